From an optimization exercise on the open Yosys and OpenROAD flow, aimed at small area and a short achievable clock period; shortcuts taken in it are not production practice. Where RTL was checked, it was by simulation tests only, not by an equivalence proof against the original. Runs are listed by start time; runs that overlapped did not see each other's results, and the first one shown may already differ from the original design. Some runs may be left out. An edit can pass the tests and still lose a function that they never use. Only the layout flow was run in runs 3, 5 to 9, 14 to 19, 21 to 23, 29 and 33; the RTL was not checked for function there.

===== run.sh =====
#!/bin/bash
# synth_recipe.tcl (not shown) runs the flow's synth.tcl, then flattens the netlist and writes it again
# the make line also repeats each setting of config.mk as NAME=value (left out here)
make -C /OpenROAD-flow-scripts/flow DESIGN_CONFIG=/design/flow/config.mk WORK_HOME=/design/flow/orfs CLKGATE_MAP_FILE= SYNTH_SCRIPT=/design/flow/synth_recipe.tcl finish

===== config.mk =====
export PLATFORM = sky130hd
export DESIGN_NAME = cubic_fixed
export DESIGN_NICKNAME = cubic_fixed
export VERILOG_FILES = /design/flow/design.v
export SDC_FILE = /design/flow/constraint.sdc
export NUM_CORES = 4
export LEC_CHECK = 0
export CAP_MARGIN = 20
export CORE_MARGIN = 2
export CORE_UTILIZATION = 40
export SLEW_MARGIN = 20

===== constraint.sdc =====
create_clock -name core_clock -period 15.0 [get_ports {clk}]
set_input_delay 3.0000 -clock core_clock [delete_from_list [all_inputs] [get_ports {clk}]]
set_output_delay 3.0000 -clock core_clock [all_outputs]
set_load 0.01 [all_outputs]

===== design.v =====
`timescale 1ns/1ps
module cubic_fixed #(
    parameter int WID     = 16,    
    parameter int FBITS   = 8      
)(
    input  logic                        clk,
    input  logic                        rst,
    input  logic signed [WID-1:0]       x,
    input  logic signed [WID-1:0]       a0,
    input  logic signed [WID-1:0]       a1,
    input  logic signed [WID-1:0]       a2,
    output logic signed [WID-1:0]       y
);
    localparam int WID_ACC1 = 2*WID - FBITS + 2;
    localparam int WID_ACC = (WID_ACC1 > 32) ? WID_ACC1 : 32; 
    logic signed [WID-1:0] x_s0, a0_s0, a1_s0, a2_s0;
    logic signed [WID_ACC-1:0] a2_s1, x_s1, x2_s1, ax1_s1;
    logic signed [WID_ACC-1:0] x2_s1_next, ax1_s1_next;
    logic signed [WID_ACC-1:0] ax2, x3, yfull;
    function automatic logic signed [WID_ACC-1:0] sat (
        input logic signed [WID_ACC-1:0] in_val
    );
        localparam logic signed [WID_ACC-1:0] max_val = (1 << (WID - 1)) - 1;
        localparam logic signed [WID_ACC-1:0] min_val = -(1 << (WID - 1));
        begin
            if (in_val > max_val) begin
                sat = max_val;
            end else if (in_val < min_val) begin
                sat = min_val;
            end else begin
                sat = in_val;
            end
        end
    endfunction
    always_comb begin
     x2_s1_next  = sat( (x_s0*x_s0)>>>FBITS );
ax1_s1_next = sat( ((a1_s0*x_s0)>>>FBITS) + a0_s0 );
          ax2 = sat((a2_s1*x2_s1)>>>FBITS);
	  x3 = sat((x2_s1*x_s1)>>>FBITS);
	  yfull = ax2+x3+ax1_s1;
	  y  = sat(yfull);
    end
    always_ff @(posedge clk) begin
        if (rst) begin
            x_s0   <= '0;
            a0_s0  <= '0;
            a1_s0  <= '0;
            a2_s0  <= '0;
            a2_s1  <= '0;
            x_s1   <= '0;
            x2_s1  <= '0;
            ax1_s1 <= '0;
        end else begin
        	x_s0 <=x;
	    	a0_s0<=a0;
		a1_s0<=a1;
	        a2_s0<=a2;
	       a2_s1 <= a2_s0;  
       	       x_s1  <=	x_s0;  
	       x2_s1 <= x2_s1_next;
	       ax1_s1 <= ax1_s1_next;
        end
    end
endmodule

==> results of run 1 <==
-- metal layers --
metal | up-vias | track usage
met5 | - | 0
met4 | 0 | 0.06274
met3 | 149 | 0.02432
met2 | 714 | 0.3464
met1 | 18040 | 0.2768
li1 | 15910 | -
-- state kept, by name, indices dropped and copies added (netlist names) --
name and count:
ax1_s1 25, x2_s1 24, a1_s0 16, a2_s0 16, x_s1 16, a0_s0 16
a2_s1 16, x_s0 16
-- metrics by stage --
| step | utilization | hold WS (ns) | cells |
|---|---|---|---|
| after global routing | 0.4365 | 0.4475 | 7055 |
| after global placement | 0.4291 | 0.4237 | 7012 |
| after detailed placement | 0.4291 | 0.4272 | 7012 |
| after floorplan | - | 0.4138 | 5435 |
| final | 0.4366 | 0.4366 | 7056 |
| after CTS | 0.4349 | 0.4389 | 7045 |
-- layout make-up --
class                   instances  area share
well taps                    1612     0.03846
repair buffers                206     0.03636
multi-input cells            3658      0.7569
inverters                    1402      0.1003
diodes                          1  0.00004772
clock inverters                12    0.002314
flip-flops and latches        145     0.05707
clock buffers                  20    0.008517
-- kinds of logic (layout without fill, tap and decap cells) --
family	count (synthesis)	in the layout	share of synthesized area
fa+ha+maj	1510	1510	0.5624
buf+inv	1632	1640	0.1267
other cells	0	1	0
compound gates	447	447	0.06138
simple gates	1505	1505	0.1543
flops	145	145	0.05976
xor+xnor	193	193	0.03480
mux	3	3	0.0006440
-- worst paths after layout --
kind,from,endpoint,slack [ns],cells after the start
hold reg to reg,a2_s0[5]$_SDFF_PP0_,a2_s1[5]$_SDFF_PP0_,0.44,1
hold / removal,a2_s0[5]$_SDFF_PP0_,a2_s1[5]$_SDFF_PP0_,0.44,1
setup / recovery,x2_s1[7]$_SDFF_PP0_,y[1],0.37,42
setup reg to reg,x_s0[5]$_SDFF_PP0_,ax1_s1[5]$_SDFF_PP0_,3.58,35
-- critical path, delay by kind of cell, from the launching register on --
family,cells,cell delay [ns]
fa+ha+maj,11,4.84
compound gates,14,2.84
simple gates,6,1.74
buf+inv,10,1.05
flops,1,0.40
xor+xnor,1,0.18
-- placed cells by master (no fill, tap or decap), types with 10 or more instances in the layout --
cell type / n
nand2_1: 644
clkdlybuf4s50_1: 65
o211a_1: 10
buf_4: 102
nor3_1: 19
xnor2_1: 133
o21a_1: 38
ha_1: 383
nand3_1: 26
or3_1: 10
and3_1: 27
and2_1: 446
o21ai_0: 78
nand2b_1: 45
buf_12: 13
dfxtp_1: 107
clkbuf_16: 19
nor4_1: 10
clkbuf_2: 14
xor2_1: 57
nor2b_1: 110
a21oi_1: 115
a211oi_1: 10
dfxtp_4: 17
inv_1: 1400
a21o_1: 56
nand4_1: 14
nor2_1: 122
a31oi_1: 13
o21bai_1: 12
dfxtp_2: 21
fa_1: 1121
-- timing repair --
item	CTS	global route
buffers inserted	1	6
resized for setup	72	77
pin swaps	6	17
gates cloned	0	3
endpoints found under the setup margin	15	15
==> impl_metrics.toml, run 1 <==
[run_status]
status = "complete, no violations"

[cells_and_area]
syn_to_final_growth_pct = 7.965
multi_input_area_sq_mm = 0.03969
fin_nets = 7006
fin_area_sq_mm = 0.05244
fillers = 11970
regArea_sq_mm = 0.002993
drive_gt1_frac = 0.04869

[sta]
tightestPinTransition_ns = 1.092
setup_viol = 0
post-route-min-period_ns = 14.63
hold_viol = 0
setup_tns_ns = 0
finalCritPeriodShare = 0.9754
maxSlewViolCount = 0
skew_ns = 0.03549
fmax_ghz = 0.06835
worst_slack_ns = 0.3685
max_slew_margin = 0.2719

[yosys]
synth_largest_area_cell = "fa_1"
syn-cell-area_sq_mm = 0.04857
ys_types = 81
synth-seq-area-share = 0.05976
dominantRegCellSynth = "dfxtp_1"
synthArstFlopShare = 0
ys_warn_count = 1
synth_commonest_cells = "inv_1, fa_1, nand2_1"
synth.area.top_cells = "fa_1, inv_1, ha_1"
synth_edf_count = 0
synth_cells = 5435
postSynthAreaPerCell_sq_um = 8.937
synth.top_cell.area_share = 0.4624
synth-seq-cells = 145
yosysMostFrequentCell = "inv_1"

[clock_tree]
numCtsBuffers = 17
hold_buffers = 0
root_buffer = "clkbuf_16"
clockBufferDepth = 2
cts_tree = "yes"
h-tree-depth = 4
cts_sinks = 145
path_clk_slew_ns = 0.07
insertion_delay_ns = 0.53

[floorplan]
pin_count = 82
die_area_sq_mm = 0.1242
fp.coreArea_sq_mm = 0.1201
die_w_um = 352.5
num_rows = 127
start_util = 0.4043
die_h_um = 352.5

[routing]
wl_met3_um = 5244
drt_first_pass_iters = 7
wl_met2_um = 59980
vias = 34820
wl_met1_um = 55060
avgViaCountPerCell = 4.935
wl_um = 124000
ant_nets = 0
highest_layer = "met4"
drc = 0
post_drt_wl_per_cell_um = 17.57
drt_iter0_drc = 1821

[grt]
grt.overflow.total = 0
grt_pass1_wl_um = 202000
grt_pass1_vias = 37810
grt_max_degree = 82
antenna_found_initial = 2
grt_util_all_layers = 0.2055

[flow_run]
maxCapViolations = 0

[setup_path]
crit_path_end_kind = "output pin"
worstSetupStartpointType = "register"
required_ns = 12.00
crit_path_frequent_cell = "fa_1"
worst-endpoint-arrival_ns = 11.63
cp_max_fo = 16
max_stage_delay_ns = 0.54
slowest_stage = "fa_1"
path_class = "register to output pin"

[worst_hold_path]
hold_class = "register to register"

[place]
place.gp.congestion = 0.8814
io_buffers = 81
pre_cts_ws_ns = -0.1562
dpl_cell_area_sq_mm = 0.05154
hpwl_um = 101300
Power of run 1 is not shown: the default activity estimate is doubtful for this run.
## Run 2: large edit since run 1, in outline
design.v: 64 -> 1307 lines; modules unchanged: 0
  cubic_fixed: edited, 63 -> 1306 lines, shown in part
==> module cubic_fixed, changes in run 2, first 51 of 1343 lines <==
@@ -12,52 +12,1295 @@
 );
-    localparam int WID_ACC1 = 2*WID - FBITS + 2;
-    localparam int WID_ACC = (WID_ACC1 > 32) ? WID_ACC1 : 32; 
-    logic signed [WID-1:0] x_s0, a0_s0, a1_s0, a2_s0;
-    logic signed [WID_ACC-1:0] a2_s1, x_s1, x2_s1, ax1_s1;
-    logic signed [WID_ACC-1:0] x2_s1_next, ax1_s1_next;
-    logic signed [WID_ACC-1:0] ax2, x3, yfull;
-    function automatic logic signed [WID_ACC-1:0] sat (
-        input logic signed [WID_ACC-1:0] in_val
-    );
-        localparam logic signed [WID_ACC-1:0] max_val = (1 << (WID - 1)) - 1;
-        localparam logic signed [WID_ACC-1:0] min_val = -(1 << (WID - 1));
-        begin
-            if (in_val > max_val) begin
-                sat = max_val;
-            end else if (in_val < min_val) begin
-                sat = min_val;
-            end else begin
-                sat = in_val;
-            end
-        end
-    endfunction
-    always_comb begin
-     x2_s1_next  = sat( (x_s0*x_s0)>>>FBITS );
-ax1_s1_next = sat( ((a1_s0*x_s0)>>>FBITS) + a0_s0 );
-          ax2 = sat((a2_s1*x2_s1)>>>FBITS);
-	  x3 = sat((x2_s1*x_s1)>>>FBITS);
-	  yfull = ax2+x3+ax1_s1;
-	  y  = sat(yfull);
+    wire        s_in = x[15];
+    wire [11:0] u = x[11:0] ^ {12{s_in}};
+    wire        x2sat_in = (x >= 16'sd2897) || (x <= -16'sd2897);
+    wire        x3sat_in = (x >= 16'sd1291) || (x <= -16'sd1291);
+    wire sq_s0, sq_c0;
+    wire sq_s1, sq_c1;
+    wire sq_s2, sq_c2;
+    wire sq_s3, sq_c3;
+    wire sq_s4, sq_c4;
+    wire sq_s5, sq_c5;
+    wire sq_s6, sq_c6;
+    wire sq_s7, sq_c7;
+    wire sq_s8, sq_c8;
+    wire sq_s9, sq_c9;
+    wire sq_s10, sq_c10;
+    wire sq_s11, sq_c11;
+    wire sq_s12, sq_c12;
+    wire sq_s13, sq_c13;
+    wire sq_s14, sq_c14;
+    wire sq_s15, sq_c15;
+    wire sq_s16, sq_c16;
--- a/config.mk
+++ b/config.mk
@@ -7,2 +7,3 @@
 export LEC_CHECK = 0
+export ABC_AREA = 1
 export CAP_MARGIN = 20
==> run 2 against run 1 <==
Core utilization grew 0.10 points. Die area shrank 46%. Clock skew shrank 0.016 ns. Via count shrank 35%. Synthesized cell count shrank 36%. Non-clock buffer count shrank 88. Fmax grew 110%. Critical path type unchanged. Setup slack gained 7.7 ns. Cell count shrank 39%. Count of clock-buffer cells in the layout shrank 3. Wire length shrank 38%. Worst hold slack lost 0.013 ns.
==> impl_metrics.toml, run 2 <==
[run_status]
status = "complete, no violations"

[setup_path]
crit_path_end_kind = "output pin"
crit_chain = "fa_1 > inv_1 > fa_1 > o21ai_2 > inv_2 > o21bai_2 > nand2_1 > nand2_2 > nand3_1 > nand2_1 > xor2_1 > nand2_1 > nand2_2 > nand2_1 > a21oi_1 > clkdlybuf4s50_1"
cp_max_fo = 15
crit_buf_inv = 3
required_ns = 12.00
worst-endpoint-arrival_ns = 3.92
crit_path_frequent_cell = "nand2_1"
worstSetupStartpointType = "register"
max_stage_delay_ns = 0.58
slowest_stage = "fa_1"
cp_top_family = "adder cells"
path_class = "register to output pin"

[sta]
finalCritPeriodShare = 0.4616
post-route-min-period_ns = 6.923
hold_viol = 0
setup_tns_ns = 0
tightestPinTransition_ns = 0.9813
setup_viol = 0
fmax_ghz = 0.1444
max_slew_margin = 0.3442
maxSlewViolCount = 0
rsz0062_at_grt = "false"
skew_ns = 0.01923

[yosys]
synth.top_cell.area_share = 0.2252
syn-cell-area_sq_mm = 0.02587
synth-seq-area-share = 0.1130
yosysMostFrequentCell = "inv_1"
synth_top_family_by_area = "adder cells"
synth.area.top_cells = "fa_1, xor2_1, dfxtp_1"
ys_warn_count = 1
synthArstFlopShare = 0
synth_commonest_cells = "inv_1, nand2_1, xor2_1"
synth-seq-cells = 146
ys_types = 55
synth_cells = 3472
synthMuxAreaShare = 0.0008706
synth_largest_area_cell = "fa_1"
synth_compound_area_frac = 0.1437
dominantRegCellSynth = "dfxtp_1"
synth_edf_count = 0
postSynthAreaPerCell_sq_um = 7.451
synth-xor-area-share = 0.1333
synthSimpleGateAreaFrac = 0.1587
synthAdderAreaFrac = 0.3297

[place]
hpwl_um = 60410
dpl_cell_area_sq_mm = 0.02748
io_buffers = 81
place.gp.congestion = 0.9161

[clock_tree]
clockBufferDepth = 2
hold_buffers = 0
root_buffer = "clkbuf_16"
cts_tree = "yes"
cts_setup_buffers = 0
numCtsBuffers = 17
post_cts_resized = 0
path_clk_slew_ns = 0.07
insertion_delay_ns = 0.50
cts_sinks = 146
h-tree-depth = 4

[cells_and_area]
fin_area_sq_mm = 0.02811
drive_gt1_frac = 0.04940
syn_to_final_growth_pct = 8.653
layout_commonest_cell = "inv_1"
fin_nets = 4042
layout_common_cells = "inv_1, nand2_1, xor2_1, o22ai_1, fa_1"

[grt]
grt.overflow.total = 0
grt_util_all_layers = 0.2335
grt_pass1_wl_um = 122800
antenna_found_initial = 1
grt_max_degree = 31
grt_pass1_vias = 22120

[flow_run]
maxCapViolations = 0

[floorplan]
start_util = 0.4027
num_rows = 93
die_w_um = 258.3
die_h_um = 258.3
fp.coreArea_sq_mm = 0.06423
die_area_sq_mm = 0.06672
pin_count = 82

[routing]
ant_nets = 0
drc = 0
vias = 22740
drt_first_pass_iters = 5
post_drt_wl_per_cell_um = 17.84
wl_um = 77380
drt_iter0_drc = 1840
avgViaCountPerCell = 5.243

[worst_hold_path]
hold_class = "register to register"
[run 2: layer usage]
| layer | share of wire | GRT usage |
|---|---|---|
| met3 | 0.095 | 0.06201 |
| met5 | 0 | 0 |
| met2 | 0.43 | 0.3499 |
| met4 | 0.023 | 0.07354 |
| met1 | 0.45 | 0.3270 |
[run 2: stage by stage]
step / setup slack (ns) / utilization / hold WS [ns] / cells
floorplan: 9.200 / - / 0.3925 / 3472
global placement: 8.078 / 0.4279 / 0.4041 / 4305
detailed placement: 8.041 / 0.4279 / 0.3975 / 4305
CTS: 7.989 / 0.4374 / 0.4189 / 4337
global route: 7.572 / 0.4376 / 0.4435 / 4338
finish: 8.077 / 0.4376 / 0.4237 / 4338
[run 2: final timing paths]
| kind | startpoint | end | slack (ns) | depth (start not counted) |
|---|---|---|---|---|
| worst min register to register | rst_s0$_DFF_P_ | rst_s1$_DFF_P_ | 0.42 | 1 |
| worst max-delay path | ax1_s1[1]$_DFF_P_ | y[8] | 8.08 | 16 |
| worst max register to register | sqa_s0[0]$_DFF_P_ | ax2_s1[0]$_DFF_P_ | 8.10 | 33 |
| worst min-delay path | rst_s0$_DFF_P_ | rst_s1$_DFF_P_ | 0.42 | 1 |
[run 2: final cells by class]
type / count / area [sq um]
clock buffers: 17 / 425.4
fillers: 6594 / 36120
repair buffers: 118 / 1089
well taps: 855 / 1070
inverters: 668 / 2517
multi-input cells: 2518 / 19890
flip-flops and latches: 146 / 2923
diodes: 1 / 2.502
clock inverters: 15 / 186.4
[run 2: kinds of logic (layout without fill, tap and decap cells)]
logic type               after synthesis  after routing
AO/OA/AOI/OAI                        636            636
XOR/XNOR                             393            393
adder cells (fa/ha/maj)              507            507
buffers and inverters                808            818
flip-flops                           146            146
multiplexers                           2              2
other                                  0              1
AND/OR/NAND/NOR                      980            980
Power of run 2 is not shown: default switching activity piles up to over one toggle a cycle in this logic, so the estimate is an artifact.
==> run 3: too many edits to list; what changed since run 2 <==
design.v: 1307 -> 1277 lines; modules unchanged: 0
  cubic_fixed: edited, 1306 -> 1276 lines, shown in part
==> module cubic_fixed as of run 3, first 64 of 1276 lines <==
module cubic_fixed #(
    parameter int WID     = 16,    
    parameter int FBITS   = 8      
)(
    input  logic                        clk,
    input  logic                        rst,
    input  logic signed [WID-1:0]       x,
    input  logic signed [WID-1:0]       a0,
    input  logic signed [WID-1:0]       a1,
    input  logic signed [WID-1:0]       a2,
    output logic signed [WID-1:0]       y
);
    wire        s_in = x[15];
    wire [11:0] u = x[11:0] ^ {12{s_in}};
    wire        x2sat_in = (x >= 16'sd2897) || (x <= -16'sd2897);
    wire        x3sat_in = (x >= 16'sd1291) || (x <= -16'sd1291);
    wire sq_s0, sq_c0;
    wire sq_s1, sq_c1;
    wire sq_s2, sq_c2;
    wire sq_s3, sq_c3;
    wire sq_s4, sq_c4;
    wire sq_s5, sq_c5;
    wire sq_s6, sq_c6;
    wire sq_s7, sq_c7;
    wire sq_s8, sq_c8;
    wire sq_s9, sq_c9;
    wire sq_s10, sq_c10;
    wire sq_s11, sq_c11;
    wire sq_s12, sq_c12;
    wire sq_s13, sq_c13;
    wire sq_s14, sq_c14;
    wire sq_s15, sq_c15;
    wire sq_s16, sq_c16;
    wire sq_s17, sq_c17;
    wire sq_s18, sq_c18;
    wire sq_s19, sq_c19;
    wire sq_s20, sq_c20;
    wire sq_s21, sq_c21;
    wire sq_s22, sq_c22;
    wire sq_s23, sq_c23;
    wire sq_s24, sq_c24;
    wire sq_s25, sq_c25;
    wire sq_s26, sq_c26;
    wire sq_s27, sq_c27;
    wire sq_s28, sq_c28;
    wire sq_s29, sq_c29;
    wire sq_s30, sq_c30;
    wire sq_s31, sq_c31;
    wire sq_s32, sq_c32;
    wire sq_s33, sq_c33;
    wire sq_s34, sq_c34;
    wire sq_s35, sq_c35;
    wire sq_s36, sq_c36;
    wire sq_s37, sq_c37;
    wire sq_s38, sq_c38;
    wire sq_s39, sq_c39;
    wire sq_s40, sq_c40;
    wire sq_s41, sq_c41;
    wire sq_s42, sq_c42;
    wire sq_s43, sq_c43;
    wire sq_s44, sq_c44;
    wire sq_s45, sq_c45;
    wire sq_s46, sq_c46;
    wire sq_s47, sq_c47;
--- a/config.mk
+++ b/config.mk
@@ -11,2 +11,3 @@
 export CORE_UTILIZATION = 40
+export GPL_TIMING_DRIVEN = 0
 export SLEW_MARGIN = 20
==> run 3 against run 2 <==
Still clean on timing, DRC and antenna. Critical path depth grew 15. Wire length grew 8.9%. Register-to-register slack lost 0.60 ns. Global-route usage rose by 2.4 points. Core utilization up 0.76 points. Critical path type is now register to register.
==> impl_metrics.toml, run 3 <==
[routing]
avgViaCountPerCell = 5.312
drc = 0
drt_iter0_drc = 2187
wl_um = 84270
drt_first_pass_iters = 5
ant_nets = 0
post_drt_wl_per_cell_um = 19.16
vias = 23370

[clock_tree]
cts_setup_buffers = 0
post_cts_resized = 0
numCtsBuffers = 17
insertion_delay_ns = 0.51
h-tree-depth = 4
cts_tree = "yes"
clockBufferDepth = 2
cts_sinks = 146
hold_buffers = 0
root_buffer = "clkbuf_16"
path_clk_slew_ns = 0.06

[place]
placed_cells = 4367
place.gp.congestion = 0.9597
dpl_cell_area_sq_mm = 0.02744
io_buffers = 81
hpwl_um = 69590

[setup_path]
cp_max_fo = 10
path_class = "register to register"
max_stage_delay_ns = 0.69
crit_path_frequent_cell = "nand2_1"
worst-endpoint-arrival_ns = 7.88
crit_path_end_kind = "register"
worstSetupStartpointType = "register"
required_ns = 15.38
slowest_stage = "clkbuf_1"

[grt]
grt_util_all_layers = 0.2572
grt_max_degree = 17
grt.overflow.total = 0
grt_pass1_vias = 22880
grt_pass1_wl_um = 131000
antenna_found_initial = 2

[sta]
tightestPinTransition_ns = 1.280
post-route-min-period_ns = 7.498
setup_tns_ns = 0
skew_ns = 0.01727
fmax_ghz = 0.1334
rsz0062_at_grt = "false"
finalCritPeriodShare = 0.4999
max_slew_margin = 0.1465
hold_viol = 0
setup_viol = 0
maxSlewViolCount = 0

[worst_hold_path]
hold_class = "register to register"

[cells_and_area]
fillers = 6647
syn_to_final_growth_pct = 9.960
layout_commonest_cell = "inv_1"
drive_gt1_frac = 0.04109
stdcell_count = 4399
fin_area_sq_mm = 0.02808
layout_common_cells = "inv_1, nand2_1, xor2_1, o22ai_1, fa_1"
antenna_cells = 0
fin_nets = 4089

[yosys]
synth.top_cell.area_share = 0.2273
synth_cells = 3440
dominantRegCellSynth = "dfxtp_1"
syn-cell-area_sq_mm = 0.02554
yosysMostFrequentCell = "inv_1"
synth_commonest_cells = "inv_1, nand2_1, xor2_1"
synth-seq-cells = 146
ys_warn_count = 1
synth.area.top_cells = "fa_1, xor2_1, dfxtp_1"
ys_types = 56
synth_edf_count = 0
synth_largest_area_cell = "fa_1"
synth-seq-area-share = 0.1144
synthArstFlopShare = 0
postSynthAreaPerCell_sq_um = 7.424

[run_status]
status = "complete, no violations"

[floorplan]
die_w_um = 256.7
start_util = 0.4049
pin_count = 82
die_area_sq_mm = 0.06589
fp.coreArea_sq_mm = 0.06308
die_h_um = 256.7
num_rows = 92

[flow_run]
maxCapViolations = 0
==> run 3: final timing paths <==
path	startpoint	endpoint	slack, ns	cells after the start
max	sqa_s0[0]$_DFF_P_	ax2_s1[5]$_DFF_P_	7.50	31
min	rst_s0$_DFF_P_	rst_s1$_DFF_P_	0.44	1
max reg2reg	sqa_s0[0]$_DFF_P_	ax2_s1[5]$_DFF_P_	7.50	31
min reg2reg	rst_s0$_DFF_P_	rst_s1$_DFF_P_	0.44	1
==> run 3: critical path, delay by kind of cell, from the launching register on <==
kind,cells,cell delay (ns)
compound gates,4,0.89
xor+xnor,1,0.21
fa+ha+maj,6,2.88
buf+inv,5,1.06
flops,1,0.33
simple gates,15,2.01
==> run 3: layout make-up <==
| class | count | area (sq um) | share of cell area |
|---|---|---|---|
| Buffer | 138 | 595.6 | 0.02121 |
| Clock inverter | 14 | 202.7 | 0.007218 |
| Clock buffer | 18 | 439.2 | 0.01564 |
| Sequential cell | 146 | 2923 | 0.1041 |
| Timing Repair Buffer | 81 | 810.8 | 0.02887 |
| Inverter | 677 | 2546 | 0.09067 |
| Tap cell | 846 | 1059 | 0.03769 |
| Multi-Input combinational cell | 2479 | 19510 | 0.6946 |
==> run 3: kinds of logic after synthesis <==
logic type / synth area share
AO/OA/AOI/OAI: 0.1420
XOR/XNOR: 0.1359
adder cells (fa/ha/maj): 0.3219
buffers and inverters: 0.1230
flip-flops: 0.1144
multiplexers: 0.0008818
AND/OR/NAND/NOR: 0.1619
==> run 3: routing by layer <==
| layer | GRT usage | wire (um) |
|---|---|---|
| met5 | 0 | 27 |
| met4 | 0.09286 | 2735 |
| met3 | 0.07285 | 9101 |
| met2 | 0.3836 | 35410 |
| met1 | 0.3535 | 36990 |
==> run 3: through the flow <==
step | utilization | setup slack [ns] | hold slack [ns]
floorplan | - | 9.189 | 0.3925
global placement | 0.4345 | 7.596 | 0.4445
detailed placement | 0.4350 | 7.627 | 0.4390
CTS | 0.4452 | 7.607 | 0.4547
global route | 0.4452 | 7.112 | 0.4696
finish | 0.4452 | 7.502 | 0.4358
Power of run 3 is left out for the same reason.
==> inputs of run 4 (changes only) <==
==> design.v: back to that of run 2 <==
==> run 4 against run 3 <==
Still clean. Die area is 1.3% higher. Sequential share of layout area down 0.11 points. Synthesized cell count increased by 0.93%. Core utilization shrank 0.34 points. Critical endpoint is now ax2_s1[11]$_DFF_P_. Largest cell class unchanged. Highest routed layer is now met4.
==> impl_metrics.toml, run 4 <==
[yosys]
synth_commonest_cells = "inv_1, nand2_1, xor2_1"
synth_edf_count = 0
synth_largest_area_cell = "fa_1"
ys_warn_count = 1
yosysMostFrequentCell = "inv_1"
synth.top_cell.area_share = 0.2252
synth_cells = 3472
syn-cell-area_sq_mm = 0.02587
synth-seq-cells = 146
synth.area.top_cells = "fa_1, xor2_1, dfxtp_1"
ys_types = 55
dominantRegCellSynth = "dfxtp_1"
synthArstFlopShare = 0
synth-seq-area-share = 0.1130
postSynthAreaPerCell_sq_um = 7.451

[setup_path]
worstSetupStartpointType = "register"
crit_buf_inv = 7
crit_path_frequent_cell = "nand2_1"
worst-endpoint-arrival_ns = 7.77
path_class = "register to register"
required_ns = 15.36
crit_path_end_kind = "register"
cp_top_family = "adder cells"
max_stage_delay_ns = 0.65
cp_max_fo = 10
slowest_stage = "clkbuf_1"

[floorplan]
die_h_um = 258.3
start_util = 0.4027
pin_count = 82
die_w_um = 258.3
num_rows = 93
die_area_sq_mm = 0.06672
fp.coreArea_sq_mm = 0.06423

[sta]
maxSlewViolCount = 0
setup_viol = 0
tightestPinTransition_ns = 1.179
skew_ns = 0.01786
setup_tns_ns = 0
hold_viol = 0
fmax_ghz = 0.1349
rsz0062_at_grt = "false"
max_slew_margin = 0.2087
finalCritPeriodShare = 0.4942
post-route-min-period_ns = 7.412

[clock_tree]
cts_tree = "yes"
post_cts_resized = 0
hold_buffers = 0
numCtsBuffers = 17
root_buffer = "clkbuf_16"
insertion_delay_ns = 0.50
h-tree-depth = 4
cts_setup_buffers = 0
path_clk_slew_ns = 0.07
clockBufferDepth = 2
cts_sinks = 146

[routing]
ant_nets = 0
wl_met3_um = 8929
avgViaCountPerCell = 5.309
post_drt_wl_per_cell_um = 19.32
drc = 0
wl_met1_um = 37770
drt_iter0_drc = 2256
wl_um = 85770
wl_met2_um = 36250
highest_layer = "met4"
vias = 23570
drt_first_pass_iters = 7

[place]
io_buffers = 81
dpl_cell_area_sq_mm = 0.02778
hpwl_um = 70540
place.gp.congestion = 0.9700

[grt]
grt_pass1_wl_um = 132800
grt_pass1_vias = 23280
grt_max_degree = 17
antenna_found_initial = 0
grt.overflow.total = 0
grt_util_all_layers = 0.2589

[cells_and_area]
layout_commonest_cell = "inv_1"
antenna_cells = 0
syn_to_final_growth_pct = 9.688
fin_area_sq_mm = 0.02837
fin_nets = 4145
drive_gt1_frac = 0.04240
layout_common_cells = "inv_1, nand2_1, xor2_1, o22ai_1, fa_1"

[flow_run]
maxCapViolations = 0

[worst_hold_path]
hold_class = "register to register"

[run_status]
status = "complete, no violations"
## run 4: cell count changes in the layout (fill, tap and decap cells not counted), sizes merged, moves of 5 or more
cell / delta
nor2: +49
nand2: -49
o21ai: +15
nor3: -5
ha: +23
a21oi: +25
## run 4: final timing paths
path,start,endpoint,slack [ns],cells past startpoint
setup / recovery,sqa_s0[0]$_DFF_P_,ax2_s1[11]$_DFF_P_,7.59,33
hold / removal,rst_s0$_DFF_P_,rst_s1$_DFF_P_,0.42,1
setup reg to reg,sqa_s0[0]$_DFF_P_,ax2_s1[11]$_DFF_P_,7.59,33
hold reg to reg,rst_s0$_DFF_P_,rst_s1$_DFF_P_,0.42,1
## run 4: cells by family after synthesis
group                    after synthesis  share of synthesized area
AO/OA/AOI/OAI                        636                     0.1437
XOR/XNOR                             393                     0.1333
buffers and inverters                808                     0.1207
AND/OR/NAND/NOR                      980                     0.1587
adder cells (fa/ha/maj)              507                     0.3297
multiplexers                           2                  0.0008706
flip-flops                           146                     0.1130
## run 4: through the flow
stage	instances	utilization	worst slack [ns]	hold WS (ns)
2_1_floorplan	3472	-	9.200	0.3925
3_3_place_gp	4408	0.4320	7.701	0.4055
3_5_place_dp	4408	0.4325	7.849	0.4162
4_1_cts	4440	0.4416	7.807	0.4251
5_1_grt	4440	0.4418	7.231	0.4329
6_report	4440	0.4418	7.588	0.4160
## run 4: final cells by class
class / instances / area [sq um]
Clock buffer: 17 / 425.4
Buffer: 140 / 605.6
Sequential cell: 146 / 2923
Timing Repair Buffer: 81 / 810.8
Clock inverter: 15 / 162.7
Multi-Input combinational cell: 2518 / 19860
Tap cell: 855 / 1070
Inverter: 668 / 2517
Fill cell: 6698 / 35860
## run 4: routing by layer
layer / GRT usage / vias to the layer above
li1: - / 11260
met1: 0.3528 / 11000
met2: 0.3910 / 1122
met3: 0.07287 / 193
met4: 0.09361 / 0
met5: 0 / -
Power of run 4 is left out for the same reason.
==> inputs of run 5 (changes only) <==
==> design.v: back to that of run 3 <==
==> flow/run.sh (new file) <==
#!/bin/bash
# Standard ORFS layout (standard.sh) with two changes:
#  - port buffers use buf_4 instead of the default delay-buffer cell;
#  - timing repair (after floorplan, CTS and global routing) aims for
#    8 ns of setup slack at the 15 ns clock, so the resizer sizes the
#    critical paths.  The SDC (clock period, I/O delays, load) is unchanged.
# Each ORFS step writes its own log under orfs/logs/; make's output goes to
# standard.log.
set -euo pipefail
export BUFFER_PORTS_ARGS="-buffer_cell sky130_fd_sc_hd__buf_4"
export SETUP_SLACK_MARGIN=8
bash standard.sh > standard.log 2>&1
==> standard.sh (new file) <==
#!/bin/bash
# synth_recipe.tcl (not shown) runs the flow's synth.tcl, then flattens the netlist and writes it again
# the make line also repeats each setting of config.mk as NAME=value (left out here)
make -C /OpenROAD-flow-scripts/flow DESIGN_CONFIG=/design/flow/config.mk WORK_HOME=/design/flow/orfs CLKGATE_MAP_FILE= SYNTH_SCRIPT=/design/flow/synth_recipe.tcl "${@:-finish}"
--- a/config.mk
+++ b/config.mk
@@ -11,3 +11,2 @@
 export CORE_UTILIZATION = 40
-export GPL_TIMING_DRIVEN = 0
 export SLEW_MARGIN = 20
removed: run.sh
==> run 5 against run 4 <==
Area after synthesis shrank 1.3%. Flip-flop and latch count unchanged. Still clean. Fmax increased by 11%. Largest cell class unchanged. Core utilization down 0.34 points. First-iteration DRC count decreased by 10%.
==> impl_metrics.toml, run 5 <==
[routing]
wl_um = 77910
avgViaCountPerCell = 5.232
drt_first_pass_iters = 8
vias = 22490
post_drt_wl_per_cell_um = 18.13
ant_nets = 0
drc = 0
drt_iter0_drc = 2029

[yosys]
ys_types = 56
synth-seq-cells = 146
ys_warn_count = 1
synth_largest_area_cell = "fa_1"
synthSimpleGateAreaFrac = 0.1619
synthMuxAreaShare = 0.0008818
synth-seq-area-share = 0.1144
synth.area.top_cells = "fa_1, xor2_1, dfxtp_1"
synthArstFlopShare = 0
synth_top_family_by_area = "adder cells"
dominantRegCellSynth = "dfxtp_1"
synth_compound_area_frac = 0.1420
synth_commonest_cells = "inv_1, nand2_1, xor2_1"
synth_cells = 3440
synth.top_cell.area_share = 0.2273
postSynthAreaPerCell_sq_um = 7.424
syn-cell-area_sq_mm = 0.02554
yosysMostFrequentCell = "inv_1"
synth_edf_count = 0
synthAdderAreaFrac = 0.3219
synth-xor-area-share = 0.1359

[cells_and_area]
layout_commonest_cell = "inv_1"
syn_to_final_growth_pct = 8.270
antenna_cells = 0
fillers = 6619
layout_common_cells = "inv_1, nand2_1, xor2_1, o22ai_1, fa_1"
fin_nets = 3988
multi_input_area_sq_mm = 0.01963
postLayoutCoreUtil = 0.4384
drive_gt1_frac = 0.07300
regArea_sq_mm = 0.002923

[sta]
setup_viol = 0
rsz0062_at_grt = "false"
post-route-min-period_ns = 6.671
timing.hold.ws_ns = 0.4133
finalCritPeriodShare = 0.4447
max_slew_margin = 0.2571
maxSlewViolCount = 0
fmax_ghz = 0.1499
tightestPinTransition_ns = 1.112
hold_viol = 0
setup_tns_ns = 0
skew_ns = 0.02902

[setup_path]
required_ns = 15.42
crit_start = "x_s0[1]$_DFF_P_"
reg2reg_from = "x_s0[1]$_DFF_P_"
max_stage_delay_ns = 0.87
worstSetupStartpointType = "register"
path_class = "register to register"
crit_path_end_kind = "register"
worst-endpoint-arrival_ns = 7.09
crit_path_frequent_cell = "nand2_1"
cp_max_fo = 29
slowest_stage = "nor2_4"

[clock_tree]
root_buffer = "clkbuf_16"
hold_buffers = 0
insertion_delay_ns = 0.50
cts_sinks = 146
numCtsBuffers = 17
path_clk_slew_ns = 0.06
cts_tree = "yes"
h-tree-depth = 4
clockBufferDepth = 2

[place]
io_buffers = 81
hpwl_um = 60200
place.gp.congestion = 0.9111

[grt]
grt_pass1_vias = 21980
grt.overflow.total = 0
antenna_found_initial = 0
grt_pass1_wl_um = 123700
grt_max_degree = 30
grt_util_all_layers = 0.2379

[floorplan]
pin_count = 82
die_area_sq_mm = 0.06589
num_rows = 92
fp.coreArea_sq_mm = 0.06308
die_w_um = 256.7
die_h_um = 256.7
start_util = 0.4049

[flow_run]
maxCapViolations = 0

[worst_hold_path]
worstHoldStart = "rst_s0$_DFF_P_"
hold_class = "register to register"

[run_status]
status = "complete, no violations"
run 5: cell count changes in the layout (fill, tap and decap cells not counted), moves of 13 or more:
cell | before | now
a21oi_1 | 159 | 132
nand2_1 | 518 | 571
clkbuf_1 | 92 | 2
buf_2 | 13 | 0
ha_1 | 216 | 192
buf_4 | 5 | 115
buf_1 | 24 | 0
clkdlybuf4s50_1 | 81 | 0
o21ai_0 | 110 | 95
nor2_1 | 252 | 195
run 5: metrics by stage:
step           instances  instance area, sq um  setup slack (ns)
4_1_cts             4294                 27510             8.125
2_1_floorplan       3440                 25540             9.189
5_1_grt             4298                 27650             8.013
3_5_place_dp        4262                 26900             8.178
3_3_place_gp        4262                 26900             8.115
6_report            4298                 27650             8.329
run 5: final cells by class:
cell class / instances / area share
Sequential cell: 146 / 0.1057
Clock buffer: 21 / 0.01665
Multi-Input combinational cell: 2481 / 0.7098
Inverter: 677 / 0.09222
Timing Repair Buffer: 116 / 0.03195
Clock inverter: 11 / 0.005430
Tap cell: 846 / 0.03828
run 5: worst paths after layout:
check                           depth (start not counted)  slack (ns)                 to
worst max-delay path                                   28        8.33  ax1_s1[3]$_DFF_P_
worst min-delay path                                    1        0.41     rst_s1$_DFF_P_
worst max register to register                         28        8.33  ax1_s1[3]$_DFF_P_
worst min register to register                          1        0.41     rst_s1$_DFF_P_
run 5: logic make-up after synthesis:
| logic type | count (synthesis) |
|---|---|
| AO/OA/AOI/OAI | 611 |
| XOR/XNOR | 393 |
| adder cells (fa/ha/maj) | 483 |
| buffers and inverters | 815 |
| flip-flops | 146 |
| multiplexers | 2 |
| AND/OR/NAND/NOR | 990 |
run 5: metal layers:
metal,part of all wire,wire length [um],vias up,GRT usage
met5,0,0,-,0
met3,0.093,7210,100,0.05417
met4,0.019,1469,0,0.06411
met2,0.43,33700,940,0.3610
li1,-,-,10950,-
met1,0.46,35520,10500,0.3386
run 5: what timing repair did:
action / CTS / global route
setup endpoints to repair: 0 / 30
setup buffers: 0 / 2
resized for setup: 0 / 25
run 5: worst max-delay path: cells and delay by family (launching register included):
kind	cells	cell delay (ns)
simple gates	13	2.34
fa+ha+maj	7	2.73
flops	1	0.29
xor+xnor	1	0.26
buf+inv	7	0.98
Power of run 5 is left out for the same reason.
==> inputs of run 6 (changes only) <==
--- a/flow/run.sh
+++ b/flow/run.sh
@@ -4,3 +4,3 @@
 #  - timing repair (after floorplan, CTS and global routing) aims for
-#    8 ns of setup slack at the 15 ns clock, so the resizer sizes the
+#    9 ns of setup slack at the 15 ns clock, so the resizer sizes the
 #    critical paths.  The SDC (clock period, I/O delays, load) is unchanged.
@@ -10,3 +10,3 @@
 export BUFFER_PORTS_ARGS="-buffer_cell sky130_fd_sc_hd__buf_4"
-export SETUP_SLACK_MARGIN=8
+export SETUP_SLACK_MARGIN=9
 bash standard.sh > standard.log 2>&1
==> run 6 against run 5 <==
Worst hold slack is essentially flat. Synthesized cell count unchanged. Via count grew 3.0%. Setup slack improved by 0.49 ns. First-iteration DRC count rose by 5.4%. Global-route usage grew 0.72 points. Sequential share of layout area down 0.65 points. Core utilization is 3.5 points higher. Cell count increased by 1.7%. Area after synthesis unchanged. Non-clock buffer count is 67 higher. Wire length grew 5.2%. Critical path type is now register to output pin.
==> impl_metrics.toml, run 6 <==
[grt]
antenna_found_initial = 0
grt.overflow.total = 0
grt_util_all_layers = 0.2451
grt_max_degree = 30
grt_pass1_vias = 22500
grt_pass1_wl_um = 127200

[cells_and_area]
fin_area_sq_mm = 0.02988
antenna_cells = 0
syn_to_final_growth_pct = 17.01
drive_gt1_frac = 0.1642
fin_nets = 4063
layout_common_cells = "inv_1, nand2_1, xor2_1, o22ai_1, fa_1"
fillers = 6373
layout_commonest_cell = "inv_1"
stdcell_count = 4373

[setup_path]
slowest_stage = "fa_1"
crit_buf_inv = 2
crit_path_frequent_cell = "nand2_2"
worst-endpoint-arrival_ns = 3.18
crit_chain = "fa_1 > inv_2 > fa_2 > o21ai_4 > a21oi_2 > o21ai_2 > nand3_1 > nand2_2 > xor2_2 > nand2_2 > nand3_2 > nand2_1 > buf_4"
required_ns = 12.00
reg2reg_from = "sqa_s0[0]$_DFF_P_"
path_class = "register to output pin"
crit_path_end_kind = "output pin"
cp_top_family = "adder cells"
worstSetupStartpointType = "register"
max_stage_delay_ns = 0.58
crit_start = "x3_s1[1]$_DFF_P_"
cp_max_fo = 6

[yosys]
synth_edf_count = 0
synth-seq-cells = 146
yosysMostFrequentCell = "inv_1"
synth-seq-area-share = 0.1144
ys_warn_count = 1
synth_commonest_cells = "inv_1, nand2_1, xor2_1"
synth_largest_area_cell = "fa_1"
synthArstFlopShare = 0
syn-cell-area_sq_mm = 0.02554
ys_types = 56
synth_cells = 3440
postSynthAreaPerCell_sq_um = 7.424
synth.top_cell.area_share = 0.2273
dominantRegCellSynth = "dfxtp_1"
synth.area.top_cells = "fa_1, xor2_1, dfxtp_1"

[place]
placed_cells = 4262
place.gp.congestion = 0.9111
io_buffers = 81
hpwl_um = 60200
dpl_cell_area_sq_mm = 0.02690

[clock_tree]
clockBufferDepth = 2
numCtsBuffers = 17
root_buffer = "clkbuf_16"
cts_tree = "yes"
path_clk_slew_ns = 0.06
h-tree-depth = 4
cts_sinks = 146
insertion_delay_ns = 0.51

[flow_run]
maxCapViolations = 0

[floorplan]
pin_count = 82
die_h_um = 256.7
fp.coreArea_sq_mm = 0.06308
start_util = 0.4049
num_rows = 92
die_w_um = 256.7
die_area_sq_mm = 0.06589

[sta]
setup_viol = 0
rsz0062_at_grt = "true"
tightestPinTransition_ns = 0.9883
skew_ns = 0.03144
max_slew_margin = 0.3404
post-route-min-period_ns = 6.183
hold_viol = 0
maxSlewViolCount = 0
setup_tns_ns = 0
finalCritPeriodShare = 0.4122
fmax_ghz = 0.1617

[routing]
drt_first_pass_iters = 6
vias = 23150
wl_um = 81990
drt_iter0_drc = 2139
post_drt_wl_per_cell_um = 18.75
ant_nets = 0
drc = 0
avgViaCountPerCell = 5.294

[worst_hold_path]
hold_class = "register to register"
worstHoldStart = "rst_s0$_DFF_P_"

[run_status]
status = "complete, no violations"
## run 6: changes by cell type in the layout (fill, tap and decap cells not counted), sizes merged
cell | previous run | this run
buf | 116 | 182
bufbuf | 0 | 1
bufinv | 3 | 5
inv | 672 | 669
nand3 | 118 | 119
clkinv | 10 | 11
clkinvlp | 3 | 5
nor2 | 205 | 206
nand2 | 598 | 602
## run 6: logic make-up (layout without fill, tap and decap cells)
group,Yosys count,count (layout),share of synthesized area
adder cells (fa/ha/maj),483,483,0.3219
multiplexers,2,2,0.0008818
flip-flops,146,146,0.1144
buffers and inverters,815,894,0.1230
AND/OR/NAND/NOR,990,998,0.1619
XOR/XNOR,393,393,0.1359
AO/OA/AOI/OAI,611,611,0.1420
## run 6: path summary, 6_finish.rpt
kind              depth (start not counted)  slack (ns)                end
hold / removal                            1        0.41     rst_s1$_DFF_P_
setup / recovery                         13        8.82               y[8]
hold reg to reg                           1        0.41     rst_s1$_DFF_P_
setup reg to reg                         33        8.96  ax2_s1[1]$_DFF_P_
## run 6: per-layer routing
metal,vias to the layer above,part of all wire,GRT usage
met4,0,0.027,0.06944
met1,10940,0.44,0.3443
met2,992,0.44,0.3738
met3,138,0.093,0.05842
met5,-,0,0
li1,11080,-,-
## run 6: area by class of cell
class | count | area (sq um) | share of cell area
Multi-Input combinational cell | 2487 | 21100 | 0.7060
Sequential cell | 146 | 2965 | 0.09923
Inverter | 677 | 2628 | 0.08792
Timing Repair Buffer | 183 | 1513 | 0.05062
Tap cell | 846 | 1059 | 0.03542
Clock buffer | 21 | 460.4 | 0.01541
Clock inverter | 11 | 150.1 | 0.005024
Timing Repair inverter | 2 | 10.01 | 0.0003349
## run 6: through the flow
stage            util  setup slack [ns]  hold slack [ns]
2_1_floorplan       -             9.189           0.3925
3_3_place_gp   0.4264             8.115           0.3995
3_5_place_dp   0.4265             8.178           0.4053
4_1_cts        0.4519             8.750           0.4198
5_1_grt        0.4738             8.641           0.4455
6_report       0.4738             8.817           0.4136
## run 6: repair_timing
item	CTS	global route
setup buffers	25	43
gates cloned	7	4
hold buffers	0	0
setup endpoints to repair	55	54
pin swaps	36	107
endpoints found under the hold margin	0	0
gates resized for setup	148	263
Power of run 6 is left out for the same reason.
==> inputs of run 7 (changes only) <==
--- a/design.v
+++ b/design.v
@@ -72,4 +72,3 @@
     wire sq_s54, sq_c54;
-    wire [8:0] sq_lo;
-    wire [14:0] sqa_in, sqb_in;
+    wire [22:0] sq_in;
     assign sq_s0 = x[6] ^ (x[0] & x[11]);
@@ -184,5 +183,3 @@
     assign sq_c54 = (x[11] & ~((x[12] & x[9]))) | (x[11] & (x[10] & x[11])) | (~((x[12] & x[9])) & (x[10] & x[11]));
-    assign sq_lo = {1'b0, sq_c38, sq_c37, sq_c36, sq_s36, (x[0] & x[2]), x[1], 1'b0, x[0]} + {1'b0, sq_s39, sq_s38, sq_s37, (x[1] & x[2]), 1'b0, (x[0] & x[1]), 1'b0, 1'b0};
-    assign sqa_in = {sq_c53, sq_c52, sq_c51, sq_c50, sq_c49, sq_c48, sq_c47, sq_c46, sq_c45, sq_c44, sq_c43, sq_c42, sq_c41, sq_c40, sq_c39};
-    assign sqb_in = {sq_s54, sq_s53, sq_s52, sq_s51, sq_s50, sq_s49, sq_s48, sq_s47, sq_s46, sq_s45, sq_s44, sq_s43, sq_s42, sq_s41, sq_s40};
+    assign sq_in = {sq_c53, sq_c52, sq_c51, sq_c50, sq_c49, sq_c48, sq_c47, sq_c46, sq_c45, sq_c44, sq_c43, sq_c42, sq_c41, sq_c40, sq_c39, sq_c38, sq_c37, sq_c36, sq_s36, (x[0] & x[2]), x[1], 1'b0, x[0]} + {sq_s54, sq_s53, sq_s52, sq_s51, sq_s50, sq_s49, sq_s48, sq_s47, sq_s46, sq_s45, sq_s44, sq_s43, sq_s42, sq_s41, sq_s40, sq_s39, sq_s38, sq_s37, (x[1] & x[2]), 1'b0, (x[0] & x[1]), 1'b0, 1'b0};
     logic               x3sat_s0, rst_s0, rst_s1;
@@ -198,12 +195,6 @@
     logic [14:0] x2;
-    logic [14:0] sqa_s0, sqb_s0;
-    logic        sqc_s0;
-    always_ff @(posedge clk) begin
-        sqa_s0   <= sqa_in | {15{x2sat_in}};
-        sqb_s0   <= sqb_in & ~{15{x2sat_in}};
-        sqc_s0   <= sq_lo[8] & ~x2sat_in;
-    end
-    logic [15:0] x2sum;
-    assign x2sum = {sqa_s0, sqc_s0} + {sqb_s0, sqc_s0};
-    assign x2 = x2sum[15:1];
+    logic [14:0] x2_s0;
+    always_ff @(posedge clk)
+        x2_s0 <= x2sat_in ? 15'h7fff : sq_in[22:8];
+    assign x2 = x2_s0;
     wire bx_one0, bx_two0, bx_neg0;
@@ -1209,65 +1200,13 @@
     assign x3_n  = x3sat_s0 ? {x_s0[15], {15{~x_s0[15]}}} : p3[23:8];
-    logic signed [15:0] ax1_s1, ax2_s1, x3_s1;
+    wire [15:0] cs_s = ax1_n ^ ax2_n ^ x3_n;
+    wire [16:1] cs_c = (ax1_n & ax2_n) | (ax1_n & x3_n) | (ax2_n & x3_n);
+    logic [15:0] cs_s_s1;
+    logic [16:1] cs_c_s1;
     always_ff @(posedge clk) begin
-        ax1_s1 <= ax1_n;
-        ax2_s1 <= ax2_n;
-        x3_s1  <= x3_n;
-        rst_s1 <= rst | rst_s0;
+        cs_s_s1 <= cs_s;
+        cs_c_s1 <= cs_c;
+        rst_s1  <= rst | rst_s0;
     end
-    wire fs_s364, fs_c364;
-    wire fs_s365, fs_c365;
-    wire fs_s366, fs_c366;
-    wire fs_s367, fs_c367;
-    wire fs_s368, fs_c368;
-    wire fs_s369, fs_c369;
-    wire fs_s370, fs_c370;
-    wire fs_s371, fs_c371;
-    wire fs_s372, fs_c372;
-    wire fs_s373, fs_c373;
-    wire fs_s374, fs_c374;
-    wire fs_s375, fs_c375;
-    wire fs_s376, fs_c376;
-    wire fs_s377, fs_c377;
-    wire fs_s378, fs_c378;
-    wire fs_s379, fs_c379;
-    wire fs_s380, fs_c380;
-    wire fs_s381, fs_c381;
-    wire [17:0] sum;
-    assign fs_s364 = ax1_s1[0] ^ ax2_s1[0];
-    assign fs_c364 = ax1_s1[0] & ax2_s1[0];
-    assign fs_s365 = ax1_s1[1] ^ ax2_s1[1] ^ x3_s1[1];
-    assign fs_c365 = (ax1_s1[1] & ax2_s1[1]) | (ax1_s1[1] & x3_s1[1]) | (ax2_s1[1] & x3_s1[1]);
-    assign fs_s366 = ax1_s1[2] ^ ax2_s1[2] ^ x3_s1[2];
-    assign fs_c366 = (ax1_s1[2] & ax2_s1[2]) | (ax1_s1[2] & x3_s1[2]) | (ax2_s1[2] & x3_s1[2]);
-    assign fs_s367 = ax1_s1[3] ^ ax2_s1[3] ^ x3_s1[3];
-    assign fs_c367 = (ax1_s1[3] & ax2_s1[3]) | (ax1_s1[3] & x3_s1[3]) | (ax2_s1[3] & x3_s1[3]);
-    assign fs_s368 = ax1_s1[4] ^ ax2_s1[4] ^ x3_s1[4];
-    assign fs_c368 = (ax1_s1[4] & ax2_s1[4]) | (ax1_s1[4] & x3_s1[4]) | (ax2_s1[4] & x3_s1[4]);
-    assign fs_s369 = ax1_s1[5] ^ ax2_s1[5] ^ x3_s1[5];
-    assign fs_c369 = (ax1_s1[5] & ax2_s1[5]) | (ax1_s1[5] & x3_s1[5]) | (ax2_s1[5] & x3_s1[5]);
-    assign fs_s370 = ax1_s1[6] ^ ax2_s1[6] ^ x3_s1[6];
-    assign fs_c370 = (ax1_s1[6] & ax2_s1[6]) | (ax1_s1[6] & x3_s1[6]) | (ax2_s1[6] & x3_s1[6]);
-    assign fs_s371 = ax1_s1[7] ^ ax2_s1[7] ^ x3_s1[7];
-    assign fs_c371 = (ax1_s1[7] & ax2_s1[7]) | (ax1_s1[7] & x3_s1[7]) | (ax2_s1[7] & x3_s1[7]);
-    assign fs_s372 = ax1_s1[8] ^ ax2_s1[8] ^ x3_s1[8];
-    assign fs_c372 = (ax1_s1[8] & ax2_s1[8]) | (ax1_s1[8] & x3_s1[8]) | (ax2_s1[8] & x3_s1[8]);
-    assign fs_s373 = ax1_s1[9] ^ ax2_s1[9] ^ x3_s1[9];
-    assign fs_c373 = (ax1_s1[9] & ax2_s1[9]) | (ax1_s1[9] & x3_s1[9]) | (ax2_s1[9] & x3_s1[9]);
-    assign fs_s374 = ax1_s1[10] ^ ax2_s1[10] ^ x3_s1[10];
-    assign fs_c374 = (ax1_s1[10] & ax2_s1[10]) | (ax1_s1[10] & x3_s1[10]) | (ax2_s1[10] & x3_s1[10]);
-    assign fs_s375 = ax1_s1[11] ^ ax2_s1[11] ^ x3_s1[11];
-    assign fs_c375 = (ax1_s1[11] & ax2_s1[11]) | (ax1_s1[11] & x3_s1[11]) | (ax2_s1[11] & x3_s1[11]);
-    assign fs_s376 = ax1_s1[12] ^ ax2_s1[12] ^ x3_s1[12];
-    assign fs_c376 = (ax1_s1[12] & ax2_s1[12]) | (ax1_s1[12] & x3_s1[12]) | (ax2_s1[12] & x3_s1[12]);
-    assign fs_s377 = ax1_s1[13] ^ ax2_s1[13] ^ x3_s1[13];
-    assign fs_c377 = (ax1_s1[13] & ax2_s1[13]) | (ax1_s1[13] & x3_s1[13]) | (ax2_s1[13] & x3_s1[13]);
-    assign fs_s378 = ax1_s1[14] ^ ax2_s1[14] ^ x3_s1[14];
-    assign fs_c378 = (ax1_s1[14] & ax2_s1[14]) | (ax1_s1[14] & x3_s1[14]) | (ax2_s1[14] & x3_s1[14]);
-    assign fs_s379 = ax1_s1[15] ^ ax2_s1[15] ^ x3_s1[15];
-    assign fs_c379 = (ax1_s1[15] & ax2_s1[15]) | (ax1_s1[15] & x3_s1[15]) | (ax2_s1[15] & x3_s1[15]);
-    assign fs_s380 = ax1_s1[15] ^ ax2_s1[15] ^ x3_s1[15];
-    assign fs_c380 = (ax1_s1[15] & ax2_s1[15]) | (ax1_s1[15] & x3_s1[15]) | (ax2_s1[15] & x3_s1[15]);
-    assign fs_s381 = ax1_s1[15] ^ ax2_s1[15] ^ x3_s1[15];
-    assign fs_c381 = (ax1_s1[15] & ax2_s1[15]) | (ax1_s1[15] & x3_s1[15]) | (ax2_s1[15] & x3_s1[15]);
-    assign sum = {fs_c380, fs_c379, fs_c378, fs_c377, fs_c376, fs_c375, fs_c374, fs_c373, fs_c372, fs_c371, fs_c370, fs_c369, fs_c368, fs_c367, fs_c366, fs_c365, fs_c364, fs_s364} + {fs_s381, fs_s380, fs_s379, fs_s378, fs_s377, fs_s376, fs_s375, fs_s374, fs_s373, fs_s372, fs_s371, fs_s370, fs_s369, fs_s368, fs_s367, fs_s366, fs_s365, x3_s1[0]};
+    logic [17:0] sum;
+    assign sum = {{2{cs_s_s1[15]}}, cs_s_s1} + {cs_c_s1[16], cs_c_s1, 1'b0};
     wire pos = ~sum[17] & (sum[16] | sum[15]);
==> run 7 against run 6 <==
Via count grew 2.3%. Register-to-register slack gained 0.16 ns. Synthesized cell count grew 1.9%. Critical path type is now input pin to register. Largest cell class unchanged.
==> impl_metrics.toml, run 7 <==
[yosys]
synth-seq-area-share = 0.09123
synth_largest_area_cell = "fa_1"
yosysMostFrequentCell = "inv_1"
synth_edf_count = 0
ys_warn_count = 1
syn-cell-area_sq_mm = 0.02502
synth_cells = 3504
synth_commonest_cells = "inv_1, nand2_1, xor2_1"
ys_types = 51
synth.area.top_cells = "fa_1, xor2_1, inv_1"
synth-seq-cells = 114
dominantRegCellSynth = "dfxtp_1"
postSynthAreaPerCell_sq_um = 7.139
synth.top_cell.area_share = 0.2321
synthArstFlopShare = 0

[clock_tree]
clockBufferDepth = 2
path_clk_slew_ns = 0.06
insertion_delay_ns = 0.50
h-tree-depth = 4
cts_sinks = 114
cts_tree = "yes"
root_buffer = "clkbuf_16"
hold_buffers = 0
numCtsBuffers = 17

[cells_and_area]
postLayoutCoreUtil = 0.4925
syn_to_final_growth_pct = 21.49
layout_commonest_cell = "inv_1"
layout_common_cells = "inv_1, nand2_1, xor2_1, o22ai_1, fa_1"
fin_nets = 4195
drive_gt1_frac = 0.1874
antenna_cells = 0

[grt]
use_met1 = 0.3654
grt_max_degree = 29
antenna_found_initial = 0
grt_pass1_vias = 22800
grt-busiest-layer = "met2"
use_met3 = 0.04937
use_met2 = 0.3778
grt_util_all_layers = 0.2547
grt_pass1_wl_um = 127800
grt.overflow.total = 0

[floorplan]
pin_count = 82
num_rows = 91
die_w_um = 254.1
start_util = 0.4054
die_h_um = 254.1
fp.coreArea_sq_mm = 0.06171
die_area_sq_mm = 0.06455

[routing]
avgViaCountPerCell = 5.267
ant_nets = 0
post_drt_wl_per_cell_um = 18.70
wl_um = 84130
drt_first_pass_iters = 8
vias = 23690
drt_iter0_drc = 2416
drc = 0

[setup_path]
path_class = "input pin to register"
cp_max_fo = 6
worstSetupStartpointType = "input pin"
worst-endpoint-arrival_ns = 6.34
required_ns = 15.34
crit_path_end_kind = "register"
reg2regPathDepth = 30

[worst_hold_path]
holdPathStages = 1
hold_class = "register to register"

[sta]
setup_tns_ns = 0
maxSlewViolCount = 0
max_slew_margin = 0.5169
post-route-min-period_ns = 6.000
fmax_ghz = 0.1667
tightestPinTransition_ns = 0.7236
hold_viol = 0
rsz0062_at_grt = "true"
setup_viol = 0
finalCritPeriodShare = 0.4000
skew_ns = 0.02433

[place]
hpwl_um = 61510
place.gp.congestion = 0.9583
io_buffers = 81

[flow_run]
maxCapViolations = 0

[run_status]
status = "complete, no violations"
## run 7: critical path: stages
cell	delay (ns)
buf_12	0.11
nand2_4	0.05
inv_2	0.03
fa_2	0.33
fa_1	0.48
inv_1	0.05
fa_1	0.49
inv_2	0.04
fa_1	0.51
inv_2	0.05
ha_4	0.24
a21oi_2	0.14
o21ai_2	0.08
a21oi_2	0.14
nand2_2	0.08
nand2_2	0.11
nand2_4	0.07
a21oi_2	0.16
or2_4	0.13
nand3_2	0.04
## run 7: logic make-up after synthesis
kind of cell,synth area share
AND/OR/NAND/NOR,0.1703
buffers and inverters,0.1360
AO/OA/AOI/OAI,0.1366
adder cells (fa/ha/maj),0.3276
XOR/XNOR,0.1369
flip-flops,0.09123
multiplexers,0.001350
## run 7: path summary, 6_finish.rpt
check,start,to,slack (ns)
max,x[1],x2_s0[14]$_SDFF_PP1_,9.00
max reg2reg,x_s0[3]$_DFF_P_,cs_s_s1[12]$_DFF_P_,9.12
min reg2reg,rst_s0$_DFF_P_,rst_s1$_DFF_P_,0.42
min,rst_s0$_DFF_P_,rst_s1$_DFF_P_,0.42
## run 7: metrics by stage
step	hold WS (ns)	cell area, sq um	cells	worst slack (ns)
after global routing	0.4272	30390	4498	8.908
after global placement	0.4039	26480	4315	8.080
final	0.4157	30390	4498	9.000
after detailed placement	0.3996	26480	4315	8.080
after floorplan	0.3925	25240	3504	8.646
after CTS	0.4192	27940	4386	8.957
## run 7: final cells by class
cell class	instances	area [sq um]
Inverter	757	3063
Sequential cell	114	2310
Clock buffer	17	425.4
Timing Repair inverter	7	46.29
Clock inverter	15	160.2
Timing Repair Buffer	253	2386
Multi-Input combinational cell	2498	20950
Fill cell	6097	31320
Tap cell	837	1047
## run 7: what timing repair did
action                                  in CTS  in global routing
cloned                                       5                 13
buffers inserted                            34                 99
gates resized for setup                    137                351
pin swaps                                   13                126
endpoints found under the setup margin      50                 53
## run 7: layer usage
metal | vias up | part of all wire
li1 | 11290 | -
met1 | 11120 | 0.44
met2 | 1111 | 0.43
met3 | 165 | 0.093
met4 | 0 | 0.031
met5 | - | 0
Power of run 7 is left out for the same reason.
==> inputs of run 8 (changes only) <==
--- a/flow/run.sh
+++ b/flow/run.sh
@@ -4,3 +4,3 @@
 #  - timing repair (after floorplan, CTS and global routing) aims for
-#    9 ns of setup slack at the 15 ns clock, so the resizer sizes the
+#    0 ns of setup slack at the 15 ns clock, so the resizer sizes the
 #    critical paths.  The SDC (clock period, I/O delays, load) is unchanged.
@@ -10,3 +10,3 @@
 export BUFFER_PORTS_ARGS="-buffer_cell sky130_fd_sc_hd__buf_4"
-export SETUP_SLACK_MARGIN=9
+export SETUP_SLACK_MARGIN=0
 bash standard.sh > standard.log 2>&1
==> run 8 against run 7 <==
Core utilization is 5.6 points lower. Critical endpoint is now cs_s_s1[4]$_DFF_P_. Die area is the same. Count of clock-buffer cells in the layout is the same.
==> impl_metrics.toml, run 8 <==
[run_status]
status = "complete, no violations"

[grt]
grt_util_all_layers = 0.2489
grt.overflow.total = 0
grt_pass1_vias = 22150
grt_pass1_wl_um = 124700
antenna_found_initial = 0
grt_max_degree = 32

[place]
io_buffers = 81
hpwl_um = 60480
dpl_cell_area_sq_mm = 0.02635
place.gp.congestion = 0.9467

[setup_path]
worstSetupStartpointType = "register"
cp_max_fo = 18
path_class = "register to register"
crit_path_end_kind = "register"
required_ns = 15.34
worst-endpoint-arrival_ns = 7.40

[yosys]
postSynthAreaPerCell_sq_um = 7.139
ys_warn_count = 1
synthArstFlopShare = 0
dominantRegCellSynth = "dfxtp_1"
synth-seq-cells = 114
synth_largest_area_cell = "fa_1"
synth_edf_count = 0
synth.area.top_cells = "fa_1, xor2_1, inv_1"
synth.top_cell.area_share = 0.2321
ys_types = 51
synth-seq-area-share = 0.09123
syn-cell-area_sq_mm = 0.02502
yosysMostFrequentCell = "inv_1"
synth_commonest_cells = "inv_1, nand2_1, xor2_1"
synth_cells = 3504

[sta]
setup_tns_ns = 0
tightestPinTransition_ns = 1.114
timing.hold.ws_ns = 0.4166
post-route-min-period_ns = 7.056
hold_viol = 0
rsz0062_at_grt = "false"
setup_viol = 0
fmax_ghz = 0.1417
maxSlewViolCount = 0
finalCritPeriodShare = 0.4704
max_slew_margin = 0.2567
skew_ns = 0.01615

[clock_tree]
h-tree-depth = 4
numCtsBuffers = 17
path_clk_slew_ns = 0.07
cts_setup_buffers = 0
cts_tree = "yes"
insertion_delay_ns = 0.48
hold_buffers = 0
post_cts_resized = 0
clockBufferDepth = 2
root_buffer = "clkbuf_16"
cts_sinks = 114

[cells_and_area]
fin_nets = 4042
layout_commonest_cell = "inv_1"
drive_gt1_frac = 0.06271
fillers = 6556
postLayoutCoreUtil = 0.4366
multi_input_area_sq_mm = 0.01935
syn_to_final_growth_pct = 7.718
fin_area_sq_mm = 0.02695
antenna_cells = 0
regArea_sq_mm = 0.002282
layout_common_cells = "inv_1, nand2_1, xor2_1, o22ai_1, fa_1"

[routing]
drt_iter0_drc = 1939
avgViaCountPerCell = 5.176
drt_first_pass_iters = 6
vias = 22490
wl_um = 78590
ant_nets = 0
drc = 0
post_drt_wl_per_cell_um = 18.09

[floorplan]
die_w_um = 254.1
start_util = 0.4054
die_h_um = 254.1
num_rows = 91
fp.coreArea_sq_mm = 0.06171
die_area_sq_mm = 0.06455
pin_count = 82

[worst_hold_path]
hold_class = "register to register"

[flow_run]
maxCapViolations = 0
==> run 8: cells by family after synthesis <==
| logic type | share of synthesized area |
|---|---|
| AO/OA/AOI/OAI | 0.1366 |
| XOR/XNOR | 0.1369 |
| multiplexers | 0.001350 |
| AND/OR/NAND/NOR | 0.1703 |
| adder cells (fa/ha/maj) | 0.3276 |
| flip-flops | 0.09123 |
| buffers and inverters | 0.1360 |
==> run 8: stage by stage <==
stage / instances / worst slack (ns)
after global routing: 4345 / 7.559
final: 4345 / 7.944
after CTS: 4345 / 8.074
after floorplan: 3504 / 8.202
after global placement: 4313 / 8.027
after detailed placement: 4313 / 7.990
==> run 8: worst max-delay path: stages, from the launching register on <==
cell and delay (ns):
dfxtp_1 0.34, ha_1 0.21, nor2_2 0.09, buf_4 0.39, clkinv_1 0.76, xor2_1 0.47
fa_1 0.46, fa_1 0.46, fa_1 0.55, inv_1 0.05, fa_1 0.48, ha_1 0.44
nand2_1 0.14, nor2_1 0.26, nand2_1 0.11, nor4_1 0.22, nand2_1 0.12, nand3_1 0.10
nand2_1 0.07, nor2_1 0.07, and2_1 0.13, nand2_1 0.08, nand2_2 0.26, nand2_1 0.14
fa_1 0.50
==> run 8: cell type report <==
| type | count | share of cell area |
|---|---|---|
| tap | 837 | 0.03887 |
| clock buffer | 17 | 0.01579 |
| timing repair buffer | 111 | 0.03093 |
| clock inverter | 15 | 0.006036 |
| sequential | 114 | 0.08470 |
| inverter | 757 | 0.1055 |
| multi-input combinational | 2494 | 0.7182 |
==> run 8: metal layers <==
metal  GRT usage  wire (um)
met1      0.3524      35890
met2      0.3763      33610
met3     0.05695       7245
met4     0.07311       1837
met5           0          0
==> run 8: path summary, 6_finish.rpt <==
check / start / to / slack [ns] / cells past startpoint
max: x_s0[9]$_DFF_P_ / cs_s_s1[4]$_DFF_P_ / 7.94 / 24
min: rst_s0$_DFF_P_ / rst_s1$_DFF_P_ / 0.42 / 1
max reg2reg: x_s0[9]$_DFF_P_ / cs_s_s1[4]$_DFF_P_ / 7.94 / 24
min reg2reg: rst_s0$_DFF_P_ / rst_s1$_DFF_P_ / 0.42 / 1
Power of run 8 is left out for the same reason.
==> inputs of run 9 (changes only) <==
--- a/flow/run.sh
+++ b/flow/run.sh
@@ -4,3 +4,3 @@
 #  - timing repair (after floorplan, CTS and global routing) aims for
-#    0 ns of setup slack at the 15 ns clock, so the resizer sizes the
+#    8 ns of setup slack at the 15 ns clock, so the resizer sizes the
 #    critical paths.  The SDC (clock period, I/O delays, load) is unchanged.
@@ -10,3 +10,3 @@
 export BUFFER_PORTS_ARGS="-buffer_cell sky130_fd_sc_hd__buf_4"
-export SETUP_SLACK_MARGIN=0
+export SETUP_SLACK_MARGIN=8
 bash standard.sh > standard.log 2>&1
==> run 9 against run 8 <==
Die area is the same. Cell count grew 0.14%. Register-to-register slack gained 0.49 ns. Fmax grew 7.5%. Largest cell class unchanged. Highest routed layer unchanged.
==> impl_metrics.toml, run 9 <==
[setup_path]
reg2reg_from = "x_s0[1]$_DFF_P_"
reg2reg_to = "cs_s_s1[4]$_DFF_P_"
max_stage_delay_ns = 0.51
crit_path_end_kind = "register"
worst-endpoint-arrival_ns = 6.91
worstSetupStartpointType = "register"
rrSetupSlack_ns = 8.43
crit_path_frequent_cell = "nand2_1"
cp_max_fo = 31
reg2regPathDepth = 29
path_class = "register to register"
required_ns = 15.34
slowest_stage = "fa_1"

[clock_tree]
clockBufferDepth = 2
path_clk_slew_ns = 0.07
h-tree-depth = 4
cts_sinks = 114
cts_tree = "yes"
hold_buffers = 0
insertion_delay_ns = 0.48
root_buffer = "clkbuf_16"
numCtsBuffers = 17

[grt]
grt_max_degree = 32
grt_util_all_layers = 0.2489
grt_pass1_vias = 22150
antenna_found_initial = 0
grt_pass1_wl_um = 124700
grt.overflow.total = 0

[sta]
tightestPinTransition_ns = 1.125
rsz0062_at_grt = "false"
setup_tns_ns = 0
worst_slack_ns = 8.434
timing.hold.ws_ns = 0.4167
setup_viol = 0
post-route-min-period_ns = 6.566
finalCritPeriodShare = 0.4377
max_slew_margin = 0.2491
fmax_ghz = 0.1523
hold_viol = 0
skew_ns = 0.01616
maxSlewViolCount = 0

[cells_and_area]
drive_gt1_frac = 0.06545
fin_nets = 4048
stdcell_count = 4351
layout_commonest_cell = "inv_1"
syn_to_final_growth_pct = 8.053
layout_common_cells = "inv_1, nand2_1, xor2_1, o22ai_1, fa_1"
antenna_cells = 0

[floorplan]
num_rows = 91
die_w_um = 254.1
fp.coreArea_sq_mm = 0.06171
start_util = 0.4054
die_h_um = 254.1
die_area_sq_mm = 0.06455
pin_count = 82

[yosys]
synth.top_cell.area_share = 0.2321
synth-seq-area-share = 0.09123
ys_warn_count = 1
synth_edf_count = 0
synthAdderAreaFrac = 0.3276
synth-seq-cells = 114
ys_types = 51
synth.area.top_cells = "fa_1, xor2_1, inv_1"
syn-cell-area_sq_mm = 0.02502
synth_top_family_by_area = "adder cells"
synthArstFlopShare = 0
synthMuxAreaShare = 0.001350
synth_cells = 3504
synth_commonest_cells = "inv_1, nand2_1, xor2_1"
synthSimpleGateAreaFrac = 0.1703
dominantRegCellSynth = "dfxtp_1"
yosysMostFrequentCell = "inv_1"
synth_largest_area_cell = "fa_1"
synth_compound_area_frac = 0.1366
synth-xor-area-share = 0.1369
postSynthAreaPerCell_sq_um = 7.139

[place]
io_buffers = 81
hpwl_um = 60480
placed_cells = 4313
pre_cts_ws_ns = 7.990
place.gp.congestion = 0.9467

[routing]
drt_iter0_drc = 2020
vias = 22480
avgViaCountPerCell = 5.167
wl_um = 78560
post_drt_wl_per_cell_um = 18.06
ant_nets = 0
drt_first_pass_iters = 6
drc = 0

[run_status]
status = "complete, no violations"

[worst_hold_path]
hold_class = "register to register"
worstHoldStart = "rst_s0$_DFF_P_"
holdPathStages = 1
worstHoldEndpoint = "rst_s1$_DFF_P_"

[flow_run]
maxCapViolations = 0
[run 9: logic make-up after synthesis]
group	Yosys count
buf+inv	896
xor+xnor	391
simple gates	1036
fa+ha+maj	481
compound gates	583
flops	114
mux	3
[run 9: what timing repair did]
action / 4_1_cts / 5_1_grt
setup buffers: 0 / 6
hold endpoints to repair: 0 / 0
resized for setup: 0 / 11
endpoints found under the setup margin: 0 / 30
[run 9: area by class of cell]
type,count,area (sq um)
clock buffer,17,425.4
clock inverter,15,162.7
fill,6549,34680
inverter,757,2845
multi-input combinational,2494,19380
sequential,114,2282
tap,837,1047
timing repair buffer,117,890.9
[run 9: worst max path at each step]
stage	depth (start not counted)	startpoint	to	slack, ns
floorplan	19	x[11]	x2_s0[14]$_SDFF_PP1_	8.20
global placement	24	x_s0[9]$_DFF_P_	cs_s_s1[10]$_DFF_P_	8.03
detailed placement	19	x[7]	x2_s0[14]$_SDFF_PP1_	7.99
CTS	25	x_s0[9]$_DFF_P_	cs_s_s1[4]$_DFF_P_	8.07
global route	29	x_s0[1]$_DFF_P_	cs_s_s1[4]$_DFF_P_	8.03
finish	29	x_s0[1]$_DFF_P_	cs_s_s1[4]$_DFF_P_	8.43
[run 9: critical path: cells and delay by family, from the launching register on]
family / cells / cell delay (ns)
AO/OA/AOI/OAI: 5 / 0.79
XOR/XNOR: 1 / 0.19
adder cells (fa/ha/maj): 7 / 2.95
buffers and inverters: 6 / 1.05
flip-flops: 1 / 0.33
AND/OR/NAND/NOR: 10 / 1.06
[run 9: metrics by stage]
stage                       util  cell area, sq um
after floorplan                -             25020
after global placement    0.4271             26350
after detailed placement  0.4271             26350
after CTS                 0.4366             26940
after global routing      0.4380             27030
final                     0.4380             27030
[run 9: layer usage]
metal / vias to the layer above / global-route usage / part of all wire / wire length [um]
met5: - / 0 / 0 / 0
met4: 0 / 0.07311 / 0.025 / 1941
met3: 111 / 0.05695 / 0.089 / 6959
met2: 905 / 0.3763 / 0.43 / 33750
met1: 10480 / 0.3524 / 0.46 / 35910
li1: 10990 / - / - / -
Power of run 9 is left out for the same reason.
==> run 10: too many edits to list; what changed since run 9 <==
design.v: 1216 -> 888 lines; modules unchanged: 0
  cubic_fixed: edited, 1215 -> 873 lines, shown in part
  cubic_fa: new, 7 lines
  cubic_ha: new, 7 lines
==> module cubic_fixed as of run 10, first 64 of 873 lines <==
module cubic_fixed #(
    parameter int WID     = 16,    
    parameter int FBITS   = 8      
)(
    input  logic                        clk,
    input  logic                        rst,
    input  logic signed [WID-1:0]       x,
    input  logic signed [WID-1:0]       a0,
    input  logic signed [WID-1:0]       a1,
    input  logic signed [WID-1:0]       a2,
    output logic signed [WID-1:0]       y
);
    wire        s_in = x[15];
    wire [11:0] u = x[11:0] ^ {12{s_in}};
    wire        x2sat_in = (x >= 16'sd2897) || (x <= -16'sd2897);
    wire        x3sat_in = (x >= 16'sd1291) || (x <= -16'sd1291);
    wire sq_s0, sq_c0;
    wire sq_s1, sq_c1;
    wire sq_s2, sq_c2;
    wire sq_s3, sq_c3;
    wire sq_s4, sq_c4;
    wire sq_s5, sq_c5;
    wire sq_s6, sq_c6;
    wire sq_s7, sq_c7;
    wire sq_s8, sq_c8;
    wire sq_s9, sq_c9;
    wire sq_s10, sq_c10;
    wire sq_s11, sq_c11;
    wire sq_s12, sq_c12;
    wire sq_s13, sq_c13;
    wire sq_s14, sq_c14;
    wire sq_s15, sq_c15;
    wire sq_s16, sq_c16;
    wire sq_s17, sq_c17;
    wire sq_s18, sq_c18;
    wire sq_s19, sq_c19;
    wire sq_s20, sq_c20;
    wire sq_s21, sq_c21;
    wire sq_s22, sq_c22;
    wire sq_s23, sq_c23;
    wire sq_s24, sq_c24;
    wire sq_s25, sq_c25;
    wire sq_s26, sq_c26;
    wire sq_s27, sq_c27;
    wire sq_s28, sq_c28;
    wire sq_s29, sq_c29;
    wire sq_s30, sq_c30;
    wire sq_s31, sq_c31;
    wire sq_s32, sq_c32;
    wire sq_s33, sq_c33;
    wire sq_s34, sq_c34;
    wire sq_s35, sq_c35;
    wire sq_s36, sq_c36;
    wire sq_s37, sq_c37;
    wire sq_s38, sq_c38;
    wire sq_s39, sq_c39;
    wire sq_s40, sq_c40;
    wire sq_s41, sq_c41;
    wire sq_s42, sq_c42;
    wire sq_s43, sq_c43;
    wire sq_s44, sq_c44;
    wire sq_s45, sq_c45;
    wire sq_s46, sq_c46;
    wire sq_s47, sq_c47;
==> module cubic_fa as of run 10 <==
module cubic_fa (
    input  logic a, b, c,
    output logic s, co
);
    assign s  = a ^ b ^ c;
    assign co = (a & b) | (a & c) | (b & c);
endmodule
==> module cubic_ha as of run 10 <==
module cubic_ha (
    input  logic a, b,
    output logic s, co
);
    assign s  = a ^ b;
    assign co = a & b;
endmodule
--- a/flow/run.sh
+++ b/flow/run.sh
@@ -4,3 +4,3 @@
 #  - timing repair (after floorplan, CTS and global routing) aims for
-#    8 ns of setup slack at the 15 ns clock, so the resizer sizes the
+#    8.5 ns of setup slack at the 15 ns clock, so the resizer sizes the
 #    critical paths.  The SDC (clock period, I/O delays, load) is unchanged.
@@ -10,3 +10,3 @@
 export BUFFER_PORTS_ARGS="-buffer_cell sky130_fd_sc_hd__buf_4"
-export SETUP_SLACK_MARGIN=8
+export SETUP_SLACK_MARGIN=8.5
 bash standard.sh > standard.log 2>&1
--- a/config.mk
+++ b/config.mk
@@ -12 +12,2 @@
 export SLEW_MARGIN = 20
+export SYNTH_HIERARCHICAL = 1
==> run 10 against run 9 <==
Wire length fell by 4.3%. Clock skew rose by 0.0032 ns. Die area fell by 5.4%. First-iteration DRC count fell by 2.9%. Count of clock-buffer cells in the layout rose by 1. Core utilization rose by 0.34 points. Global-route usage fell by 0.42 points. Setup slack improved by 0.27 ns. Critical path depth fell by 15. Synthesized cell count fell by 12%. Fmax rose by 4.3%. Critical path type is now input pin to register. Largest cell class unchanged.
==> impl_metrics.toml, run 10 <==
[run_status]
status = "complete, no violations"

[yosys]
ys_warn_count = 7
postSynthAreaPerCell_sq_um = 7.703
synth-seq-area-share = 0.09656
synth.top_cell.area_share = 0.2567
synth_commonest_cells = "nand2_1, inv_1, xor2_1"
dominantRegCellSynth = "dfxtp_1"
synth_edf_count = 0
ys_types = 54
synth_cells = 3068
synthArstFlopShare = 0
synth-seq-cells = 114
synth_largest_area_cell = "fa_1"
yosysMostFrequentCell = "nand2_1"
synth.area.top_cells = "fa_1, xor2_1, ha_1"
syn-cell-area_sq_mm = 0.02363

[cells_and_area]
postLayoutCoreUtil = 0.4414
syn_to_final_growth_pct = 9.603
fin_nets = 3638
fin_area_sq_mm = 0.02590
drive_gt1_frac = 0.09308
fillers = 5917
antenna_cells = 0
layout_common_cells = "nand2_1, xor2_1, inv_1, fa_1, o22ai_1"
layout_commonest_cell = "nand2_1"

[setup_path]
worstSetupStartpointType = "input pin"
cp_max_fo = 14
slowest_stage = "fa_1"
max_stage_delay_ns = 0.51
crit_path_frequent_cell = "fa_1"
path_class = "input pin to register"
worst-endpoint-arrival_ns = 6.68
crit_chain = "buf_4 > nand2_1 > fa_1 > fa_1 > fa_1 > fa_1 > ha_1 > a21oi_1 > o21ai_0 > a21oi_1 > nand2_1 > a31o_2 > or2_2 > nand3_1"
crit_path_end_kind = "register"
required_ns = 15.39

[place]
io_buffers = 81
hpwl_um = 57050
place.gp.congestion = 0.9192
dpl_cell_area_sq_mm = 0.02485

[routing]
drt_iter0_drc = 1962
vias = 21270
drt_first_pass_iters = 5
post_drt_wl_per_cell_um = 19.44
wl_um = 75160
avgViaCountPerCell = 5.499
drc = 0
ant_nets = 0

[sta]
hold_viol = 0
post-route-min-period_ns = 6.295
skew_ns = 0.01940
tightestPinTransition_ns = 0.7755
fmax_ghz = 0.1589
maxSlewViolCount = 0
setup_tns_ns = 0
rsz0062_at_grt = "false"
setup_viol = 0
timing.hold.ws_ns = 0.4100
max_slew_margin = 0.4824
finalCritPeriodShare = 0.4197

[floorplan]
pin_count = 82
die_area_sq_mm = 0.06105
start_util = 0.4027
num_rows = 89
fp.coreArea_sq_mm = 0.05869
die_w_um = 247.1
die_h_um = 247.1

[clock_tree]
cts_sinks = 114
root_buffer = "clkbuf_16"
path_clk_slew_ns = 0.06
insertion_delay_ns = 0.48
numCtsBuffers = 17
h-tree-depth = 4
clockBufferDepth = 2
cts_tree = "yes"
hold_buffers = 0

[grt]
use_met2 = 0.3650
use_met3 = 0.05633
grt_util_all_layers = 0.2447
grt-busiest-layer = "met2"
grt_max_degree = 33
grt_pass1_wl_um = 115700
grt_pass1_vias = 20130
antenna_found_initial = 0
grt.overflow.total = 0
use_met1 = 0.3564

[flow_run]
maxCapViolations = 0

[worst_hold_path]
hold_class = "register to register"
==> run 10: critical path, delay by kind of cell <==
kind | cells | cell delay (ns)
compound gates | 4 | 0.67
fa+ha+maj | 5 | 2.18
buf+inv | 1 | 0.20
simple gates | 4 | 0.64
==> run 10: Yosys stat by module (local to each module, per instance) <==
module	flops+latches	cells
cubic_fixed	114	2726
cubic_ha	0	1
cubic_fa	0	1
==> run 10: cell type report <==
type,instances,area [sq um],area share
tap,773,967.2,0.03734
timing repair buffer,127,1006,0.03883
timing repair inverter,5,25.02,0.0009660
clock inverter,13,102.6,0.003961
multi-input combinational,2444,19630,0.7576
sequential,114,2288,0.08834
inverter,373,1450,0.05598
clock buffer,18,439.2,0.01695
==> run 10: cells by family after synthesis <==
logic type                 after synthesis  share of synthesized area
xor gates and xnor gates               389                     0.1442
DFF                                    114                    0.09656
buffers and inverters                  513                    0.08418
and+or+nand+nor                        959                     0.1679
AOI/OAI and AO/OA                      603                     0.1515
adders and majority gates              490                     0.3557
==> run 10: per-stage QoR <==
stage | std cells | worst slack (ns)
floorplan | 3068 | 8.514
global placement | 3805 | 7.764
detailed placement | 3805 | 7.614
CTS | 3838 | 8.504
global route | 3867 | 8.467
finish | 3867 | 8.705
==> run 10: layer usage <==
layer,part of all wire,routed length [um]
met5,0,0
met4,0.017,1294
met3,0.089,6694
met1,0.46,34530
met2,0.43,32640
==> run 10: repair_timing <==
item	4_1_cts	5_1_grt
resized for setup	9	75
setup buffers	2	21
setup endpoints to repair	31	30
gates cloned	0	8
pin swaps	1	6
==> run 10: final timing paths <==
check	from	endpoint	slack (ns)	depth (start not counted)
min reg2reg	rst_s0$_DFF_P_	rst_s1$_DFF_P_	0.41	1
max	x[1]	x2_s0[12]$_SDFF_PP1_	8.70	14
min	rst_s0$_DFF_P_	rst_s1$_DFF_P_	0.41	1
max reg2reg	x_s0[7]$_DFF_P_	cs_s_s1[5]$_DFF_P_	8.84	26
Power of run 10 is left out for the same reason.
==> inputs of run 11 (changes only) <==
--- a/flow/run.sh
+++ b/flow/run.sh
@@ -4,3 +4,3 @@
 #  - timing repair (after floorplan, CTS and global routing) aims for
-#    8.5 ns of setup slack at the 15 ns clock, so the resizer sizes the
+#    8 ns of setup slack at the 15 ns clock, so the resizer sizes the
 #    critical paths.  The SDC (clock period, I/O delays, load) is unchanged.
@@ -10,3 +10,3 @@
 export BUFFER_PORTS_ARGS="-buffer_cell sky130_fd_sc_hd__buf_4"
-export SETUP_SLACK_MARGIN=8.5
+export SETUP_SLACK_MARGIN=8
 bash standard.sh > standard.log 2>&1
==> run 11 against run 10 <==
Core utilization down 0.62 points. Area after synthesis is the same. Register-to-register slack got worse by 0.39 ns. Wire length is 1.3% lower. Fmax shrank 3.8%. Critical endpoint is now cs_s_s1[11]$_DFF_P_. Worst hold slack is essentially flat. Die area unchanged. Count of clock-buffer cells in the layout stayed put. Still clean on timing, DRC and antenna. Cell count down 0.49%.
==> impl_metrics.toml, run 11 <==
[run_status]
status = "complete, no violations"

[grt]
grt_max_degree = 35
grt_pass1_vias = 20130
grt_pass1_wl_um = 115600
grt_util_all_layers = 0.2446
grt.overflow.total = 0
antenna_found_initial = 0

[floorplan]
fp.coreArea_sq_mm = 0.05869
num_rows = 89
die_h_um = 247.1
die_area_sq_mm = 0.06105
start_util = 0.4027
pin_count = 82
die_w_um = 247.1

[place]
io_buffers = 81
place.gp.congestion = 0.9192
hpwl_um = 57050
pre_cts_ws_ns = 7.614
dpl_cell_area_sq_mm = 0.02485
placed_cells = 3805

[yosys]
synth-seq-cells = 114
ys_warn_count = 7
yosysMostFrequentCell = "nand2_1"
synth_largest_area_cell = "fa_1"
dominantRegCellSynth = "dfxtp_1"
synthArstFlopShare = 0
synth_edf_count = 0
syn-cell-area_sq_mm = 0.02363
synth_cells = 3068
postSynthAreaPerCell_sq_um = 7.703
synth.top_cell.area_share = 0.2567
ys_types = 54
synth-seq-area-share = 0.09656
synth_commonest_cells = "nand2_1, inv_1, xor2_1"
synth.area.top_cells = "fa_1, xor2_1, ha_1"

[cells_and_area]
antenna_cells = 0
multi_input_area_sq_mm = 0.01944
regArea_sq_mm = 0.002287
fin_nets = 3619
layout_commonest_cell = "nand2_1"
syn_to_final_growth_pct = 8.052
stdcell_count = 3848
layout_common_cells = "nand2_1, xor2_1, inv_1, fa_1, o22ai_1"
fin_area_sq_mm = 0.02554
drive_gt1_frac = 0.07350
fillers = 5941

[sta]
post-route-min-period_ns = 6.546
maxSlewViolCount = 0
setup_tns_ns = 0
finalCritPeriodShare = 0.4364
fmax_ghz = 0.1528
hold_viol = 0
rsz0062_at_grt = "false"
skew_ns = 0.02013
tightestPinTransition_ns = 0.9746
max_slew_margin = 0.3496
worst_slack_ns = 8.454
setup_viol = 0

[clock_tree]
numCtsBuffers = 17
path_clk_slew_ns = 0.06
cts_sinks = 114
cts_tree = "yes"
clockBufferDepth = 2
insertion_delay_ns = 0.48
h-tree-depth = 4
root_buffer = "clkbuf_16"

[setup_path]
required_ns = 15.35
rrSetupSlack_ns = 8.45
slowest_stage = "dfxtp_4"
reg2reg_from = "x_s0[1]$_DFF_P_"
reg2reg_to = "cs_s_s1[11]$_DFF_P_"
max_stage_delay_ns = 0.53
crit_path_end_kind = "register"
worstSetupStartpointType = "register"
path_depth = 26
crit_start = "x_s0[1]$_DFF_P_"
path_class = "register to register"
worst-endpoint-arrival_ns = 6.89
cp_top_family = "adder cells"
cp_max_fo = 28
crit_buf_inv = 3
reg2regPathDepth = 26

[routing]
post_drt_wl_per_cell_um = 19.29
drc = 0
avgViaCountPerCell = 5.483
vias = 21100
drt_first_pass_iters = 5
drt_iter0_drc = 1892
wl_um = 74210
ant_nets = 0

[flow_run]
maxCapViolations = 0

[worst_hold_path]
hold_class = "register to register"
worstHoldEndpoint = "rst_s1$_DFF_P_"
holdPathStages = 1
worstHoldStart = "rst_s0$_DFF_P_"
## run 11: cell counts after synthesis
Identical to the previous run, type by type.
## run 11: kinds of logic (layout without fill, tap and decap cells)
group | count (synthesis) | after routing | synth area share
DFF | 114 | 114 | 0.09656
AOI/OAI and AO/OA | 603 | 603 | 0.1515
xor gates and xnor gates | 389 | 389 | 0.1442
buffers and inverters | 513 | 520 | 0.08418
adders and majority gates | 490 | 490 | 0.3557
and+or+nand+nor | 959 | 959 | 0.1679
## run 11: through the flow
| stage | util | hold slack (ns) |
|---|---|---|
| after floorplan | - | 0.3925 |
| after global placement | 0.4235 | 0.4030 |
| after detailed placement | 0.4235 | 0.4010 |
| after CTS | 0.4329 | 0.4140 |
| after global routing | 0.4352 | 0.4313 |
| final | 0.4352 | 0.4100 |
## run 11: cell type report
class | count | area share
inverter | 373 | 0.05527
tap | 773 | 0.03787
multi-input combinational | 2441 | 0.7613
clock buffer | 18 | 0.01720
timing repair inverter | 1 | 0.0001960
sequential | 114 | 0.08956
timing repair buffer | 115 | 0.03459
clock inverter | 13 | 0.004018
## run 11: what timing repair did
| item | CTS | global route |
|---|---|---|
| hold buffers | 0 | 0 |
| buffers inserted | 0 | 11 |
| gates resized for setup | 3 | 7 |
| cloned | 0 | 1 |
| pin swaps | 0 | 1 |
| endpoints found under the setup margin | 30 | 30 |
## run 11: worst max path at each step
stage	slack, ns	to
detailed placement	7.61	cs_s_s1[2]$_DFF_P_
CTS	8.11	cs_s_s1[2]$_DFF_P_
floorplan	8.51	x2_s0[12]$_SDFF_PP1_
finish	8.45	cs_s_s1[11]$_DFF_P_
global placement	7.76	cs_s_s1[9]$_DFF_P_
global route	8.00	cs_s_s1[11]$_DFF_P_
## run 11: routing by layer
metal | vias to the layer above | GRT usage | wire length (um)
li1 | 10070 | - | -
met1 | 10020 | 0.3549 | 34050
met2 | 933 | 0.3660 | 32260
met3 | 75 | 0.05698 | 6806
met4 | 0 | 0.05705 | 1101
met5 | - | 0 | 0
## run 11: worst register-to-register path: stages, from the launching register on
cell and delay, ns:
dfxtp_4 0.53, ha_1 0.37, inv_2 0.41, o22ai_1 0.17
xor2_1 0.19, ha_1 0.30, inv_1 0.05, fa_1 0.46
fa_1 0.40, fa_1 0.52, fa_1 0.42, ha_1 0.41
nand2_1 0.13, nor2_1 0.21, inv_1 0.08, nor2_1 0.13
and3_1 0.16, o21ai_0 0.07, nand2_1 0.10, nand4_1 0.13
nand3_1 0.12, nand2_2 0.08, nand2_1 0.10, nand2_2 0.19
nand2_1 0.14, nand2_1 0.08, fa_1 0.47
## run 11: per-module statistics from Yosys (local to each module, per instance)
module       copies in the design  cells  cell area, sq um  flip-flops and latches
cubic_fa                      286      1             20.02                       0
cubic_fixed                     1   2726             17210                     114
cubic_ha                       56      1             12.51                       0
Power of run 11 is left out for the same reason.
==> inputs of run 12 (changes only) <==
--- a/flow/run.sh
+++ b/flow/run.sh
@@ -4,3 +4,3 @@
 #  - timing repair (after floorplan, CTS and global routing) aims for
-#    8 ns of setup slack at the 15 ns clock, so the resizer sizes the
+#    9 ns of setup slack at the 15 ns clock, so the resizer sizes the
 #    critical paths.  The SDC (clock period, I/O delays, load) is unchanged.
@@ -10,3 +10,3 @@
 export BUFFER_PORTS_ARGS="-buffer_cell sky130_fd_sc_hd__buf_4"
-export SETUP_SLACK_MARGIN=8
+export SETUP_SLACK_MARGIN=9
 bash standard.sh > standard.log 2>&1
==> run 12 against run 11 <==
Die area unchanged. Fmax up 11%. First-iteration DRC count up 6.0%. Count of clock-buffer cells in the layout unchanged. Area after synthesis unchanged. Largest cell class unchanged. Highest routed layer unchanged.
==> impl_metrics.toml, run 12 <==
[worst_hold_path]
hold_class = "register to register"

[grt]
grt_util_all_layers = 0.2534
antenna_found_initial = 0
grt_pass1_vias = 21310
grt_max_degree = 33
grt_pass1_wl_um = 119900
grt.overflow.total = 0

[sta]
finalCritPeriodShare = 0.3928
maxSlewViolCount = 0
post-route-min-period_ns = 5.892
tightestPinTransition_ns = 0.7748
skew_ns = 0.01720
rsz0062_at_grt = "true"
setup_viol = 0
hold_viol = 0
fmax_ghz = 0.1697
worst_slack_ns = 9.108
max_slew_margin = 0.4829
setup_tns_ns = 0

[run_status]
status = "complete, no violations"

[setup_path]
required_ns = 15.35
path_class = "register to register"
cp_max_fo = 17
crit_buf_inv = 3
cp_top_family = "adder cells"
worstSetupStartpointType = "register"
worst-endpoint-arrival_ns = 6.24
max_stage_delay_ns = 0.59
crit_chain = "inv_1 > o21bai_2 > nand2_2 > buf_4 > o22ai_1 > xor2_1 > fa_1 > fa_2 > fa_1 > fa_1 > ha_4 > a21oi_1 > o21ai_0 > o21bai_1 > a21oi_1 > nand2_1 > nand2_1 > nand2_1 > nor2_1 > nand2_1 > o21ai_4 > buf_12 > nand2_1 > fa_1"
crit_path_end_kind = "register"
slowest_stage = "fa_2"
crit_path_frequent_cell = "nand2_1"

[yosys]
dominantRegCellSynth = "dfxtp_1"
ys_warn_count = 7
synth_edf_count = 0
synth.top_cell.area_share = 0.2567
synth_largest_area_cell = "fa_1"
synth.area.top_cells = "fa_1, xor2_1, ha_1"
synthArstFlopShare = 0
yosysMostFrequentCell = "nand2_1"
syn-cell-area_sq_mm = 0.02363
synth_commonest_cells = "nand2_1, inv_1, xor2_1"
synth_cells = 3068
synth-seq-area-share = 0.09656
synth-seq-cells = 114
postSynthAreaPerCell_sq_um = 7.703
ys_types = 54

[flow_run]
maxCapViolations = 0

[clock_tree]
h-tree-depth = 4
path_clk_slew_ns = 0.06
insertion_delay_ns = 0.49
cts_tree = "yes"
root_buffer = "clkbuf_16"
hold_buffers = 0
numCtsBuffers = 17
cts_sinks = 114
clockBufferDepth = 2

[cells_and_area]
drive_gt1_frac = 0.1703
antenna_cells = 0
fin_area_sq_mm = 0.02781
stdcell_count = 3944
layout_common_cells = "nand2_1, xor2_1, inv_1, fa_1, o22ai_1"
fin_nets = 3714
syn_to_final_growth_pct = 17.65
layout_commonest_cell = "nand2_1"

[floorplan]
die_h_um = 247.1
pin_count = 82
die_w_um = 247.1
num_rows = 89
start_util = 0.4027
fp.coreArea_sq_mm = 0.05869
die_area_sq_mm = 0.06105

[place]
pre_cts_ws_ns = 7.757
hpwl_um = 57000
dpl_cell_area_sq_mm = 0.02492
placed_cells = 3805
io_buffers = 81
place.gp.congestion = 0.9281

[routing]
drt_iter0_drc = 2006
vias = 21900
avgViaCountPerCell = 5.552
post_drt_wl_per_cell_um = 19.81
wl_um = 78130
drc = 0
drt_first_pass_iters = 5
ant_nets = 0
-- run 12: cell counts after synthesis --
Identical to the previous run, type by type.
-- run 12: layer usage --
layer	wire, um	share of wire	track usage	vias to the layer above
met4	2090	0.027	0.08079	0
li1	-	-	-	10280
met1	34720	0.44	0.3523	10450
met3	7602	0.097	0.06935	128
met5	0	0	0	-
met2	33710	0.43	0.3792	1040
-- run 12: final timing paths --
kind | start | depth (start not counted) | slack, ns | to
setup / recovery | x_s0[7]$_DFF_P_ | 24 | 9.11 | cs_s_s1[7]$_DFF_P_
hold / removal | rst_s0$_DFF_P_ | 1 | 0.41 | rst_s1$_DFF_P_
setup reg to reg | x_s0[7]$_DFF_P_ | 24 | 9.11 | cs_s_s1[7]$_DFF_P_
hold reg to reg | rst_s0$_DFF_P_ | 1 | 0.41 | rst_s1$_DFF_P_
-- run 12: Yosys stat by module, one instance, submodules excluded --
module       cells inside  flops+latches
cubic_fixed          2726            114
cubic_ha                1              0
cubic_fa                1              0
-- run 12: timing repair --
action	4_1_cts	5_1_grt
pin swaps	12	60
resized for setup	98	257
setup endpoints to repair	48	51
gates cloned	6	8
buffers inserted	34	59
-- run 12: cell families after synthesis --
kind of cell | share of synthesized area
and+or+nand+nor | 0.1679
AOI/OAI and AO/OA | 0.1515
DFF | 0.09656
buffers and inverters | 0.08418
xor gates and xnor gates | 0.1442
adders and majority gates | 0.3557
-- run 12: final cells by class --
class                           instances  area [sq um]
Timing Repair inverter                  7         38.79
Inverter                              373          1526
Tap cell                              773         967.2
Timing Repair Buffer                  197          1709
Fill cell                            5766         30880
Multi-Input combinational cell       2448         20660
Clock inverter                         14         141.4
Clock buffer                           18         439.2
Sequential cell                       114          2318
-- run 12: stage by stage --
stage	utilization	hold slack [ns]
floorplan	-	0.3925
global placement	0.4246	0.4032
detailed placement	0.4246	0.4005
CTS	0.4463	0.4150
global route	0.4738	0.4488
finish	0.4738	0.4129
Power of run 12 is left out for the same reason.
==> inputs of run 13 (changes only) <==
--- a/flow/run.sh
+++ b/flow/run.sh
@@ -4,3 +4,3 @@
 #  - timing repair (after floorplan, CTS and global routing) aims for
-#    9 ns of setup slack at the 15 ns clock, so the resizer sizes the
+#    8.5 ns of setup slack at the 15 ns clock, so the resizer sizes the
 #    critical paths.  The SDC (clock period, I/O delays, load) is unchanged.
@@ -10,3 +10,3 @@
 export BUFFER_PORTS_ARGS="-buffer_cell sky130_fd_sc_hd__buf_4"
-export SETUP_SLACK_MARGIN=9
+export SETUP_SLACK_MARGIN=8.5
 bash standard.sh > standard.log 2>&1
--- a/config.mk
+++ b/config.mk
@@ -10,3 +10,4 @@
 export CORE_MARGIN = 2
-export CORE_UTILIZATION = 40
+export CORE_UTILIZATION = 60
+export PLACE_DENSITY = 0.7
 export SLEW_MARGIN = 20
==> run 13 against run 12 <==
Final area is 8.0% lower. Sequential share of layout area is 0.61 points higher. Die area is 33% lower. Critical path depth stayed put. Core utilization is 19 points higher. Wire length is 0.38% lower. Via count is 2.3% higher. Synthesized cell count stayed put. Global-route usage is 13 points higher. Flip-flop and latch count stayed put. Clock skew is 0.0033 ns higher. First-iteration DRC count is 16% higher. Highest routed layer unchanged.
==> impl_metrics.toml, run 13 <==
[floorplan]
pin_count = 82
die_w_um = 202.5
fp.coreArea_sq_mm = 0.03874
die_h_um = 202.5
die_area_sq_mm = 0.04099
start_util = 0.6101
num_rows = 72

[clock_tree]
numCtsBuffers = 17
h-tree-depth = 4
cts_sinks = 114
cts_tree = "yes"
root_buffer = "clkbuf_16"
insertion_delay_ns = 0.48
clockBufferDepth = 2
hold_buffers = 0
path_clk_slew_ns = 0.06

[routing]
avgViaCountPerCell = 6.224
wl_um = 77830
post_drt_wl_per_cell_um = 21.62
vias = 22410
drc = 0
drt_first_pass_iters = 5
ant_nets = 0
drt_iter0_drc = 2333

[setup_path]
worstSetupStartpointType = "register"
worst-endpoint-arrival_ns = 6.57
path_class = "register to register"
required_ns = 15.35
cp_max_fo = 28
crit_path_end_kind = "register"

[sta]
setup_tns_ns = 0
fmax_ghz = 0.1606
max_slew_margin = 0.1956
timing.hold.ws_ns = 0.4195
tightestPinTransition_ns = 1.205
maxSlewViolCount = 0
post-route-min-period_ns = 6.229
skew_ns = 0.02050
finalCritPeriodShare = 0.4152
rsz0062_at_grt = "true"
worst_slack_ns = 8.771
setup_viol = 0
hold_viol = 0

[yosys]
synth_cells = 3068
synth_largest_area_cell = "fa_1"
postSynthAreaPerCell_sq_um = 7.703
synthArstFlopShare = 0
yosysMostFrequentCell = "nand2_1"
synth_commonest_cells = "nand2_1, inv_1, xor2_1"
synth.top_cell.area_share = 0.2567
dominantRegCellSynth = "dfxtp_1"
synth-seq-cells = 114
ys_warn_count = 7
ys_types = 54
syn-cell-area_sq_mm = 0.02363
synth.area.top_cells = "fa_1, xor2_1, ha_1"
synth_edf_count = 0
synth-seq-area-share = 0.09656

[cells_and_area]
fin_nets = 3625
layout_commonest_cell = "nand2_1"
layout_common_cells = "nand2_1, xor2_1, inv_1, fa_1, o22ai_1"
syn_to_final_growth_pct = 8.227
fin_area_sq_mm = 0.02558
drive_gt1_frac = 0.09053
antenna_cells = 0

[grt]
grt_util_all_layers = 0.3792
grt_max_degree = 33
grt_pass1_vias = 22350
antenna_found_initial = 0
grt.overflow.total = 0
grt_pass1_wl_um = 121500

[place]
hpwl_um = 59140
place.gp.congestion = 0.9876
io_buffers = 81
dpl_cell_area_sq_mm = 0.02448
pre_cts_ws_ns = 7.491

[worst_hold_path]
hold_class = "register to register"

[run_status]
status = "complete, no violations"

[flow_run]
maxCapViolations = 0
==> run 13: cell counts after synthesis <==
No cell type changed its count.
==> run 13: what timing repair did <==
| item | 4_1_cts | 5_1_grt |
|---|---|---|
| endpoints found under the setup margin | 32 | 33 |
| pin swaps | 2 | 7 |
| buffers inserted | 4 | 14 |
| gates cloned | 1 | 5 |
| resized for setup | 18 | 75 |
==> run 13: area by class of cell <==
type	count	area, sq um
Multi-Input combinational cell	2446	19680
Fill cell	3403	13160
Sequential cell	114	2288
Inverter	373	1445
Timing Repair Buffer	116	918.4
Tap cell	518	648.1
Clock buffer	25	525.5
Clock inverter	7	71.32
Timing Repair inverter	1	5.005
==> run 13: final timing paths <==
check	endpoint	slack, ns	depth (start not counted)	startpoint
worst max-delay path	cs_s_s1[6]$_DFF_P_	8.77	24	x_s0[7]$_DFF_P_
worst min-delay path	rst_s1$_DFF_P_	0.42	1	rst_s0$_DFF_P_
worst max register to register	cs_s_s1[6]$_DFF_P_	8.77	24	x_s0[7]$_DFF_P_
worst min register to register	rst_s1$_DFF_P_	0.42	1	rst_s0$_DFF_P_
==> run 13: modules after synthesis, one instance, submodules excluded <==
module	cell area [sq um]	cells inside	flip-flops and latches
cubic_fixed	17210	2726	114
cubic_fa	20.02	1	0
cubic_ha	12.51	1	0
==> run 13: metal layers <==
layer,vias to the layer above,track usage,part of all wire
met4,0,0.1950,0.053
met5,-,0,0
met1,10790,0.4949,0.40
met3,252,0.08331,0.095
li1,10090,-,-
met2,1270,0.5941,0.45
==> run 13: kinds of logic after synthesis <==
group | after synthesis | synth area share
AO/OA/AOI/OAI | 603 | 0.1515
XOR/XNOR | 389 | 0.1442
adder cells (fa/ha/maj) | 490 | 0.3557
buffers and inverters | 513 | 0.08418
flip-flops | 114 | 0.09656
AND/OR/NAND/NOR | 959 | 0.1679
==> run 13: per-stage QoR <==
stage,util,cells
floorplan,-,3068
global placement,0.6318,3543
detailed placement,0.6321,3544
CTS,0.6503,3581
global route,0.6603,3600
finish,0.6603,3600
==> run 13: critical path: stages, from the launching register on <==
cell and delay (ns):
dfxtp_1 0.37, ha_1 0.54, inv_6 0.18, o22ai_1 0.23, xor2_1 0.25, fa_1 0.50, fa_1 0.42, fa_1 0.53
fa_1 0.41, ha_1 0.37, nand2_1 0.20, o21bai_1 0.32, nand2_1 0.08, nand2_1 0.09, a21oi_1 0.09, nand2_1 0.09
nand2_1 0.05, nand2_1 0.15, nand2_1 0.07, nor2_1 0.11, nand2_1 0.12, o21ai_4 0.18, buf_12 0.15, nand2_1 0.08
fa_1 0.50
Power of run 13 is left out for the same reason.
## Run 14: large edit since run 13, in outline
design.v: 888 -> 877 lines; modules unchanged: 2
  cubic_fixed: edited, 873 -> 862 lines, shown in part
==> module cubic_fixed, changes in run 14, first 58 of 724 lines <==
@@ -130,3 +130,3 @@
     logic               x3sat_s0, rst_s0, rst_s1;
-    logic signed [15:0] x_s0, a0_s0, a1_s0, a2_s0;
+    logic signed [15:0] x_s0, a1_s0, a2_s0;
     always_ff @(posedge clk) begin
@@ -134,3 +134,2 @@
         x_s0     <= x;
-        a0_s0    <= a0;
         a1_s0    <= a1;
@@ -139,2 +138,10 @@
     end
+    wire [3:0] xneg_hi;
+    assign xneg_hi[0] = x[9]  & ~(x[8]  & x[7]);
+    assign xneg_hi[1] = x[11] & ~(x[10] & x[9]);
+    assign xneg_hi[2] = x[13] & ~(x[12] & x[11]);
+    assign xneg_hi[3] = x[15] & ~(x[14] & x[13]);
+    logic signed [16:0] a0n_s0;
+    always_ff @(posedge clk)
+        a0n_s0 <= a0 + $signed({1'b0, xneg_hi[3], 1'b0, xneg_hi[2], 1'b0, xneg_hi[1], 1'b0, xneg_hi[0]});
     logic [14:0] x2;
@@ -279,11 +286,11 @@
     wire p1_s173, p1_c173;
-    wire p1_s174, p1_c174;
-    wire p1_s175, p1_c175;
-    wire p1_s176, p1_c176;
-    wire p1_s177, p1_c177;
-    wire p1_s178, p1_c178;
-    wire p1_s179, p1_c179;
-    wire p1_s180, p1_c180;
-    wire p1_s181, p1_c181;
     wire [31:0] p1;
+    wire p2_s174, p2_c174;
+    wire p2_s175, p2_c175;
+    wire p2_s176, p2_c176;
+    wire p2_s177, p2_c177;
+    wire p2_s178, p2_c178;
+    wire p2_s179, p2_c179;
+    wire p2_s180, p2_c180;
+    wire p2_s181, p2_c181;
     wire p2_s182, p2_c182;
@@ -393,10 +400,10 @@
     wire p2_s286, p2_c286;
-    wire p2_s287, p2_c287;
-    wire p2_s288, p2_c288;
-    wire p2_s289, p2_c289;
-    wire p2_s290, p2_c290;
-    wire p2_s291, p2_c291;
-    wire p2_s292, p2_c292;
-    wire p2_s293, p2_c293;
     wire [30:0] p2;
+    wire p3_s287, p3_c287;
+    wire p3_s288, p3_c288;
+    wire p3_s289, p3_c289;
+    wire p3_s290, p3_c290;
+    wire p3_s291, p3_c291;
+    wire p3_s292, p3_c292;
+    wire p3_s293, p3_c293;
     wire p3_s294, p3_c294;
--- a/config.mk
+++ b/config.mk
@@ -10,4 +10,3 @@
 export CORE_MARGIN = 2
-export CORE_UTILIZATION = 60
-export PLACE_DENSITY = 0.7
+export CORE_UTILIZATION = 40
 export SLEW_MARGIN = 20
==> run 14 against run 13 <==
Worst hold slack got worse by 0.0039 ns. Global-route usage decreased by 14 points. Register-to-register slack improved by 0.05 ns. First-iteration DRC count decreased by 21%. Critical endpoint is now x2_s0[14]$_SDFF_PP1_. Area after synthesis increased by 0.68%. Die area increased by 50%. Sequential share of layout area decreased by 0.13 points. Clock skew increased by 0.0025 ns. Core utilization decreased by 22 points. Count of clock-buffer cells in the layout decreased by 8.
==> impl_metrics.toml, run 14 <==
[run_status]
status = "complete, no violations"

[cells_and_area]
syn_to_final_growth_pct = 10.17
antenna_cells = 0
drive_gt1_frac = 0.09314
postLayoutCoreUtil = 0.4450
fin_nets = 3636
top_register = "a0n_s0"
layout_commonest_cell = "nand2_1"
layout_common_cells = "nand2_1, xor2_1, inv_1, fa_1, o22ai_1"
fillers = 5959
largest_reg_flops = 17
fin_area_sq_mm = 0.02622

[clock_tree]
h-tree-depth = 4
root_buffer = "clkbuf_16"
hold_buffers = 0
insertion_delay_ns = 0.48
path_clk_slew_ns = 0.07
numCtsBuffers = 17
cts_tree = "yes"
cts_sinks = 115
clockBufferDepth = 2

[yosys]
synth_commonest_cells = "nand2_1, xor2_1, inv_1"
synth.top_cell.area_share = 0.2566
synth_largest_area_cell = "fa_1"
ys_types = 50
ys_warn_count = 7
synth_cells = 3065
synth-seq-cells = 115
synthArstFlopShare = 0
syn-cell-area_sq_mm = 0.02379
synth_edf_count = 0
yosysMostFrequentCell = "nand2_1"
postSynthAreaPerCell_sq_um = 7.763
synth.area.top_cells = "fa_1, xor2_1, ha_1"
dominantRegCellSynth = "dfxtp_1"
synth-seq-area-share = 0.09676

[place]
hpwl_um = 56410
dpl_cell_area_sq_mm = 0.02502
io_buffers = 81
place.gp.congestion = 0.9367

[sta]
tightestPinTransition_ns = 0.7623
fmax_ghz = 0.1613
skew_ns = 0.02302
max_slew_margin = 0.4906
setup_viol = 0
hold_viol = 0
maxSlewViolCount = 0
setup_tns_ns = 0
finalCritPeriodShare = 0.4133
post-route-min-period_ns = 6.199
rsz0062_at_grt = "false"

[flow_run]
maxCapViolations = 0

[routing]
wl_um = 74490
drt_iter0_drc = 1847
drt_first_pass_iters = 6
drc = 0
post_drt_wl_per_cell_um = 19.27
vias = 21380
avgViaCountPerCell = 5.531
ant_nets = 0

[setup_path]
max_stage_delay_ns = 0.52
crit_path_end_kind = "register"
crit_chain = "buf_4 > nand2_1 > inv_1 > fa_1 > fa_1 > fa_1 > fa_1 > ha_2 > a21oi_2 > o21ai_0 > a21oi_1 > o21ai_2 > nand2_1 > nand2_1 > nand2_1 > o211ai_1 > a21boi_0 > o21ai_0"
rrSetupSlack_ns = 8.82
slowest_stage = "fa_1"
required_ns = 15.36
worst-endpoint-arrival_ns = 6.56
worstSetupStartpointType = "input pin"
path_class = "input pin to register"
cp_max_fo = 14
crit_buf_inv = 2
cp_top_family = "adder cells"

[floorplan]
start_util = 0.4039
pin_count = 82
num_rows = 89
fp.coreArea_sq_mm = 0.05891
die_area_sq_mm = 0.06145
die_w_um = 247.9
die_h_um = 247.9

[grt]
grt.overflow.total = 0
grt_util_all_layers = 0.2429
grt_max_degree = 39
grt_pass1_wl_um = 116200
grt_pass1_vias = 20810
antenna_found_initial = 0

[worst_hold_path]
hold_class = "register to register"
==> run 14: cell count changes in the layout (fill, tap and decap cells not counted), moves of 7 or more <==
| cell | before | now |
|---|---|---|
| buf_4 | 110 | 125 |
| xor2_1 | 348 | 361 |
| nor3_1 | 21 | 14 |
| inv_1 | 342 | 333 |
| a21oi_1 | 126 | 139 |
| o21ai_0 | 86 | 94 |
| nand2_1 | 582 | 558 |
| clkbuf_8 | 7 | 0 |
==> run 14: layer usage <==
layer	global-route usage	vias up	wire, um
met5	0.009539	-	0
met4	0.07855	0	1925
met3	0.06034	124	7460
met2	0.3526	975	31040
met1	0.3498	10140	34070
li1	-	10140	-
==> run 14: cell families after synthesis <==
family / synth area share
fa+ha+maj: 0.3544
simple gates: 0.1605
xor+xnor: 0.1498
compound gates: 0.1562
flops: 0.09676
buf+inv: 0.08224
==> run 14: metrics by stage <==
stage	worst slack, ns	cells	hold WS [ns]
2_1_floorplan	8.554	3065	0.3925
5_1_grt	8.491	3865	0.4273
3_3_place_gp	8.120	3797	0.4048
3_5_place_dp	8.096	3799	0.4093
4_1_cts	8.514	3831	0.4224
6_report	8.801	3865	0.4155
==> run 14: path summary, 6_finish.rpt <==
| path | startpoint | to | depth (start not counted) |
|---|---|---|---|
| min reg2reg | rst_s0$_DFF_P_ | rst_s1$_DFF_P_ | 1 |
| max | x[2] | x2_s0[14]$_SDFF_PP1_ | 18 |
| min | rst_s0$_DFF_P_ | rst_s1$_DFF_P_ | 1 |
| max reg2reg | x_s0[1]$_DFF_P_ | cs_s_s1[6]$_DFF_P_ | 26 |
==> run 14: final cells by class <==
| class | count | area, sq um | share of cell area |
|---|---|---|---|
| Sequential cell | 115 | 2311 | 0.08815 |
| Clock buffer | 17 | 425.4 | 0.01623 |
| Clock inverter | 15 | 146.4 | 0.005584 |
| Tap cell | 773 | 967.2 | 0.03689 |
| Multi-Input combinational cell | 2446 | 19820 | 0.7559 |
| Timing Repair Buffer | 137 | 1131 | 0.04315 |
| Inverter | 362 | 1418 | 0.05408 |
==> run 14: repair_timing <==
action | CTS | global route
pin swaps | 0 | 12
endpoints found under the hold margin | 0 | 0
gates cloned | 0 | 4
endpoints found under the setup margin | 30 | 32
gates resized for setup | 8 | 83
buffers inserted | 0 | 30
==> run 14: Yosys stat by module, one instance, submodules excluded <==
module	flops+latches	area (sq um)	times used
cubic_fa	0	20.02	288
cubic_fixed	115	17350	1
cubic_ha	0	12.51	54
Power of run 14 is left out for the same reason.
==> inputs of run 15 (changes only) <==
--- a/config.mk
+++ b/config.mk
@@ -7,3 +7,3 @@
 export LEC_CHECK = 0
-export ABC_AREA = 1
+export ABC_AREA = 0
 export CAP_MARGIN = 20
==> run 15 against run 14 <==
Still clean. Cell count down 19%. Fmax down 3.9%. Setup slack worse by 0.25 ns. Critical endpoint is now cs_s_s1[4]$_DFF_P_. Flip-flop and latch count unchanged. Wire length down 6.6%.
==> impl_metrics.toml, run 15 <==
[yosys]
synth_commonest_cells = "xnor2_1, fa_1, a22oi_1"
dominantRegCellSynth = "dfxtp_1"
synth-seq-cells = 115
synth-seq-area-share = 0.1038
ys_warn_count = 7
synth_largest_area_cell = "fa_1"
syn-cell-area_sq_mm = 0.02219
synth_edf_count = 0
synthArstFlopShare = 0
yosysMostFrequentCell = "xnor2_1"
synth.area.top_cells = "fa_1, xnor2_1, ha_1"
ys_types = 86
postSynthAreaPerCell_sq_um = 9.457
synth.top_cell.area_share = 0.2752
synth_cells = 2346

[sta]
post-route-min-period_ns = 6.448
finalCritPeriodShare = 0.4299
skew_ns = 0.01266
fmax_ghz = 0.1551
setup_tns_ns = 0
maxSlewViolCount = 0
hold_viol = 0
max_slew_margin = 0.3655
setup_viol = 0
rsz0062_at_grt = "true"
tightestPinTransition_ns = 0.9518

[cells_and_area]
antenna_cells = 0
layout_common_cells = "xnor2_1, fa_1, a22oi_1, ha_1, buf_4"
fillers = 5025
syn_to_final_growth_pct = 18.30
layout_commonest_cell = "xnor2_1"
fin_nets = 2934
top_register = "a0n_s0"
drive_gt1_frac = 0.1946
regArea_sq_mm = 0.002350
multi_input_area_sq_mm = 0.02005
fin_area_sq_mm = 0.02624
largest_reg_flops = 17

[worst_hold_path]
hold_class = "register to register"
worstHoldStart = "rst_s0$_DFF_P_"

[floorplan]
die_w_um = 239.5
die_h_um = 239.5
num_rows = 86
pin_count = 82
die_area_sq_mm = 0.05736
fp.coreArea_sq_mm = 0.05499
start_util = 0.4035

[setup_path]
crit_path_frequent_cell = "fa_1"
path_class = "register to register"
worst-endpoint-arrival_ns = 6.78
worstSetupStartpointType = "register"
crit_path_end_kind = "register"
slowest_stage = "fa_1"
crit_chain = "buf_12 > ha_4 > and2b_4 > buf_12 > xnor2_1 > fa_1 > fa_2 > fa_1 > fa_1 > ha_4 > and3_4 > a221oi_4 > nand2b_4 > a2bb2oi_2 > nand2_2 > buf_4 > a31oi_4 > xor2_2 > nand3_2 > o32ai_4 > buf_6 > o211ai_4 > a21o_1 > fa_1"
crit_start = "x_s0[1]$_DFF_P_"
cp_max_fo = 7
cp_top_family = "adder cells"
crit_buf_inv = 4
reg2reg_from = "x_s0[1]$_DFF_P_"
required_ns = 15.33
max_stage_delay_ns = 0.61

[grt]
antenna_found_initial = 0
grt_pass1_wl_um = 107600
grt_util_all_layers = 0.2398
grt_max_degree = 54
grt_pass1_vias = 18840
grt.overflow.total = 0

[clock_tree]
path_clk_slew_ns = 0.06
numCtsBuffers = 17
clockBufferDepth = 2
cts_tree = "yes"
cts_sinks = 115
hold_buffers = 0
h-tree-depth = 4
root_buffer = "clkbuf_16"
insertion_delay_ns = 0.46

[place]
dpl_cell_area_sq_mm = 0.02330
hpwl_um = 47230
io_buffers = 81
place.gp.congestion = 0.9143

[routing]
drt_first_pass_iters = 6
wl_um = 69560
ant_nets = 0
drt_iter0_drc = 1564
avgViaCountPerCell = 5.907
drc = 0
post_drt_wl_per_cell_um = 22.17
vias = 18540

[run_status]
status = "complete, no violations"

[flow_run]
maxCapViolations = 0
[run 15: cell types whose count changed in the layout (fill, tap and decap cells not counted), moves of 31 or more]
| cell | before | now |
|---|---|---|
| buf_4 | 125 | 156 |
| nor2_1 | 155 | 63 |
| a22oi_1 | 1 | 254 |
| and2_1 | 1 | 73 |
| xnor2_1 | 43 | 321 |
| inv_1 | 333 | 52 |
| a21oi_1 | 139 | 78 |
| o21ai_0 | 94 | 50 |
| o22ai_1 | 294 | 2 |
| nand2_1 | 558 | 120 |
| a21o_1 | 8 | 61 |
| xor2_1 | 361 | 96 |
| nand3_1 | 99 | 20 |
[run 15: path summary, 6_finish.rpt]
kind / end / slack, ns / depth (start not counted)
worst max register to register: cs_s_s1[4]$_DFF_P_ / 8.55 / 24
worst min register to register: rst_s1$_DFF_P_ / 0.42 / 1
worst min-delay path: rst_s1$_DFF_P_ / 0.42 / 1
worst max-delay path: cs_s_s1[4]$_DFF_P_ / 8.55 / 24
[run 15: timing repair]
| action | CTS | global route |
|---|---|---|
| gates resized for setup | 187 | 118 |
| hold endpoints to repair | 0 | 0 |
| buffers inserted | 44 | 28 |
| gates cloned | 17 | 5 |
| endpoints found under the setup margin | 49 | 47 |
| pin swaps | 46 | 81 |
[run 15: cells by family after synthesis]
| group | Yosys count | synth area share |
|---|---|---|
| and+or+nand+nor | 421 | 0.09706 |
| AOI/OAI and AO/OA | 628 | 0.2034 |
| xor gates and xnor gates | 425 | 0.1681 |
| buffers and inverters | 262 | 0.04568 |
| muxes | 3 | 0.001410 |
| DFF | 115 | 0.1038 |
| adders and majority gates | 492 | 0.3806 |
[run 15: cell type report]
type | count | share of cell area
well taps | 748 | 0.03566
flip-flops and latches | 115 | 0.08954
multi-input cells | 1976 | 0.7640
clock inverters | 13 | 0.004720
clock buffers | 19 | 0.01688
inverters | 66 | 0.01197
repair buffers | 199 | 0.07662
repair inverters | 2 | 0.0006675
[run 15: per-layer routing]
| layer | vias to the layer above | part of all wire | global-route usage |
|---|---|---|---|
| li1 | 8265 | - | - |
| met1 | 9299 | 0.42 | 0.3168 |
| met2 | 806 | 0.46 | 0.3834 |
| met3 | 165 | 0.081 | 0.05417 |
| met4 | 0 | 0.032 | 0.08788 |
| met5 | - | 0 | 0 |
[run 15: metrics by stage]
stage / setup slack (ns) / utilization / cells / hold WS [ns]
floorplan: 8.379 / - / 2346 / 0.3925
global placement: 7.341 / 0.4237 / 3012 / 0.4025
detailed placement: 7.137 / 0.4237 / 3012 / 0.4015
CTS: 8.479 / 0.4622 / 3105 / 0.4175
global route: 8.339 / 0.4773 / 3138 / 0.4225
finish: 8.552 / 0.4773 / 3138 / 0.4159
[run 15: per-module statistics from Yosys (local to each module, per instance)]
| module | copies in the design | cell area, sq um |
|---|---|---|
| cubic_fa | 288 | 20.02 |
| cubic_ha | 54 | 12.51 |
| cubic_fixed | 1 | 15740 |
Power of run 15 is left out for the same reason.
==> inputs of run 16 (changes only) <==
--- a/design.v
+++ b/design.v
@@ -73,2 +73,18 @@
     wire [22:0] sq_in;
+    wire bxi_one0, bxi_two0, bxi_neg0;
+    wire bxi_one1, bxi_two1, bxi_neg1;
+    wire bxi_one2, bxi_two2, bxi_neg2;
+    wire bxi_one3, bxi_two3, bxi_neg3;
+    wire bxi_one4, bxi_two4, bxi_neg4;
+    wire bxi_one5, bxi_two5, bxi_neg5;
+    wire bxi_one6, bxi_two6, bxi_neg6;
+    wire bxi_one7, bxi_two7, bxi_neg7;
+    wire bai_one0, bai_two0, bai_neg0;
+    wire bai_one1, bai_two1, bai_neg1;
+    wire bai_one2, bai_two2, bai_neg2;
+    wire bai_one3, bai_two3, bai_neg3;
+    wire bai_one4, bai_two4, bai_neg4;
+    wire bai_one5, bai_two5, bai_neg5;
+    wire bai_one6, bai_two6, bai_neg6;
+    wire bai_one7, bai_two7, bai_neg7;
     cubic_ha u_sq_s0 (.a(x[6]), .b((x[0] & x[11])), .s(sq_s0), .co(sq_c0));
@@ -130,11 +146,109 @@
     assign sq_in = {sq_c53, sq_c52, sq_c51, sq_c50, sq_c49, sq_c48, sq_c47, sq_c46, sq_c45, sq_c44, sq_c43, sq_c42, sq_c41, sq_c40, sq_c39, sq_c38, sq_c37, sq_c36, sq_s36, (x[0] & x[2]), x[1], 1'b0, x[0]} + {sq_s54, sq_s53, sq_s52, sq_s51, sq_s50, sq_s49, sq_s48, sq_s47, sq_s46, sq_s45, sq_s44, sq_s43, sq_s42, sq_s41, sq_s40, sq_s39, sq_s38, sq_s37, (x[1] & x[2]), 1'b0, (x[0] & x[1]), 1'b0, 1'b0};
-    logic               x3sat_s0, rst_s0, rst_s1;
-    logic signed [15:0] x_s0, a1_s0, a2_s0;
+    assign bxi_one0 = x[0] ^ 1'b0;
+    assign bxi_two0 = (x[1] & ~x[0] & ~1'b0) | (~x[1] & x[0] & 1'b0);
+    assign bxi_neg0 = x[1] & ~(x[0] & 1'b0);
+    assign bxi_one1 = x[2] ^ x[1];
+    assign bxi_two1 = (x[3] & ~x[2] & ~x[1]) | (~x[3] & x[2] & x[1]);
+    assign bxi_neg1 = x[3] & ~(x[2] & x[1]);
+    assign bxi_one2 = x[4] ^ x[3];
+    assign bxi_two2 = (x[5] & ~x[4] & ~x[3]) | (~x[5] & x[4] & x[3]);
+    assign bxi_neg2 = x[5] & ~(x[4] & x[3]);
+    assign bxi_one3 = x[6] ^ x[5];
+    assign bxi_two3 = (x[7] & ~x[6] & ~x[5]) | (~x[7] & x[6] & x[5]);
+    assign bxi_neg3 = x[7] & ~(x[6] & x[5]);
+    assign bxi_one4 = x[8] ^ x[7];
+    assign bxi_two4 = (x[9] & ~x[8] & ~x[7]) | (~x[9] & x[8] & x[7]);
+    assign bxi_neg4 = x[9] & ~(x[8] & x[7]);
+    assign bxi_one5 = x[10] ^ x[9];
+    assign bxi_two5 = (x[11] & ~x[10] & ~x[9]) | (~x[11] & x[10] & x[9]);
+    assign bxi_neg5 = x[11] & ~(x[10] & x[9]);
+    assign bxi_one6 = x[12] ^ x[11];
+    assign bxi_two6 = (x[13] & ~x[12] & ~x[11]) | (~x[13] & x[12] & x[11]);
+    assign bxi_neg6 = x[13] & ~(x[12] & x[11]);
+    assign bxi_one7 = x[14] ^ x[13];
+    assign bxi_two7 = (x[15] & ~x[14] & ~x[13]) | (~x[15] & x[14] & x[13]);
+    assign bxi_neg7 = x[15] & ~(x[14] & x[13]);
+    assign bai_one0 = a2[0] ^ 1'b0;
+    assign bai_two0 = (a2[1] & ~a2[0] & ~1'b0) | (~a2[1] & a2[0] & 1'b0);
+    assign bai_neg0 = a2[1] & ~(a2[0] & 1'b0);
+    assign bai_one1 = a2[2] ^ a2[1];
+    assign bai_two1 = (a2[3] & ~a2[2] & ~a2[1]) | (~a2[3] & a2[2] & a2[1]);
+    assign bai_neg1 = a2[3] & ~(a2[2] & a2[1]);
+    assign bai_one2 = a2[4] ^ a2[3];
+    assign bai_two2 = (a2[5] & ~a2[4] & ~a2[3]) | (~a2[5] & a2[4] & a2[3]);
+    assign bai_neg2 = a2[5] & ~(a2[4] & a2[3]);
+    assign bai_one3 = a2[6] ^ a2[5];
+    assign bai_two3 = (a2[7] & ~a2[6] & ~a2[5]) | (~a2[7] & a2[6] & a2[5]);
+    assign bai_neg3 = a2[7] & ~(a2[6] & a2[5]);
+    assign bai_one4 = a2[8] ^ a2[7];
+    assign bai_two4 = (a2[9] & ~a2[8] & ~a2[7]) | (~a2[9] & a2[8] & a2[7]);
+    assign bai_neg4 = a2[9] & ~(a2[8] & a2[7]);
+    assign bai_one5 = a2[10] ^ a2[9];
+    assign bai_two5 = (a2[11] & ~a2[10] & ~a2[9]) | (~a2[11] & a2[10] & a2[9]);
+    assign bai_neg5 = a2[11] & ~(a2[10] & a2[9]);
+    assign bai_one6 = a2[12] ^ a2[11];
+    assign bai_two6 = (a2[13] & ~a2[12] & ~a2[11]) | (~a2[13] & a2[12] & a2[11]);
+    assign bai_neg6 = a2[13] & ~(a2[12] & a2[11]);
+    assign bai_one7 = a2[14] ^ a2[13];
+    assign bai_two7 = (a2[15] & ~a2[14] & ~a2[13]) | (~a2[15] & a2[14] & a2[13]);
+    assign bai_neg7 = a2[15] & ~(a2[14] & a2[13]);
+    logic               x3sat_s0, xneg_s0, rst_s0, rst_s1;
+    logic signed [15:0] a1_s0;
     always_ff @(posedge clk) begin
         x3sat_s0 <= x3sat_in;
-        x_s0     <= x;
+        xneg_s0  <= x[15];
         a1_s0    <= a1;
-        a2_s0    <= a2;
         rst_s0   <= rst;
     end
+    logic bx_one0, bx_two0, bx_neg0, bx_one1, bx_two1, bx_neg1, bx_one2, bx_two2, bx_neg2, bx_one3, bx_two3, bx_neg3, bx_one4, bx_two4, bx_neg4, bx_one5, bx_two5, bx_neg5, bx_one6, bx_two6, bx_neg6, bx_one7, bx_two7, bx_neg7, ba_one0, ba_two0, ba_neg0, ba_one1, ba_two1, ba_neg1, ba_one2, ba_two2, ba_neg2, ba_one3, ba_two3, ba_neg3, ba_one4, ba_two4, ba_neg4, ba_one5, ba_two5, ba_neg5, ba_one6, ba_two6, ba_neg6, ba_one7, ba_two7, ba_neg7;
+    always_ff @(posedge clk) begin
+        bx_one0 <= bxi_one0;
+        bx_two0 <= bxi_two0;
+        bx_neg0 <= bxi_neg0;
+        bx_one1 <= bxi_one1;
+        bx_two1 <= bxi_two1;
+        bx_neg1 <= bxi_neg1;
+        bx_one2 <= bxi_one2;
+        bx_two2 <= bxi_two2;
+        bx_neg2 <= bxi_neg2;
+        bx_one3 <= bxi_one3;
+        bx_two3 <= bxi_two3;
+        bx_neg3 <= bxi_neg3;
+        bx_one4 <= bxi_one4;
+        bx_two4 <= bxi_two4;
+        bx_neg4 <= bxi_neg4;
+        bx_one5 <= bxi_one5;
+        bx_two5 <= bxi_two5;
+        bx_neg5 <= bxi_neg5;
+        bx_one6 <= bxi_one6;
+        bx_two6 <= bxi_two6;
+        bx_neg6 <= bxi_neg6;
+        bx_one7 <= bxi_one7;
+        bx_two7 <= bxi_two7;
+        bx_neg7 <= bxi_neg7;
+        ba_one0 <= bai_one0;
+        ba_two0 <= bai_two0;
+        ba_neg0 <= bai_neg0;
+        ba_one1 <= bai_one1;
+        ba_two1 <= bai_two1;
+        ba_neg1 <= bai_neg1;
+        ba_one2 <= bai_one2;
+        ba_two2 <= bai_two2;
+        ba_neg2 <= bai_neg2;
+        ba_one3 <= bai_one3;
+        ba_two3 <= bai_two3;
+        ba_neg3 <= bai_neg3;
+        ba_one4 <= bai_one4;
+        ba_two4 <= bai_two4;
+        ba_neg4 <= bai_neg4;
+        ba_one5 <= bai_one5;
+        ba_two5 <= bai_two5;
+        ba_neg5 <= bai_neg5;
+        ba_one6 <= bai_one6;
+        ba_two6 <= bai_two6;
+        ba_neg6 <= bai_neg6;
+        ba_one7 <= bai_one7;
+        ba_two7 <= bai_two7;
+        ba_neg7 <= bai_neg7;
+    end
     wire [3:0] xneg_hi;
@@ -152,18 +266,2 @@
     assign x2 = x2_s0;
-    wire bx_one0, bx_two0, bx_neg0;
-    wire bx_one1, bx_two1, bx_neg1;
-    wire bx_one2, bx_two2, bx_neg2;
-    wire bx_one3, bx_two3, bx_neg3;
-    wire bx_one4, bx_two4, bx_neg4;
-    wire bx_one5, bx_two5, bx_neg5;
-    wire bx_one6, bx_two6, bx_neg6;
-    wire bx_one7, bx_two7, bx_neg7;
-    wire ba_one0, ba_two0, ba_neg0;
-    wire ba_one1, ba_two1, ba_neg1;
-    wire ba_one2, ba_two2, ba_neg2;
-    wire ba_one3, ba_two3, ba_neg3;
-    wire ba_one4, ba_two4, ba_neg4;
-    wire ba_one5, ba_two5, ba_neg5;
-    wire ba_one6, ba_two6, ba_neg6;
-    wire ba_one7, ba_two7, ba_neg7;
     wire p1_s55, p1_c55;
@@ -474,50 +572,2 @@
     wire [24:0] p3;
-    assign bx_one0 = x_s0[0] ^ 1'b0;
-    assign bx_two0 = (x_s0[1] & ~x_s0[0] & ~1'b0) | (~x_s0[1] & x_s0[0] & 1'b0);
-    assign bx_neg0 = x_s0[1] & ~(x_s0[0] & 1'b0);
-    assign bx_one1 = x_s0[2] ^ x_s0[1];
-    assign bx_two1 = (x_s0[3] & ~x_s0[2] & ~x_s0[1]) | (~x_s0[3] & x_s0[2] & x_s0[1]);
-    assign bx_neg1 = x_s0[3] & ~(x_s0[2] & x_s0[1]);
-    assign bx_one2 = x_s0[4] ^ x_s0[3];
-    assign bx_two2 = (x_s0[5] & ~x_s0[4] & ~x_s0[3]) | (~x_s0[5] & x_s0[4] & x_s0[3]);
-    assign bx_neg2 = x_s0[5] & ~(x_s0[4] & x_s0[3]);
-    assign bx_one3 = x_s0[6] ^ x_s0[5];
-    assign bx_two3 = (x_s0[7] & ~x_s0[6] & ~x_s0[5]) | (~x_s0[7] & x_s0[6] & x_s0[5]);
-    assign bx_neg3 = x_s0[7] & ~(x_s0[6] & x_s0[5]);
-    assign bx_one4 = x_s0[8] ^ x_s0[7];
-    assign bx_two4 = (x_s0[9] & ~x_s0[8] & ~x_s0[7]) | (~x_s0[9] & x_s0[8] & x_s0[7]);
-    assign bx_neg4 = x_s0[9] & ~(x_s0[8] & x_s0[7]);
-    assign bx_one5 = x_s0[10] ^ x_s0[9];
-    assign bx_two5 = (x_s0[11] & ~x_s0[10] & ~x_s0[9]) | (~x_s0[11] & x_s0[10] & x_s0[9]);
-    assign bx_neg5 = x_s0[11] & ~(x_s0[10] & x_s0[9]);
-    assign bx_one6 = x_s0[12] ^ x_s0[11];
-    assign bx_two6 = (x_s0[13] & ~x_s0[12] & ~x_s0[11]) | (~x_s0[13] & x_s0[12] & x_s0[11]);
-    assign bx_neg6 = x_s0[13] & ~(x_s0[12] & x_s0[11]);
-    assign bx_one7 = x_s0[14] ^ x_s0[13];
-    assign bx_two7 = (x_s0[15] & ~x_s0[14] & ~x_s0[13]) | (~x_s0[15] & x_s0[14] & x_s0[13]);
-    assign bx_neg7 = x_s0[15] & ~(x_s0[14] & x_s0[13]);
-    assign ba_one0 = a2_s0[0] ^ 1'b0;
-    assign ba_two0 = (a2_s0[1] & ~a2_s0[0] & ~1'b0) | (~a2_s0[1] & a2_s0[0] & 1'b0);
-    assign ba_neg0 = a2_s0[1] & ~(a2_s0[0] & 1'b0);
-    assign ba_one1 = a2_s0[2] ^ a2_s0[1];
-    assign ba_two1 = (a2_s0[3] & ~a2_s0[2] & ~a2_s0[1]) | (~a2_s0[3] & a2_s0[2] & a2_s0[1]);
-    assign ba_neg1 = a2_s0[3] & ~(a2_s0[2] & a2_s0[1]);
-    assign ba_one2 = a2_s0[4] ^ a2_s0[3];
-    assign ba_two2 = (a2_s0[5] & ~a2_s0[4] & ~a2_s0[3]) | (~a2_s0[5] & a2_s0[4] & a2_s0[3]);
-    assign ba_neg2 = a2_s0[5] & ~(a2_s0[4] & a2_s0[3]);
-    assign ba_one3 = a2_s0[6] ^ a2_s0[5];
-    assign ba_two3 = (a2_s0[7] & ~a2_s0[6] & ~a2_s0[5]) | (~a2_s0[7] & a2_s0[6] & a2_s0[5]);
-    assign ba_neg3 = a2_s0[7] & ~(a2_s0[6] & a2_s0[5]);
-    assign ba_one4 = a2_s0[8] ^ a2_s0[7];
-    assign ba_two4 = (a2_s0[9] & ~a2_s0[8] & ~a2_s0[7]) | (~a2_s0[9] & a2_s0[8] & a2_s0[7]);
-    assign ba_neg4 = a2_s0[9] & ~(a2_s0[8] & a2_s0[7]);
-    assign ba_one5 = a2_s0[10] ^ a2_s0[9];
-    assign ba_two5 = (a2_s0[11] & ~a2_s0[10] & ~a2_s0[9]) | (~a2_s0[11] & a2_s0[10] & a2_s0[9]);
-    assign ba_neg5 = a2_s0[11] & ~(a2_s0[10] & a2_s0[9]);
-    assign ba_one6 = a2_s0[12] ^ a2_s0[11];
-    assign ba_two6 = (a2_s0[13] & ~a2_s0[12] & ~a2_s0[11]) | (~a2_s0[13] & a2_s0[12] & a2_s0[11]);
-    assign ba_neg6 = a2_s0[13] & ~(a2_s0[12] & a2_s0[11]);
-    assign ba_one7 = a2_s0[14] ^ a2_s0[13];
-    assign ba_two7 = (a2_s0[15] & ~a2_s0[14] & ~a2_s0[13]) | (~a2_s0[15] & a2_s0[14] & a2_s0[13]);
-    assign ba_neg7 = a2_s0[15] & ~(a2_s0[14] & a2_s0[13]);
     cubic_ha u_p1_s55 (.a((((bx_one0 & a1_s0[10]) | (bx_two0 & a1_s0[9])) ^ bx_neg0)), .b((((bx_one1 & a1_s0[8]) | (bx_two1 & a1_s0[7])) ^ bx_neg1)), .s(p1_s55), .co(p1_c55));
@@ -846,3 +896,3 @@
     assign ax2_n = (&p2[30:23] | ~|p2[30:23]) ? p2[23:8] : {p2[30], {15{~p2[30]}}};
-    assign x3_n  = x3sat_s0 ? {x_s0[15], {15{~x_s0[15]}}} : p3[23:8];
+    assign x3_n  = x3sat_s0 ? {xneg_s0, {15{~xneg_s0}}} : p3[23:8];
     wire [15:0] cs_s = ax1_n ^ ax2_n ^ x3_n;
--- a/config.mk
+++ b/config.mk
@@ -7,3 +7,3 @@
 export LEC_CHECK = 0
-export ABC_AREA = 0
+export ABC_AREA = 1
 export CAP_MARGIN = 20
==> run 16 against run 15 <==
Fmax up 2.9%. Area after synthesis up 10%. First-iteration DRC count up 14%. Via count up 15%. Cell count up 25%. Die area up 10%. Synthesized cell count up 35%. Critical path type is now input pin to register. Worst hold slack worse by 0.0022 ns.
==> impl_metrics.toml, run 16 <==
[yosys]
synth-seq-cells = 132
syn-cell-area_sq_mm = 0.02445
synth_cells = 3171
synth_largest_area_cell = "fa_1"
yosysMostFrequentCell = "nand2_1"
synth.top_cell.area_share = 0.2497
synthMuxAreaShare = 0
ys_warn_count = 7
ys_types = 50
synth_compound_area_frac = 0.1377
synth.area.top_cells = "fa_1, xor2_1, dfxtp_1"
synth-seq-area-share = 0.1081
synth-xor-area-share = 0.1465
synthAdderAreaFrac = 0.3505
synthSimpleGateAreaFrac = 0.1740
dominantRegCellSynth = "dfxtp_1"
synth_edf_count = 0
synth_commonest_cells = "nand2_1, xor2_1, inv_1"
synth_top_family_by_area = "adder cells"
synthArstFlopShare = 0
postSynthAreaPerCell_sq_um = 7.710

[run_status]
status = "complete, no violations"

[setup_path]
reg2reg_from = "bx_neg3$_DFF_P_"
worst-endpoint-arrival_ns = 6.69
rrSetupSlack_ns = 8.80
cp_max_fo = 16
required_ns = 15.42
path_class = "input pin to register"
crit_chain = "buf_4 > nand2_1 > fa_1 > fa_1 > fa_1 > fa_1 > ha_2 > a21oi_2 > o21ai_0 > a21oi_1 > nand3_1 > nand2_1 > nand2_1 > nand2_1 > nand2_1 > or2_2 > nand3_1"
crit_start = "x[1]"
slowest_stage = "fa_1"
crit_path_end_kind = "register"
worstSetupStartpointType = "input pin"
max_stage_delay_ns = 0.53
crit_path_frequent_cell = "nand2_1"

[routing]
wl_um = 75470
drt_iter0_drc = 1780
drc = 0
post_drt_wl_per_cell_um = 19.21
avgViaCountPerCell = 5.448
ant_nets = 0
drt_first_pass_iters = 5
vias = 21400

[clock_tree]
cts_tree = "yes"
cts_sinks = 132
numCtsBuffers = 17
insertion_delay_ns = 0.50
clockBufferDepth = 2
h-tree-depth = 4
root_buffer = "clkbuf_16"
path_clk_slew_ns = 0.07

[worst_hold_path]
hold_class = "register to register"
worstHoldStart = "rst_s0$_DFF_P_"

[grt]
grt_max_degree = 34
grt_util_all_layers = 0.2415
grt.overflow.total = 0
grt_pass1_vias = 21380
antenna_found_initial = 1
grt_pass1_wl_um = 119400

[flow_run]
maxCapViolations = 0

[sta]
max_slew_margin = 0.2718
setup_tns_ns = 0
post-route-min-period_ns = 6.267
maxSlewViolCount = 0
finalCritPeriodShare = 0.4178
hold_viol = 0
skew_ns = 0.02507
fmax_ghz = 0.1596
tightestPinTransition_ns = 1.092
rsz0062_at_grt = "false"
setup_viol = 0

[place]
dpl_cell_area_sq_mm = 0.02551
io_buffers = 81
place.gp.congestion = 0.9198
hpwl_um = 57500

[cells_and_area]
top_register = "a0n_s0"
postLayoutCoreUtil = 0.4338
layout_commonest_cell = "nand2_1"
fillers = 6192
layout_common_cells = "nand2_1, xor2_1, inv_1, fa_1, o22ai_1"
fin_nets = 3700
syn_to_final_growth_pct = 7.088
drive_gt1_frac = 0.06296
fin_area_sq_mm = 0.02618
largest_reg_flops = 17

[floorplan]
fp.coreArea_sq_mm = 0.06036
die_area_sq_mm = 0.06312
pin_count = 82
die_h_um = 251.2
num_rows = 90
start_util = 0.4051
die_w_um = 251.2
[run 16: final timing paths]
path,depth (start not counted),end
worst max register to register,19,cs_s_s1[1]$_DFF_P_
worst min register to register,1,rst_s1$_DFF_P_
worst min-delay path,1,rst_s1$_DFF_P_
worst max-delay path,17,x2_s0[14]$_SDFF_PP1_
[run 16: logic make-up (layout without fill, tap and decap cells)]
family / after synthesis / count (layout)
DFF: 132 / 132
AOI/OAI and AO/OA: 565 / 565
xor gates and xnor gates: 409 / 409
and+or+nand+nor: 1033 / 1033
buffers and inverters: 530 / 504
adders and majority gates: 502 / 502
other: 0 / 1
[run 16: worst max-delay path, delay by kind of cell]
kind	cells	cell delay [ns]
adders and majority gates	5	2.18
and+or+nand+nor	8	0.83
AOI/OAI and AO/OA	3	0.49
buffers and inverters	1	0.19
[run 16: Yosys stat by module (local to each module, per instance)]
module / cell area, sq um / cells inside
cubic_fa: 20.02 / 1
cubic_ha: 12.51 / 1
cubic_fixed: 18010 / 2829
[run 16: layout make-up]
| type | instances | area, sq um | area share |
|---|---|---|---|
| well taps | 782 | 978.4 | 0.03737 |
| flip-flops and latches | 132 | 2654 | 0.1014 |
| inverters | 378 | 1449 | 0.05534 |
| clock inverters | 14 | 163.9 | 0.006260 |
| repair inverters | 1 | 5.005 | 0.0001911 |
| multi-input cells | 2509 | 19790 | 0.7558 |
| clock buffers | 18 | 439.2 | 0.01677 |
| repair buffers | 93 | 701.9 | 0.02681 |
| diodes | 1 | 2.502 | 0.00009557 |
[run 16: through the flow]
stage                     std cells  worst slack, ns  hold slack [ns]
after floorplan                3171            8.505           0.3925
after global placement         3891            8.271           0.4040
after detailed placement       3891            8.211           0.3987
after CTS                      3923            8.631           0.4152
after global routing           3927            8.497           0.4453
final                          3928            8.733           0.4137
[run 16: metal layers]
layer | share of wire | wire, um | track usage | vias up
met5 | 0 | 0 | 0 | -
met4 | 0.027 | 2030 | 0.08350 | 0
met3 | 0.092 | 6927 | 0.06554 | 105
met1 | 0.46 | 34520 | 0.3385 | 10130
li1 | - | - | - | 10300
met2 | 0.42 | 31990 | 0.3566 | 863
[run 16: timing repair]
action,4_1_cts,5_1_grt
hold endpoints to repair,0,0
buffers inserted,0,3
gates resized for setup,8,13
setup endpoints to repair,30,31
hold buffers,0,0
pin swaps,0,1
cloned,0,1
Power of run 16 is left out for the same reason.
==> inputs of run 17 (changes only) <==
==> design.v: back to that of run 14 <==
--- a/flow/run.sh
+++ b/flow/run.sh
@@ -2,3 +2,3 @@
 # Standard ORFS layout (standard.sh) with two changes:
-#  - port buffers use buf_4 instead of the default delay-buffer cell;
+#  - port buffers use buf_1 instead of the default delay-buffer cell;
 #  - timing repair (after floorplan, CTS and global routing) aims for
@@ -9,3 +9,3 @@
 set -euo pipefail
-export BUFFER_PORTS_ARGS="-buffer_cell sky130_fd_sc_hd__buf_4"
+export BUFFER_PORTS_ARGS="-buffer_cell sky130_fd_sc_hd__buf_1"
 export SETUP_SLACK_MARGIN=8.5
==> run 17 against run 16 <==
Setup slack gained 0.076 ns. Area after synthesis shrank 2.7%. Die area shrank 2.6%. Wire length shrank 2.7%.
==> impl_metrics.toml, run 17 <==
[floorplan]
die_w_um = 247.9
fp.coreArea_sq_mm = 0.05891
die_area_sq_mm = 0.06145
die_h_um = 247.9
pin_count = 82
start_util = 0.4039
num_rows = 89

[setup_path]
crit_chain = "clkbuf_2 > nand2_1 > inv_1 > fa_1 > fa_1 > fa_1 > ha_1 > a21oi_1 > o21ai_0 > a21oi_1 > a21oi_1 > or2_2 > a21boi_0 > o21ai_0"
cp_top_family = "adder cells"
path_class = "input pin to register"
crit_buf_inv = 2
worst-endpoint-arrival_ns = 6.55
slowest_stage = "fa_1"
crit_path_end_kind = "register"
cp_max_fo = 16
worstSetupStartpointType = "input pin"
required_ns = 15.36
max_stage_delay_ns = 0.51

[yosys]
dominantRegCellSynth = "dfxtp_1"
synth.top_cell.area_share = 0.2566
synth_largest_area_cell = "fa_1"
yosysMostFrequentCell = "nand2_1"
ys_warn_count = 7
synth_edf_count = 0
synth.area.top_cells = "fa_1, xor2_1, ha_1"
synthArstFlopShare = 0
synth-seq-cells = 115
syn-cell-area_sq_mm = 0.02379
postSynthAreaPerCell_sq_um = 7.763
synth-seq-area-share = 0.09676
synth_cells = 3065
ys_types = 50
synth_commonest_cells = "nand2_1, xor2_1, inv_1"

[place]
io_buffers = 81
dpl_cell_area_sq_mm = 0.02469
hpwl_um = 55360
place.gp.congestion = 0.9297

[sta]
rsz0062_at_grt = "true"
skew_ns = 0.01863
maxSlewViolCount = 0
tightestPinTransition_ns = 0.7382
fmax_ghz = 0.1615
max_slew_margin = 0.5074
post-route-min-period_ns = 6.192
hold_viol = 0
setup_tns_ns = 0
setup_viol = 0
finalCritPeriodShare = 0.4128

[routing]
drt_iter0_drc = 1795
wl_um = 73410
vias = 21120
avgViaCountPerCell = 5.481
drt_first_pass_iters = 7
post_drt_wl_per_cell_um = 19.05
ant_nets = 0
drc = 0

[clock_tree]
clockBufferDepth = 2
path_clk_slew_ns = 0.06
numCtsBuffers = 17
cts_tree = "yes"
cts_sinks = 115
h-tree-depth = 4
insertion_delay_ns = 0.48
root_buffer = "clkbuf_16"

[cells_and_area]
postLayoutCoreUtil = 0.4387
layout_commonest_cell = "nand2_1"
fin_nets = 3625
largest_reg_flops = 17
layout_common_cells = "nand2_1, xor2_1, inv_1, fa_1, o22ai_1"
top_register = "a0n_s0"
syn_to_final_growth_pct = 8.603
drive_gt1_frac = 0.06913
fin_area_sq_mm = 0.02584
antenna_cells = 0

[grt]
grt_max_degree = 39
antenna_found_initial = 0
grt_pass1_vias = 20300
grt_pass1_wl_um = 114600
grt_util_all_layers = 0.2393
grt.overflow.total = 0

[run_status]
status = "complete, no violations"

[flow_run]
maxCapViolations = 0

[worst_hold_path]
hold_class = "register to register"
-- run 17: final cells by class --
| cell class | instances | area [sq um] |
|---|---|---|
| fill | 5976 | 33070 |
| multi-input combinational | 2447 | 19830 |
| sequential | 115 | 2310 |
| inverter | 362 | 1419 |
| tap | 773 | 967.2 |
| timing repair buffer | 124 | 734.5 |
| clock buffer | 18 | 429.2 |
| clock inverter | 14 | 142.6 |
| timing repair inverter | 1 | 5.005 |
-- run 17: metrics by stage --
step | worst slack, ns | std cells | hold slack, ns
after floorplan | 8.554 | 3065 | 0.3925
after global placement | 7.882 | 3796 | 0.3950
after detailed placement | 7.904 | 3796 | 0.3977
after CTS | 8.522 | 3828 | 0.4126
after global routing | 8.486 | 3854 | 0.4178
final | 8.808 | 3854 | 0.4129
-- run 17: worst paths after layout --
| kind | start | to | slack, ns | depth (start not counted) |
|---|---|---|---|---|
| max | x[9] | x2_s0[11]$_SDFF_PP1_ | 8.81 | 14 |
| min | rst_s0$_DFF_P_ | rst_s1$_DFF_P_ | 0.41 | 1 |
| max reg2reg | x_s0[1]$_DFF_P_ | cs_s_s1[5]$_DFF_P_ | 8.84 | 25 |
| min reg2reg | rst_s0$_DFF_P_ | rst_s1$_DFF_P_ | 0.41 | 1 |
-- run 17: kinds of logic after synthesis --
kind of cell / after synthesis / share of synthesized area
AOI/OAI and AO/OA: 629 / 0.1562
and+or+nand+nor: 917 / 0.1605
DFF: 115 / 0.09676
adders and majority gates: 491 / 0.3544
xor gates and xnor gates: 407 / 0.1498
buffers and inverters: 506 / 0.08224
-- run 17: per-module statistics from Yosys (local to each module, per instance) --
| module | copies in the design | flops+latches |
|---|---|---|
| cubic_fa | 288 | 0 |
| cubic_fixed | 1 | 115 |
| cubic_ha | 54 | 0 |
-- run 17: metal layers --
| layer | share of wire | GRT usage | wire [um] | up-vias |
|---|---|---|---|---|
| met2 | 0.43 | 0.3543 | 31670 | 811 |
| met1 | 0.47 | 0.3514 | 34430 | 10100 |
| met4 | 0.013 | 0.05442 | 955 | 0 |
| li1 | - | - | - | 10150 |
| met5 | 0 | 0 | 0 | - |
| met3 | 0.087 | 0.05504 | 6351 | 64 |
-- run 17: repair_timing --
| action | CTS | global route |
|---|---|---|
| setup endpoints to repair | 32 | 35 |
| hold buffers | 0 | 0 |
| resized for setup | 8 | 117 |
| buffers inserted | 0 | 21 |
| pin swaps | 0 | 15 |
| gates cloned | 0 | 5 |
| hold endpoints to repair | 0 | 0 |
Power of run 17 is left out for the same reason.
==> inputs of run 18 (changes only) <==
--- a/flow/run.sh
+++ b/flow/run.sh
@@ -2,3 +2,3 @@
 # Standard ORFS layout (standard.sh) with two changes:
-#  - port buffers use buf_1 instead of the default delay-buffer cell;
+#  - port buffers use buf_2 instead of the default delay-buffer cell;
 #  - timing repair (after floorplan, CTS and global routing) aims for
@@ -9,3 +9,3 @@
 set -euo pipefail
-export BUFFER_PORTS_ARGS="-buffer_cell sky130_fd_sc_hd__buf_1"
+export BUFFER_PORTS_ARGS="-buffer_cell sky130_fd_sc_hd__buf_2"
 export SETUP_SLACK_MARGIN=8.5
==> run 18 against run 17 <==
Still clean. Via count up 0.81%. Synthesized cell count is the same. Die area did not move. Critical endpoint is now x2_s0[12]$_SDFF_PP1_.
==> impl_metrics.toml, run 18 <==
[yosys]
synthArstFlopShare = 0
synth_commonest_cells = "nand2_1, xor2_1, inv_1"
synthMuxAreaShare = 0
synth-seq-area-share = 0.09676
syn-cell-area_sq_mm = 0.02379
synth_largest_area_cell = "fa_1"
synth.area.top_cells = "fa_1, xor2_1, ha_1"
ys_types = 50
synth.top_cell.area_share = 0.2566
synth-xor-area-share = 0.1498
postSynthAreaPerCell_sq_um = 7.763
dominantRegCellSynth = "dfxtp_1"
synth_edf_count = 0
synthAdderAreaFrac = 0.3544
synthSimpleGateAreaFrac = 0.1605
ys_warn_count = 7
synth_top_family_by_area = "adder cells"
synth-seq-cells = 115
synth_compound_area_frac = 0.1562
yosysMostFrequentCell = "nand2_1"
synth_cells = 3065

[routing]
ant_nets = 0
drt_first_pass_iters = 6
highest_layer = "met4"
wl_met2_um = 31210
drc = 0
wl_met1_um = 34310
wl_met3_um = 7171
post_drt_wl_per_cell_um = 19.22
vias = 21300
wl_um = 73960
drt_iter0_drc = 1997
avgViaCountPerCell = 5.534

[cells_and_area]
largest_reg_flops = 17
drive_gt1_frac = 0.08618
top_register = "a0n_s0"
layout_common_cells = "nand2_1, xor2_1, inv_1, fa_1, o22ai_1"
syn_to_final_growth_pct = 8.461
antenna_cells = 0
layout_commonest_cell = "nand2_1"
fin_nets = 3619

[grt]
antenna_found_initial = 0
grt_util_all_layers = 0.2411
grt_pass1_wl_um = 115400
grt_pass1_vias = 20530
grt.overflow.total = 0
grt_max_degree = 39

[place]
io_buffers = 81
place.gp.congestion = 0.9096
hpwl_um = 56020

[sta]
finalCritPeriodShare = 0.4165
fmax_ghz = 0.1601
tightestPinTransition_ns = 0.7695
skew_ns = 0.01550
rsz0062_at_grt = "true"
max_slew_margin = 0.4864
setup_tns_ns = 0
post-route-min-period_ns = 6.247
setup_viol = 0
maxSlewViolCount = 0
timing.hold.ws_ns = 0.4285
hold_viol = 0

[clock_tree]
cts_tree = "yes"
root_buffer = "clkbuf_16"
clockBufferDepth = 2
path_clk_slew_ns = 0.07
insertion_delay_ns = 0.48
hold_buffers = 0
cts_sinks = 115
h-tree-depth = 4
numCtsBuffers = 17

[setup_path]
worst-endpoint-arrival_ns = 6.61
crit_path_frequent_cell = "fa_1"
crit_chain = "buf_2 > nand2_1 > inv_1 > fa_1 > fa_1 > fa_1 > fa_1 > ha_1 > a21oi_1 > o21ai_0 > a21oi_1 > o21ai_1 > nand2_1 > nand2_1 > a31o_2 > a21boi_1 > o21ai_0"
worstSetupStartpointType = "input pin"
required_ns = 15.37
slowest_stage = "fa_1"
cp_top_family = "adder cells"
cp_max_fo = 14
rrSetupSlack_ns = 8.76
path_class = "input pin to register"
max_stage_delay_ns = 0.51
crit_buf_inv = 2
crit_path_end_kind = "register"
crit_start = "x[2]"
reg2reg_from = "x_s0[3]$_DFF_P_"

[floorplan]
num_rows = 89
die_w_um = 247.9
die_h_um = 247.9
fp.coreArea_sq_mm = 0.05891
die_area_sq_mm = 0.06145
start_util = 0.4039
pin_count = 82

[run_status]
status = "complete, no violations"

[worst_hold_path]
hold_class = "register to register"
worstHoldStart = "rst_s0$_DFF_P_"

[flow_run]
maxCapViolations = 0
-- run 18: kinds of logic after synthesis --
family                   after synthesis
adder cells (fa/ha/maj)              491
XOR/XNOR                             407
flip-flops                           115
AO/OA/AOI/OAI                        629
buffers and inverters                506
AND/OR/NAND/NOR                      917
-- run 18: per-stage QoR --
step                area [sq um]    util  cells  setup slack [ns]
floorplan                  23800       -   3065             8.554
global placement           24790  0.4208   3797             8.181
detailed placement         24800  0.4210   3797             8.105
CTS                        25420  0.4315   3829             8.507
global route               25810  0.4381   3848             8.487
finish                     25810  0.4381   3848             8.753
-- run 18: metal layers --
| layer | track usage | vias to the layer above |
|---|---|---|
| met3 | 0.05774 | 71 |
| li1 | - | 10130 |
| met5 | 0 | - |
| met2 | 0.3543 | 902 |
| met1 | 0.3527 | 10190 |
| met4 | 0.05988 | 0 |
-- run 18: area by class of cell --
type	instances	area (sq um)
sequential	115	2305
inverter	362	1405
clock inverter	15	161.4
clock buffer	17	425.4
timing repair buffer	120	788.3
multi-input combinational	2446	19760
tap	773	967.2
fill	6008	33100
-- run 18: final timing paths --
check	end	depth (start not counted)
worst max-delay path	x2_s0[12]$_SDFF_PP1_	17
worst min-delay path	rst_s1$_DFF_P_	1
worst max register to register	cs_s_s1[7]$_DFF_P_	22
worst min register to register	rst_s1$_DFF_P_	1
-- run 18: modules after synthesis, one instance, submodules excluded --
module / cells inside / flip-flops and latches / copies in the design / cell area (sq um)
cubic_ha: 1 / 0 / 54 / 12.51
cubic_fa: 1 / 0 / 288 / 20.02
cubic_fixed: 2723 / 115 / 1 / 17350
-- run 18: repair_timing --
action | CTS | global route
buffers inserted | 0 | 16
setup endpoints to repair | 30 | 33
cloned | 0 | 3
gates resized for setup | 9 | 78
pin swaps | 0 | 8
Power of run 18 is left out for the same reason.
==> inputs of run 19 (changes only) <==
--- a/design.v
+++ b/design.v
@@ -148,6 +148,11 @@
     logic [14:0] x2;
-    logic [14:0] x2_s0;
-    always_ff @(posedge clk)
-        x2_s0 <= x2sat_in ? 15'h7fff : sq_in[22:8];
-    assign x2 = x2_s0;
+    logic [14:0] q_s0;
+    logic [12:0] qn_s0;
+    logic        x2sat_s0;
+    always_ff @(posedge clk) begin
+        q_s0     <= sq_in[22:8];
+        qn_s0    <= ~sq_in[20:8];
+        x2sat_s0 <= x2sat_in;
+    end
+    assign x2 = q_s0 | {15{x2sat_s0}};
     wire bx_one0, bx_two0, bx_neg0;
@@ -767,39 +772,39 @@
     assign p2 = {p2_c286, p2_c285, p2_c284, p2_c283, p2_c282, p2_c281, p2_c280, p2_c279, p2_c278, p2_c277, p2_c276, p2_c275, p2_c274, p2_c273, p2_c272, p2_c271, p2_c270, p2_c269, p2_c268, p2_c267, p2_c266, p2_c265, p2_c264, p2_c263, p2_c262, p2_c261, p2_c260, p2_c259, p2_s259, (((ba_one0 & x2[1]) | (ba_two0 & x2[0])) ^ ba_neg0), ((ba_one0 & x2[0]) ^ ba_neg0)} + {~(ba_neg7), p2_s286, p2_s285, p2_s284, p2_s283, p2_s282, p2_s281, p2_s280, p2_s279, p2_s278, p2_s277, p2_s276, p2_s275, p2_s274, p2_s273, p2_s272, p2_s271, p2_s270, p2_s269, p2_s268, p2_s267, p2_s266, p2_s265, p2_s264, p2_s263, p2_s262, p2_s261, p2_s260, ba_neg1, 1'b0, ba_neg0};
-    cubic_ha u_p3_s287 (.a((((bx_one0 & x2[10]) | (bx_two0 & x2[9])) ^ bx_neg0)), .b((((bx_one1 & x2[8]) | (bx_two1 & x2[7])) ^ bx_neg1)), .s(p3_s287), .co(p3_c287));
-    cubic_ha u_p3_s288 (.a((((bx_one0 & x2[11]) | (bx_two0 & x2[10])) ^ bx_neg0)), .b((((bx_one1 & x2[9]) | (bx_two1 & x2[8])) ^ bx_neg1)), .s(p3_s288), .co(p3_c288));
-    cubic_ha u_p3_s289 (.a((((bx_one0 & x2[12]) | (bx_two0 & x2[11])) ^ bx_neg0)), .b((((bx_one1 & x2[10]) | (bx_two1 & x2[9])) ^ bx_neg1)), .s(p3_s289), .co(p3_c289));
-    cubic_ha u_p3_s290 (.a(((bx_two0 & x2[12]) ^ bx_neg0)), .b((((bx_one1 & x2[11]) | (bx_two1 & x2[10])) ^ bx_neg1)), .s(p3_s290), .co(p3_c290));
-    cubic_ha u_p3_s291 (.a((((bx_one1 & x2[12]) | (bx_two1 & x2[11])) ^ bx_neg1)), .b((((bx_one2 & x2[10]) | (bx_two2 & x2[9])) ^ bx_neg2)), .s(p3_s291), .co(p3_c291));
-    cubic_ha u_p3_s292 (.a(((bx_two1 & x2[12]) ^ bx_neg1)), .b((((bx_one2 & x2[11]) | (bx_two2 & x2[10])) ^ bx_neg2)), .s(p3_s292), .co(p3_c292));
-    cubic_ha u_p3_s293 (.a(~(bx_neg1)), .b((((bx_one2 & x2[12]) | (bx_two2 & x2[11])) ^ bx_neg2)), .s(p3_s293), .co(p3_c293));
-    cubic_ha u_p3_s294 (.a((((bx_one0 & x2[6]) | (bx_two0 & x2[5])) ^ bx_neg0)), .b((((bx_one1 & x2[4]) | (bx_two1 & x2[3])) ^ bx_neg1)), .s(p3_s294), .co(p3_c294));
-    cubic_ha u_p3_s295 (.a((((bx_one0 & x2[7]) | (bx_two0 & x2[6])) ^ bx_neg0)), .b((((bx_one1 & x2[5]) | (bx_two1 & x2[4])) ^ bx_neg1)), .s(p3_s295), .co(p3_c295));
-    cubic_fa u_p3_s296 (.a((((bx_one0 & x2[8]) | (bx_two0 & x2[7])) ^ bx_neg0)), .b((((bx_one1 & x2[6]) | (bx_two1 & x2[5])) ^ bx_neg1)), .c((((bx_one2 & x2[4]) | (bx_two2 & x2[3])) ^ bx_neg2)), .s(p3_s296), .co(p3_c296));
-    cubic_ha u_p3_s297 (.a((((bx_one3 & x2[2]) | (bx_two3 & x2[1])) ^ bx_neg3)), .b(((bx_one4 & x2[0]) ^ bx_neg4)), .s(p3_s297), .co(p3_c297));
-    cubic_fa u_p3_s298 (.a((((bx_one0 & x2[9]) | (bx_two0 & x2[8])) ^ bx_neg0)), .b((((bx_one1 & x2[7]) | (bx_two1 & x2[6])) ^ bx_neg1)), .c((((bx_one2 & x2[5]) | (bx_two2 & x2[4])) ^ bx_neg2)), .s(p3_s298), .co(p3_c298));
-    cubic_ha u_p3_s299 (.a((((bx_one3 & x2[3]) | (bx_two3 & x2[2])) ^ bx_neg3)), .b((((bx_one4 & x2[1]) | (bx_two4 & x2[0])) ^ bx_neg4)), .s(p3_s299), .co(p3_c299));
-    cubic_fa u_p3_s300 (.a((((bx_one2 & x2[6]) | (bx_two2 & x2[5])) ^ bx_neg2)), .b((((bx_one3 & x2[4]) | (bx_two3 & x2[3])) ^ bx_neg3)), .c((((bx_one4 & x2[2]) | (bx_two4 & x2[1])) ^ bx_neg4)), .s(p3_s300), .co(p3_c300));
-    cubic_fa u_p3_s301 (.a(((bx_one5 & x2[0]) ^ bx_neg5)), .b(bx_neg5), .c(p3_s287), .s(p3_s301), .co(p3_c301));
-    cubic_fa u_p3_s302 (.a((((bx_one2 & x2[7]) | (bx_two2 & x2[6])) ^ bx_neg2)), .b((((bx_one3 & x2[5]) | (bx_two3 & x2[4])) ^ bx_neg3)), .c((((bx_one4 & x2[3]) | (bx_two4 & x2[2])) ^ bx_neg4)), .s(p3_s302), .co(p3_c302));
-    cubic_fa u_p3_s303 (.a((((bx_one5 & x2[1]) | (bx_two5 & x2[0])) ^ bx_neg5)), .b(p3_c287), .c(p3_s288), .s(p3_s303), .co(p3_c303));
-    cubic_fa u_p3_s304 (.a((((bx_one2 & x2[8]) | (bx_two2 & x2[7])) ^ bx_neg2)), .b((((bx_one3 & x2[6]) | (bx_two3 & x2[5])) ^ bx_neg3)), .c((((bx_one4 & x2[4]) | (bx_two4 & x2[3])) ^ bx_neg4)), .s(p3_s304), .co(p3_c304));
-    cubic_fa u_p3_s305 (.a((((bx_one5 & x2[2]) | (bx_two5 & x2[1])) ^ bx_neg5)), .b(p3_c288), .c(p3_s289), .s(p3_s305), .co(p3_c305));
-    cubic_fa u_p3_s306 (.a((((bx_one2 & x2[9]) | (bx_two2 & x2[8])) ^ bx_neg2)), .b((((bx_one3 & x2[7]) | (bx_two3 & x2[6])) ^ bx_neg3)), .c((((bx_one4 & x2[5]) | (bx_two4 & x2[4])) ^ bx_neg4)), .s(p3_s306), .co(p3_c306));
-    cubic_fa u_p3_s307 (.a((((bx_one5 & x2[3]) | (bx_two5 & x2[2])) ^ bx_neg5)), .b(p3_c289), .c(p3_s290), .s(p3_s307), .co(p3_c307));
-    cubic_fa u_p3_s308 (.a((((bx_one3 & x2[8]) | (bx_two3 & x2[7])) ^ bx_neg3)), .b((((bx_one4 & x2[6]) | (bx_two4 & x2[5])) ^ bx_neg4)), .c((((bx_one5 & x2[4]) | (bx_two5 & x2[3])) ^ bx_neg5)), .s(p3_s308), .co(p3_c308));
+    cubic_ha u_p3_s287 (.a((((bx_one0 & ~qn_s0[10]) | (bx_two0 & ~qn_s0[9])) ^ bx_neg0)), .b((((bx_one1 & ~qn_s0[8]) | (bx_two1 & ~qn_s0[7])) ^ bx_neg1)), .s(p3_s287), .co(p3_c287));
+    cubic_ha u_p3_s288 (.a((((bx_one0 & ~qn_s0[11]) | (bx_two0 & ~qn_s0[10])) ^ bx_neg0)), .b((((bx_one1 & ~qn_s0[9]) | (bx_two1 & ~qn_s0[8])) ^ bx_neg1)), .s(p3_s288), .co(p3_c288));
+    cubic_ha u_p3_s289 (.a((((bx_one0 & ~qn_s0[12]) | (bx_two0 & ~qn_s0[11])) ^ bx_neg0)), .b((((bx_one1 & ~qn_s0[10]) | (bx_two1 & ~qn_s0[9])) ^ bx_neg1)), .s(p3_s289), .co(p3_c289));
+    cubic_ha u_p3_s290 (.a(((bx_two0 & ~qn_s0[12]) ^ bx_neg0)), .b((((bx_one1 & ~qn_s0[11]) | (bx_two1 & ~qn_s0[10])) ^ bx_neg1)), .s(p3_s290), .co(p3_c290));
+    cubic_ha u_p3_s291 (.a((((bx_one1 & ~qn_s0[12]) | (bx_two1 & ~qn_s0[11])) ^ bx_neg1)), .b((((bx_one2 & ~qn_s0[10]) | (bx_two2 & ~qn_s0[9])) ^ bx_neg2)), .s(p3_s291), .co(p3_c291));
+    cubic_ha u_p3_s292 (.a(((bx_two1 & ~qn_s0[12]) ^ bx_neg1)), .b((((bx_one2 & ~qn_s0[11]) | (bx_two2 & ~qn_s0[10])) ^ bx_neg2)), .s(p3_s292), .co(p3_c292));
+    cubic_ha u_p3_s293 (.a(~(bx_neg1)), .b((((bx_one2 & ~qn_s0[12]) | (bx_two2 & ~qn_s0[11])) ^ bx_neg2)), .s(p3_s293), .co(p3_c293));
+    cubic_ha u_p3_s294 (.a((((bx_one0 & ~qn_s0[6]) | (bx_two0 & ~qn_s0[5])) ^ bx_neg0)), .b((((bx_one1 & ~qn_s0[4]) | (bx_two1 & ~qn_s0[3])) ^ bx_neg1)), .s(p3_s294), .co(p3_c294));
+    cubic_ha u_p3_s295 (.a((((bx_one0 & ~qn_s0[7]) | (bx_two0 & ~qn_s0[6])) ^ bx_neg0)), .b((((bx_one1 & ~qn_s0[5]) | (bx_two1 & ~qn_s0[4])) ^ bx_neg1)), .s(p3_s295), .co(p3_c295));
+    cubic_fa u_p3_s296 (.a((((bx_one0 & ~qn_s0[8]) | (bx_two0 & ~qn_s0[7])) ^ bx_neg0)), .b((((bx_one1 & ~qn_s0[6]) | (bx_two1 & ~qn_s0[5])) ^ bx_neg1)), .c((((bx_one2 & ~qn_s0[4]) | (bx_two2 & ~qn_s0[3])) ^ bx_neg2)), .s(p3_s296), .co(p3_c296));
+    cubic_ha u_p3_s297 (.a((((bx_one3 & ~qn_s0[2]) | (bx_two3 & ~qn_s0[1])) ^ bx_neg3)), .b(((bx_one4 & ~qn_s0[0]) ^ bx_neg4)), .s(p3_s297), .co(p3_c297));
+    cubic_fa u_p3_s298 (.a((((bx_one0 & ~qn_s0[9]) | (bx_two0 & ~qn_s0[8])) ^ bx_neg0)), .b((((bx_one1 & ~qn_s0[7]) | (bx_two1 & ~qn_s0[6])) ^ bx_neg1)), .c((((bx_one2 & ~qn_s0[5]) | (bx_two2 & ~qn_s0[4])) ^ bx_neg2)), .s(p3_s298), .co(p3_c298));
+    cubic_ha u_p3_s299 (.a((((bx_one3 & ~qn_s0[3]) | (bx_two3 & ~qn_s0[2])) ^ bx_neg3)), .b((((bx_one4 & ~qn_s0[1]) | (bx_two4 & ~qn_s0[0])) ^ bx_neg4)), .s(p3_s299), .co(p3_c299));
+    cubic_fa u_p3_s300 (.a((((bx_one2 & ~qn_s0[6]) | (bx_two2 & ~qn_s0[5])) ^ bx_neg2)), .b((((bx_one3 & ~qn_s0[4]) | (bx_two3 & ~qn_s0[3])) ^ bx_neg3)), .c((((bx_one4 & ~qn_s0[2]) | (bx_two4 & ~qn_s0[1])) ^ bx_neg4)), .s(p3_s300), .co(p3_c300));
+    cubic_fa u_p3_s301 (.a(((bx_one5 & ~qn_s0[0]) ^ bx_neg5)), .b(bx_neg5), .c(p3_s287), .s(p3_s301), .co(p3_c301));
+    cubic_fa u_p3_s302 (.a((((bx_one2 & ~qn_s0[7]) | (bx_two2 & ~qn_s0[6])) ^ bx_neg2)), .b((((bx_one3 & ~qn_s0[5]) | (bx_two3 & ~qn_s0[4])) ^ bx_neg3)), .c((((bx_one4 & ~qn_s0[3]) | (bx_two4 & ~qn_s0[2])) ^ bx_neg4)), .s(p3_s302), .co(p3_c302));
+    cubic_fa u_p3_s303 (.a((((bx_one5 & ~qn_s0[1]) | (bx_two5 & ~qn_s0[0])) ^ bx_neg5)), .b(p3_c287), .c(p3_s288), .s(p3_s303), .co(p3_c303));
+    cubic_fa u_p3_s304 (.a((((bx_one2 & ~qn_s0[8]) | (bx_two2 & ~qn_s0[7])) ^ bx_neg2)), .b((((bx_one3 & ~qn_s0[6]) | (bx_two3 & ~qn_s0[5])) ^ bx_neg3)), .c((((bx_one4 & ~qn_s0[4]) | (bx_two4 & ~qn_s0[3])) ^ bx_neg4)), .s(p3_s304), .co(p3_c304));
+    cubic_fa u_p3_s305 (.a((((bx_one5 & ~qn_s0[2]) | (bx_two5 & ~qn_s0[1])) ^ bx_neg5)), .b(p3_c288), .c(p3_s289), .s(p3_s305), .co(p3_c305));
+    cubic_fa u_p3_s306 (.a((((bx_one2 & ~qn_s0[9]) | (bx_two2 & ~qn_s0[8])) ^ bx_neg2)), .b((((bx_one3 & ~qn_s0[7]) | (bx_two3 & ~qn_s0[6])) ^ bx_neg3)), .c((((bx_one4 & ~qn_s0[5]) | (bx_two4 & ~qn_s0[4])) ^ bx_neg4)), .s(p3_s306), .co(p3_c306));
+    cubic_fa u_p3_s307 (.a((((bx_one5 & ~qn_s0[3]) | (bx_two5 & ~qn_s0[2])) ^ bx_neg5)), .b(p3_c289), .c(p3_s290), .s(p3_s307), .co(p3_c307));
+    cubic_fa u_p3_s308 (.a((((bx_one3 & ~qn_s0[8]) | (bx_two3 & ~qn_s0[7])) ^ bx_neg3)), .b((((bx_one4 & ~qn_s0[6]) | (bx_two4 & ~qn_s0[5])) ^ bx_neg4)), .c((((bx_one5 & ~qn_s0[4]) | (bx_two5 & ~qn_s0[3])) ^ bx_neg5)), .s(p3_s308), .co(p3_c308));
     cubic_fa u_p3_s309 (.a(bx_neg0), .b(p3_c290), .c(p3_s291), .s(p3_s309), .co(p3_c309));
-    cubic_fa u_p3_s310 (.a((((bx_one3 & x2[9]) | (bx_two3 & x2[8])) ^ bx_neg3)), .b((((bx_one4 & x2[7]) | (bx_two4 & x2[6])) ^ bx_neg4)), .c((((bx_one5 & x2[5]) | (bx_two5 & x2[4])) ^ bx_neg5)), .s(p3_s310), .co(p3_c310));
+    cubic_fa u_p3_s310 (.a((((bx_one3 & ~qn_s0[9]) | (bx_two3 & ~qn_s0[8])) ^ bx_neg3)), .b((((bx_one4 & ~qn_s0[7]) | (bx_two4 & ~qn_s0[6])) ^ bx_neg4)), .c((((bx_one5 & ~qn_s0[5]) | (bx_two5 & ~qn_s0[4])) ^ bx_neg5)), .s(p3_s310), .co(p3_c310));
     cubic_fa u_p3_s311 (.a(bx_neg0), .b(p3_c291), .c(p3_s292), .s(p3_s311), .co(p3_c311));
-    cubic_fa u_p3_s312 (.a((((bx_one3 & x2[10]) | (bx_two3 & x2[9])) ^ bx_neg3)), .b((((bx_one4 & x2[8]) | (bx_two4 & x2[7])) ^ bx_neg4)), .c((((bx_one5 & x2[6]) | (bx_two5 & x2[5])) ^ bx_neg5)), .s(p3_s312), .co(p3_c312));
+    cubic_fa u_p3_s312 (.a((((bx_one3 & ~qn_s0[10]) | (bx_two3 & ~qn_s0[9])) ^ bx_neg3)), .b((((bx_one4 & ~qn_s0[8]) | (bx_two4 & ~qn_s0[7])) ^ bx_neg4)), .c((((bx_one5 & ~qn_s0[6]) | (bx_two5 & ~qn_s0[5])) ^ bx_neg5)), .s(p3_s312), .co(p3_c312));
     cubic_fa u_p3_s313 (.a(~(bx_neg0)), .b(p3_c292), .c(p3_s293), .s(p3_s313), .co(p3_c313));
-    assign p3_s314 = 1'b1 ^ ((bx_two2 & x2[12]) ^ bx_neg2) ^ (((bx_one3 & x2[11]) | (bx_two3 & x2[10])) ^ bx_neg3);
-    assign p3_c314 = (1'b1 & ((bx_two2 & x2[12]) ^ bx_neg2)) | (1'b1 & (((bx_one3 & x2[11]) | (bx_two3 & x2[10])) ^ bx_neg3)) | (((bx_two2 & x2[12]) ^ bx_neg2) & (((bx_one3 & x2[11]) | (bx_two3 & x2[10])) ^ bx_neg3));
-    cubic_fa u_p3_s315 (.a((((bx_one4 & x2[9]) | (bx_two4 & x2[8])) ^ bx_neg4)), .b((((bx_one5 & x2[7]) | (bx_two5 & x2[6])) ^ bx_neg5)), .c(p3_c293), .s(p3_s315), .co(p3_c315));
-    cubic_fa u_p3_s316 (.a(~(bx_neg2)), .b((((bx_one3 & x2[12]) | (bx_two3 & x2[11])) ^ bx_neg3)), .c((((bx_one4 & x2[10]) | (bx_two4 & x2[9])) ^ bx_neg4)), .s(p3_s316), .co(p3_c316));
-    assign p3_s317 = 1'b1 ^ ((bx_two3 & x2[12]) ^ bx_neg3);
-    assign p3_c317 = 1'b1 & ((bx_two3 & x2[12]) ^ bx_neg3);
-    cubic_ha u_p3_s318 (.a((((bx_one0 & x2[4]) | (bx_two0 & x2[3])) ^ bx_neg0)), .b((((bx_one1 & x2[2]) | (bx_two1 & x2[1])) ^ bx_neg1)), .s(p3_s318), .co(p3_c318));
-    cubic_ha u_p3_s319 (.a((((bx_one0 & x2[5]) | (bx_two0 & x2[4])) ^ bx_neg0)), .b((((bx_one1 & x2[3]) | (bx_two1 & x2[2])) ^ bx_neg1)), .s(p3_s319), .co(p3_c319));
-    cubic_fa u_p3_s320 (.a((((bx_one2 & x2[2]) | (bx_two2 & x2[1])) ^ bx_neg2)), .b(((bx_one3 & x2[0]) ^ bx_neg3)), .c(bx_neg3), .s(p3_s320), .co(p3_c320));
-    cubic_fa u_p3_s321 (.a((((bx_one2 & x2[3]) | (bx_two2 & x2[2])) ^ bx_neg2)), .b((((bx_one3 & x2[1]) | (bx_two3 & x2[0])) ^ bx_neg3)), .c(p3_c294), .s(p3_s321), .co(p3_c321));
+    assign p3_s314 = 1'b1 ^ ((bx_two2 & ~qn_s0[12]) ^ bx_neg2) ^ (((bx_one3 & ~qn_s0[11]) | (bx_two3 & ~qn_s0[10])) ^ bx_neg3);
+    assign p3_c314 = (1'b1 & ((bx_two2 & ~qn_s0[12]) ^ bx_neg2)) | (1'b1 & (((bx_one3 & ~qn_s0[11]) | (bx_two3 & ~qn_s0[10])) ^ bx_neg3)) | (((bx_two2 & ~qn_s0[12]) ^ bx_neg2) & (((bx_one3 & ~qn_s0[11]) | (bx_two3 & ~qn_s0[10])) ^ bx_neg3));
+    cubic_fa u_p3_s315 (.a((((bx_one4 & ~qn_s0[9]) | (bx_two4 & ~qn_s0[8])) ^ bx_neg4)), .b((((bx_one5 & ~qn_s0[7]) | (bx_two5 & ~qn_s0[6])) ^ bx_neg5)), .c(p3_c293), .s(p3_s315), .co(p3_c315));
+    cubic_fa u_p3_s316 (.a(~(bx_neg2)), .b((((bx_one3 & ~qn_s0[12]) | (bx_two3 & ~qn_s0[11])) ^ bx_neg3)), .c((((bx_one4 & ~qn_s0[10]) | (bx_two4 & ~qn_s0[9])) ^ bx_neg4)), .s(p3_s316), .co(p3_c316));
+    assign p3_s317 = 1'b1 ^ ((bx_two3 & ~qn_s0[12]) ^ bx_neg3);
+    assign p3_c317 = 1'b1 & ((bx_two3 & ~qn_s0[12]) ^ bx_neg3);
+    cubic_ha u_p3_s318 (.a((((bx_one0 & ~qn_s0[4]) | (bx_two0 & ~qn_s0[3])) ^ bx_neg0)), .b((((bx_one1 & ~qn_s0[2]) | (bx_two1 & ~qn_s0[1])) ^ bx_neg1)), .s(p3_s318), .co(p3_c318));
+    cubic_ha u_p3_s319 (.a((((bx_one0 & ~qn_s0[5]) | (bx_two0 & ~qn_s0[4])) ^ bx_neg0)), .b((((bx_one1 & ~qn_s0[3]) | (bx_two1 & ~qn_s0[2])) ^ bx_neg1)), .s(p3_s319), .co(p3_c319));
+    cubic_fa u_p3_s320 (.a((((bx_one2 & ~qn_s0[2]) | (bx_two2 & ~qn_s0[1])) ^ bx_neg2)), .b(((bx_one3 & ~qn_s0[0]) ^ bx_neg3)), .c(bx_neg3), .s(p3_s320), .co(p3_c320));
+    cubic_fa u_p3_s321 (.a((((bx_one2 & ~qn_s0[3]) | (bx_two2 & ~qn_s0[2])) ^ bx_neg2)), .b((((bx_one3 & ~qn_s0[1]) | (bx_two3 & ~qn_s0[0])) ^ bx_neg3)), .c(p3_c294), .s(p3_s321), .co(p3_c321));
     cubic_fa u_p3_s322 (.a(bx_neg4), .b(p3_c295), .c(p3_s297), .s(p3_s322), .co(p3_c322));
@@ -814,11 +819,11 @@
     cubic_fa u_p3_s331 (.a(p3_c312), .b(p3_s314), .c(p3_c313), .s(p3_s331), .co(p3_c331));
-    cubic_fa u_p3_s332 (.a((((bx_one5 & x2[8]) | (bx_two5 & x2[7])) ^ bx_neg5)), .b(p3_c314), .c(p3_s316), .s(p3_s332), .co(p3_c332));
-    cubic_fa u_p3_s333 (.a((((bx_one4 & x2[11]) | (bx_two4 & x2[10])) ^ bx_neg4)), .b((((bx_one5 & x2[9]) | (bx_two5 & x2[8])) ^ bx_neg5)), .c(p3_s317), .s(p3_s333), .co(p3_c333));
-    cubic_fa u_p3_s334 (.a(~(bx_neg3)), .b((((bx_one4 & x2[12]) | (bx_two4 & x2[11])) ^ bx_neg4)), .c((((bx_one5 & x2[10]) | (bx_two5 & x2[9])) ^ bx_neg5)), .s(p3_s334), .co(p3_c334));
-    assign p3_s335 = 1'b1 ^ ((bx_two4 & x2[12]) ^ bx_neg4);
-    assign p3_c335 = 1'b1 & ((bx_two4 & x2[12]) ^ bx_neg4);
-    cubic_ha u_p3_s336 (.a((((bx_one0 & x2[2]) | (bx_two0 & x2[1])) ^ bx_neg0)), .b(((bx_one1 & x2[0]) ^ bx_neg1)), .s(p3_s336), .co(p3_c336));
-    cubic_ha u_p3_s337 (.a((((bx_one0 & x2[3]) | (bx_two0 & x2[2])) ^ bx_neg0)), .b((((bx_one1 & x2[1]) | (bx_two1 & x2[0])) ^ bx_neg1)), .s(p3_s337), .co(p3_c337));
-    cubic_fa u_p3_s338 (.a(((bx_one2 & x2[0]) ^ bx_neg2)), .b(bx_neg2), .c(p3_s318), .s(p3_s338), .co(p3_c338));
-    cubic_fa u_p3_s339 (.a((((bx_one2 & x2[1]) | (bx_two2 & x2[0])) ^ bx_neg2)), .b(p3_c318), .c(p3_s319), .s(p3_s339), .co(p3_c339));
+    cubic_fa u_p3_s332 (.a((((bx_one5 & ~qn_s0[8]) | (bx_two5 & ~qn_s0[7])) ^ bx_neg5)), .b(p3_c314), .c(p3_s316), .s(p3_s332), .co(p3_c332));
+    cubic_fa u_p3_s333 (.a((((bx_one4 & ~qn_s0[11]) | (bx_two4 & ~qn_s0[10])) ^ bx_neg4)), .b((((bx_one5 & ~qn_s0[9]) | (bx_two5 & ~qn_s0[8])) ^ bx_neg5)), .c(p3_s317), .s(p3_s333), .co(p3_c333));
+    cubic_fa u_p3_s334 (.a(~(bx_neg3)), .b((((bx_one4 & ~qn_s0[12]) | (bx_two4 & ~qn_s0[11])) ^ bx_neg4)), .c((((bx_one5 & ~qn_s0[10]) | (bx_two5 & ~qn_s0[9])) ^ bx_neg5)), .s(p3_s334), .co(p3_c334));
+    assign p3_s335 = 1'b1 ^ ((bx_two4 & ~qn_s0[12]) ^ bx_neg4);
+    assign p3_c335 = 1'b1 & ((bx_two4 & ~qn_s0[12]) ^ bx_neg4);
+    cubic_ha u_p3_s336 (.a((((bx_one0 & ~qn_s0[2]) | (bx_two0 & ~qn_s0[1])) ^ bx_neg0)), .b(((bx_one1 & ~qn_s0[0]) ^ bx_neg1)), .s(p3_s336), .co(p3_c336));
+    cubic_ha u_p3_s337 (.a((((bx_one0 & ~qn_s0[3]) | (bx_two0 & ~qn_s0[2])) ^ bx_neg0)), .b((((bx_one1 & ~qn_s0[1]) | (bx_two1 & ~qn_s0[0])) ^ bx_neg1)), .s(p3_s337), .co(p3_c337));
+    cubic_fa u_p3_s338 (.a(((bx_one2 & ~qn_s0[0]) ^ bx_neg2)), .b(bx_neg2), .c(p3_s318), .s(p3_s338), .co(p3_c338));
+    cubic_fa u_p3_s339 (.a((((bx_one2 & ~qn_s0[1]) | (bx_two2 & ~qn_s0[0])) ^ bx_neg2)), .b(p3_c318), .c(p3_s319), .s(p3_s339), .co(p3_c339));
     cubic_fa u_p3_s340 (.a(p3_c319), .b(p3_s294), .c(p3_s320), .s(p3_s340), .co(p3_c340));
@@ -838,7 +843,7 @@
     cubic_fa u_p3_s354 (.a(p3_c317), .b(p3_s334), .c(p3_c333), .s(p3_s354), .co(p3_c354));
-    cubic_fa u_p3_s355 (.a((((bx_one5 & x2[11]) | (bx_two5 & x2[10])) ^ bx_neg5)), .b(p3_s335), .c(p3_c334), .s(p3_s355), .co(p3_c355));
-    cubic_fa u_p3_s356 (.a(~(bx_neg4)), .b((((bx_one5 & x2[12]) | (bx_two5 & x2[11])) ^ bx_neg5)), .c(p3_c335), .s(p3_s356), .co(p3_c356));
-    assign p3_s357 = 1'b1 ^ ((bx_two5 & x2[12]) ^ bx_neg5);
-    assign p3_c357 = 1'b1 & ((bx_two5 & x2[12]) ^ bx_neg5);
-    assign p3 = {p3_c357, p3_c356, p3_c355, p3_c354, p3_c353, p3_c352, p3_c351, p3_c350, p3_c349, p3_c348, p3_c347, p3_c346, p3_c345, p3_c344, p3_c343, p3_c342, p3_c341, p3_c340, p3_c339, p3_c338, p3_c337, p3_c336, p3_s336, (((bx_one0 & x2[1]) | (bx_two0 & x2[0])) ^ bx_neg0), ((bx_one0 & x2[0]) ^ bx_neg0)} + {~(bx_neg5), p3_s357, p3_s356, p3_s355, p3_s354, p3_s353, p3_s352, p3_s351, p3_s350, p3_s349, p3_s348, p3_s347, p3_s346, p3_s345, p3_s344, p3_s343, p3_s342, p3_s341, p3_s340, p3_s339, p3_s338, p3_s337, bx_neg1, 1'b0, bx_neg0};
+    cubic_fa u_p3_s355 (.a((((bx_one5 & ~qn_s0[11]) | (bx_two5 & ~qn_s0[10])) ^ bx_neg5)), .b(p3_s335), .c(p3_c334), .s(p3_s355), .co(p3_c355));
+    cubic_fa u_p3_s356 (.a(~(bx_neg4)), .b((((bx_one5 & ~qn_s0[12]) | (bx_two5 & ~qn_s0[11])) ^ bx_neg5)), .c(p3_c335), .s(p3_s356), .co(p3_c356));
+    assign p3_s357 = 1'b1 ^ ((bx_two5 & ~qn_s0[12]) ^ bx_neg5);
+    assign p3_c357 = 1'b1 & ((bx_two5 & ~qn_s0[12]) ^ bx_neg5);
+    assign p3 = {p3_c357, p3_c356, p3_c355, p3_c354, p3_c353, p3_c352, p3_c351, p3_c350, p3_c349, p3_c348, p3_c347, p3_c346, p3_c345, p3_c344, p3_c343, p3_c342, p3_c341, p3_c340, p3_c339, p3_c338, p3_c337, p3_c336, p3_s336, (((bx_one0 & ~qn_s0[1]) | (bx_two0 & ~qn_s0[0])) ^ bx_neg0), ((bx_one0 & ~qn_s0[0]) ^ bx_neg0)} + {~(bx_neg5), p3_s357, p3_s356, p3_s355, p3_s354, p3_s353, p3_s352, p3_s351, p3_s350, p3_s349, p3_s348, p3_s347, p3_s346, p3_s345, p3_s344, p3_s343, p3_s342, p3_s341, p3_s340, p3_s339, p3_s338, p3_s337, bx_neg1, 1'b0, bx_neg0};
     logic signed [15:0] ax1_n, ax2_n, x3_n;
--- a/flow/run.sh
+++ b/flow/run.sh
@@ -2,3 +2,3 @@
 # Standard ORFS layout (standard.sh) with two changes:
-#  - port buffers use buf_2 instead of the default delay-buffer cell;
+#  - port buffers use buf_1 instead of the default delay-buffer cell;
 #  - timing repair (after floorplan, CTS and global routing) aims for
@@ -9,3 +9,3 @@
 set -euo pipefail
-export BUFFER_PORTS_ARGS="-buffer_cell sky130_fd_sc_hd__buf_2"
+export BUFFER_PORTS_ARGS="-buffer_cell sky130_fd_sc_hd__buf_1"
 export SETUP_SLACK_MARGIN=8.5
==> run 19 against run 18 <==
Final area is 0.95% higher. Clock skew grew 0.0096 ns. Count of clock-buffer cells in the layout increased by 1. Still clean. Global-route usage down 1.2 points. Fmax grew 0.14%. Cell count fell by 0.23%. Sequential share of layout area increased by 1.0 points. Via count shrank 2.5%. Non-clock buffer count grew 20.
==> impl_metrics.toml, run 19 <==
[run_status]
status = "complete, no violations"

[grt]
use_met2 = 0.3513
use_met1 = 0.3294
grt_pass1_vias = 20830
grt_util_all_layers = 0.2291
grt.overflow.total = 0
grt_max_degree = 33
use_met3 = 0.04222
antenna_found_initial = 0
grt_pass1_wl_um = 114000
grt-busiest-layer = "met2"

[yosys]
synth_cells = 3038
syn-cell-area_sq_mm = 0.02405
synth_edf_count = 0
postSynthAreaPerCell_sq_um = 7.916
ys_warn_count = 7
synth.top_cell.area_share = 0.2539
synthArstFlopShare = 0
synth-seq-cells = 129
synth_commonest_cells = "nand2_1, xor2_1, inv_1"
synth_largest_area_cell = "fa_1"
dominantRegCellSynth = "dfxtp_1"
ys_types = 60
yosysMostFrequentCell = "nand2_1"
synth.area.top_cells = "fa_1, xor2_1, dfxtp_1"
synth-seq-area-share = 0.1074

[setup_path]
worst-endpoint-arrival_ns = 6.60
cp_max_fo = 16
rrSetupSlack_ns = 8.81
reg2reg_to = "cs_s_s1[5]$_DFF_P_"
reg2regPathDepth = 23
reg2reg_from = "a1_s0[15]$_DFF_P_"
crit_path_frequent_cell = "nand2_1"
slowest_stage = "fa_1"
crit_path_end = "q_s0[12]$_DFF_P_"
path_class = "input pin to register"
max_stage_delay_ns = 0.51
crit_chain = "buf_2 > nand2_1 > inv_1 > ha_1 > fa_1 > fa_1 > fa_1 > ha_1 > nand2_1 > nor4_1 > nand2_1 > nand3_1 > nand2_1 > nand2_1 > nand2_1 > o211ai_1 > xor2_1 > inv_1"
required_ns = 15.36
crit_start = "x[11]"
crit_path_end_kind = "register"
worstSetupStartpointType = "input pin"

[clock_tree]
hold_buffers = 0
h-tree-depth = 4
numCtsBuffers = 17
clockBufferDepth = 2
root_buffer = "clkbuf_16"
insertion_delay_ns = 0.48
cts_sinks = 129
cts_tree = "yes"
path_clk_slew_ns = 0.06

[worst_hold_path]
worstHoldStart = "rst_s0$_DFF_P_"
hold_class = "register to register"

[sta]
finalCritPeriodShare = 0.4159
setup_viol = 0
tightestPinTransition_ns = 0.7078
post-route-min-period_ns = 6.239
hold_viol = 0
skew_ns = 0.02514
maxSlewViolCount = 0
rsz0062_at_grt = "true"
setup_tns_ns = 0
max_slew_margin = 0.5276
fmax_ghz = 0.1603

[routing]
post_drt_wl_per_cell_um = 18.35
avgViaCountPerCell = 5.408
vias = 20760
ant_nets = 0
drt_iter0_drc = 1799
drt_first_pass_iters = 5
drc = 0
wl_um = 70430

[cells_and_area]
layout_commonest_cell = "nand2_1"
fillers = 6039
drive_gt1_frac = 0.07436
multi_input_area_sq_mm = 0.01966
layout_common_cells = "nand2_1, xor2_1, inv_1, fa_1, o22ai_1"
top_register = "a0n_s0"
largest_reg_flops = 17
regArea_sq_mm = 0.002590
syn_to_final_growth_pct = 8.330
fin_nets = 3610
antenna_cells = 0

[floorplan]
fp.coreArea_sq_mm = 0.05924
die_area_sq_mm = 0.06210
die_h_um = 249.2
pin_count = 82
start_util = 0.4059
num_rows = 89
die_w_um = 249.2

[flow_run]
maxCapViolations = 0

[place]
place.gp.congestion = 0.9124
hpwl_um = 54330
io_buffers = 81
[run 19: final cells by class]
type / instances / share of cell area
clock buffer: 18 / 0.01647
clock inverter: 14 / 0.006436
inverter: 353 / 0.05245
multi-input combinational: 2409 / 0.7547
sequential: 129 / 0.09942
tap: 773 / 0.03713
timing repair buffer: 140 / 0.03285
timing repair inverter: 3 / 0.0005763
[run 19: through the flow]
stage	worst slack (ns)	hold WS [ns]	cells	instance area, sq um	utilization
2_1_floorplan	8.670	0.3925	3038	24050	-
3_3_place_gp	7.757	0.4049	3778	25020	0.4223
3_5_place_dp	7.731	0.4128	3778	25020	0.4223
4_1_cts	8.517	0.4323	3812	25650	0.4330
5_1_grt	8.481	0.4503	3839	26050	0.4397
6_report	8.761	0.4264	3839	26050	0.4397
[run 19: logic make-up (layout without fill, tap and decap cells)]
| logic type | Yosys count | count (layout) | share of synthesized area |
|---|---|---|---|
| AOI/OAI and AO/OA | 598 | 598 | 0.1478 |
| and+or+nand+nor | 903 | 904 | 0.1612 |
| xor gates and xnor gates | 416 | 416 | 0.1518 |
| adders and majority gates | 491 | 491 | 0.3507 |
| buffers and inverters | 501 | 528 | 0.08117 |
| DFF | 129 | 129 | 0.1074 |
[run 19: routing by layer]
layer  up-vias  share of wire
met4         0          0.017
met1      9931           0.47
met2       749           0.43
li1      10010              -
met3        76          0.077
met5         -              0
[run 19: worst max-delay path, delay by kind of cell]
family	cells	cell delay [ns]
fa+ha+maj	5	1.93
simple gates	8	0.85
buf+inv	3	0.43
xor+xnor	1	0.24
compound gates	1	0.14
[run 19: what timing repair did]
item | CTS | global route
pin swaps | 0 | 3
buffers inserted | 1 | 23
gates resized for setup | 8 | 63
setup endpoints to repair | 31 | 55
cloned | 1 | 3
[run 19: how the worst min path moves through the flow]
stage | cells after the start | endpoint | slack [ns]
after global routing | 1 | rst_s1$_DFF_P_ | 0.45
after global placement | 1 | rst_s1$_DFF_P_ | 0.40
after CTS | 1 | rst_s1$_DFF_P_ | 0.43
after detailed placement | 1 | rst_s1$_DFF_P_ | 0.41
after floorplan | 1 | rst_s1$_DFF_P_ | 0.39
final | 1 | rst_s1$_DFF_P_ | 0.43
[run 19: modules after synthesis (local to each module, per instance)]
module	times used	cells	area (sq um)	flops+latches
cubic_fixed	1	2696	17610	129
cubic_fa	288	1	20.02	0
cubic_ha	54	1	12.51	0
Power of run 19 is left out for the same reason.
==> inputs of run 20 (changes only) <==
--- a/design.v
+++ b/design.v
@@ -146,13 +146,8 @@
     always_ff @(posedge clk)
-        a0n_s0 <= a0 + $signed({1'b0, xneg_hi[3], 1'b0, xneg_hi[2], 1'b0, xneg_hi[1], 1'b0, xneg_hi[0]});
+        a0n_s0 <= {a0[15], a0} + {10'd0, xneg_hi[3], 1'b0, xneg_hi[2], 1'b0, xneg_hi[1], 1'b0, xneg_hi[0]};
     logic [14:0] x2;
-    logic [14:0] q_s0;
-    logic [12:0] qn_s0;
-    logic        x2sat_s0;
-    always_ff @(posedge clk) begin
-        q_s0     <= sq_in[22:8];
-        qn_s0    <= ~sq_in[20:8];
-        x2sat_s0 <= x2sat_in;
-    end
-    assign x2 = q_s0 | {15{x2sat_s0}};
+    logic [14:0] x2_s0;
+    always_ff @(posedge clk)
+        x2_s0 <= x2sat_in ? 15'h7fff : sq_in[22:8];
+    assign x2 = x2_s0;
     wire bx_one0, bx_two0, bx_neg0;
@@ -772,39 +767,39 @@
     assign p2 = {p2_c286, p2_c285, p2_c284, p2_c283, p2_c282, p2_c281, p2_c280, p2_c279, p2_c278, p2_c277, p2_c276, p2_c275, p2_c274, p2_c273, p2_c272, p2_c271, p2_c270, p2_c269, p2_c268, p2_c267, p2_c266, p2_c265, p2_c264, p2_c263, p2_c262, p2_c261, p2_c260, p2_c259, p2_s259, (((ba_one0 & x2[1]) | (ba_two0 & x2[0])) ^ ba_neg0), ((ba_one0 & x2[0]) ^ ba_neg0)} + {~(ba_neg7), p2_s286, p2_s285, p2_s284, p2_s283, p2_s282, p2_s281, p2_s280, p2_s279, p2_s278, p2_s277, p2_s276, p2_s275, p2_s274, p2_s273, p2_s272, p2_s271, p2_s270, p2_s269, p2_s268, p2_s267, p2_s266, p2_s265, p2_s264, p2_s263, p2_s262, p2_s261, p2_s260, ba_neg1, 1'b0, ba_neg0};
-    cubic_ha u_p3_s287 (.a((((bx_one0 & ~qn_s0[10]) | (bx_two0 & ~qn_s0[9])) ^ bx_neg0)), .b((((bx_one1 & ~qn_s0[8]) | (bx_two1 & ~qn_s0[7])) ^ bx_neg1)), .s(p3_s287), .co(p3_c287));
-    cubic_ha u_p3_s288 (.a((((bx_one0 & ~qn_s0[11]) | (bx_two0 & ~qn_s0[10])) ^ bx_neg0)), .b((((bx_one1 & ~qn_s0[9]) | (bx_two1 & ~qn_s0[8])) ^ bx_neg1)), .s(p3_s288), .co(p3_c288));
-    cubic_ha u_p3_s289 (.a((((bx_one0 & ~qn_s0[12]) | (bx_two0 & ~qn_s0[11])) ^ bx_neg0)), .b((((bx_one1 & ~qn_s0[10]) | (bx_two1 & ~qn_s0[9])) ^ bx_neg1)), .s(p3_s289), .co(p3_c289));
-    cubic_ha u_p3_s290 (.a(((bx_two0 & ~qn_s0[12]) ^ bx_neg0)), .b((((bx_one1 & ~qn_s0[11]) | (bx_two1 & ~qn_s0[10])) ^ bx_neg1)), .s(p3_s290), .co(p3_c290));
-    cubic_ha u_p3_s291 (.a((((bx_one1 & ~qn_s0[12]) | (bx_two1 & ~qn_s0[11])) ^ bx_neg1)), .b((((bx_one2 & ~qn_s0[10]) | (bx_two2 & ~qn_s0[9])) ^ bx_neg2)), .s(p3_s291), .co(p3_c291));
-    cubic_ha u_p3_s292 (.a(((bx_two1 & ~qn_s0[12]) ^ bx_neg1)), .b((((bx_one2 & ~qn_s0[11]) | (bx_two2 & ~qn_s0[10])) ^ bx_neg2)), .s(p3_s292), .co(p3_c292));
-    cubic_ha u_p3_s293 (.a(~(bx_neg1)), .b((((bx_one2 & ~qn_s0[12]) | (bx_two2 & ~qn_s0[11])) ^ bx_neg2)), .s(p3_s293), .co(p3_c293));
-    cubic_ha u_p3_s294 (.a((((bx_one0 & ~qn_s0[6]) | (bx_two0 & ~qn_s0[5])) ^ bx_neg0)), .b((((bx_one1 & ~qn_s0[4]) | (bx_two1 & ~qn_s0[3])) ^ bx_neg1)), .s(p3_s294), .co(p3_c294));
-    cubic_ha u_p3_s295 (.a((((bx_one0 & ~qn_s0[7]) | (bx_two0 & ~qn_s0[6])) ^ bx_neg0)), .b((((bx_one1 & ~qn_s0[5]) | (bx_two1 & ~qn_s0[4])) ^ bx_neg1)), .s(p3_s295), .co(p3_c295));
-    cubic_fa u_p3_s296 (.a((((bx_one0 & ~qn_s0[8]) | (bx_two0 & ~qn_s0[7])) ^ bx_neg0)), .b((((bx_one1 & ~qn_s0[6]) | (bx_two1 & ~qn_s0[5])) ^ bx_neg1)), .c((((bx_one2 & ~qn_s0[4]) | (bx_two2 & ~qn_s0[3])) ^ bx_neg2)), .s(p3_s296), .co(p3_c296));
-    cubic_ha u_p3_s297 (.a((((bx_one3 & ~qn_s0[2]) | (bx_two3 & ~qn_s0[1])) ^ bx_neg3)), .b(((bx_one4 & ~qn_s0[0]) ^ bx_neg4)), .s(p3_s297), .co(p3_c297));
-    cubic_fa u_p3_s298 (.a((((bx_one0 & ~qn_s0[9]) | (bx_two0 & ~qn_s0[8])) ^ bx_neg0)), .b((((bx_one1 & ~qn_s0[7]) | (bx_two1 & ~qn_s0[6])) ^ bx_neg1)), .c((((bx_one2 & ~qn_s0[5]) | (bx_two2 & ~qn_s0[4])) ^ bx_neg2)), .s(p3_s298), .co(p3_c298));
-    cubic_ha u_p3_s299 (.a((((bx_one3 & ~qn_s0[3]) | (bx_two3 & ~qn_s0[2])) ^ bx_neg3)), .b((((bx_one4 & ~qn_s0[1]) | (bx_two4 & ~qn_s0[0])) ^ bx_neg4)), .s(p3_s299), .co(p3_c299));
-    cubic_fa u_p3_s300 (.a((((bx_one2 & ~qn_s0[6]) | (bx_two2 & ~qn_s0[5])) ^ bx_neg2)), .b((((bx_one3 & ~qn_s0[4]) | (bx_two3 & ~qn_s0[3])) ^ bx_neg3)), .c((((bx_one4 & ~qn_s0[2]) | (bx_two4 & ~qn_s0[1])) ^ bx_neg4)), .s(p3_s300), .co(p3_c300));
-    cubic_fa u_p3_s301 (.a(((bx_one5 & ~qn_s0[0]) ^ bx_neg5)), .b(bx_neg5), .c(p3_s287), .s(p3_s301), .co(p3_c301));
-    cubic_fa u_p3_s302 (.a((((bx_one2 & ~qn_s0[7]) | (bx_two2 & ~qn_s0[6])) ^ bx_neg2)), .b((((bx_one3 & ~qn_s0[5]) | (bx_two3 & ~qn_s0[4])) ^ bx_neg3)), .c((((bx_one4 & ~qn_s0[3]) | (bx_two4 & ~qn_s0[2])) ^ bx_neg4)), .s(p3_s302), .co(p3_c302));
-    cubic_fa u_p3_s303 (.a((((bx_one5 & ~qn_s0[1]) | (bx_two5 & ~qn_s0[0])) ^ bx_neg5)), .b(p3_c287), .c(p3_s288), .s(p3_s303), .co(p3_c303));
-    cubic_fa u_p3_s304 (.a((((bx_one2 & ~qn_s0[8]) | (bx_two2 & ~qn_s0[7])) ^ bx_neg2)), .b((((bx_one3 & ~qn_s0[6]) | (bx_two3 & ~qn_s0[5])) ^ bx_neg3)), .c((((bx_one4 & ~qn_s0[4]) | (bx_two4 & ~qn_s0[3])) ^ bx_neg4)), .s(p3_s304), .co(p3_c304));
-    cubic_fa u_p3_s305 (.a((((bx_one5 & ~qn_s0[2]) | (bx_two5 & ~qn_s0[1])) ^ bx_neg5)), .b(p3_c288), .c(p3_s289), .s(p3_s305), .co(p3_c305));
-    cubic_fa u_p3_s306 (.a((((bx_one2 & ~qn_s0[9]) | (bx_two2 & ~qn_s0[8])) ^ bx_neg2)), .b((((bx_one3 & ~qn_s0[7]) | (bx_two3 & ~qn_s0[6])) ^ bx_neg3)), .c((((bx_one4 & ~qn_s0[5]) | (bx_two4 & ~qn_s0[4])) ^ bx_neg4)), .s(p3_s306), .co(p3_c306));
-    cubic_fa u_p3_s307 (.a((((bx_one5 & ~qn_s0[3]) | (bx_two5 & ~qn_s0[2])) ^ bx_neg5)), .b(p3_c289), .c(p3_s290), .s(p3_s307), .co(p3_c307));
-    cubic_fa u_p3_s308 (.a((((bx_one3 & ~qn_s0[8]) | (bx_two3 & ~qn_s0[7])) ^ bx_neg3)), .b((((bx_one4 & ~qn_s0[6]) | (bx_two4 & ~qn_s0[5])) ^ bx_neg4)), .c((((bx_one5 & ~qn_s0[4]) | (bx_two5 & ~qn_s0[3])) ^ bx_neg5)), .s(p3_s308), .co(p3_c308));
+    cubic_ha u_p3_s287 (.a((((bx_one0 & x2[10]) | (bx_two0 & x2[9])) ^ bx_neg0)), .b((((bx_one1 & x2[8]) | (bx_two1 & x2[7])) ^ bx_neg1)), .s(p3_s287), .co(p3_c287));
+    cubic_ha u_p3_s288 (.a((((bx_one0 & x2[11]) | (bx_two0 & x2[10])) ^ bx_neg0)), .b((((bx_one1 & x2[9]) | (bx_two1 & x2[8])) ^ bx_neg1)), .s(p3_s288), .co(p3_c288));
+    cubic_ha u_p3_s289 (.a((((bx_one0 & x2[12]) | (bx_two0 & x2[11])) ^ bx_neg0)), .b((((bx_one1 & x2[10]) | (bx_two1 & x2[9])) ^ bx_neg1)), .s(p3_s289), .co(p3_c289));
+    cubic_ha u_p3_s290 (.a(((bx_two0 & x2[12]) ^ bx_neg0)), .b((((bx_one1 & x2[11]) | (bx_two1 & x2[10])) ^ bx_neg1)), .s(p3_s290), .co(p3_c290));
+    cubic_ha u_p3_s291 (.a((((bx_one1 & x2[12]) | (bx_two1 & x2[11])) ^ bx_neg1)), .b((((bx_one2 & x2[10]) | (bx_two2 & x2[9])) ^ bx_neg2)), .s(p3_s291), .co(p3_c291));
+    cubic_ha u_p3_s292 (.a(((bx_two1 & x2[12]) ^ bx_neg1)), .b((((bx_one2 & x2[11]) | (bx_two2 & x2[10])) ^ bx_neg2)), .s(p3_s292), .co(p3_c292));
+    cubic_ha u_p3_s293 (.a(~(bx_neg1)), .b((((bx_one2 & x2[12]) | (bx_two2 & x2[11])) ^ bx_neg2)), .s(p3_s293), .co(p3_c293));
+    cubic_ha u_p3_s294 (.a((((bx_one0 & x2[6]) | (bx_two0 & x2[5])) ^ bx_neg0)), .b((((bx_one1 & x2[4]) | (bx_two1 & x2[3])) ^ bx_neg1)), .s(p3_s294), .co(p3_c294));
+    cubic_ha u_p3_s295 (.a((((bx_one0 & x2[7]) | (bx_two0 & x2[6])) ^ bx_neg0)), .b((((bx_one1 & x2[5]) | (bx_two1 & x2[4])) ^ bx_neg1)), .s(p3_s295), .co(p3_c295));
+    cubic_fa u_p3_s296 (.a((((bx_one0 & x2[8]) | (bx_two0 & x2[7])) ^ bx_neg0)), .b((((bx_one1 & x2[6]) | (bx_two1 & x2[5])) ^ bx_neg1)), .c((((bx_one2 & x2[4]) | (bx_two2 & x2[3])) ^ bx_neg2)), .s(p3_s296), .co(p3_c296));
+    cubic_ha u_p3_s297 (.a((((bx_one3 & x2[2]) | (bx_two3 & x2[1])) ^ bx_neg3)), .b(((bx_one4 & x2[0]) ^ bx_neg4)), .s(p3_s297), .co(p3_c297));
+    cubic_fa u_p3_s298 (.a((((bx_one0 & x2[9]) | (bx_two0 & x2[8])) ^ bx_neg0)), .b((((bx_one1 & x2[7]) | (bx_two1 & x2[6])) ^ bx_neg1)), .c((((bx_one2 & x2[5]) | (bx_two2 & x2[4])) ^ bx_neg2)), .s(p3_s298), .co(p3_c298));
+    cubic_ha u_p3_s299 (.a((((bx_one3 & x2[3]) | (bx_two3 & x2[2])) ^ bx_neg3)), .b((((bx_one4 & x2[1]) | (bx_two4 & x2[0])) ^ bx_neg4)), .s(p3_s299), .co(p3_c299));
+    cubic_fa u_p3_s300 (.a((((bx_one2 & x2[6]) | (bx_two2 & x2[5])) ^ bx_neg2)), .b((((bx_one3 & x2[4]) | (bx_two3 & x2[3])) ^ bx_neg3)), .c((((bx_one4 & x2[2]) | (bx_two4 & x2[1])) ^ bx_neg4)), .s(p3_s300), .co(p3_c300));
+    cubic_fa u_p3_s301 (.a(((bx_one5 & x2[0]) ^ bx_neg5)), .b(bx_neg5), .c(p3_s287), .s(p3_s301), .co(p3_c301));
+    cubic_fa u_p3_s302 (.a((((bx_one2 & x2[7]) | (bx_two2 & x2[6])) ^ bx_neg2)), .b((((bx_one3 & x2[5]) | (bx_two3 & x2[4])) ^ bx_neg3)), .c((((bx_one4 & x2[3]) | (bx_two4 & x2[2])) ^ bx_neg4)), .s(p3_s302), .co(p3_c302));
+    cubic_fa u_p3_s303 (.a((((bx_one5 & x2[1]) | (bx_two5 & x2[0])) ^ bx_neg5)), .b(p3_c287), .c(p3_s288), .s(p3_s303), .co(p3_c303));
+    cubic_fa u_p3_s304 (.a((((bx_one2 & x2[8]) | (bx_two2 & x2[7])) ^ bx_neg2)), .b((((bx_one3 & x2[6]) | (bx_two3 & x2[5])) ^ bx_neg3)), .c((((bx_one4 & x2[4]) | (bx_two4 & x2[3])) ^ bx_neg4)), .s(p3_s304), .co(p3_c304));
+    cubic_fa u_p3_s305 (.a((((bx_one5 & x2[2]) | (bx_two5 & x2[1])) ^ bx_neg5)), .b(p3_c288), .c(p3_s289), .s(p3_s305), .co(p3_c305));
+    cubic_fa u_p3_s306 (.a((((bx_one2 & x2[9]) | (bx_two2 & x2[8])) ^ bx_neg2)), .b((((bx_one3 & x2[7]) | (bx_two3 & x2[6])) ^ bx_neg3)), .c((((bx_one4 & x2[5]) | (bx_two4 & x2[4])) ^ bx_neg4)), .s(p3_s306), .co(p3_c306));
+    cubic_fa u_p3_s307 (.a((((bx_one5 & x2[3]) | (bx_two5 & x2[2])) ^ bx_neg5)), .b(p3_c289), .c(p3_s290), .s(p3_s307), .co(p3_c307));
+    cubic_fa u_p3_s308 (.a((((bx_one3 & x2[8]) | (bx_two3 & x2[7])) ^ bx_neg3)), .b((((bx_one4 & x2[6]) | (bx_two4 & x2[5])) ^ bx_neg4)), .c((((bx_one5 & x2[4]) | (bx_two5 & x2[3])) ^ bx_neg5)), .s(p3_s308), .co(p3_c308));
     cubic_fa u_p3_s309 (.a(bx_neg0), .b(p3_c290), .c(p3_s291), .s(p3_s309), .co(p3_c309));
-    cubic_fa u_p3_s310 (.a((((bx_one3 & ~qn_s0[9]) | (bx_two3 & ~qn_s0[8])) ^ bx_neg3)), .b((((bx_one4 & ~qn_s0[7]) | (bx_two4 & ~qn_s0[6])) ^ bx_neg4)), .c((((bx_one5 & ~qn_s0[5]) | (bx_two5 & ~qn_s0[4])) ^ bx_neg5)), .s(p3_s310), .co(p3_c310));
+    cubic_fa u_p3_s310 (.a((((bx_one3 & x2[9]) | (bx_two3 & x2[8])) ^ bx_neg3)), .b((((bx_one4 & x2[7]) | (bx_two4 & x2[6])) ^ bx_neg4)), .c((((bx_one5 & x2[5]) | (bx_two5 & x2[4])) ^ bx_neg5)), .s(p3_s310), .co(p3_c310));
     cubic_fa u_p3_s311 (.a(bx_neg0), .b(p3_c291), .c(p3_s292), .s(p3_s311), .co(p3_c311));
-    cubic_fa u_p3_s312 (.a((((bx_one3 & ~qn_s0[10]) | (bx_two3 & ~qn_s0[9])) ^ bx_neg3)), .b((((bx_one4 & ~qn_s0[8]) | (bx_two4 & ~qn_s0[7])) ^ bx_neg4)), .c((((bx_one5 & ~qn_s0[6]) | (bx_two5 & ~qn_s0[5])) ^ bx_neg5)), .s(p3_s312), .co(p3_c312));
+    cubic_fa u_p3_s312 (.a((((bx_one3 & x2[10]) | (bx_two3 & x2[9])) ^ bx_neg3)), .b((((bx_one4 & x2[8]) | (bx_two4 & x2[7])) ^ bx_neg4)), .c((((bx_one5 & x2[6]) | (bx_two5 & x2[5])) ^ bx_neg5)), .s(p3_s312), .co(p3_c312));
     cubic_fa u_p3_s313 (.a(~(bx_neg0)), .b(p3_c292), .c(p3_s293), .s(p3_s313), .co(p3_c313));
-    assign p3_s314 = 1'b1 ^ ((bx_two2 & ~qn_s0[12]) ^ bx_neg2) ^ (((bx_one3 & ~qn_s0[11]) | (bx_two3 & ~qn_s0[10])) ^ bx_neg3);
-    assign p3_c314 = (1'b1 & ((bx_two2 & ~qn_s0[12]) ^ bx_neg2)) | (1'b1 & (((bx_one3 & ~qn_s0[11]) | (bx_two3 & ~qn_s0[10])) ^ bx_neg3)) | (((bx_two2 & ~qn_s0[12]) ^ bx_neg2) & (((bx_one3 & ~qn_s0[11]) | (bx_two3 & ~qn_s0[10])) ^ bx_neg3));
-    cubic_fa u_p3_s315 (.a((((bx_one4 & ~qn_s0[9]) | (bx_two4 & ~qn_s0[8])) ^ bx_neg4)), .b((((bx_one5 & ~qn_s0[7]) | (bx_two5 & ~qn_s0[6])) ^ bx_neg5)), .c(p3_c293), .s(p3_s315), .co(p3_c315));
-    cubic_fa u_p3_s316 (.a(~(bx_neg2)), .b((((bx_one3 & ~qn_s0[12]) | (bx_two3 & ~qn_s0[11])) ^ bx_neg3)), .c((((bx_one4 & ~qn_s0[10]) | (bx_two4 & ~qn_s0[9])) ^ bx_neg4)), .s(p3_s316), .co(p3_c316));
-    assign p3_s317 = 1'b1 ^ ((bx_two3 & ~qn_s0[12]) ^ bx_neg3);
-    assign p3_c317 = 1'b1 & ((bx_two3 & ~qn_s0[12]) ^ bx_neg3);
-    cubic_ha u_p3_s318 (.a((((bx_one0 & ~qn_s0[4]) | (bx_two0 & ~qn_s0[3])) ^ bx_neg0)), .b((((bx_one1 & ~qn_s0[2]) | (bx_two1 & ~qn_s0[1])) ^ bx_neg1)), .s(p3_s318), .co(p3_c318));
-    cubic_ha u_p3_s319 (.a((((bx_one0 & ~qn_s0[5]) | (bx_two0 & ~qn_s0[4])) ^ bx_neg0)), .b((((bx_one1 & ~qn_s0[3]) | (bx_two1 & ~qn_s0[2])) ^ bx_neg1)), .s(p3_s319), .co(p3_c319));
-    cubic_fa u_p3_s320 (.a((((bx_one2 & ~qn_s0[2]) | (bx_two2 & ~qn_s0[1])) ^ bx_neg2)), .b(((bx_one3 & ~qn_s0[0]) ^ bx_neg3)), .c(bx_neg3), .s(p3_s320), .co(p3_c320));
-    cubic_fa u_p3_s321 (.a((((bx_one2 & ~qn_s0[3]) | (bx_two2 & ~qn_s0[2])) ^ bx_neg2)), .b((((bx_one3 & ~qn_s0[1]) | (bx_two3 & ~qn_s0[0])) ^ bx_neg3)), .c(p3_c294), .s(p3_s321), .co(p3_c321));
+    assign p3_s314 = 1'b1 ^ ((bx_two2 & x2[12]) ^ bx_neg2) ^ (((bx_one3 & x2[11]) | (bx_two3 & x2[10])) ^ bx_neg3);
+    assign p3_c314 = (1'b1 & ((bx_two2 & x2[12]) ^ bx_neg2)) | (1'b1 & (((bx_one3 & x2[11]) | (bx_two3 & x2[10])) ^ bx_neg3)) | (((bx_two2 & x2[12]) ^ bx_neg2) & (((bx_one3 & x2[11]) | (bx_two3 & x2[10])) ^ bx_neg3));
+    cubic_fa u_p3_s315 (.a((((bx_one4 & x2[9]) | (bx_two4 & x2[8])) ^ bx_neg4)), .b((((bx_one5 & x2[7]) | (bx_two5 & x2[6])) ^ bx_neg5)), .c(p3_c293), .s(p3_s315), .co(p3_c315));
+    cubic_fa u_p3_s316 (.a(~(bx_neg2)), .b((((bx_one3 & x2[12]) | (bx_two3 & x2[11])) ^ bx_neg3)), .c((((bx_one4 & x2[10]) | (bx_two4 & x2[9])) ^ bx_neg4)), .s(p3_s316), .co(p3_c316));
+    assign p3_s317 = 1'b1 ^ ((bx_two3 & x2[12]) ^ bx_neg3);
+    assign p3_c317 = 1'b1 & ((bx_two3 & x2[12]) ^ bx_neg3);
+    cubic_ha u_p3_s318 (.a((((bx_one0 & x2[4]) | (bx_two0 & x2[3])) ^ bx_neg0)), .b((((bx_one1 & x2[2]) | (bx_two1 & x2[1])) ^ bx_neg1)), .s(p3_s318), .co(p3_c318));
+    cubic_ha u_p3_s319 (.a((((bx_one0 & x2[5]) | (bx_two0 & x2[4])) ^ bx_neg0)), .b((((bx_one1 & x2[3]) | (bx_two1 & x2[2])) ^ bx_neg1)), .s(p3_s319), .co(p3_c319));
+    cubic_fa u_p3_s320 (.a((((bx_one2 & x2[2]) | (bx_two2 & x2[1])) ^ bx_neg2)), .b(((bx_one3 & x2[0]) ^ bx_neg3)), .c(bx_neg3), .s(p3_s320), .co(p3_c320));
+    cubic_fa u_p3_s321 (.a((((bx_one2 & x2[3]) | (bx_two2 & x2[2])) ^ bx_neg2)), .b((((bx_one3 & x2[1]) | (bx_two3 & x2[0])) ^ bx_neg3)), .c(p3_c294), .s(p3_s321), .co(p3_c321));
     cubic_fa u_p3_s322 (.a(bx_neg4), .b(p3_c295), .c(p3_s297), .s(p3_s322), .co(p3_c322));
@@ -819,11 +814,11 @@
     cubic_fa u_p3_s331 (.a(p3_c312), .b(p3_s314), .c(p3_c313), .s(p3_s331), .co(p3_c331));
-    cubic_fa u_p3_s332 (.a((((bx_one5 & ~qn_s0[8]) | (bx_two5 & ~qn_s0[7])) ^ bx_neg5)), .b(p3_c314), .c(p3_s316), .s(p3_s332), .co(p3_c332));
-    cubic_fa u_p3_s333 (.a((((bx_one4 & ~qn_s0[11]) | (bx_two4 & ~qn_s0[10])) ^ bx_neg4)), .b((((bx_one5 & ~qn_s0[9]) | (bx_two5 & ~qn_s0[8])) ^ bx_neg5)), .c(p3_s317), .s(p3_s333), .co(p3_c333));
-    cubic_fa u_p3_s334 (.a(~(bx_neg3)), .b((((bx_one4 & ~qn_s0[12]) | (bx_two4 & ~qn_s0[11])) ^ bx_neg4)), .c((((bx_one5 & ~qn_s0[10]) | (bx_two5 & ~qn_s0[9])) ^ bx_neg5)), .s(p3_s334), .co(p3_c334));
-    assign p3_s335 = 1'b1 ^ ((bx_two4 & ~qn_s0[12]) ^ bx_neg4);
-    assign p3_c335 = 1'b1 & ((bx_two4 & ~qn_s0[12]) ^ bx_neg4);
-    cubic_ha u_p3_s336 (.a((((bx_one0 & ~qn_s0[2]) | (bx_two0 & ~qn_s0[1])) ^ bx_neg0)), .b(((bx_one1 & ~qn_s0[0]) ^ bx_neg1)), .s(p3_s336), .co(p3_c336));
-    cubic_ha u_p3_s337 (.a((((bx_one0 & ~qn_s0[3]) | (bx_two0 & ~qn_s0[2])) ^ bx_neg0)), .b((((bx_one1 & ~qn_s0[1]) | (bx_two1 & ~qn_s0[0])) ^ bx_neg1)), .s(p3_s337), .co(p3_c337));
-    cubic_fa u_p3_s338 (.a(((bx_one2 & ~qn_s0[0]) ^ bx_neg2)), .b(bx_neg2), .c(p3_s318), .s(p3_s338), .co(p3_c338));
-    cubic_fa u_p3_s339 (.a((((bx_one2 & ~qn_s0[1]) | (bx_two2 & ~qn_s0[0])) ^ bx_neg2)), .b(p3_c318), .c(p3_s319), .s(p3_s339), .co(p3_c339));
+    cubic_fa u_p3_s332 (.a((((bx_one5 & x2[8]) | (bx_two5 & x2[7])) ^ bx_neg5)), .b(p3_c314), .c(p3_s316), .s(p3_s332), .co(p3_c332));
+    cubic_fa u_p3_s333 (.a((((bx_one4 & x2[11]) | (bx_two4 & x2[10])) ^ bx_neg4)), .b((((bx_one5 & x2[9]) | (bx_two5 & x2[8])) ^ bx_neg5)), .c(p3_s317), .s(p3_s333), .co(p3_c333));
+    cubic_fa u_p3_s334 (.a(~(bx_neg3)), .b((((bx_one4 & x2[12]) | (bx_two4 & x2[11])) ^ bx_neg4)), .c((((bx_one5 & x2[10]) | (bx_two5 & x2[9])) ^ bx_neg5)), .s(p3_s334), .co(p3_c334));
+    assign p3_s335 = 1'b1 ^ ((bx_two4 & x2[12]) ^ bx_neg4);
+    assign p3_c335 = 1'b1 & ((bx_two4 & x2[12]) ^ bx_neg4);
+    cubic_ha u_p3_s336 (.a((((bx_one0 & x2[2]) | (bx_two0 & x2[1])) ^ bx_neg0)), .b(((bx_one1 & x2[0]) ^ bx_neg1)), .s(p3_s336), .co(p3_c336));
+    cubic_ha u_p3_s337 (.a((((bx_one0 & x2[3]) | (bx_two0 & x2[2])) ^ bx_neg0)), .b((((bx_one1 & x2[1]) | (bx_two1 & x2[0])) ^ bx_neg1)), .s(p3_s337), .co(p3_c337));
+    cubic_fa u_p3_s338 (.a(((bx_one2 & x2[0]) ^ bx_neg2)), .b(bx_neg2), .c(p3_s318), .s(p3_s338), .co(p3_c338));
+    cubic_fa u_p3_s339 (.a((((bx_one2 & x2[1]) | (bx_two2 & x2[0])) ^ bx_neg2)), .b(p3_c318), .c(p3_s319), .s(p3_s339), .co(p3_c339));
     cubic_fa u_p3_s340 (.a(p3_c319), .b(p3_s294), .c(p3_s320), .s(p3_s340), .co(p3_c340));
@@ -843,7 +838,7 @@
     cubic_fa u_p3_s354 (.a(p3_c317), .b(p3_s334), .c(p3_c333), .s(p3_s354), .co(p3_c354));
-    cubic_fa u_p3_s355 (.a((((bx_one5 & ~qn_s0[11]) | (bx_two5 & ~qn_s0[10])) ^ bx_neg5)), .b(p3_s335), .c(p3_c334), .s(p3_s355), .co(p3_c355));
-    cubic_fa u_p3_s356 (.a(~(bx_neg4)), .b((((bx_one5 & ~qn_s0[12]) | (bx_two5 & ~qn_s0[11])) ^ bx_neg5)), .c(p3_c335), .s(p3_s356), .co(p3_c356));
-    assign p3_s357 = 1'b1 ^ ((bx_two5 & ~qn_s0[12]) ^ bx_neg5);
-    assign p3_c357 = 1'b1 & ((bx_two5 & ~qn_s0[12]) ^ bx_neg5);
-    assign p3 = {p3_c357, p3_c356, p3_c355, p3_c354, p3_c353, p3_c352, p3_c351, p3_c350, p3_c349, p3_c348, p3_c347, p3_c346, p3_c345, p3_c344, p3_c343, p3_c342, p3_c341, p3_c340, p3_c339, p3_c338, p3_c337, p3_c336, p3_s336, (((bx_one0 & ~qn_s0[1]) | (bx_two0 & ~qn_s0[0])) ^ bx_neg0), ((bx_one0 & ~qn_s0[0]) ^ bx_neg0)} + {~(bx_neg5), p3_s357, p3_s356, p3_s355, p3_s354, p3_s353, p3_s352, p3_s351, p3_s350, p3_s349, p3_s348, p3_s347, p3_s346, p3_s345, p3_s344, p3_s343, p3_s342, p3_s341, p3_s340, p3_s339, p3_s338, p3_s337, bx_neg1, 1'b0, bx_neg0};
+    cubic_fa u_p3_s355 (.a((((bx_one5 & x2[11]) | (bx_two5 & x2[10])) ^ bx_neg5)), .b(p3_s335), .c(p3_c334), .s(p3_s355), .co(p3_c355));
+    cubic_fa u_p3_s356 (.a(~(bx_neg4)), .b((((bx_one5 & x2[12]) | (bx_two5 & x2[11])) ^ bx_neg5)), .c(p3_c335), .s(p3_s356), .co(p3_c356));
+    assign p3_s357 = 1'b1 ^ ((bx_two5 & x2[12]) ^ bx_neg5);
+    assign p3_c357 = 1'b1 & ((bx_two5 & x2[12]) ^ bx_neg5);
+    assign p3 = {p3_c357, p3_c356, p3_c355, p3_c354, p3_c353, p3_c352, p3_c351, p3_c350, p3_c349, p3_c348, p3_c347, p3_c346, p3_c345, p3_c344, p3_c343, p3_c342, p3_c341, p3_c340, p3_c339, p3_c338, p3_c337, p3_c336, p3_s336, (((bx_one0 & x2[1]) | (bx_two0 & x2[0])) ^ bx_neg0), ((bx_one0 & x2[0]) ^ bx_neg0)} + {~(bx_neg5), p3_s357, p3_s356, p3_s355, p3_s354, p3_s353, p3_s352, p3_s351, p3_s350, p3_s349, p3_s348, p3_s347, p3_s346, p3_s345, p3_s344, p3_s343, p3_s342, p3_s341, p3_s340, p3_s339, p3_s338, p3_s337, bx_neg1, 1'b0, bx_neg0};
     logic signed [15:0] ax1_n, ax2_n, x3_n;
==> run 20 against run 19 <==
Still clean on timing, DRC and antenna. Synthesized cell count is 0.89% higher. Via count is 1.7% higher. Non-clock buffer count is 16 lower. Cell count is 0.39% higher. Count of clock-buffer cells in the layout stayed put. Setup slack better by 0.047 ns. Final area is 0.81% lower. Sequential share of layout area is 1.0 points lower. Critical path depth is 4 lower. Critical endpoint is now x2_s0[11]$_SDFF_PP1_. Largest cell class unchanged.
==> impl_metrics.toml, run 20 <==
[yosys]
postSynthAreaPerCell_sq_um = 7.763
synth_largest_area_cell = "fa_1"
synthArstFlopShare = 0
dominantRegCellSynth = "dfxtp_1"
yosysMostFrequentCell = "nand2_1"
synth-seq-area-share = 0.09676
synth_edf_count = 0
synth-seq-cells = 115
synth.area.top_cells = "fa_1, xor2_1, ha_1"
synth_commonest_cells = "nand2_1, xor2_1, inv_1"
synth_cells = 3065
ys_types = 50
synth.top_cell.area_share = 0.2566
ys_warn_count = 7
syn-cell-area_sq_mm = 0.02379

[clock_tree]
clockBufferDepth = 2
numCtsBuffers = 17
root_buffer = "clkbuf_16"
h-tree-depth = 4
cts_sinks = 115
cts_tree = "yes"
path_clk_slew_ns = 0.06
insertion_delay_ns = 0.48

[routing]
drt_first_pass_iters = 7
drt_iter0_drc = 1795
drc = 0
ant_nets = 0
post_drt_wl_per_cell_um = 19.05
vias = 21120
avgViaCountPerCell = 5.481
wl_um = 73410

[sta]
maxSlewViolCount = 0
post-route-min-period_ns = 6.192
max_slew_margin = 0.5074
finalCritPeriodShare = 0.4128
setup_tns_ns = 0
skew_ns = 0.01863
rsz0062_at_grt = "true"
tightestPinTransition_ns = 0.7382
setup_viol = 0
fmax_ghz = 0.1615
hold_viol = 0

[floorplan]
num_rows = 89
pin_count = 82
fp.coreArea_sq_mm = 0.05891
die_h_um = 247.9
die_area_sq_mm = 0.06145
start_util = 0.4039
die_w_um = 247.9

[setup_path]
path_class = "input pin to register"
rrSetupSlack_ns = 8.84
cp_max_fo = 16
crit_path_end_kind = "register"
worstSetupStartpointType = "input pin"
required_ns = 15.36
worst-endpoint-arrival_ns = 6.55

[cells_and_area]
layout_commonest_cell = "nand2_1"
drive_gt1_frac = 0.06913
top_register = "a0n_s0"
fin_nets = 3625
syn_to_final_growth_pct = 8.603
layout_common_cells = "nand2_1, xor2_1, inv_1, fa_1, o22ai_1"
largest_reg_flops = 17
antenna_cells = 0

[place]
hpwl_um = 55360
place.gp.congestion = 0.9297
io_buffers = 81

[grt]
grt_pass1_wl_um = 114600
grt_pass1_vias = 20300
grt_max_degree = 39
grt.overflow.total = 0
grt_util_all_layers = 0.2393
antenna_found_initial = 0

[run_status]
status = "complete, no violations"

[worst_hold_path]
hold_class = "register to register"

[flow_run]
maxCapViolations = 0
[run 20: cell count changes after synthesis, sizes merged, moves of 11 or more]
cell    delta
dfxtp     -14
nand3     +13
buf       +13
o21ai     +31
inv       +11
clkbuf    -17
xor2      -11
a21oi     -12
[run 20: path summary, 6_finish.rpt]
check                  startpoint  cells past startpoint                    to
setup / recovery             x[9]                     14  x2_s0[11]$_SDFF_PP1_
hold reg to reg    rst_s0$_DFF_P_                      1        rst_s1$_DFF_P_
hold / removal     rst_s0$_DFF_P_                      1        rst_s1$_DFF_P_
setup reg to reg  x_s0[1]$_DFF_P_                     25    cs_s_s1[5]$_DFF_P_
[run 20: cells by family after synthesis]
logic type | count (synthesis) | synth area share
adders and majority gates | 491 | 0.3544
and+or+nand+nor | 917 | 0.1605
xor gates and xnor gates | 407 | 0.1498
DFF | 115 | 0.09676
AOI/OAI and AO/OA | 629 | 0.1562
buffers and inverters | 506 | 0.08224
[run 20: through the flow]
| stage | instances | worst slack, ns | util | area (sq um) | hold WS (ns) |
|---|---|---|---|---|---|
| after floorplan | 3065 | 8.554 | - | 23800 | 0.3925 |
| after global placement | 3796 | 7.882 | 0.4190 | 24680 | 0.3950 |
| after detailed placement | 3796 | 7.904 | 0.4191 | 24690 | 0.3977 |
| after CTS | 3828 | 8.522 | 0.4293 | 25290 | 0.4126 |
| after global routing | 3854 | 8.486 | 0.4387 | 25840 | 0.4178 |
| final | 3854 | 8.808 | 0.4387 | 25840 | 0.4129 |
[run 20: cell type report]
| class | instances | area, sq um |
|---|---|---|
| fill | 5976 | 33070 |
| multi-input combinational | 2447 | 19830 |
| sequential | 115 | 2310 |
| inverter | 362 | 1419 |
| tap | 773 | 967.2 |
| timing repair buffer | 124 | 734.5 |
| clock buffer | 18 | 429.2 |
| clock inverter | 14 | 142.6 |
| timing repair inverter | 1 | 5.005 |
[run 20: timing repair]
action                                  in CTS  in global routing
gates cloned                                 0                  5
hold buffers                                 0                  0
endpoints found under the setup margin      32                 35
pin swaps                                    0                 15
gates resized for setup                      8                117
buffers inserted                             0                 21
[run 20: routing by layer]
| layer | part of all wire | global-route usage | up-vias |
|---|---|---|---|
| met4 | 0.013 | 0.05442 | 0 |
| met2 | 0.43 | 0.3543 | 811 |
| li1 | - | - | 10150 |
| met3 | 0.087 | 0.05504 | 64 |
| met1 | 0.47 | 0.3514 | 10100 |
| met5 | 0 | 0 | - |
[run 20: modules after synthesis (local to each module, per instance)]
module	copies in the design	flip-flops and latches
cubic_ha	54	0
cubic_fixed	1	115
cubic_fa	288	0
[run 20: critical path, cell delays in order]
cell and delay (ns):
clkbuf_2 0.32, nand2_1 0.09, inv_1 0.09, fa_1 0.44
fa_1 0.51, fa_1 0.42, ha_1 0.37, a21oi_1 0.24
o21ai_0 0.17, a21oi_1 0.25, a21oi_1 0.13, or2_2 0.29
a21boi_0 0.14, o21ai_0 0.09
Power of run 20 is left out for the same reason.
==> inputs of run 21 (changes only) <==
--- a/design.v
+++ b/design.v
@@ -148,6 +148,11 @@
     logic [14:0] x2;
-    logic [14:0] x2_s0;
-    always_ff @(posedge clk)
-        x2_s0 <= x2sat_in ? 15'h7fff : sq_in[22:8];
-    assign x2 = x2_s0;
+    logic [14:0] q_s0;
+    logic [12:0] qn_s0;
+    logic        x2sat_s0;
+    always_ff @(posedge clk) begin
+        q_s0     <= sq_in[22:8];
+        qn_s0    <= ~sq_in[20:8];
+        x2sat_s0 <= x2sat_in;
+    end
+    assign x2 = q_s0 | {15{x2sat_s0}};
     wire bx_one0, bx_two0, bx_neg0;
@@ -767,39 +772,39 @@
     assign p2 = {p2_c286, p2_c285, p2_c284, p2_c283, p2_c282, p2_c281, p2_c280, p2_c279, p2_c278, p2_c277, p2_c276, p2_c275, p2_c274, p2_c273, p2_c272, p2_c271, p2_c270, p2_c269, p2_c268, p2_c267, p2_c266, p2_c265, p2_c264, p2_c263, p2_c262, p2_c261, p2_c260, p2_c259, p2_s259, (((ba_one0 & x2[1]) | (ba_two0 & x2[0])) ^ ba_neg0), ((ba_one0 & x2[0]) ^ ba_neg0)} + {~(ba_neg7), p2_s286, p2_s285, p2_s284, p2_s283, p2_s282, p2_s281, p2_s280, p2_s279, p2_s278, p2_s277, p2_s276, p2_s275, p2_s274, p2_s273, p2_s272, p2_s271, p2_s270, p2_s269, p2_s268, p2_s267, p2_s266, p2_s265, p2_s264, p2_s263, p2_s262, p2_s261, p2_s260, ba_neg1, 1'b0, ba_neg0};
-    cubic_ha u_p3_s287 (.a((((bx_one0 & x2[10]) | (bx_two0 & x2[9])) ^ bx_neg0)), .b((((bx_one1 & x2[8]) | (bx_two1 & x2[7])) ^ bx_neg1)), .s(p3_s287), .co(p3_c287));
-    cubic_ha u_p3_s288 (.a((((bx_one0 & x2[11]) | (bx_two0 & x2[10])) ^ bx_neg0)), .b((((bx_one1 & x2[9]) | (bx_two1 & x2[8])) ^ bx_neg1)), .s(p3_s288), .co(p3_c288));
-    cubic_ha u_p3_s289 (.a((((bx_one0 & x2[12]) | (bx_two0 & x2[11])) ^ bx_neg0)), .b((((bx_one1 & x2[10]) | (bx_two1 & x2[9])) ^ bx_neg1)), .s(p3_s289), .co(p3_c289));
-    cubic_ha u_p3_s290 (.a(((bx_two0 & x2[12]) ^ bx_neg0)), .b((((bx_one1 & x2[11]) | (bx_two1 & x2[10])) ^ bx_neg1)), .s(p3_s290), .co(p3_c290));
-    cubic_ha u_p3_s291 (.a((((bx_one1 & x2[12]) | (bx_two1 & x2[11])) ^ bx_neg1)), .b((((bx_one2 & x2[10]) | (bx_two2 & x2[9])) ^ bx_neg2)), .s(p3_s291), .co(p3_c291));
-    cubic_ha u_p3_s292 (.a(((bx_two1 & x2[12]) ^ bx_neg1)), .b((((bx_one2 & x2[11]) | (bx_two2 & x2[10])) ^ bx_neg2)), .s(p3_s292), .co(p3_c292));
-    cubic_ha u_p3_s293 (.a(~(bx_neg1)), .b((((bx_one2 & x2[12]) | (bx_two2 & x2[11])) ^ bx_neg2)), .s(p3_s293), .co(p3_c293));
-    cubic_ha u_p3_s294 (.a((((bx_one0 & x2[6]) | (bx_two0 & x2[5])) ^ bx_neg0)), .b((((bx_one1 & x2[4]) | (bx_two1 & x2[3])) ^ bx_neg1)), .s(p3_s294), .co(p3_c294));
-    cubic_ha u_p3_s295 (.a((((bx_one0 & x2[7]) | (bx_two0 & x2[6])) ^ bx_neg0)), .b((((bx_one1 & x2[5]) | (bx_two1 & x2[4])) ^ bx_neg1)), .s(p3_s295), .co(p3_c295));
-    cubic_fa u_p3_s296 (.a((((bx_one0 & x2[8]) | (bx_two0 & x2[7])) ^ bx_neg0)), .b((((bx_one1 & x2[6]) | (bx_two1 & x2[5])) ^ bx_neg1)), .c((((bx_one2 & x2[4]) | (bx_two2 & x2[3])) ^ bx_neg2)), .s(p3_s296), .co(p3_c296));
-    cubic_ha u_p3_s297 (.a((((bx_one3 & x2[2]) | (bx_two3 & x2[1])) ^ bx_neg3)), .b(((bx_one4 & x2[0]) ^ bx_neg4)), .s(p3_s297), .co(p3_c297));
-    cubic_fa u_p3_s298 (.a((((bx_one0 & x2[9]) | (bx_two0 & x2[8])) ^ bx_neg0)), .b((((bx_one1 & x2[7]) | (bx_two1 & x2[6])) ^ bx_neg1)), .c((((bx_one2 & x2[5]) | (bx_two2 & x2[4])) ^ bx_neg2)), .s(p3_s298), .co(p3_c298));
-    cubic_ha u_p3_s299 (.a((((bx_one3 & x2[3]) | (bx_two3 & x2[2])) ^ bx_neg3)), .b((((bx_one4 & x2[1]) | (bx_two4 & x2[0])) ^ bx_neg4)), .s(p3_s299), .co(p3_c299));
-    cubic_fa u_p3_s300 (.a((((bx_one2 & x2[6]) | (bx_two2 & x2[5])) ^ bx_neg2)), .b((((bx_one3 & x2[4]) | (bx_two3 & x2[3])) ^ bx_neg3)), .c((((bx_one4 & x2[2]) | (bx_two4 & x2[1])) ^ bx_neg4)), .s(p3_s300), .co(p3_c300));
-    cubic_fa u_p3_s301 (.a(((bx_one5 & x2[0]) ^ bx_neg5)), .b(bx_neg5), .c(p3_s287), .s(p3_s301), .co(p3_c301));
-    cubic_fa u_p3_s302 (.a((((bx_one2 & x2[7]) | (bx_two2 & x2[6])) ^ bx_neg2)), .b((((bx_one3 & x2[5]) | (bx_two3 & x2[4])) ^ bx_neg3)), .c((((bx_one4 & x2[3]) | (bx_two4 & x2[2])) ^ bx_neg4)), .s(p3_s302), .co(p3_c302));
-    cubic_fa u_p3_s303 (.a((((bx_one5 & x2[1]) | (bx_two5 & x2[0])) ^ bx_neg5)), .b(p3_c287), .c(p3_s288), .s(p3_s303), .co(p3_c303));
-    cubic_fa u_p3_s304 (.a((((bx_one2 & x2[8]) | (bx_two2 & x2[7])) ^ bx_neg2)), .b((((bx_one3 & x2[6]) | (bx_two3 & x2[5])) ^ bx_neg3)), .c((((bx_one4 & x2[4]) | (bx_two4 & x2[3])) ^ bx_neg4)), .s(p3_s304), .co(p3_c304));
-    cubic_fa u_p3_s305 (.a((((bx_one5 & x2[2]) | (bx_two5 & x2[1])) ^ bx_neg5)), .b(p3_c288), .c(p3_s289), .s(p3_s305), .co(p3_c305));
-    cubic_fa u_p3_s306 (.a((((bx_one2 & x2[9]) | (bx_two2 & x2[8])) ^ bx_neg2)), .b((((bx_one3 & x2[7]) | (bx_two3 & x2[6])) ^ bx_neg3)), .c((((bx_one4 & x2[5]) | (bx_two4 & x2[4])) ^ bx_neg4)), .s(p3_s306), .co(p3_c306));
-    cubic_fa u_p3_s307 (.a((((bx_one5 & x2[3]) | (bx_two5 & x2[2])) ^ bx_neg5)), .b(p3_c289), .c(p3_s290), .s(p3_s307), .co(p3_c307));
-    cubic_fa u_p3_s308 (.a((((bx_one3 & x2[8]) | (bx_two3 & x2[7])) ^ bx_neg3)), .b((((bx_one4 & x2[6]) | (bx_two4 & x2[5])) ^ bx_neg4)), .c((((bx_one5 & x2[4]) | (bx_two5 & x2[3])) ^ bx_neg5)), .s(p3_s308), .co(p3_c308));
+    cubic_ha u_p3_s287 (.a((((bx_one0 & ~qn_s0[10]) | (bx_two0 & ~qn_s0[9])) ^ bx_neg0)), .b((((bx_one1 & ~qn_s0[8]) | (bx_two1 & ~qn_s0[7])) ^ bx_neg1)), .s(p3_s287), .co(p3_c287));
+    cubic_ha u_p3_s288 (.a((((bx_one0 & ~qn_s0[11]) | (bx_two0 & ~qn_s0[10])) ^ bx_neg0)), .b((((bx_one1 & ~qn_s0[9]) | (bx_two1 & ~qn_s0[8])) ^ bx_neg1)), .s(p3_s288), .co(p3_c288));
+    cubic_ha u_p3_s289 (.a((((bx_one0 & ~qn_s0[12]) | (bx_two0 & ~qn_s0[11])) ^ bx_neg0)), .b((((bx_one1 & ~qn_s0[10]) | (bx_two1 & ~qn_s0[9])) ^ bx_neg1)), .s(p3_s289), .co(p3_c289));
+    cubic_ha u_p3_s290 (.a(((bx_two0 & ~qn_s0[12]) ^ bx_neg0)), .b((((bx_one1 & ~qn_s0[11]) | (bx_two1 & ~qn_s0[10])) ^ bx_neg1)), .s(p3_s290), .co(p3_c290));
+    cubic_ha u_p3_s291 (.a((((bx_one1 & ~qn_s0[12]) | (bx_two1 & ~qn_s0[11])) ^ bx_neg1)), .b((((bx_one2 & ~qn_s0[10]) | (bx_two2 & ~qn_s0[9])) ^ bx_neg2)), .s(p3_s291), .co(p3_c291));
+    cubic_ha u_p3_s292 (.a(((bx_two1 & ~qn_s0[12]) ^ bx_neg1)), .b((((bx_one2 & ~qn_s0[11]) | (bx_two2 & ~qn_s0[10])) ^ bx_neg2)), .s(p3_s292), .co(p3_c292));
+    cubic_ha u_p3_s293 (.a(~(bx_neg1)), .b((((bx_one2 & ~qn_s0[12]) | (bx_two2 & ~qn_s0[11])) ^ bx_neg2)), .s(p3_s293), .co(p3_c293));
+    cubic_ha u_p3_s294 (.a((((bx_one0 & ~qn_s0[6]) | (bx_two0 & ~qn_s0[5])) ^ bx_neg0)), .b((((bx_one1 & ~qn_s0[4]) | (bx_two1 & ~qn_s0[3])) ^ bx_neg1)), .s(p3_s294), .co(p3_c294));
+    cubic_ha u_p3_s295 (.a((((bx_one0 & ~qn_s0[7]) | (bx_two0 & ~qn_s0[6])) ^ bx_neg0)), .b((((bx_one1 & ~qn_s0[5]) | (bx_two1 & ~qn_s0[4])) ^ bx_neg1)), .s(p3_s295), .co(p3_c295));
+    cubic_fa u_p3_s296 (.a((((bx_one0 & ~qn_s0[8]) | (bx_two0 & ~qn_s0[7])) ^ bx_neg0)), .b((((bx_one1 & ~qn_s0[6]) | (bx_two1 & ~qn_s0[5])) ^ bx_neg1)), .c((((bx_one2 & ~qn_s0[4]) | (bx_two2 & ~qn_s0[3])) ^ bx_neg2)), .s(p3_s296), .co(p3_c296));
+    cubic_ha u_p3_s297 (.a((((bx_one3 & ~qn_s0[2]) | (bx_two3 & ~qn_s0[1])) ^ bx_neg3)), .b(((bx_one4 & ~qn_s0[0]) ^ bx_neg4)), .s(p3_s297), .co(p3_c297));
+    cubic_fa u_p3_s298 (.a((((bx_one0 & ~qn_s0[9]) | (bx_two0 & ~qn_s0[8])) ^ bx_neg0)), .b((((bx_one1 & ~qn_s0[7]) | (bx_two1 & ~qn_s0[6])) ^ bx_neg1)), .c((((bx_one2 & ~qn_s0[5]) | (bx_two2 & ~qn_s0[4])) ^ bx_neg2)), .s(p3_s298), .co(p3_c298));
+    cubic_ha u_p3_s299 (.a((((bx_one3 & ~qn_s0[3]) | (bx_two3 & ~qn_s0[2])) ^ bx_neg3)), .b((((bx_one4 & ~qn_s0[1]) | (bx_two4 & ~qn_s0[0])) ^ bx_neg4)), .s(p3_s299), .co(p3_c299));
+    cubic_fa u_p3_s300 (.a((((bx_one2 & ~qn_s0[6]) | (bx_two2 & ~qn_s0[5])) ^ bx_neg2)), .b((((bx_one3 & ~qn_s0[4]) | (bx_two3 & ~qn_s0[3])) ^ bx_neg3)), .c((((bx_one4 & ~qn_s0[2]) | (bx_two4 & ~qn_s0[1])) ^ bx_neg4)), .s(p3_s300), .co(p3_c300));
+    cubic_fa u_p3_s301 (.a(((bx_one5 & ~qn_s0[0]) ^ bx_neg5)), .b(bx_neg5), .c(p3_s287), .s(p3_s301), .co(p3_c301));
+    cubic_fa u_p3_s302 (.a((((bx_one2 & ~qn_s0[7]) | (bx_two2 & ~qn_s0[6])) ^ bx_neg2)), .b((((bx_one3 & ~qn_s0[5]) | (bx_two3 & ~qn_s0[4])) ^ bx_neg3)), .c((((bx_one4 & ~qn_s0[3]) | (bx_two4 & ~qn_s0[2])) ^ bx_neg4)), .s(p3_s302), .co(p3_c302));
+    cubic_fa u_p3_s303 (.a((((bx_one5 & ~qn_s0[1]) | (bx_two5 & ~qn_s0[0])) ^ bx_neg5)), .b(p3_c287), .c(p3_s288), .s(p3_s303), .co(p3_c303));
+    cubic_fa u_p3_s304 (.a((((bx_one2 & ~qn_s0[8]) | (bx_two2 & ~qn_s0[7])) ^ bx_neg2)), .b((((bx_one3 & ~qn_s0[6]) | (bx_two3 & ~qn_s0[5])) ^ bx_neg3)), .c((((bx_one4 & ~qn_s0[4]) | (bx_two4 & ~qn_s0[3])) ^ bx_neg4)), .s(p3_s304), .co(p3_c304));
+    cubic_fa u_p3_s305 (.a((((bx_one5 & ~qn_s0[2]) | (bx_two5 & ~qn_s0[1])) ^ bx_neg5)), .b(p3_c288), .c(p3_s289), .s(p3_s305), .co(p3_c305));
+    cubic_fa u_p3_s306 (.a((((bx_one2 & ~qn_s0[9]) | (bx_two2 & ~qn_s0[8])) ^ bx_neg2)), .b((((bx_one3 & ~qn_s0[7]) | (bx_two3 & ~qn_s0[6])) ^ bx_neg3)), .c((((bx_one4 & ~qn_s0[5]) | (bx_two4 & ~qn_s0[4])) ^ bx_neg4)), .s(p3_s306), .co(p3_c306));
+    cubic_fa u_p3_s307 (.a((((bx_one5 & ~qn_s0[3]) | (bx_two5 & ~qn_s0[2])) ^ bx_neg5)), .b(p3_c289), .c(p3_s290), .s(p3_s307), .co(p3_c307));
+    cubic_fa u_p3_s308 (.a((((bx_one3 & ~qn_s0[8]) | (bx_two3 & ~qn_s0[7])) ^ bx_neg3)), .b((((bx_one4 & ~qn_s0[6]) | (bx_two4 & ~qn_s0[5])) ^ bx_neg4)), .c((((bx_one5 & ~qn_s0[4]) | (bx_two5 & ~qn_s0[3])) ^ bx_neg5)), .s(p3_s308), .co(p3_c308));
     cubic_fa u_p3_s309 (.a(bx_neg0), .b(p3_c290), .c(p3_s291), .s(p3_s309), .co(p3_c309));
-    cubic_fa u_p3_s310 (.a((((bx_one3 & x2[9]) | (bx_two3 & x2[8])) ^ bx_neg3)), .b((((bx_one4 & x2[7]) | (bx_two4 & x2[6])) ^ bx_neg4)), .c((((bx_one5 & x2[5]) | (bx_two5 & x2[4])) ^ bx_neg5)), .s(p3_s310), .co(p3_c310));
+    cubic_fa u_p3_s310 (.a((((bx_one3 & ~qn_s0[9]) | (bx_two3 & ~qn_s0[8])) ^ bx_neg3)), .b((((bx_one4 & ~qn_s0[7]) | (bx_two4 & ~qn_s0[6])) ^ bx_neg4)), .c((((bx_one5 & ~qn_s0[5]) | (bx_two5 & ~qn_s0[4])) ^ bx_neg5)), .s(p3_s310), .co(p3_c310));
     cubic_fa u_p3_s311 (.a(bx_neg0), .b(p3_c291), .c(p3_s292), .s(p3_s311), .co(p3_c311));
-    cubic_fa u_p3_s312 (.a((((bx_one3 & x2[10]) | (bx_two3 & x2[9])) ^ bx_neg3)), .b((((bx_one4 & x2[8]) | (bx_two4 & x2[7])) ^ bx_neg4)), .c((((bx_one5 & x2[6]) | (bx_two5 & x2[5])) ^ bx_neg5)), .s(p3_s312), .co(p3_c312));
+    cubic_fa u_p3_s312 (.a((((bx_one3 & ~qn_s0[10]) | (bx_two3 & ~qn_s0[9])) ^ bx_neg3)), .b((((bx_one4 & ~qn_s0[8]) | (bx_two4 & ~qn_s0[7])) ^ bx_neg4)), .c((((bx_one5 & ~qn_s0[6]) | (bx_two5 & ~qn_s0[5])) ^ bx_neg5)), .s(p3_s312), .co(p3_c312));
     cubic_fa u_p3_s313 (.a(~(bx_neg0)), .b(p3_c292), .c(p3_s293), .s(p3_s313), .co(p3_c313));
-    assign p3_s314 = 1'b1 ^ ((bx_two2 & x2[12]) ^ bx_neg2) ^ (((bx_one3 & x2[11]) | (bx_two3 & x2[10])) ^ bx_neg3);
-    assign p3_c314 = (1'b1 & ((bx_two2 & x2[12]) ^ bx_neg2)) | (1'b1 & (((bx_one3 & x2[11]) | (bx_two3 & x2[10])) ^ bx_neg3)) | (((bx_two2 & x2[12]) ^ bx_neg2) & (((bx_one3 & x2[11]) | (bx_two3 & x2[10])) ^ bx_neg3));
-    cubic_fa u_p3_s315 (.a((((bx_one4 & x2[9]) | (bx_two4 & x2[8])) ^ bx_neg4)), .b((((bx_one5 & x2[7]) | (bx_two5 & x2[6])) ^ bx_neg5)), .c(p3_c293), .s(p3_s315), .co(p3_c315));
-    cubic_fa u_p3_s316 (.a(~(bx_neg2)), .b((((bx_one3 & x2[12]) | (bx_two3 & x2[11])) ^ bx_neg3)), .c((((bx_one4 & x2[10]) | (bx_two4 & x2[9])) ^ bx_neg4)), .s(p3_s316), .co(p3_c316));
-    assign p3_s317 = 1'b1 ^ ((bx_two3 & x2[12]) ^ bx_neg3);
-    assign p3_c317 = 1'b1 & ((bx_two3 & x2[12]) ^ bx_neg3);
-    cubic_ha u_p3_s318 (.a((((bx_one0 & x2[4]) | (bx_two0 & x2[3])) ^ bx_neg0)), .b((((bx_one1 & x2[2]) | (bx_two1 & x2[1])) ^ bx_neg1)), .s(p3_s318), .co(p3_c318));
-    cubic_ha u_p3_s319 (.a((((bx_one0 & x2[5]) | (bx_two0 & x2[4])) ^ bx_neg0)), .b((((bx_one1 & x2[3]) | (bx_two1 & x2[2])) ^ bx_neg1)), .s(p3_s319), .co(p3_c319));
-    cubic_fa u_p3_s320 (.a((((bx_one2 & x2[2]) | (bx_two2 & x2[1])) ^ bx_neg2)), .b(((bx_one3 & x2[0]) ^ bx_neg3)), .c(bx_neg3), .s(p3_s320), .co(p3_c320));
-    cubic_fa u_p3_s321 (.a((((bx_one2 & x2[3]) | (bx_two2 & x2[2])) ^ bx_neg2)), .b((((bx_one3 & x2[1]) | (bx_two3 & x2[0])) ^ bx_neg3)), .c(p3_c294), .s(p3_s321), .co(p3_c321));
+    assign p3_s314 = 1'b1 ^ ((bx_two2 & ~qn_s0[12]) ^ bx_neg2) ^ (((bx_one3 & ~qn_s0[11]) | (bx_two3 & ~qn_s0[10])) ^ bx_neg3);
+    assign p3_c314 = (1'b1 & ((bx_two2 & ~qn_s0[12]) ^ bx_neg2)) | (1'b1 & (((bx_one3 & ~qn_s0[11]) | (bx_two3 & ~qn_s0[10])) ^ bx_neg3)) | (((bx_two2 & ~qn_s0[12]) ^ bx_neg2) & (((bx_one3 & ~qn_s0[11]) | (bx_two3 & ~qn_s0[10])) ^ bx_neg3));
+    cubic_fa u_p3_s315 (.a((((bx_one4 & ~qn_s0[9]) | (bx_two4 & ~qn_s0[8])) ^ bx_neg4)), .b((((bx_one5 & ~qn_s0[7]) | (bx_two5 & ~qn_s0[6])) ^ bx_neg5)), .c(p3_c293), .s(p3_s315), .co(p3_c315));
+    cubic_fa u_p3_s316 (.a(~(bx_neg2)), .b((((bx_one3 & ~qn_s0[12]) | (bx_two3 & ~qn_s0[11])) ^ bx_neg3)), .c((((bx_one4 & ~qn_s0[10]) | (bx_two4 & ~qn_s0[9])) ^ bx_neg4)), .s(p3_s316), .co(p3_c316));
+    assign p3_s317 = 1'b1 ^ ((bx_two3 & ~qn_s0[12]) ^ bx_neg3);
+    assign p3_c317 = 1'b1 & ((bx_two3 & ~qn_s0[12]) ^ bx_neg3);
+    cubic_ha u_p3_s318 (.a((((bx_one0 & ~qn_s0[4]) | (bx_two0 & ~qn_s0[3])) ^ bx_neg0)), .b((((bx_one1 & ~qn_s0[2]) | (bx_two1 & ~qn_s0[1])) ^ bx_neg1)), .s(p3_s318), .co(p3_c318));
+    cubic_ha u_p3_s319 (.a((((bx_one0 & ~qn_s0[5]) | (bx_two0 & ~qn_s0[4])) ^ bx_neg0)), .b((((bx_one1 & ~qn_s0[3]) | (bx_two1 & ~qn_s0[2])) ^ bx_neg1)), .s(p3_s319), .co(p3_c319));
+    cubic_fa u_p3_s320 (.a((((bx_one2 & ~qn_s0[2]) | (bx_two2 & ~qn_s0[1])) ^ bx_neg2)), .b(((bx_one3 & ~qn_s0[0]) ^ bx_neg3)), .c(bx_neg3), .s(p3_s320), .co(p3_c320));
+    cubic_fa u_p3_s321 (.a((((bx_one2 & ~qn_s0[3]) | (bx_two2 & ~qn_s0[2])) ^ bx_neg2)), .b((((bx_one3 & ~qn_s0[1]) | (bx_two3 & ~qn_s0[0])) ^ bx_neg3)), .c(p3_c294), .s(p3_s321), .co(p3_c321));
     cubic_fa u_p3_s322 (.a(bx_neg4), .b(p3_c295), .c(p3_s297), .s(p3_s322), .co(p3_c322));
@@ -814,11 +819,11 @@
     cubic_fa u_p3_s331 (.a(p3_c312), .b(p3_s314), .c(p3_c313), .s(p3_s331), .co(p3_c331));
-    cubic_fa u_p3_s332 (.a((((bx_one5 & x2[8]) | (bx_two5 & x2[7])) ^ bx_neg5)), .b(p3_c314), .c(p3_s316), .s(p3_s332), .co(p3_c332));
-    cubic_fa u_p3_s333 (.a((((bx_one4 & x2[11]) | (bx_two4 & x2[10])) ^ bx_neg4)), .b((((bx_one5 & x2[9]) | (bx_two5 & x2[8])) ^ bx_neg5)), .c(p3_s317), .s(p3_s333), .co(p3_c333));
-    cubic_fa u_p3_s334 (.a(~(bx_neg3)), .b((((bx_one4 & x2[12]) | (bx_two4 & x2[11])) ^ bx_neg4)), .c((((bx_one5 & x2[10]) | (bx_two5 & x2[9])) ^ bx_neg5)), .s(p3_s334), .co(p3_c334));
-    assign p3_s335 = 1'b1 ^ ((bx_two4 & x2[12]) ^ bx_neg4);
-    assign p3_c335 = 1'b1 & ((bx_two4 & x2[12]) ^ bx_neg4);
-    cubic_ha u_p3_s336 (.a((((bx_one0 & x2[2]) | (bx_two0 & x2[1])) ^ bx_neg0)), .b(((bx_one1 & x2[0]) ^ bx_neg1)), .s(p3_s336), .co(p3_c336));
-    cubic_ha u_p3_s337 (.a((((bx_one0 & x2[3]) | (bx_two0 & x2[2])) ^ bx_neg0)), .b((((bx_one1 & x2[1]) | (bx_two1 & x2[0])) ^ bx_neg1)), .s(p3_s337), .co(p3_c337));
-    cubic_fa u_p3_s338 (.a(((bx_one2 & x2[0]) ^ bx_neg2)), .b(bx_neg2), .c(p3_s318), .s(p3_s338), .co(p3_c338));
-    cubic_fa u_p3_s339 (.a((((bx_one2 & x2[1]) | (bx_two2 & x2[0])) ^ bx_neg2)), .b(p3_c318), .c(p3_s319), .s(p3_s339), .co(p3_c339));
+    cubic_fa u_p3_s332 (.a((((bx_one5 & ~qn_s0[8]) | (bx_two5 & ~qn_s0[7])) ^ bx_neg5)), .b(p3_c314), .c(p3_s316), .s(p3_s332), .co(p3_c332));
+    cubic_fa u_p3_s333 (.a((((bx_one4 & ~qn_s0[11]) | (bx_two4 & ~qn_s0[10])) ^ bx_neg4)), .b((((bx_one5 & ~qn_s0[9]) | (bx_two5 & ~qn_s0[8])) ^ bx_neg5)), .c(p3_s317), .s(p3_s333), .co(p3_c333));
+    cubic_fa u_p3_s334 (.a(~(bx_neg3)), .b((((bx_one4 & ~qn_s0[12]) | (bx_two4 & ~qn_s0[11])) ^ bx_neg4)), .c((((bx_one5 & ~qn_s0[10]) | (bx_two5 & ~qn_s0[9])) ^ bx_neg5)), .s(p3_s334), .co(p3_c334));
+    assign p3_s335 = 1'b1 ^ ((bx_two4 & ~qn_s0[12]) ^ bx_neg4);
+    assign p3_c335 = 1'b1 & ((bx_two4 & ~qn_s0[12]) ^ bx_neg4);
+    cubic_ha u_p3_s336 (.a((((bx_one0 & ~qn_s0[2]) | (bx_two0 & ~qn_s0[1])) ^ bx_neg0)), .b(((bx_one1 & ~qn_s0[0]) ^ bx_neg1)), .s(p3_s336), .co(p3_c336));
+    cubic_ha u_p3_s337 (.a((((bx_one0 & ~qn_s0[3]) | (bx_two0 & ~qn_s0[2])) ^ bx_neg0)), .b((((bx_one1 & ~qn_s0[1]) | (bx_two1 & ~qn_s0[0])) ^ bx_neg1)), .s(p3_s337), .co(p3_c337));
+    cubic_fa u_p3_s338 (.a(((bx_one2 & ~qn_s0[0]) ^ bx_neg2)), .b(bx_neg2), .c(p3_s318), .s(p3_s338), .co(p3_c338));
+    cubic_fa u_p3_s339 (.a((((bx_one2 & ~qn_s0[1]) | (bx_two2 & ~qn_s0[0])) ^ bx_neg2)), .b(p3_c318), .c(p3_s319), .s(p3_s339), .co(p3_c339));
     cubic_fa u_p3_s340 (.a(p3_c319), .b(p3_s294), .c(p3_s320), .s(p3_s340), .co(p3_c340));
@@ -838,7 +843,7 @@
     cubic_fa u_p3_s354 (.a(p3_c317), .b(p3_s334), .c(p3_c333), .s(p3_s354), .co(p3_c354));
-    cubic_fa u_p3_s355 (.a((((bx_one5 & x2[11]) | (bx_two5 & x2[10])) ^ bx_neg5)), .b(p3_s335), .c(p3_c334), .s(p3_s355), .co(p3_c355));
-    cubic_fa u_p3_s356 (.a(~(bx_neg4)), .b((((bx_one5 & x2[12]) | (bx_two5 & x2[11])) ^ bx_neg5)), .c(p3_c335), .s(p3_s356), .co(p3_c356));
-    assign p3_s357 = 1'b1 ^ ((bx_two5 & x2[12]) ^ bx_neg5);
-    assign p3_c357 = 1'b1 & ((bx_two5 & x2[12]) ^ bx_neg5);
-    assign p3 = {p3_c357, p3_c356, p3_c355, p3_c354, p3_c353, p3_c352, p3_c351, p3_c350, p3_c349, p3_c348, p3_c347, p3_c346, p3_c345, p3_c344, p3_c343, p3_c342, p3_c341, p3_c340, p3_c339, p3_c338, p3_c337, p3_c336, p3_s336, (((bx_one0 & x2[1]) | (bx_two0 & x2[0])) ^ bx_neg0), ((bx_one0 & x2[0]) ^ bx_neg0)} + {~(bx_neg5), p3_s357, p3_s356, p3_s355, p3_s354, p3_s353, p3_s352, p3_s351, p3_s350, p3_s349, p3_s348, p3_s347, p3_s346, p3_s345, p3_s344, p3_s343, p3_s342, p3_s341, p3_s340, p3_s339, p3_s338, p3_s337, bx_neg1, 1'b0, bx_neg0};
+    cubic_fa u_p3_s355 (.a((((bx_one5 & ~qn_s0[11]) | (bx_two5 & ~qn_s0[10])) ^ bx_neg5)), .b(p3_s335), .c(p3_c334), .s(p3_s355), .co(p3_c355));
+    cubic_fa u_p3_s356 (.a(~(bx_neg4)), .b((((bx_one5 & ~qn_s0[12]) | (bx_two5 & ~qn_s0[11])) ^ bx_neg5)), .c(p3_c335), .s(p3_s356), .co(p3_c356));
+    assign p3_s357 = 1'b1 ^ ((bx_two5 & ~qn_s0[12]) ^ bx_neg5);
+    assign p3_c357 = 1'b1 & ((bx_two5 & ~qn_s0[12]) ^ bx_neg5);
+    assign p3 = {p3_c357, p3_c356, p3_c355, p3_c354, p3_c353, p3_c352, p3_c351, p3_c350, p3_c349, p3_c348, p3_c347, p3_c346, p3_c345, p3_c344, p3_c343, p3_c342, p3_c341, p3_c340, p3_c339, p3_c338, p3_c337, p3_c336, p3_s336, (((bx_one0 & ~qn_s0[1]) | (bx_two0 & ~qn_s0[0])) ^ bx_neg0), ((bx_one0 & ~qn_s0[0]) ^ bx_neg0)} + {~(bx_neg5), p3_s357, p3_s356, p3_s355, p3_s354, p3_s353, p3_s352, p3_s351, p3_s350, p3_s349, p3_s348, p3_s347, p3_s346, p3_s345, p3_s344, p3_s343, p3_s342, p3_s341, p3_s340, p3_s339, p3_s338, p3_s337, bx_neg1, 1'b0, bx_neg0};
     logic signed [15:0] ax1_n, ax2_n, x3_n;
--- a/flow/run.sh
+++ b/flow/run.sh
@@ -4,3 +4,3 @@
 #  - timing repair (after floorplan, CTS and global routing) aims for
-#    8.5 ns of setup slack at the 15 ns clock, so the resizer sizes the
+#    9 ns of setup slack at the 15 ns clock, so the resizer sizes the
 #    critical paths.  The SDC (clock period, I/O delays, load) is unchanged.
@@ -10,3 +10,3 @@
 export BUFFER_PORTS_ARGS="-buffer_cell sky130_fd_sc_hd__buf_1"
-export SETUP_SLACK_MARGIN=8.5
+export SETUP_SLACK_MARGIN=9
 bash standard.sh > standard.log 2>&1
==> run 21 against run 20 <==
Global-route usage is 0.71 points lower. Highest routed layer unchanged. Non-clock buffer count rose by 77. Clock skew is 0.0012 ns lower. Still clean on timing, DRC and antenna. Sequential share of layout area rose by 0.32 points. Fmax up 5.7%. Area after synthesis grew 1.1%. Critical path depth is 3 higher. Final area is 9.3% higher. Setup slack improved by 0.33 ns. Wire length up 0.40%.
==> impl_metrics.toml, run 21 <==
[clock_tree]
h-tree-depth = 4
hold_buffers = 0
insertion_delay_ns = 0.48
cts_tree = "yes"
path_clk_slew_ns = 0.07
cts_sinks = 129
clockBufferDepth = 2
numCtsBuffers = 17
root_buffer = "clkbuf_16"

[setup_path]
reg2regPathDepth = 27
path_depth = 17
crit_buf_inv = 3
reg2reg_to = "cs_s_s1[6]$_DFF_P_"
cp_max_fo = 13
crit_chain = "clkbuf_4 > nand2_1 > inv_1 > fa_2 > fa_1 > fa_1 > ha_4 > nand2_2 > nor4_2 > nand2_1 > nand3_2 > nand2_1 > nand2_1 > nand2_1 > o211ai_1 > xor2_1 > inv_1"
crit_path_end_kind = "register"
reg2reg_from = "x_s0[1]$_DFF_P_"
crit_start = "x[1]"
crit_path_end = "q_s0[12]$_DFF_P_"
worstSetupStartpointType = "input pin"
rrSetupSlack_ns = 9.15
path_class = "input pin to register"
required_ns = 15.36
crit_path_frequent_cell = "nand2_1"
slowest_stage = "fa_2"
worst-endpoint-arrival_ns = 6.22
max_stage_delay_ns = 0.58
cp_top_family = "adder cells"

[cells_and_area]
layout_common_cells = "nand2_1, xor2_1, inv_1, fa_1, o22ai_1"
syn_to_final_growth_pct = 17.45
fillers = 5790
fin_area_sq_mm = 0.02824
fin_nets = 3679
antenna_cells = 0
top_register = "a0n_s0"
largest_reg_flops = 17
layout_commonest_cell = "nand2_1"
drive_gt1_frac = 0.1703

[yosys]
synth_top_family_by_area = "adder cells"
synth-xor-area-share = 0.1518
postSynthAreaPerCell_sq_um = 7.916
synth_cells = 3038
synth_largest_area_cell = "fa_1"
synth_commonest_cells = "nand2_1, xor2_1, inv_1"
synthSimpleGateAreaFrac = 0.1612
synth_compound_area_frac = 0.1478
dominantRegCellSynth = "dfxtp_1"
synth.area.top_cells = "fa_1, xor2_1, dfxtp_1"
synthMuxAreaShare = 0
synth.top_cell.area_share = 0.2539
syn-cell-area_sq_mm = 0.02405
ys_warn_count = 7
ys_types = 60
synth_edf_count = 0
synth-seq-area-share = 0.1074
synth-seq-cells = 129
synthAdderAreaFrac = 0.3507
yosysMostFrequentCell = "nand2_1"
synthArstFlopShare = 0

[floorplan]
pin_count = 82
num_rows = 89
die_w_um = 249.2
die_h_um = 249.2
start_util = 0.4059
fp.coreArea_sq_mm = 0.05924
die_area_sq_mm = 0.06210

[worst_hold_path]
hold_class = "register to register"
holdPathStages = 1

[run_status]
status = "complete, no violations"

[sta]
tightestPinTransition_ns = 0.7823
max_slew_margin = 0.4779
hold_viol = 0
fmax_ghz = 0.1707
rsz0062_at_grt = "false"
setup_tns_ns = 0
setup_viol = 0
maxSlewViolCount = 0
finalCritPeriodShare = 0.3906
post-route-min-period_ns = 5.859
skew_ns = 0.01743

[routing]
avgViaCountPerCell = 5.493
wl_um = 73700
drc = 0
vias = 21470
post_drt_wl_per_cell_um = 18.86
ant_nets = 0
drt_first_pass_iters = 5
drt_iter0_drc = 1884

[grt]
grt.overflow.total = 0
grt_util_all_layers = 0.2322
antenna_found_initial = 0
grt_pass1_wl_um = 115800
grt_max_degree = 33
grt_pass1_vias = 21220

[flow_run]
maxCapViolations = 0

[place]
place.gp.congestion = 0.9091
hpwl_um = 54690
io_buffers = 81
dpl_cell_area_sq_mm = 0.02507
[run 21: metal layers]
layer | track usage | share of wire | vias up
li1 | - | - | 10150
met1 | 0.3278 | 0.46 | 10340
met2 | 0.3577 | 0.44 | 872
met3 | 0.04786 | 0.080 | 110
met4 | 0.06730 | 0.023 | 0
met5 | 0 | 0 | -
[run 21: stage by stage]
step | utilization | instances | hold WS [ns] | setup WS [ns]
finish | 0.4768 | 3908 | 0.4193 | 9.141
global route | 0.4768 | 3908 | 0.4561 | 8.950
CTS | 0.4452 | 3843 | 0.4278 | 8.986
detailed placement | 0.4231 | 3777 | 0.4048 | 7.896
global placement | 0.4231 | 3777 | 0.4070 | 7.890
floorplan | - | 3038 | 0.3925 | 8.828
[run 21: logic make-up after synthesis]
family / count (synthesis)
AND/OR/NAND/NOR: 903
AO/OA/AOI/OAI: 598
buffers and inverters: 501
adder cells (fa/ha/maj): 491
XOR/XNOR: 416
flip-flops: 129
[run 21: worst min-delay path by stage]
stage | start | endpoint
after floorplan | rst_s0$_DFF_P_ | rst_s1$_DFF_P_
after global placement | rst_s0$_DFF_P_ | rst_s1$_DFF_P_
after detailed placement | rst_s0$_DFF_P_ | rst_s1$_DFF_P_
after CTS | rst_s0$_DFF_P_ | rst_s1$_DFF_P_
after global routing | rst_s0$_DFF_P_ | rst_s1$_DFF_P_
final | rst_s0$_DFF_P_ | rst_s1$_DFF_P_
[run 21: final cells by class]
cell class | instances | area (sq um) | share of cell area
Tap cell | 773 | 967.2 | 0.03424
Sequential cell | 129 | 2616 | 0.09263
Timing Repair inverter | 7 | 50.05 | 0.001772
Clock buffer | 18 | 439.2 | 0.01555
Timing Repair Buffer | 201 | 1593 | 0.05639
Multi-Input combinational cell | 2413 | 21030 | 0.7446
Clock inverter | 14 | 142.6 | 0.005050
Inverter | 353 | 1405 | 0.04975
[run 21: timing repair]
action	CTS	global route
setup endpoints to repair	63	56
setup buffers	27	57
gates cloned	7	8
pin swaps	16	109
resized for setup	140	307
[run 21: per-module statistics from Yosys, one instance, submodules excluded]
module       cells inside  cell area, sq um
cubic_ha                1             12.51
cubic_fa                1             20.02
cubic_fixed          2696             17610
Power of run 21 is left out for the same reason.
==> inputs of run 22 (changes only) <==
--- a/flow/run.sh
+++ b/flow/run.sh
@@ -4,3 +4,3 @@
 #  - timing repair (after floorplan, CTS and global routing) aims for
-#    9 ns of setup slack at the 15 ns clock, so the resizer sizes the
+#    9.5 ns of setup slack at the 15 ns clock, so the resizer sizes the
 #    critical paths.  The SDC (clock period, I/O delays, load) is unchanged.
@@ -10,3 +10,3 @@
 export BUFFER_PORTS_ARGS="-buffer_cell sky130_fd_sc_hd__buf_1"
-export SETUP_SLACK_MARGIN=9
+export SETUP_SLACK_MARGIN=9.5
 bash standard.sh > standard.log 2>&1
==> run 22 against run 21 <==
Still clean on timing, DRC and antenna. Count of clock-buffer cells in the layout did not move. Flip-flop and latch count did not move. Core utilization rose by 5.6 points.
==> impl_metrics.toml, run 22 <==
[cells_and_area]
largest_reg_flops = 17
fillers = 5322
drive_gt1_frac = 0.2998
antenna_cells = 0
syn_to_final_growth_pct = 31.24
layout_commonest_cell = "nand2_1"
fin_nets = 3830
top_register = "a0n_s0"
layout_common_cells = "nand2_1, xor2_1, inv_1, o22ai_1, fa_1"

[clock_tree]
numCtsBuffers = 17
clockBufferDepth = 2
path_clk_slew_ns = 0.06
cts_sinks = 129
root_buffer = "clkbuf_16"
h-tree-depth = 4
hold_buffers = 0
insertion_delay_ns = 0.49
cts_tree = "yes"

[setup_path]
slowest_stage = "fa_1"
path_class = "input pin to register"
crit_chain = "buf_12 > nand2_4 > inv_2 > ha_4 > fa_2 > fa_1 > fa_1 > ha_4 > buf_6 > a211oi_4 > nand3_2 > nand2_2 > nand2_2 > nand2_2 > o211ai_1 > nand2_1 > nand2_1 > nand2_1 > nand2_1"
cp_max_fo = 4
crit_path_frequent_cell = "nand2_1"
max_stage_delay_ns = 0.57
crit_start = "x[11]"
worst-endpoint-arrival_ns = 6.13
cp_top_family = "adder cells"
required_ns = 15.37
crit_buf_inv = 3
reg2regPathDepth = 26
crit_path_end_kind = "register"
reg2reg_to = "cs_s_s1[11]$_DFF_P_"
worstSetupStartpointType = "input pin"
reg2reg_from = "x_s0[13]$_DFF_P_"
rrSetupSlack_ns = 9.26

[yosys]
synth.top_cell.area_share = 0.2539
synthArstFlopShare = 0
yosysMostFrequentCell = "nand2_1"
postSynthAreaPerCell_sq_um = 7.916
syn-cell-area_sq_mm = 0.02405
synth_largest_area_cell = "fa_1"
ys_types = 60
synth.area.top_cells = "fa_1, xor2_1, dfxtp_1"
synth-seq-cells = 129
ys_warn_count = 7
synth-seq-area-share = 0.1074
synth_commonest_cells = "nand2_1, xor2_1, inv_1"
synth_edf_count = 0
synth_cells = 3038
dominantRegCellSynth = "dfxtp_1"

[sta]
setup_tns_ns = 0
tightestPinTransition_ns = 0.9337
rsz0062_at_grt = "true"
hold_viol = 0
skew_ns = 0.01880
max_slew_margin = 0.3767
post-route-min-period_ns = 5.762
fmax_ghz = 0.1736
maxSlewViolCount = 0
finalCritPeriodShare = 0.3841
setup_viol = 0

[routing]
wl_met2_um = 35480
drt_first_pass_iters = 6
ant_nets = 0
wl_met1_um = 34140
vias = 22390
post_drt_wl_per_cell_um = 19.21
wl_um = 77980
avgViaCountPerCell = 5.517
wl_met3_um = 6091
drt_iter0_drc = 1956
drc = 0
highest_layer = "met4"

[grt]
grt_pass1_wl_um = 121600
grt_pass1_vias = 22340
grt_max_degree = 33
grt.overflow.total = 0
antenna_found_initial = 0
grt_util_all_layers = 0.2441

[floorplan]
num_rows = 89
start_util = 0.4059
fp.coreArea_sq_mm = 0.05924
pin_count = 82
die_h_um = 249.2
die_w_um = 249.2
die_area_sq_mm = 0.06210

[worst_hold_path]
hold_class = "register to register"
worstHoldEndpoint = "rst_s1$_DFF_P_"
worstHoldStart = "rst_s0$_DFF_P_"
holdPathStages = 1

[flow_run]
maxCapViolations = 0

[place]
hpwl_um = 53650
place.gp.congestion = 0.8914
io_buffers = 81

[run_status]
status = "complete, no violations"
run 22: worst max path at each step:
stage	slack, ns	to	cells past startpoint
floorplan	8.83	q_s0[12]$_DFF_P_	18
global placement	8.18	q_s0[12]$_DFF_P_	18
detailed placement	8.16	q_s0[12]$_DFF_P_	18
CTS	9.25	cs_s_s1[7]$_DFF_P_	25
global route	9.01	cs_s_s1[11]$_DFF_P_	25
finish	9.24	q_s0[13]$_DFF_P_	19
run 22: cells by family (layout without fill, tap and decap cells):
family / count (synthesis) / in the layout / synth area share
compound gates: 598 / 598 / 0.1478
xor+xnor: 416 / 416 / 0.1518
fa+ha+maj: 491 / 491 / 0.3507
buf+inv: 501 / 743 / 0.08117
flops: 129 / 129 / 0.1074
simple gates: 903 / 909 / 0.1612
run 22: layout make-up:
class,count,area (sq um),share of cell area
Multi-Input combinational cell,2414,22480,0.7123
Timing Repair Buffer,354,3373,0.1069
Sequential cell,129,2638,0.08357
Inverter,353,1444,0.04575
Tap cell,773,967.2,0.03064
Clock buffer,18,439.2,0.01391
Clock inverter,14,190.2,0.006026
Timing Repair inverter,4,27.53,0.0008722
run 22: per-module statistics from Yosys (local to each module, per instance):
module | area [sq um] | copies in the design | cells
cubic_fixed | 17610 | 1 | 2696
cubic_fa | 20.02 | 288 | 1
cubic_ha | 12.51 | 54 | 1
run 22: layer usage:
metal / vias up / GRT usage
li1: 10450 / -
met1: 10770 / 0.3355
met2: 1002 / 0.3838
met3: 165 / 0.04441
met4: 0 / 0.08709
met5: - / 0
run 22: through the flow:
stage                       util  worst slack (ns)  instance area [sq um]  hold slack [ns]  cells
final                     0.5328             9.238                  31560           0.4210   4059
after global routing      0.5328             9.010                  31560           0.4294   4059
after CTS                 0.5009             9.245                  29670           0.4240   3983
after detailed placement  0.4257             8.164                  25220           0.4107   3767
after global placement    0.4257             8.181                  25220           0.4071   3767
after floorplan                -             8.831                  24530           0.3925   3038
run 22: what timing repair did:
action	CTS	global route
gates resized for setup	520	279
pin swaps	168	153
endpoints found under the setup margin	75	63
gates cloned	16	6
buffers inserted	168	70
Power of run 22 is left out for the same reason.
==> inputs of run 23 (changes only) <==
--- a/flow/run.sh
+++ b/flow/run.sh
@@ -4,3 +4,3 @@
 #  - timing repair (after floorplan, CTS and global routing) aims for
-#    9.5 ns of setup slack at the 15 ns clock, so the resizer sizes the
+#    9 ns of setup slack at the 15 ns clock, so the resizer sizes the
 #    critical paths.  The SDC (clock period, I/O delays, load) is unchanged.
@@ -10,3 +10,3 @@
 export BUFFER_PORTS_ARGS="-buffer_cell sky130_fd_sc_hd__buf_1"
-export SETUP_SLACK_MARGIN=9.5
+export SETUP_SLACK_MARGIN=9
 bash standard.sh > standard.log 2>&1
--- a/config.mk
+++ b/config.mk
@@ -13 +13,2 @@
 export SYNTH_HIERARCHICAL = 1
+export TNS_END_PERCENT = 0
==> run 23 against run 22 <==
Area after synthesis is the same. Critical path type is now register to register. Via count down 4.1%. Largest cell class unchanged. Still clean. Highest routed layer unchanged. Sequential share of layout area increased by 0.80 points. Global-route usage decreased by 0.98 points.
==> impl_metrics.toml, run 23 <==
[run_status]
status = "complete, no violations"

[routing]
post_drt_wl_per_cell_um = 18.92
drt_first_pass_iters = 6
drt_iter0_drc = 1745
ant_nets = 0
wl_um = 74220
drc = 0
avgViaCountPerCell = 5.475
vias = 21470

[yosys]
ys_warn_count = 7
postSynthAreaPerCell_sq_um = 7.916
dominantRegCellSynth = "dfxtp_1"
synth-seq-area-share = 0.1074
yosysMostFrequentCell = "nand2_1"
synth.top_cell.area_share = 0.2539
synth_commonest_cells = "nand2_1, xor2_1, inv_1"
ys_types = 60
synth-seq-cells = 129
syn-cell-area_sq_mm = 0.02405
synth_edf_count = 0
synth_cells = 3038
synth.area.top_cells = "fa_1, xor2_1, dfxtp_1"
synthArstFlopShare = 0
synth_largest_area_cell = "fa_1"

[setup_path]
path_class = "register to register"
worstSetupStartpointType = "register"
max_stage_delay_ns = 0.60
slowest_stage = "fa_1"
crit_path_frequent_cell = "nand2_2"
cp_max_fo = 8
crit_chain = "ha_4 > clkinvlp_4 > buf_6 > buf_4 > o22ai_2 > xor2_1 > fa_2 > fa_2 > fa_1 > fa_1 > ha_4 > nand2_2 > nand2_2 > nand2_2 > nand2_1 > o21bai_2 > a21oi_2 > nand3_1 > a21oi_1 > nand2_1 > nand3b_1 > nand2_4 > nand2_2 > fa_1"
crit_path_end_kind = "register"
required_ns = 15.41
worst-endpoint-arrival_ns = 6.40

[place]
io_buffers = 81
place.gp.congestion = 0.9037
hpwl_um = 54610

[clock_tree]
insertion_delay_ns = 0.48
path_clk_slew_ns = 0.06
numCtsBuffers = 17
h-tree-depth = 4
root_buffer = "clkbuf_16"
hold_buffers = 0
cts_sinks = 129
cts_tree = "yes"
clockBufferDepth = 2

[grt]
grt_util_all_layers = 0.2342
grt_max_degree = 33
grt.overflow.total = 0
grt_pass1_vias = 21270
grt_pass1_wl_um = 117000
antenna_found_initial = 0

[cells_and_area]
antenna_cells = 0
syn_to_final_growth_pct = 18.37
drive_gt1_frac = 0.1864
largest_reg_flops = 17
layout_commonest_cell = "nand2_1"
fin_nets = 3693
layout_common_cells = "nand2_1, xor2_1, inv_1, fa_1, o22ai_1"
fillers = 5802
top_register = "a0n_s0"

[sta]
setup_viol = 0
skew_ns = 0.02118
tightestPinTransition_ns = 1.008
rsz0062_at_grt = "true"
post-route-min-period_ns = 5.990
fmax_ghz = 0.1669
maxSlewViolCount = 0
setup_tns_ns = 0
hold_viol = 0
max_slew_margin = 0.3276
finalCritPeriodShare = 0.3993

[floorplan]
start_util = 0.4059
num_rows = 89
fp.coreArea_sq_mm = 0.05924
pin_count = 82
die_h_um = 249.2
die_area_sq_mm = 0.06210
die_w_um = 249.2

[worst_hold_path]
hold_class = "register to register"

[flow_run]
maxCapViolations = 0
[run 23: cell types whose count changed in the layout (fill, tap and decap cells not counted), sizes merged]
cell / delta
bufinv: -3
nor2: +1
inv: +15
nand2: -2
clkinv: -3
buf: -143
bufbuf: -6
clkinvlp: -6
clkbuf: +10
[run 23: logic make-up after synthesis]
logic type,count (synthesis),share of synthesized area
adder cells (fa/ha/maj),491,0.3507
AND/OR/NAND/NOR,903,0.1612
flip-flops,129,0.1074
AO/OA/AOI/OAI,598,0.1478
XOR/XNOR,416,0.1518
buffers and inverters,501,0.08117
[run 23: per-module statistics from Yosys, one instance, submodules excluded]
| module | flops+latches | cell area (sq um) | copies in the design | cells |
|---|---|---|---|---|
| cubic_fixed | 129 | 17610 | 1 | 2696 |
| cubic_fa | 0 | 20.02 | 288 | 1 |
| cubic_ha | 0 | 12.51 | 54 | 1 |
[run 23: metal layers]
| layer | global-route usage | vias to the layer above | share of wire |
|---|---|---|---|
| li1 | - | 10190 | - |
| met1 | 0.3351 | 10300 | 0.46 |
| met2 | 0.3612 | 875 | 0.44 |
| met3 | 0.04138 | 101 | 0.081 |
| met4 | 0.06661 | 0 | 0.024 |
| met5 | 0 | - | 0 |
[run 23: timing repair]
action | in CTS | in global routing
gates cloned | 6 | 8
pin swaps | 9 | 125
buffers inserted | 28 | 72
resized for setup | 119 | 357
setup endpoints to repair | 63 | 58
[run 23: worst paths after layout]
kind / start / slack [ns] / end / depth (start not counted)
max reg2reg: x_s0[3]$_DFF_P_ / 9.01 / cs_s_s1[5]$_DFF_P_ / 24
min reg2reg: rst_s0$_DFF_P_ / 0.42 / rst_s1$_DFF_P_ / 1
max: x_s0[3]$_DFF_P_ / 9.01 / cs_s_s1[5]$_DFF_P_ / 24
min: rst_s0$_DFF_P_ / 0.42 / rst_s1$_DFF_P_ / 1
[run 23: worst max-delay path: cells and delay by family (launching register included)]
| kind | cells | cell delay (ns) |
|---|---|---|
| compound gates | 4 | 0.70 |
| xor+xnor | 1 | 0.23 |
| fa+ha+maj | 7 | 3.00 |
| buf+inv | 3 | 0.50 |
| flops | 1 | 0.37 |
| simple gates | 9 | 1.11 |
[run 23: through the flow]
stage | cells | instance area (sq um) | setup slack (ns) | util | hold WS (ns)
after detailed placement | 3776 | 25040 | 7.940 | 0.4227 | 0.4038
final | 3922 | 28470 | 9.010 | 0.4805 | 0.4191
after global routing | 3922 | 28470 | 8.815 | 0.4805 | 0.4314
after CTS | 3842 | 26330 | 8.978 | 0.4444 | 0.4236
after floorplan | 3038 | 24110 | 8.823 | - | 0.3925
after global placement | 3776 | 25040 | 7.901 | 0.4227 | 0.4070
[run 23: cell type report]
cell class / count / area (sq um) / share of cell area
clock buffer: 18 / 439.2 / 0.01543
sequential: 129 / 2606 / 0.09156
clock inverter: 14 / 141.4 / 0.004967
timing repair buffer: 215 / 1648 / 0.05789
timing repair inverter: 7 / 50.05 / 0.001758
multi-input combinational: 2413 / 21210 / 0.7452
inverter: 353 / 1403 / 0.04927
tap: 773 / 967.2 / 0.03398
Power of run 23 is left out for the same reason.
## Run 24: large edit since run 23, in outline
design.v: 882 -> 897 lines; modules unchanged: 2
  cubic_fixed: edited, 867 -> 882 lines, shown in part
==> module cubic_fixed as of run 24, first 64 of 882 lines <==
module cubic_fixed #(
    parameter int WID     = 16,    
    parameter int FBITS   = 8      
)(
    input  logic                        clk,
    input  logic                        rst,
    input  logic signed [WID-1:0]       x,
    input  logic signed [WID-1:0]       a0,
    input  logic signed [WID-1:0]       a1,
    input  logic signed [WID-1:0]       a2,
    output logic signed [WID-1:0]       y
);
    wire        s_in = x[15];
    wire [11:0] u = x[11:0] ^ {12{s_in}};
    wire        x2sat_in = (x >= 16'sd2897) || (x <= -16'sd2897);
    wire        x3sat_in = (x >= 16'sd1291) || (x <= -16'sd1291);
    wire sq_s0, sq_c0;
    wire sq_s1, sq_c1;
    wire sq_s2, sq_c2;
    wire sq_s3, sq_c3;
    wire sq_s4, sq_c4;
    wire sq_s5, sq_c5;
    wire sq_s6, sq_c6;
    wire sq_s7, sq_c7;
    wire sq_s8, sq_c8;
    wire sq_s9, sq_c9;
    wire sq_s10, sq_c10;
    wire sq_s11, sq_c11;
    wire sq_s12, sq_c12;
    wire sq_s13, sq_c13;
    wire sq_s14, sq_c14;
    wire sq_s15, sq_c15;
    wire sq_s16, sq_c16;
    wire sq_s17, sq_c17;
    wire sq_s18, sq_c18;
    wire sq_s19, sq_c19;
    wire sq_s20, sq_c20;
    wire sq_s21, sq_c21;
    wire sq_s22, sq_c22;
    wire sq_s23, sq_c23;
    wire sq_s24, sq_c24;
    wire sq_s25, sq_c25;
    wire sq_s26, sq_c26;
    wire sq_s27, sq_c27;
    wire sq_s28, sq_c28;
    wire sq_s29, sq_c29;
    wire sq_s30, sq_c30;
    wire sq_s31, sq_c31;
    wire sq_s32, sq_c32;
    wire sq_s33, sq_c33;
    wire sq_s34, sq_c34;
    wire sq_s35, sq_c35;
    wire sq_s36, sq_c36;
    wire sq_s37, sq_c37;
    wire sq_s38, sq_c38;
    wire sq_s39, sq_c39;
    wire sq_s40, sq_c40;
    wire sq_s41, sq_c41;
    wire sq_s42, sq_c42;
    wire sq_s43, sq_c43;
    wire sq_s44, sq_c44;
    wire sq_s45, sq_c45;
    wire sq_s46, sq_c46;
    wire sq_s47, sq_c47;
--- a/flow/run.sh
+++ b/flow/run.sh
@@ -4,3 +4,3 @@
 #  - timing repair (after floorplan, CTS and global routing) aims for
-#    9 ns of setup slack at the 15 ns clock, so the resizer sizes the
+#    8.5 ns of setup slack at the 15 ns clock, so the resizer sizes the
 #    critical paths.  The SDC (clock period, I/O delays, load) is unchanged.
@@ -10,3 +10,3 @@
 export BUFFER_PORTS_ARGS="-buffer_cell sky130_fd_sc_hd__buf_1"
-export SETUP_SLACK_MARGIN=9
+export SETUP_SLACK_MARGIN=8.5
 bash standard.sh > standard.log 2>&1
--- a/config.mk
+++ b/config.mk
@@ -13,2 +13 @@
 export SYNTH_HIERARCHICAL = 1
-export TNS_END_PERCENT = 0
==> run 24 against run 23 <==
Still clean. Count of clock-buffer cells in the layout is the same. Register-to-register slack lost 0.13 ns. Final area shrank 7.2%. Setup slack lost 0.24 ns. Die area grew 2.6%. Largest cell class unchanged. Highest routed layer unchanged.
==> impl_metrics.toml, run 24 <==
[run_status]
status = "complete, no violations"

[yosys]
synth.top_cell.area_share = 0.2475
ys_types = 49
synth-seq-cells = 129
synth-seq-area-share = 0.1047
yosysMostFrequentCell = "nand2_1"
synth_commonest_cells = "nand2_1, xor2_1, inv_1"
ys_warn_count = 7
postSynthAreaPerCell_sq_um = 7.830
synth_edf_count = 0
dominantRegCellSynth = "dfxtp_1"
synthArstFlopShare = 0
synth.area.top_cells = "fa_1, xor2_1, ha_1"
synth_largest_area_cell = "fa_1"
synth_cells = 3151
syn-cell-area_sq_mm = 0.02467

[cells_and_area]
top_register = "a0n_s0"
layout_commonest_cell = "nand2_1"
multi_input_area_sq_mm = 0.02005
fillers = 6261
largest_reg_flops = 17
antenna_cells = 0
fin_nets = 3735
regArea_sq_mm = 0.002585
drive_gt1_frac = 0.05285
layout_common_cells = "nand2_1, xor2_1, inv_1, fa_1, o22ai_1"
fin_area_sq_mm = 0.02640
syn_to_final_growth_pct = 7.019

[setup_path]
reg2regPathDepth = 21
crit_path_end = "q_s0[11]$_DFF_P_"
path_class = "input pin to register"
worstSetupStartpointType = "input pin"
reg2reg_to = "cs_s_s1[15]$_DFF_P_"
reg2reg_from = "a2_s0[1]$_DFF_P_"
worst-endpoint-arrival_ns = 6.61
rrSetupSlack_ns = 8.88
cp_max_fo = 16
required_ns = 15.37
crit_start = "x[11]"
crit_path_end_kind = "register"

[sta]
hold_viol = 0
post-route-min-period_ns = 6.232
max_slew_margin = 0.2867
maxSlewViolCount = 0
rsz0062_at_grt = "true"
worst_slack_ns = 8.768
setup_viol = 0
tightestPinTransition_ns = 1.069
fmax_ghz = 0.1605
setup_tns_ns = 0
finalCritPeriodShare = 0.4155
skew_ns = 0.02022

[routing]
post_drt_wl_per_cell_um = 18.27
ant_nets = 0
drt_iter0_drc = 1669
wl_um = 72180
drc = 0
drt_first_pass_iters = 5
avgViaCountPerCell = 5.444
vias = 21510

[place]
dpl_cell_area_sq_mm = 0.02568
pre_cts_ws_ns = 7.739
place.gp.congestion = 0.8966
hpwl_um = 55550
io_buffers = 81

[floorplan]
die_h_um = 252.4
die_w_um = 252.4
fp.coreArea_sq_mm = 0.06137
die_area_sq_mm = 0.06368
pin_count = 82
start_util = 0.4020
num_rows = 91

[worst_hold_path]
hold_class = "register to register"

[clock_tree]
path_clk_slew_ns = 0.06
h-tree-depth = 4
numCtsBuffers = 17
root_buffer = "clkbuf_16"
hold_buffers = 0
cts_sinks = 129
insertion_delay_ns = 0.49
cts_tree = "yes"
clockBufferDepth = 2

[flow_run]
maxCapViolations = 0

[grt]
antenna_found_initial = 0
grt_pass1_wl_um = 115600
grt.overflow.total = 0
grt_util_all_layers = 0.2296
grt_max_degree = 36
grt_pass1_vias = 21210
==> run 24: cell count changes after synthesis, moves of 11 or more <==
cell	change
a21oi_1	-27
buf_2	+12
ha_1	+30
inv_1	+38
nand2_2	-13
nand2_4	-11
nand3_1	+38
nor2_1	+35
o21bai_1	+14
xnor2_1	-11
==> run 24: cell families after synthesis <==
group                    synth area share
buffers and inverters             0.08581
AO/OA/AOI/OAI                      0.1393
flip-flops                         0.1047
adder cells (fa/ha/maj)            0.3570
XOR/XNOR                           0.1455
AND/OR/NAND/NOR                    0.1677
==> run 24: metal layers <==
metal	global-route usage	wire length, um
met5	0	0
met4	0.07320	1737
met3	0.03800	4516
met2	0.3580	32320
met1	0.3239	33600
==> run 24: final cells by class <==
class,count,area share
Timing Repair Buffer,126,0.02554
Sequential cell,129,0.09790
Tap cell,790,0.03744
Multi-Input combinational cell,2476,0.7592
Timing Repair inverter,2,0.0003791
Clock inverter,13,0.005781
Clock buffer,18,0.01663
Inverter,396,0.05710
==> run 24: worst min-delay path by stage <==
stage                         startpoint        endpoint  slack [ns]  depth (start not counted)
after floorplan           rst_s0$_DFF_P_  rst_s1$_DFF_P_        0.39                          1
after global placement    rst_s0$_DFF_P_  rst_s1$_DFF_P_        0.40                          1
after detailed placement  rst_s0$_DFF_P_  rst_s1$_DFF_P_        0.40                          1
after CTS                 rst_s0$_DFF_P_  rst_s1$_DFF_P_        0.41                          1
after global routing      rst_s0$_DFF_P_  rst_s1$_DFF_P_        0.44                          1
final                     rst_s0$_DFF_P_  rst_s1$_DFF_P_        0.41                          1
==> run 24: per-module statistics from Yosys (local to each module, per instance) <==
| module | flops+latches | times used |
|---|---|---|
| cubic_fa | 0 | 286 |
| cubic_ha | 0 | 58 |
| cubic_fixed | 129 | 1 |
==> run 24: metrics by stage <==
step                std cells  utilization  hold WS, ns
finish                   3950       0.4302       0.4126
global route             3950       0.4302       0.4418
CTS                      3943       0.4284       0.4144
detailed placement       3912       0.4184       0.3989
global placement         3912       0.4184       0.3954
floorplan                3151            -       0.3925
==> run 24: what timing repair did <==
item / CTS / global route
buffers inserted: 0 / 5
pin swaps: 0 / 2
gates resized for setup: 7 / 38
endpoints found under the setup margin: 37 / 42
gates cloned: 0 / 2
==> run 24: critical path, cell delays in order <==
cell and delay (ns):
buf_1 0.56, nand2_1 0.11, inv_1 0.11, fa_1 0.41, fa_1 0.53, fa_1 0.42, ha_1 0.36, a21oi_1 0.35
o21ai_0 0.14, a211oi_1 0.24, nand3_1 0.12, xor2_1 0.19, inv_1 0.06
Power of run 24 is left out for the same reason.
==> inputs of run 25 (changes only) <==
--- a/flow/run.sh
+++ b/flow/run.sh
@@ -4,3 +4,3 @@
 #  - timing repair (after floorplan, CTS and global routing) aims for
-#    8.5 ns of setup slack at the 15 ns clock, so the resizer sizes the
+#    9.5 ns of setup slack at the 15 ns clock, so the resizer sizes the
 #    critical paths.  The SDC (clock period, I/O delays, load) is unchanged.
@@ -10,3 +10,3 @@
 export BUFFER_PORTS_ARGS="-buffer_cell sky130_fd_sc_hd__buf_1"
-export SETUP_SLACK_MARGIN=8.5
+export SETUP_SLACK_MARGIN=9.5
 bash standard.sh > standard.log 2>&1
==> run 25 against run 24 <==
Still clean. Wire length up 8.3%. Setup slack better by 0.51 ns. Count of clock-buffer cells in the layout down 1. Flip-flop and latch count unchanged. Clock skew up 0.0092 ns. Die area unchanged. Critical path depth up 2. Critical path type unchanged. Critical endpoint unchanged.
==> impl_metrics.toml, run 25 <==
[grt]
use_met1 = 0.3397
grt_pass1_vias = 22360
grt-busiest-layer = "met2"
grt_max_degree = 33
antenna_found_initial = 1
grt_util_all_layers = 0.2410
use_met2 = 0.3784
grt_pass1_wl_um = 121500
grt.overflow.total = 0
use_met3 = 0.04016

[floorplan]
die_h_um = 252.4
fp.coreArea_sq_mm = 0.06137
die_area_sq_mm = 0.06368
start_util = 0.4020
pin_count = 82
die_w_um = 252.4
num_rows = 91

[yosys]
synth-seq-area-share = 0.1047
synthMuxAreaShare = 0
synth_edf_count = 0
synth_commonest_cells = "nand2_1, xor2_1, inv_1"
dominantRegCellSynth = "dfxtp_1"
synth_cells = 3151
yosysMostFrequentCell = "nand2_1"
synth_compound_area_frac = 0.1393
ys_types = 49
synth.top_cell.area_share = 0.2475
synthAdderAreaFrac = 0.3570
synth_top_family_by_area = "adder cells"
ys_warn_count = 7
postSynthAreaPerCell_sq_um = 7.830
synthSimpleGateAreaFrac = 0.1677
synth.area.top_cells = "fa_1, xor2_1, ha_1"
synth-xor-area-share = 0.1455
synthArstFlopShare = 0
syn-cell-area_sq_mm = 0.02467
synth-seq-cells = 129
synth_largest_area_cell = "fa_1"

[sta]
tightestPinTransition_ns = 0.8605
skew_ns = 0.02946
maxSlewViolCount = 0
finalCritPeriodShare = 0.3816
timing.hold.ws_ns = 0.4131
hold_viol = 0
max_slew_margin = 0.4222
post-route-min-period_ns = 5.724
setup_tns_ns = 0
setup_viol = 0
fmax_ghz = 0.1747
rsz0062_at_grt = "true"

[routing]
drc = 0
wl_um = 78190
ant_nets = 0
post_drt_wl_per_cell_um = 19.11
drt_first_pass_iters = 5
vias = 22530
avgViaCountPerCell = 5.506
drt_iter0_drc = 1878

[clock_tree]
path_clk_slew_ns = 0.07
clockBufferDepth = 2
cts_tree = "yes"
numCtsBuffers = 17
h-tree-depth = 4
hold_buffers = 0
insertion_delay_ns = 0.50
cts_sinks = 129
root_buffer = "clkbuf_16"

[cells_and_area]
largest_reg_flops = 17
layout_commonest_cell = "nand2_1"
syn_to_final_growth_pct = 22.28
top_register = "a0n_s0"
drive_gt1_frac = 0.2151
layout_common_cells = "nand2_1, xor2_1, inv_1, o22ai_1, fa_1"
fin_nets = 3875

[place]
hpwl_um = 55960
io_buffers = 81
place.gp.congestion = 0.9381

[setup_path]
required_ns = 15.37
crit_path_end_kind = "register"
worst-endpoint-arrival_ns = 6.09
worstSetupStartpointType = "input pin"
path_class = "input pin to register"
cp_max_fo = 5

[flow_run]
maxCapViolations = 0

[run_status]
status = "complete, no violations"

[worst_hold_path]
hold_class = "register to register"
-- run 25: repair_timing --
action / 4_1_cts / 5_1_grt
setup endpoints to repair: 75 / 73
gates resized for setup: 277 / 325
setup buffers: 80 / 52
pin swaps: 105 / 167
gates cloned: 9 / 4
-- run 25: logic make-up after synthesis --
group / Yosys count
AND/OR/NAND/NOR: 970
buffers and inverters: 546
AO/OA/AOI/OAI: 575
XOR/XNOR: 410
adder cells (fa/ha/maj): 521
flip-flops: 129
-- run 25: metrics by stage --
step	util	instances	worst slack [ns]	cell area, sq um
floorplan	-	3151	8.991	25040
global placement	0.4227	3914	8.121	25940
detailed placement	0.4227	3914	8.026	25940
CTS	0.4624	4035	9.314	28380
global route	0.4916	4092	9.115	30170
finish	0.4916	4092	9.276	30170
-- run 25: cell type report --
| type | count | area [sq um] |
|---|---|---|
| Antenna cell | 1 | 2.502 |
| Clock buffer | 17 | 425.4 |
| Clock inverter | 15 | 163.9 |
| Fill cell | 5803 | 31200 |
| Inverter | 396 | 1587 |
| Multi-Input combinational cell | 2481 | 22240 |
| Sequential cell | 129 | 2619 |
| Tap cell | 790 | 988.4 |
| Timing Repair Buffer | 259 | 2111 |
| Timing Repair inverter | 4 | 31.28 |
-- run 25: worst paths after layout --
| path | to | cells after the start | startpoint | slack (ns) |
|---|---|---|---|---|
| setup / recovery | q_s0[11]$_DFF_P_ | 15 | x[9] | 9.28 |
| hold / removal | rst_s1$_DFF_P_ | 1 | rst_s0$_DFF_P_ | 0.41 |
| setup reg to reg | cs_s_s1[6]$_DFF_P_ | 23 | x_s0[1]$_DFF_P_ | 9.29 |
| hold reg to reg | rst_s1$_DFF_P_ | 1 | rst_s0$_DFF_P_ | 0.41 |
-- run 25: critical path: stages --
cell and delay (ns):
buf_6 0.09, buf_6 0.11, buf_6 0.12, nand2_2 0.06, inv_2 0.04, fa_2 0.55, fa_1 0.45, fa_2 0.51
ha_4 0.35, nand2_4 0.08, nor4_4 0.28, nand3_1 0.13, nand3_2 0.10, xor2_1 0.17, inv_1 0.05
-- run 25: per-module statistics from Yosys, one instance, submodules excluded --
| module | times used | flip-flops and latches | cells inside | area (sq um) |
|---|---|---|---|---|
| cubic_fa | 286 | 0 | 1 | 20.02 |
| cubic_fixed | 1 | 129 | 2807 | 18220 |
| cubic_ha | 58 | 0 | 1 | 12.51 |
-- run 25: layer usage --
layer / vias to the layer above / share of wire
li1: 10620 / -
met2: 853 / 0.46
met1: 10930 / 0.45
met4: 0 / 0.024
met3: 120 / 0.067
met5: - / 0
Power of run 25 is left out for the same reason.
==> inputs of run 26 (changes only) <==
--- a/flow/run.sh
+++ b/flow/run.sh
@@ -4,3 +4,3 @@
 #  - timing repair (after floorplan, CTS and global routing) aims for
-#    9.5 ns of setup slack at the 15 ns clock, so the resizer sizes the
+#    10 ns of setup slack at the 15 ns clock, so the resizer sizes the
 #    critical paths.  The SDC (clock period, I/O delays, load) is unchanged.
@@ -10,3 +10,3 @@
 export BUFFER_PORTS_ARGS="-buffer_cell sky130_fd_sc_hd__buf_1"
-export SETUP_SLACK_MARGIN=9.5
+export SETUP_SLACK_MARGIN=10
 bash standard.sh > standard.log 2>&1
==> run 26 against run 25 <==
Still clean on timing, DRC and antenna. Non-clock buffer count grew 97. Synthesized cell count is the same. Area after synthesis is the same. Die area is the same. Core utilization grew 3.6 points. First-iteration DRC count grew 7.9%. Flip-flop and latch count is the same. Sequential share of layout area shrank 0.53 points. Highest routed layer unchanged.
==> impl_metrics.toml, run 26 <==
[flow_run]
maxCapViolations = 0

[clock_tree]
root_buffer = "clkbuf_16"
cts_sinks = 129
clockBufferDepth = 2
insertion_delay_ns = 0.49
numCtsBuffers = 17
cts_tree = "yes"
h-tree-depth = 4
path_clk_slew_ns = 0.06
hold_buffers = 0

[yosys]
synth.area.top_cells = "fa_1, xor2_1, ha_1"
syn-cell-area_sq_mm = 0.02467
postSynthAreaPerCell_sq_um = 7.830
synth_cells = 3151
synthArstFlopShare = 0
synth_commonest_cells = "nand2_1, xor2_1, inv_1"
synth_largest_area_cell = "fa_1"
synth-seq-area-share = 0.1047
dominantRegCellSynth = "dfxtp_1"
ys_types = 49
synth-seq-cells = 129
yosysMostFrequentCell = "nand2_1"
synth.top_cell.area_share = 0.2475
synth_edf_count = 0
ys_warn_count = 7

[setup_path]
required_ns = 15.37
reg2reg_to = "cs_s_s1[11]$_DFF_P_"
crit_chain = "buf_12 > clkinvlp_4 > buf_6 > nor4_4 > fa_1 > fa_1 > fa_1 > ha_4 > buf_4 > inv_4 > o221ai_2 > a21oi_2 > nand2_2 > a21oi_4 > inv_2 > nand2_1 > nand2_1"
crit_path_frequent_cell = "fa_1"
cp_max_fo = 4
path_depth = 17
crit_start = "x[7]"
cp_top_family = "adder cells"
worstSetupStartpointType = "input pin"
max_stage_delay_ns = 0.59
crit_path_end_kind = "register"
rrSetupSlack_ns = 9.52
path_class = "input pin to register"
reg2regPathDepth = 22
crit_buf_inv = 6
slowest_stage = "fa_1"
reg2reg_from = "a2_s0[1]$_DFF_P_"
worst-endpoint-arrival_ns = 6.11
crit_path_end = "q_s0[12]$_DFF_P_"

[floorplan]
die_w_um = 252.4
fp.coreArea_sq_mm = 0.06137
pin_count = 82
start_util = 0.4020
die_h_um = 252.4
die_area_sq_mm = 0.06368
num_rows = 91

[grt]
grt_pass1_wl_um = 123600
grt.overflow.total = 0
grt_max_degree = 34
antenna_found_initial = 1
grt_util_all_layers = 0.2450
grt_pass1_vias = 22620

[sta]
post-route-min-period_ns = 5.745
tightestPinTransition_ns = 0.8034
setup_tns_ns = 0
fmax_ghz = 0.1741
max_slew_margin = 0.4638
finalCritPeriodShare = 0.3830
skew_ns = 0.02434
maxSlewViolCount = 0
setup_viol = 0
rsz0062_at_grt = "true"
hold_viol = 0

[routing]
drc = 0
drt_iter0_drc = 2026
avgViaCountPerCell = 5.482
post_drt_wl_per_cell_um = 18.95
drt_first_pass_iters = 6
ant_nets = 0
vias = 22970
wl_um = 79410

[worst_hold_path]
hold_class = "register to register"

[run_status]
status = "complete, no violations"

[cells_and_area]
antenna_cells = 0
layout_common_cells = "nand2_1, xor2_1, inv_1, o22ai_1, fa_1"
drive_gt1_frac = 0.2834
top_register = "a0n_s0"
fillers = 5513
syn_to_final_growth_pct = 31.14
fin_nets = 3975
largest_reg_flops = 17
layout_commonest_cell = "nand2_1"

[place]
place.gp.congestion = 0.8858
io_buffers = 81
hpwl_um = 55640
run 26: cell types whose count changed in the layout (fill, tap and decap cells not counted), sizes merged, moves of 2 or more:
cell,change
buf,+91
inv,-13
clkinvlp,+9
clkbuf,+5
nand2,+3
bufbuf,+2
run 26: what timing repair did:
item / in CTS / in global routing
setup endpoints to repair: 81 / 80
gates cloned: 16 / 5
gates resized for setup: 473 / 224
pin swaps: 197 / 177
buffers inserted: 156 / 90
run 26: per-stage QoR:
step	worst slack, ns	hold slack [ns]	cell area (sq um)	util	instances
2_1_floorplan	8.991	0.3925	26250	-	3151
3_3_place_gp	8.089	0.3946	26550	0.4326	3892
3_5_place_dp	8.009	0.4007	26550	0.4326	3892
4_1_cts	9.305	0.4154	30520	0.4973	4096
5_1_grt	9.121	0.4278	32360	0.5272	4191
6_report	9.255	0.4119	32360	0.5272	4191
run 26: how the worst min path moves through the flow:
| stage | cells after the start | from | end | slack, ns |
|---|---|---|---|---|
| finish | 1 | rst_s0$_DFF_P_ | rst_s1$_DFF_P_ | 0.41 |
| global route | 1 | rst_s0$_DFF_P_ | rst_s1$_DFF_P_ | 0.43 |
| CTS | 1 | rst_s0$_DFF_P_ | rst_s1$_DFF_P_ | 0.42 |
| detailed placement | 1 | rst_s0$_DFF_P_ | rst_s1$_DFF_P_ | 0.40 |
| global placement | 1 | rst_s0$_DFF_P_ | rst_s1$_DFF_P_ | 0.39 |
| floorplan | 1 | rst_s0$_DFF_P_ | rst_s1$_DFF_P_ | 0.39 |
run 26: cell families (layout without fill, tap and decap cells):
family          Yosys count  in the layout  share of synthesized area
fa+ha+maj               521            521                     0.3570
buf+inv                 546            787                    0.08581
simple gates            970            978                     0.1677
compound gates          575            576                     0.1393
flops                   129            129                     0.1047
xor+xnor                410            410                     0.1455
run 26: per-module statistics from Yosys (local to each module, per instance):
module | flip-flops and latches | copies in the design | cells inside
cubic_fa | 0 | 286 | 1
cubic_fixed | 129 | 1 | 2807
cubic_ha | 0 | 58 | 1
run 26: metal layers:
metal,GRT usage,vias up,part of all wire
met3,0.04274,148,0.070
met4,0.07625,0,0.025
met2,0.3888,911,0.46
met1,0.3397,11090,0.45
li1,-,10830,-
met5,0,-,0
run 26: area by class of cell:
class	count	area, sq um	share of cell area
multi-input combinational	2485	23200	0.7169
timing repair buffer	356	3257	0.1007
sequential	129	2638	0.08152
inverter	396	1647	0.05089
tap	790	988.4	0.03055
clock buffer	18	439.2	0.01357
clock inverter	14	170.2	0.005259
timing repair inverter	3	20.02	0.0006187
run 26: worst register-to-register path, cell delays in order (launching register included):
cell and delay [ns]:
dfxtp_4 0.36, buf_12 0.13, ha_4 0.27, clkinvlp_4 0.15, buf_4 0.18, o22ai_2 0.15
xor2_1 0.22, fa_1 0.47, fa_2 0.35, fa_1 0.46, fa_1 0.57, ha_4 0.23
a21o_1 0.18, nor2_2 0.14, nand2_2 0.11, a21oi_4 0.22, nand2_4 0.10, nand2_4 0.08
nand3_4 0.16, nand3_4 0.24, nand2_2 0.08, inv_2 0.08, fa_2 0.43
Power of run 26 is left out for the same reason.
==> inputs of run 27 (changes only) <==
--- a/flow/run.sh
+++ b/flow/run.sh
@@ -4,3 +4,3 @@
 #  - timing repair (after floorplan, CTS and global routing) aims for
-#    10 ns of setup slack at the 15 ns clock, so the resizer sizes the
+#    9 ns of setup slack at the 15 ns clock, so the resizer sizes the
 #    critical paths.  The SDC (clock period, I/O delays, load) is unchanged.
@@ -10,3 +10,3 @@
 export BUFFER_PORTS_ARGS="-buffer_cell sky130_fd_sc_hd__buf_1"
-export SETUP_SLACK_MARGIN=10
+export SETUP_SLACK_MARGIN=9
 bash standard.sh > standard.log 2>&1
==> run 27 against run 26 <==
Still clean on timing, DRC and antenna. Flip-flop and latch count stayed put. Via count is 5.3% lower. Wire length is 7.8% lower. Sequential share of layout area is 1.4 points higher. Count of clock-buffer cells in the layout is 1 lower. Die area stayed put. Non-clock buffer count is 192 lower. Area after synthesis stayed put.
==> impl_metrics.toml, run 27 <==
[run_status]
status = "complete, no violations"

[floorplan]
die_area_sq_mm = 0.06368
die_h_um = 252.4
die_w_um = 252.4
num_rows = 91
start_util = 0.4020
pin_count = 82
fp.coreArea_sq_mm = 0.06137

[clock_tree]
cts_tree = "yes"
clockBufferDepth = 2
root_buffer = "clkbuf_16"
insertion_delay_ns = 0.48
path_clk_slew_ns = 0.06
h-tree-depth = 4
cts_sinks = 129
numCtsBuffers = 17

[cells_and_area]
top_register = "a0n_s0"
fillers = 6188
largest_reg_flops = 17
layout_common_cells = "nand2_1, xor2_1, inv_1, o22ai_1, fa_1"
fin_nets = 3777
drive_gt1_frac = 0.08617
layout_commonest_cell = "nand2_1"
syn_to_final_growth_pct = 10.36
antenna_cells = 0
postLayoutCoreUtil = 0.4437

[sta]
timing.hold.ws_ns = 0.4148
setup_tns_ns = 0
maxSlewViolCount = 0
setup_viol = 0
finalCritPeriodShare = 0.3911
max_slew_margin = 0.4823
hold_viol = 0
skew_ns = 0.01801
post-route-min-period_ns = 5.867
rsz0062_at_grt = "true"
tightestPinTransition_ns = 0.7758
fmax_ghz = 0.1705

[yosys]
yosysMostFrequentCell = "nand2_1"
syn-cell-area_sq_mm = 0.02467
synth-seq-area-share = 0.1047
synth_cells = 3151
dominantRegCellSynth = "dfxtp_1"
synth_largest_area_cell = "fa_1"
ys_warn_count = 7
synth_commonest_cells = "nand2_1, xor2_1, inv_1"
postSynthAreaPerCell_sq_um = 7.830
synthArstFlopShare = 0
synth_edf_count = 0
ys_types = 49
synth.top_cell.area_share = 0.2475
synth-seq-cells = 129
synth.area.top_cells = "fa_1, xor2_1, ha_1"

[setup_path]
path_class = "input pin to register"
worst-endpoint-arrival_ns = 6.22
worstSetupStartpointType = "input pin"
cp_max_fo = 16
required_ns = 15.36
crit_path_end_kind = "register"

[routing]
avgViaCountPerCell = 5.450
drt_first_pass_iters = 6
ant_nets = 0
wl_um = 73180
drc = 0
vias = 21760
drt_iter0_drc = 1872
post_drt_wl_per_cell_um = 18.33

[grt]
grt.overflow.total = 0
grt_pass1_vias = 21560
antenna_found_initial = 0
grt_util_all_layers = 0.2299
grt_max_degree = 36
grt_pass1_wl_um = 116100

[worst_hold_path]
hold_class = "register to register"

[place]
hpwl_um = 55130
io_buffers = 81
place.gp.congestion = 0.9162

[flow_run]
maxCapViolations = 0
-- run 27: cell counts after synthesis --
Identical to the previous run, type by type.
-- run 27: worst max-delay path, stage by stage --
cell and delay, ns:
buf_6 0.16, clkinvlp_4 0.18, ha_4 0.26, nand2_1 0.05
inv_1 0.06, fa_2 0.37, fa_1 0.48, fa_2 0.58
ha_4 0.23, a21oi_2 0.19, o21ai_1 0.11, a211oi_2 0.22
nand3_1 0.11, xor2_1 0.18, inv_1 0.06
-- run 27: cell families after synthesis --
logic type,synth area share
buffers and inverters,0.08581
adder cells (fa/ha/maj),0.3570
XOR/XNOR,0.1455
flip-flops,0.1047
AND/OR/NAND/NOR,0.1677
AO/OA/AOI/OAI,0.1393
-- run 27: Yosys stat by module, one instance, submodules excluded --
module | cells | times used
cubic_fixed | 2807 | 1
cubic_fa | 1 | 286
cubic_ha | 1 | 58
-- run 27: final cells by class --
class	instances	area, sq um	share of cell area
repair buffers	164	1084	0.03980
clock buffers	17	425.4	0.01562
well taps	790	988.4	0.03630
multi-input cells	2477	20400	0.7494
flip-flops and latches	129	2596	0.09535
inverters	396	1555	0.05712
clock inverters	15	142.6	0.005239
repair inverters	5	32.53	0.001195
-- run 27: repair_timing --
action,in CTS,in global routing
cloned,2,5
hold buffers,0,0
resized for setup,27,101
setup endpoints to repair,48,56
pin swaps,0,4
buffers inserted,5,38
-- run 27: per-layer routing --
| metal | share of wire | routed length (um) | GRT usage | up-vias |
|---|---|---|---|---|
| met3 | 0.071 | 5167 | 0.04459 | 107 |
| met4 | 0.021 | 1530 | 0.06982 | 0 |
| met1 | 0.46 | 33900 | 0.3223 | 10410 |
| met5 | 0 | 0 | 0 | - |
| met2 | 0.45 | 32580 | 0.3578 | 839 |
| li1 | - | - | - | 10410 |
-- run 27: through the flow --
step | cell area, sq um | worst slack, ns | std cells
2_1_floorplan | 24940 | 8.990 | 3151
3_3_place_gp | 25850 | 8.127 | 3911
3_5_place_dp | 25850 | 8.007 | 3911
4_1_cts | 26520 | 8.992 | 3950
5_1_grt | 27230 | 8.974 | 3993
6_report | 27230 | 9.133 | 3993
-- run 27: worst paths after layout --
path / startpoint / end / slack [ns] / depth (start not counted)
setup reg to reg: x_s0[13]$_DFF_P_ / cs_s_s1[5]$_DFF_P_ / 9.30 / 22
hold / removal: rst_s0$_DFF_P_ / rst_s1$_DFF_P_ / 0.41 / 1
hold reg to reg: rst_s0$_DFF_P_ / rst_s1$_DFF_P_ / 0.41 / 1
setup / recovery: x[7] / q_s0[11]$_DFF_P_ / 9.13 / 15
Power of run 27 is left out for the same reason.
==> inputs of run 28 (changes only) <==
--- a/flow/run.sh
+++ b/flow/run.sh
@@ -4,3 +4,3 @@
 #  - timing repair (after floorplan, CTS and global routing) aims for
-#    9 ns of setup slack at the 15 ns clock, so the resizer sizes the
+#    9.25 ns of setup slack at the 15 ns clock, so the resizer sizes the
 #    critical paths.  The SDC (clock period, I/O delays, load) is unchanged.
@@ -10,3 +10,3 @@
 export BUFFER_PORTS_ARGS="-buffer_cell sky130_fd_sc_hd__buf_1"
-export SETUP_SLACK_MARGIN=9
+export SETUP_SLACK_MARGIN=9.25
 bash standard.sh > standard.log 2>&1
==> run 28 against run 27 <==
Core utilization grew 2.2 points. Worst hold slack lost 0.0027 ns. Critical path depth grew 2.
==> impl_metrics.toml, run 28 <==
[run_status]
status = "complete, no violations"

[routing]
highest_layer = "met4"
drc = 0
post_drt_wl_per_cell_um = 18.38
vias = 22020
drt_first_pass_iters = 5
avgViaCountPerCell = 5.437
wl_um = 74430
wl_met3_um = 5579
wl_met1_um = 33450
ant_nets = 0
drt_iter0_drc = 1927
wl_met2_um = 33540

[flow_run]
maxCapViolations = 0

[grt]
grt_pass1_vias = 21700
grt_util_all_layers = 0.2328
grt_max_degree = 33
antenna_found_initial = 0
grt.overflow.total = 0
grt_pass1_wl_um = 117700

[setup_path]
required_ns = 15.37
rrSetupSlack_ns = 9.39
worst-endpoint-arrival_ns = 6.16
path_class = "input pin to register"
reg2reg_from = "x_s0[1]$_DFF_P_"
crit_path_end_kind = "register"
reg2regPathDepth = 23
cp_max_fo = 5
worstSetupStartpointType = "input pin"
reg2reg_to = "cs_s_s1[1]$_DFF_P_"

[clock_tree]
cts_tree = "yes"
root_buffer = "clkbuf_16"
insertion_delay_ns = 0.48
hold_buffers = 0
h-tree-depth = 4
clockBufferDepth = 2
numCtsBuffers = 17
path_clk_slew_ns = 0.06
cts_sinks = 129

[yosys]
yosysMostFrequentCell = "nand2_1"
dominantRegCellSynth = "dfxtp_1"
synth_edf_count = 0
ys_warn_count = 7
synth-seq-cells = 129
synthArstFlopShare = 0
synth.top_cell.area_share = 0.2475
postSynthAreaPerCell_sq_um = 7.830
ys_types = 49
synth.area.top_cells = "fa_1, xor2_1, ha_1"
synth_commonest_cells = "nand2_1, xor2_1, inv_1"
synth-seq-area-share = 0.1047
synth_cells = 3151
synth_largest_area_cell = "fa_1"
syn-cell-area_sq_mm = 0.02467

[floorplan]
die_h_um = 252.4
fp.coreArea_sq_mm = 0.06137
start_util = 0.4020
die_w_um = 252.4
num_rows = 91
pin_count = 82
die_area_sq_mm = 0.06368

[sta]
max_slew_margin = 0.4548
rsz0062_at_grt = "true"
finalCritPeriodShare = 0.3861
hold_viol = 0
tightestPinTransition_ns = 0.8170
fmax_ghz = 0.1727
skew_ns = 0.02047
setup_tns_ns = 0
setup_viol = 0
post-route-min-period_ns = 5.792
maxSlewViolCount = 0

[cells_and_area]
drive_gt1_frac = 0.1436
largest_reg_flops = 17
fin_nets = 3835
antenna_cells = 0
layout_common_cells = "nand2_1, xor2_1, inv_1, o22ai_1, fa_1"
syn_to_final_growth_pct = 15.85
layout_commonest_cell = "nand2_1"
top_register = "a0n_s0"

[place]
hpwl_um = 55600
io_buffers = 81
place.gp.congestion = 0.9184

[worst_hold_path]
worstHoldStart = "rst_s0$_DFF_P_"
holdPathStages = 1
worstHoldEndpoint = "rst_s1$_DFF_P_"
hold_class = "register to register"
==> run 28: metrics by stage <==
stage | area (sq um) | cells | util | worst slack, ns | hold slack [ns]
floorplan | 24970 | 3151 | - | 8.991 | 0.3925
global placement | 25900 | 3915 | 0.4220 | 8.163 | 0.3963
detailed placement | 25900 | 3915 | 0.4220 | 8.073 | 0.3986
CTS | 26980 | 3967 | 0.4396 | 9.252 | 0.4128
global route | 28580 | 4050 | 0.4658 | 9.113 | 0.4141
finish | 28580 | 4050 | 0.4658 | 9.208 | 0.4121
==> run 28: how the worst max path moves through the flow <==
stage	startpoint	endpoint	slack, ns	cells after the start
finish	x[5]	q_s0[12]$_DFF_P_	9.21	17
CTS	x[6]	q_s0[13]$_DFF_P_	9.25	14
global placement	x[7]	q_s0[13]$_DFF_P_	8.16	14
global route	x[5]	q_s0[12]$_DFF_P_	9.11	17
detailed placement	x[7]	q_s0[13]$_DFF_P_	8.07	14
floorplan	x[6]	q_s0[11]$_DFF_P_	8.99	15
==> run 28: area by class of cell <==
type / instances / area [sq um]
well taps: 790 / 988.4
repair inverters: 4 / 28.78
clock inverters: 13 / 153.9
repair buffers: 220 / 1610
fillers: 5971 / 32790
flip-flops and latches: 129 / 2601
clock buffers: 18 / 429.2
multi-input cells: 2480 / 21200
inverters: 396 / 1575
==> run 28: repair_timing <==
| item | CTS | global route |
|---|---|---|
| pin swaps | 9 | 74 |
| gates cloned | 2 | 8 |
| hold endpoints to repair | 0 | 0 |
| endpoints found under the setup margin | 70 | 60 |
| resized for setup | 84 | 220 |
| setup buffers | 19 | 75 |
==> run 28: logic make-up (layout without fill, tap and decap cells) <==
group / after synthesis / count (layout) / share of synthesized area
compound gates: 575 / 575 / 0.1393
simple gates: 970 / 974 / 0.1677
flops: 129 / 129 / 0.1047
fa+ha+maj: 521 / 521 / 0.3570
xor+xnor: 410 / 410 / 0.1455
buf+inv: 546 / 651 / 0.08581
==> run 28: per-module statistics from Yosys (local to each module, per instance) <==
module / flops+latches / cell area (sq um) / cells
cubic_fa: 0 / 20.02 / 1
cubic_fixed: 129 / 18220 / 2807
cubic_ha: 0 / 12.51 / 1
==> run 28: per-layer routing <==
layer  global-route usage  vias up
li1                     -    10550
met1               0.3255    10470
met2               0.3610      874
met3              0.04552      130
met4              0.07489        0
met5                    0        -
==> run 28: critical path: stages <==
cell        delay (ns)
buf_1             0.08
buf_6             0.12
clkinvlp_4        0.13
nor4_4            0.25
fa_1              0.48
fa_1              0.46
fa_1              0.54
ha_4              0.23
buf_4             0.14
nand2_4           0.07
o221ai_2          0.10
a21oi_2           0.12
nand2_2           0.12
a21oi_4           0.17
inv_2             0.06
nand2_1           0.05
nand2_1           0.04
Power of run 28 is left out for the same reason.
==> inputs of run 29 (changes only) <==
--- a/design.v
+++ b/design.v
@@ -76,2 +76,18 @@
     wire [22:0] sq_in;
+    wire bxi_one0, bxi_two0, bxi_neg0;
+    wire bxi_one1, bxi_two1, bxi_neg1;
+    wire bxi_one2, bxi_two2, bxi_neg2;
+    wire bxi_one3, bxi_two3, bxi_neg3;
+    wire bxi_one4, bxi_two4, bxi_neg4;
+    wire bxi_one5, bxi_two5, bxi_neg5;
+    wire bxi_one6, bxi_two6, bxi_neg6;
+    wire bxi_one7, bxi_two7, bxi_neg7;
+    wire bai_one0, bai_two0, bai_neg0;
+    wire bai_one1, bai_two1, bai_neg1;
+    wire bai_one2, bai_two2, bai_neg2;
+    wire bai_one3, bai_two3, bai_neg3;
+    wire bai_one4, bai_two4, bai_neg4;
+    wire bai_one5, bai_two5, bai_neg5;
+    wire bai_one6, bai_two6, bai_neg6;
+    wire bai_one7, bai_two7, bai_neg7;
     cubic_ha u_sq_s0 (.a(x[4]), .b((x[0] & x[7])), .s(sq_s0), .co(sq_c0));
@@ -137,11 +153,110 @@
     assign sq_in = {sq_c56, sq_c55, sq_c54, sq_c53, sq_c52, sq_c51, sq_c50, sq_c49, sq_c48, sq_c47, sq_c46, sq_c45, sq_c44, sq_c43, sq_c42, sq_c41, sq_c40, sq_c39, sq_s39, (x[0] & x[2]), x[1], 1'b0, x[0]} + {sq_s57, sq_s56, sq_s55, sq_s54, sq_s53, sq_s52, sq_s51, sq_s50, sq_s49, sq_s48, sq_s47, sq_s46, sq_s45, sq_s44, sq_s43, sq_s42, sq_s41, sq_s40, (x[1] & x[2]), 1'b0, (x[0] & x[1]), 1'b0, 1'b0};
-    logic               x3sat_s0, rst_s0, rst_s1;
-    logic signed [15:0] x_s0, a1_s0, a2_s0;
+    assign bxi_one0 = x[0] ^ 1'b0;
+    assign bxi_two0 = (x[1] & ~x[0] & ~1'b0) | (~x[1] & x[0] & 1'b0);
+    assign bxi_neg0 = x[1] & ~(x[0] & 1'b0);
+    assign bxi_one1 = x[2] ^ x[1];
+    assign bxi_two1 = (x[3] & ~x[2] & ~x[1]) | (~x[3] & x[2] & x[1]);
+    assign bxi_neg1 = x[3] & ~(x[2] & x[1]);
+    assign bxi_one2 = x[4] ^ x[3];
+    assign bxi_two2 = (x[5] & ~x[4] & ~x[3]) | (~x[5] & x[4] & x[3]);
+    assign bxi_neg2 = x[5] & ~(x[4] & x[3]);
+    assign bxi_one3 = x[6] ^ x[5];
+    assign bxi_two3 = (x[7] & ~x[6] & ~x[5]) | (~x[7] & x[6] & x[5]);
+    assign bxi_neg3 = x[7] & ~(x[6] & x[5]);
+    assign bxi_one4 = x[8] ^ x[7];
+    assign bxi_two4 = (x[9] & ~x[8] & ~x[7]) | (~x[9] & x[8] & x[7]);
+    assign bxi_neg4 = x[9] & ~(x[8] & x[7]);
+    assign bxi_one5 = x[10] ^ x[9];
+    assign bxi_two5 = (x[11] & ~x[10] & ~x[9]) | (~x[11] & x[10] & x[9]);
+    assign bxi_neg5 = x[11] & ~(x[10] & x[9]);
+    assign bxi_one6 = x[12] ^ x[11];
+    assign bxi_two6 = (x[13] & ~x[12] & ~x[11]) | (~x[13] & x[12] & x[11]);
+    assign bxi_neg6 = x[13] & ~(x[12] & x[11]);
+    assign bxi_one7 = x[14] ^ x[13];
+    assign bxi_two7 = (x[15] & ~x[14] & ~x[13]) | (~x[15] & x[14] & x[13]);
+    assign bxi_neg7 = x[15] & ~(x[14] & x[13]);
+    assign bai_one0 = a2[0] ^ 1'b0;
+    assign bai_two0 = (a2[1] & ~a2[0] & ~1'b0) | (~a2[1] & a2[0] & 1'b0);
+    assign bai_neg0 = a2[1] & ~(a2[0] & 1'b0);
+    assign bai_one1 = a2[2] ^ a2[1];
+    assign bai_two1 = (a2[3] & ~a2[2] & ~a2[1]) | (~a2[3] & a2[2] & a2[1]);
+    assign bai_neg1 = a2[3] & ~(a2[2] & a2[1]);
+    assign bai_one2 = a2[4] ^ a2[3];
+    assign bai_two2 = (a2[5] & ~a2[4] & ~a2[3]) | (~a2[5] & a2[4] & a2[3]);
+    assign bai_neg2 = a2[5] & ~(a2[4] & a2[3]);
+    assign bai_one3 = a2[6] ^ a2[5];
+    assign bai_two3 = (a2[7] & ~a2[6] & ~a2[5]) | (~a2[7] & a2[6] & a2[5]);
+    assign bai_neg3 = a2[7] & ~(a2[6] & a2[5]);
+    assign bai_one4 = a2[8] ^ a2[7];
+    assign bai_two4 = (a2[9] & ~a2[8] & ~a2[7]) | (~a2[9] & a2[8] & a2[7]);
+    assign bai_neg4 = a2[9] & ~(a2[8] & a2[7]);
+    assign bai_one5 = a2[10] ^ a2[9];
+    assign bai_two5 = (a2[11] & ~a2[10] & ~a2[9]) | (~a2[11] & a2[10] & a2[9]);
+    assign bai_neg5 = a2[11] & ~(a2[10] & a2[9]);
+    assign bai_one6 = a2[12] ^ a2[11];
+    assign bai_two6 = (a2[13] & ~a2[12] & ~a2[11]) | (~a2[13] & a2[12] & a2[11]);
+    assign bai_neg6 = a2[13] & ~(a2[12] & a2[11]);
+    assign bai_one7 = a2[14] ^ a2[13];
+    assign bai_two7 = (a2[15] & ~a2[14] & ~a2[13]) | (~a2[15] & a2[14] & a2[13]);
+    assign bai_neg7 = a2[15] & ~(a2[14] & a2[13]);
+    logic               x3sat_s0, xneg_s0, a2neg_s0, rst_s0, rst_s1;
+    logic signed [15:0] a1_s0;
     always_ff @(posedge clk) begin
         x3sat_s0 <= x3sat_in;
-        x_s0     <= x;
+        xneg_s0  <= x[15];
+        a2neg_s0 <= a2[15];
         a1_s0    <= a1;
-        a2_s0    <= a2;
         rst_s0   <= rst;
     end
+    logic bx_one0, bx_two0, bx_neg0, bx_one1, bx_two1, bx_neg1, bx_one2, bx_two2, bx_neg2, bx_one3, bx_two3, bx_neg3, bx_one4, bx_two4, bx_neg4, bx_one5, bx_two5, bx_neg5, bx_one6, bx_two6, bx_neg6, bx_one7, bx_two7, bx_neg7, ba_one0, ba_two0, ba_neg0, ba_one1, ba_two1, ba_neg1, ba_one2, ba_two2, ba_neg2, ba_one3, ba_two3, ba_neg3, ba_one4, ba_two4, ba_neg4, ba_one5, ba_two5, ba_neg5, ba_one6, ba_two6, ba_neg6, ba_one7, ba_two7, ba_neg7;
+    always_ff @(posedge clk) begin
+        bx_one0 <= bxi_one0;
+        bx_two0 <= bxi_two0;
+        bx_neg0 <= bxi_neg0;
+        bx_one1 <= bxi_one1;
+        bx_two1 <= bxi_two1;
+        bx_neg1 <= bxi_neg1;
+        bx_one2 <= bxi_one2;
+        bx_two2 <= bxi_two2;
+        bx_neg2 <= bxi_neg2;
+        bx_one3 <= bxi_one3;
+        bx_two3 <= bxi_two3;
+        bx_neg3 <= bxi_neg3;
+        bx_one4 <= bxi_one4;
+        bx_two4 <= bxi_two4;
+        bx_neg4 <= bxi_neg4;
+        bx_one5 <= bxi_one5;
+        bx_two5 <= bxi_two5;
+        bx_neg5 <= bxi_neg5;
+        bx_one6 <= bxi_one6;
+        bx_two6 <= bxi_two6;
+        bx_neg6 <= bxi_neg6;
+        bx_one7 <= bxi_one7;
+        bx_two7 <= bxi_two7;
+        bx_neg7 <= bxi_neg7;
+        ba_one0 <= bai_one0;
+        ba_two0 <= bai_two0;
+        ba_neg0 <= bai_neg0;
+        ba_one1 <= bai_one1;
+        ba_two1 <= bai_two1;
+        ba_neg1 <= bai_neg1;
+        ba_one2 <= bai_one2;
+        ba_two2 <= bai_two2;
+        ba_neg2 <= bai_neg2;
+        ba_one3 <= bai_one3;
+        ba_two3 <= bai_two3;
+        ba_neg3 <= bai_neg3;
+        ba_one4 <= bai_one4;
+        ba_two4 <= bai_two4;
+        ba_neg4 <= bai_neg4;
+        ba_one5 <= bai_one5;
+        ba_two5 <= bai_two5;
+        ba_neg5 <= bai_neg5;
+        ba_one6 <= bai_one6;
+        ba_two6 <= bai_two6;
+        ba_neg6 <= bai_neg6;
+        ba_one7 <= bai_one7;
+        ba_two7 <= bai_two7;
+        ba_neg7 <= bai_neg7;
+    end
     wire [3:0] xneg_hi;
@@ -164,18 +279,2 @@
     assign x2 = q_s0 | {15{x2sat_s0}};
-    wire bx_one0, bx_two0, bx_neg0;
-    wire bx_one1, bx_two1, bx_neg1;
-    wire bx_one2, bx_two2, bx_neg2;
-    wire bx_one3, bx_two3, bx_neg3;
-    wire bx_one4, bx_two4, bx_neg4;
-    wire bx_one5, bx_two5, bx_neg5;
-    wire bx_one6, bx_two6, bx_neg6;
-    wire bx_one7, bx_two7, bx_neg7;
-    wire ba_one0, ba_two0, ba_neg0;
-    wire ba_one1, ba_two1, ba_neg1;
-    wire ba_one2, ba_two2, ba_neg2;
-    wire ba_one3, ba_two3, ba_neg3;
-    wire ba_one4, ba_two4, ba_neg4;
-    wire ba_one5, ba_two5, ba_neg5;
-    wire ba_one6, ba_two6, ba_neg6;
-    wire ba_one7, ba_two7, ba_neg7;
     wire p1_s58, p1_c58;
@@ -490,50 +589,2 @@
     wire [24:0] p3;
-    assign bx_one0 = x_s0[0] ^ 1'b0;
-    assign bx_two0 = (x_s0[1] & ~x_s0[0] & ~1'b0) | (~x_s0[1] & x_s0[0] & 1'b0);
-    assign bx_neg0 = x_s0[1] & ~(x_s0[0] & 1'b0);
-    assign bx_one1 = x_s0[2] ^ x_s0[1];
-    assign bx_two1 = (x_s0[3] & ~x_s0[2] & ~x_s0[1]) | (~x_s0[3] & x_s0[2] & x_s0[1]);
-    assign bx_neg1 = x_s0[3] & ~(x_s0[2] & x_s0[1]);
-    assign bx_one2 = x_s0[4] ^ x_s0[3];
-    assign bx_two2 = (x_s0[5] & ~x_s0[4] & ~x_s0[3]) | (~x_s0[5] & x_s0[4] & x_s0[3]);
-    assign bx_neg2 = x_s0[5] & ~(x_s0[4] & x_s0[3]);
-    assign bx_one3 = x_s0[6] ^ x_s0[5];
-    assign bx_two3 = (x_s0[7] & ~x_s0[6] & ~x_s0[5]) | (~x_s0[7] & x_s0[6] & x_s0[5]);
-    assign bx_neg3 = x_s0[7] & ~(x_s0[6] & x_s0[5]);
-    assign bx_one4 = x_s0[8] ^ x_s0[7];
-    assign bx_two4 = (x_s0[9] & ~x_s0[8] & ~x_s0[7]) | (~x_s0[9] & x_s0[8] & x_s0[7]);
-    assign bx_neg4 = x_s0[9] & ~(x_s0[8] & x_s0[7]);
-    assign bx_one5 = x_s0[10] ^ x_s0[9];
-    assign bx_two5 = (x_s0[11] & ~x_s0[10] & ~x_s0[9]) | (~x_s0[11] & x_s0[10] & x_s0[9]);
-    assign bx_neg5 = x_s0[11] & ~(x_s0[10] & x_s0[9]);
-    assign bx_one6 = x_s0[12] ^ x_s0[11];
-    assign bx_two6 = (x_s0[13] & ~x_s0[12] & ~x_s0[11]) | (~x_s0[13] & x_s0[12] & x_s0[11]);
-    assign bx_neg6 = x_s0[13] & ~(x_s0[12] & x_s0[11]);
-    assign bx_one7 = x_s0[14] ^ x_s0[13];
-    assign bx_two7 = (x_s0[15] & ~x_s0[14] & ~x_s0[13]) | (~x_s0[15] & x_s0[14] & x_s0[13]);
-    assign bx_neg7 = x_s0[15] & ~(x_s0[14] & x_s0[13]);
-    assign ba_one0 = a2_s0[0] ^ 1'b0;
-    assign ba_two0 = (a2_s0[1] & ~a2_s0[0] & ~1'b0) | (~a2_s0[1] & a2_s0[0] & 1'b0);
-    assign ba_neg0 = a2_s0[1] & ~(a2_s0[0] & 1'b0);
-    assign ba_one1 = a2_s0[2] ^ a2_s0[1];
-    assign ba_two1 = (a2_s0[3] & ~a2_s0[2] & ~a2_s0[1]) | (~a2_s0[3] & a2_s0[2] & a2_s0[1]);
-    assign ba_neg1 = a2_s0[3] & ~(a2_s0[2] & a2_s0[1]);
-    assign ba_one2 = a2_s0[4] ^ a2_s0[3];
-    assign ba_two2 = (a2_s0[5] & ~a2_s0[4] & ~a2_s0[3]) | (~a2_s0[5] & a2_s0[4] & a2_s0[3]);
-    assign ba_neg2 = a2_s0[5] & ~(a2_s0[4] & a2_s0[3]);
-    assign ba_one3 = a2_s0[6] ^ a2_s0[5];
-    assign ba_two3 = (a2_s0[7] & ~a2_s0[6] & ~a2_s0[5]) | (~a2_s0[7] & a2_s0[6] & a2_s0[5]);
-    assign ba_neg3 = a2_s0[7] & ~(a2_s0[6] & a2_s0[5]);
-    assign ba_one4 = a2_s0[8] ^ a2_s0[7];
-    assign ba_two4 = (a2_s0[9] & ~a2_s0[8] & ~a2_s0[7]) | (~a2_s0[9] & a2_s0[8] & a2_s0[7]);
-    assign ba_neg4 = a2_s0[9] & ~(a2_s0[8] & a2_s0[7]);
-    assign ba_one5 = a2_s0[10] ^ a2_s0[9];
-    assign ba_two5 = (a2_s0[11] & ~a2_s0[10] & ~a2_s0[9]) | (~a2_s0[11] & a2_s0[10] & a2_s0[9]);
-    assign ba_neg5 = a2_s0[11] & ~(a2_s0[10] & a2_s0[9]);
-    assign ba_one6 = a2_s0[12] ^ a2_s0[11];
-    assign ba_two6 = (a2_s0[13] & ~a2_s0[12] & ~a2_s0[11]) | (~a2_s0[13] & a2_s0[12] & a2_s0[11]);
-    assign ba_neg6 = a2_s0[13] & ~(a2_s0[12] & a2_s0[11]);
-    assign ba_one7 = a2_s0[14] ^ a2_s0[13];
-    assign ba_two7 = (a2_s0[15] & ~a2_s0[14] & ~a2_s0[13]) | (~a2_s0[15] & a2_s0[14] & a2_s0[13]);
-    assign ba_neg7 = a2_s0[15] & ~(a2_s0[14] & a2_s0[13]);
     cubic_ha u_p1_s58 (.a((((bx_one0 & a1_s0[10]) | (bx_two0 & a1_s0[9])) ^ bx_neg0)), .b((((bx_one1 & a1_s0[8]) | (bx_two1 & a1_s0[7])) ^ bx_neg1)), .s(p1_s58), .co(p1_c58));
@@ -864,5 +915,5 @@
     logic signed [15:0] ax1_n, ax2_n, x3_n;
-    assign ax1_n = p1_ok ? p1_t[23:8] : {(a1_s0[15] ^ x_s0[15]), {15{~(a1_s0[15] ^ x_s0[15])}}};
-    assign ax2_n = p2_ok ? p2_t[23:8] : {a2_s0[15], {15{~a2_s0[15]}}};
-    assign x3_n  = x3sat_s0 ? {x_s0[15], {15{~x_s0[15]}}} : p3[23:8];
+    assign ax1_n = p1_ok ? p1_t[23:8] : {(a1_s0[15] ^ xneg_s0), {15{~(a1_s0[15] ^ xneg_s0)}}};
+    assign ax2_n = p2_ok ? p2_t[23:8] : {a2neg_s0, {15{~a2neg_s0}}};
+    assign x3_n  = x3sat_s0 ? {xneg_s0, {15{~xneg_s0}}} : p3[23:8];
     wire [15:0] cs_s = ax1_n ^ ax2_n ^ x3_n;
--- a/flow/run.sh
+++ b/flow/run.sh
@@ -4,3 +4,3 @@
 #  - timing repair (after floorplan, CTS and global routing) aims for
-#    9.25 ns of setup slack at the 15 ns clock, so the resizer sizes the
+#    9 ns of setup slack at the 15 ns clock, so the resizer sizes the
 #    critical paths.  The SDC (clock period, I/O delays, load) is unchanged.
@@ -10,3 +10,3 @@
 export BUFFER_PORTS_ARGS="-buffer_cell sky130_fd_sc_hd__buf_1"
-export SETUP_SLACK_MARGIN=9.25
+export SETUP_SLACK_MARGIN=9
 bash standard.sh > standard.log 2>&1
==> run 29 against run 28 <==
Wire length down 2.1%. Final area down 4.8%. Die area up 1.7%. Still clean. Worst hold slack better by 0.014 ns. Count of clock-buffer cells in the layout down 1. Flip-flop and latch count up 18. Via count down 1.9%. Largest cell class unchanged. First-iteration DRC count down 3.0%. Critical endpoint is now q_s0[14]$_DFF_P_. Cell count down 0.15%.
==> impl_metrics.toml, run 29 <==
[cells_and_area]
syn_to_final_growth_pct = 8.439
drive_gt1_frac = 0.06579
fin_nets = 3787
layout_common_cells = "nand2_1, xor2_1, inv_1, o22ai_1, fa_1"
fillers = 6252
largest_reg_flops = 17
top_register = "a0n_s0"
layout_commonest_cell = "nand2_1"
regArea_sq_mm = 0.002967
postLayoutCoreUtil = 0.4403
stdcell_count = 4044
multi_input_area_sq_mm = 0.02022
antenna_cells = 0

[sta]
rsz0062_at_grt = "true"
setup_tns_ns = 0
fmax_ghz = 0.1699
max_slew_margin = 0.2576
hold_viol = 0
skew_ns = 0.02397
tightestPinTransition_ns = 1.112
setup_viol = 0
maxSlewViolCount = 0
post-route-min-period_ns = 5.885
finalCritPeriodShare = 0.3923

[setup_path]
reg2regPathDepth = 21
cp_top_family = "adder cells"
reg2reg_to = "cs_s_s1[0]$_DFF_P_"
crit_buf_inv = 3
max_stage_delay_ns = 0.49
worst-endpoint-arrival_ns = 6.24
crit_path_frequent_cell = "fa_1"
worstSetupStartpointType = "input pin"
crit_path_end_kind = "register"
reg2reg_from = "x2sat_s0$_DFF_P_"
path_class = "input pin to register"
required_ns = 15.36
slowest_stage = "fa_1"
rrSetupSlack_ns = 9.29
cp_max_fo = 16
crit_chain = "clkbuf_4 > inv_2 > ha_1 > nand2_1 > fa_2 > inv_1 > fa_1 > fa_1 > ha_4 > nand4_1 > nor3_2 > nand3_1 > nand3_2 > a21oi_2 > xor2_1"

[clock_tree]
cts_sinks = 147
numCtsBuffers = 17
clockBufferDepth = 2
insertion_delay_ns = 0.50
root_buffer = "clkbuf_16"
h-tree-depth = 4
path_clk_slew_ns = 0.07
cts_tree = "yes"

[worst_hold_path]
holdPathStages = 1
worstHoldStart = "rst_s0$_DFF_P_"
worstHoldEndpoint = "rst_s1$_DFF_P_"
hold_class = "register to register"

[yosys]
synth_largest_area_cell = "fa_1"
syn-cell-area_sq_mm = 0.02510
synth-seq-cells = 147
ys_warn_count = 7
synth.top_cell.area_share = 0.2432
synth_cells = 3194
dominantRegCellSynth = "dfxtp_1"
synth_edf_count = 0
postSynthAreaPerCell_sq_um = 7.859
synthArstFlopShare = 0
synth-seq-area-share = 0.1172
synth.area.top_cells = "fa_1, xor2_1, dfxtp_1"
ys_types = 50
synth_commonest_cells = "nand2_1, xor2_1, inv_1"
yosysMostFrequentCell = "nand2_1"

[routing]
post_drt_wl_per_cell_um = 18.01
wl_um = 72830
vias = 21610
ant_nets = 0
avgViaCountPerCell = 5.342
drt_first_pass_iters = 5
drt_iter0_drc = 1870
drc = 0

[grt]
antenna_found_initial = 0
grt_pass1_vias = 20990
grt_pass1_wl_um = 116600
grt_max_degree = 33
grt_util_all_layers = 0.2292
grt.overflow.total = 0

[flow_run]
maxCapViolations = 0

[floorplan]
die_area_sq_mm = 0.06477
die_h_um = 254.5
start_util = 0.4060
num_rows = 91
fp.coreArea_sq_mm = 0.06183
pin_count = 82
die_w_um = 254.5

[place]
placed_cells = 3985
hpwl_um = 56230
place.gp.congestion = 0.8979
io_buffers = 81

[run_status]
status = "complete, no violations"
run 29: cell count changes in the layout (fill, tap and decap cells not counted), moves of 15 or more:
cell	previous run	this run
inv_1	347	371
fa_2	26	4
o22ai_1	286	301
ha_1	172	216
dfxtp_1	118	136
fa_1	279	301
nand2_2	36	18
a21oi_1	106	121
ha_4	38	6
buf_4	120	42
clkinvlp_4	22	7
nor2_1	183	200
nand2_1	518	565
run 29: worst max-delay path by stage:
stage / start / endpoint / slack [ns] / cells after the start
4_1_cts: x[12] / q_s0[12]$_DFF_P_ / 8.95 / 13
2_1_floorplan: x[3] / q_s0[12]$_DFF_P_ / 8.96 / 14
3_5_place_dp: x[5] / q_s0[12]$_DFF_P_ / 7.72 / 16
3_3_place_gp: x[5] / q_s0[12]$_DFF_P_ / 7.72 / 16
5_1_grt: x[7] / q_s0[12]$_DFF_P_ / 8.96 / 15
6_report: x[0] / q_s0[14]$_DFF_P_ / 9.12 / 15
run 29: modules after synthesis (local to each module, per instance):
module | flip-flops and latches | cells | times used | cell area [sq um]
cubic_fixed | 147 | 2850 | 1 | 18650
cubic_fa | 0 | 1 | 286 | 20.02
cubic_ha | 0 | 1 | 58 | 12.51
run 29: area by class of cell:
| cell class | instances | share of cell area |
|---|---|---|
| clock inverters | 15 | 0.006849 |
| flip-flops and latches | 147 | 0.1090 |
| multi-input cells | 2487 | 0.7427 |
| clock buffers | 17 | 0.01563 |
| well taps | 837 | 0.03847 |
| repair buffers | 130 | 0.02864 |
| inverters | 411 | 0.05870 |
run 29: cell families after synthesis:
logic type / Yosys count / synth area share
compound gates: 561 / 0.1324
fa+ha+maj: 527 / 0.3539
buf+inv: 560 / 0.08648
simple gates: 991 / 0.1673
xor+xnor: 408 / 0.1427
flops: 147 / 0.1172
run 29: per-stage QoR:
stage | worst slack, ns | cell area, sq um | hold slack (ns)
floorplan | 8.956 | 25300 | 0.3925
global placement | 7.721 | 26120 | 0.3943
detailed placement | 7.721 | 26120 | 0.3980
CTS | 8.952 | 26820 | 0.4265
global route | 8.960 | 27220 | 0.4439
finish | 9.115 | 27220 | 0.4258
run 29: timing repair:
item	in CTS	in global routing
resized for setup	33	67
endpoints found under the setup margin	51	60
cloned	0	1
hold buffers	0	0
setup buffers	5	21
hold endpoints to repair	0	0
pin swaps	0	21
run 29: per-layer routing:
metal  up-vias  GRT usage  part of all wire  wire (um)
met5         -          0                 0          0
met4         0    0.05563             0.016       1192
met3        85    0.04164             0.074       5364
met2       774     0.3510              0.44      32120
met1     10330     0.3329              0.47      34160
li1      10420          -                 -          -
Power of run 29 is left out for the same reason.
==> inputs of run 30 (changes only) <==
==> design.v: back to that of run 24 <==
--- a/config.mk
+++ b/config.mk
@@ -11,2 +11,3 @@
 export CORE_UTILIZATION = 40
+export GPL_TIMING_DRIVEN = 0
 export SLEW_MARGIN = 20
==> run 30 against run 29 <==
Cell count increased by 1.1%. Wire length increased by 6.6%. Synthesized cell count decreased by 1.3%. Area after synthesis decreased by 1.7%. Register-to-register slack got worse by 0.13 ns. Core utilization increased by 2.2 points.
==> impl_metrics.toml, run 30 <==
[sta]
fmax_ghz = 0.1694
worst_slack_ns = 9.095
maxSlewViolCount = 0
setup_tns_ns = 0
post-route-min-period_ns = 5.905
finalCritPeriodShare = 0.3936
rsz0062_at_grt = "true"
skew_ns = 0.03544
hold_viol = 0
max_slew_margin = 0.4414
tightestPinTransition_ns = 0.8379
setup_viol = 0

[clock_tree]
numCtsBuffers = 17
root_buffer = "clkbuf_16"
clockBufferDepth = 2
path_clk_slew_ns = 0.07
hold_buffers = 0
cts_sinks = 129
h-tree-depth = 4
insertion_delay_ns = 0.50
cts_tree = "yes"

[yosys]
synth-seq-area-share = 0.1047
synth-seq-cells = 129
yosysMostFrequentCell = "nand2_1"
dominantRegCellSynth = "dfxtp_1"
synth_edf_count = 0
postSynthAreaPerCell_sq_um = 7.830
synth.area.top_cells = "fa_1, xor2_1, ha_1"
synth_largest_area_cell = "fa_1"
synth_commonest_cells = "nand2_1, xor2_1, inv_1"
synthArstFlopShare = 0
synth.top_cell.area_share = 0.2475
ys_types = 49
ys_warn_count = 7
synth_cells = 3151
syn-cell-area_sq_mm = 0.02467

[setup_path]
slowest_stage = "fa_1"
worstSetupStartpointType = "input pin"
required_ns = 15.37
path_class = "input pin to register"
cp_max_fo = 6
max_stage_delay_ns = 0.52
crit_chain = "buf_2 > clkbuf_16 > inv_8 > nor4_4 > fa_1 > fa_1 > fa_1 > ha_4 > nand2_4 > nor4_4 > nand3_1 > nand3_2 > xor2_1 > inv_1"
rrSetupSlack_ns = 9.16
reg2reg_to = "cs_s_s1[11]$_DFF_P_"
crit_path_end_kind = "register"
reg2regPathDepth = 23
reg2reg_from = "x_s0[8]$_DFF_P_"
worst-endpoint-arrival_ns = 6.28
crit_path_frequent_cell = "fa_1"

[cells_and_area]
largest_reg_flops = 17
top_register = "a0n_s0"
layout_commonest_cell = "nand2_1"
regArea_sq_mm = 0.002609
postLayoutCoreUtil = 0.4619
drive_gt1_frac = 0.1246
fin_nets = 3873
fillers = 6063
syn_to_final_growth_pct = 14.90
multi_input_area_sq_mm = 0.02092
layout_common_cells = "nand2_1, xor2_1, inv_1, o22ai_1, fa_1"
antenna_cells = 0

[routing]
avgViaCountPerCell = 5.446
vias = 22270
ant_nets = 0
wl_met1_um = 35070
wl_um = 77630
drc = 0
drt_first_pass_iters = 7
post_drt_wl_per_cell_um = 18.99
drt_iter0_drc = 1815
wl_met2_um = 34150
wl_met3_um = 6293
highest_layer = "met4"

[grt]
grt.overflow.total = 0
antenna_found_initial = 0
grt_pass1_wl_um = 121900
grt_max_degree = 18
grt_util_all_layers = 0.2455
grt_pass1_vias = 21990

[floorplan]
die_h_um = 252.4
num_rows = 91
start_util = 0.4020
pin_count = 82
fp.coreArea_sq_mm = 0.06137
die_area_sq_mm = 0.06368
die_w_um = 252.4

[run_status]
status = "complete, no violations"

[place]
place.gp.congestion = 0.9592
pre_cts_ws_ns = 8.045
hpwl_um = 63610
io_buffers = 81

[worst_hold_path]
holdPathStages = 1
hold_class = "register to register"
worstHoldEndpoint = "rst_s1$_DFF_P_"
worstHoldStart = "rst_s0$_DFF_P_"

[flow_run]
maxCapViolations = 0
-- run 30: through the flow --
step	std cells	instance area [sq um]	hold slack, ns
floorplan	3151	24940	0.3925
global placement	4022	26230	0.3960
detailed placement	4022	26250	0.3975
CTS	4059	27370	0.4268
global route	4089	28350	0.4367
finish	4089	28350	0.4267
-- run 30: cell type report --
cell class / count / share of cell area
inverters: 396 / 0.05340
multi-input cells: 2476 / 0.7379
clock buffers: 17 / 0.01501
well taps: 790 / 0.03487
repair buffers: 116 / 0.02158
flip-flops and latches: 129 / 0.09202
plain buffers: 150 / 0.03879
clock inverters: 15 / 0.006400
-- run 30: metal layers --
layer | vias to the layer above | GRT usage
met1 | 10650 | 0.3424
met5 | - | 0
met2 | 870 | 0.3783
met3 | 127 | 0.05396
li1 | 10620 | -
met4 | 0 | 0.07625
-- run 30: worst max-delay path by stage --
stage / start / endpoint / slack, ns / depth (start not counted)
final: x[6] / q_s0[11]$_DFF_P_ / 9.10 / 14
after global routing: x_s0[4]$_DFF_P_ / cs_s_s1[11]$_DFF_P_ / 8.96 / 22
after CTS: x_s0[1]$_DFF_P_ / cs_s_s1[11]$_DFF_P_ / 8.99 / 25
after detailed placement: x_s0[1]$_DFF_P_ / cs_s_s1[11]$_DFF_P_ / 8.05 / 21
after global placement: x_s0[9]$_DFF_P_ / cs_s_s1[11]$_DFF_P_ / 8.03 / 22
after floorplan: x[6] / q_s0[11]$_DFF_P_ / 8.99 / 15
-- run 30: cell families after synthesis --
family | after synthesis | synth area share
XOR/XNOR | 410 | 0.1455
AO/OA/AOI/OAI | 575 | 0.1393
flip-flops | 129 | 0.1047
adder cells (fa/ha/maj) | 521 | 0.3570
AND/OR/NAND/NOR | 970 | 0.1677
buffers and inverters | 546 | 0.08581
-- run 30: what timing repair did --
item,CTS,global route
cloned,0,0
setup endpoints to repair,51,57
setup buffers,5,30
resized for setup,166,306
pin swaps,14,57
-- run 30: per-module statistics from Yosys, one instance, submodules excluded --
module / copies in the design / area, sq um / cells inside / flops+latches
cubic_fa: 286 / 20.02 / 1 / 0
cubic_ha: 58 / 12.51 / 1 / 0
cubic_fixed: 1 / 18220 / 2807 / 129
-- run 30: critical path: cells and delay by family --
family	cells	cell delay, ns
xor gates and xnor gates	1	0.18
adders and majority gates	4	1.83
buffers and inverters	4	0.44
and+or+nand+nor	5	0.81
Power of run 30 is left out for the same reason.
==> inputs of run 31 (changes only) <==
--- a/config.mk
+++ b/config.mk
@@ -10,4 +10,4 @@
 export CORE_MARGIN = 2
-export CORE_UTILIZATION = 40
-export GPL_TIMING_DRIVEN = 0
+export CORE_UTILIZATION = 55
+export GPL_ROUTABILITY_DRIVEN = 0
 export SLEW_MARGIN = 20
==> run 31 against run 30 <==
Still clean. Fmax grew 0.92%. Critical path depth unchanged. Flip-flop and latch count stayed put. Largest cell class unchanged. Critical path type unchanged. Die area shrank 27%.
==> impl_metrics.toml, run 31 <==
[routing]
vias = 22450
drc = 0
drt_iter0_drc = 2081
highest_layer = "met5"
wl_met1_um = 32050
drt_first_pass_iters = 5
wl_met3_um = 6160
wl_um = 75360
post_drt_wl_per_cell_um = 19.82
ant_nets = 0
avgViaCountPerCell = 5.905
wl_met2_um = 34870

[floorplan]
die_w_um = 215.8
pin_count = 82
die_h_um = 215.8
num_rows = 77
start_util = 0.5579
die_area_sq_mm = 0.04657
fp.coreArea_sq_mm = 0.04422

[grt]
grt.overflow.total = 0
grt_pass1_wl_um = 119500
grt_util_all_layers = 0.3235
antenna_found_initial = 2
grt_max_degree = 34
grt_pass1_vias = 22270

[place]
hpwl_um = 56880
placed_cells = 3711
io_buffers = 81
dpl_cell_area_sq_mm = 0.02558

[setup_path]
slowest_stage = "fa_1"
crit_start = "x[8]"
reg2regPathDepth = 21
cp_max_fo = 15
reg2reg_from = "a2_s0[11]$_DFF_P_"
crit_path_end = "q_s0[13]$_DFF_P_"
path_class = "input pin to register"
crit_chain = "buf_4 > nand2_1 > nor3_2 > fa_1 > fa_1 > fa_1 > ha_4 > nand2_4 > nor3_2 > inv_1 > nor3_2 > nand4_1 > o2111ai_2 > xor2_1"
worst-endpoint-arrival_ns = 6.25
reg2reg_to = "cs_s_s1[15]$_DFF_P_"
worstSetupStartpointType = "input pin"
max_stage_delay_ns = 0.54
rrSetupSlack_ns = 9.24
required_ns = 15.39
crit_path_end_kind = "register"

[clock_tree]
clockBufferDepth = 2
cts_sinks = 129
path_clk_slew_ns = 0.06
numCtsBuffers = 17
hold_buffers = 0
insertion_delay_ns = 0.47
cts_tree = "yes"
root_buffer = "clkbuf_16"
h-tree-depth = 4

[cells_and_area]
stdcell_count = 3802
largest_reg_flops = 17
layout_common_cells = "nand2_1, xor2_1, inv_1, o22ai_1, fa_1"
layout_commonest_cell = "nand2_1"
antenna_cells = 0
fin_nets = 3786
syn_to_final_growth_pct = 9.808
fin_area_sq_mm = 0.02709
drive_gt1_frac = 0.09034
top_register = "a0n_s0"

[yosys]
synth-seq-cells = 129
postSynthAreaPerCell_sq_um = 7.830
synth.top_cell.area_share = 0.2475
synth.area.top_cells = "fa_1, xor2_1, ha_1"
synth_edf_count = 0
yosysMostFrequentCell = "nand2_1"
synth_cells = 3151
ys_warn_count = 7
synth_commonest_cells = "nand2_1, xor2_1, inv_1"
synth_largest_area_cell = "fa_1"
dominantRegCellSynth = "dfxtp_1"
synthArstFlopShare = 0
ys_types = 49
syn-cell-area_sq_mm = 0.02467
synth-seq-area-share = 0.1047

[sta]
skew_ns = 0.01577
tightestPinTransition_ns = 0.7231
setup_tns_ns = 0
rsz0062_at_grt = "false"
setup_viol = 0
max_slew_margin = 0.5174
finalCritPeriodShare = 0.3900
post-route-min-period_ns = 5.851
maxSlewViolCount = 0
hold_viol = 0
fmax_ghz = 0.1709

[flow_run]
maxCapViolations = 0

[worst_hold_path]
hold_class = "register to register"
holdPathStages = 1
worstHoldStart = "rst_s0$_DFF_P_"

[run_status]
status = "complete, no violations"
-- run 31: cell count changes in the layout (fill, tap and decap cells not counted), moves of 11 or more --
cell	previous run	this run
buf_4	46	80
clkbuf_2	32	0
clkbuf_4	30	4
clkbuf_1	26	1
buf_2	25	2
clkinvlp_4	2	20
nor2_1	174	192
inv_1	367	351
nand2_2	33	19
ha_4	26	13
nor2_4	20	7
nand2_1	524	535
-- run 31: logic make-up (layout without fill, tap and decap cells) --
| family | count (synthesis) | after routing | share of synthesized area |
|---|---|---|---|
| AOI/OAI and AO/OA | 575 | 575 | 0.1393 |
| xor gates and xnor gates | 410 | 410 | 0.1455 |
| and+or+nand+nor | 970 | 970 | 0.1677 |
| DFF | 129 | 129 | 0.1047 |
| adders and majority gates | 521 | 521 | 0.3570 |
| buffers and inverters | 546 | 605 | 0.08581 |
-- run 31: modules after synthesis, one instance, submodules excluded --
module       cells  copies in the design  cell area [sq um]  flip-flops and latches
cubic_fa         1                   286              20.02                       0
cubic_fixed   2807                     1              18220                     129
cubic_ha         1                    58              12.51                       0
-- run 31: worst max-delay path: cells and delay by family --
family,cells,cell delay [ns]
xor gates and xnor gates,1,0.16
adders and majority gates,4,1.84
and+or+nand+nor,6,0.83
buffers and inverters,2,0.31
AOI/OAI and AO/OA,1,0.10
-- run 31: layer usage --
layer | vias to the layer above | global-route usage
li1 | 10410 | -
met1 | 10850 | 0.4317
met2 | 1037 | 0.5238
met3 | 148 | 0.05835
met4 | 6 | 0.1223
met5 | - | 0
-- run 31: worst min path at each step --
stage                     end  slack, ns
2_1_floorplan  rst_s1$_DFF_P_       0.39
3_3_place_gp   rst_s1$_DFF_P_       0.40
3_5_place_dp   rst_s1$_DFF_P_       0.40
4_1_cts        rst_s1$_DFF_P_       0.42
5_1_grt        rst_s1$_DFF_P_       0.44
6_report       rst_s1$_DFF_P_       0.41
-- run 31: final cells by class --
class                      instances  area [sq um]
clock buffer                      19         442.9
clock inverter                    11         130.1
fill                            4011         17130
inverter                         396          1567
multi-input combinational       2476         20380
sequential                       129          2595
tap                              592         740.7
timing repair buffer             175          1210
timing repair inverter             4         22.52
-- run 31: timing repair --
item / CTS / global route
gates cloned: 2 / 2
resized for setup: 46 / 117
pin swaps: 0 / 16
endpoints found under the setup margin: 53 / 65
setup buffers: 1 / 56
-- run 31: metrics by stage --
stage	setup slack [ns]	hold WS [ns]	utilization
after CTS	8.995	0.4186	0.5936
after detailed placement	7.987	0.4039	0.5784
final	9.149	0.4147	0.6127
after global routing	8.980	0.4392	0.6127
after floorplan	8.990	0.3925	-
after global placement	8.002	0.3971	0.5784
Power of run 31 is left out for the same reason.
==> inputs of run 32 (changes only) <==
--- a/config.mk
+++ b/config.mk
@@ -8,7 +8,6 @@
 export ABC_AREA = 1
-export CAP_MARGIN = 20
+export CAP_MARGIN = 5
 export CORE_MARGIN = 2
-export CORE_UTILIZATION = 55
-export GPL_ROUTABILITY_DRIVEN = 0
-export SLEW_MARGIN = 20
+export CORE_UTILIZATION = 40
+export SLEW_MARGIN = 5
 export SYNTH_HIERARCHICAL = 1
==> run 32 against run 31 <==
Core utilization decreased by 17 points. Largest cell class unchanged. Sequential share of layout area about the same. Count of clock-buffer cells in the layout decreased by 2. Fmax decreased by 0.27%. Register-to-register slack improved by 0.06 ns.
==> impl_metrics.toml, run 32 <==
[routing]
post_drt_wl_per_cell_um = 18.33
wl_um = 73180
avgViaCountPerCell = 5.450
ant_nets = 0
drc = 0
drt_first_pass_iters = 6
drt_iter0_drc = 1872
vias = 21760

[sta]
setup_viol = 0
skew_ns = 0.01801
hold_viol = 0
setup_tns_ns = 0
max_slew_margin = 0.4823
fmax_ghz = 0.1705
post-route-min-period_ns = 5.867
rsz0062_at_grt = "true"
tightestPinTransition_ns = 0.7758
maxSlewViolCount = 0
finalCritPeriodShare = 0.3911

[cells_and_area]
syn_to_final_growth_pct = 10.36
layout_common_cells = "nand2_1, xor2_1, inv_1, o22ai_1, fa_1"
layout_commonest_cell = "nand2_1"
largest_reg_flops = 17
antenna_cells = 0
fin_nets = 3777
drive_gt1_frac = 0.08617
top_register = "a0n_s0"

[floorplan]
die_area_sq_mm = 0.06368
die_h_um = 252.4
num_rows = 91
die_w_um = 252.4
start_util = 0.4020
fp.coreArea_sq_mm = 0.06137
pin_count = 82

[flow_run]
maxCapViolations = 0

[clock_tree]
numCtsBuffers = 17
cts_sinks = 129
root_buffer = "clkbuf_16"
clockBufferDepth = 2
path_clk_slew_ns = 0.06
insertion_delay_ns = 0.48
cts_tree = "yes"
h-tree-depth = 4

[yosys]
dominantRegCellSynth = "dfxtp_1"
synth_edf_count = 0
syn-cell-area_sq_mm = 0.02467
synth_cells = 3151
postSynthAreaPerCell_sq_um = 7.830
yosysMostFrequentCell = "nand2_1"
synthArstFlopShare = 0
synth-seq-area-share = 0.1047
synth.area.top_cells = "fa_1, xor2_1, ha_1"
synth_largest_area_cell = "fa_1"
synth_commonest_cells = "nand2_1, xor2_1, inv_1"
ys_types = 49
synth-seq-cells = 129
ys_warn_count = 7
synth.top_cell.area_share = 0.2475

[setup_path]
reg2reg_to = "cs_s_s1[5]$_DFF_P_"
required_ns = 15.36
crit_path_end = "q_s0[11]$_DFF_P_"
worst-endpoint-arrival_ns = 6.22
reg2reg_from = "x_s0[13]$_DFF_P_"
path_class = "input pin to register"
crit_path_end_kind = "register"
worstSetupStartpointType = "input pin"
cp_max_fo = 16
reg2regPathDepth = 22
crit_start = "x[7]"
rrSetupSlack_ns = 9.30

[worst_hold_path]
hold_class = "register to register"
holdPathStages = 1

[place]
hpwl_um = 55130
io_buffers = 81
place.gp.congestion = 0.9162

[grt]
grt.overflow.total = 0
grt_pass1_vias = 21560
grt_pass1_wl_um = 116100
grt_util_all_layers = 0.2299
antenna_found_initial = 0
grt_max_degree = 36

[run_status]
status = "complete, no violations"
==> run 32: cell types whose count changed in the layout (fill, tap and decap cells not counted), sizes merged <==
cell / change
inv: +10
nand3: +1
clkinv: +1
buf: -12
clkinvlp: -4
clkbuf: -1
bufinv: -2
==> run 32: repair_timing <==
item | CTS | global route
endpoints found under the setup margin | 48 | 56
hold buffers | 0 | 0
pin swaps | 0 | 4
buffers inserted | 5 | 38
gates resized for setup | 27 | 101
cloned | 2 | 5
hold endpoints to repair | 0 | 0
==> run 32: worst min path at each step <==
stage | start | endpoint
finish | rst_s0$_DFF_P_ | rst_s1$_DFF_P_
global route | rst_s0$_DFF_P_ | rst_s1$_DFF_P_
CTS | rst_s0$_DFF_P_ | rst_s1$_DFF_P_
detailed placement | rst_s0$_DFF_P_ | rst_s1$_DFF_P_
global placement | rst_s0$_DFF_P_ | rst_s1$_DFF_P_
floorplan | rst_s0$_DFF_P_ | rst_s1$_DFF_P_
==> run 32: worst max-delay path, cell delays in order <==
cell,delay [ns]
buf_6,0.16
clkinvlp_4,0.18
ha_4,0.26
nand2_1,0.05
inv_1,0.06
fa_2,0.37
fa_1,0.48
fa_2,0.58
ha_4,0.23
a21oi_2,0.19
o21ai_1,0.11
a211oi_2,0.22
nand3_1,0.11
xor2_1,0.18
inv_1,0.06
==> run 32: routing by layer <==
metal / global-route usage / share of wire / vias to the layer above / wire, um
met4: 0.06982 / 0.021 / 0 / 1530
met1: 0.3223 / 0.46 / 10410 / 33900
met3: 0.04459 / 0.071 / 107 / 5167
li1: - / - / 10410 / -
met5: 0 / 0 / - / 0
met2: 0.3578 / 0.45 / 839 / 32580
==> run 32: layout make-up <==
| type | count | area (sq um) |
|---|---|---|
| Timing Repair inverter | 5 | 32.53 |
| Sequential cell | 129 | 2596 |
| Inverter | 396 | 1555 |
| Clock buffer | 17 | 425.4 |
| Tap cell | 790 | 988.4 |
| Timing Repair Buffer | 164 | 1084 |
| Fill cell | 6188 | 34140 |
| Clock inverter | 15 | 142.6 |
| Multi-Input combinational cell | 2477 | 20400 |
==> run 32: logic make-up after synthesis <==
group,Yosys count,synth area share
adders and majority gates,521,0.3570
AOI/OAI and AO/OA,575,0.1393
DFF,129,0.1047
and+or+nand+nor,970,0.1677
buffers and inverters,546,0.08581
xor gates and xnor gates,410,0.1455
==> run 32: per-module statistics from Yosys, one instance, submodules excluded <==
module	copies in the design	cell area, sq um
cubic_fa	286	20.02
cubic_fixed	1	18220
cubic_ha	58	12.51
==> run 32: metrics by stage <==
stage	utilization	hold slack [ns]	instances	setup WS [ns]	instance area [sq um]
after floorplan	-	0.3925	3151	8.990	24940
after global placement	0.4212	0.4012	3911	8.127	25850
after detailed placement	0.4212	0.4064	3911	8.007	25850
after CTS	0.4321	0.4217	3950	8.992	26520
after global routing	0.4437	0.4324	3993	8.974	27230
final	0.4437	0.4148	3993	9.133	27230
Power of run 32 is left out for the same reason.
==> inputs of run 33 (changes only) <==
--- a/design.v
+++ b/design.v
@@ -13,4 +13,2 @@
 );
-    wire        s_in = x[15];
-    wire [11:0] u = x[11:0] ^ {12{s_in}};
     wire        x2sat_in = (x >= 16'sd2897) || (x <= -16'sd2897);
@@ -136,3 +134,4 @@
     cubic_fa u_sq_s57 (.a((~x[9] & x[12])), .b(sq_c37), .c(sq_s38), .s(sq_s57), .co(sq_c57));
-    assign sq_in = {sq_c56, sq_c55, sq_c54, sq_c53, sq_c52, sq_c51, sq_c50, sq_c49, sq_c48, sq_c47, sq_c46, sq_c45, sq_c44, sq_c43, sq_c42, sq_c41, sq_c40, sq_c39, sq_s39, (x[0] & x[2]), x[1], 1'b0, x[0]} + {sq_s57, sq_s56, sq_s55, sq_s54, sq_s53, sq_s52, sq_s51, sq_s50, sq_s49, sq_s48, sq_s47, sq_s46, sq_s45, sq_s44, sq_s43, sq_s42, sq_s41, sq_s40, (x[1] & x[2]), 1'b0, (x[0] & x[1]), 1'b0, 1'b0};
+    cubic_sqadd u_sqadd (.a({sq_c56, sq_c55, sq_c54, sq_c53, sq_c52, sq_c51, sq_c50, sq_c49, sq_c48, sq_c47, sq_c46, sq_c45, sq_c44, sq_c43, sq_c42, sq_c41, sq_c40, sq_c39, sq_s39, (x[0] & x[2]), x[1], 1'b0, x[0]}), .b({sq_s57, sq_s56, sq_s55, sq_s54, sq_s53, sq_s52, sq_s51, sq_s50, sq_s49, sq_s48, sq_s47, sq_s46, sq_s45, sq_s44, sq_s43, sq_s42, sq_s41, sq_s40, (x[1] & x[2]), 1'b0, (x[0] & x[1]), 1'b0, 1'b0}), .s(sq_in[22:8]));
+    assign sq_in[7:0] = 8'd0;
     logic               x3sat_s0, rst_s0, rst_s1;
@@ -897 +896,9 @@
 endmodule
+module cubic_sqadd (
+    input  logic [22:0] a, b,
+    output logic [22:8] s
+);
+    logic [22:0] t;
+    assign t = a + b;
+    assign s = t[22:8];
+endmodule
--- a/config.mk
+++ b/config.mk
@@ -8,6 +8,6 @@
 export ABC_AREA = 1
-export CAP_MARGIN = 5
+export CAP_MARGIN = 20
 export CORE_MARGIN = 2
 export CORE_UTILIZATION = 40
-export SLEW_MARGIN = 5
+export SLEW_MARGIN = 20
 export SYNTH_HIERARCHICAL = 1
==> run 33 against run 32 <==
Fmax up 1.3%. Cell count up 5.7%. Still clean on timing, DRC and antenna. Final area up 1.2%. Setup slack better by 0.077 ns. Critical path depth up 1. Core utilization down 0.44 points. Count of clock-buffer cells in the layout unchanged. Sequential share of layout area down 0.13 points. Clock skew up 0.0041 ns. Wire length up 1.8%. Via count up 2.8%. Global-route usage about the same.
==> impl_metrics.toml, run 33 <==
[yosys]
synthArstFlopShare = 0
synth_cells = 3335
synth_commonest_cells = "nand2_1, inv_1, xor2_1"
syn-cell-area_sq_mm = 0.02527
synth-seq-cells = 129
ys_types = 52
yosysMostFrequentCell = "nand2_1"
synth_largest_area_cell = "fa_1"
synth-seq-area-share = 0.1022
synth.top_cell.area_share = 0.2416
synth_edf_count = 0
ys_warn_count = 7
dominantRegCellSynth = "dfxtp_1"
synth.area.top_cells = "fa_1, xor2_1, ha_1"
postSynthAreaPerCell_sq_um = 7.578

[routing]
drc = 0
avgViaCountPerCell = 5.305
drt_first_pass_iters = 5
wl_um = 74520
post_drt_wl_per_cell_um = 17.66
ant_nets = 0
vias = 22380
drt_iter0_drc = 1734

[setup_path]
path_class = "input pin to register"
worst-endpoint-arrival_ns = 6.17
required_ns = 15.38
crit_chain = "buf_4 > inv_1 > nor4_2 > fa_1 > fa_1 > fa_1 > ha_1 > nand2_2 > nor2_2 > inv_1 > nor2_1 > nand3_1 > nand3_1 > nand2_1 > nand2_1 > inv_1"
crit_buf_inv = 4
cp_max_fo = 19
slowest_stage = "fa_1"
worstSetupStartpointType = "input pin"
crit_path_end_kind = "register"
max_stage_delay_ns = 0.47
cp_top_family = "adder cells"

[sta]
finalCritPeriodShare = 0.3860
skew_ns = 0.02207
tightestPinTransition_ns = 0.6968
hold_viol = 0
setup_viol = 0
setup_tns_ns = 0
rsz0062_at_grt = "true"
max_slew_margin = 0.5350
fmax_ghz = 0.1727
maxSlewViolCount = 0
post-route-min-period_ns = 5.790

[cells_and_area]
fin_nets = 3949
layout_commonest_cell = "nand2_1"
drive_gt1_frac = 0.06997
largest_reg_flops = 17
multi_input_area_sq_mm = 0.02063
antenna_cells = 0
regArea_sq_mm = 0.002591
top_register = "a0n_s0"
layout_common_cells = "nand2_1, inv_1, xor2_1, fa_1, o22ai_1"
fillers = 6408
syn_to_final_growth_pct = 9.036

[floorplan]
pin_count = 82
start_util = 0.4028
fp.coreArea_sq_mm = 0.06274
die_h_um = 255.4
die_w_um = 255.4
die_area_sq_mm = 0.06521
num_rows = 92

[place]
io_buffers = 81
place.gp.congestion = 0.8833
hpwl_um = 57650

[flow_run]
maxCapViolations = 0

[clock_tree]
hold_buffers = 0
cts_tree = "yes"
root_buffer = "clkbuf_16"
cts_sinks = 129
path_clk_slew_ns = 0.07
clockBufferDepth = 2
h-tree-depth = 4
insertion_delay_ns = 0.50
numCtsBuffers = 17

[worst_hold_path]
hold_class = "register to register"

[run_status]
status = "complete, no violations"

[grt]
grt_pass1_vias = 22190
grt_max_degree = 32
grt_util_all_layers = 0.2295
grt.overflow.total = 0
grt_pass1_wl_um = 120300
antenna_found_initial = 1
==> run 33: kinds of logic after synthesis <==
group	after synthesis	synth area share
compound gates	559	0.1313
xor+xnor	400	0.1386
fa+ha+maj	523	0.3495
buf+inv	610	0.09313
flops	129	0.1022
other cells	1	0.0001484
simple gates	1113	0.1851
==> run 33: final timing paths <==
| kind | from | endpoint | slack, ns | cells after the start |
|---|---|---|---|---|
| setup reg to reg | x_s0[7]$_DFF_P_ | cs_s_s1[2]$_DFF_P_ | 9.22 | 21 |
| setup / recovery | x[9] | qn_s0[12]$_DFF_P_ | 9.21 | 16 |
| hold / removal | rst_s0$_DFF_P_ | rst_s1$_DFF_P_ | 0.42 | 1 |
| hold reg to reg | rst_s0$_DFF_P_ | rst_s1$_DFF_P_ | 0.42 | 1 |
==> run 33: repair_timing <==
action	in CTS	in global routing
pin swaps	1	9
cloned	3	3
endpoints found under the setup margin	49	66
buffers inserted	6	21
gates resized for setup	35	73
==> run 33: final cells by class <==
type	count	share of cell area
multi-input cells	2602	0.7487
flip-flops and latches	129	0.09404
inverters	459	0.06393
well taps	846	0.03841
repair buffers	148	0.03351
clock buffers	17	0.01544
clock inverters	15	0.005267
repair inverters	3	0.0007265
==> run 33: stage by stage <==
step	hold WS [ns]	cells	utilization	instance area (sq um)	worst slack, ns
2_1_floorplan	0.3925	3339	-	25330	9.003
3_3_place_gp	0.4008	4154	0.4208	26400	8.233
3_5_place_dp	0.4069	4154	0.4208	26400	8.173
4_1_cts	0.4246	4195	0.4329	27160	9.003
5_1_grt	0.4385	4219	0.4392	27560	8.926
6_report	0.4198	4219	0.4392	27560	9.210
==> run 33: Yosys stat by module (local to each module, per instance) <==
| module | cell area, sq um | copies in the design | cells |
|---|---|---|---|
| cubic_fa | 20.02 | 286 | 1 |
| cubic_fixed | 17290 | 1 | 2671 |
| cubic_ha | 12.51 | 58 | 1 |
| cubic_sqadd | 1526 | 1 | 320 |
==> run 33: per-layer routing <==
metal,global-route usage,share of wire
met1,0.3167,0.46
met2,0.3610,0.45
met3,0.05188,0.072
met4,0.06127,0.019
met5,0,0.00016
Power of run 33 is left out for the same reason.
==> inputs of run 34 (changes only) <==
--- a/design.v
+++ b/design.v
@@ -13,2 +13,4 @@
 );
+    wire        s_in = x[15];
+    wire [11:0] u = x[11:0] ^ {12{s_in}};
     wire        x2sat_in = (x >= 16'sd2897) || (x <= -16'sd2897);
@@ -134,4 +136,3 @@
     cubic_fa u_sq_s57 (.a((~x[9] & x[12])), .b(sq_c37), .c(sq_s38), .s(sq_s57), .co(sq_c57));
-    cubic_sqadd u_sqadd (.a({sq_c56, sq_c55, sq_c54, sq_c53, sq_c52, sq_c51, sq_c50, sq_c49, sq_c48, sq_c47, sq_c46, sq_c45, sq_c44, sq_c43, sq_c42, sq_c41, sq_c40, sq_c39, sq_s39, (x[0] & x[2]), x[1], 1'b0, x[0]}), .b({sq_s57, sq_s56, sq_s55, sq_s54, sq_s53, sq_s52, sq_s51, sq_s50, sq_s49, sq_s48, sq_s47, sq_s46, sq_s45, sq_s44, sq_s43, sq_s42, sq_s41, sq_s40, (x[1] & x[2]), 1'b0, (x[0] & x[1]), 1'b0, 1'b0}), .s(sq_in[22:8]));
-    assign sq_in[7:0] = 8'd0;
+    assign sq_in = {sq_c56, sq_c55, sq_c54, sq_c53, sq_c52, sq_c51, sq_c50, sq_c49, sq_c48, sq_c47, sq_c46, sq_c45, sq_c44, sq_c43, sq_c42, sq_c41, sq_c40, sq_c39, sq_s39, (x[0] & x[2]), x[1], 1'b0, x[0]} + {sq_s57, sq_s56, sq_s55, sq_s54, sq_s53, sq_s52, sq_s51, sq_s50, sq_s49, sq_s48, sq_s47, sq_s46, sq_s45, sq_s44, sq_s43, sq_s42, sq_s41, sq_s40, (x[1] & x[2]), 1'b0, (x[0] & x[1]), 1'b0, 1'b0};
     logic               x3sat_s0, rst_s0, rst_s1;
@@ -896,9 +897 @@
 endmodule
-module cubic_sqadd (
-    input  logic [22:0] a, b,
-    output logic [22:8] s
-);
-    logic [22:0] t;
-    assign t = a + b;
-    assign s = t[22:8];
-endmodule
--- a/config.mk
+++ b/config.mk
@@ -11,2 +11,3 @@
 export CORE_UTILIZATION = 40
+export PLACE_DENSITY = 0.45
 export SLEW_MARGIN = 20
==> run 34 against run 33 <==
Still clean. Setup slack worse by 0.087 ns. Area after synthesis fell by 2.4%. First-iteration DRC count shrank 11%. Count of clock-buffer cells in the layout increased by 3. Non-clock buffer count rose by 32. Clock skew rose by 0.0034 ns. Worst hold slack worse by 0.0094 ns. Die area decreased by 2.3%. Wire length is 12% higher. Critical endpoint unchanged. Highest routed layer is now met4.
==> impl_metrics.toml, run 34 <==
[routing]
drt_iter0_drc = 1540
vias = 21740
avgViaCountPerCell = 5.427
post_drt_wl_per_cell_um = 20.76
drc = 0
wl_um = 83170
drt_first_pass_iters = 5
ant_nets = 0

[clock_tree]
numCtsBuffers = 17
insertion_delay_ns = 0.48
hold_buffers = 0
clockBufferDepth = 2
path_clk_slew_ns = 0.06
root_buffer = "clkbuf_16"
h-tree-depth = 4
cts_sinks = 129
cts_tree = "yes"

[grt]
antenna_found_initial = 0
grt_pass1_wl_um = 129100
grt_max_degree = 34
grt.overflow.total = 0
grt_util_all_layers = 0.2622
grt_pass1_vias = 22600

[sta]
finalCritPeriodShare = 0.3918
maxSlewViolCount = 0
setup_tns_ns = 0
max_slew_margin = 0.5068
tightestPinTransition_ns = 0.7390
fmax_ghz = 0.1702
rsz0062_at_grt = "true"
hold_viol = 0
post-route-min-period_ns = 5.877
skew_ns = 0.02547
setup_viol = 0

[floorplan]
die_w_um = 252.4
die_area_sq_mm = 0.06368
start_util = 0.4020
num_rows = 91
die_h_um = 252.4
fp.coreArea_sq_mm = 0.06137
pin_count = 82

[place]
place.gp.congestion = 0.8633
hpwl_um = 63630
io_buffers = 81

[yosys]
synth-seq-cells = 129
postSynthAreaPerCell_sq_um = 7.830
synth.area.top_cells = "fa_1, xor2_1, ha_1"
synth_edf_count = 0
synth.top_cell.area_share = 0.2475
synthArstFlopShare = 0
synth-seq-area-share = 0.1047
dominantRegCellSynth = "dfxtp_1"
synth_commonest_cells = "nand2_1, xor2_1, inv_1"
syn-cell-area_sq_mm = 0.02467
yosysMostFrequentCell = "nand2_1"
ys_warn_count = 7
synth_cells = 3151
ys_types = 49
synth_largest_area_cell = "fa_1"

[setup_path]
worst-endpoint-arrival_ns = 6.23
crit_path_end_kind = "register"
required_ns = 15.36
worstSetupStartpointType = "input pin"
cp_max_fo = 16
path_class = "input pin to register"

[worst_hold_path]
hold_class = "register to register"

[cells_and_area]
layout_commonest_cell = "nand2_1"
antenna_cells = 0
fin_nets = 3791
drive_gt1_frac = 0.1029
layout_common_cells = "nand2_1, xor2_1, inv_1, o22ai_1, fa_1"
syn_to_final_growth_pct = 12.71
largest_reg_flops = 17
top_register = "a0n_s0"

[flow_run]
maxCapViolations = 0

[run_status]
status = "complete, no violations"
==> run 34: worst max-delay path, stage by stage <==
cell and delay (ns):
buf_8 0.14, clkinvlp_4 0.17, ha_4 0.26, nand2_1 0.05, inv_1 0.05, fa_2 0.36
fa_1 0.42, fa_1 0.52, ha_4 0.31, a21oi_4 0.17, o221ai_1 0.14, a21oi_1 0.17
nand2_2 0.12, a21oi_2 0.17, inv_1 0.07, nand2_1 0.06, nand2_1 0.04
==> run 34: cell families (layout without fill, tap and decap cells) <==
family,count (synthesis),after routing,share of synthesized area
and+or+nand+nor,970,972,0.1677
AOI/OAI and AO/OA,575,575,0.1393
buffers and inverters,546,609,0.08581
adders and majority gates,521,521,0.3570
xor gates and xnor gates,410,410,0.1455
DFF,129,129,0.1047
==> run 34: per-stage QoR <==
stage,worst slack (ns),cell area (sq um),std cells,hold slack [ns],utilization
2_1_floorplan,8.990,24940,3151,0.3925,-
3_3_place_gp,7.956,25850,3909,0.3963,0.4212
6_report,9.123,27810,4006,0.4104,0.4531
4_1_cts,9.004,26720,3951,0.4109,0.4354
5_1_grt,8.963,27810,4006,0.4421,0.4531
3_5_place_dp,7.877,25850,3909,0.3967,0.4212
==> run 34: path summary, 6_finish.rpt <==
path,from,end,slack (ns),cells after the start
hold / removal,rst_s0$_DFF_P_,rst_s1$_DFF_P_,0.41,1
setup / recovery,x[7],qn_s0[12]$_DFF_P_,9.12,17
setup reg to reg,x_s0[1]$_DFF_P_,cs_s_s1[1]$_DFF_P_,9.22,24
hold reg to reg,rst_s0$_DFF_P_,rst_s1$_DFF_P_,0.41,1
==> run 34: timing repair <==
action	CTS	global route
endpoints found under the setup margin	52	66
gates cloned	2	5
pin swaps	0	25
setup buffers	9	50
resized for setup	77	158
==> run 34: area by class of cell <==
type	count	area [sq um]
fill	6244	33560
multi-input combinational	2478	20700
sequential	129	2595
inverter	396	1572
timing repair buffer	180	1344
tap	790	988.4
clock buffer	20	466.7
clock inverter	11	128.9
timing repair inverter	2	16.27
==> run 34: modules after synthesis (local to each module, per instance) <==
module,cells inside,flip-flops and latches
cubic_fa,1,0
cubic_ha,1,0
cubic_fixed,2807,129
==> run 34: layer usage <==
layer  wire (um)  track usage  share of wire
met1       37980       0.3595           0.46
met2       38730       0.4235           0.47
met3        4887      0.04428          0.059
met4        1581      0.07675          0.019
met5           0            0              0
Power of run 34 is left out for the same reason.
==> inputs of run 35 (changes only) <==
--- a/config.mk
+++ b/config.mk
@@ -11,3 +11,3 @@
 export CORE_UTILIZATION = 40
-export PLACE_DENSITY = 0.45
+export PLACE_DENSITY = 0.8
 export SLEW_MARGIN = 20
==> run 35 against run 34 <==
Final area shrank 1.9%. Core utilization fell by 0.88 points. Fmax up 0.28%. Die area did not move. Via count increased by 4.8%. Global-route usage is 3.8 points lower. Synthesized cell count stayed put. Non-clock buffer count decreased by 27. Flip-flop and latch count stayed put. Critical endpoint is now cs_s_s1[10]$_DFF_P_. Cell count down 0.57%.
==> impl_metrics.toml, run 35 <==
[run_status]
status = "complete, no violations"

[yosys]
synth-seq-cells = 129
yosysMostFrequentCell = "nand2_1"
ys_types = 49
postSynthAreaPerCell_sq_um = 7.830
synth_largest_area_cell = "fa_1"
synth_edf_count = 0
synth.top_cell.area_share = 0.2475
ys_warn_count = 7
synth_cells = 3151
syn-cell-area_sq_mm = 0.02467
synth-seq-area-share = 0.1047
dominantRegCellSynth = "dfxtp_1"
synth.area.top_cells = "fa_1, xor2_1, ha_1"
synth_commonest_cells = "nand2_1, xor2_1, inv_1"
synthArstFlopShare = 0

[sta]
tightestPinTransition_ns = 0.7957
setup_tns_ns = 0
skew_ns = 0.02541
hold_viol = 0
finalCritPeriodShare = 0.3907
rsz0062_at_grt = "false"
max_slew_margin = 0.4657
post-route-min-period_ns = 5.861
setup_viol = 0
maxSlewViolCount = 0
fmax_ghz = 0.1706

[routing]
wl_um = 73000
avgViaCountPerCell = 5.721
drt_first_pass_iters = 8
drt_iter0_drc = 2564
ant_nets = 0
drc = 0
post_drt_wl_per_cell_um = 18.33
vias = 22790

[clock_tree]
numCtsBuffers = 17
cts_sinks = 129
insertion_delay_ns = 0.49
hold_buffers = 0
h-tree-depth = 4
path_clk_slew_ns = 0.08
cts_tree = "yes"
root_buffer = "clkbuf_16"
clockBufferDepth = 2

[setup_path]
path_class = "register to register"
required_ns = 15.35
worst-endpoint-arrival_ns = 6.21
slowest_stage = "fa_1"
crit_path_end_kind = "register"
max_stage_delay_ns = 0.55
worstSetupStartpointType = "register"
cp_max_fo = 15
crit_chain = "ha_2 > clkinvlp_4 > buf_4 > o22ai_1 > xor2_1 > fa_1 > fa_1 > fa_1 > fa_1 > ha_1 > nand2_1 > nor2_1 > inv_1 > o21ai_1 > nand2_1 > nand3_1 > nand2_1 > nand3_4 > buf_4 > nand2_8 > nand2_1 > nand2_1 > fa_1"

[grt]
antenna_found_initial = 0
grt_pass1_vias = 22160
grt_pass1_wl_um = 115300
grt.overflow.total = 0
grt_util_all_layers = 0.2243
grt_max_degree = 34

[floorplan]
fp.coreArea_sq_mm = 0.06137
pin_count = 82
die_area_sq_mm = 0.06368
die_h_um = 252.4
num_rows = 91
start_util = 0.4020
die_w_um = 252.4

[place]
io_buffers = 81
place.gp.congestion = 0.9402
hpwl_um = 53540

[cells_and_area]
syn_to_final_growth_pct = 10.53
top_register = "a0n_s0"
largest_reg_flops = 17
drive_gt1_frac = 0.08553
fin_nets = 3767
layout_common_cells = "nand2_1, xor2_1, inv_1, fa_1, o22ai_1"
layout_commonest_cell = "nand2_1"

[worst_hold_path]
hold_class = "register to register"

[flow_run]
maxCapViolations = 0
==> run 35: what timing repair did <==
| action | in CTS | in global routing |
|---|---|---|
| buffers inserted | 8 | 31 |
| endpoints found under the setup margin | 49 | 59 |
| gates resized for setup | 38 | 116 |
| cloned | 3 | 4 |
| pin swaps | 1 | 16 |
==> run 35: path summary, 6_finish.rpt <==
path | start | to | slack [ns] | cells past startpoint
hold reg to reg | rst_s0$_DFF_P_ | rst_s1$_DFF_P_ | 0.41 | 1
setup / recovery | x_s0[2]$_DFF_P_ | cs_s_s1[10]$_DFF_P_ | 9.14 | 23
hold / removal | rst_s0$_DFF_P_ | rst_s1$_DFF_P_ | 0.41 | 1
setup reg to reg | x_s0[2]$_DFF_P_ | cs_s_s1[10]$_DFF_P_ | 9.14 | 23
==> run 35: through the flow <==
stage / cell area, sq um / hold slack [ns] / instances / setup WS, ns / utilization
detailed placement: 25800 / 0.3986 / 3905 / 8.044 / 0.4204
floorplan: 24940 / 0.3925 / 3151 / 8.990 / -
CTS: 26570 / 0.4130 / 3947 / 9.002 / 0.4330
global route: 27270 / 0.4208 / 3982 / 8.951 / 0.4443
global placement: 25800 / 0.4008 / 3905 / 8.134 / 0.4204
finish: 27270 / 0.4126 / 3983 / 9.139 / 0.4444
==> run 35: area by class of cell <==
type,instances,area [sq um]
Timing Repair Buffer,153,1007
Inverter,396,1570
Tap cell,790,988.4
Timing Repair inverter,5,31.28
Antenna cell,1,2.502
Fill cell,5806,34100
Multi-Input combinational cell,2478,20510
Clock buffer,18,439.2
Clock inverter,13,127.6
Sequential cell,129,2595
==> run 35: Yosys stat by module (local to each module, per instance) <==
module / cells inside / flops+latches / area, sq um
cubic_fa: 1 / 0 / 20.02
cubic_ha: 1 / 0 / 12.51
cubic_fixed: 2807 / 129 / 18220
==> run 35: metal layers <==
metal / GRT usage / vias up / routed length [um]
li1: - / 10400 / -
met1: 0.2981 / 10820 / 30380
met2: 0.3540 / 1307 / 32990
met3: 0.04573 / 266 / 6591
met4: 0.09586 / 0 / 3041
met5: 0 / - / 0
==> run 35: critical path, delay by kind of cell (launching register included) <==
| kind | cells | cell delay, ns |
|---|---|---|
| compound gates | 2 | 0.43 |
| xor+xnor | 1 | 0.23 |
| fa+ha+maj | 7 | 3.16 |
| buf+inv | 4 | 0.58 |
| flops | 1 | 0.36 |
| simple gates | 9 | 0.96 |
==> run 35: kinds of logic after synthesis <==
family,Yosys count,share of synthesized area
flops,129,0.1047
simple gates,970,0.1677
compound gates,575,0.1393
fa+ha+maj,521,0.3570
xor+xnor,410,0.1455
buf+inv,546,0.08581
Power of run 35 is left out for the same reason.
==> inputs of run 36 (changes only) <==
--- a/config.mk
+++ b/config.mk
@@ -11,3 +11,4 @@
 export CORE_UTILIZATION = 40
-export PLACE_DENSITY = 0.8
+export CTS_BUF_LIST = sky130_fd_sc_hd__clkbuf_8
+export CTS_CLUSTER_SIZE = 30
 export SLEW_MARGIN = 20
==> run 36 against run 35 <==
Wire length is 0.12% higher. Final area is 1.0% lower. Core utilization is 0.46 points lower. First-iteration DRC count is 34% lower. Clock skew is 0.0020 ns higher.
==> impl_metrics.toml, run 36 <==
[clock_tree]
cts_sinks = 129
root_buffer = "clkbuf_8"
numCtsBuffers = 17
clockBufferDepth = 2
cts_tree = "yes"
path_clk_slew_ns = 0.08
hold_buffers = 0
h-tree-depth = 4
insertion_delay_ns = 0.54

[sta]
maxSlewViolCount = 0
skew_ns = 0.02745
post-route-min-period_ns = 5.847
finalCritPeriodShare = 0.3898
timing.hold.ws_ns = 0.4198
setup_viol = 0
fmax_ghz = 0.1710
max_slew_margin = 0.4967
setup_tns_ns = 0
rsz0062_at_grt = "true"
worst_slack_ns = 9.153
hold_viol = 0
tightestPinTransition_ns = 0.7542

[yosys]
dominantRegCellSynth = "dfxtp_1"
synth_edf_count = 0
ys_warn_count = 7
ys_types = 49
postSynthAreaPerCell_sq_um = 7.830
synth_commonest_cells = "nand2_1, xor2_1, inv_1"
synthArstFlopShare = 0
synth.top_cell.area_share = 0.2475
yosysMostFrequentCell = "nand2_1"
synth-seq-cells = 129
synth_cells = 3151
syn-cell-area_sq_mm = 0.02467
synth.area.top_cells = "fa_1, xor2_1, ha_1"
synth-seq-area-share = 0.1047
synth_largest_area_cell = "fa_1"

[floorplan]
num_rows = 91
start_util = 0.4020
pin_count = 82
fp.coreArea_sq_mm = 0.06137
die_w_um = 252.4
die_h_um = 252.4
die_area_sq_mm = 0.06368

[grt]
use_met2 = 0.3559
use_met1 = 0.3220
grt_util_all_layers = 0.2298
grt.overflow.total = 0
grt_pass1_wl_um = 116000
grt_pass1_vias = 21570
use_met3 = 0.04470
grt_max_degree = 36
antenna_found_initial = 1
grt-busiest-layer = "met2"

[cells_and_area]
multi_input_area_sq_mm = 0.02039
fin_nets = 3774
syn_to_final_growth_pct = 9.387
fillers = 6207
largest_reg_flops = 17
top_register = "a0n_s0"
drive_gt1_frac = 0.08531
regArea_sq_mm = 0.002596
layout_commonest_cell = "nand2_1"
layout_common_cells = "nand2_1, xor2_1, inv_1, o22ai_1, fa_1"
fin_area_sq_mm = 0.02699

[worst_hold_path]
hold_class = "register to register"
worstHoldStart = "rst_s0$_DFF_P_"

[setup_path]
cp_max_fo = 14
required_ns = 15.42
crit_start = "x[1]"
path_class = "input pin to register"
crit_path_end_kind = "register"
reg2reg_from = "x_s0[13]$_DFF_P_"
worst-endpoint-arrival_ns = 6.26
worstSetupStartpointType = "input pin"

[place]
place.gp.congestion = 0.9162
io_buffers = 81
dpl_cell_area_sq_mm = 0.02585
hpwl_um = 55130
pre_cts_ws_ns = 8.007

[routing]
vias = 21820
drc = 0
post_drt_wl_per_cell_um = 18.31
wl_um = 73090
avgViaCountPerCell = 5.467
ant_nets = 0
drt_iter0_drc = 1701
drt_first_pass_iters = 6

[run_status]
status = "complete, no violations"

[flow_run]
maxCapViolations = 0
run 36: routing by layer:
layer,share of wire,vias to the layer above
met2,0.44,817
met5,0,-
met3,0.073,123
met4,0.024,0
met1,0.46,10470
li1,-,10410
run 36: what timing repair did:
action                                  4_1_cts  5_1_grt
endpoints found under the setup margin       60       66
resized for setup                            27       98
setup buffers                                 5       34
pin swaps                                     0        6
gates cloned                                  2        6
hold endpoints to repair                      0        0
run 36: path summary, 6_finish.rpt:
path                         to  slack [ns]  depth (start not counted)
min              rst_s1$_DFF_P_        0.42                          1
max            q_s0[12]$_DFF_P_        9.15                         17
max reg2reg  cs_s_s1[0]$_DFF_P_        9.27                         22
min reg2reg      rst_s1$_DFF_P_        0.42                          1
run 36: metrics by stage:
stage | util | instances
detailed placement | 0.4212 | 3911
global placement | 0.4212 | 3911
floorplan | - | 3151
CTS | 0.4292 | 3950
finish | 0.4398 | 3991
global route | 0.4398 | 3991
run 36: logic make-up after synthesis:
kind of cell    synth area share
flops                     0.1047
fa+ha+maj                 0.3570
compound gates            0.1393
simple gates              0.1677
buf+inv                  0.08581
xor+xnor                  0.1455
run 36: area by class of cell:
type | instances | area share
Timing Repair inverter | 5 | 0.001205
Tap cell | 790 | 0.03662
Clock buffer | 17 | 0.008669
Timing Repair Buffer | 160 | 0.03880
Sequential cell | 129 | 0.09620
Clock inverter | 15 | 0.005285
Multi-Input combinational cell | 2478 | 0.7555
Antenna cell | 1 | 0.00009272
Inverter | 396 | 0.05763
run 36: worst max-delay path: stages:
cell,delay (ns)
buf_2,0.27
inv_4,0.08
ha_4,0.27
nand2_2,0.05
fa_2,0.36
inv_2,0.06
fa_1,0.44
fa_1,0.57
ha_4,0.25
a21oi_2,0.16
o221ai_1,0.13
a21oi_1,0.12
nand2_1,0.13
a21oi_2,0.20
inv_1,0.07
nand2_1,0.05
nand2_1,0.04
run 36: modules after synthesis, one instance, submodules excluded:
module	cells inside	area, sq um
cubic_fa	1	20.02
cubic_fixed	2807	18220
cubic_ha	1	12.51
Power of run 36 is left out for the same reason.
==> inputs of run 37 (changes only) <==
--- a/config.mk
+++ b/config.mk
@@ -11,4 +11,3 @@
 export CORE_UTILIZATION = 40
-export CTS_BUF_LIST = sky130_fd_sc_hd__clkbuf_8
-export CTS_CLUSTER_SIZE = 30
+export CTS_BUF_LIST = sky130_fd_sc_hd__clkbuf_4 sky130_fd_sc_hd__clkbuf_8
 export SLEW_MARGIN = 20
==> run 37 against run 36 <==
Still clean on timing, DRC and antenna. Register-to-register slack about the same. Global-route usage unchanged. First-iteration DRC count unchanged. Die area stayed put. Wire length is the same. Clock skew unchanged. Non-clock buffer count unchanged. Setup slack did not move. Worst hold slack stayed put. Fmax unchanged. Critical path type unchanged. Critical endpoint unchanged.
==> impl_metrics.toml, run 37 <==
[yosys]
synth-seq-cells = 129
yosysMostFrequentCell = "nand2_1"
synth.top_cell.area_share = 0.2475
synth_edf_count = 0
synth.area.top_cells = "fa_1, xor2_1, ha_1"
synth_cells = 3151
ys_warn_count = 7
dominantRegCellSynth = "dfxtp_1"
syn-cell-area_sq_mm = 0.02467
synth-seq-area-share = 0.1047
synth_largest_area_cell = "fa_1"
synthArstFlopShare = 0
postSynthAreaPerCell_sq_um = 7.830
ys_types = 49
synth_commonest_cells = "nand2_1, xor2_1, inv_1"

[worst_hold_path]
worstHoldEndpoint = "rst_s1$_DFF_P_"
hold_class = "register to register"
holdPathStages = 1
worstHoldStart = "rst_s0$_DFF_P_"

[sta]
rsz0062_at_grt = "true"
max_slew_margin = 0.4967
skew_ns = 0.02745
post-route-min-period_ns = 5.847
finalCritPeriodShare = 0.3898
tightestPinTransition_ns = 0.7542
setup_viol = 0
setup_tns_ns = 0
fmax_ghz = 0.1710
maxSlewViolCount = 0
hold_viol = 0

[routing]
avgViaCountPerCell = 5.467
drt_iter0_drc = 1701
wl_um = 73090
post_drt_wl_per_cell_um = 18.31
ant_nets = 0
vias = 21820
drt_first_pass_iters = 6
drc = 0

[grt]
grt.overflow.total = 0
grt_pass1_vias = 21570
grt_util_all_layers = 0.2298
grt_max_degree = 36
grt_pass1_wl_um = 116000
antenna_found_initial = 1

[floorplan]
die_h_um = 252.4
num_rows = 91
fp.coreArea_sq_mm = 0.06137
die_w_um = 252.4
die_area_sq_mm = 0.06368
pin_count = 82
start_util = 0.4020

[setup_path]
cp_max_fo = 14
crit_chain = "buf_2 > inv_4 > ha_4 > nand2_2 > fa_2 > inv_2 > fa_1 > fa_1 > ha_4 > a21oi_2 > o221ai_1 > a21oi_1 > nand2_1 > a21oi_2 > inv_1 > nand2_1 > nand2_1"
worst-endpoint-arrival_ns = 6.26
reg2reg_from = "x_s0[13]$_DFF_P_"
crit_path_end_kind = "register"
max_stage_delay_ns = 0.57
required_ns = 15.42
slowest_stage = "fa_1"
reg2regPathDepth = 22
worstSetupStartpointType = "input pin"
reg2reg_to = "cs_s_s1[0]$_DFF_P_"
cp_top_family = "adder cells"
rrSetupSlack_ns = 9.27
crit_buf_inv = 4
path_class = "input pin to register"
crit_path_frequent_cell = "nand2_1"

[cells_and_area]
drive_gt1_frac = 0.08531
multi_input_area_sq_mm = 0.02039
fillers = 6207
regArea_sq_mm = 0.002596
syn_to_final_growth_pct = 9.387
stdcell_count = 3991
postLayoutCoreUtil = 0.4398
fin_nets = 3774
layout_common_cells = "nand2_1, xor2_1, inv_1, o22ai_1, fa_1"
largest_reg_flops = 17
top_register = "a0n_s0"
layout_commonest_cell = "nand2_1"

[flow_run]
maxCapViolations = 0

[place]
place.gp.congestion = 0.9162
io_buffers = 81
placed_cells = 3911
hpwl_um = 55130

[clock_tree]
cts_tree = "yes"
insertion_delay_ns = 0.54
path_clk_slew_ns = 0.08
clockBufferDepth = 2
cts_sinks = 129
hold_buffers = 0
numCtsBuffers = 17
h-tree-depth = 4
root_buffer = "clkbuf_8"

[run_status]
status = "complete, no violations"
run 37: cell counts in the layout (fill, tap and decap cells not counted):
Identical to the previous run, type by type.
run 37: through the flow:
step                area, sq um  worst slack [ns]  hold slack, ns
floorplan                 24940             8.990          0.3925
global placement          25850             8.127          0.4012
detailed placement        25850             8.007          0.4064
CTS                       26340             8.988          0.4278
global route              26990             8.979          0.4383
finish                    26990             9.153          0.4198
run 37: routing by layer:
layer,share of wire,vias up,GRT usage
met4,0.024,0,0.07303
li1,-,10410,-
met5,0,-,0
met3,0.073,123,0.04470
met2,0.44,817,0.3559
met1,0.46,10470,0.3220
run 37: final cells by class:
cell class,instances,area share
diodes,1,0.00009272
clock buffers,17,0.008669
clock inverters,15,0.005285
inverters,396,0.05763
multi-input cells,2478,0.7555
flip-flops and latches,129,0.09620
well taps,790,0.03662
repair buffers,160,0.03880
repair inverters,5,0.001205
run 37: per-module statistics from Yosys (local to each module, per instance):
| module | flops+latches | cells inside | area [sq um] |
|---|---|---|---|
| cubic_fa | 0 | 1 | 20.02 |
| cubic_fixed | 129 | 2807 | 18220 |
| cubic_ha | 0 | 1 | 12.51 |
run 37: cell families after synthesis:
| kind of cell | Yosys count | share of synthesized area |
|---|---|---|
| DFF | 129 | 0.1047 |
| AOI/OAI and AO/OA | 575 | 0.1393 |
| adders and majority gates | 521 | 0.3570 |
| and+or+nand+nor | 970 | 0.1677 |
| xor gates and xnor gates | 410 | 0.1455 |
| buffers and inverters | 546 | 0.08581 |
run 37: what timing repair did:
item / CTS / global route
cloned: 2 / 6
pin swaps: 0 / 6
resized for setup: 27 / 98
setup buffers: 5 / 34
setup endpoints to repair: 60 / 66
run 37: worst max path at each step:
stage,from,to,slack [ns],cells after the start
detailed placement,x[7],q_s0[11]$_DFF_P_,8.01,15
global placement,x[7],q_s0[11]$_DFF_P_,8.13,15
finish,x[1],q_s0[12]$_DFF_P_,9.15,17
global route,a2_s0[1]$_DFF_P_,cs_s_s1[8]$_DFF_P_,8.98,22
floorplan,x[6],q_s0[11]$_DFF_P_,8.99,15
CTS,x_s0[1]$_DFF_P_,cs_s_s1[0]$_DFF_P_,8.99,24
Power of run 37 is left out for the same reason.
==> inputs of run 38 (changes only) <==
--- a/design.v
+++ b/design.v
@@ -13,4 +13,2 @@
 );
-    wire        s_in = x[15];
-    wire [11:0] u = x[11:0] ^ {12{s_in}};
     wire        x2sat_in = (x >= 16'sd2897) || (x <= -16'sd2897);
==> run 38 against run 37 <==
Worst hold slack is essentially flat. Still clean. Non-clock buffer count shrank 9. Flip-flop and latch count is the same. Highest routed layer unchanged.
==> impl_metrics.toml, run 38 <==
[run_status]
status = "complete, no violations"

[yosys]
synthMuxAreaShare = 0
synthAdderAreaFrac = 0.3571
yosysMostFrequentCell = "nand2_1"
synthArstFlopShare = 0
synth_cells = 3154
ys_types = 50
dominantRegCellSynth = "dfxtp_1"
syn-cell-area_sq_mm = 0.02467
synth.area.top_cells = "fa_1, xor2_1, ha_1"
synth-seq-cells = 129
synth-xor-area-share = 0.1438
synth_edf_count = 0
postSynthAreaPerCell_sq_um = 7.822
synthSimpleGateAreaFrac = 0.1725
synth_commonest_cells = "nand2_1, xor2_1, inv_1"
synth_compound_area_frac = 0.1377
ys_warn_count = 7
synth-seq-area-share = 0.1047
synth.top_cell.area_share = 0.2475
synth_top_family_by_area = "adder cells"
synth_largest_area_cell = "fa_1"

[cells_and_area]
top_register = "a0n_s0"
drive_gt1_frac = 0.08683
syn_to_final_growth_pct = 9.276
largest_reg_flops = 17
fin_nets = 3764
layout_commonest_cell = "nand2_1"
layout_common_cells = "nand2_1, xor2_1, inv_1, fa_1, o22ai_1"
stdcell_count = 3981

[floorplan]
pin_count = 82
fp.coreArea_sq_mm = 0.06137
die_h_um = 252.3
num_rows = 91
die_w_um = 252.3
start_util = 0.4020
die_area_sq_mm = 0.06368

[sta]
rsz0062_at_grt = "true"
finalCritPeriodShare = 0.3890
fmax_ghz = 0.1714
tightestPinTransition_ns = 0.7554
maxSlewViolCount = 0
setup_tns_ns = 0
post-route-min-period_ns = 5.835
skew_ns = 0.03435
max_slew_margin = 0.4958
setup_viol = 0
hold_viol = 0

[routing]
avgViaCountPerCell = 5.489
drc = 0
drt_first_pass_iters = 6
vias = 21850
drt_iter0_drc = 1945
ant_nets = 0
wl_um = 74220
post_drt_wl_per_cell_um = 18.64

[clock_tree]
root_buffer = "clkbuf_8"
cts_tree = "yes"
cts_sinks = 129
hold_buffers = 0
clockBufferDepth = 2
path_clk_slew_ns = 0.09
numCtsBuffers = 17
insertion_delay_ns = 0.57
h-tree-depth = 4

[setup_path]
path_class = "input pin to register"
slowest_stage = "fa_1"
crit_start = "x[0]"
crit_path_end_kind = "register"
worst-endpoint-arrival_ns = 6.27
reg2reg_from = "x_s0[4]$_DFF_P_"
crit_chain = "buf_2 > inv_1 > ha_1 > nand2_1 > fa_1 > inv_1 > fa_1 > fa_1 > ha_1 > nand2_1 > nor2_1 > nand3_1 > nand2_1 > a31oi_2 > xor2_1"
max_stage_delay_ns = 0.45
worstSetupStartpointType = "input pin"
cp_max_fo = 16
required_ns = 15.44

[grt]
grt_util_all_layers = 0.2341
grt_pass1_wl_um = 117600
grt_max_degree = 34
grt_pass1_vias = 21280
grt.overflow.total = 0
antenna_found_initial = 1

[flow_run]
maxCapViolations = 0

[worst_hold_path]
worstHoldStart = "rst_s0$_DFF_P_"
hold_class = "register to register"

[place]
place.gp.congestion = 0.8987
hpwl_um = 56640
placed_cells = 3914
io_buffers = 81
run 38: metal layers:
metal | wire [um] | GRT usage | up-vias
met1 | 33970 | 0.3297 | 10530
met4 | 1793 | 0.07270 | 0
met2 | 33320 | 0.3636 | 780
met3 | 5135 | 0.04284 | 116
met5 | 0 | 0 | -
li1 | - | - | 10420
run 38: path summary, 6_finish.rpt:
check                                     endpoint  slack, ns  depth (start not counted)
worst max-delay path             qn_s0[11]$_DFF_P_       9.17                         15
worst min-delay path                rst_s1$_DFF_P_       0.42                          1
worst max register to register  cs_s_s1[5]$_DFF_P_       9.27                         19
worst min register to register      rst_s1$_DFF_P_       0.42                          1
run 38: area by class of cell:
cell class              instances  area, sq um
clock inverters                15        157.7
repair inverters                2        12.51
multi-input cells            2490        20480
inverters                     386         1506
repair buffers                151        983.4
diodes                          1        2.502
clock buffers                  17        234.0
fillers                      6189        34410
flip-flops and latches        129         2594
well taps                     790        988.4
run 38: Yosys stat by module, one instance, submodules excluded:
module,copies in the design,cell area (sq um),flip-flops and latches,cells
cubic_fixed,1,18220,129,2810
cubic_fa,286,20.02,0,1
cubic_ha,58,12.51,0,1
run 38: cells by family (layout without fill, tap and decap cells):
family / after synthesis / count (layout)
compound gates: 569 / 569
other cells: 0 / 1
buf+inv: 537 / 571
flops: 129 / 129
simple gates: 993 / 995
fa+ha+maj: 521 / 521
xor+xnor: 405 / 405
run 38: repair_timing:
| action | CTS | global route |
|---|---|---|
| setup buffers | 3 | 25 |
| gates resized for setup | 31 | 118 |
| setup endpoints to repair | 58 | 66 |
| pin swaps | 3 | 11 |
| cloned | 2 | 4 |
run 38: per-stage QoR:
step	utilization	hold slack [ns]	setup WS, ns	cell area [sq um]
2_1_floorplan	-	0.3925	8.928	24850
3_3_place_gp	0.4204	0.4058	8.163	25800
3_5_place_dp	0.4204	0.4074	8.094	25800
4_1_cts	0.4291	0.4282	9.002	26340
5_1_grt	0.4393	0.4579	8.974	26960
6_report	0.4393	0.4195	9.165	26960
run 38: worst max-delay path, delay by kind of cell:
| family | cells | cell delay, ns |
|---|---|---|
| simple gates | 5 | 0.56 |
| xor+xnor | 1 | 0.17 |
| compound gates | 1 | 0.13 |
| fa+ha+maj | 5 | 1.94 |
| buf+inv | 3 | 0.46 |
Power of run 38 is left out for the same reason.
==> inputs of run 39 (changes only) <==
==> run.sh (new file) <==
#!/bin/bash
# synth_recipe.tcl (not shown) runs the flow's synth.tcl, then flattens the netlist and writes it again
# the make line also repeats each setting of config.mk as NAME=value (left out here)
make -C /OpenROAD-flow-scripts/flow DESIGN_CONFIG=/design/flow/config.mk WORK_HOME=/design/flow/orfs CLKGATE_MAP_FILE= SYNTH_SCRIPT=/design/flow/synth_recipe.tcl finish
removed: flow/run.sh
removed: standard.sh
==> run 39 against run 38 <==
Clock skew about the same. Die area unchanged. Synthesized cell count unchanged. Wire length down 3.5%. Still clean on timing, DRC and antenna. Non-clock buffer count down 31. Global-route usage down 0.54 points. Register-to-register slack worse by 1.3 ns. Setup slack worse by 1.2 ns. Critical endpoint is now cs_s_s1[11]$_DFF_P_. Count of clock-buffer cells in the layout unchanged.
==> impl_metrics.toml, run 39 <==
[sta]
maxSlewViolCount = 0
setup_viol = 0
skew_ns = 0.03459
rsz0062_at_grt = "false"
tightestPinTransition_ns = 1.094
post-route-min-period_ns = 6.997
finalCritPeriodShare = 0.4665
setup_tns_ns = 0
hold_viol = 0
timing.hold.ws_ns = 0.4170
max_slew_margin = 0.2699
fmax_ghz = 0.1429

[setup_path]
slowest_stage = "clkinv_1"
max_stage_delay_ns = 0.58
cp_max_fo = 39
worstSetupStartpointType = "register"
cp_top_family = "adder cells"
required_ns = 15.48
path_class = "register to register"
crit_path_frequent_cell = "fa_1"
crit_buf_inv = 3
crit_path_end_kind = "register"
worst-endpoint-arrival_ns = 7.48
crit_chain = "buf_4 > clkinv_1 > o21ai_0 > o21ai_2 > buf_4 > o22ai_1 > xor2_1 > fa_1 > fa_1 > fa_1 > fa_1 > ha_1 > a21oi_1 > o21ai_0 > a21oi_1 > nand4_1 > nand2_1 > nand2_1 > nand3_2 > nand2_1 > fa_1"

[yosys]
synth_compound_area_frac = 0.1377
synth_commonest_cells = "nand2_1, xor2_1, inv_1"
synthAdderAreaFrac = 0.3571
synth_cells = 3154
synthMuxAreaShare = 0
synth-xor-area-share = 0.1438
yosysMostFrequentCell = "nand2_1"
synth.top_cell.area_share = 0.2475
synth_edf_count = 0
syn-cell-area_sq_mm = 0.02467
ys_types = 50
dominantRegCellSynth = "dfxtp_1"
synth-seq-area-share = 0.1047
postSynthAreaPerCell_sq_um = 7.822
ys_warn_count = 7
synth-seq-cells = 129
synth_top_family_by_area = "adder cells"
synth_largest_area_cell = "fa_1"
synthArstFlopShare = 0
synth.area.top_cells = "fa_1, xor2_1, ha_1"
synthSimpleGateAreaFrac = 0.1725

[floorplan]
die_h_um = 252.3
pin_count = 82
start_util = 0.4020
num_rows = 91
fp.coreArea_sq_mm = 0.06137
die_area_sq_mm = 0.06368
die_w_um = 252.3

[cells_and_area]
drive_gt1_frac = 0.04437
syn_to_final_growth_pct = 7.648
layout_commonest_cell = "nand2_1"
layout_common_cells = "nand2_1, xor2_1, inv_1, fa_1, o22ai_1"
fin_nets = 3729
fillers = 6230
largest_reg_flops = 17
top_register = "a0n_s0"

[place]
io_buffers = 81
place.gp.congestion = 0.9323
hpwl_um = 56240

[grt]
grt_max_degree = 40
grt_pass1_vias = 20840
grt.overflow.total = 0
grt_pass1_wl_um = 115700
antenna_found_initial = 2
grt_util_all_layers = 0.2287

[routing]
wl_um = 71660
drt_first_pass_iters = 5
ant_nets = 0
drc = 0
avgViaCountPerCell = 5.440
drt_iter0_drc = 1735
vias = 21470
post_drt_wl_per_cell_um = 18.16

[clock_tree]
cts_sinks = 129
h-tree-depth = 4
insertion_delay_ns = 0.56
clockBufferDepth = 2
cts_tree = "yes"
cts_setup_buffers = 0
post_cts_resized = 0
path_clk_slew_ns = 0.10
root_buffer = "clkbuf_8"
hold_buffers = 0
numCtsBuffers = 17

[flow_run]
maxCapViolations = 0

[worst_hold_path]
hold_class = "register to register"

[run_status]
status = "complete, no violations"
==> run 39: changes by cell type in the layout (fill, tap and decap cells not counted), sizes merged <==
| cell | change |
|---|---|
| buf | -97 |
| nand2 | -1 |
| bufinv | -1 |
| clkbuf | -14 |
| inv | +9 |
| bufbuf | -1 |
| clkinv | +2 |
| clkdlybuf4s50 | +81 |
| clkinvlp | -12 |
| nand3 | -1 |
==> run 39: final timing paths <==
check	start	cells past startpoint	endpoint	slack [ns]
setup / recovery	x_s0[1]$_DFF_P_	21	cs_s_s1[11]$_DFF_P_	8.00
setup reg to reg	x_s0[1]$_DFF_P_	21	cs_s_s1[11]$_DFF_P_	8.00
hold / removal	rst_s0$_DFF_P_	1	rst_s1$_DFF_P_	0.42
hold reg to reg	rst_s0$_DFF_P_	1	rst_s1$_DFF_P_	0.42
==> run 39: modules after synthesis, one instance, submodules excluded <==
| module | times used | cells | flip-flops and latches |
|---|---|---|---|
| cubic_fa | 286 | 1 | 0 |
| cubic_ha | 58 | 1 | 0 |
| cubic_fixed | 1 | 2810 | 129 |
==> run 39: worst register-to-register path, stage by stage (launching register included) <==
cell and delay, ns:
dfxtp_2 0.33, buf_4 0.48, clkinv_1 0.63, o21ai_0 0.36, o21ai_2 0.08, buf_4 0.24, o22ai_1 0.19, xor2_1 0.24
fa_1 0.48, fa_1 0.46, fa_1 0.53, fa_1 0.48, ha_1 0.41, a21oi_1 0.24, o21ai_0 0.20, a21oi_1 0.24
nand4_1 0.18, nand2_1 0.12, nand2_1 0.09, nand3_2 0.22, nand2_1 0.18, fa_1 0.55
==> run 39: metrics by stage <==
step                std cells  cell area (sq um)    util  setup slack (ns)
finish                   3946              26560  0.4327             8.003
global route             3946              26560  0.4327             7.588
CTS                      3945              26550  0.4326             8.097
detailed placement       3913              26180  0.4265             7.681
global placement         3913              26180  0.4265             7.743
floorplan                3154              24670       -             8.647
==> run 39: metal layers <==
metal / GRT usage / vias to the layer above / share of wire
met2: 0.3551 / 782 / 0.45
met3: 0.04253 / 73 / 0.075
met5: 0 / - / 0
met1: 0.3286 / 10250 / 0.47
met4: 0.05359 / 0 / 0.014
li1: - / 10360 / -
==> run 39: cells by family after synthesis <==
| group | Yosys count |
|---|---|
| and+or+nand+nor | 993 |
| xor gates and xnor gates | 405 |
| adders and majority gates | 521 |
| AOI/OAI and AO/OA | 569 |
| buffers and inverters | 537 |
| DFF | 129 |
==> run 39: layout make-up <==
type                            instances  area, sq um  area share
Sequential cell                       129         2584     0.09729
Tap cell                              790        988.4     0.03722
Multi-Input combinational cell       2488        20060      0.7552
Clock buffer                           17        234.0    0.008810
Timing Repair Buffer                  120         1104     0.04155
Clock inverter                         15        138.9    0.005230
Antenna cell                            1        2.502  0.00009423
Inverter                              386         1449     0.05456
Power of run 39 is left out for the same reason.

==> separate check: timing with driven ports <==
The flow's constraints put no driver on any port. The routed layouts listed below were extracted and timed again, unchanged, in two steps.
Step 1 sets driving cells, clkbuf_16 on the clock port and buf_2 on the other inputs (assumed; they add their load-dependent delay and slew).
Step 2 times the ports against the registers' clock, not the clock port: input delays grow and output delays shrink by t, the midpoint of the rising clock arrivals with the driver on.
a / b / c = no drivers / after step 1 / after step 2; a / b = the first two.
run	shift t [ns]	slack for setup (ns)	worst register clock-pin slew, ns
run 1	0.585	0.368 / 0.299 / 0.884	0.10 / 0.10
run 2	0.550	8.077 / 8.017 / 8.102	0.08 / 0.08
run 3	0.554	7.502 / 7.502 / 7.502	0.08 / 0.08
run 4	0.547	7.588 / 7.588 / 7.588	0.07 / 0.07
run 5	0.546	8.329 / 8.329 / 8.329	0.09 / 0.09
run 6	0.549	8.817 / 8.759 / 8.962	0.09 / 0.09
run 7	0.544	9.000 / 8.974 / 8.429	0.09 / 0.09
run 8	0.530	7.944 / 7.944 / 7.944	0.07 / 0.07
run 9	0.529	8.434 / 8.434 / 7.991	0.07 / 0.07
run 10	0.532	8.705 / 8.740 / 8.208	0.07 / 0.07
run 11	0.532	8.454 / 8.454 / 8.211	0.07 / 0.07
run 12	0.539	9.108 / 9.108 / 8.574	0.07 / 0.07
run 13	0.531	8.771 / 8.771 / 8.288	0.07 / 0.07
run 14	0.534	8.801 / 8.818 / 8.309	0.08 / 0.08
run 15	0.510	8.552 / 8.518 / 8.051	0.06 / 0.06
run 16	0.544	8.733 / 8.768 / 8.224	0.09 / 0.09
run 17	0.526	8.808 / 8.838 / 8.318	0.07 / 0.07
run 18	0.534	8.753 / 8.756 / 8.259	0.07 / 0.07
run 19	0.533	8.761 / 8.794 / 8.261	0.07 / 0.07
run 20	0.526	8.808 / 8.838 / 8.318	0.07 / 0.07
run 21	0.530	9.141 / 9.147 / 8.637	0.08 / 0.08
run 22	0.532	9.238 / 9.233 / 8.707	0.07 / 0.07
run 23	0.530	9.010 / 9.010 / 8.545	0.07 / 0.07
run 24	0.540	8.768 / 8.800 / 8.261	0.08 / 0.08
run 25	0.540	9.276 / 9.291 / 8.764	0.09 / 0.09
run 26	0.537	9.255 / 9.257 / 8.720	0.08 / 0.08
run 27	0.532	9.133 / 9.155 / 8.623	0.08 / 0.08
run 28	0.535	9.208 / 9.245 / 8.710	0.07 / 0.07
run 29	0.547	9.115 / 9.150 / 8.603	0.09 / 0.09
run 30	0.549	9.095 / 9.136 / 8.587	0.10 / 0.10
run 31	0.524	9.149 / 9.181 / 8.657	0.07 / 0.07
run 32	0.532	9.133 / 9.155 / 8.623	0.08 / 0.08
run 33	0.542	9.210 / 9.164 / 8.694	0.08 / 0.08
run 34	0.532	9.123 / 9.138 / 8.605	0.08 / 0.08
run 35	0.536	9.139 / 9.139 / 8.642	0.08 / 0.08
run 36	0.587	9.153 / 9.173 / 8.604	0.11 / 0.11
run 37	0.587	9.153 / 9.173 / 8.604	0.11 / 0.11
run 38	0.616	9.165 / 9.205 / 8.589	0.12 / 0.12
run 39	0.597	8.003 / 8.003 / 7.650	0.11 / 0.11
After both steps setup and hold are still met in every run listed. The setup slack of run 38, which loses most, moves by +0.040 ns with the drivers and by -0.576 ns with both steps.
